What follows belongs to an exercise in optimizing a design on an open flow for small area and a short achievable clock period; a production flow would make more cautious choices. Where RTL was checked, it was by simulation tests only, not by an equivalence proof against the original. Runs are listed by start time; runs that overlapped did not see each other's results, and the first one shown may already differ from the original design. Some runs may be left out. An edit can pass the tests and still lose a function that they never use. The RTL of runs 2 to 4, 8, 12, 13, 21, 23 and 28 was laid out without a check of its function.

### flow/config.mk
export PLATFORM = sky130hd
export DESIGN_NAME = DF_Fir_Tree
export DESIGN_NICKNAME = DF_Fir_Tree
export VERILOG_FILES = /design/flow/design.v
export SDC_FILE = /design/flow/constraint.sdc
export NUM_CORES = 4
export LEC_CHECK = 0
export CAP_MARGIN = 20
export CORE_MARGIN = 2
export CORE_UTILIZATION = 40
export PLACE_DENSITY = 0.6
export SLEW_MARGIN = 20
### flow/constraint.sdc
create_clock -name core_clock -period 13.0 [get_ports {clk}]
set_input_delay 2.6000 -clock core_clock [delete_from_list [all_inputs] [get_ports {clk}]]
set_output_delay 2.6000 -clock core_clock [all_outputs]
set_load 0.01 [all_outputs]
### flow/design.v
`timescale 1 ns / 1 ns
module DF_Fir_Tree
               (
                clk,
                clk_enable,
                reset,
                filter_in,
                filter_out
                );
  input   clk; 
  input   clk_enable; 
  input   reset; 
  input   signed [15:0] filter_in; 
  output  signed [32:0] filter_out;
  parameter signed [15:0] coeff1 = 16'b1111111011110100;
  parameter signed [15:0] coeff2 = 16'b0000000111111000;
  parameter signed [15:0] coeff3 = 16'b0001011011011010;
  parameter signed [15:0] coeff4 = 16'b0011111001001011;
  parameter signed [15:0] coeff5 = 16'b0101001111011110;
  parameter signed [15:0] coeff6 = 16'b0011111001001011;
  parameter signed [15:0] coeff7 = 16'b0001011011011010;
  parameter signed [15:0] coeff8 = 16'b0000000111111000;
  parameter signed [15:0] coeff9 = 16'b1111111011110100;
  reg  signed [15:0] delay_pipeline [0:8];
  wire signed [30:0] product9, product8, product7,
                     product6, product5, product4,
                     product3, product2, product1;
  wire signed [31:0] mul_temp, mul_temp_1, mul_temp_2,
                     mul_temp_3, mul_temp_4, mul_temp_5,
                     mul_temp_6,mul_temp_7, mul_temp_8;
  wire signed [32:0] sum1_1, sum1_2, sum1_3,
                     sum1_4, sum2_1, sum2_2,
                     sum3_1, sum4_1;
  wire signed [30:0] add_signext, add_signext_1,  add_signext_2,
                     add_signext_3,  add_signext_4,  add_signext_5,  
                     add_signext_6,  add_signext_7; 
  wire signed [32:0] add_signext_8, add_signext_9, add_signext_10, 
                     add_signext_11, add_signext_12, add_signext_13, 
                     add_signext_14, add_signext_15; 
  wire signed [31:0] add_temp, add_temp_1, add_temp_2, add_temp_3;
  wire signed [33:0] add_temp_4, add_temp_5, add_temp_6, add_temp_7; 
  reg  signed [32:0] output_register; 
  always @( posedge clk or posedge reset)
    begin
      if (reset == 1'b1) begin
        delay_pipeline[0] <= 0;
        delay_pipeline[1] <= 0;
        delay_pipeline[2] <= 0;
        delay_pipeline[3] <= 0;
        delay_pipeline[4] <= 0;
        delay_pipeline[5] <= 0;
        delay_pipeline[6] <= 0;
        delay_pipeline[7] <= 0;
        delay_pipeline[8] <= 0;
        output_register <= 0;
      end
      else begin
        if (clk_enable == 1'b1) begin
          delay_pipeline[0] <= filter_in;
          delay_pipeline[1] <= delay_pipeline[0];
          delay_pipeline[2] <= delay_pipeline[1];
          delay_pipeline[3] <= delay_pipeline[2];
          delay_pipeline[4] <= delay_pipeline[3];
          delay_pipeline[5] <= delay_pipeline[4];
          delay_pipeline[6] <= delay_pipeline[5];
          delay_pipeline[7] <= delay_pipeline[6];
          delay_pipeline[8] <= delay_pipeline[7];
          output_register <= sum4_1;
        end
      end
    end 
  assign mul_temp = delay_pipeline[8] * coeff9;
  assign product9 = mul_temp[30:0];
  assign mul_temp_1 = delay_pipeline[7] * coeff8;
  assign product8 = mul_temp_1[30:0];
  assign mul_temp_2 = delay_pipeline[6] * coeff7;
  assign product7 = mul_temp_2[30:0];
  assign mul_temp_3 = delay_pipeline[5] * coeff6;
  assign product6 = mul_temp_3[30:0];
  assign mul_temp_4 = delay_pipeline[4] * coeff5;
  assign product5 = mul_temp_4[30:0];
  assign mul_temp_5 = delay_pipeline[3] * coeff4;
  assign product4 = mul_temp_5[30:0];
  assign mul_temp_6 = delay_pipeline[2] * coeff3;
  assign product3 = mul_temp_6[30:0];
  assign mul_temp_7 = delay_pipeline[1] * coeff2;
  assign product2 = mul_temp_7[30:0];
  assign mul_temp_8 = delay_pipeline[0] * coeff1;
  assign product1 = mul_temp_8[30:0];
  assign add_signext = product9;
  assign add_signext_1 = product8;
  assign add_temp = add_signext + add_signext_1;
  assign sum1_1 = $signed({{1{add_temp[31]}}, add_temp});
  assign add_signext_2 = product7;
  assign add_signext_3 = product6;
  assign add_temp_1 = add_signext_2 + add_signext_3;
  assign sum1_2 = $signed({{1{add_temp_1[31]}}, add_temp_1});
  assign add_signext_4 = product5;
  assign add_signext_5 = product4;
  assign add_temp_2 = add_signext_4 + add_signext_5;
  assign sum1_3 = $signed({{1{add_temp_2[31]}}, add_temp_2});
  assign add_signext_6 = product3;
  assign add_signext_7 = product2;
  assign add_temp_3 = add_signext_6 + add_signext_7;
  assign sum1_4 = $signed({{1{add_temp_3[31]}}, add_temp_3});
  assign add_signext_8 = sum1_1;
  assign add_signext_9 = sum1_2;
  assign add_temp_4 = add_signext_8 + add_signext_9;
  assign sum2_1 = add_temp_4[32:0];
  assign add_signext_10 = sum1_3;
  assign add_signext_11 = sum1_4;
  assign add_temp_5 = add_signext_10 + add_signext_11;
  assign sum2_2 = add_temp_5[32:0];
  assign add_signext_12 = sum2_1;
  assign add_signext_13 = sum2_2;
  assign add_temp_6 = add_signext_12 + add_signext_13;
  assign sum3_1 = add_temp_6[32:0];
  assign add_signext_14 = sum3_1;
  assign add_signext_15 = $signed({{2{product1[30]}}, product1});
  assign add_temp_7 = add_signext_14 + add_signext_15;
  assign sum4_1 = add_temp_7[32:0];
  assign filter_out = output_register;
endmodule   
### flow/run.sh
#!/bin/bash
# synth_recipe.tcl (not shown) runs the flow's synth.tcl, then flattens the netlist and writes it again
# the make line also repeats each setting of config.mk as NAME=value (left out here)
make -C /OpenROAD-flow-scripts/flow DESIGN_CONFIG=/design/flow/config.mk WORK_HOME=/design/flow/orfs CLKGATE_MAP_FILE= SYNTH_SCRIPT=/design/flow/synth_recipe.tcl finish
==> flow_summary.json, run 1 <==
{
  "final_layout_size_suffix_gt1_share_pct": 3.34,
  "place.port_buffers": 51,
  "finalWirelength_mm": 120,
  "io_pins": 52,
  "report.final.slew_viol_count": 0,
  "gr-usage-met3_pct": 2.02,
  "grt_overflow": 0,
  "core.rowCount": 125,
  "critical_path.max_stage_delay_ns": 0.60,
  "clock_path_buffers": 2,
  "async_set_or_reset_register_ratio_after_synthesis_pct": 100,
  "cts_sinks": 177,
  "floorplan.core_area_mm2": 0.116,
  "post-route-period-util_pct": 95.7,
  "final-hold-violation-count": 0,
  "grt_first_pass_wirelength_mm": 192,
  "cts_setup_buffers": 0,
  "synth-edff-count": 0,
  "worst_clock_skew_ns": 0.0276,
  "dominantRegCellSynth": "sky130_fd_sc_hd__dfrtp_1",
  "worstSetupEndpointType": "flip-flop",
  "chipWidth_um": 345,
  "final_instance_area_mm2": 0.0497,
  "cp_data_arrival_time_ns": 12.92,
  "critical_path_peak_fanout": 10,
  "finalSetupViolCount": 0,
  "globalRouteMet2Util_pct": 36.3,
  "drt-vias-per-instance": 4.80,
  "cts.root.buffer_cell": "sky130_fd_sc_hd__clkbuf_16",
  "syn_area_mm2": 0.0466,
  "floorplan.initialDensity_pct": 40.2,
  "critPathSlowestCell": "sky130_fd_sc_hd__dfrtp_1",
  "timing.setup.tns_ns": 0,
  "most_used_routing_layer": "met2",
  "number_of_library_cell_types_mapped_by_synthesis": 66,
  "fin_nets": 6406,
  "synth.ff_latch_count": 177,
  "groute.layer.met1.usage_pct": 29.3,
  "die-height_um": 345,
  "detail_route.drc_violations": 0,
  "gr-usage-all-layers_pct": 21.4,
  "gpl.final_weighted_congestion": 0.969,
  "area_growth_pct": 6.71,
  "portion_of_the_post_synthesis_area_used_by_sequential_elements_pct": 9.51,
  "worst_r2r_path_depth": 41,
  "vias": 30100,
  "critPathMostFrequentCell": "sky130_fd_sc_hd__fa_1",
  "hold_path_class": "flip-flop to flip-flop",
  "path_class": "flip-flop to flip-flop",
  "placement.cell_area_mm2": 0.0491,
  "drt_iter0_markers": 1722,
  "antenna_found_initial": 6,
  "tritoncts": "yes",
  "critical_path.startpoint_type": "flip-flop",
  "dp.final_hpwl_mm": 106,
  "antenna_left": 0,
  "max_transition_margin_pct": 26.3,
  "insertion_delay_ns": 0.56,
  "result_of_the_run": "finished clean",
  "detail_route.wl_per_cell_um": 19.2,
  "worst_ep_required_time_ns": 13.48,
  "synth_cells": 4662,
  "synthesis.yosys.warnings": 2,
  "min_period_ns": 12.44,
  "unrepaired_setup_endpoints_after_global_routing": "false",
  "clkTransAtPathRegs_ns": 0.09,
  "timing.fmax_mhz": 80.4,
  "max-cap-violations": 0,
  "first_global_vias": 32700,
  "drt_pass1_iterations": 5,
  "grt_start_max_net_pins": 116,
  "max_slew.worst_pin.slew_ns": 1.10,
  "cts_buffers": 17,
  "postSynthAreaPerCell_um2": 9.99,
  "ctsHtreeMaxLevel": 4,
  "timing.hold.worst_path_depth": 1,
  "fp.dieArea_mm2": 0.119
}
[kinds of logic (layout without fill, tap and decap cells)]
kind of cell | count (synthesis) | count (layout) | synth area share (%)
buffers and inverters | 1602 | 1672 | 12.9
AND/OR/NAND/NOR | 415 | 415 | 4.07
adder cells (fa/ha/maj) | 1668 | 1668 | 60.8
other | 0 | 1 | 0
XOR/XNOR | 219 | 219 | 4.15
multiplexers | 81 | 81 | 1.93
AO/OA/AOI/OAI | 500 | 500 | 6.61
flip-flops | 177 | 177 | 9.51
[sequential cells by signal (all words and copies together) (netlist names)]
signal,count
delay_pipeline,144
output_register,33
[placed cells by master (no fill, tap or decap), drive strengths merged, types with 4 or more instances in the layout]
cell type / n
nor3: 24
a211o: 4
inv: 1569
or3: 14
a22o: 5
a21oi: 116
a211oi: 14
nand3: 19
o211ai: 11
o21a: 18
o31a: 4
fa: 993
clkbuf: 18
mux2: 72
ha: 675
nor2: 86
o21ai: 188
nand2b: 35
and2: 7
nand2: 179
xor2: 83
a41oi: 4
clkdlybuf4s50: 50
buf: 27
nor4: 5
a21o: 66
nor2b: 21
mux2i: 9
clkinv: 6
a21boi: 5
xnor2: 135
o21bai: 17
a31oi: 8
o31ai: 5
or2: 9
dfrtp: 177
and3: 6
[synthesized netlist by cell type, types with 5 or more instances]
cell	count	area, um^2
sky130_fd_sc_hd__inv_1	1563	5870
sky130_fd_sc_hd__fa_1	993	19900
sky130_fd_sc_hd__ha_1	675	8450
sky130_fd_sc_hd__o21ai_0	186	931
sky130_fd_sc_hd__nand2_1	179	672
sky130_fd_sc_hd__dfrtp_1	177	4430
sky130_fd_sc_hd__xnor2_1	135	1180
sky130_fd_sc_hd__a21oi_1	114	571
sky130_fd_sc_hd__nor2_1	86	323
sky130_fd_sc_hd__xor2_1	83	727
sky130_fd_sc_hd__mux2_2	72	811
sky130_fd_sc_hd__a21o_1	66	495
sky130_fd_sc_hd__nand2b_1	35	219
sky130_fd_sc_hd__clkbuf_1	33	124
sky130_fd_sc_hd__nor3_1	24	120
sky130_fd_sc_hd__nor2b_1	21	131
sky130_fd_sc_hd__nand3_1	19	95.1
sky130_fd_sc_hd__o21a_1	18	135
sky130_fd_sc_hd__o21bai_1	17	128
sky130_fd_sc_hd__a211oi_1	14	105
sky130_fd_sc_hd__or3_1	14	87.6
sky130_fd_sc_hd__o211ai_1	11	82.6
sky130_fd_sc_hd__mux2i_1	9	90.1
sky130_fd_sc_hd__or2_2	9	56.3
sky130_fd_sc_hd__a31oi_1	8	50.1
sky130_fd_sc_hd__and2_1	7	43.8
sky130_fd_sc_hd__and3_1	6	37.5
sky130_fd_sc_hd__buf_1	6	22.5
sky130_fd_sc_hd__a21boi_0	5	37.5
sky130_fd_sc_hd__a22o_1	5	43.8
sky130_fd_sc_hd__nor4_1	5	31.3
sky130_fd_sc_hd__o31ai_1	5	37.5
[through the flow]
stage	util [%]	instances	hold slack (ns)	setup WS (ns)
5_1_grt	42.9	6256	0.521	0.00911
3_3_place_gp	42.3	6224	0.492	0.336
3_5_place_dp	42.3	6224	0.497	0.234
4_1_cts	42.8	6256	0.513	0.189
2_1_floorplan	-	4662	0.524	1.11
6_report	42.9	6257	0.507	0.557
[timing repair]
action	CTS	global route
setup endpoints to repair	0	2
hold buffers	0	0
gates resized for setup	0	8
[path summary, 6_finish.rpt]
kind	startpoint	endpoint	slack, ns
min in group asynchronous	reset	delay_pipeline[2][1]	2.58
max	delay_pipeline[4][14]	output_register[32]	0.56
max in group asynchronous	reset	delay_pipeline[5][15]	9.08
min reg2reg	output_register[14]	output_register[14]	0.51
min	output_register[14]	output_register[14]	0.51
max reg2reg	delay_pipeline[4][14]	output_register[32]	0.56
[cell type report]
| class | instances | area, um^2 |
|---|---|---|
| Clock buffer | 18 | 439 |
| Inverter | 1563 | 5870 |
| Sequential cell | 177 | 4430 |
| Antenna cell | 1 | 2.50 |
| Multi-Input combinational cell | 2883 | 36200 |
| Fill cell | 11300 | 66200 |
| Clock inverter | 14 | 150 |
| Tap cell | 1524 | 1910 |
| Timing Repair Buffer | 77 | 711 |
[critical path: cells and delay by family (launching register included)]
kind | cells | cell delay (ns)
AO/OA/AOI/OAI | 14 | 2.78
XOR/XNOR | 3 | 0.85
flip-flops | 1 | 0.60
adder cells (fa/ha/maj) | 16 | 7.46
AND/OR/NAND/NOR | 1 | 0.22
buffers and inverters | 7 | 0.45
[per-layer routing]
layer	vias to the layer above	wire length [um]	share of wire (%)
met3	88	4040	3.4
met2	485	58800	49
met4	2	3160	2.6
li1	14000	-	-
met5	-	13	0.011
met1	15500	54200	45
Power of run 1 is left out: the tool's default activity adds up to more than one toggle a clock period on the data nets, which glitch-free logic cannot reach.
==> run 2: changes to the inputs <==
==> flow/design.v (replaced) <==
`timescale 1 ns / 1 ns
module DF_Fir_Tree (clk, clk_enable, reset, filter_in, filter_out);
  input clk;
  input clk_enable;
  input reset;
  input signed [15:0] filter_in;
  output signed [32:0] filter_out;
  reg signed [15:0] d0, d1, d2, d3, d4, d5, d6, d7, d8;
  reg signed [32:0] output_register;
  wire signed [16:0] a1 = d0 + d8;
  wire signed [16:0] a2 = d1 + d7;
  wire signed [16:0] a3 = d2 + d6;
  wire signed [16:0] a4 = d3 + d5;
  wire t_1 = a1[11] ^ ~a1[9];
  wire t_2 = a1[11] & ~a1[9];
  wire t_3 = a1[12] ^ ~a1[10] ^ ~a1[6];
  wire t_4 = (a1[12] & ~a1[10]) | (a1[12] & ~a1[6]) | (~a1[10] & ~a1[6]);
  wire t_5 = ~a2[11] ^ a2[5] ^ a3[13];
  wire t_6 = (~a2[11] & a2[5]) | (~a2[11] & a3[13]) | (a2[5] & a3[13]);
  wire t_7 = a1[13] ^ ~a1[11] ^ ~a1[7];
  wire t_8 = (a1[13] & ~a1[11]) | (a1[13] & ~a1[7]) | (~a1[11] & ~a1[7]);
  wire t_9 = ~a2[12] ^ a2[6] ^ a3[14];
  wire t_10 = (~a2[12] & a2[6]) | (~a2[12] & a3[14]) | (a2[6] & a3[14]);
  wire t_11 = ~a3[12] ^ ~a3[10];
  wire t_12 = ~a3[12] & ~a3[10];
  wire t_13 = a1[14] ^ ~a1[12] ^ ~a1[8];
  wire t_14 = (a1[14] & ~a1[12]) | (a1[14] & ~a1[8]) | (~a1[12] & ~a1[8]);
  wire t_15 = ~a2[13] ^ a2[7] ^ a3[15];
  wire t_16 = (~a2[13] & a2[7]) | (~a2[13] & a3[15]) | (a2[7] & a3[15]);
  wire t_17 = ~a3[13] ^ ~a3[11] ^ ~a3[8];
  wire t_18 = (~a3[13] & ~a3[11]) | (~a3[13] & ~a3[8]) | (~a3[11] & ~a3[8]);
  wire t_19 = a1[15] ^ ~a1[13] ^ ~a1[9];
  wire t_20 = (a1[15] & ~a1[13]) | (a1[15] & ~a1[9]) | (~a1[13] & ~a1[9]);
  wire t_21 = ~a2[14] ^ a2[8] ^ ~a3[16];
  wire t_22 = (~a2[14] & a2[8]) | (~a2[14] & ~a3[16]) | (a2[8] & ~a3[16]);
  wire t_23 = 1'b1 ^ ~a1[16] ^ ~a1[14];
  wire t_24 = (1'b1 & ~a1[16]) | (1'b1 & ~a1[14]) | (~a1[16] & ~a1[14]);
  wire t_25 = ~a1[10] ^ ~a2[15];
  wire t_26 = ~a1[10] & ~a2[15];
  wire t_27 = a1[6] ^ ~a1[4];
  wire t_28 = a1[6] & ~a1[4];
  wire t_29 = a1[7] ^ ~a1[5] ^ ~a1[1];
  wire t_30 = (a1[7] & ~a1[5]) | (a1[7] & ~a1[1]) | (~a1[5] & ~a1[1]);
  wire t_31 = ~a2[6] ^ a2[0] ^ a3[8];
  wire t_32 = (~a2[6] & a2[0]) | (~a2[6] & a3[8]) | (a2[0] & a3[8]);
  wire t_33 = 1'b1 ^ a1[8] ^ ~a1[6];
  wire t_34 = (1'b1 & a1[8]) | (1'b1 & ~a1[6]) | (a1[8] & ~a1[6]);
  wire t_35 = ~a1[2] ^ ~a2[7] ^ a2[1];
  wire t_36 = (~a1[2] & ~a2[7]) | (~a1[2] & a2[1]) | (~a2[7] & a2[1]);
  wire t_37 = a3[9] ^ ~a3[7] ^ ~a3[5];
  wire t_38 = (a3[9] & ~a3[7]) | (a3[9] & ~a3[5]) | (~a3[7] & ~a3[5]);
  wire t_39 = ~a3[2] ^ ~a4[10];
  wire t_40 = ~a3[2] & ~a4[10];
  wire t_41 = 1'b1 ^ a1[9] ^ ~a1[7];
  wire t_42 = (1'b1 & a1[9]) | (1'b1 & ~a1[7]) | (a1[9] & ~a1[7]);
  wire t_43 = ~a1[3] ^ ~a2[8] ^ a2[2];
  wire t_44 = (~a1[3] & ~a2[8]) | (~a1[3] & a2[2]) | (~a2[8] & a2[2]);
  wire t_45 = a3[10] ^ ~a3[8] ^ ~a3[6];
  wire t_46 = (a3[10] & ~a3[8]) | (a3[10] & ~a3[6]) | (~a3[8] & ~a3[6]);
  wire t_47 = ~a3[3] ^ ~a3[0] ^ ~a4[11];
  wire t_48 = (~a3[3] & ~a3[0]) | (~a3[3] & ~a4[11]) | (~a3[0] & ~a4[11]);
  wire t_49 = ~a4[9] ^ a4[7] ^ a4[5];
  wire t_50 = (~a4[9] & a4[7]) | (~a4[9] & a4[5]) | (a4[7] & a4[5]);
  wire t_51 = a1[10] ^ ~a1[8] ^ ~a1[4];
  wire t_52 = (a1[10] & ~a1[8]) | (a1[10] & ~a1[4]) | (~a1[8] & ~a1[4]);
  wire t_53 = ~a2[9] ^ a2[3] ^ a3[11];
  wire t_54 = (~a2[9] & a2[3]) | (~a2[9] & a3[11]) | (a2[3] & a3[11]);
  wire t_55 = ~a3[9] ^ ~a3[7] ^ ~a3[4];
  wire t_56 = (~a3[9] & ~a3[7]) | (~a3[9] & ~a3[4]) | (~a3[7] & ~a3[4]);
  wire t_57 = ~a3[1] ^ ~a4[12] ^ ~a4[10];
  wire t_58 = (~a3[1] & ~a4[12]) | (~a3[1] & ~a4[10]) | (~a4[12] & ~a4[10]);
  wire t_59 = a4[8] ^ a4[6] ^ ~a4[3];
  wire t_60 = (a4[8] & a4[6]) | (a4[8] & ~a4[3]) | (a4[6] & ~a4[3]);
  wire t_61 = ~d4[11] ^ ~d4[7];
  wire t_62 = ~d4[11] & ~d4[7];
  wire t_63 = ~a1[5] ^ ~a2[10] ^ a2[4];
  wire t_64 = (~a1[5] & ~a2[10]) | (~a1[5] & a2[4]) | (~a2[10] & a2[4]);
  wire t_65 = a3[12] ^ ~a3[10] ^ ~a3[8];
  wire t_66 = (a3[12] & ~a3[10]) | (a3[12] & ~a3[8]) | (~a3[10] & ~a3[8]);
  wire t_67 = ~a3[5] ^ ~a3[2] ^ a3[0];
  wire t_68 = (~a3[5] & ~a3[2]) | (~a3[5] & a3[0]) | (~a3[2] & a3[0]);
  wire t_69 = ~a4[13] ^ ~a4[11] ^ a4[9];
  wire t_70 = (~a4[13] & ~a4[11]) | (~a4[13] & a4[9]) | (~a4[11] & a4[9]);
  wire t_71 = a4[7] ^ ~a4[4] ^ ~d4[12];
  wire t_72 = (a4[7] & ~a4[4]) | (a4[7] & ~d4[12]) | (~a4[4] & ~d4[12]);
  wire t_73 = ~d4[8] ^ d4[3] ^ d4[1];
  wire t_74 = (~d4[8] & d4[3]) | (~d4[8] & d4[1]) | (d4[3] & d4[1]);
  wire t_75 = ~a3[11] ^ ~a3[9] ^ ~a3[6];
  wire t_76 = (~a3[11] & ~a3[9]) | (~a3[11] & ~a3[6]) | (~a3[9] & ~a3[6]);
  wire t_77 = ~a3[3] ^ a3[1] ^ ~a4[14];
  wire t_78 = (~a3[3] & a3[1]) | (~a3[3] & ~a4[14]) | (a3[1] & ~a4[14]);
  wire t_79 = ~a4[12] ^ a4[10] ^ a4[8];
  wire t_80 = (~a4[12] & a4[10]) | (~a4[12] & a4[8]) | (a4[10] & a4[8]);
  wire t_81 = ~a4[5] ^ a4[0] ^ ~d4[13];
  wire t_82 = (~a4[5] & a4[0]) | (~a4[5] & ~d4[13]) | (a4[0] & ~d4[13]);
  wire t_83 = ~d4[9] ^ d4[4] ^ d4[2];
  wire t_84 = (~d4[9] & d4[4]) | (~d4[9] & d4[2]) | (d4[4] & d4[2]);
  wire t_85 = d4[0] ^ t_2 ^ t_3;
  wire t_86 = (d4[0] & t_2) | (d4[0] & t_3) | (t_2 & t_3);
  wire t_87 = ~a3[7] ^ ~a3[4] ^ a3[2];
  wire t_88 = (~a3[7] & ~a3[4]) | (~a3[7] & a3[2]) | (~a3[4] & a3[2]);
  wire t_89 = ~a4[15] ^ ~a4[13] ^ a4[11];
  wire t_90 = (~a4[15] & ~a4[13]) | (~a4[15] & a4[11]) | (~a4[13] & a4[11]);
  wire t_91 = a4[9] ^ ~a4[6] ^ a4[1];
  wire t_92 = (a4[9] & ~a4[6]) | (a4[9] & a4[1]) | (~a4[6] & a4[1]);
  wire t_93 = ~d4[14] ^ ~d4[10] ^ d4[5];
  wire t_94 = (~d4[14] & ~d4[10]) | (~d4[14] & d4[5]) | (~d4[10] & d4[5]);
  wire t_95 = d4[3] ^ d4[1] ^ t_11;
  wire t_96 = (d4[3] & d4[1]) | (d4[3] & t_11) | (d4[1] & t_11);
  wire t_97 = t_4 ^ t_6 ^ t_7;
  wire t_98 = (t_4 & t_6) | (t_4 & t_7) | (t_6 & t_7);
  wire t_99 = ~a3[5] ^ a3[3] ^ a4[16];
  wire t_100 = (~a3[5] & a3[3]) | (~a3[5] & a4[16]) | (a3[3] & a4[16]);
  wire t_101 = ~a4[14] ^ a4[12] ^ a4[10];
  wire t_102 = (~a4[14] & a4[12]) | (~a4[14] & a4[10]) | (a4[12] & a4[10]);
  wire t_103 = ~a4[7] ^ a4[2] ^ d4[15];
  wire t_104 = (~a4[7] & a4[2]) | (~a4[7] & d4[15]) | (a4[2] & d4[15]);
  wire t_105 = ~d4[11] ^ d4[6] ^ d4[4];
  wire t_106 = (~d4[11] & d4[6]) | (~d4[11] & d4[4]) | (d4[6] & d4[4]);
  wire t_107 = d4[2] ^ t_12 ^ t_8;
  wire t_108 = (d4[2] & t_12) | (d4[2] & t_8) | (t_12 & t_8);
  wire t_109 = t_10 ^ t_13 ^ t_15;
  wire t_110 = (t_10 & t_13) | (t_10 & t_15) | (t_13 & t_15);
  wire t_111 = ~a3[14] ^ ~a3[12] ^ ~a3[9];
  wire t_112 = (~a3[14] & ~a3[12]) | (~a3[14] & ~a3[9]) | (~a3[12] & ~a3[9]);
  wire t_113 = ~a3[6] ^ a3[4] ^ ~a4[15];
  wire t_114 = (~a3[6] & a3[4]) | (~a3[6] & ~a4[15]) | (a3[4] & ~a4[15]);
  wire t_115 = a4[13] ^ a4[11] ^ ~a4[8];
  wire t_116 = (a4[13] & a4[11]) | (a4[13] & ~a4[8]) | (a4[11] & ~a4[8]);
  wire t_117 = a4[3] ^ ~d4[12] ^ d4[7];
  wire t_118 = (a4[3] & ~d4[12]) | (a4[3] & d4[7]) | (~d4[12] & d4[7]);
  wire t_119 = d4[5] ^ d4[3] ^ t_14;
  wire t_120 = (d4[5] & d4[3]) | (d4[5] & t_14) | (d4[3] & t_14);
  wire t_121 = t_16 ^ t_18 ^ t_19;
  wire t_122 = (t_16 & t_18) | (t_16 & t_19) | (t_18 & t_19);
  wire t_123 = a2[9] ^ ~a3[15] ^ ~a3[13];
  wire t_124 = (a2[9] & ~a3[15]) | (a2[9] & ~a3[13]) | (~a3[15] & ~a3[13]);
  wire t_125 = ~a3[10] ^ ~a3[7] ^ a3[5];
  wire t_126 = (~a3[10] & ~a3[7]) | (~a3[10] & a3[5]) | (~a3[7] & a3[5]);
  wire t_127 = a4[16] ^ a4[14] ^ a4[12];
  wire t_128 = (a4[16] & a4[14]) | (a4[16] & a4[12]) | (a4[14] & a4[12]);
  wire t_129 = ~a4[9] ^ a4[4] ^ ~d4[13];
  wire t_130 = (~a4[9] & a4[4]) | (~a4[9] & ~d4[13]) | (a4[4] & ~d4[13]);
  wire t_131 = d4[8] ^ d4[6] ^ d4[4];
  wire t_132 = (d4[8] & d4[6]) | (d4[8] & d4[4]) | (d4[6] & d4[4]);
  wire t_133 = t_25 ^ t_20 ^ t_22;
  wire t_134 = (t_25 & t_20) | (t_25 & t_22) | (t_20 & t_22);
  wire t_135 = ~a1[15] ^ ~a1[11] ^ a2[16];
  wire t_136 = (~a1[15] & ~a1[11]) | (~a1[15] & a2[16]) | (~a1[11] & a2[16]);
  wire t_137 = a2[10] ^ a3[16] ^ ~a3[14];
  wire t_138 = (a2[10] & a3[16]) | (a2[10] & ~a3[14]) | (a3[16] & ~a3[14]);
  wire t_139 = ~a3[11] ^ ~a3[8] ^ a3[6];
  wire t_140 = (~a3[11] & ~a3[8]) | (~a3[11] & a3[6]) | (~a3[8] & a3[6]);
  wire t_141 = a4[15] ^ a4[13] ^ ~a4[10];
  wire t_142 = (a4[15] & a4[13]) | (a4[15] & ~a4[10]) | (a4[13] & ~a4[10]);
  wire t_143 = a4[5] ^ ~d4[14] ^ d4[9];
  wire t_144 = (a4[5] & ~d4[14]) | (a4[5] & d4[9]) | (~d4[14] & d4[9]);
  wire t_145 = d4[7] ^ d4[5] ^ t_26;
  wire t_146 = (d4[7] & d4[5]) | (d4[7] & t_26) | (d4[5] & t_26);
  wire t_147 = 1'b1 ^ a1[16] ^ ~a1[12];
  wire t_148 = (1'b1 & a1[16]) | (1'b1 & ~a1[12]) | (a1[16] & ~a1[12]);
  wire t_149 = a2[11] ^ ~a3[15] ^ ~a3[12];
  wire t_150 = (a2[11] & ~a3[15]) | (a2[11] & ~a3[12]) | (~a3[15] & ~a3[12]);
  wire t_151 = ~a3[9] ^ a3[7] ^ ~a4[16];
  wire t_152 = (~a3[9] & a3[7]) | (~a3[9] & ~a4[16]) | (a3[7] & ~a4[16]);
  wire t_153 = a4[14] ^ ~a4[11] ^ a4[6];
  wire t_154 = (a4[14] & ~a4[11]) | (a4[14] & a4[6]) | (~a4[11] & a4[6]);
  wire t_155 = d4[15] ^ d4[10];
  wire t_156 = d4[15] & d4[10];
  wire t_157 = ~a1[13] ^ a2[12] ^ a3[16];
  wire t_158 = (~a1[13] & a2[12]) | (~a1[13] & a3[16]) | (a2[12] & a3[16]);
  wire t_159 = ~a3[13] ^ ~a3[10] ^ a3[8];
  wire t_160 = (~a3[13] & ~a3[10]) | (~a3[13] & a3[8]) | (~a3[10] & a3[8]);
  wire t_161 = 1'b1 ^ ~a1[14];
  wire t_162 = 1'b1 & ~a1[14];
  wire t_163 = 1'b1 ^ a1[3] ^ ~a1[1];
  wire t_164 = (1'b1 & a1[3]) | (1'b1 & ~a1[1]) | (a1[3] & ~a1[1]);
  wire t_165 = ~a2[2] ^ a3[4];
  wire t_166 = ~a2[2] & a3[4];
  wire t_167 = 1'b1 ^ a1[4] ^ ~a1[2];
  wire t_168 = (1'b1 & a1[4]) | (1'b1 & ~a1[2]) | (a1[4] & ~a1[2]);
  wire t_169 = ~a2[3] ^ a3[5] ^ ~a3[3];
  wire t_170 = (~a2[3] & a3[5]) | (~a2[3] & ~a3[3]) | (a3[5] & ~a3[3]);
  wire t_171 = ~a3[1] ^ ~a4[6] ^ ~a4[4];
  wire t_172 = (~a3[1] & ~a4[6]) | (~a3[1] & ~a4[4]) | (~a4[6] & ~a4[4]);
  wire t_173 = a1[5] ^ ~a1[3] ^ ~a2[4];
  wire t_174 = (a1[5] & ~a1[3]) | (a1[5] & ~a2[4]) | (~a1[3] & ~a2[4]);
  wire t_175 = a3[6] ^ ~a3[4] ^ ~a3[2];
  wire t_176 = (a3[6] & ~a3[4]) | (a3[6] & ~a3[2]) | (~a3[4] & ~a3[2]);
  wire t_177 = ~a4[7] ^ ~a4[5] ^ a4[3];
  wire t_178 = (~a4[7] & ~a4[5]) | (~a4[7] & a4[3]) | (~a4[5] & a4[3]);
  wire t_179 = ~a1[0] ^ ~a2[5] ^ a3[7];
  wire t_180 = (~a1[0] & ~a2[5]) | (~a1[0] & a3[7]) | (~a2[5] & a3[7]);
  wire t_181 = ~a3[5] ^ ~a3[3] ^ ~a3[0];
  wire t_182 = (~a3[5] & ~a3[3]) | (~a3[5] & ~a3[0]) | (~a3[3] & ~a3[0]);
  wire t_183 = ~a4[8] ^ ~a4[6] ^ a4[4];
  wire t_184 = (~a4[8] & ~a4[6]) | (~a4[8] & a4[4]) | (~a4[6] & a4[4]);
  wire t_185 = a4[2] ^ ~d4[7];
  wire t_186 = a4[2] & ~d4[7];
  wire t_187 = ~a3[6] ^ ~a3[4] ^ ~a3[1];
  wire t_188 = (~a3[6] & ~a3[4]) | (~a3[6] & ~a3[1]) | (~a3[4] & ~a3[1]);
  wire t_189 = ~a4[9] ^ ~a4[7] ^ a4[5];
  wire t_190 = (~a4[9] & ~a4[7]) | (~a4[9] & a4[5]) | (~a4[7] & a4[5]);
  wire t_191 = a4[3] ^ ~a4[0] ^ ~d4[8];
  wire t_192 = (a4[3] & ~a4[0]) | (a4[3] & ~d4[8]) | (~a4[0] & ~d4[8]);
  wire t_193 = ~d4[4] ^ t_28 ^ t_29;
  wire t_194 = (~d4[4] & t_28) | (~d4[4] & t_29) | (t_28 & t_29);
  wire t_195 = ~a4[8] ^ a4[6] ^ a4[4];
  wire t_196 = (~a4[8] & a4[6]) | (~a4[8] & a4[4]) | (a4[6] & a4[4]);
  wire t_197 = ~a4[1] ^ ~d4[9] ^ ~d4[5];
  wire t_198 = (~a4[1] & ~d4[9]) | (~a4[1] & ~d4[5]) | (~d4[9] & ~d4[5]);
  wire t_199 = d4[0] ^ t_39 ^ t_30;
  wire t_200 = (d4[0] & t_39) | (d4[0] & t_30) | (t_39 & t_30);
  wire t_201 = t_32 ^ t_33 ^ t_35;
  wire t_202 = (t_32 & t_33) | (t_32 & t_35) | (t_33 & t_35);
  wire t_203 = ~a4[2] ^ ~d4[10] ^ ~d4[6];
  wire t_204 = (~a4[2] & ~d4[10]) | (~a4[2] & ~d4[6]) | (~d4[10] & ~d4[6]);
  wire t_205 = d4[1] ^ t_40 ^ t_34;
  wire t_206 = (d4[1] & t_40) | (d4[1] & t_34) | (t_40 & t_34);
  wire t_207 = t_36 ^ t_38 ^ t_41;
  wire t_208 = (t_36 & t_38) | (t_36 & t_41) | (t_38 & t_41);
  wire t_209 = t_43 ^ t_45 ^ t_47;
  wire t_210 = (t_43 & t_45) | (t_43 & t_47) | (t_45 & t_47);
  wire t_211 = d4[2] ^ d4[0] ^ t_61;
  wire t_212 = (d4[2] & d4[0]) | (d4[2] & t_61) | (d4[0] & t_61);
  wire t_213 = t_42 ^ t_44 ^ t_46;
  wire t_214 = (t_42 & t_44) | (t_42 & t_46) | (t_44 & t_46);
  wire t_215 = t_48 ^ t_50 ^ t_51;
  wire t_216 = (t_48 & t_50) | (t_48 & t_51) | (t_50 & t_51);
  wire t_217 = t_53 ^ t_55 ^ t_57;
  wire t_218 = (t_53 & t_55) | (t_53 & t_57) | (t_55 & t_57);
  wire t_219 = t_62 ^ t_1 ^ t_52;
  wire t_220 = (t_62 & t_1) | (t_62 & t_52) | (t_1 & t_52);
  wire t_221 = t_54 ^ t_56 ^ t_58;
  wire t_222 = (t_54 & t_56) | (t_54 & t_58) | (t_56 & t_58);
  wire t_223 = t_60 ^ t_63 ^ t_65;
  wire t_224 = (t_60 & t_63) | (t_60 & t_65) | (t_63 & t_65);
  wire t_225 = t_67 ^ t_69 ^ t_71;
  wire t_226 = (t_67 & t_69) | (t_67 & t_71) | (t_69 & t_71);
  wire t_227 = t_64 ^ t_66 ^ t_68;
  wire t_228 = (t_64 & t_66) | (t_64 & t_68) | (t_66 & t_68);
  wire t_229 = t_70 ^ t_72 ^ t_74;
  wire t_230 = (t_70 & t_72) | (t_70 & t_74) | (t_72 & t_74);
  wire t_231 = t_75 ^ t_77 ^ t_79;
  wire t_232 = (t_75 & t_77) | (t_75 & t_79) | (t_77 & t_79);
  wire t_233 = t_81 ^ t_83 ^ t_5;
  wire t_234 = (t_81 & t_83) | (t_81 & t_5) | (t_83 & t_5);
  wire t_235 = t_76 ^ t_78 ^ t_80;
  wire t_236 = (t_76 & t_78) | (t_76 & t_80) | (t_78 & t_80);
  wire t_237 = t_82 ^ t_84 ^ t_87;
  wire t_238 = (t_82 & t_84) | (t_82 & t_87) | (t_84 & t_87);
  wire t_239 = t_89 ^ t_91 ^ t_93;
  wire t_240 = (t_89 & t_91) | (t_89 & t_93) | (t_91 & t_93);
  wire t_241 = t_9 ^ t_95 ^ t_86;
  wire t_242 = (t_9 & t_95) | (t_9 & t_86) | (t_95 & t_86);
  wire t_243 = t_88 ^ t_90 ^ t_92;
  wire t_244 = (t_88 & t_90) | (t_88 & t_92) | (t_90 & t_92);
  wire t_245 = t_94 ^ t_99 ^ t_101;
  wire t_246 = (t_94 & t_99) | (t_94 & t_101) | (t_99 & t_101);
  wire t_247 = t_103 ^ t_105 ^ t_17;
  wire t_248 = (t_103 & t_105) | (t_103 & t_17) | (t_105 & t_17);
  wire t_249 = t_96 ^ t_98 ^ t_107;
  wire t_250 = (t_96 & t_98) | (t_96 & t_107) | (t_98 & t_107);
  wire t_251 = t_100 ^ t_102 ^ t_104;
  wire t_252 = (t_100 & t_102) | (t_100 & t_104) | (t_102 & t_104);
  wire t_253 = t_106 ^ t_111 ^ t_113;
  wire t_254 = (t_106 & t_111) | (t_106 & t_113) | (t_111 & t_113);
  wire t_255 = t_115 ^ t_117 ^ t_21;
  wire t_256 = (t_115 & t_117) | (t_115 & t_21) | (t_117 & t_21);
  wire t_257 = t_108 ^ t_110 ^ t_119;
  wire t_258 = (t_108 & t_110) | (t_108 & t_119) | (t_110 & t_119);
  wire t_259 = t_112 ^ t_114 ^ t_116;
  wire t_260 = (t_112 & t_114) | (t_112 & t_116) | (t_114 & t_116);
  wire t_261 = t_118 ^ t_123 ^ t_125;
  wire t_262 = (t_118 & t_123) | (t_118 & t_125) | (t_123 & t_125);
  wire t_263 = t_127 ^ t_129 ^ t_131;
  wire t_264 = (t_127 & t_129) | (t_127 & t_131) | (t_129 & t_131);
  wire t_265 = t_23 ^ t_120 ^ t_122;
  wire t_266 = (t_23 & t_120) | (t_23 & t_122) | (t_120 & t_122);
  wire t_267 = t_124 ^ t_126 ^ t_128;
  wire t_268 = (t_124 & t_126) | (t_124 & t_128) | (t_126 & t_128);
  wire t_269 = t_130 ^ t_132 ^ t_135;
  wire t_270 = (t_130 & t_132) | (t_130 & t_135) | (t_132 & t_135);
  wire t_271 = t_137 ^ t_139 ^ t_141;
  wire t_272 = (t_137 & t_139) | (t_137 & t_141) | (t_139 & t_141);
  wire t_273 = t_143 ^ t_24 ^ t_145;
  wire t_274 = (t_143 & t_24) | (t_143 & t_145) | (t_24 & t_145);
  wire t_275 = d4[8] ^ d4[6] ^ t_155;
  wire t_276 = (d4[8] & d4[6]) | (d4[8] & t_155) | (d4[6] & t_155);
  wire t_277 = t_136 ^ t_138 ^ t_140;
  wire t_278 = (t_136 & t_138) | (t_136 & t_140) | (t_138 & t_140);
  wire t_279 = t_142 ^ t_144 ^ t_147;
  wire t_280 = (t_142 & t_144) | (t_142 & t_147) | (t_144 & t_147);
  wire t_281 = t_149 ^ t_151 ^ t_153;
  wire t_282 = (t_149 & t_151) | (t_149 & t_153) | (t_151 & t_153);
  wire t_283 = a4[15] ^ ~a4[12] ^ a4[7];
  wire t_284 = (a4[15] & ~a4[12]) | (a4[15] & a4[7]) | (~a4[12] & a4[7]);
  wire t_285 = d4[11] ^ d4[9] ^ d4[7];
  wire t_286 = (d4[11] & d4[9]) | (d4[11] & d4[7]) | (d4[9] & d4[7]);
  wire t_287 = t_156 ^ t_148 ^ t_150;
  wire t_288 = (t_156 & t_148) | (t_156 & t_150) | (t_148 & t_150);
  wire t_289 = t_152 ^ t_154 ^ t_157;
  wire t_290 = (t_152 & t_154) | (t_152 & t_157) | (t_154 & t_157);
  wire t_291 = a2[13] ^ ~a3[14] ^ ~a3[11];
  wire t_292 = (a2[13] & ~a3[14]) | (a2[13] & ~a3[11]) | (~a3[14] & ~a3[11]);
  wire t_293 = a3[9] ^ ~a4[16] ^ ~a4[13];
  wire t_294 = (a3[9] & ~a4[16]) | (a3[9] & ~a4[13]) | (~a4[16] & ~a4[13]);
  wire t_295 = a4[8] ^ d4[12] ^ d4[10];
  wire t_296 = (a4[8] & d4[12]) | (a4[8] & d4[10]) | (d4[12] & d4[10]);
  wire t_297 = d4[8] ^ t_161 ^ t_158;
  wire t_298 = (d4[8] & t_161) | (d4[8] & t_158) | (t_161 & t_158);
  wire t_299 = ~a1[15] ^ a2[14] ^ ~a3[15];
  wire t_300 = (~a1[15] & a2[14]) | (~a1[15] & ~a3[15]) | (a2[14] & ~a3[15]);
  wire t_301 = ~a3[12] ^ a3[10] ^ ~a4[14];
  wire t_302 = (~a3[12] & a3[10]) | (~a3[12] & ~a4[14]) | (a3[10] & ~a4[14]);
  wire t_303 = a4[9] ^ d4[13] ^ d4[11];
  wire t_304 = (a4[9] & d4[13]) | (a4[9] & d4[11]) | (d4[13] & d4[11]);
  wire t_305 = 1'b1 ^ a1[16] ^ a2[15];
  wire t_306 = (1'b1 & a1[16]) | (1'b1 & a2[15]) | (a1[16] & a2[15]);
  wire t_307 = a3[16] ^ ~a3[13] ^ a3[11];
  wire t_308 = (a3[16] & ~a3[13]) | (a3[16] & a3[11]) | (~a3[13] & a3[11]);
  wire t_309 = ~a4[15] ^ a4[10];
  wire t_310 = ~a4[15] & a4[10];
  wire t_311 = 1'b1 ^ ~a2[16] ^ ~a3[14];
  wire t_312 = (1'b1 & ~a2[16]) | (1'b1 & ~a3[14]) | (~a2[16] & ~a3[14]);
  wire t_313 = a3[12] ^ a4[16];
  wire t_314 = a3[12] & a4[16];
  wire t_315 = a1[1] ^ ~a2[0];
  wire t_316 = a1[1] & ~a2[0];
  wire t_317 = a1[2] ^ ~a1[0] ^ ~a2[1];
  wire t_318 = (a1[2] & ~a1[0]) | (a1[2] & ~a2[1]) | (~a1[0] & ~a2[1]);
  wire t_319 = a3[3] ^ ~a3[1] ^ ~a4[4];
  wire t_320 = (a3[3] & ~a3[1]) | (a3[3] & ~a4[4]) | (~a3[1] & ~a4[4]);
  wire t_321 = ~a3[2] ^ ~a3[0] ^ ~a4[5];
  wire t_322 = (~a3[2] & ~a3[0]) | (~a3[2] & ~a4[5]) | (~a3[0] & ~a4[5]);
  wire t_323 = ~a4[3] ^ a4[1] ^ ~d4[4];
  wire t_324 = (~a4[3] & a4[1]) | (~a4[3] & ~d4[4]) | (a4[1] & ~d4[4]);
  wire t_325 = ~d4[0] ^ t_165;
  wire t_326 = ~d4[0] & t_165;
  wire t_327 = a4[2] ^ a4[0] ^ ~d4[5];
  wire t_328 = (a4[2] & a4[0]) | (a4[2] & ~d4[5]) | (a4[0] & ~d4[5]);
  wire t_329 = ~d4[1] ^ t_166 ^ t_164;
  wire t_330 = (~d4[1] & t_166) | (~d4[1] & t_164) | (t_166 & t_164);
  wire t_331 = t_167 ^ t_169 ^ t_171;
  wire t_332 = (t_167 & t_169) | (t_167 & t_171) | (t_169 & t_171);
  wire t_333 = a4[1] ^ ~d4[6] ^ ~d4[2];
  wire t_334 = (a4[1] & ~d4[6]) | (a4[1] & ~d4[2]) | (~d4[6] & ~d4[2]);
  wire t_335 = t_168 ^ t_170 ^ t_172;
  wire t_336 = (t_168 & t_170) | (t_168 & t_172) | (t_170 & t_172);
  wire t_337 = t_173 ^ t_175 ^ t_177;
  wire t_338 = (t_173 & t_175) | (t_173 & t_177) | (t_175 & t_177);
  wire t_339 = ~d4[3] ^ t_185 ^ t_27;
  wire t_340 = (~d4[3] & t_185) | (~d4[3] & t_27) | (t_185 & t_27);
  wire t_341 = t_174 ^ t_176 ^ t_178;
  wire t_342 = (t_174 & t_176) | (t_174 & t_178) | (t_176 & t_178);
  wire t_343 = t_179 ^ t_181 ^ t_183;
  wire t_344 = (t_179 & t_181) | (t_179 & t_183) | (t_181 & t_183);
  wire t_345 = t_186 ^ t_180 ^ t_182;
  wire t_346 = (t_186 & t_180) | (t_186 & t_182) | (t_180 & t_182);
  wire t_347 = t_184 ^ t_187 ^ t_189;
  wire t_348 = (t_184 & t_187) | (t_184 & t_189) | (t_187 & t_189);
  wire t_349 = t_191 ^ t_31 ^ t_193;
  wire t_350 = (t_191 & t_31) | (t_191 & t_193) | (t_31 & t_193);
  wire t_351 = t_188 ^ t_190 ^ t_192;
  wire t_352 = (t_188 & t_190) | (t_188 & t_192) | (t_190 & t_192);
  wire t_353 = t_195 ^ t_197 ^ t_37;
  wire t_354 = (t_195 & t_197) | (t_195 & t_37) | (t_197 & t_37);
  wire t_355 = t_194 ^ t_199 ^ t_201;
  wire t_356 = (t_194 & t_199) | (t_194 & t_201) | (t_199 & t_201);
  wire t_357 = t_196 ^ t_198 ^ t_203;
  wire t_358 = (t_196 & t_198) | (t_196 & t_203) | (t_198 & t_203);
  wire t_359 = t_49 ^ t_200 ^ t_202;
  wire t_360 = (t_49 & t_200) | (t_49 & t_202) | (t_200 & t_202);
  wire t_361 = t_205 ^ t_207 ^ t_209;
  wire t_362 = (t_205 & t_207) | (t_205 & t_209) | (t_207 & t_209);
  wire t_363 = t_204 ^ t_59 ^ t_211;
  wire t_364 = (t_204 & t_59) | (t_204 & t_211) | (t_59 & t_211);
  wire t_365 = t_206 ^ t_208 ^ t_210;
  wire t_366 = (t_206 & t_208) | (t_206 & t_210) | (t_208 & t_210);
  wire t_367 = t_213 ^ t_215 ^ t_217;
  wire t_368 = (t_213 & t_215) | (t_213 & t_217) | (t_215 & t_217);
  wire t_369 = t_73 ^ t_212 ^ t_214;
  wire t_370 = (t_73 & t_212) | (t_73 & t_214) | (t_212 & t_214);
  wire t_371 = t_216 ^ t_218 ^ t_219;
  wire t_372 = (t_216 & t_218) | (t_216 & t_219) | (t_218 & t_219);
  wire t_373 = t_221 ^ t_223 ^ t_225;
  wire t_374 = (t_221 & t_223) | (t_221 & t_225) | (t_223 & t_225);
  wire t_375 = t_220 ^ t_222 ^ t_224;
  wire t_376 = (t_220 & t_222) | (t_220 & t_224) | (t_222 & t_224);
  wire t_377 = t_226 ^ t_227 ^ t_229;
  wire t_378 = (t_226 & t_227) | (t_226 & t_229) | (t_227 & t_229);
  wire t_379 = t_231 ^ t_233 ^ t_85;
  wire t_380 = (t_231 & t_233) | (t_231 & t_85) | (t_233 & t_85);
  wire t_381 = t_228 ^ t_230 ^ t_232;
  wire t_382 = (t_228 & t_230) | (t_228 & t_232) | (t_230 & t_232);
  wire t_383 = t_234 ^ t_235 ^ t_237;
  wire t_384 = (t_234 & t_235) | (t_234 & t_237) | (t_235 & t_237);
  wire t_385 = t_239 ^ t_97 ^ t_241;
  wire t_386 = (t_239 & t_97) | (t_239 & t_241) | (t_97 & t_241);
  wire t_387 = t_236 ^ t_238 ^ t_240;
  wire t_388 = (t_236 & t_238) | (t_236 & t_240) | (t_238 & t_240);
  wire t_389 = t_243 ^ t_245 ^ t_247;
  wire t_390 = (t_243 & t_245) | (t_243 & t_247) | (t_245 & t_247);
  wire t_391 = t_109 ^ t_242 ^ t_249;
  wire t_392 = (t_109 & t_242) | (t_109 & t_249) | (t_242 & t_249);
  wire t_393 = t_244 ^ t_246 ^ t_248;
  wire t_394 = (t_244 & t_246) | (t_244 & t_248) | (t_246 & t_248);
  wire t_395 = t_251 ^ t_253 ^ t_255;
  wire t_396 = (t_251 & t_253) | (t_251 & t_255) | (t_253 & t_255);
  wire t_397 = t_121 ^ t_250 ^ t_257;
  wire t_398 = (t_121 & t_250) | (t_121 & t_257) | (t_250 & t_257);
  wire t_399 = t_252 ^ t_254 ^ t_256;
  wire t_400 = (t_252 & t_254) | (t_252 & t_256) | (t_254 & t_256);
  wire t_401 = t_259 ^ t_261 ^ t_263;
  wire t_402 = (t_259 & t_261) | (t_259 & t_263) | (t_261 & t_263);
  wire t_403 = t_133 ^ t_258 ^ t_265;
  wire t_404 = (t_133 & t_258) | (t_133 & t_265) | (t_258 & t_265);
  wire t_405 = t_260 ^ t_262 ^ t_264;
  wire t_406 = (t_260 & t_262) | (t_260 & t_264) | (t_262 & t_264);
  wire t_407 = t_267 ^ t_269 ^ t_271;
  wire t_408 = (t_267 & t_269) | (t_267 & t_271) | (t_269 & t_271);
  wire t_409 = t_134 ^ t_273 ^ t_266;
  wire t_410 = (t_134 & t_273) | (t_134 & t_266) | (t_273 & t_266);
  wire t_411 = t_275 ^ t_146 ^ t_268;
  wire t_412 = (t_275 & t_146) | (t_275 & t_268) | (t_146 & t_268);
  wire t_413 = t_270 ^ t_272 ^ t_277;
  wire t_414 = (t_270 & t_272) | (t_270 & t_277) | (t_272 & t_277);
  wire t_415 = t_279 ^ t_281 ^ t_274;
  wire t_416 = (t_279 & t_281) | (t_279 & t_274) | (t_281 & t_274);
  wire t_417 = t_283 ^ t_285 ^ t_159;
  wire t_418 = (t_283 & t_285) | (t_283 & t_159) | (t_285 & t_159);
  wire t_419 = t_276 ^ t_278 ^ t_280;
  wire t_420 = (t_276 & t_278) | (t_276 & t_280) | (t_278 & t_280);
  wire t_421 = t_282 ^ t_287 ^ t_289;
  wire t_422 = (t_282 & t_287) | (t_282 & t_289) | (t_287 & t_289);
  wire t_423 = t_284 ^ t_286 ^ t_291;
  wire t_424 = (t_284 & t_286) | (t_284 & t_291) | (t_286 & t_291);
  wire t_425 = t_293 ^ t_295 ^ t_160;
  wire t_426 = (t_293 & t_295) | (t_293 & t_160) | (t_295 & t_160);
  wire t_427 = t_288 ^ t_290 ^ t_297;
  wire t_428 = (t_288 & t_290) | (t_288 & t_297) | (t_290 & t_297);
  wire t_429 = d4[9] ^ t_162 ^ t_292;
  wire t_430 = (d4[9] & t_162) | (d4[9] & t_292) | (t_162 & t_292);
  wire t_431 = t_294 ^ t_296 ^ t_299;
  wire t_432 = (t_294 & t_296) | (t_294 & t_299) | (t_296 & t_299);
  wire t_433 = t_301 ^ t_303 ^ t_298;
  wire t_434 = (t_301 & t_303) | (t_301 & t_298) | (t_303 & t_298);
  wire t_435 = d4[14] ^ d4[12] ^ d4[10];
  wire t_436 = (d4[14] & d4[12]) | (d4[14] & d4[10]) | (d4[12] & d4[10]);
  wire t_437 = t_309 ^ t_300 ^ t_302;
  wire t_438 = (t_309 & t_300) | (t_309 & t_302) | (t_300 & t_302);
  wire t_439 = t_304 ^ t_305 ^ t_307;
  wire t_440 = (t_304 & t_305) | (t_304 & t_307) | (t_305 & t_307);
  wire t_441 = a4[11] ^ ~d4[15] ^ d4[13];
  wire t_442 = (a4[11] & ~d4[15]) | (a4[11] & d4[13]) | (~d4[15] & d4[13]);
  wire t_443 = d4[11] ^ t_310 ^ t_313;
  wire t_444 = (d4[11] & t_310) | (d4[11] & t_313) | (t_310 & t_313);
  wire t_445 = t_306 ^ t_308 ^ t_311;
  wire t_446 = (t_306 & t_308) | (t_306 & t_311) | (t_308 & t_311);
  wire t_447 = 1'b1 ^ ~a3[15] ^ a3[13];
  wire t_448 = (1'b1 & ~a3[15]) | (1'b1 & a3[13]) | (~a3[15] & a3[13]);
  wire t_449 = a4[12] ^ d4[14] ^ d4[12];
  wire t_450 = (a4[12] & d4[14]) | (a4[12] & d4[12]) | (d4[14] & d4[12]);
  wire t_451 = t_314 ^ t_312;
  wire t_452 = t_314 & t_312;
  wire t_453 = a3[16] ^ a3[14] ^ a4[13];
  wire t_454 = (a3[16] & a3[14]) | (a3[16] & a4[13]) | (a3[14] & a4[13]);
  wire t_455 = 1'b1 ^ a1[0] ^ a3[1];
  wire t_456 = (1'b1 & a1[0]) | (1'b1 & a3[1]) | (a1[0] & a3[1]);
  wire t_457 = a3[2] ^ ~a3[0] ^ ~a4[3];
  wire t_458 = (a3[2] & ~a3[0]) | (a3[2] & ~a4[3]) | (~a3[0] & ~a4[3]);
  wire t_459 = ~a4[1] ^ ~d4[2];
  wire t_460 = ~a4[1] & ~d4[2];
  wire t_461 = ~a4[2] ^ a4[0] ^ ~d4[3];
  wire t_462 = (~a4[2] & a4[0]) | (~a4[2] & ~d4[3]) | (a4[0] & ~d4[3]);
  wire t_463 = t_316 ^ t_317 ^ t_319;
  wire t_464 = (t_316 & t_317) | (t_316 & t_319) | (t_317 & t_319);
  wire t_465 = t_318 ^ t_320 ^ t_321;
  wire t_466 = (t_318 & t_320) | (t_318 & t_321) | (t_320 & t_321);
  wire t_467 = t_323 ^ t_163 ^ t_325;
  wire t_468 = (t_323 & t_163) | (t_323 & t_325) | (t_163 & t_325);
  wire t_469 = t_322 ^ t_324 ^ t_327;
  wire t_470 = (t_322 & t_324) | (t_322 & t_327) | (t_324 & t_327);
  wire t_471 = t_326 ^ t_329 ^ t_331;
  wire t_472 = (t_326 & t_329) | (t_326 & t_331) | (t_329 & t_331);
  wire t_473 = t_328 ^ t_333 ^ t_330;
  wire t_474 = (t_328 & t_333) | (t_328 & t_330) | (t_333 & t_330);
  wire t_475 = t_332 ^ t_335 ^ t_337;
  wire t_476 = (t_332 & t_335) | (t_332 & t_337) | (t_335 & t_337);
  wire t_477 = t_334 ^ t_339 ^ t_336;
  wire t_478 = (t_334 & t_339) | (t_334 & t_336) | (t_339 & t_336);
  wire t_479 = t_338 ^ t_341 ^ t_343;
  wire t_480 = (t_338 & t_341) | (t_338 & t_343) | (t_341 & t_343);
  wire t_481 = t_340 ^ t_342 ^ t_344;
  wire t_482 = (t_340 & t_342) | (t_340 & t_344) | (t_342 & t_344);
  wire t_483 = t_345 ^ t_347 ^ t_349;
  wire t_484 = (t_345 & t_347) | (t_345 & t_349) | (t_347 & t_349);
  wire t_485 = t_346 ^ t_348 ^ t_351;
  wire t_486 = (t_346 & t_348) | (t_346 & t_351) | (t_348 & t_351);
  wire t_487 = t_353 ^ t_350 ^ t_355;
  wire t_488 = (t_353 & t_350) | (t_353 & t_355) | (t_350 & t_355);
  wire t_489 = t_352 ^ t_354 ^ t_357;
  wire t_490 = (t_352 & t_354) | (t_352 & t_357) | (t_354 & t_357);
  wire t_491 = t_356 ^ t_359 ^ t_361;
  wire t_492 = (t_356 & t_359) | (t_356 & t_361) | (t_359 & t_361);
  wire t_493 = t_358 ^ t_363 ^ t_360;
  wire t_494 = (t_358 & t_363) | (t_358 & t_360) | (t_363 & t_360);
  wire t_495 = t_362 ^ t_365 ^ t_367;
  wire t_496 = (t_362 & t_365) | (t_362 & t_367) | (t_365 & t_367);
  wire t_497 = t_364 ^ t_366 ^ t_368;
  wire t_498 = (t_364 & t_366) | (t_364 & t_368) | (t_366 & t_368);
  wire t_499 = t_369 ^ t_371 ^ t_373;
  wire t_500 = (t_369 & t_371) | (t_369 & t_373) | (t_371 & t_373);
  wire t_501 = t_370 ^ t_372 ^ t_374;
  wire t_502 = (t_370 & t_372) | (t_370 & t_374) | (t_372 & t_374);
  wire t_503 = t_375 ^ t_377 ^ t_379;
  wire t_504 = (t_375 & t_377) | (t_375 & t_379) | (t_377 & t_379);
  wire t_505 = t_376 ^ t_378 ^ t_380;
  wire t_506 = (t_376 & t_378) | (t_376 & t_380) | (t_378 & t_380);
  wire t_507 = t_381 ^ t_383 ^ t_385;
  wire t_508 = (t_381 & t_383) | (t_381 & t_385) | (t_383 & t_385);
  wire t_509 = t_382 ^ t_384 ^ t_387;
  wire t_510 = (t_382 & t_384) | (t_382 & t_387) | (t_384 & t_387);
  wire t_511 = t_389 ^ t_386 ^ t_391;
  wire t_512 = (t_389 & t_386) | (t_389 & t_391) | (t_386 & t_391);
  wire t_513 = t_388 ^ t_390 ^ t_393;
  wire t_514 = (t_388 & t_390) | (t_388 & t_393) | (t_390 & t_393);
  wire t_515 = t_395 ^ t_392 ^ t_397;
  wire t_516 = (t_395 & t_392) | (t_395 & t_397) | (t_392 & t_397);
  wire t_517 = t_394 ^ t_396 ^ t_399;
  wire t_518 = (t_394 & t_396) | (t_394 & t_399) | (t_396 & t_399);
  wire t_519 = t_401 ^ t_398 ^ t_403;
  wire t_520 = (t_401 & t_398) | (t_401 & t_403) | (t_398 & t_403);
  wire t_521 = t_400 ^ t_402 ^ t_405;
  wire t_522 = (t_400 & t_402) | (t_400 & t_405) | (t_402 & t_405);
  wire t_523 = t_407 ^ t_404 ^ t_409;
  wire t_524 = (t_407 & t_404) | (t_407 & t_409) | (t_404 & t_409);
  wire t_525 = t_406 ^ t_408 ^ t_411;
  wire t_526 = (t_406 & t_408) | (t_406 & t_411) | (t_408 & t_411);
  wire t_527 = t_413 ^ t_415 ^ t_410;
  wire t_528 = (t_413 & t_415) | (t_413 & t_410) | (t_415 & t_410);
  wire t_529 = t_417 ^ t_412 ^ t_414;
  wire t_530 = (t_417 & t_412) | (t_417 & t_414) | (t_412 & t_414);
  wire t_531 = t_419 ^ t_421 ^ t_416;
  wire t_532 = (t_419 & t_421) | (t_419 & t_416) | (t_421 & t_416);
  wire t_533 = t_418 ^ t_423 ^ t_425;
  wire t_534 = (t_418 & t_423) | (t_418 & t_425) | (t_423 & t_425);
  wire t_535 = t_420 ^ t_422 ^ t_427;
  wire t_536 = (t_420 & t_422) | (t_420 & t_427) | (t_422 & t_427);
  wire t_537 = t_424 ^ t_426 ^ t_429;
  wire t_538 = (t_424 & t_426) | (t_424 & t_429) | (t_426 & t_429);
  wire t_539 = t_431 ^ t_428 ^ t_433;
  wire t_540 = (t_431 & t_428) | (t_431 & t_433) | (t_428 & t_433);
  wire t_541 = t_435 ^ t_430 ^ t_432;
  wire t_542 = (t_435 & t_430) | (t_435 & t_432) | (t_430 & t_432);
  wire t_543 = t_437 ^ t_439 ^ t_434;
  wire t_544 = (t_437 & t_439) | (t_437 & t_434) | (t_439 & t_434);
  wire t_545 = t_436 ^ t_441 ^ t_443;
  wire t_546 = (t_436 & t_441) | (t_436 & t_443) | (t_441 & t_443);
  wire t_547 = t_438 ^ t_440 ^ t_445;
  wire t_548 = (t_438 & t_440) | (t_438 & t_445) | (t_440 & t_445);
  wire t_549 = t_442 ^ t_447 ^ t_449;
  wire t_550 = (t_442 & t_447) | (t_442 & t_449) | (t_447 & t_449);
  wire t_551 = t_444 ^ t_451 ^ t_446;
  wire t_552 = (t_444 & t_451) | (t_444 & t_446) | (t_451 & t_446);
  wire t_553 = ~d4[15] ^ d4[13] ^ t_448;
  wire t_554 = (~d4[15] & d4[13]) | (~d4[15] & t_448) | (d4[13] & t_448);
  wire t_555 = t_450 ^ t_453 ^ t_452;
  wire t_556 = (t_450 & t_453) | (t_450 & t_452) | (t_453 & t_452);
  wire t_557 = a3[15] ^ a4[14] ^ d4[14];
  wire t_558 = (a3[15] & a4[14]) | (a3[15] & d4[14]) | (a4[14] & d4[14]);
  wire t_559 = 1'b1 ^ ~a3[16];
  wire t_560 = 1'b1 & ~a3[16];
  wire t_561 = 1'b1 ^ a3[0];
  wire t_562 = 1'b1 & a3[0];
  wire t_563 = ~a4[2] ^ ~a4[0] ^ ~d4[1];
  wire t_564 = (~a4[2] & ~a4[0]) | (~a4[2] & ~d4[1]) | (~a4[0] & ~d4[1]);
  wire t_565 = t_459 ^ t_315 ^ t_456;
  wire t_566 = (t_459 & t_315) | (t_459 & t_456) | (t_315 & t_456);
  wire t_567 = t_460 ^ t_458 ^ t_461;
  wire t_568 = (t_460 & t_458) | (t_460 & t_461) | (t_458 & t_461);
  wire t_569 = t_462 ^ t_464 ^ t_465;
  wire t_570 = (t_462 & t_464) | (t_462 & t_465) | (t_464 & t_465);
  wire t_571 = t_466 ^ t_469 ^ t_468;
  wire t_572 = (t_466 & t_469) | (t_466 & t_468) | (t_469 & t_468);
  wire t_573 = t_470 ^ t_472 ^ t_473;
  wire t_574 = (t_470 & t_472) | (t_470 & t_473) | (t_472 & t_473);
  wire t_575 = t_474 ^ t_476 ^ t_477;
  wire t_576 = (t_474 & t_476) | (t_474 & t_477) | (t_476 & t_477);
  wire t_577 = t_478 ^ t_480 ^ t_481;
  wire t_578 = (t_478 & t_480) | (t_478 & t_481) | (t_480 & t_481);
  wire t_579 = t_482 ^ t_485 ^ t_484;
  wire t_580 = (t_482 & t_485) | (t_482 & t_484) | (t_485 & t_484);
  wire t_581 = t_486 ^ t_489 ^ t_488;
  wire t_582 = (t_486 & t_489) | (t_486 & t_488) | (t_489 & t_488);
  wire t_583 = t_490 ^ t_492 ^ t_493;
  wire t_584 = (t_490 & t_492) | (t_490 & t_493) | (t_492 & t_493);
  wire t_585 = t_494 ^ t_496 ^ t_497;
  wire t_586 = (t_494 & t_496) | (t_494 & t_497) | (t_496 & t_497);
  wire t_587 = t_498 ^ t_500 ^ t_501;
  wire t_588 = (t_498 & t_500) | (t_498 & t_501) | (t_500 & t_501);
  wire t_589 = t_502 ^ t_504 ^ t_505;
  wire t_590 = (t_502 & t_504) | (t_502 & t_505) | (t_504 & t_505);
  wire t_591 = t_506 ^ t_509 ^ t_508;
  wire t_592 = (t_506 & t_509) | (t_506 & t_508) | (t_509 & t_508);
  wire t_593 = t_510 ^ t_513 ^ t_512;
  wire t_594 = (t_510 & t_513) | (t_510 & t_512) | (t_513 & t_512);
  wire t_595 = t_514 ^ t_517 ^ t_516;
  wire t_596 = (t_514 & t_517) | (t_514 & t_516) | (t_517 & t_516);
  wire t_597 = t_518 ^ t_521 ^ t_520;
  wire t_598 = (t_518 & t_521) | (t_518 & t_520) | (t_521 & t_520);
  wire t_599 = t_522 ^ t_525 ^ t_524;
  wire t_600 = (t_522 & t_525) | (t_522 & t_524) | (t_525 & t_524);
  wire t_601 = t_526 ^ t_529 ^ t_531;
  wire t_602 = (t_526 & t_529) | (t_526 & t_531) | (t_529 & t_531);
  wire t_603 = t_533 ^ t_530 ^ t_535;
  wire t_604 = (t_533 & t_530) | (t_533 & t_535) | (t_530 & t_535);
  wire t_605 = t_534 ^ t_537 ^ t_536;
  wire t_606 = (t_534 & t_537) | (t_534 & t_536) | (t_537 & t_536);
  wire t_607 = t_538 ^ t_541 ^ t_540;
  wire t_608 = (t_538 & t_541) | (t_538 & t_540) | (t_541 & t_540);
  wire t_609 = t_545 ^ t_542 ^ t_547;
  wire t_610 = (t_545 & t_542) | (t_545 & t_547) | (t_542 & t_547);
  wire t_611 = t_549 ^ t_546 ^ t_548;
  wire t_612 = (t_549 & t_546) | (t_549 & t_548) | (t_546 & t_548);
  wire t_613 = t_550 ^ t_553 ^ t_555;
  wire t_614 = (t_550 & t_553) | (t_550 & t_555) | (t_553 & t_555);
  wire t_615 = t_557 ^ t_454 ^ t_554;
  wire t_616 = (t_557 & t_454) | (t_557 & t_554) | (t_454 & t_554);
  wire t_617 = a4[15] ^ ~d4[15] ^ t_559;
  wire t_618 = (a4[15] & ~d4[15]) | (a4[15] & t_559) | (~d4[15] & t_559);
  wire t_619 = 1'b1 ^ ~a4[16];
  wire t_620 = 1'b1 & ~a4[16];
  wire t_621 = ~a4[1] ^ ~d4[0];
  wire t_622 = ~a4[1] & ~d4[0];
  wire t_623 = t_562 ^ t_563 ^ t_455;
  wire t_624 = (t_562 & t_563) | (t_562 & t_455) | (t_563 & t_455);
  wire t_625 = t_564 ^ t_457 ^ t_565;
  wire t_626 = (t_564 & t_457) | (t_564 & t_565) | (t_457 & t_565);
  wire t_627 = t_566 ^ t_567 ^ t_463;
  wire t_628 = (t_566 & t_567) | (t_566 & t_463) | (t_567 & t_463);
  wire t_629 = t_568 ^ t_467 ^ t_569;
  wire t_630 = (t_568 & t_467) | (t_568 & t_569) | (t_467 & t_569);
  wire t_631 = t_570 ^ t_471 ^ t_571;
  wire t_632 = (t_570 & t_471) | (t_570 & t_571) | (t_471 & t_571);
  wire t_633 = t_475 ^ t_572 ^ t_573;
  wire t_634 = (t_475 & t_572) | (t_475 & t_573) | (t_572 & t_573);
  wire t_635 = t_479 ^ t_574 ^ t_575;
  wire t_636 = (t_479 & t_574) | (t_479 & t_575) | (t_574 & t_575);
  wire t_637 = t_576 ^ t_577 ^ t_483;
  wire t_638 = (t_576 & t_577) | (t_576 & t_483) | (t_577 & t_483);
  wire t_639 = t_578 ^ t_487 ^ t_579;
  wire t_640 = (t_578 & t_487) | (t_578 & t_579) | (t_487 & t_579);
  wire t_641 = t_491 ^ t_580 ^ t_581;
  wire t_642 = (t_491 & t_580) | (t_491 & t_581) | (t_580 & t_581);
  wire t_643 = t_495 ^ t_582 ^ t_583;
  wire t_644 = (t_495 & t_582) | (t_495 & t_583) | (t_582 & t_583);
  wire t_645 = t_499 ^ t_584 ^ t_585;
  wire t_646 = (t_499 & t_584) | (t_499 & t_585) | (t_584 & t_585);
  wire t_647 = t_503 ^ t_586 ^ t_587;
  wire t_648 = (t_503 & t_586) | (t_503 & t_587) | (t_586 & t_587);
  wire t_649 = t_588 ^ t_589 ^ t_507;
  wire t_650 = (t_588 & t_589) | (t_588 & t_507) | (t_589 & t_507);
  wire t_651 = t_590 ^ t_511 ^ t_591;
  wire t_652 = (t_590 & t_511) | (t_590 & t_591) | (t_511 & t_591);
  wire t_653 = t_515 ^ t_592 ^ t_593;
  wire t_654 = (t_515 & t_592) | (t_515 & t_593) | (t_592 & t_593);
  wire t_655 = t_519 ^ t_594 ^ t_595;
  wire t_656 = (t_519 & t_594) | (t_519 & t_595) | (t_594 & t_595);
  wire t_657 = t_523 ^ t_596 ^ t_597;
  wire t_658 = (t_523 & t_596) | (t_523 & t_597) | (t_596 & t_597);
  wire t_659 = t_527 ^ t_598 ^ t_599;
  wire t_660 = (t_527 & t_598) | (t_527 & t_599) | (t_598 & t_599);
  wire t_661 = t_528 ^ t_601 ^ t_600;
  wire t_662 = (t_528 & t_601) | (t_528 & t_600) | (t_601 & t_600);
  wire t_663 = t_532 ^ t_603 ^ t_602;
  wire t_664 = (t_532 & t_603) | (t_532 & t_602) | (t_603 & t_602);
  wire t_665 = t_539 ^ t_604 ^ t_605;
  wire t_666 = (t_539 & t_604) | (t_539 & t_605) | (t_604 & t_605);
  wire t_667 = t_543 ^ t_606 ^ t_607;
  wire t_668 = (t_543 & t_606) | (t_543 & t_607) | (t_606 & t_607);
  wire t_669 = t_609 ^ t_544 ^ t_608;
  wire t_670 = (t_609 & t_544) | (t_609 & t_608) | (t_544 & t_608);
  wire t_671 = t_551 ^ t_610 ^ t_611;
  wire t_672 = (t_551 & t_610) | (t_551 & t_611) | (t_610 & t_611);
  wire t_673 = t_552 ^ t_613 ^ t_612;
  wire t_674 = (t_552 & t_613) | (t_552 & t_612) | (t_613 & t_612);
  wire t_675 = t_556 ^ t_615 ^ t_614;
  wire t_676 = (t_556 & t_615) | (t_556 & t_614) | (t_615 & t_614);
  wire t_677 = t_558 ^ t_617 ^ t_616;
  wire t_678 = (t_558 & t_617) | (t_558 & t_616) | (t_617 & t_616);
  wire t_679 = t_619 ^ t_560 ^ t_618;
  wire t_680 = (t_619 & t_560) | (t_619 & t_618) | (t_560 & t_618);
  wire [32:0] r0 = {1'b1, t_620, t_679, t_677, t_675, t_672, t_671, t_668, t_666, t_665, t_663, t_660, t_658, t_656, t_654, t_652, t_650, t_648, t_646, t_644, t_642, t_640, t_638, t_636, t_634, t_632, t_630, t_628, t_626, t_624, t_622, t_621, 1'b1};
  wire [32:0] r1 = {1'b0, t_680, t_678, t_676, t_674, t_673, t_670, t_669, t_667, t_664, t_662, t_661, t_659, t_657, t_655, t_653, t_651, t_649, t_647, t_645, t_643, t_641, t_639, t_637, t_635, t_633, t_631, t_629, t_627, t_625, t_623, t_561, ~a4[0]};
  wire [32:0] sum = r0 + r1;
  always @(posedge clk or posedge reset)
    if (reset) begin
      d0 <= 0; d1 <= 0; d2 <= 0; d3 <= 0; d4 <= 0; d5 <= 0; d6 <= 0; d7 <= 0; d8 <= 0;
      output_register <= 0;
    end else if (clk_enable) begin
      d0 <= filter_in; d1 <= d0; d2 <= d1; d3 <= d2; d4 <= d3;
      d5 <= d4; d6 <= d5; d7 <= d6; d8 <= d7;
      output_register <= sum;
    end
  assign filter_out = output_register;
endmodule
==> flow_summary.json, run 2 <==
{
  "worstHoldEndpoint": "output_register[27]",
  "ctsHtreeMaxLevel": 4,
  "finalSetupViolCount": 0,
  "drt_iter0_markers": 821,
  "finalWirelength_mm": 51.4,
  "dp.final_hpwl_mm": 43.2,
  "floorplan.initialDensity_pct": 40.8,
  "result_of_the_run": "finished clean",
  "first_global_vias": 13400,
  "final_layout_size_suffix_gt1_share_pct": 11.8,
  "detail_route.wl_per_cell_um": 21.0,
  "core.rowCount": 79,
  "critical_path.max_stage_delay_ns": 0.59,
  "startpoint_of_the_most_critical_hold_path": "output_register[27]",
  "yosys-top-cells-count": "sky130_fd_sc_hd__inv_1 (402), sky130_fd_sc_hd__fa_1 (298), sky130_fd_sc_hd__dfrtp_1 (177), sky130_fd_sc_hd__mux2_2 (143), sky130_fd_sc_hd__ha_1 (128)",
  "place.port_buffers": 51,
  "dominantRegCellSynth": "sky130_fd_sc_hd__dfrtp_1",
  "fin_nets": 2270,
  "cts_buffers": 17,
  "critPathMostFrequentCell": "sky130_fd_sc_hd__fa_1",
  "critical_path_peak_fanout": 6,
  "io_pins": 52,
  "cts-resized-gates": 0,
  "max_flop_register": "output_register",
  "mostFrequentLayoutCell": "sky130_fd_sc_hd__inv_1",
  "min_period_ns": 8.82,
  "fill_cells": 4468,
  "synth_cells": 1769,
  "layout.cells.most_common_list": "sky130_fd_sc_hd__inv_1 (401), sky130_fd_sc_hd__fa_1 (298), sky130_fd_sc_hd__dfrtp_1 (177)",
  "vias": 12500,
  "insertion_delay_ns": 0.51,
  "rr_startpoint": "d0[0]",
  "hold_path_class": "flip-flop to flip-flop",
  "cts_sinks": 177,
  "cp_data_arrival_time_ns": 9.26,
  "grt_start_max_net_pins": 114,
  "die-height_um": 222,
  "cts_setup_buffers": 0,
  "synth-edff-count": 0,
  "unrepaired_setup_endpoints_after_global_routing": "false",
  "critical_path.startpoint_type": "flip-flop",
  "clock_path_buffers": 2,
  "worst_r2r_endpoint": "output_register[31]",
  "antenna_left": 0,
  "placement.setup.worst_slack_ns": 4.18,
  "postSynthAreaPerCell_um2": 10.8,
  "cts.root.buffer_cell": "sky130_fd_sc_hd__clkbuf_16",
  "worst_r2r_path_depth": 28,
  "portion_of_the_post_synthesis_area_used_by_sequential_elements_pct": 23.2,
  "synthesis.yosys.warnings": 1,
  "hold_buffers": 0,
  "grt_first_pass_wirelength_mm": 79.1,
  "floorplan.core_area_mm2": 0.0468,
  "gpl.final_weighted_congestion": 0.943,
  "diodes": 0,
  "max_slew.worst_pin.slew_ns": 1.06,
  "grt_overflow": 0,
  "synthMostInstantiatedCell": "sky130_fd_sc_hd__inv_1",
  "syn_area_mm2": 0.0191,
  "largest_reg_flops": 33,
  "setup_slack_after_layout_ns": 4.18,
  "number_of_library_cell_types_mapped_by_synthesis": 67,
  "async_set_or_reset_register_ratio_after_synthesis_pct": 100,
  "gr-usage-all-layers_pct": 21.7,
  "area_share_of_the_largest_cell_type_after_synthesis_pct": 31.3,
  "synth.largest_area_cell": "sky130_fd_sc_hd__fa_1",
  "clkTransAtPathRegs_ns": 0.08,
  "critPathSlowestCell": "sky130_fd_sc_hd__xor2_1",
  "timing.hold.worst_path_depth": 2,
  "chipWidth_um": 222,
  "path_class": "flip-flop to flip-flop",
  "drt_pass1_iterations": 7,
  "top_cells_by_area_in_the_synthesized_netlist": "sky130_fd_sc_hd__fa_1 (31%), sky130_fd_sc_hd__dfrtp_1 (23%), sky130_fd_sc_hd__mux2_2 (8.4%)",
  "area_growth_pct": 9.87,
  "utilization_pct": 44.8,
  "final-hold-violation-count": 0,
  "worst_clock_skew_ns": 0.0143,
  "tritoncts": "yes",
  "timing.fmax_mhz": 113,
  "report.final.slew_viol_count": 0,
  "detail_route.drc_violations": 0,
  "antenna_found_initial": 0,
  "fp.dieArea_mm2": 0.0494,
  "timing.setup.tns_ns": 0,
  "drt-vias-per-instance": 5.13,
  "worst-r2r-setup-slack_ns": 4.18,
  "max-cap-violations": 0,
  "synth.ff_latch_count": 177,
  "worst_ep_required_time_ns": 13.44,
  "max_transition_margin_pct": 28.6,
  "hold-worst-slack_ns": 0.491,
  "worstSetupEndpointType": "flip-flop",
  "post-route-period-util_pct": 67.9
}
## run 2: changes by cell type after synthesis, sizes merged, moves of 28 or more
cell / delta
fa: -695
nand2: -115
nor2: -34
mux2: +71
xnor2: -67
a21o: -28
ha: -547
o21ai: -138
inv: -1159
a21oi: -40
xor2: -52
## run 2: cells by family after synthesis
kind of cell / after synthesis / synth area share [%]
mux: 143 / 8.45
compound gates: 270 / 9.58
buf+inv: 433 / 8.53
xor+xnor: 101 / 4.82
fa+ha+maj: 434 / 40.1
simple gates: 211 / 5.26
flops: 177 / 23.2
## run 2: per-layer routing
| layer | share of wire, % | wire length (um) | global-route usage (%) |
|---|---|---|---|
| met1 | 47 | 24100 | 29.4 |
| met2 | 46 | 23800 | 35.2 |
| met3 | 3.9 | 2030 | 3.64 |
| met4 | 2.7 | 1400 | 7.35 |
| met5 | 0 | 0 | 0 |
## run 2: worst max-delay path by stage
stage / from / to / slack, ns / cells after the start
6_report: d0[0] / output_register[31] / 4.18 / 28
5_1_grt: d0[0] / output_register[31] / 3.61 / 28
4_1_cts: d0[0] / output_register[31] / 4.13 / 28
3_5_place_dp: d0[0] / output_register[31] / 4.18 / 28
3_3_place_gp: d2[2] / output_register[31] / 4.23 / 27
2_1_floorplan: d3[1] / output_register[28] / 5.33 / 27
## run 2: stage by stage
step | instance area, um^2 | instances
2_1_floorplan | 19100 | 1769
3_5_place_dp | 20400 | 2413
3_3_place_gp | 20300 | 2413
6_report | 20900 | 2445
4_1_cts | 20900 | 2445
5_1_grt | 20900 | 2445
## run 2: cell type report
cell class                 instances  area [um^2]  share of cell area, %
clock buffer                      17          425                   2.03
clock inverter                    15          163                  0.777
inverter                         404         1520                   7.28
multi-input combinational       1159        13000                   62.1
sequential                       177         4430                   21.2
tap                              607          759                   3.63
timing repair buffer              66          627                   2.99
## run 2: critical path: cells and delay by family, from the launching register on
family / cells / cell delay, ns
AO/OA/AOI/OAI: 6 / 1.91
XOR/XNOR: 1 / 0.59
adder cells (fa/ha/maj): 10 / 4.11
buffers and inverters: 5 / 0.40
flip-flops: 1 / 0.40
AND/OR/NAND/NOR: 6 / 1.32
Power of run 2 is left out for the same reason.
==> run 3: changes to the inputs <==
==> flow/design.v (replaced) <==
`timescale 1 ns / 1 ns
module DF_Fir_Tree (clk, clk_enable, reset, filter_in, filter_out);
  input clk;
  input clk_enable;
  input reset;
  input signed [15:0] filter_in;
  output signed [32:0] filter_out;
  reg signed [15:0] d0, d1, d2, d3, d4, d5, d6, d7, d8;
  reg signed [32:0] output_register;
  reg [32:0] Rs, Rc;
  wire signed [16:0] pa0 = d0 + d6;
  wire signed [16:0] pa1 = d1 + d5;
  wire signed [16:0] pa2 = d2 + d4;
  wire t_1, t_2;
  fir_fa ut_1 (.a(d3[9]), .b(d3[5]), .c(~d3[0]), .s(t_1), .co(t_2));
  wire t_3 = d3[10] ^ d3[6];
  wire t_4 = d3[10] & d3[6];
  wire t_5, t_6;
  fir_fa ut_5 (.a(d3[1]), .b(pa0[2]), .c(pa1[10]), .s(t_5), .co(t_6));
  wire t_7, t_8;
  fir_fa ut_7 (.a(d3[11]), .b(d3[7]), .c(~d3[2]), .s(t_7), .co(t_8));
  wire t_9, t_10;
  fir_fa ut_9 (.a(d3[0]), .b(pa0[3]), .c(pa1[11]), .s(t_9), .co(t_10));
  wire t_11 = pa0[9] ^ pa1[9];
  wire t_12 = pa0[9] | pa1[9];
  wire t_13, t_14;
  fir_fa ut_13 (.a(d3[12]), .b(d3[8]), .c(~d3[3]), .s(t_13), .co(t_14));
  wire t_15, t_16;
  fir_fa ut_15 (.a(d3[1]), .b(pa0[4]), .c(pa1[12]), .s(t_15), .co(t_16));
  wire t_17, t_18;
  fir_fa ut_17 (.a(pa0[10]), .b(pa1[10]), .c(pa1[8]), .s(t_17), .co(t_18));
  wire t_19 = pa1[5] ^ pa1[2];
  wire t_20 = pa1[5] | pa1[2];
  wire t_21, t_22;
  fir_fa ut_21 (.a(d3[13]), .b(d3[9]), .c(~d3[4]), .s(t_21), .co(t_22));
  wire t_23, t_24;
  fir_fa ut_23 (.a(d3[2]), .b(d3[0]), .c(pa0[5]), .s(t_23), .co(t_24));
  wire t_25, t_26;
  fir_fa ut_25 (.a(pa0[11]), .b(pa1[11]), .c(pa1[9]), .s(t_25), .co(t_26));
  wire t_27, t_28;
  fir_fa ut_27 (.a(pa1[13]), .b(pa1[1]), .c(pa2[10]), .s(t_27), .co(t_28));
  wire t_29, t_30;
  fir_fa ut_29 (.a(pa1[6]), .b(pa1[3]), .c(pa2[14]), .s(t_29), .co(t_30));
  wire t_31, t_32;
  fir_fa ut_31 (.a(d3[14]), .b(d3[10]), .c(~d3[5]), .s(t_31), .co(t_32));
  wire t_33, t_34;
  fir_fa ut_33 (.a(d3[3]), .b(d3[1]), .c(pa0[6]), .s(t_33), .co(t_34));
  wire t_35, t_36;
  fir_fa ut_35 (.a(pa0[12]), .b(pa1[12]), .c(pa1[10]), .s(t_35), .co(t_36));
  wire t_37, t_38;
  fir_fa ut_37 (.a(pa1[14]), .b(pa1[2]), .c(pa2[11]), .s(t_37), .co(t_38));
  wire t_39, t_40;
  fir_fa ut_39 (.a(pa1[7]), .b(pa1[4]), .c(pa2[15]), .s(t_39), .co(t_40));
  wire t_41 = pa2[13] ^ pa2[6];
  wire t_42 = pa2[13] | pa2[6];
  wire t_43, t_44;
  fir_fa ut_43 (.a(d3[15]), .b(d3[6]), .c(d3[4]), .s(t_43), .co(t_44));
  wire t_45, t_46;
  fir_fa ut_45 (.a(d3[11]), .b(pa0[13]), .c(pa1[13]), .s(t_45), .co(t_46));
  wire t_47, t_48;
  fir_fa ut_47 (.a(d3[2]), .b(pa0[7]), .c(pa1[15]), .s(t_47), .co(t_48));
  wire t_49, t_50;
  fir_fa ut_49 (.a(pa1[11]), .b(pa1[8]), .c(pa1[5]), .s(t_49), .co(t_50));
  wire t_51, t_52;
  fir_fa ut_51 (.a(pa1[3]), .b(pa2[16]), .c(pa2[12]), .s(t_51), .co(t_52));
  wire t_53, t_54;
  fir_fa ut_53 (.a(pa2[14]), .b(~pa2[10]), .c(pa2[7]), .s(t_53), .co(t_54));
  wire t_55, t_56;
  fir_fa ut_55 (.a(~d3[12]), .b(d3[7]), .c(d3[5]), .s(t_55), .co(t_56));
  wire t_57, t_58;
  fir_fa ut_57 (.a(d3[3]), .b(pa0[8]), .c(pa1[4]), .s(t_57), .co(t_58));
  wire t_59, t_60;
  fir_fa ut_59 (.a(pa0[14]), .b(pa1[16]), .c(pa1[14]), .s(t_59), .co(t_60));
  wire t_61, t_62;
  fir_fa ut_61 (.a(pa1[12]), .b(pa1[9]), .c(pa1[6]), .s(t_61), .co(t_62));
  wire t_63, t_64;
  fir_fa ut_63 (.a(~pa2[15]), .b(pa2[13]), .c(pa2[11]), .s(t_63), .co(t_64));
  wire t_65, t_66;
  fir_fa ut_65 (.a(~d3[13]), .b(d3[8]), .c(d3[6]), .s(t_65), .co(t_66));
  wire t_67, t_68;
  fir_fa ut_67 (.a(d3[4]), .b(pa0[9]), .c(pa1[5]), .s(t_67), .co(t_68));
  wire t_69, t_70;
  fir_fa ut_69 (.a(pa0[15]), .b(pa1[15]), .c(pa1[13]), .s(t_69), .co(t_70));
  wire t_71, t_72;
  fir_fa ut_71 (.a(pa1[10]), .b(pa1[7]), .c(pa2[9]), .s(t_71), .co(t_72));
  wire t_73 = d3[9] ^ d3[7];
  wire t_74 = d3[9] | d3[7];
  wire t_75, t_76;
  fir_fa ut_75 (.a(d3[14]), .b(pa1[14]), .c(pa1[11]), .s(t_75), .co(t_76));
  wire t_77, t_78;
  fir_fa ut_77 (.a(d3[5]), .b(pa0[16]), .c(pa0[10]), .s(t_77), .co(t_78));
  wire t_79, t_80;
  fir_ha ut_79 (.a(pa1[16]), .b(pa1[6]), .s(t_79), .co(t_80));
  wire t_81, t_82;
  fir_fa ut_81 (.a(d3[15]), .b(d3[10]), .c(d3[8]), .s(t_81), .co(t_82));
  wire t_83, t_84;
  fir_fa ut_83 (.a(d3[6]), .b(pa0[11]), .c(pa1[7]), .s(t_83), .co(t_84));
  wire t_85 = d3[5] ^ d3[1];
  wire t_86 = d3[5] & d3[1];
  wire t_87, t_88;
  fir_fa ut_87 (.a(d3[6]), .b(d3[2]), .c(pa0[4]), .s(t_87), .co(t_88));
  wire t_89 = d3[7] ^ d3[3];
  wire t_90 = d3[7] & d3[3];
  wire t_91, t_92;
  fir_fa ut_91 (.a(pa0[5]), .b(pa1[5]), .c(pa1[3]), .s(t_91), .co(t_92));
  wire t_93, t_94;
  fir_fa ut_93 (.a(d3[8]), .b(pa0[0]), .c(pa1[8]), .s(t_93), .co(t_94));
  wire t_95, t_96;
  fir_fa ut_95 (.a(d3[4]), .b(pa0[6]), .c(pa1[6]), .s(t_95), .co(t_96));
  wire t_97, t_98;
  fir_fa ut_97 (.a(pa1[4]), .b(pa1[1]), .c(pa2[9]), .s(t_97), .co(t_98));
  wire t_99, t_100;
  fir_fa ut_99 (.a(d3[8]), .b(t_1), .c(pa0[7]), .s(t_99), .co(t_100));
  wire t_101, t_102;
  fir_fa ut_101 (.a(pa0[1]), .b(pa1[9]), .c(pa2[6]), .s(t_101), .co(t_102));
  wire t_103, t_104;
  fir_fa ut_103 (.a(pa1[7]), .b(pa1[5]), .c(pa1[2]), .s(t_103), .co(t_104));
  wire t_105 = pa2[10] ^ pa2[8];
  wire t_106 = pa2[10] | pa2[8];
  wire t_107, t_108;
  fir_fa ut_107 (.a(t_3), .b(t_2), .c(pa0[8]), .s(t_107), .co(t_108));
  wire t_109, t_110;
  fir_fa ut_109 (.a(pa1[8]), .b(pa1[6]), .c(pa1[3]), .s(t_109), .co(t_110));
  wire t_111, t_112;
  fir_fa ut_111 (.a(pa1[0]), .b(pa2[11]), .c(pa2[9]), .s(t_111), .co(t_112));
  wire t_113, t_114;
  fir_fa ut_113 (.a(pa2[7]), .b(pa2[5]), .c(t_5), .s(t_113), .co(t_114));
  wire t_115, t_116;
  fir_fa ut_115 (.a(t_4), .b(t_7), .c(pa1[7]), .s(t_115), .co(t_116));
  wire t_117, t_118;
  fir_fa ut_117 (.a(pa1[4]), .b(pa1[1]), .c(pa2[12]), .s(t_117), .co(t_118));
  wire t_119, t_120;
  fir_fa ut_119 (.a(~pa2[10]), .b(pa2[8]), .c(pa2[6]), .s(t_119), .co(t_120));
  wire t_121, t_122;
  fir_fa ut_121 (.a(~pa2[3]), .b(t_11), .c(t_6), .s(t_121), .co(t_122));
  wire t_123, t_124;
  fir_fa ut_123 (.a(t_8), .b(t_13), .c(pa2[13]), .s(t_123), .co(t_124));
  wire t_125, t_126;
  fir_fa ut_125 (.a(pa1[0]), .b(pa2[9]), .c(pa2[7]), .s(t_125), .co(t_126));
  wire t_127, t_128;
  fir_fa ut_127 (.a(pa2[11]), .b(pa2[4]), .c(t_12), .s(t_127), .co(t_128));
  wire t_129, t_130;
  fir_fa ut_129 (.a(t_19), .b(t_10), .c(t_15), .s(t_129), .co(t_130));
  wire t_131, t_132;
  fir_fa ut_131 (.a(t_14), .b(t_21), .c(pa2[12]), .s(t_131), .co(t_132));
  wire t_133, t_134;
  fir_fa ut_133 (.a(pa2[8]), .b(pa2[0]), .c(t_16), .s(t_133), .co(t_134));
  wire t_135, t_136;
  fir_fa ut_135 (.a(pa2[5]), .b(t_20), .c(t_18), .s(t_135), .co(t_136));
  wire t_137, t_138;
  fir_fa ut_137 (.a(t_23), .b(~t_25), .c(t_27), .s(t_137), .co(t_138));
  wire t_139, t_140;
  fir_fa ut_139 (.a(t_22), .b(t_31), .c(t_26), .s(t_139), .co(t_140));
  wire t_141, t_142;
  fir_fa ut_141 (.a(pa2[9]), .b(pa2[1]), .c(t_41), .s(t_141), .co(t_142));
  wire t_143, t_144;
  fir_fa ut_143 (.a(t_24), .b(t_28), .c(t_33), .s(t_143), .co(t_144));
  wire t_145, t_146;
  fir_fa ut_145 (.a(t_30), .b(t_35), .c(t_39), .s(t_145), .co(t_146));
  wire t_147, t_148;
  fir_fa ut_147 (.a(t_32), .b(t_42), .c(t_36), .s(t_147), .co(t_148));
  wire t_149, t_150;
  fir_fa ut_149 (.a(t_43), .b(pa2[2]), .c(t_34), .s(t_149), .co(t_150));
  wire t_151, t_152;
  fir_fa ut_151 (.a(t_38), .b(t_47), .c(t_51), .s(t_151), .co(t_152));
  wire t_153, t_154;
  fir_fa ut_153 (.a(t_40), .b(t_45), .c(t_49), .s(t_153), .co(t_154));
  wire t_155, t_156;
  fir_fa ut_155 (.a(t_44), .b(t_55), .c(pa2[3]), .s(t_155), .co(t_156));
  wire t_157, t_158;
  fir_fa ut_157 (.a(pa2[8]), .b(t_46), .c(t_50), .s(t_157), .co(t_158));
  wire t_159, t_160;
  fir_fa ut_159 (.a(t_48), .b(t_52), .c(t_57), .s(t_159), .co(t_160));
  wire t_161, t_162;
  fir_fa ut_161 (.a(t_54), .b(t_59), .c(t_61), .s(t_161), .co(t_162));
  wire t_163, t_164;
  fir_fa ut_163 (.a(t_56), .b(t_65), .c(pa2[16]), .s(t_163), .co(t_164));
  wire t_165, t_166;
  fir_fa ut_165 (.a(pa2[14]), .b(pa2[12]), .c(pa2[4]), .s(t_165), .co(t_166));
  wire t_167, t_168;
  fir_fa ut_167 (.a(t_58), .b(t_64), .c(t_67), .s(t_167), .co(t_168));
  wire t_169, t_170;
  fir_fa ut_169 (.a(t_60), .b(t_62), .c(t_69), .s(t_169), .co(t_170));
  wire t_171, t_172;
  fir_fa ut_171 (.a(t_73), .b(pa1[8]), .c(pa2[10]), .s(t_171), .co(t_172));
  wire t_173, t_174;
  fir_fa ut_173 (.a(t_66), .b(pa2[15]), .c(pa2[13]), .s(t_173), .co(t_174));
  wire t_175, t_176;
  fir_fa ut_175 (.a(pa2[5]), .b(t_79), .c(t_68), .s(t_175), .co(t_176));
  wire t_177, t_178;
  fir_fa ut_177 (.a(t_70), .b(t_72), .c(t_75), .s(t_177), .co(t_178));
  wire t_179, t_180;
  fir_fa ut_179 (.a(t_74), .b(t_81), .c(pa2[14]), .s(t_179), .co(t_180));
  wire t_181, t_182;
  fir_fa ut_181 (.a(pa1[15]), .b(pa1[12]), .c(pa1[9]), .s(t_181), .co(t_182));
  wire t_183, t_184;
  fir_fa ut_183 (.a(pa2[16]), .b(pa2[11]), .c(t_76), .s(t_183), .co(t_184));
  wire t_185, t_186;
  fir_fa ut_185 (.a(pa2[6]), .b(t_80), .c(t_78), .s(t_185), .co(t_186));
  wire t_187, t_188;
  fir_fa ut_187 (.a(~d3[11]), .b(d3[9]), .c(d3[7]), .s(t_187), .co(t_188));
  wire t_189, t_190;
  fir_fa ut_189 (.a(t_82), .b(pa0[12]), .c(pa1[16]), .s(t_189), .co(t_190));
  wire t_191, t_192;
  fir_fa ut_191 (.a(pa1[13]), .b(pa1[10]), .c(pa2[12]), .s(t_191), .co(t_192));
  wire t_193, t_194;
  fir_fa ut_193 (.a(pa1[8]), .b(pa2[15]), .c(pa2[7]), .s(t_193), .co(t_194));
  wire t_195 = d3[11] ^ d3[12];
  wire t_196 = d3[11] | d3[12];
  wire t_197, t_198;
  fir_fa ut_197 (.a(d3[10]), .b(d3[8]), .c(pa0[13]), .s(t_197), .co(t_198));
  wire t_199, t_200;
  fir_fa ut_199 (.a(pa1[14]), .b(pa1[11]), .c(pa2[16]), .s(t_199), .co(t_200));
  wire t_201, t_202;
  fir_ha ut_201 (.a(pa1[9]), .b(pa2[8]), .s(t_201), .co(t_202));
  wire t_203, t_204;
  fir_fa ut_203 (.a(d3[13]), .b(d3[11]), .c(d3[9]), .s(t_203), .co(t_204));
  wire t_205, t_206;
  fir_fa ut_205 (.a(pa0[14]), .b(pa1[10]), .c(pa2[9]), .s(t_205), .co(t_206));
  wire t_207, t_208;
  fir_fa ut_207 (.a(d3[14]), .b(d3[12]), .c(d3[10]), .s(t_207), .co(t_208));
  wire t_209 = pa1[3] ^ pa2[0];
  wire t_210 = pa1[3] | pa2[0];
  wire t_211, t_212;
  fir_fa ut_211 (.a(d3[4]), .b(d3[0]), .c(pa0[2]), .s(t_211), .co(t_212));
  wire t_213, t_214;
  fir_fa ut_213 (.a(~pa1[4]), .b(pa1[2]), .c(pa1[0]), .s(t_213), .co(t_214));
  wire t_215, t_216;
  fir_fa ut_215 (.a(t_85), .b(pa0[3]), .c(pa1[3]), .s(t_215), .co(t_216));
  wire t_217, t_218;
  fir_fa ut_217 (.a(pa1[5]), .b(pa2[2]), .c(pa2[0]), .s(t_217), .co(t_218));
  wire t_219 = pa1[1] ^ pa2[6];
  wire t_220 = pa1[1] | pa2[6];
  wire t_221, t_222;
  fir_fa ut_221 (.a(t_86), .b(pa1[4]), .c(pa1[2]), .s(t_221), .co(t_222));
  wire t_223, t_224;
  fir_fa ut_223 (.a(pa1[6]), .b(pa2[3]), .c(pa2[1]), .s(t_223), .co(t_224));
  wire t_225, t_226;
  fir_fa ut_225 (.a(pa2[7]), .b(pa2[5]), .c(t_87), .s(t_225), .co(t_226));
  wire t_227, t_228;
  fir_fa ut_227 (.a(t_89), .b(pa1[0]), .c(pa2[8]), .s(t_227), .co(t_228));
  wire t_229, t_230;
  fir_fa ut_229 (.a(pa1[7]), .b(pa2[4]), .c(pa2[2]), .s(t_229), .co(t_230));
  wire t_231, t_232;
  fir_fa ut_231 (.a(pa2[6]), .b(t_88), .c(t_91), .s(t_231), .co(t_232));
  wire t_233, t_234;
  fir_fa ut_233 (.a(t_90), .b(pa2[7]), .c(pa2[0]), .s(t_233), .co(t_234));
  wire t_235, t_236;
  fir_fa ut_235 (.a(pa2[5]), .b(pa2[3]), .c(t_93), .s(t_235), .co(t_236));
  wire t_237, t_238;
  fir_fa ut_237 (.a(t_92), .b(t_95), .c(t_97), .s(t_237), .co(t_238));
  wire t_239, t_240;
  fir_fa ut_239 (.a(pa2[4]), .b(t_105), .c(t_94), .s(t_239), .co(t_240));
  wire t_241, t_242;
  fir_fa ut_241 (.a(pa2[1]), .b(t_96), .c(t_98), .s(t_241), .co(t_242));
  wire t_243, t_244;
  fir_fa ut_243 (.a(t_99), .b(~t_101), .c(t_103), .s(t_243), .co(t_244));
  wire t_245, t_246;
  fir_fa ut_245 (.a(pa2[2]), .b(t_106), .c(t_100), .s(t_245), .co(t_246));
  wire t_247, t_248;
  fir_fa ut_247 (.a(~t_102), .b(t_104), .c(t_107), .s(t_247), .co(t_248));
  wire t_249, t_250;
  fir_fa ut_249 (.a(t_109), .b(t_111), .c(~t_113), .s(t_249), .co(t_250));
  wire t_251, t_252;
  fir_fa ut_251 (.a(t_108), .b(t_110), .c(t_112), .s(t_251), .co(t_252));
  wire t_253, t_254;
  fir_fa ut_253 (.a(t_115), .b(t_117), .c(~t_119), .s(t_253), .co(t_254));
  wire t_255, t_256;
  fir_fa ut_255 (.a(t_9), .b(t_114), .c(t_121), .s(t_255), .co(t_256));
  wire t_257, t_258;
  fir_fa ut_257 (.a(t_116), .b(t_118), .c(t_123), .s(t_257), .co(t_258));
  wire t_259, t_260;
  fir_fa ut_259 (.a(t_120), .b(t_125), .c(t_122), .s(t_259), .co(t_260));
  wire t_261, t_262;
  fir_fa ut_261 (.a(t_17), .b(t_127), .c(~t_129), .s(t_261), .co(t_262));
  wire t_263, t_264;
  fir_fa ut_263 (.a(t_124), .b(t_131), .c(t_29), .s(t_263), .co(t_264));
  wire t_265, t_266;
  fir_fa ut_265 (.a(t_126), .b(t_130), .c(t_133), .s(t_265), .co(t_266));
  wire t_267, t_268;
  fir_fa ut_267 (.a(t_128), .b(t_135), .c(~t_137), .s(t_267), .co(t_268));
  wire t_269, t_270;
  fir_fa ut_269 (.a(t_132), .b(t_136), .c(t_139), .s(t_269), .co(t_270));
  wire t_271, t_272;
  fir_fa ut_271 (.a(t_37), .b(t_141), .c(t_134), .s(t_271), .co(t_272));
  wire t_273, t_274;
  fir_fa ut_273 (.a(t_138), .b(t_143), .c(~t_145), .s(t_273), .co(t_274));
  wire t_275, t_276;
  fir_fa ut_275 (.a(t_53), .b(t_140), .c(t_146), .s(t_275), .co(t_276));
  wire t_277, t_278;
  fir_fa ut_277 (.a(t_142), .b(t_144), .c(t_149), .s(t_277), .co(t_278));
  wire t_279, t_280;
  fir_fa ut_279 (.a(t_147), .b(~t_151), .c(t_153), .s(t_279), .co(t_280));
  wire t_281, t_282;
  fir_fa ut_281 (.a(t_155), .b(t_63), .c(t_150), .s(t_281), .co(t_282));
  wire t_283, t_284;
  fir_fa ut_283 (.a(t_148), .b(t_154), .c(t_157), .s(t_283), .co(t_284));
  wire t_285, t_286;
  fir_fa ut_285 (.a(t_152), .b(t_159), .c(~t_161), .s(t_285), .co(t_286));
  wire t_287, t_288;
  fir_fa ut_287 (.a(t_156), .b(t_163), .c(t_165), .s(t_287), .co(t_288));
  wire t_289, t_290;
  fir_fa ut_289 (.a(t_71), .b(t_158), .c(t_162), .s(t_289), .co(t_290));
  wire t_291, t_292;
  fir_fa ut_291 (.a(t_160), .b(t_167), .c(~t_169), .s(t_291), .co(t_292));
  wire t_293, t_294;
  fir_fa ut_293 (.a(t_164), .b(t_166), .c(t_173), .s(t_293), .co(t_294));
  wire t_295, t_296;
  fir_fa ut_295 (.a(t_171), .b(t_170), .c(t_177), .s(t_295), .co(t_296));
  wire t_297, t_298;
  fir_fa ut_297 (.a(t_77), .b(t_168), .c(t_175), .s(t_297), .co(t_298));
  wire t_299, t_300;
  fir_fa ut_299 (.a(t_172), .b(t_181), .c(t_178), .s(t_299), .co(t_300));
  wire t_301, t_302;
  fir_fa ut_301 (.a(t_174), .b(t_179), .c(t_83), .s(t_301), .co(t_302));
  wire t_303, t_304;
  fir_fa ut_303 (.a(t_176), .b(~t_183), .c(t_185), .s(t_303), .co(t_304));
  wire t_305, t_306;
  fir_fa ut_305 (.a(t_187), .b(t_180), .c(t_189), .s(t_305), .co(t_306));
  wire t_307, t_308;
  fir_fa ut_307 (.a(t_182), .b(t_191), .c(t_184), .s(t_307), .co(t_308));
  wire t_309, t_310;
  fir_fa ut_309 (.a(t_193), .b(t_84), .c(t_186), .s(t_309), .co(t_310));
  wire t_311, t_312;
  fir_fa ut_311 (.a(t_195), .b(pa2[13]), .c(t_192), .s(t_311), .co(t_312));
  wire t_313, t_314;
  fir_fa ut_313 (.a(t_188), .b(t_201), .c(t_190), .s(t_313), .co(t_314));
  wire t_315, t_316;
  fir_fa ut_315 (.a(t_194), .b(t_197), .c(~t_199), .s(t_315), .co(t_316));
  wire t_317, t_318;
  fir_fa ut_317 (.a(t_196), .b(t_203), .c(t_202), .s(t_317), .co(t_318));
  wire t_319, t_320;
  fir_fa ut_319 (.a(pa1[15]), .b(pa1[12]), .c(pa2[14]), .s(t_319), .co(t_320));
  wire t_321, t_322;
  fir_fa ut_321 (.a(t_198), .b(~t_200), .c(t_205), .s(t_321), .co(t_322));
  wire t_323, t_324;
  fir_fa ut_323 (.a(t_204), .b(t_207), .c(pa0[15]), .s(t_323), .co(t_324));
  wire t_325, t_326;
  fir_fa ut_325 (.a(pa1[16]), .b(pa1[11]), .c(pa2[10]), .s(t_325), .co(t_326));
  wire t_327, t_328;
  fir_fa ut_327 (.a(pa1[13]), .b(pa2[15]), .c(~t_206), .s(t_327), .co(t_328));
  wire t_329, t_330;
  fir_fa ut_329 (.a(~d3[15]), .b(d3[13]), .c(d3[11]), .s(t_329), .co(t_330));
  wire t_331, t_332;
  fir_fa ut_331 (.a(t_208), .b(pa1[12]), .c(pa2[16]), .s(t_331), .co(t_332));
  wire t_333, t_334;
  fir_fa ut_333 (.a(pa0[16]), .b(pa1[14]), .c(~pa2[11]), .s(t_333), .co(t_334));
  wire t_335, t_336;
  fir_fa ut_335 (.a(d3[14]), .b(d3[12]), .c(pa1[13]), .s(t_335), .co(t_336));
  wire t_337, t_338;
  fir_fa ut_337 (.a(d3[2]), .b(pa0[0]), .c(pa1[0]), .s(t_337), .co(t_338));
  wire t_339 = pa1[2] ^ pa2[3];
  wire t_340 = pa1[2] & ~pa2[3];
  wire t_341, t_342;
  fir_fa ut_341 (.a(d3[3]), .b(pa0[1]), .c(pa1[1]), .s(t_341), .co(t_342));
  wire t_343, t_344;
  fir_fa ut_343 (.a(pa2[4]), .b(pa2[2]), .c(t_209), .s(t_343), .co(t_344));
  wire t_345, t_346;
  fir_fa ut_345 (.a(pa2[5]), .b(pa2[3]), .c(t_211), .s(t_345), .co(t_346));
  wire t_347, t_348;
  fir_fa ut_347 (.a(pa2[1]), .b(t_210), .c(~t_213), .s(t_347), .co(t_348));
  wire t_349, t_350;
  fir_fa ut_349 (.a(pa2[4]), .b(t_212), .c(t_214), .s(t_349), .co(t_350));
  wire t_351, t_352;
  fir_fa ut_351 (.a(t_219), .b(~t_215), .c(t_217), .s(t_351), .co(t_352));
  wire t_353, t_354;
  fir_fa ut_353 (.a(t_220), .b(t_216), .c(t_221), .s(t_353), .co(t_354));
  wire t_355, t_356;
  fir_fa ut_355 (.a(t_218), .b(t_223), .c(~t_225), .s(t_355), .co(t_356));
  wire t_357, t_358;
  fir_fa ut_357 (.a(t_222), .b(t_227), .c(t_226), .s(t_357), .co(t_358));
  wire t_359, t_360;
  fir_fa ut_359 (.a(t_224), .b(t_229), .c(~t_231), .s(t_359), .co(t_360));
  wire t_361, t_362;
  fir_fa ut_361 (.a(t_228), .b(t_233), .c(t_232), .s(t_361), .co(t_362));
  wire t_363, t_364;
  fir_fa ut_363 (.a(t_230), .b(t_235), .c(~t_237), .s(t_363), .co(t_364));
  wire t_365, t_366;
  fir_fa ut_365 (.a(t_234), .b(t_238), .c(t_241), .s(t_365), .co(t_366));
  wire t_367, t_368;
  fir_fa ut_367 (.a(t_236), .b(t_239), .c(~t_243), .s(t_367), .co(t_368));
  wire t_369, t_370;
  fir_fa ut_369 (.a(~t_240), .b(t_242), .c(t_244), .s(t_369), .co(t_370));
  wire t_371, t_372;
  fir_fa ut_371 (.a(t_245), .b(t_247), .c(t_249), .s(t_371), .co(t_372));
  wire t_373, t_374;
  fir_fa ut_373 (.a(t_246), .b(t_248), .c(t_251), .s(t_373), .co(t_374));
  wire t_375, t_376;
  fir_fa ut_375 (.a(t_253), .b(t_250), .c(~t_255), .s(t_375), .co(t_376));
  wire t_377, t_378;
  fir_fa ut_377 (.a(t_252), .b(t_254), .c(t_257), .s(t_377), .co(t_378));
  wire t_379, t_380;
  fir_fa ut_379 (.a(t_256), .b(t_259), .c(~t_261), .s(t_379), .co(t_380));
  wire t_381, t_382;
  fir_fa ut_381 (.a(t_258), .b(t_263), .c(t_262), .s(t_381), .co(t_382));
  wire t_383, t_384;
  fir_fa ut_383 (.a(t_260), .b(t_265), .c(~t_267), .s(t_383), .co(t_384));
  wire t_385, t_386;
  fir_fa ut_385 (.a(t_264), .b(t_268), .c(t_269), .s(t_385), .co(t_386));
  wire t_387, t_388;
  fir_fa ut_387 (.a(t_266), .b(t_271), .c(t_273), .s(t_387), .co(t_388));
  wire t_389, t_390;
  fir_fa ut_389 (.a(t_270), .b(t_275), .c(t_279), .s(t_389), .co(t_390));
  wire t_391, t_392;
  fir_fa ut_391 (.a(t_272), .b(t_274), .c(t_277), .s(t_391), .co(t_392));
  wire t_393, t_394;
  fir_fa ut_393 (.a(t_276), .b(t_280), .c(t_283), .s(t_393), .co(t_394));
  wire t_395, t_396;
  fir_fa ut_395 (.a(t_278), .b(t_281), .c(t_285), .s(t_395), .co(t_396));
  wire t_397, t_398;
  fir_fa ut_397 (.a(t_287), .b(t_282), .c(t_286), .s(t_397), .co(t_398));
  wire t_399, t_400;
  fir_fa ut_399 (.a(t_284), .b(t_289), .c(~t_291), .s(t_399), .co(t_400));
  wire t_401, t_402;
  fir_fa ut_401 (.a(t_288), .b(t_293), .c(t_292), .s(t_401), .co(t_402));
  wire t_403, t_404;
  fir_fa ut_403 (.a(t_290), .b(t_295), .c(~t_297), .s(t_403), .co(t_404));
  wire t_405, t_406;
  fir_fa ut_405 (.a(t_294), .b(t_301), .c(t_298), .s(t_405), .co(t_406));
  wire t_407, t_408;
  fir_fa ut_407 (.a(t_296), .b(t_299), .c(~t_303), .s(t_407), .co(t_408));
  wire t_409, t_410;
  fir_fa ut_409 (.a(t_302), .b(t_305), .c(t_304), .s(t_409), .co(t_410));
  wire t_411, t_412;
  fir_fa ut_411 (.a(t_300), .b(t_307), .c(~t_309), .s(t_411), .co(t_412));
  wire t_413, t_414;
  fir_fa ut_413 (.a(t_306), .b(t_313), .c(t_315), .s(t_413), .co(t_414));
  wire t_415, t_416;
  fir_fa ut_415 (.a(t_311), .b(t_308), .c(~t_310), .s(t_415), .co(t_416));
  wire t_417, t_418;
  fir_fa ut_417 (.a(t_319), .b(~t_317), .c(t_312), .s(t_417), .co(t_418));
  wire t_419, t_420;
  fir_fa ut_419 (.a(t_314), .b(t_316), .c(t_321), .s(t_419), .co(t_420));
  wire t_421, t_422;
  fir_fa ut_421 (.a(~t_320), .b(t_323), .c(t_325), .s(t_421), .co(t_422));
  wire t_423, t_424;
  fir_fa ut_423 (.a(t_318), .b(t_322), .c(~t_327), .s(t_423), .co(t_424));
  wire t_425, t_426;
  fir_fa ut_425 (.a(t_329), .b(t_324), .c(t_326), .s(t_425), .co(t_426));
  wire t_427, t_428;
  fir_fa ut_427 (.a(~t_331), .b(t_333), .c(t_328), .s(t_427), .co(t_428));
  wire t_429, t_430;
  fir_fa ut_429 (.a(t_330), .b(pa2[12]), .c(t_332), .s(t_429), .co(t_430));
  wire t_431, t_432;
  fir_fa ut_431 (.a(pa1[15]), .b(t_334), .c(~t_335), .s(t_431), .co(t_432));
  wire t_433, t_434;
  fir_fa ut_433 (.a(d3[13]), .b(d3[15]), .c(~pa1[16]), .s(t_433), .co(t_434));
  wire t_435, t_436;
  fir_fa ut_435 (.a(pa1[14]), .b(pa2[13]), .c(t_336), .s(t_435), .co(t_436));
  wire t_437, t_438;
  fir_fa ut_437 (.a(d3[13]), .b(d3[14]), .c(pa1[15]), .s(t_437), .co(t_438));
  wire t_439, t_440;
  fir_fa ut_439 (.a(d3[1]), .b(pa1[1]), .c(~pa2[2]), .s(t_439), .co(t_440));
  wire t_441, t_442;
  fir_fa ut_441 (.a(d3[1]), .b(pa2[1]), .c(t_339), .s(t_441), .co(t_442));
  wire t_443, t_444;
  fir_fa ut_443 (.a(~t_340), .b(t_338), .c(t_341), .s(t_443), .co(t_444));
  wire t_445, t_446;
  fir_fa ut_445 (.a(t_342), .b(t_344), .c(t_345), .s(t_445), .co(t_446));
  wire t_447, t_448;
  fir_fa ut_447 (.a(t_346), .b(~t_348), .c(t_349), .s(t_447), .co(t_448));
  wire t_449, t_450;
  fir_fa ut_449 (.a(t_350), .b(~t_352), .c(t_353), .s(t_449), .co(t_450));
  wire t_451, t_452;
  fir_fa ut_451 (.a(t_354), .b(~t_356), .c(t_357), .s(t_451), .co(t_452));
  wire t_453, t_454;
  fir_fa ut_453 (.a(t_358), .b(~t_360), .c(t_361), .s(t_453), .co(t_454));
  wire t_455, t_456;
  fir_fa ut_455 (.a(t_362), .b(~t_364), .c(t_365), .s(t_455), .co(t_456));
  wire t_457, t_458;
  fir_fa ut_457 (.a(t_366), .b(t_369), .c(t_371), .s(t_457), .co(t_458));
  wire t_459, t_460;
  fir_fa ut_459 (.a(t_370), .b(t_373), .c(t_372), .s(t_459), .co(t_460));
  wire t_461, t_462;
  fir_fa ut_461 (.a(t_374), .b(t_377), .c(t_376), .s(t_461), .co(t_462));
  wire t_463, t_464;
  fir_fa ut_463 (.a(t_378), .b(~t_380), .c(t_381), .s(t_463), .co(t_464));
  wire t_465, t_466;
  fir_fa ut_465 (.a(t_382), .b(~t_384), .c(t_385), .s(t_465), .co(t_466));
  wire t_467, t_468;
  fir_fa ut_467 (.a(t_386), .b(~t_388), .c(t_389), .s(t_467), .co(t_468));
  wire t_469, t_470;
  fir_fa ut_469 (.a(t_390), .b(~t_392), .c(t_393), .s(t_469), .co(t_470));
  wire t_471, t_472;
  fir_fa ut_471 (.a(~t_394), .b(t_396), .c(t_397), .s(t_471), .co(t_472));
  wire t_473, t_474;
  fir_fa ut_473 (.a(t_398), .b(~t_400), .c(t_401), .s(t_473), .co(t_474));
  wire t_475, t_476;
  fir_fa ut_475 (.a(t_402), .b(~t_404), .c(t_405), .s(t_475), .co(t_476));
  wire t_477, t_478;
  fir_fa ut_477 (.a(t_406), .b(~t_408), .c(t_409), .s(t_477), .co(t_478));
  wire t_479, t_480;
  fir_fa ut_479 (.a(t_413), .b(t_410), .c(~t_412), .s(t_479), .co(t_480));
  wire t_481, t_482;
  fir_fa ut_481 (.a(t_414), .b(~t_417), .c(t_419), .s(t_481), .co(t_482));
  wire t_483, t_484;
  fir_fa ut_483 (.a(t_421), .b(t_420), .c(t_423), .s(t_483), .co(t_484));
  wire t_485, t_486;
  fir_fa ut_485 (.a(t_422), .b(t_425), .c(t_424), .s(t_485), .co(t_486));
  wire t_487, t_488;
  fir_fa ut_487 (.a(t_426), .b(t_429), .c(~t_431), .s(t_487), .co(t_488));
  wire t_489, t_490;
  fir_fa ut_489 (.a(t_433), .b(~t_430), .c(t_432), .s(t_489), .co(t_490));
  wire t_491, t_492;
  fir_fa ut_491 (.a(pa2[14]), .b(t_437), .c(t_436), .s(t_491), .co(t_492));
  wire t_493, t_494;
  fir_fa ut_493 (.a(d3[15]), .b(pa2[15]), .c(t_438), .s(t_493), .co(t_494));
  wire t_495, t_496;
  fir_ha ut_495 (.a(d3[0]), .b(pa1[0]), .s(t_495), .co(t_496));
  wire t_497, t_498;
  fir_fa ut_497 (.a(d3[0]), .b(pa2[0]), .c(~t_439), .s(t_497), .co(t_498));
  wire t_499, t_500;
  fir_fa ut_499 (.a(~t_440), .b(t_337), .c(t_441), .s(t_499), .co(t_500));
  wire t_501, t_502;
  fir_fa ut_501 (.a(t_442), .b(t_343), .c(t_443), .s(t_501), .co(t_502));
  wire t_503, t_504;
  fir_fa ut_503 (.a(t_444), .b(~t_347), .c(t_445), .s(t_503), .co(t_504));
  wire t_505, t_506;
  fir_fa ut_505 (.a(~t_351), .b(t_446), .c(t_447), .s(t_505), .co(t_506));
  wire t_507, t_508;
  fir_fa ut_507 (.a(t_448), .b(t_449), .c(~t_355), .s(t_507), .co(t_508));
  wire t_509, t_510;
  fir_fa ut_509 (.a(t_450), .b(~t_359), .c(t_451), .s(t_509), .co(t_510));
  wire t_511, t_512;
  fir_fa ut_511 (.a(~t_363), .b(t_452), .c(t_453), .s(t_511), .co(t_512));
  wire t_513, t_514;
  fir_fa ut_513 (.a(~t_367), .b(t_454), .c(t_455), .s(t_513), .co(t_514));
  wire t_515, t_516;
  fir_fa ut_515 (.a(~t_368), .b(t_456), .c(t_457), .s(t_515), .co(t_516));
  wire t_517, t_518;
  fir_fa ut_517 (.a(t_375), .b(t_458), .c(t_459), .s(t_517), .co(t_518));
  wire t_519, t_520;
  fir_fa ut_519 (.a(~t_379), .b(t_460), .c(t_461), .s(t_519), .co(t_520));
  wire t_521, t_522;
  fir_fa ut_521 (.a(~t_383), .b(t_462), .c(t_463), .s(t_521), .co(t_522));
  wire t_523, t_524;
  fir_fa ut_523 (.a(~t_387), .b(t_464), .c(t_465), .s(t_523), .co(t_524));
  wire t_525, t_526;
  fir_fa ut_525 (.a(~t_391), .b(t_466), .c(t_467), .s(t_525), .co(t_526));
  wire t_527, t_528;
  fir_fa ut_527 (.a(~t_395), .b(t_468), .c(t_469), .s(t_527), .co(t_528));
  wire t_529, t_530;
  fir_fa ut_529 (.a(t_399), .b(t_470), .c(~t_471), .s(t_529), .co(t_530));
  wire t_531, t_532;
  fir_fa ut_531 (.a(~t_403), .b(t_472), .c(t_473), .s(t_531), .co(t_532));
  wire t_533, t_534;
  fir_fa ut_533 (.a(~t_407), .b(t_474), .c(t_475), .s(t_533), .co(t_534));
  wire t_535, t_536;
  fir_fa ut_535 (.a(~t_411), .b(t_476), .c(t_477), .s(t_535), .co(t_536));
  wire t_537, t_538;
  fir_fa ut_537 (.a(~t_415), .b(t_478), .c(t_479), .s(t_537), .co(t_538));
  wire t_539, t_540;
  fir_fa ut_539 (.a(t_481), .b(~t_416), .c(t_480), .s(t_539), .co(t_540));
  wire t_541, t_542;
  fir_fa ut_541 (.a(~t_418), .b(t_482), .c(t_483), .s(t_541), .co(t_542));
  wire t_543, t_544;
  fir_fa ut_543 (.a(~t_427), .b(t_484), .c(t_485), .s(t_543), .co(t_544));
  wire t_545, t_546;
  fir_fa ut_545 (.a(t_487), .b(~t_428), .c(t_486), .s(t_545), .co(t_546));
  wire t_547, t_548;
  fir_fa ut_547 (.a(t_435), .b(t_488), .c(~t_489), .s(t_547), .co(t_548));
  wire t_549, t_550;
  fir_fa ut_549 (.a(t_434), .b(t_490), .c(~t_491), .s(t_549), .co(t_550));
  wire t_551, t_552;
  fir_fa ut_551 (.a(~pa1[16]), .b(t_493), .c(t_492), .s(t_551), .co(t_552));
  wire t_553, t_554;
  fir_fa ut_553 (.a(d3[15]), .b(~pa2[16]), .c(t_494), .s(t_553), .co(t_554));
  wire [32:0] ns = {1'b1, ~d3[15], t_553, ~t_550, t_548, t_547, t_544, t_542, t_541, t_538, t_536, t_534, t_532, ~t_530, ~t_528, ~t_526, ~t_524, ~t_522, ~t_520, ~t_518, ~t_516, ~t_514, ~t_512, ~t_510, ~t_508, ~t_506, ~t_504, ~t_502, ~t_500, ~t_498, t_496, ~pa2[1], 1'b1};
  wire [32:0] nc = {1'b0, t_554, t_552, t_551, ~t_549, t_546, t_545, t_543, t_540, t_539, t_537, t_535, t_533, t_531, ~t_529, ~t_527, ~t_525, ~t_523, ~t_521, ~t_519, ~t_517, ~t_515, ~t_513, ~t_511, ~t_509, ~t_507, ~t_505, ~t_503, ~t_501, ~t_499, ~t_497, t_495, ~pa2[0]};
  wire tb_1, tb_2;
  fir_ha utb_1 (.a(d0[4]), .b(d8[4]), .s(tb_1), .co(tb_2));
  wire tb_3, tb_4;
  fir_ha utb_3 (.a(d0[5]), .b(d8[5]), .s(tb_3), .co(tb_4));
  wire tb_5, tb_6;
  fir_fa utb_5 (.a(d0[6]), .b(d8[6]), .c(Rs[8]), .s(tb_5), .co(tb_6));
  wire tb_7 = d0[4] ^ d0[0];
  wire tb_8 = d0[4] | d0[0];
  wire tb_9 = d0[7] ^ d8[7];
  wire tb_10 = d0[7] | d8[7];
  wire tb_11, tb_12;
  fir_fa utb_11 (.a(d0[5]), .b(d0[1]), .c(d8[5]), .s(tb_11), .co(tb_12));
  wire tb_13 = Rs[9] ^ d8[1];
  wire tb_14 = Rs[9] & ~d8[1];
  wire tb_15, tb_16;
  fir_fa utb_15 (.a(d0[8]), .b(d8[8]), .c(Rs[10]), .s(tb_15), .co(tb_16));
  wire tb_17, tb_18;
  fir_fa utb_17 (.a(d0[6]), .b(d0[2]), .c(d8[6]), .s(tb_17), .co(tb_18));
  wire tb_19 = Rc[10] ^ d8[2];
  wire tb_20 = Rc[10] & ~d8[2];
  wire tb_21, tb_22;
  fir_fa utb_21 (.a(d0[9]), .b(d8[9]), .c(Rs[11]), .s(tb_21), .co(tb_22));
  wire tb_23, tb_24;
  fir_fa utb_23 (.a(d0[7]), .b(d0[3]), .c(d8[7]), .s(tb_23), .co(tb_24));
  wire tb_25 = Rc[11] ^ d8[3];
  wire tb_26 = Rc[11] & ~d8[3];
  wire tb_27, tb_28;
  fir_fa utb_27 (.a(d0[10]), .b(d8[10]), .c(Rs[12]), .s(tb_27), .co(tb_28));
  wire tb_29, tb_30;
  fir_fa utb_29 (.a(d0[8]), .b(d0[4]), .c(d8[8]), .s(tb_29), .co(tb_30));
  wire tb_31 = Rc[12] ^ d8[4];
  wire tb_32 = Rc[12] & ~d8[4];
  wire tb_33, tb_34;
  fir_fa utb_33 (.a(d0[11]), .b(d8[11]), .c(Rs[13]), .s(tb_33), .co(tb_34));
  wire tb_35, tb_36;
  fir_fa utb_35 (.a(d0[9]), .b(d0[5]), .c(d8[9]), .s(tb_35), .co(tb_36));
  wire tb_37 = Rc[13] ^ d8[5];
  wire tb_38 = Rc[13] & ~d8[5];
  wire tb_39, tb_40;
  fir_fa utb_39 (.a(d0[12]), .b(d8[12]), .c(Rs[14]), .s(tb_39), .co(tb_40));
  wire tb_41, tb_42;
  fir_fa utb_41 (.a(d0[10]), .b(d0[6]), .c(d8[10]), .s(tb_41), .co(tb_42));
  wire tb_43 = Rc[14] ^ d8[6];
  wire tb_44 = Rc[14] & ~d8[6];
  wire tb_45, tb_46;
  fir_fa utb_45 (.a(d0[13]), .b(d8[13]), .c(Rs[15]), .s(tb_45), .co(tb_46));
  wire tb_47, tb_48;
  fir_fa utb_47 (.a(d0[11]), .b(d0[7]), .c(d8[11]), .s(tb_47), .co(tb_48));
  wire tb_49 = Rc[15] ^ d8[7];
  wire tb_50 = Rc[15] & ~d8[7];
  wire tb_51, tb_52;
  fir_fa utb_51 (.a(d0[14]), .b(d8[14]), .c(Rs[16]), .s(tb_51), .co(tb_52));
  wire tb_53, tb_54;
  fir_fa utb_53 (.a(d0[12]), .b(d0[8]), .c(d8[12]), .s(tb_53), .co(tb_54));
  wire tb_55 = Rc[16] ^ d8[8];
  wire tb_56 = Rc[16] & ~d8[8];
  wire tb_57, tb_58;
  fir_fa utb_57 (.a(d0[15]), .b(d0[13]), .c(d0[9]), .s(tb_57), .co(tb_58));
  wire tb_59, tb_60;
  fir_fa utb_59 (.a(d8[15]), .b(d8[13]), .c(d8[9]), .s(tb_59), .co(tb_60));
  wire tb_61, tb_62;
  fir_ha utb_61 (.a(Rs[17]), .b(Rc[17]), .s(tb_61), .co(tb_62));
  wire tb_63 = Rs[18] ^ Rc[18];
  wire tb_64 = Rs[18] | Rc[18];
  wire tb_65, tb_66;
  fir_fa utb_65 (.a(d0[14]), .b(d0[10]), .c(d8[14]), .s(tb_65), .co(tb_66));
  wire tb_67 = d0[15] ^ d8[15];
  wire tb_68 = d0[15] | d8[15];
  wire tb_69 = d0[11] ^ d8[11];
  wire tb_70 = d0[11] | d8[11];
  wire tb_71, tb_72;
  fir_fa utb_71 (.a(d0[2]), .b(d8[2]), .c(Rs[4]), .s(tb_71), .co(tb_72));
  wire tb_73, tb_74;
  fir_fa utb_73 (.a(d0[3]), .b(d0[1]), .c(d8[1]), .s(tb_73), .co(tb_74));
  wire tb_75, tb_76;
  fir_ha utb_75 (.a(d8[3]), .b(Rs[5]), .s(tb_75), .co(tb_76));
  wire tb_77, tb_78;
  fir_fa utb_77 (.a(d0[3]), .b(tb_1), .c(Rs[6]), .s(tb_77), .co(tb_78));
  wire tb_79, tb_80;
  fir_fa utb_79 (.a(d0[2]), .b(d8[2]), .c(~Rc[6]), .s(tb_79), .co(tb_80));
  wire tb_81, tb_82;
  fir_fa utb_81 (.a(d0[3]), .b(d8[3]), .c(~tb_2), .s(tb_81), .co(tb_82));
  wire tb_83, tb_84;
  fir_fa utb_83 (.a(tb_3), .b(Rs[7]), .c(Rc[7]), .s(tb_83), .co(tb_84));
  wire tb_85, tb_86;
  fir_fa utb_85 (.a(d8[4]), .b(d8[0]), .c(~tb_4), .s(tb_85), .co(tb_86));
  wire tb_87, tb_88;
  fir_fa utb_87 (.a(tb_7), .b(Rc[8]), .c(tb_5), .s(tb_87), .co(tb_88));
  wire tb_89, tb_90;
  fir_fa utb_89 (.a(tb_8), .b(tb_9), .c(tb_11), .s(tb_89), .co(tb_90));
  wire tb_91, tb_92;
  fir_fa utb_91 (.a(Rc[9]), .b(~tb_13), .c(tb_6), .s(tb_91), .co(tb_92));
  wire tb_93, tb_94;
  fir_fa utb_93 (.a(tb_10), .b(tb_14), .c(tb_15), .s(tb_93), .co(tb_94));
  wire tb_95, tb_96;
  fir_fa utb_95 (.a(tb_12), .b(tb_17), .c(tb_19), .s(tb_95), .co(tb_96));
  wire tb_97, tb_98;
  fir_fa utb_97 (.a(tb_18), .b(tb_23), .c(tb_25), .s(tb_97), .co(tb_98));
  wire tb_99, tb_100;
  fir_fa utb_99 (.a(tb_20), .b(tb_16), .c(tb_21), .s(tb_99), .co(tb_100));
  wire tb_101, tb_102;
  fir_fa utb_101 (.a(tb_24), .b(tb_29), .c(tb_31), .s(tb_101), .co(tb_102));
  wire tb_103, tb_104;
  fir_fa utb_103 (.a(tb_26), .b(tb_22), .c(tb_27), .s(tb_103), .co(tb_104));
  wire tb_105, tb_106;
  fir_fa utb_105 (.a(tb_30), .b(tb_35), .c(tb_37), .s(tb_105), .co(tb_106));
  wire tb_107, tb_108;
  fir_fa utb_107 (.a(tb_32), .b(tb_28), .c(tb_33), .s(tb_107), .co(tb_108));
  wire tb_109, tb_110;
  fir_fa utb_109 (.a(tb_36), .b(tb_41), .c(tb_43), .s(tb_109), .co(tb_110));
  wire tb_111, tb_112;
  fir_fa utb_111 (.a(tb_38), .b(tb_34), .c(tb_39), .s(tb_111), .co(tb_112));
  wire tb_113, tb_114;
  fir_fa utb_113 (.a(tb_42), .b(tb_47), .c(tb_49), .s(tb_113), .co(tb_114));
  wire tb_115, tb_116;
  fir_fa utb_115 (.a(tb_44), .b(tb_40), .c(tb_45), .s(tb_115), .co(tb_116));
  wire tb_117, tb_118;
  fir_fa utb_117 (.a(tb_48), .b(tb_53), .c(tb_55), .s(tb_117), .co(tb_118));
  wire tb_119, tb_120;
  fir_fa utb_119 (.a(tb_50), .b(tb_46), .c(tb_51), .s(tb_119), .co(tb_120));
  wire tb_121, tb_122;
  fir_fa utb_121 (.a(tb_54), .b(tb_57), .c(tb_59), .s(tb_121), .co(tb_122));
  wire tb_123, tb_124;
  fir_fa utb_123 (.a(tb_56), .b(tb_61), .c(tb_52), .s(tb_123), .co(tb_124));
  wire tb_125, tb_126;
  fir_fa utb_125 (.a(d8[10]), .b(tb_58), .c(tb_60), .s(tb_125), .co(tb_126));
  wire tb_127, tb_128;
  fir_fa utb_127 (.a(tb_65), .b(~tb_62), .c(tb_63), .s(tb_127), .co(tb_128));
  wire tb_129, tb_130;
  fir_fa utb_129 (.a(tb_67), .b(~tb_69), .c(tb_66), .s(tb_129), .co(tb_130));
  wire tb_131, tb_132;
  fir_fa utb_131 (.a(Rs[19]), .b(Rc[19]), .c(tb_64), .s(tb_131), .co(tb_132));
  wire tb_133, tb_134;
  fir_fa utb_133 (.a(d0[12]), .b(d8[12]), .c(tb_70), .s(tb_133), .co(tb_134));
  wire tb_135, tb_136;
  fir_fa utb_135 (.a(tb_68), .b(Rs[20]), .c(Rc[20]), .s(tb_135), .co(tb_136));
  wire tb_137 = Rs[21] ^ Rc[21];
  wire tb_138 = Rs[21] | Rc[21];
  wire tb_139 = d0[13] ^ d8[13];
  wire tb_140 = d0[13] | d8[13];
  wire tb_141 = Rs[22] ^ Rc[22];
  wire tb_142 = Rs[22] | Rc[22];
  wire tb_143 = d0[14] ^ d8[14];
  wire tb_144 = d0[14] | d8[14];
  wire tb_145 = d0[15] ^ d8[15];
  wire tb_146 = d0[15] | d8[15];
  wire tb_147, tb_148;
  fir_ha utb_147 (.a(Rs[23]), .b(Rc[23]), .s(tb_147), .co(tb_148));
  wire tb_149, tb_150;
  fir_ha utb_149 (.a(d0[0]), .b(d8[0]), .s(tb_149), .co(tb_150));
  wire tb_151, tb_152;
  fir_fa utb_151 (.a(d0[1]), .b(d8[1]), .c(Rs[3]), .s(tb_151), .co(tb_152));
  wire tb_153, tb_154;
  fir_fa utb_153 (.a(d0[0]), .b(d8[0]), .c(~Rc[4]), .s(tb_153), .co(tb_154));
  wire tb_155, tb_156;
  fir_fa utb_155 (.a(~tb_73), .b(Rc[5]), .c(tb_75), .s(tb_155), .co(tb_156));
  wire tb_157, tb_158;
  fir_fa utb_157 (.a(~tb_74), .b(tb_76), .c(tb_77), .s(tb_157), .co(tb_158));
  wire tb_159, tb_160;
  fir_fa utb_159 (.a(tb_81), .b(~tb_78), .c(tb_80), .s(tb_159), .co(tb_160));
  wire tb_161, tb_162;
  fir_fa utb_161 (.a(tb_82), .b(tb_85), .c(~tb_84), .s(tb_161), .co(tb_162));
  wire tb_163, tb_164;
  fir_fa utb_163 (.a(tb_86), .b(tb_89), .c(~tb_88), .s(tb_163), .co(tb_164));
  wire tb_165, tb_166;
  fir_fa utb_165 (.a(tb_90), .b(tb_95), .c(~tb_92), .s(tb_165), .co(tb_166));
  wire tb_167, tb_168;
  fir_fa utb_167 (.a(tb_96), .b(tb_97), .c(~tb_94), .s(tb_167), .co(tb_168));
  wire tb_169, tb_170;
  fir_fa utb_169 (.a(tb_98), .b(tb_101), .c(~tb_100), .s(tb_169), .co(tb_170));
  wire tb_171, tb_172;
  fir_fa utb_171 (.a(tb_102), .b(tb_105), .c(~tb_104), .s(tb_171), .co(tb_172));
  wire tb_173, tb_174;
  fir_fa utb_173 (.a(tb_106), .b(tb_109), .c(~tb_108), .s(tb_173), .co(tb_174));
  wire tb_175, tb_176;
  fir_fa utb_175 (.a(tb_110), .b(tb_113), .c(~tb_112), .s(tb_175), .co(tb_176));
  wire tb_177, tb_178;
  fir_fa utb_177 (.a(tb_114), .b(tb_117), .c(~tb_116), .s(tb_177), .co(tb_178));
  wire tb_179, tb_180;
  fir_fa utb_179 (.a(tb_121), .b(tb_118), .c(~tb_120), .s(tb_179), .co(tb_180));
  wire tb_181, tb_182;
  fir_fa utb_181 (.a(tb_122), .b(tb_125), .c(tb_127), .s(tb_181), .co(tb_182));
  wire tb_183, tb_184;
  fir_fa utb_183 (.a(tb_126), .b(tb_129), .c(tb_128), .s(tb_183), .co(tb_184));
  wire tb_185, tb_186;
  fir_fa utb_185 (.a(tb_133), .b(tb_130), .c(~tb_135), .s(tb_185), .co(tb_186));
  wire tb_187, tb_188;
  fir_fa utb_187 (.a(~tb_139), .b(tb_134), .c(tb_137), .s(tb_187), .co(tb_188));
  wire tb_189, tb_190;
  fir_fa utb_189 (.a(~tb_140), .b(tb_143), .c(tb_138), .s(tb_189), .co(tb_190));
  wire tb_191, tb_192;
  fir_fa utb_191 (.a(tb_144), .b(tb_145), .c(~tb_142), .s(tb_191), .co(tb_192));
  wire tb_193, tb_194;
  fir_fa utb_193 (.a(tb_146), .b(Rs[24]), .c(Rc[24]), .s(tb_193), .co(tb_194));
  wire tb_195, tb_196;
  fir_ha utb_195 (.a(tb_149), .b(Rs[2]), .s(tb_195), .co(tb_196));
  wire tb_197, tb_198;
  fir_fa utb_197 (.a(tb_150), .b(Rc[3]), .c(tb_151), .s(tb_197), .co(tb_198));
  wire tb_199, tb_200;
  fir_fa utb_199 (.a(tb_152), .b(~tb_153), .c(tb_71), .s(tb_199), .co(tb_200));
  wire tb_201, tb_202;
  fir_fa utb_201 (.a(~tb_154), .b(tb_72), .c(tb_155), .s(tb_201), .co(tb_202));
  wire tb_203, tb_204;
  fir_fa utb_203 (.a(~tb_79), .b(tb_156), .c(tb_157), .s(tb_203), .co(tb_204));
  wire tb_205, tb_206;
  fir_fa utb_205 (.a(tb_83), .b(tb_158), .c(~tb_159), .s(tb_205), .co(tb_206));
  wire tb_207, tb_208;
  fir_fa utb_207 (.a(tb_160), .b(tb_161), .c(~tb_87), .s(tb_207), .co(tb_208));
  wire tb_209, tb_210;
  fir_fa utb_209 (.a(tb_162), .b(~tb_91), .c(tb_163), .s(tb_209), .co(tb_210));
  wire tb_211, tb_212;
  fir_fa utb_211 (.a(~tb_93), .b(tb_164), .c(tb_165), .s(tb_211), .co(tb_212));
  wire tb_213, tb_214;
  fir_fa utb_213 (.a(~tb_99), .b(tb_166), .c(tb_167), .s(tb_213), .co(tb_214));
  wire tb_215, tb_216;
  fir_fa utb_215 (.a(~tb_103), .b(tb_168), .c(tb_169), .s(tb_215), .co(tb_216));
  wire tb_217, tb_218;
  fir_fa utb_217 (.a(~tb_107), .b(tb_170), .c(tb_171), .s(tb_217), .co(tb_218));
  wire tb_219, tb_220;
  fir_fa utb_219 (.a(~tb_111), .b(tb_172), .c(tb_173), .s(tb_219), .co(tb_220));
  wire tb_221, tb_222;
  fir_fa utb_221 (.a(~tb_115), .b(tb_174), .c(tb_175), .s(tb_221), .co(tb_222));
  wire tb_223, tb_224;
  fir_fa utb_223 (.a(~tb_119), .b(tb_176), .c(tb_177), .s(tb_223), .co(tb_224));
  wire tb_225, tb_226;
  fir_fa utb_225 (.a(~tb_123), .b(tb_178), .c(tb_179), .s(tb_225), .co(tb_226));
  wire tb_227, tb_228;
  fir_fa utb_227 (.a(~tb_124), .b(tb_181), .c(tb_180), .s(tb_227), .co(tb_228));
  wire tb_229, tb_230;
  fir_fa utb_229 (.a(~tb_131), .b(tb_182), .c(tb_183), .s(tb_229), .co(tb_230));
  wire tb_231, tb_232;
  fir_fa utb_231 (.a(~tb_132), .b(tb_185), .c(tb_184), .s(tb_231), .co(tb_232));
  wire tb_233, tb_234;
  fir_fa utb_233 (.a(~tb_136), .b(tb_187), .c(tb_186), .s(tb_233), .co(tb_234));
  wire tb_235, tb_236;
  fir_fa utb_235 (.a(tb_141), .b(tb_188), .c(~tb_189), .s(tb_235), .co(tb_236));
  wire tb_237, tb_238;
  fir_fa utb_237 (.a(tb_147), .b(tb_190), .c(~tb_191), .s(tb_237), .co(tb_238));
  wire tb_239, tb_240;
  fir_fa utb_239 (.a(tb_148), .b(tb_193), .c(~tb_192), .s(tb_239), .co(tb_240));
  wire tb_241, tb_242;
  fir_fa utb_241 (.a(~Rs[25]), .b(Rc[25]), .c(tb_194), .s(tb_241), .co(tb_242));
  wire tb_243, tb_244;
  fir_fa utb_243 (.a(Rs[25]), .b(~Rs[26]), .c(Rc[26]), .s(tb_243), .co(tb_244));
  wire tb_245, tb_246;
  fir_fa utb_245 (.a(Rs[26]), .b(~Rs[27]), .c(Rc[27]), .s(tb_245), .co(tb_246));
  wire tb_247, tb_248;
  fir_fa utb_247 (.a(Rs[27]), .b(~Rs[28]), .c(Rc[28]), .s(tb_247), .co(tb_248));
  wire tb_249, tb_250;
  fir_fa utb_249 (.a(Rs[28]), .b(~Rs[29]), .c(Rc[29]), .s(tb_249), .co(tb_250));
  wire tb_251, tb_252;
  fir_fa utb_251 (.a(Rs[29]), .b(~Rs[30]), .c(Rc[30]), .s(tb_251), .co(tb_252));
  wire tb_253, tb_254;
  fir_fa utb_253 (.a(Rs[30]), .b(~Rs[31]), .c(Rc[31]), .s(tb_253), .co(tb_254));
  wire tb_255, tb_256;
  fir_fa utb_255 (.a(Rs[31]), .b(~Rs[32]), .c(Rc[32]), .s(tb_255), .co(tb_256));
  wire [32:0] r0 = {tb_254, tb_252, tb_250, tb_248, tb_246, tb_244, tb_243, tb_241, tb_238, ~tb_236, ~tb_235, ~tb_233, ~tb_230, ~tb_229, ~tb_226, ~tb_224, ~tb_222, ~tb_220, ~tb_218, ~tb_216, ~tb_214, ~tb_212, ~tb_210, ~tb_208, tb_206, tb_204, tb_202, tb_200, tb_198, tb_196, Rc[2], Rs[1], Rs[0]};
  wire [32:0] r1 = {tb_255, tb_253, tb_251, tb_249, tb_247, tb_245, tb_242, tb_240, tb_239, tb_237, ~tb_234, ~tb_232, ~tb_231, ~tb_228, ~tb_227, ~tb_225, ~tb_223, ~tb_221, ~tb_219, ~tb_217, ~tb_215, ~tb_213, ~tb_211, ~tb_209, ~tb_207, tb_205, tb_203, tb_201, tb_199, tb_197, tb_195, Rc[1], Rc[0]};
  wire [32:0] sum = r0 + r1;
  always @(posedge clk or posedge reset)
    if (reset) begin
      d0 <= 0; d1 <= 0; d2 <= 0; d3 <= 0; d4 <= 0; d5 <= 0; d6 <= 0; d7 <= 0; d8 <= 0;
      Rs <= 33'd7754072059;
      Rc <= 33'd835862533;
      output_register <= 0;
    end else if (clk_enable) begin
      d0 <= filter_in;
      d1 <= d0; d2 <= d1; d3 <= d2; d4 <= d3; d5 <= d4; d6 <= d5; d7 <= d6; d8 <= d7;
      Rs <= ns;
      Rc <= nc;
      output_register <= sum;
    end
  assign filter_out = output_register;
endmodule
module fir_fa (a, b, c, s, co);
  input a, b, c;
  output s, co;
  assign s = a ^ b ^ c;
  assign co = (a & b) | (a & c) | (b & c);
endmodule
module fir_ha (a, b, s, co);
  input a, b;
  output s, co;
  assign s = a ^ b;
  assign co = a & b;
endmodule
--- a/flow/config.mk
+++ b/flow/config.mk
@@ -12 +12,3 @@
 export SLEW_MARGIN = 20
+export SYNTH_HIERARCHICAL = 1
+export SYNTH_MINIMUM_KEEP_SIZE = 0
==> flow_summary.json, run 3 <==
{
  "hold_buffers": 0,
  "tritoncts": "yes",
  "multi_input_comb_area_mm2": 0.0140,
  "result_of_the_run": "finished clean",
  "finalSetupViolCount": 0,
  "synthMostInstantiatedCell": "sky130_fd_sc_hd__fa_1",
  "largest_registers": "output_register (33), Rc (32), Rs (31)",
  "drt_iter0_markers": 737,
  "vias": 12900,
  "place.port_buffers": 51,
  "async_set_or_reset_register_ratio_after_synthesis_pct": 100,
  "yosys-top-cells-count": "sky130_fd_sc_hd__fa_1 (369), sky130_fd_sc_hd__inv_1 (255), sky130_fd_sc_hd__dfrtp_1 (208), sky130_fd_sc_hd__mux2_2 (148), sky130_fd_sc_hd__ha_1 (118)",
  "gpl.final_weighted_congestion": 0.914,
  "hold_path_class": "flip-flop to flip-flop",
  "critical_path.startpoint_type": "flip-flop",
  "io_pins": 52,
  "worstHoldEndpoint": "d8[15]",
  "postSynthAreaPerCell_um2": 12.2,
  "gr-usage-all-layers_pct": 20.8,
  "detail_route.wl_per_cell_um": 21.7,
  "post_layout_cell_count": 2516,
  "drt_pass1_iterations": 5,
  "max_flop_register": "output_register",
  "synthesis.yosys.warnings": 7,
  "timing.setup.tns_ns": 0,
  "unrepaired_setup_endpoints_after_global_routing": "false",
  "final-hold-violation-count": 0,
  "first_global_vias": 14200,
  "syn_area_mm2": 0.0211,
  "startpoint_of_the_most_critical_hold_path": "d7[15]",
  "top_cells_by_area_in_the_synthesized_netlist": "sky130_fd_sc_hd__fa_1 (35%), sky130_fd_sc_hd__dfrtp_1 (25%), sky130_fd_sc_hd__mux2_2 (7.9%)",
  "rr_startpoint": "d1[0]",
  "floorplan.initialDensity_pct": 40.4,
  "synth.ff_latch_count": 240,
  "clkTransAtPathRegs_ns": 0.06,
  "floorplan.core_area_mm2": 0.0523,
  "worst_clock_skew_ns": 0.0167,
  "max_transition_margin_pct": 36.5,
  "worst_r2r_path_depth": 18,
  "numPlacedInstances": 2463,
  "cts_buffers": 28,
  "worst_ep_required_time_ns": 13.44,
  "core.rowCount": 84,
  "antenna_left": 0,
  "portion_of_the_post_synthesis_area_used_by_sequential_elements_pct": 28.6,
  "fin_nets": 2311,
  "cp_data_arrival_time_ns": 6.90,
  "grt_first_pass_wirelength_mm": 85.1,
  "layout.cells.most_common_list": "sky130_fd_sc_hd__fa_1 (369), sky130_fd_sc_hd__inv_1 (254), sky130_fd_sc_hd__dfrtp_1 (208)",
  "regArea_mm2": 0.00605,
  "cts-resized-gates": 0,
  "area_share_of_the_largest_cell_type_after_synthesis_pct": 35.0,
  "mostFrequentLayoutCell": "sky130_fd_sc_hd__fa_1",
  "cts_setup_buffers": 0,
  "clock_path_buffers": 3,
  "max_slew.worst_pin.slew_ns": 0.953,
  "drt-vias-per-instance": 5.13,
  "cts_sinks": 240,
  "max-cap-violations": 0,
  "worstSetupEndpointType": "flip-flop",
  "critical_path_peak_fanout": 4,
  "area_growth_pct": 11.3,
  "hold-worst-slack_ns": 0.482,
  "timing.fmax_mhz": 155,
  "worst-r2r-setup-slack_ns": 6.54,
  "min_period_ns": 6.46,
  "utilization_pct": 44.9,
  "insertion_delay_ns": 0.57,
  "grt_overflow": 0,
  "chipWidth_um": 234,
  "largest_reg_flops": 33,
  "worst_r2r_endpoint": "Rc[19]",
  "number_of_library_cell_types_mapped_by_synthesis": 70,
  "cts.root.buffer_cell": "sky130_fd_sc_hd__clkbuf_16",
  "fill_cells": 4779,
  "synth-edff-count": 0,
  "grt_start_max_net_pins": 138,
  "timing.hold.worst_path_depth": 2,
  "ctsHtreeMaxLevel": 1,
  "synth.largest_area_cell": "sky130_fd_sc_hd__fa_1",
  "path_class": "flip-flop to flip-flop",
  "detail_route.drc_violations": 0,
  "report.final.slew_viol_count": 0,
  "die-height_um": 234,
  "finalWirelength_mm": 54.5,
  "final_layout_size_suffix_gt1_share_pct": 15.6,
  "synth_cells": 1737,
  "post-route-period-util_pct": 49.7,
  "dominantRegCellSynth": "sky130_fd_sc_hd__dfrtp_1",
  "antenna_found_initial": 3,
  "fp.dieArea_mm2": 0.0547,
  "dp.final_hpwl_mm": 44.2
}
## run 3: changes by cell type after synthesis, sizes merged, moves of 12 or more
cell	before	now
a21o	38	26
xnor2	68	50
inv	404	255
dfstp	0	32
o21ai	50	85
dfrtp	177	208
nand2	64	96
fa	298	369
## run 3: how the worst max path moves through the flow
stage	start	to	slack (ns)	cells past startpoint
CTS	d1[0]	Rc[19]	6.48	18
detailed placement	d1[0]	Rc[19]	6.49	18
global placement	d1[1]	Rc[19]	6.32	19
global route	d1[0]	Rc[18]	6.20	19
floorplan	reset	Rc[10]	3.86	1
finish	d1[0]	Rc[19]	6.54	18
## run 3: final cells by class
cell class | instances | share of cell area (%)
Inverter | 256 | 4.12
Tap cell | 688 | 3.66
Clock inverter | 6 | 0.351
Antenna cell | 1 | 0.0106
Sequential cell | 240 | 25.7
Clock buffer | 46 | 3.74
Multi-Input combinational cell | 1201 | 59.4
Timing Repair Buffer | 78 | 3.05
## run 3: stage by stage
step	worst slack, ns	cell area, um^2
after CTS	6.48	23500
after detailed placement	6.49	22600
after floorplan	3.86	21100
after global routing	6.20	23500
after global placement	6.32	22500
final	6.54	23500
## run 3: kinds of logic after synthesis
logic type / synth area share, %
other: 0.0178
muxes: 8.20
xor gates and xnor gates: 2.90
AOI/OAI and AO/OA: 8.43
DFF: 28.6
and+or+nand+nor: 4.50
adders and majority gates: 42.0
buffers and inverters: 5.37
## run 3: worst max-delay path: stages, from the launching register on
cell and delay, ns:
sky130_fd_sc_hd__dfrtp_1 0.39, sky130_fd_sc_hd__ha_1 0.24, sky130_fd_sc_hd__fa_1 0.41, sky130_fd_sc_hd__a21o_1 0.21, sky130_fd_sc_hd__a21oi_1 0.23, sky130_fd_sc_hd__o21bai_1 0.12, sky130_fd_sc_hd__a2111oi_0 0.43, sky130_fd_sc_hd__nor3_1 0.19
sky130_fd_sc_hd__a21oi_1 0.23, sky130_fd_sc_hd__a211oi_1 0.17, sky130_fd_sc_hd__a31oi_1 0.57, sky130_fd_sc_hd__fa_1 0.56, sky130_fd_sc_hd__fa_1 0.51, sky130_fd_sc_hd__inv_1 0.05, sky130_fd_sc_hd__fa_1 0.37, sky130_fd_sc_hd__fa_1 0.42
sky130_fd_sc_hd__fa_1 0.57, sky130_fd_sc_hd__fa_1 0.40, sky130_fd_sc_hd__mux2_2 0.26
## run 3: Yosys stat by module, one instance, submodules excluded
| module | flip-flops and latches | cells inside | times used |
|---|---|---|---|
| DF_Fir_Tree | 240 | 1362 | 1 |
| fir_fa | 0 | 1 | 365 |
| fir_ha | 0 | 1 | 10 |
## run 3: metal layers
layer | wire length, um | GRT usage (%)
met1 | 25900 | 30.1
met2 | 25500 | 33.9
met3 | 1810 | 1.81
met4 | 1310 | 5.50
met5 | 0 | 0
Power of run 3 is left out for the same reason.
==> run 4: changes to the inputs <==
==> flow/design.v (replaced) <==
`timescale 1 ns / 1 ns
module DF_Fir_Tree (clk, clk_enable, reset, filter_in, filter_out);
  input clk;
  input clk_enable;
  input reset;
  input signed [15:0] filter_in;
  output signed [32:0] filter_out;
  reg signed [15:0] d0, d1, d2, d3, d4, d5, d6, d7, d8;
  reg signed [32:0] output_register;
  wire signed [16:0] a1 = d0 + d8;
  wire signed [16:0] a2 = d1 + d7;
  wire signed [16:0] a3 = d2 + d6;
  wire signed [16:0] a4 = d3 + d5;
  wire t_1 = d4[12] ^ d4[8];
  wire t_2 = d4[12] | d4[8];
  wire t_3, t_4;
  fir_fa ut_3 (.a(d4[13]), .b(d4[9]), .c(~d4[4]), .s(t_3), .co(t_4));
  wire t_5, t_6;
  fir_fa ut_5 (.a(d4[2]), .b(d4[0]), .c(a1[12]), .s(t_5), .co(t_6));
  wire t_7, t_8;
  fir_fa ut_7 (.a(d4[14]), .b(d4[10]), .c(~d4[5]), .s(t_7), .co(t_8));
  wire t_9, t_10;
  fir_fa ut_9 (.a(d4[3]), .b(d4[1]), .c(a1[13]), .s(t_9), .co(t_10));
  wire t_11 = a1[11] ^ a1[7];
  wire t_12 = a1[11] | a1[7];
  wire t_13, t_14;
  fir_fa ut_13 (.a(d4[15]), .b(d4[6]), .c(d4[4]), .s(t_13), .co(t_14));
  wire t_15, t_16;
  fir_fa ut_15 (.a(d4[11]), .b(a1[12]), .c(a1[8]), .s(t_15), .co(t_16));
  wire t_17, t_18;
  fir_fa ut_17 (.a(d4[2]), .b(a1[14]), .c(a2[7]), .s(t_17), .co(t_18));
  wire t_19, t_20;
  fir_fa ut_19 (.a(~d4[12]), .b(d4[7]), .c(d4[5]), .s(t_19), .co(t_20));
  wire t_21, t_22;
  fir_fa ut_21 (.a(d4[3]), .b(a1[15]), .c(a2[8]), .s(t_21), .co(t_22));
  wire t_23 = d4[8] ^ d4[6];
  wire t_24 = d4[8] | d4[6];
  wire t_25 = d4[4] ^ d4[13];
  wire t_26 = d4[4] & ~d4[13];
  wire t_27 = d4[7] ^ d4[3];
  wire t_28 = d4[7] | d4[3];
  wire t_29, t_30;
  fir_fa ut_29 (.a(d4[8]), .b(d4[4]), .c(a1[5]), .s(t_29), .co(t_30));
  wire t_31, t_32;
  fir_fa ut_31 (.a(a1[7]), .b(a2[0]), .c(a3[8]), .s(t_31), .co(t_32));
  wire t_33 = d4[9] ^ d4[5];
  wire t_34 = d4[9] & d4[5];
  wire t_35, t_36;
  fir_fa ut_35 (.a(d4[0]), .b(a1[8]), .c(a2[1]), .s(t_35), .co(t_36));
  wire t_37, t_38;
  fir_fa ut_37 (.a(a1[6]), .b(a1[2]), .c(a2[7]), .s(t_37), .co(t_38));
  wire t_39, t_40;
  fir_ha ut_39 (.a(a3[9]), .b(a4[6]), .s(t_39), .co(t_40));
  wire t_41 = d4[10] ^ d4[6];
  wire t_42 = d4[10] & d4[6];
  wire t_43, t_44;
  fir_fa ut_43 (.a(d4[1]), .b(a1[9]), .c(a2[2]), .s(t_43), .co(t_44));
  wire t_45, t_46;
  fir_fa ut_45 (.a(a1[7]), .b(a1[3]), .c(a2[8]), .s(t_45), .co(t_46));
  wire t_47, t_48;
  fir_fa ut_47 (.a(a3[10]), .b(a4[7]), .c(a4[5]), .s(t_47), .co(t_48));
  wire t_49, t_50;
  fir_fa ut_49 (.a(a3[8]), .b(a3[6]), .c(a3[3]), .s(t_49), .co(t_50));
  wire t_51, t_52;
  fir_fa ut_51 (.a(d4[11]), .b(d4[7]), .c(~d4[2]), .s(t_51), .co(t_52));
  wire t_53, t_54;
  fir_fa ut_53 (.a(d4[0]), .b(a1[10]), .c(a2[3]), .s(t_53), .co(t_54));
  wire t_55, t_56;
  fir_fa ut_55 (.a(a1[8]), .b(a1[4]), .c(a2[9]), .s(t_55), .co(t_56));
  wire t_57, t_58;
  fir_fa ut_57 (.a(a3[11]), .b(a4[8]), .c(a4[6]), .s(t_57), .co(t_58));
  wire t_59, t_60;
  fir_fa ut_59 (.a(a3[9]), .b(a3[7]), .c(a3[4]), .s(t_59), .co(t_60));
  wire t_61 = a3[1] ^ a4[12];
  wire t_62 = a3[1] | a4[12];
  wire t_63, t_64;
  fir_fa ut_63 (.a(d4[3]), .b(d4[1]), .c(t_1), .s(t_63), .co(t_64));
  wire t_65, t_66;
  fir_fa ut_65 (.a(a1[11]), .b(a2[4]), .c(a3[12]), .s(t_65), .co(t_66));
  wire t_67, t_68;
  fir_fa ut_67 (.a(a1[9]), .b(a1[5]), .c(a2[10]), .s(t_67), .co(t_68));
  wire t_69, t_70;
  fir_fa ut_69 (.a(a3[10]), .b(a3[8]), .c(a3[5]), .s(t_69), .co(t_70));
  wire t_71, t_72;
  fir_fa ut_71 (.a(a3[2]), .b(a4[13]), .c(a4[11]), .s(t_71), .co(t_72));
  wire t_73, t_74;
  fir_fa ut_73 (.a(a3[0]), .b(a4[9]), .c(a4[7]), .s(t_73), .co(t_74));
  wire t_75, t_76;
  fir_fa ut_75 (.a(t_2), .b(t_3), .c(a1[10]), .s(t_75), .co(t_76));
  wire t_77, t_78;
  fir_fa ut_77 (.a(a1[6]), .b(a2[11]), .c(a3[11]), .s(t_77), .co(t_78));
  wire t_79, t_80;
  fir_fa ut_79 (.a(a2[5]), .b(a3[13]), .c(a3[1]), .s(t_79), .co(t_80));
  wire t_81, t_82;
  fir_fa ut_81 (.a(a3[9]), .b(a3[6]), .c(a3[3]), .s(t_81), .co(t_82));
  wire t_83, t_84;
  fir_fa ut_83 (.a(a4[14]), .b(a4[12]), .c(a4[5]), .s(t_83), .co(t_84));
  wire t_85, t_86;
  fir_fa ut_85 (.a(a4[10]), .b(a4[8]), .c(a4[0]), .s(t_85), .co(t_86));
  wire t_87, t_88;
  fir_fa ut_87 (.a(t_4), .b(t_7), .c(a2[12]), .s(t_87), .co(t_88));
  wire t_89, t_90;
  fir_fa ut_89 (.a(a2[6]), .b(a3[14]), .c(a3[2]), .s(t_89), .co(t_90));
  wire t_91, t_92;
  fir_fa ut_91 (.a(a3[12]), .b(a3[10]), .c(a3[7]), .s(t_91), .co(t_92));
  wire t_93, t_94;
  fir_fa ut_93 (.a(a3[4]), .b(a4[15]), .c(a4[13]), .s(t_93), .co(t_94));
  wire t_95, t_96;
  fir_fa ut_95 (.a(a4[11]), .b(a4[9]), .c(a4[1]), .s(t_95), .co(t_96));
  wire t_97, t_98;
  fir_fa ut_97 (.a(~a4[6]), .b(t_11), .c(t_6), .s(t_97), .co(t_98));
  wire t_99, t_100;
  fir_fa ut_99 (.a(t_8), .b(a2[13]), .c(a3[13]), .s(t_99), .co(t_100));
  wire t_101, t_102;
  fir_fa ut_101 (.a(t_13), .b(a3[15]), .c(a3[3]), .s(t_101), .co(t_102));
  wire t_103, t_104;
  fir_fa ut_103 (.a(a3[11]), .b(a3[8]), .c(a3[5]), .s(t_103), .co(t_104));
  wire t_105, t_106;
  fir_fa ut_105 (.a(a4[16]), .b(a4[12]), .c(a4[10]), .s(t_105), .co(t_106));
  wire t_107, t_108;
  fir_fa ut_107 (.a(a4[14]), .b(a4[7]), .c(~a4[2]), .s(t_107), .co(t_108));
  wire t_109, t_110;
  fir_fa ut_109 (.a(t_12), .b(~t_10), .c(t_15), .s(t_109), .co(t_110));
  wire t_111, t_112;
  fir_fa ut_111 (.a(t_14), .b(t_19), .c(a3[4]), .s(t_111), .co(t_112));
  wire t_113, t_114;
  fir_fa ut_113 (.a(a1[13]), .b(a1[9]), .c(a2[14]), .s(t_113), .co(t_114));
  wire t_115, t_116;
  fir_fa ut_115 (.a(a3[16]), .b(a3[14]), .c(a3[12]), .s(t_115), .co(t_116));
  wire t_117, t_118;
  fir_fa ut_117 (.a(a3[9]), .b(a3[6]), .c(a4[15]), .s(t_117), .co(t_118));
  wire t_119, t_120;
  fir_fa ut_119 (.a(a4[13]), .b(a4[11]), .c(a4[3]), .s(t_119), .co(t_120));
  wire t_121, t_122;
  fir_fa ut_121 (.a(a4[8]), .b(t_16), .c(~t_18), .s(t_121), .co(t_122));
  wire t_123, t_124;
  fir_fa ut_123 (.a(t_23), .b(t_25), .c(~t_20), .s(t_123), .co(t_124));
  wire t_125, t_126;
  fir_fa ut_125 (.a(a1[16]), .b(a1[14]), .c(a1[10]), .s(t_125), .co(t_126));
  wire t_127, t_128;
  fir_fa ut_127 (.a(a2[15]), .b(a3[15]), .c(a3[13]), .s(t_127), .co(t_128));
  wire t_129, t_130;
  fir_fa ut_129 (.a(a2[9]), .b(a3[5]), .c(a4[16]), .s(t_129), .co(t_130));
  wire t_131, t_132;
  fir_fa ut_131 (.a(a3[10]), .b(a3[7]), .c(a4[9]), .s(t_131), .co(t_132));
  wire t_133, t_134;
  fir_fa ut_133 (.a(a4[14]), .b(a4[12]), .c(a4[4]), .s(t_133), .co(t_134));
  wire t_135, t_136;
  fir_fa ut_135 (.a(~d4[14]), .b(d4[9]), .c(d4[7]), .s(t_135), .co(t_136));
  wire t_137, t_138;
  fir_fa ut_137 (.a(d4[5]), .b(t_24), .c(t_26), .s(t_137), .co(t_138));
  wire t_139, t_140;
  fir_fa ut_139 (.a(a1[15]), .b(a1[11]), .c(a3[14]), .s(t_139), .co(t_140));
  wire t_141, t_142;
  fir_fa ut_141 (.a(a2[16]), .b(a2[10]), .c(a3[16]), .s(t_141), .co(t_142));
  wire t_143, t_144;
  fir_fa ut_143 (.a(a3[11]), .b(a3[8]), .c(a4[10]), .s(t_143), .co(t_144));
  wire t_145, t_146;
  fir_fa ut_145 (.a(a3[6]), .b(a4[15]), .c(a4[13]), .s(t_145), .co(t_146));
  wire t_147 = d4[15] ^ d4[10];
  wire t_148 = d4[15] | d4[10];
  wire t_149, t_150;
  fir_fa ut_149 (.a(d4[8]), .b(d4[6]), .c(a1[16]), .s(t_149), .co(t_150));
  wire t_151, t_152;
  fir_fa ut_151 (.a(a1[12]), .b(a3[15]), .c(a3[12]), .s(t_151), .co(t_152));
  wire t_153, t_154;
  fir_fa ut_153 (.a(a2[11]), .b(a3[7]), .c(a4[14]), .s(t_153), .co(t_154));
  wire t_155 = a3[9] ^ a4[16];
  wire t_156 = a3[9] | a4[16];
  wire t_157, t_158;
  fir_fa ut_157 (.a(d4[11]), .b(d4[9]), .c(d4[7]), .s(t_157), .co(t_158));
  wire t_159, t_160;
  fir_fa ut_159 (.a(a1[13]), .b(a3[13]), .c(a3[10]), .s(t_159), .co(t_160));
  wire t_161 = d4[4] ^ d4[0];
  wire t_162 = d4[4] & d4[0];
  wire t_163, t_164;
  fir_ha ut_163 (.a(a1[3]), .b(a3[4]), .s(t_163), .co(t_164));
  wire t_165 = d4[5] ^ d4[1];
  wire t_166 = d4[5] & d4[1];
  wire t_167, t_168;
  fir_fa ut_167 (.a(a1[4]), .b(a3[5]), .c(a4[2]), .s(t_167), .co(t_168));
  wire t_169, t_170;
  fir_fa ut_169 (.a(a1[2]), .b(a2[3]), .c(a3[3]), .s(t_169), .co(t_170));
  wire t_171, t_172;
  fir_fa ut_171 (.a(d4[6]), .b(d4[2]), .c(a1[3]), .s(t_171), .co(t_172));
  wire t_173, t_174;
  fir_fa ut_173 (.a(a1[5]), .b(a3[6]), .c(a4[3]), .s(t_173), .co(t_174));
  wire t_175, t_176;
  fir_fa ut_175 (.a(a2[4]), .b(a3[4]), .c(a3[2]), .s(t_175), .co(t_176));
  wire t_177, t_178;
  fir_fa ut_177 (.a(t_27), .b(a1[6]), .c(a3[7]), .s(t_177), .co(t_178));
  wire t_179, t_180;
  fir_fa ut_179 (.a(a1[4]), .b(a1[0]), .c(a2[5]), .s(t_179), .co(t_180));
  wire t_181, t_182;
  fir_fa ut_181 (.a(a3[5]), .b(a3[3]), .c(a3[0]), .s(t_181), .co(t_182));
  wire t_183 = a4[8] ^ a4[6];
  wire t_184 = a4[8] | a4[6];
  wire t_185, t_186;
  fir_fa ut_185 (.a(t_28), .b(a1[1]), .c(a2[6]), .s(t_185), .co(t_186));
  wire t_187, t_188;
  fir_fa ut_187 (.a(a3[6]), .b(a3[4]), .c(a3[1]), .s(t_187), .co(t_188));
  wire t_189, t_190;
  fir_fa ut_189 (.a(a4[9]), .b(a4[7]), .c(a4[0]), .s(t_189), .co(t_190));
  wire t_191, t_192;
  fir_fa ut_191 (.a(a4[5]), .b(a4[3]), .c(t_31), .s(t_191), .co(t_192));
  wire t_193, t_194;
  fir_fa ut_193 (.a(t_33), .b(a3[7]), .c(a3[5]), .s(t_193), .co(t_194));
  wire t_195, t_196;
  fir_fa ut_195 (.a(a3[2]), .b(a4[10]), .c(a4[8]), .s(t_195), .co(t_196));
  wire t_197, t_198;
  fir_fa ut_197 (.a(a4[4]), .b(t_39), .c(t_32), .s(t_197), .co(t_198));
  wire t_199, t_200;
  fir_fa ut_199 (.a(a4[1]), .b(t_30), .c(t_37), .s(t_199), .co(t_200));
  wire t_201, t_202;
  fir_fa ut_201 (.a(t_34), .b(t_41), .c(a3[0]), .s(t_201), .co(t_202));
  wire t_203, t_204;
  fir_fa ut_203 (.a(a4[11]), .b(a4[9]), .c(a4[2]), .s(t_203), .co(t_204));
  wire t_205, t_206;
  fir_fa ut_205 (.a(t_40), .b(t_36), .c(t_43), .s(t_205), .co(t_206));
  wire t_207, t_208;
  fir_fa ut_207 (.a(t_38), .b(t_45), .c(t_49), .s(t_207), .co(t_208));
  wire t_209, t_210;
  fir_fa ut_209 (.a(t_42), .b(t_51), .c(a4[10]), .s(t_209), .co(t_210));
  wire t_211, t_212;
  fir_fa ut_211 (.a(a4[3]), .b(t_46), .c(t_50), .s(t_211), .co(t_212));
  wire t_213, t_214;
  fir_fa ut_213 (.a(t_61), .b(t_44), .c(t_48), .s(t_213), .co(t_214));
  wire t_215, t_216;
  fir_fa ut_215 (.a(t_53), .b(~t_55), .c(t_57), .s(t_215), .co(t_216));
  wire t_217, t_218;
  fir_fa ut_217 (.a(t_52), .b(~t_63), .c(a4[4]), .s(t_217), .co(t_218));
  wire t_219, t_220;
  fir_fa ut_219 (.a(t_62), .b(t_56), .c(t_60), .s(t_219), .co(t_220));
  wire t_221, t_222;
  fir_fa ut_221 (.a(t_54), .b(t_58), .c(t_65), .s(t_221), .co(t_222));
  wire t_223, t_224;
  fir_fa ut_223 (.a(t_67), .b(t_69), .c(t_71), .s(t_223), .co(t_224));
  wire t_225, t_226;
  fir_fa ut_225 (.a(t_64), .b(t_66), .c(t_74), .s(t_225), .co(t_226));
  wire t_227, t_228;
  fir_fa ut_227 (.a(t_68), .b(t_70), .c(t_72), .s(t_227), .co(t_228));
  wire t_229, t_230;
  fir_fa ut_229 (.a(t_75), .b(t_77), .c(t_81), .s(t_229), .co(t_230));
  wire t_231, t_232;
  fir_fa ut_231 (.a(t_79), .b(t_85), .c(t_5), .s(t_231), .co(t_232));
  wire t_233, t_234;
  fir_fa ut_233 (.a(t_76), .b(t_78), .c(t_82), .s(t_233), .co(t_234));
  wire t_235, t_236;
  fir_fa ut_235 (.a(t_80), .b(t_86), .c(t_89), .s(t_235), .co(t_236));
  wire t_237, t_238;
  fir_fa ut_237 (.a(t_84), .b(t_87), .c(t_91), .s(t_237), .co(t_238));
  wire t_239, t_240;
  fir_fa ut_239 (.a(~t_93), .b(t_95), .c(t_9), .s(t_239), .co(t_240));
  wire t_241, t_242;
  fir_fa ut_241 (.a(t_88), .b(t_92), .c(t_94), .s(t_241), .co(t_242));
  wire t_243, t_244;
  fir_fa ut_243 (.a(t_90), .b(t_96), .c(t_101), .s(t_243), .co(t_244));
  wire t_245, t_246;
  fir_fa ut_245 (.a(t_99), .b(t_103), .c(t_107), .s(t_245), .co(t_246));
  wire t_247, t_248;
  fir_fa ut_247 (.a(t_105), .b(t_17), .c(t_98), .s(t_247), .co(t_248));
  wire t_249, t_250;
  fir_fa ut_249 (.a(t_100), .b(t_104), .c(t_108), .s(t_249), .co(t_250));
  wire t_251, t_252;
  fir_fa ut_251 (.a(t_102), .b(t_106), .c(t_111), .s(t_251), .co(t_252));
  wire t_253, t_254;
  fir_fa ut_253 (.a(t_113), .b(t_115), .c(t_117), .s(t_253), .co(t_254));
  wire t_255, t_256;
  fir_fa ut_255 (.a(t_119), .b(t_21), .c(~t_110), .s(t_255), .co(t_256));
  wire t_257, t_258;
  fir_fa ut_257 (.a(t_123), .b(t_114), .c(t_116), .s(t_257), .co(t_258));
  wire t_259, t_260;
  fir_fa ut_259 (.a(t_112), .b(t_120), .c(t_129), .s(t_259), .co(t_260));
  wire t_261, t_262;
  fir_fa ut_261 (.a(t_118), .b(t_125), .c(t_127), .s(t_261), .co(t_262));
  wire t_263, t_264;
  fir_fa ut_263 (.a(~t_131), .b(t_133), .c(t_22), .s(t_263), .co(t_264));
  wire t_265, t_266;
  fir_fa ut_265 (.a(t_135), .b(t_137), .c(a4[5]), .s(t_265), .co(t_266));
  wire t_267, t_268;
  fir_fa ut_267 (.a(t_124), .b(t_126), .c(t_128), .s(t_267), .co(t_268));
  wire t_269, t_270;
  fir_fa ut_269 (.a(t_130), .b(t_134), .c(t_141), .s(t_269), .co(t_270));
  wire t_271, t_272;
  fir_fa ut_271 (.a(t_132), .b(t_139), .c(t_143), .s(t_271), .co(t_272));
  wire t_273, t_274;
  fir_fa ut_273 (.a(~t_147), .b(t_136), .c(t_138), .s(t_273), .co(t_274));
  wire t_275, t_276;
  fir_fa ut_275 (.a(a4[11]), .b(t_140), .c(t_144), .s(t_275), .co(t_276));
  wire t_277, t_278;
  fir_fa ut_277 (.a(a4[6]), .b(t_155), .c(t_142), .s(t_277), .co(t_278));
  wire t_279, t_280;
  fir_fa ut_279 (.a(t_146), .b(t_149), .c(t_153), .s(t_279), .co(t_280));
  wire t_281, t_282;
  fir_fa ut_281 (.a(t_148), .b(t_157), .c(a2[12]), .s(t_281), .co(t_282));
  wire t_283, t_284;
  fir_fa ut_283 (.a(a3[16]), .b(a3[8]), .c(a4[15]), .s(t_283), .co(t_284));
  wire t_285, t_286;
  fir_fa ut_285 (.a(a4[12]), .b(t_156), .c(t_152), .s(t_285), .co(t_286));
  wire t_287, t_288;
  fir_fa ut_287 (.a(a4[7]), .b(t_150), .c(t_154), .s(t_287), .co(t_288));
  wire t_289, t_290;
  fir_fa ut_289 (.a(~d4[12]), .b(d4[10]), .c(d4[8]), .s(t_289), .co(t_290));
  wire t_291, t_292;
  fir_fa ut_291 (.a(t_158), .b(a2[13]), .c(a3[9]), .s(t_291), .co(t_292));
  wire t_293, t_294;
  fir_fa ut_293 (.a(a1[14]), .b(a3[14]), .c(a3[11]), .s(t_293), .co(t_294));
  wire t_295, t_296;
  fir_fa ut_295 (.a(a4[16]), .b(a4[13]), .c(~a4[8]), .s(t_295), .co(t_296));
  wire t_297, t_298;
  fir_fa ut_297 (.a(d4[12]), .b(d4[13]), .c(d4[11]), .s(t_297), .co(t_298));
  wire t_299, t_300;
  fir_fa ut_299 (.a(d4[9]), .b(a2[14]), .c(a3[10]), .s(t_299), .co(t_300));
  wire t_301, t_302;
  fir_fa ut_301 (.a(a1[15]), .b(a3[15]), .c(a3[12]), .s(t_301), .co(t_302));
  wire t_303 = d4[14] ^ d4[12];
  wire t_304 = d4[14] | d4[12];
  wire t_305, t_306;
  fir_fa ut_305 (.a(d4[10]), .b(a1[16]), .c(a2[15]), .s(t_305), .co(t_306));
  wire t_307, t_308;
  fir_ha ut_307 (.a(a3[16]), .b(a3[11]), .s(t_307), .co(t_308));
  wire t_309 = d4[13] ^ d4[11];
  wire t_310 = d4[13] | d4[11];
  wire t_311 = d4[15] ^ a2[16];
  wire t_312 = d4[15] | a2[16];
  wire t_313 = d4[2] ^ a2[0];
  wire t_314 = d4[2] | a2[0];
  wire t_315, t_316;
  fir_fa ut_315 (.a(d4[3]), .b(a1[0]), .c(a2[1]), .s(t_315), .co(t_316));
  wire t_317, t_318;
  fir_fa ut_317 (.a(a1[2]), .b(a3[3]), .c(a4[0]), .s(t_317), .co(t_318));
  wire t_319, t_320;
  fir_fa ut_319 (.a(t_161), .b(a1[1]), .c(a2[2]), .s(t_319), .co(t_320));
  wire t_321, t_322;
  fir_fa ut_321 (.a(a3[2]), .b(a3[0]), .c(a4[5]), .s(t_321), .co(t_322));
  wire t_323 = a4[1] ^ a4[3];
  wire t_324 = a4[1] & ~a4[3];
  wire t_325, t_326;
  fir_fa ut_325 (.a(t_162), .b(t_165), .c(a3[1]), .s(t_325), .co(t_326));
  wire t_327, t_328;
  fir_fa ut_327 (.a(a4[6]), .b(a4[4]), .c(~a4[0]), .s(t_327), .co(t_328));
  wire t_329, t_330;
  fir_fa ut_329 (.a(t_164), .b(t_167), .c(~t_169), .s(t_329), .co(t_330));
  wire t_331, t_332;
  fir_fa ut_331 (.a(t_166), .b(a4[7]), .c(a4[5]), .s(t_331), .co(t_332));
  wire t_333, t_334;
  fir_fa ut_333 (.a(a4[1]), .b(t_168), .c(t_173), .s(t_333), .co(t_334));
  wire t_335, t_336;
  fir_fa ut_335 (.a(t_170), .b(t_171), .c(t_175), .s(t_335), .co(t_336));
  wire t_337, t_338;
  fir_fa ut_337 (.a(a4[4]), .b(a4[2]), .c(t_183), .s(t_337), .co(t_338));
  wire t_339, t_340;
  fir_fa ut_339 (.a(t_172), .b(t_176), .c(t_179), .s(t_339), .co(t_340));
  wire t_341, t_342;
  fir_fa ut_341 (.a(t_174), .b(t_177), .c(~t_181), .s(t_341), .co(t_342));
  wire t_343, t_344;
  fir_fa ut_343 (.a(t_184), .b(t_180), .c(t_182), .s(t_343), .co(t_344));
  wire t_345, t_346;
  fir_fa ut_345 (.a(~t_178), .b(t_185), .c(t_187), .s(t_345), .co(t_346));
  wire t_347, t_348;
  fir_fa ut_347 (.a(t_189), .b(t_29), .c(~t_191), .s(t_347), .co(t_348));
  wire t_349, t_350;
  fir_fa ut_349 (.a(t_186), .b(t_188), .c(t_190), .s(t_349), .co(t_350));
  wire t_351, t_352;
  fir_fa ut_351 (.a(t_193), .b(t_195), .c(~t_35), .s(t_351), .co(t_352));
  wire t_353, t_354;
  fir_fa ut_353 (.a(t_192), .b(t_197), .c(~t_199), .s(t_353), .co(t_354));
  wire t_355, t_356;
  fir_fa ut_355 (.a(t_194), .b(t_196), .c(t_201), .s(t_355), .co(t_356));
  wire t_357, t_358;
  fir_fa ut_357 (.a(t_203), .b(t_200), .c(t_207), .s(t_357), .co(t_358));
  wire t_359, t_360;
  fir_fa ut_359 (.a(t_47), .b(t_198), .c(t_205), .s(t_359), .co(t_360));
  wire t_361, t_362;
  fir_fa ut_361 (.a(t_202), .b(t_204), .c(t_209), .s(t_361), .co(t_362));
  wire t_363, t_364;
  fir_fa ut_363 (.a(t_59), .b(t_208), .c(t_211), .s(t_363), .co(t_364));
  wire t_365, t_366;
  fir_fa ut_365 (.a(t_206), .b(t_213), .c(t_215), .s(t_365), .co(t_366));
  wire t_367, t_368;
  fir_fa ut_367 (.a(t_210), .b(t_217), .c(~t_73), .s(t_367), .co(t_368));
  wire t_369, t_370;
  fir_fa ut_369 (.a(t_212), .b(t_219), .c(t_223), .s(t_369), .co(t_370));
  wire t_371, t_372;
  fir_fa ut_371 (.a(t_214), .b(t_216), .c(t_221), .s(t_371), .co(t_372));
  wire t_373, t_374;
  fir_fa ut_373 (.a(t_218), .b(t_83), .c(t_220), .s(t_373), .co(t_374));
  wire t_375, t_376;
  fir_fa ut_375 (.a(t_222), .b(t_225), .c(t_231), .s(t_375), .co(t_376));
  wire t_377, t_378;
  fir_fa ut_377 (.a(t_224), .b(t_227), .c(t_229), .s(t_377), .co(t_378));
  wire t_379, t_380;
  fir_fa ut_379 (.a(t_226), .b(t_232), .c(t_235), .s(t_379), .co(t_380));
  wire t_381, t_382;
  fir_fa ut_381 (.a(t_228), .b(t_230), .c(t_233), .s(t_381), .co(t_382));
  wire t_383, t_384;
  fir_fa ut_383 (.a(~t_237), .b(t_239), .c(t_97), .s(t_383), .co(t_384));
  wire t_385, t_386;
  fir_fa ut_385 (.a(t_234), .b(t_238), .c(t_241), .s(t_385), .co(t_386));
  wire t_387, t_388;
  fir_fa ut_387 (.a(t_236), .b(t_240), .c(t_243), .s(t_387), .co(t_388));
  wire t_389, t_390;
  fir_fa ut_389 (.a(t_245), .b(t_109), .c(~t_247), .s(t_389), .co(t_390));
  wire t_391, t_392;
  fir_fa ut_391 (.a(t_242), .b(t_246), .c(t_249), .s(t_391), .co(t_392));
  wire t_393, t_394;
  fir_fa ut_393 (.a(t_244), .b(t_251), .c(~t_253), .s(t_393), .co(t_394));
  wire t_395, t_396;
  fir_fa ut_395 (.a(~t_121), .b(t_248), .c(t_255), .s(t_395), .co(t_396));
  wire t_397, t_398;
  fir_fa ut_397 (.a(t_250), .b(t_254), .c(t_257), .s(t_397), .co(t_398));
  wire t_399, t_400;
  fir_fa ut_399 (.a(t_252), .b(t_259), .c(t_263), .s(t_399), .co(t_400));
  wire t_401, t_402;
  fir_fa ut_401 (.a(t_261), .b(t_122), .c(~t_256), .s(t_401), .co(t_402));
  wire t_403, t_404;
  fir_fa ut_403 (.a(t_265), .b(t_145), .c(t_260), .s(t_403), .co(t_404));
  wire t_405, t_406;
  fir_fa ut_405 (.a(t_258), .b(t_262), .c(t_267), .s(t_405), .co(t_406));
  wire t_407, t_408;
  fir_fa ut_407 (.a(t_264), .b(t_269), .c(~t_271), .s(t_407), .co(t_408));
  wire t_409, t_410;
  fir_fa ut_409 (.a(t_273), .b(t_266), .c(~t_151), .s(t_409), .co(t_410));
  wire t_411, t_412;
  fir_fa ut_411 (.a(t_268), .b(t_272), .c(t_275), .s(t_411), .co(t_412));
  wire t_413, t_414;
  fir_fa ut_413 (.a(t_270), .b(t_277), .c(t_279), .s(t_413), .co(t_414));
  wire t_415, t_416;
  fir_fa ut_415 (.a(t_274), .b(t_281), .c(t_283), .s(t_415), .co(t_416));
  wire t_417, t_418;
  fir_fa ut_417 (.a(t_159), .b(t_276), .c(t_285), .s(t_417), .co(t_418));
  wire t_419, t_420;
  fir_fa ut_419 (.a(t_278), .b(t_280), .c(t_287), .s(t_419), .co(t_420));
  wire t_421, t_422;
  fir_fa ut_421 (.a(t_289), .b(t_282), .c(t_284), .s(t_421), .co(t_422));
  wire t_423, t_424;
  fir_fa ut_423 (.a(~t_291), .b(t_293), .c(t_295), .s(t_423), .co(t_424));
  wire t_425, t_426;
  fir_fa ut_425 (.a(t_160), .b(t_286), .c(~t_288), .s(t_425), .co(t_426));
  wire t_427, t_428;
  fir_fa ut_427 (.a(t_290), .b(t_297), .c(a4[9]), .s(t_427), .co(t_428));
  wire t_429, t_430;
  fir_fa ut_429 (.a(a4[14]), .b(t_294), .c(t_296), .s(t_429), .co(t_430));
  wire t_431, t_432;
  fir_fa ut_431 (.a(t_292), .b(t_299), .c(~t_301), .s(t_431), .co(t_432));
  wire t_433, t_434;
  fir_fa ut_433 (.a(t_303), .b(a3[13]), .c(a4[15]), .s(t_433), .co(t_434));
  wire t_435, t_436;
  fir_fa ut_435 (.a(t_298), .b(a4[10]), .c(t_307), .s(t_435), .co(t_436));
  wire t_437, t_438;
  fir_fa ut_437 (.a(t_300), .b(~t_302), .c(t_305), .s(t_437), .co(t_438));
  wire t_439, t_440;
  fir_fa ut_439 (.a(t_304), .b(a3[12]), .c(a4[16]), .s(t_439), .co(t_440));
  wire t_441, t_442;
  fir_fa ut_441 (.a(t_309), .b(a3[14]), .c(~a4[11]), .s(t_441), .co(t_442));
  wire t_443, t_444;
  fir_fa ut_443 (.a(t_308), .b(t_311), .c(t_306), .s(t_443), .co(t_444));
  wire t_445 = d4[14] ^ d4[12];
  wire t_446 = d4[14] | d4[12];
  wire t_447, t_448;
  fir_fa ut_447 (.a(t_310), .b(a3[13]), .c(a4[12]), .s(t_447), .co(t_448));
  wire t_449 = a3[15] ^ t_312;
  wire t_450 = a3[15] | t_312;
  wire t_451, t_452;
  fir_fa ut_451 (.a(~d4[15]), .b(d4[13]), .c(a3[16]), .s(t_451), .co(t_452));
  wire t_453 = a1[0] ^ a3[1];
  wire t_454 = a1[0] | a3[1];
  wire t_455, t_456;
  fir_fa ut_455 (.a(a1[1]), .b(a3[2]), .c(~a3[0]), .s(t_455), .co(t_456));
  wire t_457 = a4[3] ^ a4[1];
  wire t_458 = a4[3] | a4[1];
  wire t_459, t_460;
  fir_fa ut_459 (.a(a3[1]), .b(a4[4]), .c(a4[2]), .s(t_459), .co(t_460));
  wire t_461, t_462;
  fir_fa ut_461 (.a(t_314), .b(t_315), .c(~t_317), .s(t_461), .co(t_462));
  wire t_463, t_464;
  fir_fa ut_463 (.a(t_323), .b(t_316), .c(t_319), .s(t_463), .co(t_464));
  wire t_465, t_466;
  fir_fa ut_465 (.a(t_163), .b(t_318), .c(~t_321), .s(t_465), .co(t_466));
  wire t_467, t_468;
  fir_fa ut_467 (.a(~t_324), .b(t_320), .c(t_322), .s(t_467), .co(t_468));
  wire t_469, t_470;
  fir_fa ut_469 (.a(t_325), .b(t_327), .c(~t_329), .s(t_469), .co(t_470));
  wire t_471, t_472;
  fir_fa ut_471 (.a(t_326), .b(t_328), .c(t_331), .s(t_471), .co(t_472));
  wire t_473, t_474;
  fir_fa ut_473 (.a(t_330), .b(t_333), .c(~t_335), .s(t_473), .co(t_474));
  wire t_475, t_476;
  fir_fa ut_475 (.a(t_332), .b(t_336), .c(t_339), .s(t_475), .co(t_476));
  wire t_477, t_478;
  fir_fa ut_477 (.a(t_337), .b(t_334), .c(t_341), .s(t_477), .co(t_478));
  wire t_479, t_480;
  fir_fa ut_479 (.a(t_338), .b(~t_340), .c(t_342), .s(t_479), .co(t_480));
  wire t_481, t_482;
  fir_fa ut_481 (.a(t_343), .b(t_345), .c(t_347), .s(t_481), .co(t_482));
  wire t_483, t_484;
  fir_fa ut_483 (.a(t_344), .b(t_346), .c(t_349), .s(t_483), .co(t_484));
  wire t_485, t_486;
  fir_fa ut_485 (.a(t_351), .b(t_348), .c(~t_353), .s(t_485), .co(t_486));
  wire t_487, t_488;
  fir_fa ut_487 (.a(t_350), .b(t_352), .c(t_355), .s(t_487), .co(t_488));
  wire t_489, t_490;
  fir_fa ut_489 (.a(t_354), .b(~t_357), .c(t_359), .s(t_489), .co(t_490));
  wire t_491, t_492;
  fir_fa ut_491 (.a(t_356), .b(t_361), .c(t_358), .s(t_491), .co(t_492));
  wire t_493, t_494;
  fir_fa ut_493 (.a(t_360), .b(~t_363), .c(t_365), .s(t_493), .co(t_494));
  wire t_495, t_496;
  fir_fa ut_495 (.a(t_362), .b(t_367), .c(t_364), .s(t_495), .co(t_496));
  wire t_497, t_498;
  fir_fa ut_497 (.a(t_366), .b(~t_369), .c(t_371), .s(t_497), .co(t_498));
  wire t_499, t_500;
  fir_fa ut_499 (.a(t_368), .b(t_370), .c(t_373), .s(t_499), .co(t_500));
  wire t_501, t_502;
  fir_fa ut_501 (.a(t_372), .b(t_375), .c(~t_377), .s(t_501), .co(t_502));
  wire t_503, t_504;
  fir_fa ut_503 (.a(t_374), .b(t_378), .c(t_381), .s(t_503), .co(t_504));
  wire t_505, t_506;
  fir_fa ut_505 (.a(t_376), .b(t_379), .c(t_383), .s(t_505), .co(t_506));
  wire t_507, t_508;
  fir_fa ut_507 (.a(t_380), .b(t_384), .c(t_387), .s(t_507), .co(t_508));
  wire t_509, t_510;
  fir_fa ut_509 (.a(t_382), .b(t_385), .c(t_389), .s(t_509), .co(t_510));
  wire t_511, t_512;
  fir_fa ut_511 (.a(t_386), .b(~t_388), .c(t_391), .s(t_511), .co(t_512));
  wire t_513, t_514;
  fir_fa ut_513 (.a(t_393), .b(~t_390), .c(t_395), .s(t_513), .co(t_514));
  wire t_515, t_516;
  fir_fa ut_515 (.a(t_392), .b(~t_394), .c(t_397), .s(t_515), .co(t_516));
  wire t_517, t_518;
  fir_fa ut_517 (.a(t_399), .b(t_396), .c(~t_401), .s(t_517), .co(t_518));
  wire t_519, t_520;
  fir_fa ut_519 (.a(~t_398), .b(t_400), .c(t_403), .s(t_519), .co(t_520));
  wire t_521, t_522;
  fir_fa ut_521 (.a(t_405), .b(~t_407), .c(t_402), .s(t_521), .co(t_522));
  wire t_523, t_524;
  fir_fa ut_523 (.a(t_409), .b(t_404), .c(t_408), .s(t_523), .co(t_524));
  wire t_525, t_526;
  fir_fa ut_525 (.a(t_406), .b(t_411), .c(~t_413), .s(t_525), .co(t_526));
  wire t_527, t_528;
  fir_fa ut_527 (.a(t_410), .b(t_415), .c(t_414), .s(t_527), .co(t_528));
  wire t_529, t_530;
  fir_fa ut_529 (.a(t_412), .b(t_417), .c(~t_419), .s(t_529), .co(t_530));
  wire t_531, t_532;
  fir_fa ut_531 (.a(t_416), .b(t_421), .c(~t_423), .s(t_531), .co(t_532));
  wire t_533, t_534;
  fir_fa ut_533 (.a(t_418), .b(~t_420), .c(t_425), .s(t_533), .co(t_534));
  wire t_535, t_536;
  fir_fa ut_535 (.a(t_427), .b(t_422), .c(t_431), .s(t_535), .co(t_536));
  wire t_537, t_538;
  fir_fa ut_537 (.a(t_424), .b(t_429), .c(t_426), .s(t_537), .co(t_538));
  wire t_539, t_540;
  fir_fa ut_539 (.a(t_428), .b(t_435), .c(t_432), .s(t_539), .co(t_540));
  wire t_541, t_542;
  fir_fa ut_541 (.a(t_433), .b(t_430), .c(~t_437), .s(t_541), .co(t_542));
  wire t_543, t_544;
  fir_fa ut_543 (.a(t_434), .b(~t_439), .c(t_441), .s(t_543), .co(t_544));
  wire t_545, t_546;
  fir_fa ut_545 (.a(t_436), .b(t_438), .c(t_443), .s(t_545), .co(t_546));
  wire t_547, t_548;
  fir_fa ut_547 (.a(t_445), .b(~t_440), .c(t_442), .s(t_547), .co(t_548));
  wire t_549, t_550;
  fir_fa ut_549 (.a(t_447), .b(t_449), .c(t_444), .s(t_549), .co(t_550));
  wire t_551, t_552;
  fir_fa ut_551 (.a(t_446), .b(a3[14]), .c(a4[13]), .s(t_551), .co(t_552));
  wire t_553, t_554;
  fir_fa ut_553 (.a(t_448), .b(t_451), .c(~t_450), .s(t_553), .co(t_554));
  wire t_555, t_556;
  fir_fa ut_555 (.a(d4[14]), .b(a3[15]), .c(a4[14]), .s(t_555), .co(t_556));
  wire t_557, t_558;
  fir_fa ut_557 (.a(d4[1]), .b(a4[2]), .c(a4[0]), .s(t_557), .co(t_558));
  wire t_559, t_560;
  fir_fa ut_559 (.a(t_454), .b(t_457), .c(t_313), .s(t_559), .co(t_560));
  wire t_561, t_562;
  fir_fa ut_561 (.a(t_458), .b(~t_456), .c(t_459), .s(t_561), .co(t_562));
  wire t_563, t_564;
  fir_fa ut_563 (.a(t_460), .b(t_462), .c(t_463), .s(t_563), .co(t_564));
  wire t_565, t_566;
  fir_fa ut_565 (.a(t_464), .b(~t_466), .c(t_467), .s(t_565), .co(t_566));
  wire t_567, t_568;
  fir_fa ut_567 (.a(t_468), .b(t_471), .c(t_470), .s(t_567), .co(t_568));
  wire t_569, t_570;
  fir_fa ut_569 (.a(t_472), .b(~t_474), .c(t_475), .s(t_569), .co(t_570));
  wire t_571, t_572;
  fir_fa ut_571 (.a(~t_476), .b(t_478), .c(t_479), .s(t_571), .co(t_572));
  wire t_573, t_574;
  fir_fa ut_573 (.a(~t_480), .b(t_483), .c(t_482), .s(t_573), .co(t_574));
  wire t_575, t_576;
  fir_fa ut_575 (.a(t_484), .b(t_487), .c(t_486), .s(t_575), .co(t_576));
  wire t_577, t_578;
  fir_fa ut_577 (.a(t_488), .b(~t_490), .c(t_491), .s(t_577), .co(t_578));
  wire t_579, t_580;
  fir_fa ut_579 (.a(t_492), .b(~t_494), .c(t_495), .s(t_579), .co(t_580));
  wire t_581, t_582;
  fir_fa ut_581 (.a(t_496), .b(~t_498), .c(t_499), .s(t_581), .co(t_582));
  wire t_583, t_584;
  fir_fa ut_583 (.a(t_500), .b(~t_502), .c(t_503), .s(t_583), .co(t_584));
  wire t_585, t_586;
  fir_fa ut_585 (.a(~t_504), .b(t_506), .c(t_507), .s(t_585), .co(t_586));
  wire t_587, t_588;
  fir_fa ut_587 (.a(~t_508), .b(t_511), .c(t_510), .s(t_587), .co(t_588));
  wire t_589, t_590;
  fir_fa ut_589 (.a(t_512), .b(t_515), .c(~t_514), .s(t_589), .co(t_590));
  wire t_591, t_592;
  fir_fa ut_591 (.a(~t_516), .b(t_519), .c(t_518), .s(t_591), .co(t_592));
  wire t_593, t_594;
  fir_fa ut_593 (.a(t_520), .b(t_523), .c(~t_525), .s(t_593), .co(t_594));
  wire t_595, t_596;
  fir_fa ut_595 (.a(t_524), .b(~t_526), .c(t_527), .s(t_595), .co(t_596));
  wire t_597, t_598;
  fir_fa ut_597 (.a(t_531), .b(t_528), .c(~t_530), .s(t_597), .co(t_598));
  wire t_599, t_600;
  fir_fa ut_599 (.a(t_532), .b(t_535), .c(~t_534), .s(t_599), .co(t_600));
  wire t_601, t_602;
  fir_fa ut_601 (.a(t_536), .b(t_539), .c(~t_541), .s(t_601), .co(t_602));
  wire t_603, t_604;
  fir_fa ut_603 (.a(t_543), .b(~t_540), .c(t_542), .s(t_603), .co(t_604));
  wire t_605, t_606;
  fir_fa ut_605 (.a(t_544), .b(t_547), .c(~t_546), .s(t_605), .co(t_606));
  wire t_607, t_608;
  fir_fa ut_607 (.a(t_551), .b(~t_548), .c(t_553), .s(t_607), .co(t_608));
  wire t_609, t_610;
  fir_fa ut_609 (.a(t_552), .b(t_555), .c(t_452), .s(t_609), .co(t_610));
  wire t_611, t_612;
  fir_fa ut_611 (.a(d4[15]), .b(~a3[16]), .c(a4[15]), .s(t_611), .co(t_612));
  wire t_613, t_614;
  fir_ha ut_613 (.a(d4[0]), .b(a3[0]), .s(t_613), .co(t_614));
  wire t_615, t_616;
  fir_fa ut_615 (.a(d4[0]), .b(t_453), .c(t_557), .s(t_615), .co(t_616));
  wire t_617, t_618;
  fir_fa ut_617 (.a(~t_558), .b(t_455), .c(t_559), .s(t_617), .co(t_618));
  wire t_619, t_620;
  fir_fa ut_619 (.a(~t_560), .b(t_561), .c(t_461), .s(t_619), .co(t_620));
  wire t_621, t_622;
  fir_fa ut_621 (.a(t_562), .b(~t_465), .c(t_563), .s(t_621), .co(t_622));
  wire t_623, t_624;
  fir_fa ut_623 (.a(t_564), .b(t_565), .c(t_469), .s(t_623), .co(t_624));
  wire t_625, t_626;
  fir_fa ut_625 (.a(t_566), .b(~t_473), .c(t_567), .s(t_625), .co(t_626));
  wire t_627, t_628;
  fir_fa ut_627 (.a(~t_477), .b(t_568), .c(t_569), .s(t_627), .co(t_628));
  wire t_629, t_630;
  fir_fa ut_629 (.a(t_570), .b(~t_571), .c(t_481), .s(t_629), .co(t_630));
  wire t_631, t_632;
  fir_fa ut_631 (.a(~t_572), .b(t_485), .c(t_573), .s(t_631), .co(t_632));
  wire t_633, t_634;
  fir_fa ut_633 (.a(~t_489), .b(t_574), .c(t_575), .s(t_633), .co(t_634));
  wire t_635, t_636;
  fir_fa ut_635 (.a(~t_493), .b(t_576), .c(t_577), .s(t_635), .co(t_636));
  wire t_637, t_638;
  fir_fa ut_637 (.a(~t_497), .b(t_578), .c(t_579), .s(t_637), .co(t_638));
  wire t_639, t_640;
  fir_fa ut_639 (.a(~t_501), .b(t_580), .c(t_581), .s(t_639), .co(t_640));
  wire t_641, t_642;
  fir_fa ut_641 (.a(~t_505), .b(t_582), .c(t_583), .s(t_641), .co(t_642));
  wire t_643, t_644;
  fir_fa ut_643 (.a(t_584), .b(~t_585), .c(t_509), .s(t_643), .co(t_644));
  wire t_645, t_646;
  fir_fa ut_645 (.a(t_586), .b(t_513), .c(~t_587), .s(t_645), .co(t_646));
  wire t_647, t_648;
  fir_fa ut_647 (.a(~t_517), .b(t_588), .c(t_589), .s(t_647), .co(t_648));
  wire t_649, t_650;
  fir_fa ut_649 (.a(t_521), .b(t_590), .c(~t_591), .s(t_649), .co(t_650));
  wire t_651, t_652;
  fir_fa ut_651 (.a(t_593), .b(~t_522), .c(t_592), .s(t_651), .co(t_652));
  wire t_653, t_654;
  fir_fa ut_653 (.a(~t_529), .b(t_594), .c(t_595), .s(t_653), .co(t_654));
  wire t_655, t_656;
  fir_fa ut_655 (.a(~t_533), .b(t_596), .c(t_597), .s(t_655), .co(t_656));
  wire t_657, t_658;
  fir_fa ut_657 (.a(~t_537), .b(t_598), .c(t_599), .s(t_657), .co(t_658));
  wire t_659, t_660;
  fir_fa ut_659 (.a(t_601), .b(~t_538), .c(t_600), .s(t_659), .co(t_660));
  wire t_661, t_662;
  fir_fa ut_661 (.a(t_545), .b(t_602), .c(~t_603), .s(t_661), .co(t_662));
  wire t_663, t_664;
  fir_fa ut_663 (.a(~t_549), .b(t_604), .c(t_605), .s(t_663), .co(t_664));
  wire t_665, t_666;
  fir_fa ut_665 (.a(t_550), .b(t_607), .c(~t_606), .s(t_665), .co(t_666));
  wire t_667, t_668;
  fir_fa ut_667 (.a(t_609), .b(t_554), .c(t_608), .s(t_667), .co(t_668));
  wire t_669, t_670;
  fir_fa ut_669 (.a(t_611), .b(t_556), .c(t_610), .s(t_669), .co(t_670));
  wire t_671, t_672;
  fir_fa ut_671 (.a(d4[15]), .b(~a4[16]), .c(t_612), .s(t_671), .co(t_672));
  wire [32:0] r0 = {1'b1, ~d4[15], t_671, t_669, t_667, ~t_664, t_662, t_661, t_658, t_656, t_654, t_653, ~t_650, ~t_648, t_646, ~t_644, ~t_642, ~t_640, ~t_638, ~t_636, ~t_634, ~t_632, ~t_630, ~t_628, ~t_626, ~t_624, ~t_622, ~t_620, t_618, ~t_616, t_614, ~a4[1], 1'b1};
  wire [32:0] r1 = {1'b0, t_672, t_670, t_668, t_666, t_665, ~t_663, t_660, t_659, t_657, t_655, t_652, t_651, ~t_649, ~t_647, t_645, ~t_643, ~t_641, ~t_639, ~t_637, ~t_635, ~t_633, ~t_631, ~t_629, ~t_627, ~t_625, ~t_623, ~t_621, ~t_619, t_617, ~t_615, t_613, ~a4[0]};
  wire [32:0] sum = r0 + r1;
  always @(posedge clk or posedge reset)
    if (reset) begin
      d0 <= 0; d1 <= 0; d2 <= 0; d3 <= 0; d4 <= 0; d5 <= 0; d6 <= 0; d7 <= 0; d8 <= 0;
      output_register <= 0;
    end else if (clk_enable) begin
      d0 <= filter_in; d1 <= d0; d2 <= d1; d3 <= d2; d4 <= d3;
      d5 <= d4; d6 <= d5; d7 <= d6; d8 <= d7;
      output_register <= sum;
    end
  assign filter_out = output_register;
endmodule
module fir_fa (a, b, c, s, co);
  input a, b, c;
  output s, co;
  assign s = a ^ b ^ c;
  assign co = (a & b) | (a & c) | (b & c);
endmodule
module fir_ha (a, b, s, co);
  input a, b;
  output s, co;
  assign s = a ^ b;
  assign co = a & b;
endmodule
==> flow_summary.json, run 4 <==
{
  "fill_cells": 4114,
  "gr-usage-all-layers_pct": 21.1,
  "cp_data_arrival_time_ns": 8.59,
  "floorplan.initialDensity_pct": 40.3,
  "mostFrequentLayoutCell": "sky130_fd_sc_hd__fa_1",
  "dominantRegCellSynth": "sky130_fd_sc_hd__dfrtp_1",
  "unrepaired_setup_endpoints_after_global_routing": "false",
  "grt_overflow": 0,
  "max_flop_register": "output_register",
  "critical_path_peak_fanout": 7,
  "finalSetupViolCount": 0,
  "report.final.slew_viol_count": 0,
  "antenna_found_initial": 0,
  "worst_clock_skew_ns": 0.0134,
  "clkTransAtPathRegs_ns": 0.08,
  "syn_area_mm2": 0.0182,
  "synth_cells": 1532,
  "synth-edff-count": 0,
  "hold_path_class": "flip-flop to flip-flop",
  "cts.root.buffer_cell": "sky130_fd_sc_hd__clkbuf_16",
  "vias": 11700,
  "synthMostInstantiatedCell": "sky130_fd_sc_hd__fa_1",
  "critical_path.startpoint_type": "flip-flop",
  "hold-worst-slack_ns": 0.492,
  "setup_slack_after_layout_ns": 4.77,
  "cts_setup_buffers": 0,
  "synthesis.yosys.warnings": 7,
  "final_layout_size_suffix_gt1_share_pct": 13.9,
  "final-hold-violation-count": 0,
  "place.port_buffers": 51,
  "cts_buffers": 17,
  "synth.ff_latch_count": 177,
  "worstSetupEndpointType": "flip-flop",
  "grt_start_max_net_pins": 116,
  "layout.cells.most_common_list": "sky130_fd_sc_hd__fa_1 (315), sky130_fd_sc_hd__inv_1 (195), sky130_fd_sc_hd__dfrtp_1 (177)",
  "fin_nets": 2042,
  "chipWidth_um": 217,
  "grt_first_pass_wirelength_mm": 74.3,
  "insertion_delay_ns": 0.47,
  "drt-vias-per-instance": 5.32,
  "antenna_left": 0,
  "yosys-top-cells-count": "sky130_fd_sc_hd__fa_1 (315), sky130_fd_sc_hd__inv_1 (196), sky130_fd_sc_hd__dfrtp_1 (177), sky130_fd_sc_hd__mux2_2 (146), sky130_fd_sc_hd__ha_1 (119)",
  "post-route-period-util_pct": 63.3,
  "placement.setup.worst_slack_ns": 4.91,
  "core.rowCount": 78,
  "path_class": "flip-flop to flip-flop",
  "portion_of_the_post_synthesis_area_used_by_sequential_elements_pct": 24.3,
  "gpl.final_weighted_congestion": 0.951,
  "area_growth_pct": 10.5,
  "postSynthAreaPerCell_um2": 11.9,
  "area_share_of_the_largest_cell_type_after_synthesis_pct": 34.6,
  "async_set_or_reset_register_ratio_after_synthesis_pct": 100,
  "max_transition_margin_pct": 27.8,
  "fp.dieArea_mm2": 0.0472,
  "max_slew.worst_pin.slew_ns": 1.08,
  "drt_pass1_iterations": 5,
  "result_of_the_run": "finished clean",
  "timing.setup.tns_ns": 0,
  "diodes": 0,
  "drt_iter0_markers": 630,
  "cts-resized-gates": 0,
  "floorplan.core_area_mm2": 0.0452,
  "die-height_um": 217,
  "largest_reg_flops": 33,
  "finalWirelength_mm": 47.1,
  "timing.fmax_mhz": 122,
  "tritoncts": "yes",
  "ctsHtreeMaxLevel": 4,
  "min_period_ns": 8.23,
  "worst_ep_required_time_ns": 13.36,
  "hold_buffers": 0,
  "clock_path_buffers": 2,
  "dp.final_hpwl_mm": 38.8,
  "number_of_library_cell_types_mapped_by_synthesis": 68,
  "top_cells_by_area_in_the_synthesized_netlist": "sky130_fd_sc_hd__fa_1 (35%), sky130_fd_sc_hd__dfrtp_1 (24%), sky130_fd_sc_hd__mux2_2 (9.0%)",
  "detail_route.drc_violations": 0,
  "io_pins": 52,
  "synth.largest_area_cell": "sky130_fd_sc_hd__fa_1",
  "max-cap-violations": 0,
  "detail_route.wl_per_cell_um": 21.4,
  "first_global_vias": 12500,
  "cts_sinks": 177
}
run 4: cell count changes in the layout (fill, tap and decap cells not counted), sizes merged, moves of 18 or more:
cell / change
fa: -54
inv: -50
o21ai: -34
nand2: -33
dfstp: -32
dfrtp: -31
clkbuf: -28
nor2: -18
run 4: logic make-up after synthesis:
logic type / count (synthesis) / share of synthesized area, %
adders and majority gates: 434 / 42.8
muxes: 147 / 9.09
DFF: 177 / 24.3
xor gates and xnor gates: 69 / 3.32
AOI/OAI and AO/OA: 265 / 9.92
and+or+nand+nor: 209 / 5.62
buffers and inverters: 231 / 4.91
run 4: path summary, 6_finish.rpt:
check                      cells past startpoint                  end          startpoint  slack [ns]
setup / recovery                              22  output_register[31]               d2[6]        4.77
hold / removal                                 1   output_register[4]  output_register[4]        0.49
setup reg to reg                              22  output_register[31]               d2[6]        4.77
hold reg to reg                                1   output_register[4]  output_register[4]        0.49
max in group asynchronous                      3               d0[15]               reset        8.96
min in group asynchronous                      2                d8[2]               reset        2.69
run 4: area by class of cell:
class / instances / area (um^2) / share of cell area (%)
clock buffers: 17 / 425 / 2.11
clock inverters: 15 / 185 / 0.920
inverters: 196 / 743 / 3.69
multi-input cells: 1124 / 12900 / 64.1
flip-flops and latches: 177 / 4430 / 22.0
well taps: 600 / 751 / 3.73
repair buffers: 73 / 679 / 3.38
run 4: per-module statistics from Yosys, one instance, submodules excluded:
module       cells  cell area, um^2  flip-flops and latches
fir_ha           1             12.5                       0
DF_Fir_Tree   1218            11900                     177
fir_fa           1             20.0                       0
run 4: layer usage:
metal	GRT usage [%]	up-vias	wire (um)
met5	0	-	0
met4	5.48	0	855
met3	2.38	51	1630
met2	35.4	239	22900
met1	29.1	6121	21700
li1	-	5304	-
run 4: through the flow:
| stage | utilization (%) | cell area (um^2) | cells |
|---|---|---|---|
| 2_1_floorplan | - | 18200 | 1532 |
| 3_3_place_gp | 43.2 | 19500 | 2170 |
| 3_5_place_dp | 43.2 | 19500 | 2170 |
| 4_1_cts | 44.5 | 20100 | 2202 |
| 5_1_grt | 44.5 | 20100 | 2202 |
| 6_report | 44.5 | 20100 | 2202 |
run 4: worst max-delay path: stages, from the launching register on:
cell and delay, ns:
sky130_fd_sc_hd__dfrtp_1 0.41, sky130_fd_sc_hd__ha_1 0.22, sky130_fd_sc_hd__or3_1 0.41, sky130_fd_sc_hd__a311oi_1 0.58, sky130_fd_sc_hd__o311ai_1 0.22, sky130_fd_sc_hd__a211o_1 0.30
sky130_fd_sc_hd__a21o_1 0.21, sky130_fd_sc_hd__xor2_1 0.76, sky130_fd_sc_hd__fa_1 0.57, sky130_fd_sc_hd__fa_1 0.40, sky130_fd_sc_hd__fa_1 0.44, sky130_fd_sc_hd__fa_1 0.54
sky130_fd_sc_hd__inv_1 0.05, sky130_fd_sc_hd__fa_1 0.46, sky130_fd_sc_hd__fa_1 0.49, sky130_fd_sc_hd__ha_1 0.38, sky130_fd_sc_hd__a21oi_1 0.35, sky130_fd_sc_hd__o21ai_1 0.20
sky130_fd_sc_hd__o21ai_0 0.30, sky130_fd_sc_hd__nor2_1 0.11, sky130_fd_sc_hd__a31oi_1 0.35, sky130_fd_sc_hd__a2111oi_0 0.16, sky130_fd_sc_hd__nand3b_1 0.21
Power of run 4 is left out for the same reason.
## Run 5: large edit since run 4, in outline
flow/design.v: 711 -> 946 lines; modules unchanged: 2
  DF_Fir_Tree: edited, 698 -> 933 lines, shown in part
==> module DF_Fir_Tree, changes in run 5, first 43 of 1318 lines <==
@@ -6,682 +6,912 @@
   output signed [32:0] filter_out;
-  reg signed [15:0] d0, d1, d2, d3, d4, d5, d6, d7, d8;
+  reg signed [15:0] d0, d1, d2, d3, d4, d5, d6, d7;
+  reg signed [16:0] pa, pb;
   reg signed [32:0] output_register;
-  wire signed [16:0] a1 = d0 + d8;
-  wire signed [16:0] a2 = d1 + d7;
-  wire signed [16:0] a3 = d2 + d6;
-  wire signed [16:0] a4 = d3 + d5;
-  wire t_1 = d4[12] ^ d4[8];
-  wire t_2 = d4[12] | d4[8];
-  wire t_3, t_4;
-  fir_fa ut_3 (.a(d4[13]), .b(d4[9]), .c(~d4[4]), .s(t_3), .co(t_4));
+  reg [32:0] Rs, Rc;
+  wire signed [16:0] pa_n = d0 + d4;
+  wire signed [16:0] pb_n = d1 + d3;
+  wire t_1 = d0[2] ^ pa[10];
+  wire t_2 = d0[2] | pa[10];
+  wire t_3 = d0[8] ^ pa[8];
+  wire t_4 = d0[8] | pa[8];
   wire t_5, t_6;
-  fir_fa ut_5 (.a(d4[2]), .b(d4[0]), .c(a1[12]), .s(t_5), .co(t_6));
+  fir_fa ut_5 (.a(d0[9]), .b(pa[9]), .c(pa[7]), .s(t_5), .co(t_6));
   wire t_7, t_8;
-  fir_fa ut_7 (.a(d4[14]), .b(d4[10]), .c(~d4[5]), .s(t_7), .co(t_8));
+  fir_fa ut_7 (.a(d0[3]), .b(pa[11]), .c(pb[8]), .s(t_7), .co(t_8));
   wire t_9, t_10;
-  fir_fa ut_9 (.a(d4[3]), .b(d4[1]), .c(a1[13]), .s(t_9), .co(t_10));
-  wire t_11 = a1[11] ^ a1[7];
-  wire t_12 = a1[11] | a1[7];
-  wire t_13, t_14;
-  fir_fa ut_13 (.a(d4[15]), .b(d4[6]), .c(d4[4]), .s(t_13), .co(t_14));
+  fir_fa ut_9 (.a(d0[10]), .b(pa[10]), .c(pa[8]), .s(t_9), .co(t_10));
+  wire t_11, t_12;
+  fir_fa ut_11 (.a(d0[4]), .b(pa[12]), .c(pa[0]), .s(t_11), .co(t_12));
+  wire t_13 = pa[5] ^ pa[2];
+  wire t_14 = pa[5] | pa[2];
   wire t_15, t_16;
-  fir_fa ut_15 (.a(d4[11]), .b(a1[12]), .c(a1[8]), .s(t_15), .co(t_16));
+  fir_fa ut_15 (.a(d0[11]), .b(pa[11]), .c(pa[9]), .s(t_15), .co(t_16));
   wire t_17, t_18;
-  fir_fa ut_17 (.a(d4[2]), .b(a1[14]), .c(a2[7]), .s(t_17), .co(t_18));
==> flow_summary.json, run 5 <==
{
  "synth.ff_latch_count": 258,
  "synthMostInstantiatedCell": "sky130_fd_sc_hd__fa_1",
  "ctsHtreeMaxLevel": 1,
  "cts.root.buffer_cell": "sky130_fd_sc_hd__clkbuf_16",
  "largest_reg_flops": 33,
  "insertion_delay_ns": 0.58,
  "worstSetupEndpointType": "flip-flop",
  "vias": 13000,
  "drt_iter0_markers": 877,
  "final-hold-violation-count": 0,
  "synth_cells": 1726,
  "antenna_left": 0,
  "max_flop_register": "output_register",
  "top_cells_by_area_in_the_synthesized_netlist": "sky130_fd_sc_hd__fa_1 (37%), sky130_fd_sc_hd__dfrtp_1 (26%), sky130_fd_sc_hd__mux2_2 (7.6%)",
  "mostFrequentLayoutCell": "sky130_fd_sc_hd__fa_1",
  "antenna_found_initial": 0,
  "finalSetupViolCount": 0,
  "clock_path_buffers": 3,
  "grt_start_max_net_pins": 128,
  "drt-vias-per-instance": 5.22,
  "cts_buffers": 31,
  "tritoncts": "yes",
  "timing.setup.tns_ns": 0,
  "largest_registers": "output_register (33), Rc (32), Rs (31)",
  "critPathSlowestCell": "sky130_fd_sc_hd__buf_4",
  "detail_route.wl_per_cell_um": 21.9,
  "placement.setup.worst_slack_ns": 7.36,
  "max-cap-violations": 0,
  "timing.fmax_mhz": 201,
  "first_global_vias": 14100,
  "critical_path.max_stage_delay_ns": 0.86,
  "critical_path.startpoint_type": "input port",
  "chipWidth_um": 238,
  "gpl.final_weighted_congestion": 0.921,
  "detail_route.drc_violations": 0,
  "syn_area_mm2": 0.0218,
  "critPathMostFrequentCell": "sky130_fd_sc_hd__buf_4",
  "io_pins": 52,
  "finalWirelength_mm": 54.6,
  "floorplan.initialDensity_pct": 40.5,
  "number_of_library_cell_types_mapped_by_synthesis": 70,
  "worst_ep_required_time_ns": 13.52,
  "grt_overflow": 0,
  "max_slew.worst_pin.slew_ns": 1.00,
  "layout.cells.most_common_list": "sky130_fd_sc_hd__fa_1 (401), sky130_fd_sc_hd__dfrtp_1 (226), sky130_fd_sc_hd__inv_1 (213)",
  "area_share_of_the_largest_cell_type_after_synthesis_pct": 36.8,
  "cts_sinks": 258,
  "post-route-period-util_pct": 38.4,
  "min_period_ns": 4.99,
  "dominantRegCellSynth": "sky130_fd_sc_hd__dfrtp_1",
  "synth-edff-count": 0,
  "cts_setup_buffers": 0,
  "cp_data_arrival_time_ns": 5.51,
  "placement.cell_area_mm2": 0.0231,
  "final_instance_area_mm2": 0.0241,
  "fp.dieArea_mm2": 0.0565,
  "postSynthAreaPerCell_um2": 12.7,
  "place.port_buffers": 51,
  "hold_path_class": "flip-flop to flip-flop",
  "path_cells": "buf_8, buf_4, buf_4, nand3b_1, a211oi_1, a211o_1",
  "fill_cells": 4898,
  "core.rowCount": 85,
  "drt_pass1_iterations": 4,
  "unrepaired_setup_endpoints_after_global_routing": "false",
  "cts-resized-gates": 0,
  "synthesis.yosys.warnings": 7,
  "floorplan.core_area_mm2": 0.0539,
  "critical_path_peak_fanout": 115,
  "portion_of_the_post_synthesis_area_used_by_sequential_elements_pct": 29.7,
  "area_growth_pct": 10.4,
  "die-height_um": 238,
  "yosys-top-cells-count": "sky130_fd_sc_hd__fa_1 (401), sky130_fd_sc_hd__dfrtp_1 (226), sky130_fd_sc_hd__inv_1 (215), sky130_fd_sc_hd__mux2_2 (147), sky130_fd_sc_hd__nand2_1 (115)",
  "dp.final_hpwl_mm": 42.3,
  "diodes": 0,
  "worst_r2r_path_depth": 10,
  "grt_first_pass_wirelength_mm": 84.5,
  "worst_clock_skew_ns": 0.0170,
  "setup_slack_after_layout_ns": 8.01,
  "hold_buffers": 0,
  "final_layout_size_suffix_gt1_share_pct": 14.5,
  "async_set_or_reset_register_ratio_after_synthesis_pct": 100,
  "path_class": "input port to flip-flop",
  "report.final.slew_viol_count": 0,
  "gr-usage-all-layers_pct": 19.9,
  "result_of_the_run": "finished clean",
  "timing.hold.worst_path_depth": 2,
  "max_transition_margin_pct": 33.2,
  "fin_nets": 2305,
  "clkTransAtPathRegs_ns": 0.06,
  "utilization_pct": 44.7,
  "synth.largest_area_cell": "sky130_fd_sc_hd__fa_1"
}
## run 5: kinds of logic after synthesis
| logic type | Yosys count | share of synthesized area [%] |
|---|---|---|
| fa+ha+maj | 515 | 43.3 |
| compound gates | 265 | 7.78 |
| buf+inv | 260 | 4.50 |
| flops | 258 | 29.7 |
| simple gates | 219 | 4.57 |
| mux | 162 | 8.27 |
| xor+xnor | 46 | 1.84 |
| other cells | 1 | 0.0172 |
## run 5: metrics by stage
stage / instances / hold WS [ns]
finish: 2488 / 0.481
global route: 2488 / 0.503
CTS: 2488 / 0.484
detailed placement: 2434 / 0.471
global placement: 2434 / 0.459
floorplan: 1727 / 0.449
## run 5: area by class of cell
cell class                 count  area [um^2]  share of cell area, %
sequential                   258         6500                   26.9
timing repair buffer          56          553                   2.29
multi-input combinational   1209        14400                   59.6
clock buffer                  38          832                   3.45
inverter                     215          815                   3.38
tap                          696          871                   3.61
clock inverter                16          174                  0.721
## run 5: path summary, 6_finish.rpt
| check | from | end | slack, ns |
|---|---|---|---|
| min in group asynchronous | reset | d2[15] | 2.63 |
| setup reg to reg | d0[7] | Rc[19] | 8.35 |
| hold reg to reg | d2[5] | d3[5] | 0.48 |
| hold / removal | d2[5] | d3[5] | 0.48 |
| max in group asynchronous | reset | output_register[0] | 8.91 |
| setup / recovery | clk_enable | pb[16] | 8.01 |
## run 5: routing by layer
metal	vias up	global-route usage, %	part of all wire [%]	routed length, um
met4	0	6.38	3.2	1760
li1	5771	-	-	-
met2	299	32.0	47	25500
met1	6823	27.4	45	24400
met3	101	3.88	5.3	2900
met5	-	0	0	0
## run 5: per-module statistics from Yosys, one instance, submodules excluded
module / flip-flops and latches / times used / cells inside
DF_Fir_Tree: 258 / 1 / 1317
fir_ha: 0 / 11 / 1
fir_fa: 0 / 398 / 1
## run 5: worst max-delay path: cells and delay by family
family                 cells  cell delay, ns
AO/OA/AOI/OAI              2            0.41
buffers and inverters      3            2.18
AND/OR/NAND/NOR            1            0.19
Power of run 5 is left out for the same reason.
==> run 6: changes to the inputs <==
--- a/flow/config.mk
+++ b/flow/config.mk
@@ -7,3 +7,3 @@
 export LEC_CHECK = 0
-export CAP_MARGIN = 20
+export CAP_MARGIN = 50
 export CORE_MARGIN = 2
@@ -11,3 +11,3 @@
 export PLACE_DENSITY = 0.6
-export SLEW_MARGIN = 20
+export SLEW_MARGIN = 80
 export SYNTH_HIERARCHICAL = 1
==> flow_summary.json, run 6 <==
{
  "worst_r2r_endpoint": "Rc[19]",
  "worstSetupEndpointType": "flip-flop",
  "timing.setup.tns_ns": 0,
  "max_flop_register": "output_register",
  "diodes": 0,
  "cts.root.buffer_cell": "sky130_fd_sc_hd__clkbuf_16",
  "dp.final_hpwl_mm": 44.5,
  "hold-worst-slack_ns": 0.474,
  "insertion_delay_ns": 0.59,
  "critPathMostFrequentCell": "sky130_fd_sc_hd__fa_1",
  "worst_r2r_path_depth": 11,
  "multi_input_comb_area_mm2": 0.0147,
  "vias": 13300,
  "result_of_the_run": "finished clean",
  "hold_path_class": "flip-flop to flip-flop",
  "placement.cell_area_mm2": 0.0242,
  "worst-path-stages": 11,
  "area_growth_pct": 16.0,
  "drt_iter0_markers": 920,
  "synth.ff_latch_count": 258,
  "place.port_buffers": 51,
  "tritoncts": "yes",
  "critical_path_peak_fanout": 6,
  "path_cells": "fa_1, fa_1, fa_1, inv_1, fa_1, inv_1, fa_1, inv_1, fa_1, fa_1, mux2_2",
  "regArea_mm2": 0.00673,
  "clock_path_buffers": 3,
  "final_layout_size_suffix_gt1_share_pct": 22.5,
  "gr-usage-all-layers_pct": 20.4,
  "top_cells_by_area_in_the_synthesized_netlist": "sky130_fd_sc_hd__fa_1 (37%), sky130_fd_sc_hd__dfrtp_1 (26%), sky130_fd_sc_hd__mux2_2 (7.6%)",
  "worst-r2r-setup-slack_ns": 8.55,
  "cts-resized-gates": 0,
  "layout.cells.most_common_list": "sky130_fd_sc_hd__fa_1 (401), sky130_fd_sc_hd__inv_1 (210), sky130_fd_sc_hd__mux2_2 (147)",
  "synth-edff-count": 0,
  "fp.dieArea_mm2": 0.0565,
  "final_instance_area_mm2": 0.0253,
  "largest_registers": "output_register (33), Rc (32), Rs (31)",
  "detail_route.wl_per_cell_um": 22.0,
  "io_pins": 52,
  "gpl.final_weighted_congestion": 0.921,
  "critical_path.max_stage_delay_ns": 0.61,
  "critical_path.startpoint_type": "flip-flop",
  "critPathBufInv": 3,
  "syn_area_mm2": 0.0218,
  "drt-vias-per-instance": 5.25,
  "critical_path_end": "Rc[19]",
  "core.rowCount": 85,
  "synth_cells": 1726,
  "final-hold-violation-count": 0,
  "postSynthAreaPerCell_um2": 12.7,
  "hold_buffers": 0,
  "die-height_um": 238,
  "grt_start_max_net_pins": 41,
  "dominantRegCellSynth": "sky130_fd_sc_hd__dfrtp_1",
  "path_class": "flip-flop to flip-flop",
  "min_period_ns": 4.45,
  "grt_overflow": 0,
  "fin_nets": 2342,
  "mostFrequentLayoutCell": "sky130_fd_sc_hd__fa_1",
  "cts_setup_buffers": 0,
  "wl_met1_mm": 24.4,
  "numPlacedInstances": 2466,
  "worst_ep_required_time_ns": 13.46,
  "max-cap-violations": 0,
  "cts_buffers": 31,
  "largest_reg_flops": 33,
  "first_global_vias": 14500,
  "async_set_or_reset_register_ratio_after_synthesis_pct": 100,
  "synthMostInstantiatedCell": "sky130_fd_sc_hd__fa_1",
  "critPathSlowestCell": "sky130_fd_sc_hd__fa_1",
  "cp_data_arrival_time_ns": 4.91,
  "floorplan.initialDensity_pct": 40.5,
  "highest-signal-layer": "met4",
  "finalSetupViolCount": 0,
  "detail_route.drc_violations": 0,
  "timing.fmax_mhz": 225,
  "antenna_found_initial": 0,
  "path_delay_family": "adder cells",
  "worst_clock_skew_ns": 0.0127,
  "post-route-period-util_pct": 34.2,
  "drt_pass1_iterations": 4,
  "met3RoutedLength_mm": 3.03,
  "synthesis.yosys.warnings": 7,
  "floorplan.core_area_mm2": 0.0539,
  "ctsHtreeMaxLevel": 1,
  "portion_of_the_post_synthesis_area_used_by_sequential_elements_pct": 29.7,
  "startpoint": "pa[15]",
  "synth.largest_area_cell": "sky130_fd_sc_hd__fa_1",
  "clkTransAtPathRegs_ns": 0.06,
  "grt_first_pass_wirelength_mm": 87.1,
  "detail_route_met2_wl_mm": 26.8,
  "finalWirelength_mm": 55.6,
  "yosys-top-cells-count": "sky130_fd_sc_hd__fa_1 (401), sky130_fd_sc_hd__dfrtp_1 (226), sky130_fd_sc_hd__inv_1 (215), sky130_fd_sc_hd__mux2_2 (147), sky130_fd_sc_hd__nand2_1 (115)",
  "cts_sinks": 258,
  "post_layout_cell_count": 2528,
  "antenna_left": 0,
  "area_share_of_the_largest_cell_type_after_synthesis_pct": 36.8,
  "fill_cells": 4752,
  "unrepaired_setup_endpoints_after_global_routing": "false",
  "report.final.slew_viol_count": 0,
  "number_of_library_cell_types_mapped_by_synthesis": 70,
  "chipWidth_um": 238,
  "rr_startpoint": "pa[15]"
}
-- run 6: cell types whose count changed in the layout (fill, tap and decap cells not counted), sizes merged --
cell	previous run	this run
buf	6	39
clkdlybuf4s25	0	1
clkdlybuf4s50	50	51
clkbuf	38	49
clkinvlp	3	2
clkinv	9	5
bufinv	3	2
-- run 6: stage by stage --
stage	setup WS [ns]	utilization, %
6_report	8.55	47.0
3_3_place_gp	7.44	42.8
4_1_cts	8.57	46.7
5_1_grt	8.49	47.0
3_5_place_dp	8.38	44.8
2_1_floorplan	3.35	-
-- run 6: layout make-up --
type                       instances  share of cell area (%)
clock inverter                    10                   0.430
multi-input combinational       1209                    57.9
clock buffer                      47                    3.65
inverter                         215                    3.25
timing repair buffer              93                    4.83
tap                              696                    3.44
sequential                       258                    26.5
-- run 6: per-module statistics from Yosys, one instance, submodules excluded --
module       times used  flip-flops and latches
DF_Fir_Tree           1                     258
fir_ha               11                       0
fir_fa              398                       0
-- run 6: how the worst min path moves through the flow --
stage	slack (ns)	to	cells after the start	startpoint
after floorplan	0.45	d3[15]	2	d2[15]
final	0.47	d3[5]	2	d2[5]
after global placement	0.46	d3[5]	2	d2[5]
after detailed placement	0.47	d3[5]	2	d2[5]
after global routing	0.50	output_register[10]	1	output_register[10]
after CTS	0.48	d3[5]	2	d2[5]
-- run 6: per-layer routing --
layer	vias up	track usage (%)
li1	5842	-
met1	6989	28.6
met2	355	33.6
met3	80	2.79
met4	0	5.22
met5	-	0
-- run 6: logic make-up after synthesis --
kind of cell,count (synthesis),share of synthesized area [%]
AOI/OAI and AO/OA,265,7.78
muxes,162,8.27
DFF,258,29.7
adders and majority gates,515,43.3
xor gates and xnor gates,46,1.84
buffers and inverters,260,4.50
other,1,0.0172
and+or+nand+nor,219,4.57
-- run 6: worst register-to-register path, cell delays in order (launching register included) --
cell and delay [ns]:
sky130_fd_sc_hd__dfrtp_4 0.56, sky130_fd_sc_hd__fa_1 0.61, sky130_fd_sc_hd__fa_1 0.44, sky130_fd_sc_hd__fa_1 0.49
sky130_fd_sc_hd__inv_1 0.05, sky130_fd_sc_hd__fa_1 0.47, sky130_fd_sc_hd__inv_1 0.06, sky130_fd_sc_hd__fa_1 0.36
sky130_fd_sc_hd__inv_1 0.09, sky130_fd_sc_hd__fa_1 0.48, sky130_fd_sc_hd__fa_1 0.44, sky130_fd_sc_hd__mux2_2 0.27
Power of run 6 is left out for the same reason.
==> run 7: changes to the inputs <==
--- a/flow/config.mk
+++ b/flow/config.mk
@@ -7,7 +7,7 @@
 export LEC_CHECK = 0
-export CAP_MARGIN = 50
+export CAP_MARGIN = 20
 export CORE_MARGIN = 2
-export CORE_UTILIZATION = 40
-export PLACE_DENSITY = 0.6
-export SLEW_MARGIN = 80
+export CORE_UTILIZATION = 65
+export PLACE_DENSITY = 0.75
+export SLEW_MARGIN = 60
 export SYNTH_HIERARCHICAL = 1
==> flow_summary.json, run 7 <==
{
  "critical_path.max_stage_delay_ns": 0.56,
  "synth.ff_latch_count": 258,
  "max-cap-violations": 0,
  "drt-vias-per-instance": 5.97,
  "finalSetupViolCount": 0,
  "synth.largest_area_cell": "sky130_fd_sc_hd__fa_1",
  "diodes": 0,
  "max_flop_register": "output_register",
  "clock_path_buffers": 3,
  "min_period_ns": 4.53,
  "detail_route.wl_per_cell_um": 23.7,
  "timing.setup.tns_ns": 0,
  "synth-edff-count": 0,
  "cts_setup_buffers": 0,
  "area_growth_pct": 9.93,
  "critPathMostFrequentCell": "sky130_fd_sc_hd__fa_1",
  "core.rowCount": 67,
  "chipWidth_um": 187,
  "final_layout_size_suffix_gt1_share_pct": 16.5,
  "vias": 13400,
  "top_cells_by_area_in_the_synthesized_netlist": "sky130_fd_sc_hd__fa_1 (37%), sky130_fd_sc_hd__dfrtp_1 (26%), sky130_fd_sc_hd__mux2_2 (7.6%)",
  "placement.cell_area_mm2": 0.0229,
  "worst_ep_required_time_ns": 13.44,
  "floorplan.initialDensity_pct": 65.6,
  "floorplan.core_area_mm2": 0.0333,
  "layout.cells.most_common_list": "sky130_fd_sc_hd__fa_1 (401), sky130_fd_sc_hd__inv_1 (213), sky130_fd_sc_hd__dfrtp_1 (192)",
  "final_instance_area_mm2": 0.0240,
  "cts-resized-gates": 0,
  "die-height_um": 187,
  "path_class": "flip-flop to flip-flop",
  "path_cells": "inv_1, ha_1, fa_1, fa_1, inv_1, fa_1, inv_1, fa_1, inv_1, fa_1, fa_1, mux2_2",
  "syn_area_mm2": 0.0218,
  "dp.final_hpwl_mm": 41.7,
  "antenna_found_initial": 1,
  "synth_cells": 1726,
  "largest_reg_flops": 33,
  "max_slew.worst_pin.slew_ns": 0.566,
  "io_pins": 52,
  "drt_pass1_iterations": 5,
  "fp.dieArea_mm2": 0.0351,
  "synthesis.yosys.warnings": 7,
  "gpl.final_weighted_congestion": 0.993,
  "critPathSlowestCell": "sky130_fd_sc_hd__dfrtp_1",
  "finalWirelength_mm": 53.3,
  "timing.fmax_mhz": 221,
  "number_of_library_cell_types_mapped_by_synthesis": 70,
  "cts_sinks": 258,
  "first_global_vias": 14600,
  "largest_registers": "output_register (33), Rc (32), Rs (31)",
  "cp_data_arrival_time_ns": 4.98,
  "hold_path_class": "flip-flop to flip-flop",
  "antenna_left": 0,
  "unrepaired_setup_endpoints_after_global_routing": "false",
  "tritoncts": "yes",
  "fin_nets": 2308,
  "clkTransAtPathRegs_ns": 0.07,
  "detail_route.drc_violations": 0,
  "grt_overflow": 0,
  "final-hold-violation-count": 0,
  "portion_of_the_post_synthesis_area_used_by_sequential_elements_pct": 29.7,
  "drt_iter0_markers": 925,
  "hold_buffers": 0,
  "report.final.slew_viol_count": 0,
  "post-route-period-util_pct": 34.9,
  "utilization_pct": 72.2,
  "worst_clock_skew_ns": 0.0265,
  "dominantRegCellSynth": "sky130_fd_sc_hd__dfrtp_1",
  "postSynthAreaPerCell_um2": 12.7,
  "insertion_delay_ns": 0.58,
  "grt_start_max_net_pins": 127,
  "async_set_or_reset_register_ratio_after_synthesis_pct": 100,
  "grt_first_pass_wirelength_mm": 84.4,
  "area_share_of_the_largest_cell_type_after_synthesis_pct": 36.8,
  "max_transition_margin_pct": 62.2,
  "critical_path_peak_fanout": 5,
  "yosys-top-cells-count": "sky130_fd_sc_hd__fa_1 (401), sky130_fd_sc_hd__dfrtp_1 (226), sky130_fd_sc_hd__inv_1 (215), sky130_fd_sc_hd__mux2_2 (147), sky130_fd_sc_hd__nand2_1 (115)",
  "ctsHtreeMaxLevel": 1,
  "gr-usage-all-layers_pct": 32.2,
  "cts.root.buffer_cell": "sky130_fd_sc_hd__clkbuf_16",
  "synthMostInstantiatedCell": "sky130_fd_sc_hd__fa_1",
  "place.port_buffers": 51,
  "cts_buffers": 30,
  "critical_path.startpoint_type": "flip-flop",
  "mostFrequentLayoutCell": "sky130_fd_sc_hd__fa_1",
  "result_of_the_run": "finished clean",
  "worstSetupEndpointType": "flip-flop"
}
## run 7: modules after synthesis, one instance, submodules excluded
module,copies in the design,area (um^2)
fir_ha,11,12.5
fir_fa,398,20.0
DF_Fir_Tree,1,13700
## run 7: routing by layer
metal / up-vias / track usage (%) / share of wire, %
met5: - / 0 / 0
met4: 0 / 8.85 / 3.0
met3: 101 / 8.86 / 8.3
met2: 493 / 50.6 / 47
met1: 7004 / 44.8 / 42
li1: 5802 / - / -
## run 7: logic make-up after synthesis
family | synth area share [%]
AND/OR/NAND/NOR | 4.57
adder cells (fa/ha/maj) | 43.3
XOR/XNOR | 1.84
buffers and inverters | 4.50
flip-flops | 29.7
multiplexers | 8.27
other | 0.0172
AO/OA/AOI/OAI | 7.78
## run 7: path summary, 6_finish.rpt
| path | from | end | slack, ns | cells after the start |
|---|---|---|---|---|
| max in group asynchronous | reset | Rc[21] | 9.54 | 3 |
| max reg2reg | d0[8] | Rc[19] | 8.47 | 12 |
| min in group asynchronous | reset | d4[12] | 2.57 | 2 |
| min reg2reg | d2[15] | d3[15] | 0.49 | 2 |
| min | d2[15] | d3[15] | 0.49 | 2 |
| max | d0[8] | Rc[19] | 8.47 | 12 |
## run 7: critical path: cells and delay by family (launching register included)
kind	cells	cell delay (ns)
fa+ha+maj	7	3.12
flops	1	0.56
mux	1	0.28
buf+inv	4	0.46
## run 7: through the flow
stage          setup slack [ns]  cells  hold WS [ns]
2_1_floorplan              3.35   1727         0.449
3_3_place_gp               8.32   2186         0.464
3_5_place_dp               8.50   2189         0.472
4_1_cts                    8.44   2245         0.486
5_1_grt                    8.39   2246         0.503
6_report                   8.47   2246         0.486
## run 7: cell type report
type / instances / area [um^2]
Fill cell: 2312 / 9270
Sequential cell: 258 / 6540
Inverter: 215 / 836
Multi-Input combinational cell: 1209 / 14400
Timing Repair Buffer: 60 / 683
Clock buffer: 50 / 946
Clock inverter: 6 / 76.3
Tap cell: 448 / 561
Power of run 7 is left out for the same reason.
==> run 8: too many edits to list; what changed since run 7 <==
flow/design.v: 946 -> 882 lines; modules unchanged: 2
  DF_Fir_Tree: edited, 933 -> 869 lines, shown in part
==> module DF_Fir_Tree, changes in run 8, first 41 of 1385 lines <==
@@ -12,906 +12,842 @@
   wire signed [16:0] pb_n = d1 + d3;
-  wire t_1 = d0[2] ^ pa[10];
-  wire t_2 = d0[2] | pa[10];
-  wire t_3 = d0[8] ^ pa[8];
-  wire t_4 = d0[8] | pa[8];
+  wire t_1 = pb[1] ^ d3[0];
+  wire t_2 = pb[1] & d3[0];
+  wire t_3, t_4;
+  fir_fa ut_3 (.a(pb[2]), .b(pb[0]), .c(d3[1]), .s(t_3), .co(t_4));
   wire t_5, t_6;
-  fir_fa ut_5 (.a(d0[9]), .b(pa[9]), .c(pa[7]), .s(t_5), .co(t_6));
-  wire t_7, t_8;
-  fir_fa ut_7 (.a(d0[3]), .b(pa[11]), .c(pb[8]), .s(t_7), .co(t_8));
+  fir_fa ut_5 (.a(~d7[0]), .b(pa[1]), .c(t_2), .s(t_5), .co(t_6));
+  wire t_7 = pa[2] ^ d7[1];
+  wire t_8 = pa[2] | d7[1];
   wire t_9, t_10;
-  fir_fa ut_9 (.a(d0[10]), .b(pa[10]), .c(pa[8]), .s(t_9), .co(t_10));
+  fir_fa ut_9 (.a(d0[0]), .b(pa[0]), .c(pb[3]), .s(t_9), .co(t_10));
   wire t_11, t_12;
-  fir_fa ut_11 (.a(d0[4]), .b(pa[12]), .c(pa[0]), .s(t_11), .co(t_12));
-  wire t_13 = pa[5] ^ pa[2];
-  wire t_14 = pa[5] | pa[2];
+  fir_fa ut_11 (.a(pb[1]), .b(d3[2]), .c(d6[0]), .s(t_11), .co(t_12));
+  wire t_13, t_14;
+  fir_fa ut_13 (.a(~pa[1]), .b(t_7), .c(t_4), .s(t_13), .co(t_14));
   wire t_15, t_16;
-  fir_fa ut_15 (.a(d0[11]), .b(pa[11]), .c(pa[9]), .s(t_15), .co(t_16));
-  wire t_17, t_18;
-  fir_fa ut_17 (.a(d0[5]), .b(pa[13]), .c(pa[1]), .s(t_17), .co(t_18));
+  fir_fa ut_15 (.a(t_9), .b(t_11), .c(t_6), .s(t_15), .co(t_16));
+  wire t_17 = d0[1] ^ pa[1];
+  wire t_18 = d0[1] | pa[1];
   wire t_19, t_20;
-  fir_fa ut_19 (.a(pa[6]), .b(pa[3]), .c(pb[14]), .s(t_19), .co(t_20));
+  fir_fa ut_19 (.a(pb[4]), .b(pb[2]), .c(d3[3]), .s(t_19), .co(t_20));
   wire t_21, t_22;
-  fir_fa ut_21 (.a(pb[12]), .b(pb[5]), .c(d3[13]), .s(t_21), .co(t_22));
+  fir_fa ut_21 (.a(pa[3]), .b(pb[0]), .c(d7[2]), .s(t_21), .co(t_22));
   wire t_23, t_24;
--- a/flow/config.mk
+++ b/flow/config.mk
@@ -9,4 +9,4 @@
 export CORE_MARGIN = 2
-export CORE_UTILIZATION = 65
-export PLACE_DENSITY = 0.75
+export CORE_UTILIZATION = 40
+export PLACE_DENSITY = 0.6
 export SLEW_MARGIN = 60
==> flow_summary.json, run 8 <==
{
  "result_of_the_run": "finished clean",
  "cts.root.buffer_cell": "sky130_fd_sc_hd__clkbuf_16",
  "area_share_of_the_largest_cell_type_after_synthesis_pct": 38.5,
  "mostFrequentLayoutCell": "sky130_fd_sc_hd__fa_1",
  "post_layout_cell_count": 2420,
  "dp.final_hpwl_mm": 41.7,
  "drt_pass1_iterations": 5,
  "synth_cells": 1654,
  "place.port_buffers": 51,
  "worst_ep_required_time_ns": 13.45,
  "insertion_delay_ns": 0.58,
  "critical_path.startpoint_type": "flip-flop",
  "max_flop_register": "output_register",
  "cts_sinks": 258,
  "layout.cells.most_common_list": "sky130_fd_sc_hd__fa_1 (410), sky130_fd_sc_hd__inv_1 (208), sky130_fd_sc_hd__dfrtp_1 (173)",
  "syn_area_mm2": 0.0213,
  "top_cells_by_area_in_the_synthesized_netlist": "sky130_fd_sc_hd__fa_1 (39%), sky130_fd_sc_hd__dfrtp_1 (27%), sky130_fd_sc_hd__mux2_2 (8.8%)",
  "diodes": 0,
  "synth.ff_latch_count": 258,
  "worst_r2r_endpoint": "output_register[30]",
  "timing.hold.worst_path_depth": 2,
  "hold_buffers": 0,
  "die-height_um": 235,
  "worstSetupEndpointType": "flip-flop",
  "core.rowCount": 84,
  "gr-usage-all-layers_pct": 20.4,
  "clock_path_buffers": 3,
  "startpoint_of_the_most_critical_hold_path": "Rs[4]",
  "number_of_library_cell_types_mapped_by_synthesis": 66,
  "worstHoldEndpoint": "Rs[4]",
  "critical_path_peak_fanout": 8,
  "grt_first_pass_wirelength_mm": 86.3,
  "report.final.slew_viol_count": 0,
  "detail_route.drc_violations": 0,
  "portion_of_the_post_synthesis_area_used_by_sequential_elements_pct": 30.5,
  "dominantRegCellSynth": "sky130_fd_sc_hd__dfrtp_1",
  "worst_r2r_path_depth": 14,
  "regArea_mm2": 0.00656,
  "multi_input_comb_area_mm2": 0.0139,
  "async_set_or_reset_register_ratio_after_synthesis_pct": 100,
  "numPlacedInstances": 2360,
  "cts_setup_buffers": 0,
  "hold_path_class": "flip-flop to flip-flop",
  "placement.setup.worst_slack_ns": 8.21,
  "floorplan.core_area_mm2": 0.0526,
  "vias": 12900,
  "chipWidth_um": 235,
  "antenna_left": 0,
  "synth.largest_area_cell": "sky130_fd_sc_hd__fa_1",
  "synth-edff-count": 0,
  "min_period_ns": 4.73,
  "ctsHtreeMaxLevel": 1,
  "grt_start_max_net_pins": 87,
  "max_transition_margin_pct": 57.9,
  "max-cap-violations": 0,
  "gpl.final_weighted_congestion": 0.955,
  "postSynthAreaPerCell_um2": 12.9,
  "detail_route.wl_per_cell_um": 22.6,
  "rr_startpoint": "d0[7]",
  "area_growth_pct": 12.3,
  "synthMostInstantiatedCell": "sky130_fd_sc_hd__fa_1",
  "drt_iter0_markers": 737,
  "cts-resized-gates": 0,
  "path_class": "flip-flop to flip-flop",
  "cp_data_arrival_time_ns": 5.19,
  "final-hold-violation-count": 0,
  "fin_nets": 2211,
  "io_pins": 52,
  "floorplan.initialDensity_pct": 40.5,
  "drt-vias-per-instance": 5.31,
  "tritoncts": "yes",
  "clkTransAtPathRegs_ns": 0.06,
  "unrepaired_setup_endpoints_after_global_routing": "false",
  "finalWirelength_mm": 54.8,
  "worst-r2r-setup-slack_ns": 8.27,
  "grt_overflow": 0,
  "max_slew.worst_pin.slew_ns": 0.630,
  "worst_clock_skew_ns": 0.0178,
  "fp.dieArea_mm2": 0.0551,
  "setup_slack_after_layout_ns": 8.27,
  "timing.setup.tns_ns": 0,
  "yosys-top-cells-count": "sky130_fd_sc_hd__fa_1 (410), sky130_fd_sc_hd__dfrtp_1 (226), sky130_fd_sc_hd__inv_1 (210), sky130_fd_sc_hd__mux2_2 (166), sky130_fd_sc_hd__nand2_1 (101)",
  "antenna_found_initial": 0,
  "timing.fmax_mhz": 211,
  "fill_cells": 4747,
  "largest_reg_flops": 33,
  "first_global_vias": 14400,
  "post-route-period-util_pct": 36.4,
  "synthesis.yosys.warnings": 7,
  "cts_buffers": 31,
  "finalSetupViolCount": 0,
  "largest_registers": "output_register (33), Rc (32), Rs (31)",
  "final_layout_size_suffix_gt1_share_pct": 18.9
}
## run 8: final cells by class
class,count,area share [%]
repair buffers,63,3.23
flip-flops and latches,258,27.5
well taps,688,3.60
clock buffers,44,3.70
clock inverters,13,0.707
inverters,210,3.35
multi-input cells,1144,58.0
## run 8: critical path: stages (launching register included)
cell                       delay (ns)
sky130_fd_sc_hd__dfrtp_2         0.56
sky130_fd_sc_hd__fa_1            0.47
sky130_fd_sc_hd__inv_1           0.07
sky130_fd_sc_hd__fa_1            0.42
sky130_fd_sc_hd__fa_1            0.49
sky130_fd_sc_hd__inv_1           0.04
sky130_fd_sc_hd__ha_1            0.36
sky130_fd_sc_hd__and3_1          0.22
sky130_fd_sc_hd__nand4_1         0.11
sky130_fd_sc_hd__or3_4           0.44
sky130_fd_sc_hd__a211oi_4        0.42
sky130_fd_sc_hd__o21ai_2         0.19
sky130_fd_sc_hd__a311oi_4        0.37
sky130_fd_sc_hd__nor4_1          0.10
sky130_fd_sc_hd__or3b_1          0.35
## run 8: worst max-delay path by stage
stage,slack [ns],from,to
floorplan,3.35,reset,Rc[10]
global placement,8.23,clk_enable,pb[13]
detailed placement,8.21,clk_enable,pb[13]
CTS,8.26,d0[6],output_register[30]
global route,8.09,d0[7],output_register[30]
finish,8.27,d0[7],output_register[30]
## run 8: per-stage QoR
stage	area [um^2]	hold WS (ns)	util [%]
CTS	23800	0.484	45.3
floorplan	21300	0.449	-
finish	23900	0.486	45.5
detailed placement	22800	0.468	43.3
global placement	22600	0.472	42.9
global route	23900	0.499	45.5
## run 8: layer usage
| layer | GRT usage, % | part of all wire (%) | vias to the layer above |
|---|---|---|---|
| met3 | 2.73 | 5.0 | 94 |
| met1 | 27.9 | 43 | 6909 |
| met5 | 0 | 0 | - |
| met2 | 34.2 | 49 | 316 |
| met4 | 5.79 | 2.7 | 0 |
| li1 | - | - | 5538 |
## run 8: logic make-up after synthesis
group           synth area share (%)
fa+ha+maj                       42.9
buf+inv                         4.47
xor+xnor                        1.85
other cells                   0.0176
simple gates                    4.28
mux                             9.01
compound gates                  6.96
flops                           30.5
## run 8: modules after synthesis, one instance, submodules excluded
module       cells inside  copies in the design  cell area [um^2]  flip-flops and latches
DF_Fir_Tree          1246                     1             13100                     258
fir_fa                  1                   407              20.0                       0
fir_ha                  1                     1              12.5                       0
Power of run 8 is left out for the same reason.
==> run 9: changes to the inputs <==
==> flow/design.v: back to that of run 5 <==
--- a/flow/config.mk
+++ b/flow/config.mk
@@ -10,2 +10,3 @@
 export CORE_UTILIZATION = 40
+export CTS_BUF_LIST = sky130_fd_sc_hd__clkbuf_8
 export PLACE_DENSITY = 0.6
==> flow_summary.json, run 9 <==
{
  "ctsHtreeMaxLevel": 2,
  "synth.largest_area_cell": "sky130_fd_sc_hd__fa_1",
  "syn_area_mm2": 0.0218,
  "cts_sinks": 258,
  "critPathBufInv": 4,
  "drt_iter0_markers": 918,
  "finalWirelength_mm": 55.3,
  "die-height_um": 238,
  "synthesis.yosys.warnings": 7,
  "portion_of_the_post_synthesis_area_used_by_sequential_elements_pct": 29.7,
  "worst_ep_required_time_ns": 13.50,
  "worstSetupEndpointType": "flip-flop",
  "max_transition_margin_pct": 60.9,
  "cp_data_arrival_time_ns": 5.04,
  "hold-worst-slack_ns": 0.478,
  "number_of_library_cell_types_mapped_by_synthesis": 70,
  "utilization_pct": 45.2,
  "timing.setup.tns_ns": 0,
  "path_class": "flip-flop to flip-flop",
  "worst_r2r_endpoint": "Rc[19]",
  "vias": 13300,
  "fp.dieArea_mm2": 0.0565,
  "path_delay_family": "adder cells",
  "unrepaired_setup_endpoints_after_global_routing": "false",
  "critPathMostFrequentCell": "sky130_fd_sc_hd__fa_1",
  "worst-path-stages": 12,
  "gr-usage-all-layers_pct": 20.3,
  "fin_nets": 2330,
  "worst_r2r_path_depth": 12,
  "startpoint": "d0[8]",
  "critical_path.max_stage_delay_ns": 0.56,
  "io_pins": 52,
  "grt_start_max_net_pins": 91,
  "floorplan.core_area_mm2": 0.0539,
  "core.rowCount": 85,
  "postSynthAreaPerCell_um2": 12.7,
  "synth.ff_latch_count": 258,
  "insertion_delay_ns": 0.63,
  "post-route-period-util_pct": 34.9,
  "report.final.slew_viol_count": 0,
  "area_share_of_the_largest_cell_type_after_synthesis_pct": 36.8,
  "antenna_left": 0,
  "first_global_vias": 14500,
  "grt_overflow": 0,
  "drt_pass1_iterations": 5,
  "result_of_the_run": "finished clean",
  "max-cap-violations": 0,
  "top_cells_by_area_in_the_synthesized_netlist": "sky130_fd_sc_hd__fa_1 (37%), sky130_fd_sc_hd__dfrtp_1 (26%), sky130_fd_sc_hd__mux2_2 (7.6%)",
  "critical_path_end": "Rc[19]",
  "path_cells": "inv_1, ha_1, fa_1, fa_1, inv_1, fa_1, inv_1, fa_1, inv_1, fa_1, fa_1, mux2_2",
  "fill_cells": 4865,
  "min_period_ns": 4.54,
  "dp.final_hpwl_mm": 42.7,
  "antenna_found_initial": 0,
  "critPathSlowestCell": "sky130_fd_sc_hd__dfrtp_1",
  "largest_reg_flops": 33,
  "rr_startpoint": "d0[8]",
  "dominantRegCellSynth": "sky130_fd_sc_hd__dfrtp_1",
  "final-hold-violation-count": 0,
  "hold_path_class": "flip-flop to flip-flop",
  "cts_buffers": 48,
  "area_growth_pct": 11.6,
  "chipWidth_um": 238,
  "synth_cells": 1726,
  "mostFrequentLayoutCell": "sky130_fd_sc_hd__fa_1",
  "clock_path_buffers": 3,
  "final_layout_size_suffix_gt1_share_pct": 17.8,
  "gpl.final_weighted_congestion": 0.921,
  "synthMostInstantiatedCell": "sky130_fd_sc_hd__fa_1",
  "finalSetupViolCount": 0,
  "detail_route.drc_violations": 0,
  "clkTransAtPathRegs_ns": 0.06,
  "diodes": 0,
  "layout.cells.most_common_list": "sky130_fd_sc_hd__fa_1 (401), sky130_fd_sc_hd__inv_1 (229), sky130_fd_sc_hd__dfrtp_1 (189)",
  "hold_buffers": 0,
  "critical_path_peak_fanout": 5,
  "numPlacedInstances": 2437,
  "synth-edff-count": 0,
  "post_layout_cell_count": 2529,
  "worst_clock_skew_ns": 0.0279,
  "cts_setup_buffers": 0,
  "place.port_buffers": 51,
  "grt_first_pass_wirelength_mm": 85.8,
  "critical_path.startpoint_type": "flip-flop",
  "timing.fmax_mhz": 220,
  "tritoncts": "yes",
  "cts-resized-gates": 0,
  "drt-vias-per-instance": 5.24,
  "max_slew.worst_pin.slew_ns": 0.586,
  "floorplan.initialDensity_pct": 40.5,
  "max_flop_register": "output_register",
  "cts.root.buffer_cell": "sky130_fd_sc_hd__clkbuf_8",
  "async_set_or_reset_register_ratio_after_synthesis_pct": 100,
  "yosys-top-cells-count": "sky130_fd_sc_hd__fa_1 (401), sky130_fd_sc_hd__dfrtp_1 (226), sky130_fd_sc_hd__inv_1 (215), sky130_fd_sc_hd__mux2_2 (147), sky130_fd_sc_hd__nand2_1 (115)",
  "detail_route.wl_per_cell_um": 21.8,
  "worst-r2r-setup-slack_ns": 8.46,
  "largest_registers": "output_register (33), Rc (32), Rs (31)"
}
-- run 9: cell types whose count changed in the layout (fill, tap and decap cells not counted), sizes merged, moves of 7 or more --
cell / previous run / this run
a31oi: 15 / 8
clkbuf: 44 / 61
fa: 410 / 401
ha: 74 / 114
inv: 211 / 231
mux2: 166 / 147
mux2i: 5 / 15
nand2: 101 / 115
o21a: 3 / 12
o21ai: 94 / 103
-- run 9: logic make-up (layout without fill, tap and decap cells) --
logic type	count (synthesis)	after routing	share of synthesized area, %
other	1	2	0.0172
buffers and inverters	260	366	4.50
xor gates and xnor gates	46	46	1.84
and+or+nand+nor	219	219	4.57
DFF	258	258	29.7
adders and majority gates	515	515	43.3
AOI/OAI and AO/OA	265	265	7.78
muxes	162	162	8.27
-- run 9: worst min path at each step --
stage               startpoint  endpoint  slack, ns  depth (start not counted)
floorplan               d2[15]    d3[15]       0.45                          2
global placement         d2[5]     d3[5]       0.46                          2
detailed placement       d2[5]     d3[5]       0.47                          2
CTS                      d2[5]     d3[5]       0.48                          2
global route             d2[5]     d3[5]       0.50                          2
finish                   d2[5]     d3[5]       0.48                          2
-- run 9: modules after synthesis, one instance, submodules excluded --
module / copies in the design / cell area, um^2 / flops+latches / cells inside
DF_Fir_Tree: 1 / 13700 / 258 / 1317
fir_fa: 398 / 20.0 / 0 / 1
fir_ha: 11 / 12.5 / 0 / 1
-- run 9: metrics by stage --
step / setup slack (ns) / cell area [um^2]
6_report: 8.46 / 24400
5_1_grt: 8.33 / 24400
2_1_floorplan: 3.35 / 21800
4_1_cts: 8.37 / 24200
3_5_place_dp: 8.34 / 23300
3_3_place_gp: 7.44 / 23100
-- run 9: tightest hold or removal path, stage by stage (launching register included) --
cell and delay, ns:
sky130_fd_sc_hd__dfrtp_1 0.33, sky130_fd_sc_hd__nand2_1 0.05, sky130_fd_sc_hd__o21ai_0 0.06
-- run 9: cell type report --
class / instances / area (um^2) / share of cell area [%]
multi-input combinational: 1209 / 14400 / 58.9
sequential: 258 / 6540 / 26.8
tap: 696 / 871 / 3.57
clock buffer: 61 / 840 / 3.44
inverter: 215 / 823 / 3.38
timing repair buffer: 64 / 795 / 3.26
clock inverter: 26 / 141 / 0.580
-- run 9: layer usage --
metal | up-vias | GRT usage [%] | part of all wire (%)
li1 | 5854 | - | -
met1 | 6933 | 27.1 | 43
met2 | 379 | 32.4 | 47
met3 | 94 | 5.20 | 6.4
met4 | 0 | 6.84 | 3.2
met5 | - | 0 | 0
Power of run 9 is left out for the same reason.
==> run 10: changes to the inputs <==
--- a/flow/config.mk
+++ b/flow/config.mk
@@ -10,3 +10,3 @@
 export CORE_UTILIZATION = 40
-export CTS_BUF_LIST = sky130_fd_sc_hd__clkbuf_8
+export CTS_BUF_LIST = sky130_fd_sc_hd__clkbuf_4
 export PLACE_DENSITY = 0.6
==> flow_summary.json, run 10 <==
{
  "grt_first_pass_wirelength_mm": 86.8,
  "min_period_ns": 4.64,
  "worstSetupEndpointType": "flip-flop",
  "largest_registers": "output_register (33), Rc (32), Rs (31)",
  "synthMuxAreaShare_pct": 8.27,
  "timing.fmax_mhz": 216,
  "wl_met1_mm": 24.6,
  "unrepaired_setup_endpoints_after_global_routing": "false",
  "max_flop_register": "output_register",
  "cts.root.buffer_cell": "sky130_fd_sc_hd__clkbuf_4",
  "synth_simple_gate_area_share_pct": 4.57,
  "synth_xor_area_share_pct": 1.84,
  "dp.final_hpwl_mm": 42.7,
  "area_share_of_the_largest_cell_type_after_synthesis_pct": 36.8,
  "fin_nets": 2356,
  "path_cells": "inv_1, ha_1, fa_1, fa_1, fa_1, fa_1, inv_1, fa_1, fa_1, mux2_2",
  "cts_sinks": 258,
  "layout.cells.most_common_list": "sky130_fd_sc_hd__fa_1 (401), sky130_fd_sc_hd__inv_1 (213), sky130_fd_sc_hd__dfrtp_1 (190)",
  "largest_reg_flops": 33,
  "cts_buffers": 74,
  "max-cap-violations": 0,
  "post-route-period-util_pct": 35.7,
  "synthMostInstantiatedCell": "sky130_fd_sc_hd__fa_1",
  "finalWirelength_mm": 55.3,
  "clock_path_buffers": 3,
  "critPathSlowestCell": "sky130_fd_sc_hd__dfrtp_1",
  "async_set_or_reset_register_ratio_after_synthesis_pct": 100,
  "die-height_um": 238,
  "final_layout_size_suffix_gt1_share_pct": 20.2,
  "yosys.area_share.adder_pct": 43.3,
  "antenna_left": 0,
  "number_of_library_cell_types_mapped_by_synthesis": 70,
  "tritoncts": "yes",
  "first_global_vias": 14700,
  "synthesis.yosys.warnings": 7,
  "fp.dieArea_mm2": 0.0565,
  "io_pins": 52,
  "critical_path_peak_fanout": 6,
  "floorplan.initialDensity_pct": 40.5,
  "drt_iter0_markers": 962,
  "critical_path.startpoint_type": "flip-flop",
  "antenna_found_initial": 1,
  "timing.setup.tns_ns": 0,
  "worst_ep_required_time_ns": 13.69,
  "clkTransAtPathRegs_ns": 0.07,
  "top_cells_by_area_in_the_synthesized_netlist": "sky130_fd_sc_hd__fa_1 (37%), sky130_fd_sc_hd__dfrtp_1 (26%), sky130_fd_sc_hd__mux2_2 (7.6%)",
  "timing.hold.worst_path_depth": 2,
  "report.final.slew_viol_count": 0,
  "numPlacedInstances": 2437,
  "worst_r2r_path_depth": 10,
  "final_instance_area_mm2": 0.0244,
  "mostFrequentLayoutCell": "sky130_fd_sc_hd__fa_1",
  "insertion_delay_ns": 0.83,
  "hold_path_class": "flip-flop to flip-flop",
  "syn_area_mm2": 0.0218,
  "ctsHtreeMaxLevel": 3,
  "core.rowCount": 85,
  "yosys-top-cells-count": "sky130_fd_sc_hd__fa_1 (401), sky130_fd_sc_hd__dfrtp_1 (226), sky130_fd_sc_hd__inv_1 (215), sky130_fd_sc_hd__mux2_2 (147), sky130_fd_sc_hd__nand2_1 (115)",
  "cts_setup_buffers": 0,
  "place.port_buffers": 51,
  "synth.ff_latch_count": 258,
  "detail_route.drc_violations": 0,
  "area_growth_pct": 11.6,
  "final-hold-violation-count": 0,
  "max_slew.worst_pin.slew_ns": 0.573,
  "gpl.final_weighted_congestion": 0.921,
  "postSynthAreaPerCell_um2": 12.7,
  "drt_pass1_iterations": 4,
  "utilization_pct": 45.2,
  "critical_path.max_stage_delay_ns": 0.70,
  "finalSetupViolCount": 0,
  "detail_route_met2_wl_mm": 26.1,
  "worst_clock_skew_ns": 0.0498,
  "synth-edff-count": 0,
  "synth_cells": 1726,
  "floorplan.core_area_mm2": 0.0539,
  "synth_top_family_by_area": "adder cells",
  "grt_start_max_net_pins": 91,
  "chipWidth_um": 238,
  "max_transition_margin_pct": 61.8,
  "cp_data_arrival_time_ns": 5.33,
  "synth.largest_area_cell": "sky130_fd_sc_hd__fa_1",
  "met3RoutedLength_mm": 3.01,
  "post_layout_cell_count": 2576,
  "cts-resized-gates": 0,
  "hold_buffers": 0,
  "drt-vias-per-instance": 5.25,
  "portion_of_the_post_synthesis_area_used_by_sequential_elements_pct": 29.7,
  "critPathMostFrequentCell": "sky130_fd_sc_hd__fa_1",
  "highest-signal-layer": "met4",
  "result_of_the_run": "finished clean",
  "detail_route.wl_per_cell_um": 21.5,
  "synth-compound-area-share_pct": 7.78,
  "vias": 13500,
  "grt_overflow": 0,
  "path_class": "flip-flop to flip-flop",
  "placement.cell_area_mm2": 0.0233,
  "dominantRegCellSynth": "sky130_fd_sc_hd__dfrtp_1",
  "gr-usage-all-layers_pct": 20.6
}
-- run 10: cell counts after synthesis --
No cell type changed its count.
-- run 10: final timing paths --
path,from,to,slack (ns)
min in group asynchronous,reset,output_register[15],2.31
max in group asynchronous,reset,Rc[7],9.83
max,d0[9],Rc[19],8.36
min,d2[5],d3[5],0.48
max reg2reg,d0[9],Rc[19],8.36
min reg2reg,d2[5],d3[5],0.48
-- run 10: layout make-up --
type	count	area (um^2)
clock buffers	114	856
well taps	696	871
diodes	1	2.50
clock inverters	19	129
repair buffers	64	787
fillers	4899	29500
multi-input cells	1209	14400
flip-flops and latches	258	6540
inverters	215	823
-- run 10: critical path, delay by kind of cell (launching register included) --
kind       cells  cell delay, ns
mux            1            0.27
fa+ha+maj      7            3.21
buf+inv        2            0.33
flops          1            0.70
-- run 10: cells by family (layout without fill, tap and decap cells) --
group           Yosys count  in the layout
compound gates          265            265
simple gates            219            219
xor+xnor                 46             46
mux                     162            162
fa+ha+maj               515            515
other cells               1              3
flops                   258            258
buf+inv                 260            412
-- run 10: layer usage --
layer	track usage, %	vias up
li1	-	5937
met1	28.1	7086
met2	32.7	384
met3	3.75	109
met4	8.00	0
met5	0	-
-- run 10: per-module statistics from Yosys (local to each module, per instance) --
| module | cells inside | flip-flops and latches | copies in the design | area (um^2) |
|---|---|---|---|---|
| fir_fa | 1 | 0 | 398 | 20.0 |
| DF_Fir_Tree | 1317 | 258 | 1 | 13700 |
| fir_ha | 1 | 0 | 11 | 12.5 |
-- run 10: per-stage QoR --
stage                     hold WS, ns  setup WS [ns]
after floorplan                 0.449           3.35
after global placement          0.459           7.44
after detailed placement        0.470           8.34
after CTS                       0.486           8.38
after global routing            0.501           8.26
final                           0.481           8.36
Power of run 10 is left out for the same reason.
==> run 11: changes to the inputs <==
--- a/flow/config.mk
+++ b/flow/config.mk
@@ -10,3 +10,2 @@
 export CORE_UTILIZATION = 40
-export CTS_BUF_LIST = sky130_fd_sc_hd__clkbuf_4
 export PLACE_DENSITY = 0.6
==> flow_summary.json, run 11 <==
{
  "result_of_the_run": "finished clean",
  "dominantRegCellSynth": "sky130_fd_sc_hd__dfrtp_1",
  "area_growth_pct": 11.8,
  "grt_start_max_net_pins": 91,
  "fin_nets": 2312,
  "drt_iter0_markers": 943,
  "critPathSlowestCell": "sky130_fd_sc_hd__dfrtp_1",
  "floorplan.initialDensity_pct": 40.5,
  "layout.cells.most_common_list": "sky130_fd_sc_hd__fa_1 (401), sky130_fd_sc_hd__inv_1 (213), sky130_fd_sc_hd__dfrtp_1 (189)",
  "area_share_of_the_largest_cell_type_after_synthesis_pct": 36.8,
  "critical_path_peak_fanout": 5,
  "antenna_found_initial": 0,
  "synth.ff_latch_count": 258,
  "min_period_ns": 4.50,
  "max_transition_margin_pct": 61.2,
  "path_delay_family": "adder cells",
  "gpl.final_weighted_congestion": 0.921,
  "synth_cells": 1726,
  "path_cells": "inv_1, ha_1, fa_1, fa_1, inv_1, fa_1, inv_1, fa_1, inv_1, fa_1, fa_1, mux2_2",
  "detail_route.drc_violations": 0,
  "grt_overflow": 0,
  "final_layout_size_suffix_gt1_share_pct": 16.8,
  "cp_data_arrival_time_ns": 4.97,
  "core.rowCount": 85,
  "cts_sinks": 258,
  "postSynthAreaPerCell_um2": 12.7,
  "critical_path.startpoint_type": "flip-flop",
  "clkTransAtPathRegs_ns": 0.06,
  "hold_buffers": 0,
  "cts.root.buffer_cell": "sky130_fd_sc_hd__clkbuf_16",
  "mostFrequentLayoutCell": "sky130_fd_sc_hd__fa_1",
  "unrepaired_setup_endpoints_after_global_routing": "false",
  "cts_setup_buffers": 0,
  "die-height_um": 238,
  "largest_reg_flops": 33,
  "critPathBufInv": 4,
  "timing.fmax_mhz": 222,
  "worstSetupEndpointType": "flip-flop",
  "yosys-top-cells-count": "sky130_fd_sc_hd__fa_1 (401), sky130_fd_sc_hd__dfrtp_1 (226), sky130_fd_sc_hd__inv_1 (215), sky130_fd_sc_hd__mux2_2 (147), sky130_fd_sc_hd__nand2_1 (115)",
  "synth-edff-count": 0,
  "grt_first_pass_wirelength_mm": 85.1,
  "largest_registers": "output_register (33), Rc (32), Rs (31)",
  "floorplan.core_area_mm2": 0.0539,
  "max-cap-violations": 0,
  "final-hold-violation-count": 0,
  "drt-vias-per-instance": 5.23,
  "dp.final_hpwl_mm": 42.7,
  "max_slew.worst_pin.slew_ns": 0.583,
  "worst_clock_skew_ns": 0.0212,
  "top_cells_by_area_in_the_synthesized_netlist": "sky130_fd_sc_hd__fa_1 (37%), sky130_fd_sc_hd__dfrtp_1 (26%), sky130_fd_sc_hd__mux2_2 (7.6%)",
  "vias": 13100,
  "async_set_or_reset_register_ratio_after_synthesis_pct": 100,
  "place.port_buffers": 51,
  "timing.setup.tns_ns": 0,
  "fp.dieArea_mm2": 0.0565,
  "finalWirelength_mm": 54.7,
  "syn_area_mm2": 0.0218,
  "io_pins": 52,
  "cts_buffers": 30,
  "finalSetupViolCount": 0,
  "drt_pass1_iterations": 4,
  "antenna_left": 0,
  "hold_path_class": "flip-flop to flip-flop",
  "detail_route.wl_per_cell_um": 21.9,
  "gr-usage-all-layers_pct": 20.1,
  "number_of_library_cell_types_mapped_by_synthesis": 70,
  "post-route-period-util_pct": 34.6,
  "critical_path.max_stage_delay_ns": 0.55,
  "critPathMostFrequentCell": "sky130_fd_sc_hd__fa_1",
  "portion_of_the_post_synthesis_area_used_by_sequential_elements_pct": 29.7,
  "max_flop_register": "output_register",
  "clock_path_buffers": 3,
  "synthesis.yosys.warnings": 7,
  "synth.largest_area_cell": "sky130_fd_sc_hd__fa_1",
  "path_class": "flip-flop to flip-flop",
  "diodes": 0,
  "cts-resized-gates": 0,
  "first_global_vias": 14300,
  "synthMostInstantiatedCell": "sky130_fd_sc_hd__fa_1",
  "insertion_delay_ns": 0.59,
  "chipWidth_um": 238,
  "tritoncts": "yes",
  "report.final.slew_viol_count": 0,
  "ctsHtreeMaxLevel": 1,
  "worst_ep_required_time_ns": 13.47
}
-- run 11: cell counts after synthesis --
No cell type changed its count.
-- run 11: cells by family (layout without fill, tap and decap cells) --
logic type	after synthesis	after routing	synth area share, %
simple gates	219	219	4.57
xor+xnor	46	46	1.84
other cells	1	2	0.0172
buf+inv	260	335	4.50
compound gates	265	265	7.78
mux	162	162	8.27
fa+ha+maj	515	515	43.3
flops	258	258	29.7
-- run 11: worst min-delay path, delay by kind of cell (launching register included) --
family           cells  cell delay, ns
flip-flops           1            0.33
AND/OR/NAND/NOR      1            0.05
AO/OA/AOI/OAI        1            0.06
-- run 11: final timing paths --
kind	from	endpoint	slack, ns	cells after the start
max reg2reg	d0[8]	Rc[19]	8.50	12
max in group asynchronous	reset	Rs[4]	9.59	4
min reg2reg	d2[5]	d3[5]	0.48	2
min	d2[5]	d3[5]	0.48	2
min in group asynchronous	reset	d5[13]	2.51	2
max	d0[8]	Rc[19]	8.50	12
-- run 11: metrics by stage --
step           hold slack (ns)  instances  area [um^2]  util, %  setup slack, ns
6_report                 0.478       2498        24400     45.3             8.50
3_3_place_gp             0.459       2434        23100     42.8             7.44
2_1_floorplan            0.449       1727        21800        -             3.35
4_1_cts                  0.483       2493        24300     45.0             8.38
3_5_place_dp             0.470       2437        23300     43.1             8.34
5_1_grt                  0.498       2498        24400     45.3             8.29
-- run 11: area by class of cell --
class                      count  area, um^2
clock inverter                13         174
inverter                     215         823
fill                        4845       29500
multi-input combinational   1209       14400
tap                          696         871
clock buffer                  43         851
sequential                   258        6540
timing repair buffer          64         779
-- run 11: per-layer routing --
| metal | share of wire, % | global-route usage, % |
|---|---|---|
| met1 | 43 | 27.2 |
| met2 | 47 | 32.0 |
| met3 | 6.4 | 4.44 |
| met4 | 3.5 | 6.73 |
| met5 | 0 | 0 |
-- run 11: per-module statistics from Yosys, one instance, submodules excluded --
module       times used  cells  flops+latches  area [um^2]
DF_Fir_Tree           1   1317            258        13700
fir_fa              398      1              0         20.0
fir_ha               11      1              0         12.5
Power of run 11 is left out for the same reason.
==> run 12: changes to the inputs <==
--- a/flow/design.v
+++ b/flow/design.v
@@ -11,4 +11,4 @@
   reg [32:0] Rs, Rc;
-  wire signed [16:0] pa_n = d0 + d4;
-  wire signed [16:0] pb_n = d1 + d3;
+  wire signed [16:0] pa_n = (d0 + d4);
+  wire signed [16:0] pb_n = (d1 + d3);
   wire t_1 = d0[2] ^ pa[10];
@@ -759,54 +759,54 @@
   fir_fa ut_745 (.a(pb[15]), .b(pb[16]), .c(t_686), .s(t_745), .co(t_746));
-  wire [32:0] ns = {1'b1, pb[15], ~t_745, t_743, t_741, t_739, ~t_737, t_735, t_733, t_730, t_728, t_726, t_724, t_722, ~t_720, ~t_718, ~t_716, ~t_714, ~t_712, ~t_710, ~t_708, ~t_706, ~t_704, ~t_702, ~t_700, ~t_698, ~t_696, t_694, ~t_692, ~t_690, ~t_688, ~d3[0], 1'b1};
-  wire [32:0] nc = {1'b0, ~t_746, t_744, t_742, t_740, ~t_738, t_736, t_734, t_732, t_731, t_729, t_727, t_725, t_723, t_721, ~t_719, ~t_717, ~t_715, ~t_713, ~t_711, ~t_709, ~t_707, ~t_705, ~t_703, ~t_701, ~t_699, ~t_697, ~t_695, t_693, ~t_691, ~t_689, t_687, ~pb[0]};
+  wire [32:0] ns = {1'b1, pb[15], t_745, t_743, t_741, t_739, t_737, t_735, t_733, t_730, t_728, t_726, t_724, t_722, t_720, t_718, t_716, t_714, t_712, t_710, t_708, t_706, t_704, t_702, t_700, t_698, t_696, t_694, t_692, t_690, t_688, d3[0], 1'b1};
+  wire [32:0] nc = {1'b0, t_746, t_744, t_742, t_740, t_738, t_736, t_734, t_732, t_731, t_729, t_727, t_725, t_723, t_721, t_719, t_717, t_715, t_713, t_711, t_709, t_707, t_705, t_703, t_701, t_699, t_697, t_695, t_693, t_691, t_689, t_687, pb[0]};
   wire tb_1, tb_2;
   fir_ha utb_1 (.a(d0[3]), .b(Rs[5]), .s(tb_1), .co(tb_2));
-  wire tb_3, tb_4;
-  fir_ha utb_3 (.a(d0[4]), .b(Rs[6]), .s(tb_3), .co(tb_4));
-  wire tb_5, tb_6;
-  fir_ha utb_5 (.a(d0[5]), .b(Rs[7]), .s(tb_5), .co(tb_6));
-  wire tb_7 = d0[6] ^ Rs[8];
-  wire tb_8 = d0[6] | Rs[8];
-  wire tb_9 = d0[4] ^ d0[0];
-  wire tb_10 = d0[4] | d0[0];
+  wire tb_3 = d0[4] ^ d0[2];
+  wire tb_4 = d0[4] & ~d0[2];
+  wire tb_5 = d0[5] ^ d0[3];
+  wire tb_6 = d0[5] & ~d0[3];
+  wire tb_7 = d0[4] ^ d0[0];
+  wire tb_8 = d0[4] & d0[0];
+  wire tb_9 = d0[6] ^ Rs[8];
+  wire tb_10 = d0[6] & ~Rs[8];
   wire tb_11, tb_12;
-  fir_fa utb_11 (.a(d0[7]), .b(Rs[9]), .c(Rc[9]), .s(tb_11), .co(tb_12));
-  wire tb_13 = d0[5] ^ d0[1];
-  wire tb_14 = d0[5] | d0[1];
+  fir_fa utb_11 (.a(~d0[7]), .b(d0[5]), .c(d0[1]), .s(tb_11), .co(tb_12));
+  wire tb_13 = Rs[9] ^ Rc[9];
+  wire tb_14 = Rs[9] | Rc[9];
   wire tb_15, tb_16;
-  fir_fa utb_15 (.a(d0[8]), .b(Rs[10]), .c(Rc[10]), .s(tb_15), .co(tb_16));
-  wire tb_17 = d0[6] ^ d0[2];
-  wire tb_18 = d0[6] | d0[2];
+  fir_fa utb_15 (.a(~d0[8]), .b(d0[6]), .c(d0[2]), .s(tb_15), .co(tb_16));
+  wire tb_17 = Rs[10] ^ Rc[10];
+  wire tb_18 = Rs[10] | Rc[10];
   wire tb_19, tb_20;
-  fir_fa utb_19 (.a(d0[9]), .b(Rs[11]), .c(Rc[11]), .s(tb_19), .co(tb_20));
-  wire tb_21 = d0[7] ^ d0[3];
-  wire tb_22 = d0[7] | d0[3];
+  fir_fa utb_19 (.a(~d0[9]), .b(d0[7]), .c(d0[3]), .s(tb_19), .co(tb_20));
+  wire tb_21 = Rs[11] ^ Rc[11];
+  wire tb_22 = Rs[11] | Rc[11];
   wire tb_23, tb_24;
-  fir_fa utb_23 (.a(d0[10]), .b(Rs[12]), .c(Rc[12]), .s(tb_23), .co(tb_24));
-  wire tb_25 = d0[8] ^ d0[4];
-  wire tb_26 = d0[8] | d0[4];
+  fir_fa utb_23 (.a(~d0[10]), .b(d0[8]), .c(d0[4]), .s(tb_23), .co(tb_24));
+  wire tb_25 = Rs[12] ^ Rc[12];
+  wire tb_26 = Rs[12] | Rc[12];
   wire tb_27, tb_28;
-  fir_fa utb_27 (.a(d0[11]), .b(Rs[13]), .c(Rc[13]), .s(tb_27), .co(tb_28));
-  wire tb_29 = d0[9] ^ d0[5];
-  wire tb_30 = d0[9] | d0[5];
+  fir_fa utb_27 (.a(~d0[11]), .b(d0[9]), .c(d0[5]), .s(tb_27), .co(tb_28));
+  wire tb_29 = Rs[13] ^ Rc[13];
+  wire tb_30 = Rs[13] | Rc[13];
   wire tb_31, tb_32;
-  fir_fa utb_31 (.a(d0[12]), .b(Rs[14]), .c(Rc[14]), .s(tb_31), .co(tb_32));
-  wire tb_33 = d0[10] ^ d0[6];
-  wire tb_34 = d0[10] | d0[6];
+  fir_fa utb_31 (.a(~d0[12]), .b(d0[10]), .c(d0[6]), .s(tb_31), .co(tb_32));
+  wire tb_33 = Rs[14] ^ Rc[14];
+  wire tb_34 = Rs[14] | Rc[14];
   wire tb_35, tb_36;
-  fir_fa utb_35 (.a(d0[13]), .b(Rs[15]), .c(Rc[15]), .s(tb_35), .co(tb_36));
-  wire tb_37 = d0[11] ^ d0[7];
-  wire tb_38 = d0[11] | d0[7];
+  fir_fa utb_35 (.a(~d0[13]), .b(d0[11]), .c(d0[7]), .s(tb_35), .co(tb_36));
+  wire tb_37 = Rs[15] ^ Rc[15];
+  wire tb_38 = Rs[15] | Rc[15];
   wire tb_39, tb_40;
-  fir_fa utb_39 (.a(d0[14]), .b(Rs[16]), .c(Rc[16]), .s(tb_39), .co(tb_40));
-  wire tb_41 = d0[12] ^ d0[8];
-  wire tb_42 = d0[12] | d0[8];
-  wire tb_43 = Rs[17] ^ Rc[17];
-  wire tb_44 = Rs[17] | Rc[17];
+  fir_fa utb_39 (.a(~d0[14]), .b(d0[12]), .c(d0[8]), .s(tb_39), .co(tb_40));
+  wire tb_41 = Rs[16] ^ Rc[16];
+  wire tb_42 = Rs[16] | Rc[16];
+  wire tb_43 = d0[15] ^ d0[13];
+  wire tb_44 = d0[15] & d0[13];
   wire tb_45, tb_46;
-  fir_fa utb_45 (.a(d0[15]), .b(d0[13]), .c(d0[9]), .s(tb_45), .co(tb_46));
-  wire tb_47 = Rs[18] ^ Rc[18];
-  wire tb_48 = Rs[18] | Rc[18];
-  wire tb_49 = d0[14] ^ d0[10];
-  wire tb_50 = d0[14] | d0[10];
+  fir_fa utb_45 (.a(d0[9]), .b(Rs[17]), .c(Rc[17]), .s(tb_45), .co(tb_46));
+  wire tb_47 = d0[14] ^ d0[10];
+  wire tb_48 = d0[14] & d0[10];
+  wire tb_49 = Rc[18] ^ Rs[18];
+  wire tb_50 = Rc[18] & ~Rs[18];
   wire tb_51, tb_52;
@@ -816,31 +816,31 @@
   wire tb_55, tb_56;
-  fir_fa utb_55 (.a(d0[2]), .b(Rc[5]), .c(tb_1), .s(tb_55), .co(tb_56));
+  fir_fa utb_55 (.a(~d0[2]), .b(d0[1]), .c(Rc[5]), .s(tb_55), .co(tb_56));
   wire tb_57, tb_58;
-  fir_fa utb_57 (.a(~d0[2]), .b(Rc[6]), .c(tb_2), .s(tb_57), .co(tb_58));
+  fir_fa utb_57 (.a(Rs[6]), .b(Rc[6]), .c(tb_3), .s(tb_57), .co(tb_58));
   wire tb_59, tb_60;
-  fir_fa utb_59 (.a(~d0[3]), .b(Rc[7]), .c(tb_4), .s(tb_59), .co(tb_60));
+  fir_fa utb_59 (.a(Rs[7]), .b(Rc[7]), .c(tb_5), .s(tb_59), .co(tb_60));
   wire tb_61, tb_62;
-  fir_fa utb_61 (.a(Rc[8]), .b(tb_6), .c(tb_9), .s(tb_61), .co(tb_62));
+  fir_fa utb_61 (.a(Rc[8]), .b(tb_7), .c(tb_9), .s(tb_61), .co(tb_62));
   wire tb_63, tb_64;
-  fir_fa utb_63 (.a(tb_8), .b(tb_13), .c(tb_11), .s(tb_63), .co(tb_64));
+  fir_fa utb_63 (.a(~tb_8), .b(tb_10), .c(tb_13), .s(tb_63), .co(tb_64));
   wire tb_65, tb_66;
-  fir_fa utb_65 (.a(~tb_14), .b(tb_17), .c(tb_12), .s(tb_65), .co(tb_66));
+  fir_fa utb_65 (.a(tb_14), .b(tb_12), .c(tb_15), .s(tb_65), .co(tb_66));
   wire tb_67, tb_68;
-  fir_fa utb_67 (.a(~tb_18), .b(tb_21), .c(tb_16), .s(tb_67), .co(tb_68));
+  fir_fa utb_67 (.a(tb_18), .b(tb_16), .c(tb_19), .s(tb_67), .co(tb_68));
   wire tb_69, tb_70;
-  fir_fa utb_69 (.a(~tb_22), .b(tb_25), .c(tb_20), .s(tb_69), .co(tb_70));
+  fir_fa utb_69 (.a(tb_22), .b(tb_20), .c(tb_23), .s(tb_69), .co(tb_70));
   wire tb_71, tb_72;
-  fir_fa utb_71 (.a(~tb_26), .b(tb_29), .c(tb_24), .s(tb_71), .co(tb_72));
+  fir_fa utb_71 (.a(tb_26), .b(tb_24), .c(tb_27), .s(tb_71), .co(tb_72));
   wire tb_73, tb_74;
-  fir_fa utb_73 (.a(~tb_30), .b(tb_33), .c(tb_28), .s(tb_73), .co(tb_74));
+  fir_fa utb_73 (.a(tb_30), .b(tb_28), .c(tb_31), .s(tb_73), .co(tb_74));
   wire tb_75, tb_76;
-  fir_fa utb_75 (.a(~tb_34), .b(tb_37), .c(tb_32), .s(tb_75), .co(tb_76));
+  fir_fa utb_75 (.a(tb_34), .b(tb_32), .c(tb_35), .s(tb_75), .co(tb_76));
   wire tb_77, tb_78;
-  fir_fa utb_77 (.a(~tb_38), .b(tb_41), .c(tb_36), .s(tb_77), .co(tb_78));
+  fir_fa utb_77 (.a(tb_38), .b(tb_36), .c(tb_39), .s(tb_77), .co(tb_78));
   wire tb_79, tb_80;
-  fir_fa utb_79 (.a(tb_42), .b(tb_43), .c(tb_45), .s(tb_79), .co(tb_80));
+  fir_fa utb_79 (.a(tb_42), .b(tb_43), .c(tb_40), .s(tb_79), .co(tb_80));
   wire tb_81, tb_82;
-  fir_fa utb_81 (.a(tb_44), .b(~tb_47), .c(tb_49), .s(tb_81), .co(tb_82));
+  fir_fa utb_81 (.a(tb_44), .b(tb_47), .c(tb_49), .s(tb_81), .co(tb_82));
   wire tb_83, tb_84;
-  fir_fa utb_83 (.a(d0[11]), .b(~tb_48), .c(tb_50), .s(tb_83), .co(tb_84));
+  fir_fa utb_83 (.a(d0[11]), .b(tb_48), .c(~tb_50), .s(tb_83), .co(tb_84));
   wire tb_85, tb_86;
@@ -853,38 +853,38 @@
   fir_fa utb_91 (.a(Rs[22]), .b(d0[15]), .c(Rs[23]), .s(tb_91), .co(tb_92));
-  wire tb_93, tb_94;
-  fir_ha utb_93 (.a(d0[0]), .b(Rs[2]), .s(tb_93), .co(tb_94));
+  wire tb_93 = d0[0] ^ Rs[2];
+  wire tb_94 = d0[0] & ~Rs[2];
   wire tb_95, tb_96;
-  fir_fa utb_95 (.a(d0[1]), .b(Rs[3]), .c(Rc[3]), .s(tb_95), .co(tb_96));
+  fir_fa utb_95 (.a(~d0[1]), .b(Rs[3]), .c(Rc[3]), .s(tb_95), .co(tb_96));
   wire tb_97, tb_98;
-  fir_fa utb_97 (.a(Rs[4]), .b(Rc[4]), .c(tb_53), .s(tb_97), .co(tb_98));
+  fir_fa utb_97 (.a(~Rs[4]), .b(Rc[4]), .c(tb_53), .s(tb_97), .co(tb_98));
   wire tb_99, tb_100;
-  fir_fa utb_99 (.a(d0[1]), .b(tb_54), .c(~tb_55), .s(tb_99), .co(tb_100));
+  fir_fa utb_99 (.a(tb_54), .b(~tb_1), .c(tb_55), .s(tb_99), .co(tb_100));
   wire tb_101, tb_102;
-  fir_fa utb_101 (.a(tb_3), .b(tb_56), .c(tb_57), .s(tb_101), .co(tb_102));
+  fir_fa utb_101 (.a(~tb_2), .b(tb_56), .c(tb_57), .s(tb_101), .co(tb_102));
   wire tb_103, tb_104;
-  fir_fa utb_103 (.a(tb_5), .b(tb_58), .c(tb_59), .s(tb_103), .co(tb_104));
+  fir_fa utb_103 (.a(~tb_4), .b(tb_58), .c(tb_59), .s(tb_103), .co(tb_104));
   wire tb_105, tb_106;
-  fir_fa utb_105 (.a(~tb_7), .b(tb_60), .c(tb_61), .s(tb_105), .co(tb_106));
+  fir_fa utb_105 (.a(~tb_6), .b(tb_60), .c(tb_61), .s(tb_105), .co(tb_106));
   wire tb_107, tb_108;
-  fir_fa utb_107 (.a(~tb_10), .b(tb_62), .c(tb_63), .s(tb_107), .co(tb_108));
+  fir_fa utb_107 (.a(tb_11), .b(tb_62), .c(~tb_63), .s(tb_107), .co(tb_108));
   wire tb_109, tb_110;
-  fir_fa utb_109 (.a(tb_15), .b(tb_64), .c(tb_65), .s(tb_109), .co(tb_110));
+  fir_fa utb_109 (.a(tb_17), .b(tb_64), .c(~tb_65), .s(tb_109), .co(tb_110));
   wire tb_111, tb_112;
-  fir_fa utb_111 (.a(tb_19), .b(tb_66), .c(tb_67), .s(tb_111), .co(tb_112));
+  fir_fa utb_111 (.a(~tb_21), .b(tb_66), .c(tb_67), .s(tb_111), .co(tb_112));
   wire tb_113, tb_114;
-  fir_fa utb_113 (.a(tb_23), .b(tb_68), .c(tb_69), .s(tb_113), .co(tb_114));
+  fir_fa utb_113 (.a(~tb_25), .b(tb_68), .c(tb_69), .s(tb_113), .co(tb_114));
   wire tb_115, tb_116;
-  fir_fa utb_115 (.a(tb_27), .b(tb_70), .c(tb_71), .s(tb_115), .co(tb_116));
+  fir_fa utb_115 (.a(~tb_29), .b(tb_70), .c(tb_71), .s(tb_115), .co(tb_116));
   wire tb_117, tb_118;
-  fir_fa utb_117 (.a(tb_31), .b(tb_72), .c(tb_73), .s(tb_117), .co(tb_118));
+  fir_fa utb_117 (.a(~tb_33), .b(tb_72), .c(tb_73), .s(tb_117), .co(tb_118));
   wire tb_119, tb_120;
-  fir_fa utb_119 (.a(tb_35), .b(tb_74), .c(tb_75), .s(tb_119), .co(tb_120));
+  fir_fa utb_119 (.a(~tb_37), .b(tb_74), .c(tb_75), .s(tb_119), .co(tb_120));
   wire tb_121, tb_122;
-  fir_fa utb_121 (.a(tb_39), .b(tb_76), .c(tb_77), .s(tb_121), .co(tb_122));
+  fir_fa utb_121 (.a(~tb_41), .b(tb_76), .c(tb_77), .s(tb_121), .co(tb_122));
   wire tb_123, tb_124;
-  fir_fa utb_123 (.a(tb_40), .b(tb_78), .c(~tb_79), .s(tb_123), .co(tb_124));
+  fir_fa utb_123 (.a(tb_45), .b(tb_78), .c(tb_79), .s(tb_123), .co(tb_124));
   wire tb_125, tb_126;
-  fir_fa utb_125 (.a(tb_46), .b(~tb_81), .c(tb_80), .s(tb_125), .co(tb_126));
+  fir_fa utb_125 (.a(tb_46), .b(tb_81), .c(tb_80), .s(tb_125), .co(tb_126));
   wire tb_127, tb_128;
-  fir_fa utb_127 (.a(tb_51), .b(tb_82), .c(~tb_83), .s(tb_127), .co(tb_128));
+  fir_fa utb_127 (.a(~tb_51), .b(tb_82), .c(tb_83), .s(tb_127), .co(tb_128));
   wire tb_129, tb_130;
@@ -902,5 +902,5 @@
   wire tb_141, tb_142;
-  fir_fa utb_141 (.a(Rs[25]), .b(~Rs[26]), .c(Rc[26]), .s(tb_141), .co(tb_142));
+  fir_fa utb_141 (.a(~Rs[25]), .b(Rc[26]), .c(Rs[26]), .s(tb_141), .co(tb_142));
   wire tb_143, tb_144;
-  fir_fa utb_143 (.a(Rs[26]), .b(~Rs[27]), .c(Rc[27]), .s(tb_143), .co(tb_144));
+  fir_fa utb_143 (.a(~Rc[26]), .b(Rs[27]), .c(Rc[27]), .s(tb_143), .co(tb_144));
   wire tb_145, tb_146;
@@ -910,9 +910,7 @@
   wire tb_149, tb_150;
-  fir_fa utb_149 (.a(Rs[29]), .b(~Rs[30]), .c(Rc[30]), .s(tb_149), .co(tb_150));
+  fir_fa utb_149 (.a(~Rs[29]), .b(Rc[30]), .c(Rs[30]), .s(tb_149), .co(tb_150));
   wire tb_151, tb_152;
-  fir_fa utb_151 (.a(Rs[30]), .b(~Rs[31]), .c(Rc[31]), .s(tb_151), .co(tb_152));
-  wire tb_153, tb_154;
-  fir_fa utb_153 (.a(Rs[31]), .b(~Rs[32]), .c(Rc[32]), .s(tb_153), .co(tb_154));
-  wire [32:0] r0 = {tb_152, tb_150, tb_148, tb_146, tb_144, tb_142, tb_140, tb_139, tb_136, ~tb_134, ~tb_132, ~tb_131, tb_128, tb_127, tb_124, tb_122, tb_120, tb_118, tb_116, tb_114, tb_112, tb_110, tb_108, tb_106, tb_104, tb_102, ~tb_100, tb_98, tb_96, tb_94, Rc[2], Rs[1], Rs[0]};
-  wire [32:0] r1 = {tb_153, tb_151, tb_149, tb_147, tb_145, tb_143, tb_141, tb_138, tb_137, tb_135, ~tb_133, ~tb_130, ~tb_129, ~tb_126, ~tb_125, tb_123, tb_121, tb_119, tb_117, tb_115, tb_113, tb_111, tb_109, tb_107, tb_105, tb_103, tb_101, ~tb_99, tb_97, tb_95, tb_93, Rc[1], Rc[0]};
+  fir_fa utb_151 (.a(~Rc[30]), .b(Rs[31]), .c(Rc[31]), .s(tb_151), .co(tb_152));
+  wire [32:0] r0 = {Rs[31], ~tb_150, tb_148, tb_146, ~tb_144, ~tb_142, tb_140, tb_139, tb_136, ~tb_134, ~tb_132, ~tb_131, ~tb_128, ~tb_127, ~tb_124, ~tb_122, ~tb_120, ~tb_118, ~tb_116, ~tb_114, ~tb_112, tb_110, ~tb_108, ~tb_106, ~tb_104, ~tb_102, ~tb_100, tb_98, ~tb_96, tb_94, ~Rc[2], ~Rs[1], 1'b1};
+  wire [32:0] r1 = {~tb_152, ~tb_151, ~tb_149, tb_147, tb_145, ~tb_143, ~tb_141, tb_138, tb_137, tb_135, ~tb_133, ~tb_130, ~tb_129, ~tb_126, ~tb_125, ~tb_123, ~tb_121, ~tb_119, ~tb_117, ~tb_115, ~tb_113, ~tb_111, tb_109, ~tb_107, ~tb_105, ~tb_103, ~tb_101, ~tb_99, tb_97, ~tb_95, ~tb_93, Rc[1], ~Rc[0]};
   wire [32:0] sum = r0 + r1;
@@ -922,4 +920,4 @@
       pa <= 0; pb <= 0;
-      Rs <= 33'd6171721503;
-      Rc <= 33'd2418213089;
+      Rs <= 33'd5030740161;
+      Rc <= 33'd404815628;
       output_register <= 0;
==> flow_summary.json, run 12 <==
{
  "result_of_the_run": "finished clean",
  "tritoncts": "yes",
  "synth.ff_latch_count": 257,
  "finalWirelength_mm": 57.9,
  "final_layout_size_suffix_gt1_share_pct": 16.8,
  "hold_path_class": "flip-flop to flip-flop",
  "antenna_found_initial": 0,
  "vias": 13600,
  "synth.largest_area_cell": "sky130_fd_sc_hd__fa_1",
  "critPathSlowestCell": "sky130_fd_sc_hd__dfrtp_1",
  "worst_r2r_endpoint": "output_register[32]",
  "grt_first_pass_wirelength_mm": 90.1,
  "top_cells_by_area_in_the_synthesized_netlist": "sky130_fd_sc_hd__fa_1 (36%), sky130_fd_sc_hd__dfrtp_1 (26%), sky130_fd_sc_hd__mux2_2 (8.3%)",
  "report.final.slew_viol_count": 0,
  "max-cap-violations": 0,
  "gpl.final_weighted_congestion": 0.943,
  "ctsHtreeMaxLevel": 1,
  "multi_input_comb_area_mm2": 0.0144,
  "rr_startpoint": "d0[9]",
  "antenna_left": 0,
  "async_set_or_reset_register_ratio_after_synthesis_pct": 100,
  "synthesis.yosys.warnings": 7,
  "clkTransAtPathRegs_ns": 0.07,
  "drt_pass1_iterations": 5,
  "critical_path.startpoint_type": "flip-flop",
  "synth_cells": 1790,
  "regArea_mm2": 0.00651,
  "syn_area_mm2": 0.0220,
  "insertion_delay_ns": 0.59,
  "max_flop_register": "output_register",
  "grt_overflow": 0,
  "detail_route.drc_violations": 0,
  "drt_iter0_markers": 927,
  "cts_buffers": 30,
  "fin_nets": 2373,
  "fill_cells": 4983,
  "worstSetupEndpointType": "flip-flop",
  "unrepaired_setup_endpoints_after_global_routing": "false",
  "critPathBufInv": 2,
  "final-hold-violation-count": 0,
  "largest_reg_flops": 33,
  "detail_route.wl_per_cell_um": 22.5,
  "area_growth_pct": 11.9,
  "dominantRegCellSynth": "sky130_fd_sc_hd__dfrtp_1",
  "yosys-top-cells-count": "sky130_fd_sc_hd__fa_1 (400), sky130_fd_sc_hd__inv_1 (284), sky130_fd_sc_hd__dfrtp_1 (232), sky130_fd_sc_hd__mux2_2 (162), sky130_fd_sc_hd__ha_1 (115)",
  "diodes": 0,
  "dp.final_hpwl_mm": 45.6,
  "critical_path_end": "output_register[32]",
  "io_pins": 52,
  "first_global_vias": 14800,
  "floorplan.initialDensity_pct": 40.2,
  "timing.fmax_mhz": 207,
  "fp.dieArea_mm2": 0.0570,
  "largest_registers": "output_register (33), Rc (32), Rs (30)",
  "worst_clock_skew_ns": 0.0168,
  "postSynthAreaPerCell_um2": 12.3,
  "die-height_um": 239,
  "timing.setup.tns_ns": 0,
  "worst-path-stages": 14,
  "worst_r2r_path_depth": 14,
  "number_of_library_cell_types_mapped_by_synthesis": 64,
  "gr-usage-all-layers_pct": 21.2,
  "min_period_ns": 4.84,
  "path_cells": "inv_1, fa_1, fa_1, fa_1, inv_1, ha_1, nand2_1, o21ai_1, a31oi_1, o21ai_1, a31oi_1, a211o_1, a41o_1, a21oi_1",
  "cts-resized-gates": 0,
  "path_delay_family": "adder cells",
  "critical_path.max_stage_delay_ns": 0.70,
  "cts.root.buffer_cell": "sky130_fd_sc_hd__clkbuf_16",
  "clock_path_buffers": 3,
  "synthMostInstantiatedCell": "sky130_fd_sc_hd__fa_1",
  "floorplan.core_area_mm2": 0.0548,
  "post-route-period-util_pct": 37.2,
  "worst_ep_required_time_ns": 13.52,
  "area_share_of_the_largest_cell_type_after_synthesis_pct": 36.3,
  "path_class": "flip-flop to flip-flop",
  "core.rowCount": 86,
  "worst-r2r-setup-slack_ns": 8.16,
  "layout.cells.most_common_list": "sky130_fd_sc_hd__fa_1 (400), sky130_fd_sc_hd__inv_1 (282), sky130_fd_sc_hd__dfrtp_1 (193)",
  "finalSetupViolCount": 0,
  "cp_data_arrival_time_ns": 5.36,
  "mostFrequentLayoutCell": "sky130_fd_sc_hd__fa_1",
  "critPathMostFrequentCell": "sky130_fd_sc_hd__fa_1",
  "grt_start_max_net_pins": 89,
  "chipWidth_um": 239,
  "portion_of_the_post_synthesis_area_used_by_sequential_elements_pct": 29.3,
  "max_slew.worst_pin.slew_ns": 0.657,
  "max_transition_margin_pct": 56.1,
  "cts_setup_buffers": 0,
  "critical_path_peak_fanout": 6,
  "drt-vias-per-instance": 5.31,
  "synth-edff-count": 0,
  "hold_buffers": 0,
  "startpoint": "d0[9]",
  "cts_sinks": 257,
  "place.port_buffers": 51
}
-- run 12: cells by family (layout without fill, tap and decap cells) --
kind of cell	after synthesis	count (layout)	share of synthesized area, %
AO/OA/AOI/OAI	253	253	7.30
XOR/XNOR	43	43	1.71
adder cells (fa/ha/maj)	515	515	42.9
buffers and inverters	332	405	5.66
flip-flops	257	257	29.3
multiplexers	169	169	8.62
AND/OR/NAND/NOR	221	221	4.53
-- run 12: per-module statistics from Yosys, one instance, submodules excluded --
module       area [um^2]  times used  flops+latches
fir_ha              12.5           8              0
DF_Fir_Tree        14000           1            257
fir_fa              20.0         397              0
-- run 12: layer usage --
metal	up-vias	GRT usage (%)	share of wire, %
met2	310	35.4	49
met1	7326	29.7	44
met5	-	0	0
met4	0	5.21	2.5
li1	5916	-	-
met3	80	2.54	4.2
-- run 12: worst min-delay path by stage --
stage	startpoint	end	slack, ns	depth (start not counted)
floorplan	d2[15]	d3[15]	0.45	2
global placement	output_register[23]	output_register[23]	0.47	2
detailed placement	output_register[14]	output_register[14]	0.47	1
CTS	output_register[14]	output_register[14]	0.49	1
global route	output_register[25]	output_register[25]	0.51	1
finish	output_register[14]	output_register[14]	0.48	1
-- run 12: worst register-to-register path: stages, from the launching register on --
cell and delay [ns]:
sky130_fd_sc_hd__dfrtp_1 0.70, sky130_fd_sc_hd__inv_1 0.29, sky130_fd_sc_hd__fa_1 0.61, sky130_fd_sc_hd__fa_1 0.43, sky130_fd_sc_hd__fa_1 0.49, sky130_fd_sc_hd__inv_1 0.04, sky130_fd_sc_hd__ha_1 0.34, sky130_fd_sc_hd__nand2_1 0.16
sky130_fd_sc_hd__o21ai_1 0.30, sky130_fd_sc_hd__a31oi_1 0.16, sky130_fd_sc_hd__o21ai_1 0.29, sky130_fd_sc_hd__a31oi_1 0.28, sky130_fd_sc_hd__a211o_1 0.34, sky130_fd_sc_hd__a41o_1 0.23, sky130_fd_sc_hd__a21oi_1 0.10
-- run 12: cell type report --
| type | instances | area share (%) |
|---|---|---|
| clock buffers | 40 | 3.40 |
| inverters | 284 | 4.39 |
| clock inverters | 16 | 1.00 |
| flip-flops and latches | 257 | 26.4 |
| well taps | 704 | 3.57 |
| repair buffers | 65 | 3.01 |
| multi-input cells | 1201 | 58.2 |
-- run 12: per-stage QoR --
step	util [%]	setup WS [ns]	std cells	area (um^2)	hold slack (ns)
final	45.0	8.16	2567	24700	0.481
after global routing	45.0	7.84	2567	24700	0.513
after CTS	44.8	8.16	2564	24600	0.488
after detailed placement	42.8	8.19	2508	23500	0.474
after global placement	42.6	7.64	2506	23300	0.471
after floorplan	-	3.37	1790	22000	0.449
Power of run 12 is left out for the same reason.
## Run 13: large edit since run 12, in outline
flow/design.v: 944 -> 880 lines; modules unchanged: 2
  DF_Fir_Tree: edited, 931 -> 867 lines, shown in part
==> module DF_Fir_Tree, changes in run 13, first 41 of 1385 lines <==
@@ -12,904 +12,840 @@
   wire signed [16:0] pb_n = (d1 + d3);
-  wire t_1 = d0[2] ^ pa[10];
-  wire t_2 = d0[2] | pa[10];
-  wire t_3 = d0[8] ^ pa[8];
-  wire t_4 = d0[8] | pa[8];
+  wire t_1 = pb[1] ^ d3[0];
+  wire t_2 = pb[1] & d3[0];
+  wire t_3, t_4;
+  fir_fa ut_3 (.a(pb[2]), .b(pb[0]), .c(d3[1]), .s(t_3), .co(t_4));
   wire t_5, t_6;
-  fir_fa ut_5 (.a(d0[9]), .b(pa[9]), .c(pa[7]), .s(t_5), .co(t_6));
-  wire t_7, t_8;
-  fir_fa ut_7 (.a(d0[3]), .b(pa[11]), .c(pb[8]), .s(t_7), .co(t_8));
+  fir_fa ut_5 (.a(~d7[0]), .b(pa[1]), .c(t_2), .s(t_5), .co(t_6));
+  wire t_7 = pa[2] ^ d7[1];
+  wire t_8 = pa[2] | d7[1];
   wire t_9, t_10;
-  fir_fa ut_9 (.a(d0[10]), .b(pa[10]), .c(pa[8]), .s(t_9), .co(t_10));
+  fir_fa ut_9 (.a(d0[0]), .b(pa[0]), .c(pb[3]), .s(t_9), .co(t_10));
   wire t_11, t_12;
-  fir_fa ut_11 (.a(d0[4]), .b(pa[12]), .c(pa[0]), .s(t_11), .co(t_12));
-  wire t_13 = pa[5] ^ pa[2];
-  wire t_14 = pa[5] | pa[2];
+  fir_fa ut_11 (.a(pb[1]), .b(d3[2]), .c(d6[0]), .s(t_11), .co(t_12));
+  wire t_13, t_14;
+  fir_fa ut_13 (.a(~pa[1]), .b(t_7), .c(t_4), .s(t_13), .co(t_14));
   wire t_15, t_16;
-  fir_fa ut_15 (.a(d0[11]), .b(pa[11]), .c(pa[9]), .s(t_15), .co(t_16));
-  wire t_17, t_18;
-  fir_fa ut_17 (.a(d0[5]), .b(pa[13]), .c(pa[1]), .s(t_17), .co(t_18));
+  fir_fa ut_15 (.a(t_9), .b(t_11), .c(t_6), .s(t_15), .co(t_16));
+  wire t_17 = d0[1] ^ pa[1];
+  wire t_18 = d0[1] | pa[1];
   wire t_19, t_20;
-  fir_fa ut_19 (.a(pa[6]), .b(pa[3]), .c(pb[14]), .s(t_19), .co(t_20));
+  fir_fa ut_19 (.a(pb[4]), .b(pb[2]), .c(d3[3]), .s(t_19), .co(t_20));
   wire t_21, t_22;
-  fir_fa ut_21 (.a(pb[12]), .b(pb[5]), .c(d3[13]), .s(t_21), .co(t_22));
+  fir_fa ut_21 (.a(pa[3]), .b(pb[0]), .c(d7[2]), .s(t_21), .co(t_22));
   wire t_23, t_24;
==> flow_summary.json, run 13 <==
{
  "cts_buffers": 31,
  "detail_route.wl_per_cell_um": 22.3,
  "postSynthAreaPerCell_um2": 13.1,
  "max_slew.worst_pin.slew_ns": 0.553,
  "path_class": "flip-flop to flip-flop",
  "floorplan.core_area_mm2": 0.0535,
  "cts_setup_buffers": 0,
  "fill_cells": 4871,
  "gr-usage-all-layers_pct": 20.5,
  "timing.setup.tns_ns": 0,
  "utilization_pct": 45.0,
  "grt_overflow": 0,
  "cts-resized-gates": 0,
  "worst_clock_skew_ns": 0.0147,
  "fp.dieArea_mm2": 0.0557,
  "worst_ep_required_time_ns": 13.50,
  "unrepaired_setup_endpoints_after_global_routing": "false",
  "max_flop_register": "output_register",
  "gr-usage-met3_pct": 3.09,
  "die-height_um": 236,
  "rr_startpoint": "pa[12]",
  "first_global_vias": 14600,
  "result_of_the_run": "finished clean",
  "ctsHtreeMaxLevel": 1,
  "worst_r2r_path_depth": 9,
  "synthesis.yosys.warnings": 7,
  "core.rowCount": 85,
  "finalWirelength_mm": 53.7,
  "grt_first_pass_wirelength_mm": 85.6,
  "min_period_ns": 4.39,
  "post-route-period-util_pct": 33.8,
  "chipWidth_um": 236,
  "numPlacedInstances": 2353,
  "io_pins": 52,
  "diodes": 0,
  "most_used_routing_layer": "met2",
  "tritoncts": "yes",
  "synth.ff_latch_count": 258,
  "post_layout_cell_count": 2413,
  "yosys-top-cells-count": "sky130_fd_sc_hd__fa_1 (409), sky130_fd_sc_hd__dfrtp_1 (230), sky130_fd_sc_hd__inv_1 (203), sky130_fd_sc_hd__mux2_2 (194), sky130_fd_sc_hd__nand2_1 (78)",
  "detail_route.drc_violations": 0,
  "cp_data_arrival_time_ns": 4.89,
  "synth-edff-count": 0,
  "drt_pass1_iterations": 4,
  "clkTransAtPathRegs_ns": 0.07,
  "area_growth_pct": 11.9,
  "report.final.slew_viol_count": 0,
  "vias": 12900,
  "hold_buffers": 0,
  "mostFrequentLayoutCell": "sky130_fd_sc_hd__fa_1",
  "async_set_or_reset_register_ratio_after_synthesis_pct": 100,
  "synth.largest_area_cell": "sky130_fd_sc_hd__fa_1",
  "largest_registers": "output_register (33), Rc (32), Rs (31)",
  "worst-r2r-setup-slack_ns": 8.61,
  "max_transition_margin_pct": 63.1,
  "worstSetupEndpointType": "flip-flop",
  "clock_path_buffers": 3,
  "groute.layer.met1.usage_pct": 26.8,
  "synthMostInstantiatedCell": "sky130_fd_sc_hd__fa_1",
  "drt-vias-per-instance": 5.35,
  "area_share_of_the_largest_cell_type_after_synthesis_pct": 38.0,
  "antenna_found_initial": 0,
  "synth_cells": 1640,
  "fin_nets": 2196,
  "max-cap-violations": 0,
  "antenna_left": 0,
  "worst_r2r_endpoint": "Rc[19]",
  "finalSetupViolCount": 0,
  "final_layout_size_suffix_gt1_share_pct": 20.9,
  "syn_area_mm2": 0.0215,
  "grt_start_max_net_pins": 115,
  "timing.fmax_mhz": 228,
  "largest_reg_flops": 33,
  "place.port_buffers": 51,
  "dp.final_hpwl_mm": 41.4,
  "drt_iter0_markers": 829,
  "gpl.final_weighted_congestion": 0.920,
  "cts_sinks": 258,
  "dominantRegCellSynth": "sky130_fd_sc_hd__dfrtp_1",
  "hold-worst-slack_ns": 0.477,
  "layout.cells.most_common_list": "sky130_fd_sc_hd__fa_1 (409), sky130_fd_sc_hd__inv_1 (202), sky130_fd_sc_hd__mux2_2 (194)",
  "critical_path_peak_fanout": 6,
  "portion_of_the_post_synthesis_area_used_by_sequential_elements_pct": 30.2,
  "startpoint": "pa[12]",
  "hold_path_class": "flip-flop to flip-flop",
  "globalRouteMet2Util_pct": 35.3,
  "number_of_library_cell_types_mapped_by_synthesis": 65,
  "final-hold-violation-count": 0,
  "floorplan.initialDensity_pct": 40.2,
  "top_cells_by_area_in_the_synthesized_netlist": "sky130_fd_sc_hd__fa_1 (38%), sky130_fd_sc_hd__dfrtp_1 (27%), sky130_fd_sc_hd__mux2_2 (10%)",
  "insertion_delay_ns": 0.58,
  "critical_path_end": "Rc[19]",
  "critical_path.startpoint_type": "flip-flop",
  "cts.root.buffer_cell": "sky130_fd_sc_hd__clkbuf_16"
}
run 13: how the worst min path moves through the flow:
| stage | start | to | slack, ns | depth (start not counted) |
|---|---|---|---|---|
| 5_1_grt | d2[9] | d3[9] | 0.52 | 1 |
| 3_5_place_dp | d2[13] | d3[13] | 0.47 | 2 |
| 6_report | d2[13] | d3[13] | 0.48 | 2 |
| 2_1_floorplan | d2[13] | d3[13] | 0.45 | 2 |
| 4_1_cts | d2[13] | d3[13] | 0.48 | 2 |
| 3_3_place_gp | d2[13] | d3[13] | 0.47 | 2 |
run 13: per-layer routing:
layer,routed length [um],up-vias
met2,27000,328
met1,22400,6991
li1,-,5498
met3,2590,97
met5,0,-
met4,1790,0
run 13: metrics by stage:
step / setup slack [ns] / instance area, um^2
final: 8.61 / 24100
after global routing: 8.44 / 24100
after CTS: 8.56 / 24000
after detailed placement: 8.42 / 23000
after global placement: 7.61 / 22800
after floorplan: 3.35 / 21500
run 13: cell families after synthesis:
group | synth area share (%)
flops | 30.2
simple gates | 3.71
buf+inv | 4.30
fa+ha+maj | 42.4
compound gates | 6.89
mux | 10.5
xor+xnor | 2.03
run 13: modules after synthesis, one instance, submodules excluded:
module,area [um^2],times used,cells
fir_fa,20.0,406,1
DF_Fir_Tree,13400,1,1234
run 13: area by class of cell:
cell class	instances	area, um^2	area share [%]
repair buffers	62	743	3.08
flip-flops and latches	258	6560	27.2
clock inverters	11	116	0.483
well taps	696	871	3.61
multi-input cells	1136	14100	58.6
clock buffers	46	882	3.66
inverters	204	793	3.29
run 13: worst max-delay path: stages, from the launching register on:
cell and delay (ns):
sky130_fd_sc_hd__dfrtp_1 0.69, sky130_fd_sc_hd__fa_1 0.55, sky130_fd_sc_hd__fa_1 0.43, sky130_fd_sc_hd__fa_1 0.56
sky130_fd_sc_hd__fa_1 0.44, sky130_fd_sc_hd__fa_1 0.40, sky130_fd_sc_hd__fa_1 0.49, sky130_fd_sc_hd__inv_1 0.05
sky130_fd_sc_hd__fa_1 0.42, sky130_fd_sc_hd__mux2_2 0.27
Power of run 13 is left out for the same reason.
==> run 14: changes to the inputs <==
--- a/flow/design.v
+++ b/flow/design.v
@@ -849,5 +849,6 @@
   fir_fa utb_123 (.a(Rc[31]), .b(Rs[30]), .c(Rs[31]), .s(tb_123), .co(tb_124));
-  wire [32:0] r0 = {~Rs[31], tb_122, tb_120, tb_118, tb_116, tb_114, tb_112, tb_111, tb_108, ~tb_104, tb_100, tb_99, tb_92, ~tb_86, ~tb_80, tb_74, ~tb_68, ~tb_62, tb_56, ~tb_50, ~tb_44, ~tb_38, ~tb_32, ~tb_26, ~tb_20, ~tb_16, ~tb_12, ~tb_8, ~tb_4, ~tb_3, ~Rc[2], Rs[1], 1'b1};
-  wire [32:0] r1 = {tb_124, tb_123, tb_121, tb_119, tb_117, tb_115, tb_113, ~tb_110, ~tb_109, tb_107, ~tb_103, tb_96, tb_95, tb_91, ~tb_85, ~tb_79, tb_73, ~tb_67, ~tb_61, tb_55, ~tb_49, ~tb_43, ~tb_37, ~tb_31, ~tb_25, ~tb_19, ~tb_15, ~tb_11, ~tb_7, tb_2, ~tb_1, ~Rc[1], ~Rc[0]};
-  wire [32:0] sum = r0 + r1;
+  wire [32:0] n0 = {Rs[31], ~tb_122, ~tb_120, ~tb_118, ~tb_116, ~tb_114, ~tb_112, ~tb_111, ~tb_108, tb_104, ~tb_100, ~tb_99, ~tb_92, tb_86, tb_80, ~tb_74, tb_68, tb_62, ~tb_56, tb_50, tb_44, tb_38, tb_32, tb_26, tb_20, tb_16, tb_12, tb_8, tb_4, tb_3, Rc[2], ~Rs[1], 1'b0};
+  wire [32:0] n1 = {~tb_124, ~tb_123, ~tb_121, ~tb_119, ~tb_117, ~tb_115, ~tb_113, tb_110, tb_109, ~tb_107, tb_103, ~tb_96, ~tb_95, ~tb_91, tb_85, tb_79, ~tb_73, tb_67, tb_61, ~tb_55, tb_49, tb_43, tb_37, tb_31, tb_25, tb_19, tb_15, tb_11, tb_7, ~tb_2, tb_1, Rc[1], Rc[0]};
+  wire [32:0] nsum = n0 + n1 + 33'd1;
+  wire [32:0] sum = ~nsum;
   always @(posedge clk or posedge reset)
==> flow_summary.json, run 14 <==
{
  "largest_reg_flops": 33,
  "worst_ep_required_time_ns": 13.43,
  "synth-edff-count": 0,
  "worst_clock_skew_ns": 0.0350,
  "cts.root.buffer_cell": "sky130_fd_sc_hd__clkbuf_16",
  "insertion_delay_ns": 0.57,
  "floorplan.initialDensity_pct": 40.4,
  "worst-r2r-setup-slack_ns": 8.43,
  "final_layout_size_suffix_gt1_share_pct": 19.8,
  "path_delay_family": "adder cells",
  "cts-resized-gates": 0,
  "globalRouteMet2Util_pct": 34.6,
  "regArea_mm2": 0.00655,
  "io_pins": 52,
  "async_set_or_reset_register_ratio_after_synthesis_pct": 100,
  "path_class": "flip-flop to flip-flop",
  "yosys-top-cells-count": "sky130_fd_sc_hd__fa_1 (409), sky130_fd_sc_hd__dfrtp_1 (230), sky130_fd_sc_hd__inv_1 (203), sky130_fd_sc_hd__mux2_2 (178), sky130_fd_sc_hd__ha_1 (74)",
  "dp.final_hpwl_mm": 40.3,
  "cts_sinks": 258,
  "clkTransAtPathRegs_ns": 0.06,
  "finalSetupViolCount": 0,
  "path_cells": "fa_1, inv_1, fa_1, fa_1, inv_1, ha_1, and3_1, and2_1, a221oi_1, o21ai_2, a21oi_2, a31oi_2, xnor2_1, mux2_2",
  "place.port_buffers": 51,
  "drt_iter0_markers": 784,
  "antenna_found_initial": 0,
  "cts_buffers": 35,
  "fin_nets": 2193,
  "placement.setup.worst_slack_ns": 8.24,
  "critical_path.startpoint_type": "flip-flop",
  "grt_start_max_net_pins": 90,
  "diodes": 0,
  "chipWidth_um": 235,
  "cts_setup_buffers": 0,
  "postSynthAreaPerCell_um2": 13.1,
  "timing.setup.tns_ns": 0,
  "critical_path_peak_fanout": 7,
  "grt_first_pass_wirelength_mm": 85.3,
  "setup_slack_after_layout_ns": 8.43,
  "first_global_vias": 14300,
  "detail_route.wl_per_cell_um": 22.3,
  "number_of_library_cell_types_mapped_by_synthesis": 55,
  "dominantRegCellSynth": "sky130_fd_sc_hd__dfrtp_1",
  "drt-vias-per-instance": 5.29,
  "result_of_the_run": "finished clean",
  "final-hold-violation-count": 0,
  "critical_path.max_stage_delay_ns": 0.59,
  "fill_cells": 4770,
  "syn_area_mm2": 0.0213,
  "report.final.slew_viol_count": 0,
  "multi_input_comb_area_mm2": 0.0139,
  "antenna_left": 0,
  "finalWirelength_mm": 53.7,
  "grt_overflow": 0,
  "cp_data_arrival_time_ns": 5.00,
  "layout.cells.most_common_list": "sky130_fd_sc_hd__fa_1 (409), sky130_fd_sc_hd__inv_1 (202), sky130_fd_sc_hd__dfrtp_1 (182)",
  "max-cap-violations": 0,
  "vias": 12700,
  "critPathBufInv": 2,
  "area_growth_pct": 13.0,
  "gpl.final_weighted_congestion": 0.933,
  "synth_cells": 1627,
  "synthMostInstantiatedCell": "sky130_fd_sc_hd__fa_1",
  "drt_pass1_iterations": 5,
  "gr-usage-met3_pct": 3.04,
  "gr-usage-all-layers_pct": 20.9,
  "detail_route.drc_violations": 0,
  "critPathSlowestCell": "sky130_fd_sc_hd__dfrtp_1",
  "mostFrequentLayoutCell": "sky130_fd_sc_hd__fa_1",
  "worstSetupEndpointType": "flip-flop",
  "synthesis.yosys.warnings": 7,
  "timing.fmax_mhz": 219,
  "groute.layer.met1.usage_pct": 28.6,
  "max_transition_margin_pct": 62.0,
  "post-route-period-util_pct": 35.2,
  "largest_registers": "output_register (33), Rc (32), Rs (31)",
  "utilization_pct": 45.7,
  "hold_buffers": 0,
  "clock_path_buffers": 3,
  "max_flop_register": "output_register",
  "floorplan.core_area_mm2": 0.0526,
  "area_share_of_the_largest_cell_type_after_synthesis_pct": 38.5,
  "synth.largest_area_cell": "sky130_fd_sc_hd__fa_1",
  "die-height_um": 235,
  "hold_path_class": "flip-flop to flip-flop",
  "ctsHtreeMaxLevel": 2,
  "unrepaired_setup_endpoints_after_global_routing": "false",
  "fp.dieArea_mm2": 0.0550,
  "max_slew.worst_pin.slew_ns": 0.569,
  "portion_of_the_post_synthesis_area_used_by_sequential_elements_pct": 30.5,
  "critPathMostFrequentCell": "sky130_fd_sc_hd__fa_1",
  "most_used_routing_layer": "met2",
  "synth.ff_latch_count": 258,
  "tritoncts": "yes",
  "min_period_ns": 4.57,
  "top_cells_by_area_in_the_synthesized_netlist": "sky130_fd_sc_hd__fa_1 (39%), sky130_fd_sc_hd__dfrtp_1 (27%), sky130_fd_sc_hd__mux2_2 (9.4%)",
  "core.rowCount": 84
}
==> run 14: metal layers <==
layer	share of wire [%]	up-vias
li1	-	5496
met1	43	6787
met2	49	331
met3	5.2	102
met4	3.0	0
met5	0	-
==> run 14: cell families (layout without fill, tap and decap cells) <==
logic type,count (synthesis),in the layout,share of synthesized area (%)
adders and majority gates,483,483,42.9
and+or+nand+nor,191,191,4.19
DFF,258,258,30.5
xor gates and xnor gates,46,46,1.90
muxes,180,180,9.52
AOI/OAI and AO/OA,226,226,6.68
buffers and inverters,243,334,4.29
==> run 14: path summary, 6_finish.rpt <==
path / start / endpoint / cells after the start
min: d5[7] / d6[7] / 1
max reg2reg: d0[4] / output_register[27] / 14
max: d0[4] / output_register[27] / 14
min in group asynchronous: reset / d0[11] / 2
min reg2reg: d5[7] / d6[7] / 1
max in group asynchronous: reset / Rc[14] / 5
==> run 14: per-stage QoR <==
step | cells | cell area, um^2 | hold WS, ns
finish | 2406 | 24000 | 0.483
global placement | 2336 | 22600 | 0.463
floorplan | 1627 | 21300 | 0.449
CTS | 2402 | 23900 | 0.478
global route | 2406 | 24000 | 0.513
detailed placement | 2338 | 22700 | 0.476
==> run 14: Yosys stat by module, one instance, submodules excluded <==
module       copies in the design  flip-flops and latches  cell area (um^2)
DF_Fir_Tree                     1                     258             13100
fir_fa                        406                       0              20.0
==> run 14: worst register-to-register path, delay by kind of cell, from the launching register on <==
family	cells	cell delay, ns
adder cells (fa/ha/maj)	4	1.74
XOR/XNOR	1	0.18
buffers and inverters	2	0.12
AO/OA/AOI/OAI	4	1.10
flip-flops	1	0.59
multiplexers	1	0.27
AND/OR/NAND/NOR	2	0.43
==> run 14: final cells by class <==
cell class	instances	area share, %
well taps	688	3.58
clock inverters	14	0.713
inverters	203	3.22
flip-flops and latches	258	27.3
multi-input cells	1126	57.8
clock buffers	50	4.17
repair buffers	67	3.29
Power of run 14 is left out for the same reason.
==> run 15: changes to the inputs <==
--- a/flow/config.mk
+++ b/flow/config.mk
@@ -10,2 +10,4 @@
 export CORE_UTILIZATION = 40
+export CTS_CLUSTER_DIAMETER = 70
+export CTS_CLUSTER_SIZE = 26
 export PLACE_DENSITY = 0.6
==> flow_summary.json, run 15 <==
{
  "result_of_the_run": "finished clean",
  "hold_path_class": "flip-flop to flip-flop",
  "worstHoldEndpoint": "output_register[1]",
  "insertion_delay_ns": 0.58,
  "final-hold-violation-count": 0,
  "clkTransAtPathRegs_ns": 0.09,
  "unrepaired_setup_endpoints_after_global_routing": "false",
  "synthesis.yosys.warnings": 7,
  "utilization_pct": 45.2,
  "placement.setup.worst_slack_ns": 8.24,
  "timing.hold.worst_path_depth": 2,
  "number_of_library_cell_types_mapped_by_synthesis": 55,
  "drt_iter0_markers": 788,
  "worst_clock_skew_ns": 0.0220,
  "postSynthAreaPerCell_um2": 13.1,
  "setup_slack_after_layout_ns": 8.38,
  "clock_path_buffers": 3,
  "antenna_found_initial": 0,
  "tritoncts": "yes",
  "detail_route.wl_per_cell_um": 22.3,
  "grt_start_max_net_pins": 90,
  "cts-resized-gates": 0,
  "max_transition_margin_pct": 61.9,
  "chipWidth_um": 235,
  "gpl.final_weighted_congestion": 0.933,
  "die-height_um": 235,
  "critPathMostFrequentCell": "sky130_fd_sc_hd__fa_1",
  "path_delay_family": "adder cells",
  "max_flop_register": "output_register",
  "cp_data_arrival_time_ns": 5.08,
  "vias": 12600,
  "post-route-period-util_pct": 35.6,
  "dp.final_hpwl_mm": 40.3,
  "yosys-top-cells-count": "sky130_fd_sc_hd__fa_1 (409), sky130_fd_sc_hd__dfrtp_1 (230), sky130_fd_sc_hd__inv_1 (203), sky130_fd_sc_hd__mux2_2 (178), sky130_fd_sc_hd__ha_1 (74)",
  "synth.ff_latch_count": 258,
  "antenna_left": 0,
  "critical_path.startpoint_type": "flip-flop",
  "mostFrequentLayoutCell": "sky130_fd_sc_hd__fa_1",
  "cts_buffers": 24,
  "critical_path_peak_fanout": 7,
  "top_cells_by_area_in_the_synthesized_netlist": "sky130_fd_sc_hd__fa_1 (39%), sky130_fd_sc_hd__dfrtp_1 (27%), sky130_fd_sc_hd__mux2_2 (9.4%)",
  "max-cap-violations": 0,
  "area_growth_pct": 11.7,
  "fill_cells": 4797,
  "path_cells": "fa_1, inv_1, fa_1, fa_1, inv_1, ha_1, and3_1, and2_1, a221oi_1, o21ai_2, a21oi_2, a31oi_2, xnor2_1, mux2_2",
  "floorplan.core_area_mm2": 0.0526,
  "worst_r2r_path_depth": 14,
  "synth_cells": 1627,
  "largest_reg_flops": 33,
  "hold_buffers": 0,
  "io_pins": 52,
  "rr_startpoint": "d0[4]",
  "synth.largest_area_cell": "sky130_fd_sc_hd__fa_1",
  "timing.fmax_mhz": 216,
  "dominantRegCellSynth": "sky130_fd_sc_hd__dfrtp_1",
  "grt_overflow": 0,
  "cts.root.buffer_cell": "sky130_fd_sc_hd__clkbuf_16",
  "cts_setup_buffers": 0,
  "min_period_ns": 4.62,
  "finalWirelength_mm": 53.3,
  "floorplan.initialDensity_pct": 40.4,
  "portion_of_the_post_synthesis_area_used_by_sequential_elements_pct": 30.5,
  "grt_first_pass_wirelength_mm": 84.9,
  "timing.setup.tns_ns": 0,
  "drt-vias-per-instance": 5.30,
  "finalSetupViolCount": 0,
  "worst_ep_required_time_ns": 13.46,
  "drt_pass1_iterations": 5,
  "worst-r2r-setup-slack_ns": 8.38,
  "startpoint_of_the_most_critical_hold_path": "output_register[1]",
  "critical_path.max_stage_delay_ns": 0.60,
  "place.port_buffers": 51,
  "synth-edff-count": 0,
  "report.final.slew_viol_count": 0,
  "critPathBufInv": 2,
  "max_slew.worst_pin.slew_ns": 0.571,
  "largest_registers": "output_register (33), Rc (32), Rs (31)",
  "async_set_or_reset_register_ratio_after_synthesis_pct": 100,
  "area_share_of_the_largest_cell_type_after_synthesis_pct": 38.5,
  "worst_r2r_endpoint": "output_register[27]",
  "final_layout_size_suffix_gt1_share_pct": 19.4,
  "diodes": 0,
  "fp.dieArea_mm2": 0.0550,
  "gr-usage-all-layers_pct": 20.7,
  "core.rowCount": 84,
  "detail_route.drc_violations": 0,
  "critPathSlowestCell": "sky130_fd_sc_hd__dfrtp_1",
  "fin_nets": 2182,
  "worstSetupEndpointType": "flip-flop",
  "cts_sinks": 258,
  "syn_area_mm2": 0.0213,
  "synthMostInstantiatedCell": "sky130_fd_sc_hd__fa_1",
  "first_global_vias": 14200,
  "path_class": "flip-flop to flip-flop",
  "layout.cells.most_common_list": "sky130_fd_sc_hd__fa_1 (409), sky130_fd_sc_hd__inv_1 (202), sky130_fd_sc_hd__dfrtp_1 (181)",
  "ctsHtreeMaxLevel": 1
}
## run 15: cell counts after synthesis
Identical to the previous run, type by type.
## run 15: final cells by class
cell class	count	area, um^2	area share (%)
Multi-Input combinational cell	1126	13900	58.4
Timing Repair Buffer	67	791	3.33
Inverter	203	774	3.26
Clock inverter	19	279	1.17
Clock buffer	25	614	2.59
Tap cell	688	861	3.62
Sequential cell	258	6550	27.6
## run 15: worst max-delay path by stage
| stage | start | end | slack [ns] | cells past startpoint |
|---|---|---|---|---|
| 6_report | d0[4] | output_register[27] | 8.38 | 14 |
| 3_3_place_gp | clk_enable | output_register[31] | 7.74 | 6 |
| 2_1_floorplan | reset | Rc[0] | 3.35 | 1 |
| 3_5_place_dp | d0[4] | output_register[27] | 8.24 | 14 |
| 4_1_cts | d0[4] | output_register[27] | 8.17 | 14 |
| 5_1_grt | d0[4] | output_register[27] | 8.15 | 14 |
## run 15: metal layers
layer  GRT usage, %  vias up  wire length [um]
li1               -     5466                 -
met1           28.9     6760             23300
met2           34.4      320             26100
met3           2.53       89              2450
met4           5.54        0              1440
met5              0        -                 0
## run 15: worst register-to-register path, delay by kind of cell (launching register included)
family          cells  cell delay [ns]
xor+xnor            1             0.18
simple gates        2             0.43
mux                 1             0.26
fa+ha+maj           4             1.74
flops               1             0.60
compound gates      4             1.17
buf+inv             2             0.12
## run 15: kinds of logic (layout without fill, tap and decap cells)
kind of cell | count (synthesis) | after routing | share of synthesized area, %
flops | 258 | 258 | 30.5
compound gates | 226 | 226 | 6.68
fa+ha+maj | 483 | 483 | 42.9
xor+xnor | 46 | 46 | 1.90
simple gates | 191 | 191 | 4.19
mux | 180 | 180 | 9.52
buf+inv | 243 | 314 | 4.29
## run 15: modules after synthesis (local to each module, per instance)
module	cells inside	cell area, um^2
DF_Fir_Tree	1221	13100
fir_fa	1	20.0
## run 15: through the flow
stage / std cells / hold WS [ns] / area [um^2]
3_3_place_gp: 2336 / 0.463 / 22600
6_report: 2386 / 0.488 / 23700
4_1_cts: 2382 / 0.496 / 23600
5_1_grt: 2386 / 0.521 / 23700
2_1_floorplan: 1627 / 0.449 / 21300
3_5_place_dp: 2338 / 0.476 / 22700
Power of run 15 is left out for the same reason.
==> run 16: changes to the inputs <==
--- a/flow/config.mk
+++ b/flow/config.mk
@@ -10,4 +10,4 @@
 export CORE_UTILIZATION = 40
-export CTS_CLUSTER_DIAMETER = 70
-export CTS_CLUSTER_SIZE = 26
+export CTS_CLUSTER_DIAMETER = 100
+export CTS_CLUSTER_SIZE = 20
 export PLACE_DENSITY = 0.6
==> flow_summary.json, run 16 <==
{
  "synth-edff-count": 0,
  "antenna_found_initial": 0,
  "path_class": "flip-flop to flip-flop",
  "floorplan.initialDensity_pct": 40.4,
  "fin_nets": 2177,
  "cts-resized-gates": 0,
  "dp.final_hpwl_mm": 40.3,
  "cts_sinks": 258,
  "worst_r2r_path_depth": 14,
  "min_period_ns": 4.62,
  "floorplan.core_area_mm2": 0.0526,
  "grt_overflow": 0,
  "synthMostInstantiatedCell": "sky130_fd_sc_hd__fa_1",
  "largest_registers": "output_register (33), Rc (32), Rs (31)",
  "worst-r2r-setup-slack_ns": 8.38,
  "cts_setup_buffers": 0,
  "max_slew.worst_pin.slew_ns": 0.575,
  "worstSetupEndpointType": "flip-flop",
  "synth.largest_area_cell": "sky130_fd_sc_hd__fa_1",
  "drt_iter0_markers": 833,
  "antenna_left": 0,
  "first_global_vias": 14200,
  "post-route-period-util_pct": 35.5,
  "dominantRegCellSynth": "sky130_fd_sc_hd__dfrtp_1",
  "die-height_um": 235,
  "vias": 12600,
  "startpoint_of_the_most_critical_hold_path": "output_register[1]",
  "finalSetupViolCount": 0,
  "largest_reg_flops": 33,
  "report.final.slew_viol_count": 0,
  "place.port_buffers": 51,
  "max_flop_register": "output_register",
  "worst_ep_required_time_ns": 13.42,
  "synthesis.yosys.warnings": 7,
  "timing.fmax_mhz": 217,
  "cts_buffers": 19,
  "detail_route.wl_per_cell_um": 22.4,
  "gpl.final_weighted_congestion": 0.933,
  "rr_startpoint": "d0[4]",
  "grt_start_max_net_pins": 90,
  "worst_clock_skew_ns": 0.0412,
  "timing.hold.worst_path_depth": 2,
  "worstHoldEndpoint": "output_register[1]",
  "top_cells_by_area_in_the_synthesized_netlist": "sky130_fd_sc_hd__fa_1 (39%), sky130_fd_sc_hd__dfrtp_1 (27%), sky130_fd_sc_hd__mux2_2 (9.4%)",
  "result_of_the_run": "finished clean",
  "clock_path_buffers": 3,
  "max_transition_margin_pct": 61.7,
  "cts.root.buffer_cell": "sky130_fd_sc_hd__clkbuf_16",
  "async_set_or_reset_register_ratio_after_synthesis_pct": 100,
  "cp_data_arrival_time_ns": 5.03,
  "mostFrequentLayoutCell": "sky130_fd_sc_hd__fa_1",
  "area_share_of_the_largest_cell_type_after_synthesis_pct": 38.5,
  "chipWidth_um": 235,
  "layout.cells.most_common_list": "sky130_fd_sc_hd__fa_1 (409), sky130_fd_sc_hd__inv_1 (202), sky130_fd_sc_hd__dfrtp_1 (182)",
  "ctsHtreeMaxLevel": 1,
  "fill_cells": 4838,
  "diodes": 0,
  "fp.dieArea_mm2": 0.0550,
  "clkTransAtPathRegs_ns": 0.09,
  "number_of_library_cell_types_mapped_by_synthesis": 55,
  "critical_path_peak_fanout": 7,
  "finalWirelength_mm": 53.2,
  "core.rowCount": 84,
  "grt_first_pass_wirelength_mm": 84.5,
  "area_growth_pct": 10.3,
  "hold_buffers": 0,
  "detail_route.drc_violations": 0,
  "final-hold-violation-count": 0,
  "synth.ff_latch_count": 258,
  "yosys-top-cells-count": "sky130_fd_sc_hd__fa_1 (409), sky130_fd_sc_hd__dfrtp_1 (230), sky130_fd_sc_hd__inv_1 (203), sky130_fd_sc_hd__mux2_2 (178), sky130_fd_sc_hd__ha_1 (74)",
  "max-cap-violations": 0,
  "critical_path.startpoint_type": "flip-flop",
  "syn_area_mm2": 0.0213,
  "final_layout_size_suffix_gt1_share_pct": 18.5,
  "unrepaired_setup_endpoints_after_global_routing": "false",
  "timing.setup.tns_ns": 0,
  "insertion_delay_ns": 0.55,
  "synth_cells": 1627,
  "drt_pass1_iterations": 5,
  "io_pins": 52,
  "portion_of_the_post_synthesis_area_used_by_sequential_elements_pct": 30.5,
  "postSynthAreaPerCell_um2": 13.1,
  "hold_path_class": "flip-flop to flip-flop",
  "drt-vias-per-instance": 5.30,
  "tritoncts": "yes",
  "gr-usage-all-layers_pct": 20.6,
  "worst_r2r_endpoint": "output_register[27]"
}
[run 16: worst max-delay path, stage by stage, from the launching register on]
cell	delay (ns)
sky130_fd_sc_hd__dfrtp_1	0.60
sky130_fd_sc_hd__fa_1	0.50
sky130_fd_sc_hd__inv_1	0.08
sky130_fd_sc_hd__fa_1	0.43
sky130_fd_sc_hd__fa_1	0.50
sky130_fd_sc_hd__inv_1	0.04
sky130_fd_sc_hd__ha_1	0.34
sky130_fd_sc_hd__and3_1	0.26
sky130_fd_sc_hd__and2_1	0.17
sky130_fd_sc_hd__a221oi_1	0.28
sky130_fd_sc_hd__o21ai_2	0.21
sky130_fd_sc_hd__a21oi_2	0.39
sky130_fd_sc_hd__a31oi_2	0.22
sky130_fd_sc_hd__xnor2_1	0.18
sky130_fd_sc_hd__mux2_2	0.27
[run 16: metrics by stage]
| step | cell area (um^2) | worst slack [ns] | cells | hold slack, ns | util (%) |
|---|---|---|---|---|---|
| 2_1_floorplan | 21300 | 3.35 | 1627 | 0.449 | - |
| 3_3_place_gp | 22600 | 7.74 | 2336 | 0.463 | 43.0 |
| 3_5_place_dp | 22700 | 8.24 | 2338 | 0.476 | 43.2 |
| 4_1_cts | 23300 | 8.15 | 2372 | 0.499 | 44.3 |
| 5_1_grt | 23400 | 8.14 | 2376 | 0.523 | 44.6 |
| 6_report | 23400 | 8.38 | 2376 | 0.490 | 44.6 |
[run 16: per-layer routing]
layer / GRT usage [%] / part of all wire [%] / wire length (um)
met5: 0 / 0 / 0
met4: 5.62 / 3.0 / 1600
met3: 2.34 / 4.2 / 2240
met2: 34.4 / 49 / 25900
met1: 28.8 / 44 / 23400
[run 16: how the worst max path moves through the flow]
stage | start | slack (ns) | to
final | d0[4] | 8.38 | output_register[27]
after global routing | d0[4] | 8.14 | output_register[27]
after CTS | d0[4] | 8.15 | output_register[27]
after detailed placement | d0[4] | 8.24 | output_register[27]
after global placement | clk_enable | 7.74 | output_register[31]
after floorplan | reset | 3.35 | Rc[0]
[run 16: cell families (layout without fill, tap and decap cells)]
family	Yosys count	in the layout	synth area share (%)
mux	180	180	9.52
fa+ha+maj	483	483	42.9
compound gates	226	226	6.68
flops	258	258	30.5
xor+xnor	46	46	1.90
buf+inv	243	304	4.29
simple gates	191	191	4.19
[run 16: area by class of cell]
type,instances,area [um^2],area share (%)
multi-input combinational,1126,13900,59.2
sequential,258,6550,28.0
tap,688,861,3.67
timing repair buffer,67,791,3.37
inverter,203,774,3.30
clock buffer,26,502,2.14
clock inverter,8,82.6,0.352
[run 16: modules after synthesis (local to each module, per instance)]
| module | times used | flip-flops and latches |
|---|---|---|
| fir_fa | 406 | 0 |
| DF_Fir_Tree | 1 | 258 |
Power of run 16 is left out for the same reason.
==> run 17: changes to the inputs <==
==> flow/flow/run.sh (new file) <==
#!/bin/bash
# Standard ORFS layout with two changes to how it is optimised:
#  - port buffers use buf_2 instead of the resizer's default pick;
#  - repair_timing aims for extra setup slack on the worst endpoints.
# Everything else (synthesis, floorplan, CTS, routing) is standard.sh.
set -euo pipefail
bash standard.sh \
  "BUFFER_PORTS_ARGS=-buffer_cell sky130_fd_sc_hd__buf_2" \
  SETUP_SLACK_MARGIN=8.9 \
  TNS_END_PERCENT=10 \
  finish > standard_make.log 2>&1
==> flow/standard.sh (new file) <==
#!/bin/bash
# synth_recipe.tcl (not shown) runs the flow's synth.tcl, then flattens the netlist and writes it again
# the make line also repeats each setting of config.mk as NAME=value (left out here)
make -C /OpenROAD-flow-scripts/flow DESIGN_CONFIG=/design/flow/config.mk WORK_HOME=/design/flow/orfs CLKGATE_MAP_FILE= SYNTH_SCRIPT=/design/flow/synth_recipe.tcl "${@:-finish}"
removed: flow/run.sh
==> flow_summary.json, run 17 <==
{
  "hold_buffers": 0,
  "area_share_of_the_largest_cell_type_after_synthesis_pct": 38.5,
  "timing.fmax_mhz": 240,
  "fin_nets": 2277,
  "cp_data_arrival_time_ns": 4.64,
  "area_growth_pct": 14.9,
  "max_transition_margin_pct": 66.4,
  "largest_registers": "output_register (33), Rc (32), Rs (31)",
  "result_of_the_run": "finished clean",
  "die-height_um": 235,
  "cts.root.buffer_cell": "sky130_fd_sc_hd__clkbuf_16",
  "insertion_delay_ns": 0.55,
  "floorplan.core_area_mm2": 0.0526,
  "drt_pass1_iterations": 5,
  "grt_start_max_net_pins": 77,
  "max_flop_register": "output_register",
  "cts_sinks": 258,
  "drt-vias-per-instance": 5.28,
  "max-cap-violations": 0,
  "ctsHtreeMaxLevel": 1,
  "tritoncts": "yes",
  "worstSetupEndpointType": "flip-flop",
  "timing.setup.tns_ns": 0,
  "layout.cells.most_common_list": "sky130_fd_sc_hd__fa_1 (349), sky130_fd_sc_hd__inv_1 (199), sky130_fd_sc_hd__mux2_2 (178)",
  "synthMostInstantiatedCell": "sky130_fd_sc_hd__fa_1",
  "rr_startpoint": "pb[4]",
  "gr-usage-all-layers_pct": 21.9,
  "fp.dieArea_mm2": 0.0550,
  "drt_iter0_markers": 890,
  "hold_path_class": "flip-flop to flip-flop",
  "synth.largest_area_cell": "sky130_fd_sc_hd__fa_1",
  "final-hold-violation-count": 0,
  "min_period_ns": 4.17,
  "async_set_or_reset_register_ratio_after_synthesis_pct": 100,
  "dominantRegCellSynth": "sky130_fd_sc_hd__dfrtp_1",
  "finalWirelength_mm": 57.4,
  "synth_cells": 1627,
  "diodes": 0,
  "fill_cells": 4744,
  "path_class": "flip-flop to flip-flop",
  "worstHoldEndpoint": "d3[15]",
  "finalSetupViolCount": 0,
  "number_of_library_cell_types_mapped_by_synthesis": 55,
  "worst_r2r_path_depth": 9,
  "synth.ff_latch_count": 258,
  "worst_ep_required_time_ns": 13.47,
  "hold-worst-slack_ns": 0.496,
  "syn_area_mm2": 0.0213,
  "final_layout_size_suffix_gt1_share_pct": 31.4,
  "critical_path_peak_fanout": 5,
  "worst_r2r_endpoint": "Rc[14]",
  "place.port_buffers": 51,
  "grt_overflow": 0,
  "antenna_found_initial": 0,
  "mostFrequentLayoutCell": "sky130_fd_sc_hd__fa_1",
  "synthesis.yosys.warnings": 7,
  "post-route-period-util_pct": 32.1,
  "portion_of_the_post_synthesis_area_used_by_sequential_elements_pct": 30.5,
  "clkTransAtPathRegs_ns": 0.09,
  "gpl.final_weighted_congestion": 0.959,
  "dp.final_hpwl_mm": 41.9,
  "antenna_left": 0,
  "io_pins": 52,
  "postSynthAreaPerCell_um2": 13.1,
  "synth-edff-count": 0,
  "utilization_pct": 46.5,
  "grt_first_pass_wirelength_mm": 88.8,
  "max_slew.worst_pin.slew_ns": 0.498,
  "detail_route.drc_violations": 0,
  "chipWidth_um": 235,
  "worst-r2r-setup-slack_ns": 8.83,
  "report.final.slew_viol_count": 0,
  "floorplan.initialDensity_pct": 40.4,
  "largest_reg_flops": 33,
  "core.rowCount": 84,
  "worst_clock_skew_ns": 0.0345,
  "first_global_vias": 14600,
  "yosys-top-cells-count": "sky130_fd_sc_hd__fa_1 (409), sky130_fd_sc_hd__dfrtp_1 (230), sky130_fd_sc_hd__inv_1 (203), sky130_fd_sc_hd__mux2_2 (178), sky130_fd_sc_hd__ha_1 (74)",
  "clock_path_buffers": 3,
  "vias": 13100,
  "unrepaired_setup_endpoints_after_global_routing": "true",
  "timing.hold.worst_path_depth": 2,
  "detail_route.wl_per_cell_um": 23.2,
  "cts_buffers": 19,
  "critical_path.startpoint_type": "flip-flop",
  "top_cells_by_area_in_the_synthesized_netlist": "sky130_fd_sc_hd__fa_1 (39%), sky130_fd_sc_hd__dfrtp_1 (27%), sky130_fd_sc_hd__mux2_2 (9.4%)",
  "startpoint_of_the_most_critical_hold_path": "d2[15]"
}
-- run 17: layout make-up --
type | count | area, um^2 | share of cell area (%)
multi-input combinational | 1126 | 14200 | 58.1
sequential | 258 | 6640 | 27.2
timing repair buffer | 167 | 1350 | 5.51
tap | 688 | 861 | 3.52
inverter | 203 | 766 | 3.14
clock buffer | 26 | 502 | 2.05
clock inverter | 8 | 114 | 0.466
-- run 17: worst max path at each step --
stage	slack, ns	depth (start not counted)	endpoint	startpoint
after CTS	8.83	9	Rc[18]	d3[11]
final	8.83	9	Rc[14]	pb[4]
after global routing	8.73	9	Rc[18]	d3[9]
after floorplan	7.02	1	Rc[0]	reset
after detailed placement	8.38	5	Rs[11]	clk_enable
after global placement	8.42	14	output_register[27]	d0[8]
-- run 17: metal layers --
layer / global-route usage [%] / vias to the layer above / wire length [um]
met5: 0 / - / 0
met1: 29.6 / 6990 / 24600
met4: 7.25 / 0 / 2270
met2: 36.3 / 352 / 27600
met3: 3.16 / 113 / 2880
li1: - / 5628 / -
-- run 17: kinds of logic after synthesis --
group,share of synthesized area (%)
multiplexers,9.52
flip-flops,30.5
AO/OA/AOI/OAI,6.68
adder cells (fa/ha/maj),42.9
buffers and inverters,4.29
AND/OR/NAND/NOR,4.19
XOR/XNOR,1.90
-- run 17: metrics by stage --
stage,std cells,setup slack (ns),instance area (um^2)
after CTS,2442,8.83,23900
after detailed placement,2341,8.38,22500
after floorplan,1627,7.02,21300
final,2476,8.83,24400
after global placement,2335,8.42,22300
after global routing,2476,8.73,24400
-- run 17: repair_timing --
action / in CTS / in global routing
pin swaps: 14 / 53
resized for setup: 97 / 63
setup endpoints to repair: 31 / 38
setup buffers: 67 / 33
endpoints found under the hold margin: 0 / 0
-- run 17: critical path, stage by stage (launching register included) --
cell                      delay [ns]
sky130_fd_sc_hd__dfrtp_4        0.57
sky130_fd_sc_hd__fa_1           0.46
sky130_fd_sc_hd__fa_1           0.49
sky130_fd_sc_hd__fa_2           0.43
sky130_fd_sc_hd__fa_1           0.47
sky130_fd_sc_hd__fa_1           0.42
sky130_fd_sc_hd__fa_1           0.50
sky130_fd_sc_hd__inv_1          0.05
sky130_fd_sc_hd__fa_1           0.44
sky130_fd_sc_hd__mux2_2         0.29
-- run 17: modules after synthesis (local to each module, per instance) --
module | area, um^2 | cells | flops+latches
DF_Fir_Tree | 13100 | 1221 | 258
fir_fa | 20.0 | 1 | 0
Power of run 17 is left out for the same reason.
==> run 18: changes to the inputs <==
--- a/flow/config.mk
+++ b/flow/config.mk
@@ -13,3 +13,3 @@
 export PLACE_DENSITY = 0.6
-export SLEW_MARGIN = 60
+export SLEW_MARGIN = 40
 export SYNTH_HIERARCHICAL = 1
==> flow_summary.json, run 18 <==
{
  "hold_path_class": "flip-flop to flip-flop",
  "synthMostInstantiatedCell": "sky130_fd_sc_hd__fa_1",
  "max_transition_margin_pct": 55.1,
  "cts_buffers": 18,
  "floorplan.initialDensity_pct": 40.4,
  "timing.hold.worst_path_depth": 1,
  "critPathMostFrequentCell": "sky130_fd_sc_hd__fa_1",
  "synth.ff_latch_count": 258,
  "ctsHtreeMaxLevel": 1,
  "fin_nets": 2268,
  "fp.dieArea_mm2": 0.0550,
  "numPlacedInstances": 2339,
  "post-route-period-util_pct": 32.1,
  "portion_of_the_post_synthesis_area_used_by_sequential_elements_pct": 30.5,
  "gpl.final_weighted_congestion": 0.959,
  "cts_sinks": 258,
  "area_share_of_the_largest_cell_type_after_synthesis_pct": 38.5,
  "io_pins": 52,
  "chipWidth_um": 235,
  "unrepaired_setup_endpoints_after_global_routing": "true",
  "mostFrequentLayoutCell": "sky130_fd_sc_hd__fa_1",
  "critical_path.startpoint_type": "flip-flop",
  "multi_input_comb_area_mm2": 0.0142,
  "synth_cells": 1627,
  "floorplan.core_area_mm2": 0.0526,
  "critical_path_peak_fanout": 6,
  "drt_pass1_iterations": 5,
  "layout.cells.most_common_list": "sky130_fd_sc_hd__fa_1 (358), sky130_fd_sc_hd__inv_1 (200), sky130_fd_sc_hd__mux2_2 (177)",
  "syn_area_mm2": 0.0213,
  "worstSetupEndpointType": "flip-flop",
  "cp_data_arrival_time_ns": 4.65,
  "top_cells_by_area_in_the_synthesized_netlist": "sky130_fd_sc_hd__fa_1 (39%), sky130_fd_sc_hd__dfrtp_1 (27%), sky130_fd_sc_hd__mux2_2 (9.4%)",
  "min_period_ns": 4.18,
  "regArea_mm2": 0.00664,
  "hold-worst-slack_ns": 0.479,
  "timing.fmax_mhz": 239,
  "path_class": "flip-flop to flip-flop",
  "die-height_um": 235,
  "antenna_left": 0,
  "dominantRegCellSynth": "sky130_fd_sc_hd__dfrtp_1",
  "max_flop_register": "output_register",
  "synthesis.yosys.warnings": 7,
  "finalSetupViolCount": 0,
  "finalWirelength_mm": 57.2,
  "area_growth_pct": 14.8,
  "final-hold-violation-count": 0,
  "worst_clock_skew_ns": 0.0355,
  "grt_start_max_net_pins": 113,
  "postSynthAreaPerCell_um2": 13.1,
  "utilization_pct": 46.4,
  "path_cells": "fa_1, fa_1, fa_1, fa_2, fa_1, inv_1, fa_1, fa_1, mux2_2",
  "tritoncts": "yes",
  "max-cap-violations": 0,
  "detail_route.wl_per_cell_um": 23.2,
  "place.port_buffers": 51,
  "antenna_found_initial": 0,
  "yosys-top-cells-count": "sky130_fd_sc_hd__fa_1 (409), sky130_fd_sc_hd__dfrtp_1 (230), sky130_fd_sc_hd__inv_1 (203), sky130_fd_sc_hd__mux2_2 (178), sky130_fd_sc_hd__ha_1 (74)",
  "number_of_library_cell_types_mapped_by_synthesis": 55,
  "clock_path_buffers": 3,
  "grt_overflow": 0,
  "first_global_vias": 14500,
  "drt_iter0_markers": 865,
  "final_layout_size_suffix_gt1_share_pct": 30.5,
  "diodes": 0,
  "result_of_the_run": "finished clean",
  "vias": 13100,
  "critical_path.max_stage_delay_ns": 0.57,
  "detail_route.drc_violations": 0,
  "worst_ep_required_time_ns": 13.47,
  "clkTransAtPathRegs_ns": 0.08,
  "dp.final_hpwl_mm": 41.6,
  "fill_cells": 4721,
  "worst_r2r_path_depth": 9,
  "post_layout_cell_count": 2466,
  "drt-vias-per-instance": 5.32,
  "timing.setup.tns_ns": 0,
  "largest_reg_flops": 33,
  "synth-edff-count": 0,
  "critPathSlowestCell": "sky130_fd_sc_hd__dfrtp_4",
  "async_set_or_reset_register_ratio_after_synthesis_pct": 100,
  "insertion_delay_ns": 0.54,
  "critPathBufInv": 1,
  "largest_registers": "output_register (33), Rc (32), Rs (31)",
  "gr-usage-all-layers_pct": 21.8,
  "grt_first_pass_wirelength_mm": 88.6,
  "worst-path-stages": 9,
  "cts.root.buffer_cell": "sky130_fd_sc_hd__clkbuf_16",
  "path_delay_family": "adder cells",
  "synth.largest_area_cell": "sky130_fd_sc_hd__fa_1",
  "report.final.slew_viol_count": 0,
  "max_slew.worst_pin.slew_ns": 0.673,
  "core.rowCount": 84
}
run 18: cell counts after synthesis:
No cell type changed its count.
run 18: worst reg2reg max path, cell delays in order, from the launching register on:
cell and delay (ns):
sky130_fd_sc_hd__dfrtp_4 0.57, sky130_fd_sc_hd__fa_1 0.53, sky130_fd_sc_hd__fa_1 0.45, sky130_fd_sc_hd__fa_1 0.52, sky130_fd_sc_hd__fa_2 0.44, sky130_fd_sc_hd__fa_1 0.36, sky130_fd_sc_hd__inv_1 0.07, sky130_fd_sc_hd__fa_1 0.42
sky130_fd_sc_hd__fa_1 0.47, sky130_fd_sc_hd__mux2_2 0.28
run 18: per-layer routing:
layer | vias to the layer above | share of wire (%) | GRT usage, % | wire length, um
met1 | 7042 | 42 | 29.1 | 24200
met4 | 0 | 3.8 | 7.61 | 2190
met2 | 359 | 49 | 36.5 | 28200
met3 | 100 | 4.7 | 3.08 | 2680
li1 | 5625 | - | - | -
met5 | - | 0 | 0 | 0
run 18: cells by family after synthesis:
family	synth area share (%)
adder cells (fa/ha/maj)	42.9
flip-flops	30.5
buffers and inverters	4.29
AO/OA/AOI/OAI	6.68
AND/OR/NAND/NOR	4.19
multiplexers	9.52
XOR/XNOR	1.90
run 18: path summary, 6_finish.rpt:
check	startpoint	end	slack, ns
min in group asynchronous	reset	output_register[3]	2.07
max reg2reg	pa[5]	Rc[18]	8.82
min	d2[3]	d3[3]	0.48
max	pa[5]	Rc[18]	8.82
max in group asynchronous	reset	pb[9]	9.60
min reg2reg	d2[3]	d3[3]	0.48
run 18: area by class of cell:
cell class	instances	share of cell area, %
Inverter	203	3.14
Clock buffer	26	2.06
Clock inverter	6	0.425
Tap cell	688	3.53
Timing Repair Buffer	159	5.42
Sequential cell	258	27.2
Multi-Input combinational cell	1126	58.2
run 18: timing repair:
| item | 4_1_cts | 5_1_grt |
|---|---|---|
| setup buffers | 72 | 22 |
| pin swaps | 16 | 31 |
| hold buffers | 0 | 0 |
| setup endpoints to repair | 34 | 33 |
| resized for setup | 145 | 45 |
run 18: modules after synthesis (local to each module, per instance):
module,cell area [um^2],flops+latches
DF_Fir_Tree,13100,258
fir_fa,20.0,0
run 18: per-stage QoR:
step	area, um^2	worst slack [ns]
floorplan	21300	7.02
global placement	22300	8.42
detailed placement	22400	8.37
CTS	24000	8.83
global route	24400	8.73
finish	24400	8.82
Power of run 18 is left out for the same reason.
==> run 19: changes to the inputs <==
--- a/flow/flow/run.sh
+++ b/flow/flow/run.sh
@@ -8,4 +8,4 @@
   "BUFFER_PORTS_ARGS=-buffer_cell sky130_fd_sc_hd__buf_2" \
-  SETUP_SLACK_MARGIN=8.9 \
-  TNS_END_PERCENT=10 \
+  SETUP_SLACK_MARGIN=9.0 \
+  TNS_END_PERCENT=25 \
   finish > standard_make.log 2>&1
--- a/flow/config.mk
+++ b/flow/config.mk
@@ -13,3 +13,3 @@
 export PLACE_DENSITY = 0.6
-export SLEW_MARGIN = 40
+export SLEW_MARGIN = 20
 export SYNTH_HIERARCHICAL = 1
==> flow_summary.json, run 19 <==
{
  "groute.layer.met1.usage_pct": 29.8,
  "mostFrequentLayoutCell": "sky130_fd_sc_hd__fa_1",
  "core.rowCount": 84,
  "timing.setup.tns_ns": 0,
  "worst-r2r-setup-slack_ns": 8.81,
  "fill_cells": 4749,
  "dominantRegCellSynth": "sky130_fd_sc_hd__dfrtp_1",
  "fin_nets": 2281,
  "cts_buffers": 19,
  "antenna_left": 0,
  "finalWirelength_mm": 57.7,
  "clock_path_buffers": 3,
  "min_period_ns": 4.19,
  "critical_path.startpoint_type": "flip-flop",
  "most_used_routing_layer": "met2",
  "max_transition_margin_pct": 28.1,
  "worst_clock_skew_ns": 0.0288,
  "postSynthAreaPerCell_um2": 13.1,
  "globalRouteMet2Util_pct": 36.7,
  "final-hold-violation-count": 0,
  "tritoncts": "yes",
  "floorplan.core_area_mm2": 0.0526,
  "post-route-period-util_pct": 32.2,
  "max-cap-violations": 0,
  "worst_ep_required_time_ns": 13.48,
  "synth_cells": 1627,
  "first_global_vias": 14600,
  "hold_path_class": "flip-flop to flip-flop",
  "floorplan.initialDensity_pct": 40.4,
  "area_share_of_the_largest_cell_type_after_synthesis_pct": 38.5,
  "final_instance_area_mm2": 0.0244,
  "post_layout_cell_count": 2480,
  "drt-vias-per-instance": 5.32,
  "max_slew.worst_pin.slew_ns": 1.08,
  "fp.dieArea_mm2": 0.0550,
  "gr-usage-met3_pct": 3.17,
  "max_flop_register": "output_register",
  "largest_registers": "output_register (33), Rc (32), Rs (31)",
  "worstSetupEndpointType": "flip-flop",
  "diodes": 0,
  "detail_route.wl_per_cell_um": 23.3,
  "layout.cells.most_common_list": "sky130_fd_sc_hd__fa_1 (335), sky130_fd_sc_hd__inv_1 (198), sky130_fd_sc_hd__mux2_2 (178)",
  "result_of_the_run": "finished clean",
  "unrepaired_setup_endpoints_after_global_routing": "true",
  "synthesis.yosys.warnings": 7,
  "drt_pass1_iterations": 5,
  "grt_first_pass_wirelength_mm": 89.4,
  "final_layout_size_suffix_gt1_share_pct": 32.6,
  "cts.root.buffer_cell": "sky130_fd_sc_hd__clkbuf_16",
  "synth.largest_area_cell": "sky130_fd_sc_hd__fa_1",
  "place.port_buffers": 51,
  "dp.final_hpwl_mm": 41.1,
  "portion_of_the_post_synthesis_area_used_by_sequential_elements_pct": 30.5,
  "synth-edff-count": 0,
  "report.final.slew_viol_count": 0,
  "top_cells_by_area_in_the_synthesized_netlist": "sky130_fd_sc_hd__fa_1 (39%), sky130_fd_sc_hd__dfrtp_1 (27%), sky130_fd_sc_hd__mux2_2 (9.4%)",
  "ctsHtreeMaxLevel": 1,
  "die-height_um": 235,
  "insertion_delay_ns": 0.55,
  "area_growth_pct": 14.9,
  "largest_reg_flops": 33,
  "critical_path_peak_fanout": 3,
  "finalSetupViolCount": 0,
  "synthMostInstantiatedCell": "sky130_fd_sc_hd__fa_1",
  "clkTransAtPathRegs_ns": 0.09,
  "syn_area_mm2": 0.0213,
  "cts_sinks": 258,
  "yosys-top-cells-count": "sky130_fd_sc_hd__fa_1 (409), sky130_fd_sc_hd__dfrtp_1 (230), sky130_fd_sc_hd__inv_1 (203), sky130_fd_sc_hd__mux2_2 (178), sky130_fd_sc_hd__ha_1 (74)",
  "io_pins": 52,
  "vias": 13200,
  "grt_start_max_net_pins": 210,
  "async_set_or_reset_register_ratio_after_synthesis_pct": 100,
  "antenna_found_initial": 0,
  "synth.ff_latch_count": 258,
  "grt_overflow": 0,
  "number_of_library_cell_types_mapped_by_synthesis": 55,
  "timing.fmax_mhz": 239,
  "detail_route.drc_violations": 0,
  "cp_data_arrival_time_ns": 4.66,
  "gpl.final_weighted_congestion": 0.959,
  "gr-usage-all-layers_pct": 22.0,
  "path_class": "flip-flop to flip-flop",
  "placement.cell_area_mm2": 0.0223,
  "numPlacedInstances": 2335,
  "chipWidth_um": 235,
  "drt_iter0_markers": 1009
}
[run 19: cell types whose count changed in the layout (fill, tap and decap cells not counted), sizes merged]
| cell | change |
|---|---|
| inv | +3 |
| clkinvlp | -1 |
| clkinv | +1 |
| buf | +12 |
| bufinv | -2 |
| clkbuf | +1 |
[run 19: worst max-delay path, cell delays in order, from the launching register on]
cell	delay, ns
sky130_fd_sc_hd__dfrtp_4	0.52
sky130_fd_sc_hd__buf_4	0.16
sky130_fd_sc_hd__fa_1	0.54
sky130_fd_sc_hd__fa_1	0.44
sky130_fd_sc_hd__fa_2	0.37
sky130_fd_sc_hd__fa_1	0.47
sky130_fd_sc_hd__fa_2	0.36
sky130_fd_sc_hd__fa_1	0.49
sky130_fd_sc_hd__inv_1	0.05
sky130_fd_sc_hd__fa_1	0.43
sky130_fd_sc_hd__mux2_2	0.28
[run 19: path summary, 6_finish.rpt]
kind                       start            endpoint  cells after the start
max                        d0[3]              Rc[14]                     10
min                        d2[3]               d3[3]                      1
max reg2reg                d0[3]              Rc[14]                     10
min reg2reg                d2[3]               d3[3]                      1
max in group asynchronous  reset              pb[15]                      3
min in group asynchronous  reset  output_register[3]                      2
[run 19: per-module statistics from Yosys, one instance, submodules excluded]
module | flops+latches | copies in the design
DF_Fir_Tree | 258 | 1
fir_fa | 0 | 406
[run 19: routing by layer]
| metal | wire length [um] | share of wire (%) |
|---|---|---|
| met4 | 2390 | 4.2 |
| met2 | 27800 | 48 |
| met1 | 24600 | 43 |
| met3 | 2840 | 4.9 |
| met5 | 0 | 0 |
[run 19: logic make-up (layout without fill, tap and decap cells)]
group	Yosys count	in the layout	share of synthesized area (%)
adders and majority gates	483	483	42.9
DFF	258	258	30.5
buffers and inverters	243	408	4.29
AOI/OAI and AO/OA	226	226	6.68
and+or+nand+nor	191	191	4.19
muxes	180	180	9.52
xor gates and xnor gates	46	46	1.90
[run 19: repair_timing]
item | in CTS | in global routing
setup buffers | 82 | 29
resized for setup | 182 | 43
pin swaps | 48 | 32
hold buffers | 0 | 0
endpoints found under the setup margin | 41 | 41
[run 19: final cells by class]
type	count	area (um^2)	share of cell area [%]
multi-input combinational	1126	14300	58.4
sequential	258	6640	27.2
timing repair buffer	171	1310	5.35
tap	688	861	3.52
inverter	203	766	3.14
clock buffer	27	515	2.11
clock inverter	7	81.3	0.333
[run 19: per-stage QoR]
stage          utilization [%]  hold WS [ns]  setup slack [ns]
4_1_cts                   45.8         0.490              8.83
3_5_place_dp              42.5         0.477              8.37
2_1_floorplan                -         0.449              7.02
3_3_place_gp              42.5         0.461              8.42
6_report                  46.5         0.482              8.81
5_1_grt                   46.5         0.514              8.74
Power of run 19 is left out for the same reason.
==> run 20: changes to the inputs <==
--- a/flow/flow/run.sh
+++ b/flow/flow/run.sh
@@ -8,4 +8,4 @@
   "BUFFER_PORTS_ARGS=-buffer_cell sky130_fd_sc_hd__buf_2" \
-  SETUP_SLACK_MARGIN=9.0 \
-  TNS_END_PERCENT=25 \
+  SETUP_SLACK_MARGIN=8.9 \
+  TNS_END_PERCENT=10 \
   finish > standard_make.log 2>&1
--- a/flow/config.mk
+++ b/flow/config.mk
@@ -9,6 +9,6 @@
 export CORE_MARGIN = 2
-export CORE_UTILIZATION = 40
+export CORE_UTILIZATION = 60
 export CTS_CLUSTER_DIAMETER = 100
 export CTS_CLUSTER_SIZE = 20
-export PLACE_DENSITY = 0.6
+export PLACE_DENSITY = 0.72
 export SLEW_MARGIN = 20
==> flow_summary.json, run 20 <==
{
  "gpl.final_weighted_congestion": 0.964,
  "synth-compound-area-share_pct": 6.68,
  "critPathSlowestCell": "sky130_fd_sc_hd__fa_2",
  "post-route-period-util_pct": 32.3,
  "portion_of_the_post_synthesis_area_used_by_sequential_elements_pct": 30.5,
  "yosys.area_share.adder_pct": 42.9,
  "synthesis.yosys.warnings": 7,
  "final_instance_area_mm2": 0.0241,
  "min_period_ns": 4.20,
  "postSynthAreaPerCell_um2": 13.1,
  "synth_simple_gate_area_share_pct": 4.19,
  "clock_path_buffers": 3,
  "clkTransAtPathRegs_ns": 0.09,
  "area_share_of_the_largest_cell_type_after_synthesis_pct": 38.5,
  "yosys-top-cells-count": "sky130_fd_sc_hd__fa_1 (409), sky130_fd_sc_hd__dfrtp_1 (230), sky130_fd_sc_hd__inv_1 (203), sky130_fd_sc_hd__mux2_2 (178), sky130_fd_sc_hd__ha_1 (74)",
  "unrepaired_setup_endpoints_after_global_routing": "true",
  "final-hold-violation-count": 0,
  "grt_overflow": 0,
  "worst_clock_skew_ns": 0.0266,
  "critical_path.startpoint_type": "flip-flop",
  "number_of_library_cell_types_mapped_by_synthesis": 55,
  "synthMostInstantiatedCell": "sky130_fd_sc_hd__fa_1",
  "grt_first_pass_wirelength_mm": 81.9,
  "detail_route.drc_violations": 0,
  "dp.final_hpwl_mm": 38.0,
  "detail_route.wl_per_cell_um": 23.3,
  "timing.fmax_mhz": 238,
  "synth.ff_latch_count": 258,
  "dominantRegCellSynth": "sky130_fd_sc_hd__dfrtp_1",
  "critical_path.max_stage_delay_ns": 0.60,
  "max_slew.worst_pin.slew_ns": 1.04,
  "vias": 13300,
  "syn_area_mm2": 0.0213,
  "chipWidth_um": 192,
  "critPathBufInv": 2,
  "path_delay_family": "adder cells",
  "cts.root.buffer_cell": "sky130_fd_sc_hd__clkbuf_16",
  "insertion_delay_ns": 0.53,
  "worst_ep_required_time_ns": 13.46,
  "antenna_left": 0,
  "layout.cells.most_common_list": "sky130_fd_sc_hd__fa_1 (351), sky130_fd_sc_hd__inv_1 (193), sky130_fd_sc_hd__mux2_2 (176)",
  "fin_nets": 2292,
  "place.port_buffers": 51,
  "hold-worst-slack_ns": 0.487,
  "drt_pass1_iterations": 5,
  "max_flop_register": "output_register",
  "ctsHtreeMaxLevel": 1,
  "hold_buffers": 0,
  "result_of_the_run": "finished clean",
  "synth_cells": 1627,
  "floorplan.core_area_mm2": 0.0347,
  "placement.cell_area_mm2": 0.0220,
  "finalWirelength_mm": 52.7,
  "mostFrequentLayoutCell": "sky130_fd_sc_hd__fa_1",
  "hold_path_class": "flip-flop to flip-flop",
  "cp_data_arrival_time_ns": 4.65,
  "first_global_vias": 14200,
  "fp.dieArea_mm2": 0.0369,
  "synth-edff-count": 0,
  "grt_start_max_net_pins": 94,
  "die-height_um": 192,
  "largest_registers": "output_register (33), Rc (32), Rs (31)",
  "tritoncts": "yes",
  "finalSetupViolCount": 0,
  "critical_path_peak_fanout": 5,
  "report.final.slew_viol_count": 0,
  "area_growth_pct": 13.2,
  "max_transition_margin_pct": 30.7,
  "drt_iter0_markers": 997,
  "core.rowCount": 68,
  "cts_sinks": 258,
  "drt-vias-per-instance": 5.88,
  "floorplan.initialDensity_pct": 61.2,
  "timing.setup.tns_ns": 0,
  "top_cells_by_area_in_the_synthesized_netlist": "sky130_fd_sc_hd__fa_1 (39%), sky130_fd_sc_hd__dfrtp_1 (27%), sky130_fd_sc_hd__mux2_2 (9.4%)",
  "synthMuxAreaShare_pct": 9.52,
  "critPathMostFrequentCell": "sky130_fd_sc_hd__fa_1",
  "async_set_or_reset_register_ratio_after_synthesis_pct": 100,
  "path_class": "flip-flop to flip-flop",
  "worstSetupEndpointType": "flip-flop",
  "fill_cells": 2369,
  "antenna_found_initial": 1,
  "io_pins": 52,
  "cts_buffers": 17,
  "synth.largest_area_cell": "sky130_fd_sc_hd__fa_1",
  "largest_reg_flops": 33,
  "utilization_pct": 69.3,
  "final_layout_size_suffix_gt1_share_pct": 32.2,
  "max-cap-violations": 0,
  "path_cells": "buf_4, fa_2, fa_1, fa_2, fa_1, fa_2, fa_1, inv_1, fa_1, mux2_2",
  "synth_xor_area_share_pct": 1.90,
  "synth_top_family_by_area": "adder cells",
  "gr-usage-all-layers_pct": 30.1
}
## run 20: cell counts after synthesis
Identical to the previous run, type by type.
## run 20: Yosys stat by module (local to each module, per instance)
| module | cell area (um^2) | times used | flops+latches |
|---|---|---|---|
| DF_Fir_Tree | 13100 | 1 | 258 |
| fir_fa | 20.0 | 406 | 0 |
## run 20: per-stage QoR
stage          setup slack, ns  std cells
2_1_floorplan             7.02       1627
3_3_place_gp              7.81       2100
3_5_place_dp              7.77       2100
4_1_cts                   8.81       2194
5_1_grt                   8.71       2256
6_report                  8.80       2257
## run 20: worst paths after layout
| check | start | end | slack (ns) | cells after the start |
|---|---|---|---|---|
| worst max-delay path | pb[8] | Rc[17] | 8.80 | 10 |
| worst min-delay path | d2[3] | d3[3] | 0.49 | 1 |
| worst max register to register | pb[8] | Rc[17] | 8.80 | 10 |
| worst min register to register | d2[3] | d3[3] | 0.49 | 1 |
| max in group asynchronous | reset | pa[13] | 9.09 | 4 |
| min in group asynchronous | reset | output_register[9] | 2.20 | 2 |
## run 20: cells by family (layout without fill, tap and decap cells)
group / after synthesis / in the layout
buffers and inverters: 243 / 417
xor gates and xnor gates: 46 / 46
DFF: 258 / 258
adders and majority gates: 483 / 483
other: 0 / 1
muxes: 180 / 180
AOI/OAI and AO/OA: 226 / 226
and+or+nand+nor: 191 / 191
## run 20: repair_timing
action	CTS	global route
resized for setup	113	95
setup buffers	63	62
cloned	1	0
endpoints found under the setup margin	121	198
pin swaps	11	64
## run 20: per-layer routing
metal  vias to the layer above  GRT usage, %  wire length (um)
li1                       5647             -                 -
met1                      6989          43.0             22100
met2                       515          47.6             24400
met3                       113          6.63              4440
met4                         0          7.57              1680
met5                         -             0                 0
## run 20: area by class of cell
| cell class | count | area (um^2) | area share (%) |
|---|---|---|---|
| Multi-Input combinational cell | 1126 | 14200 | 59.1 |
| Sequential cell | 258 | 6630 | 27.5 |
| Timing Repair Buffer | 183 | 1340 | 5.58 |
| Inverter | 203 | 769 | 3.20 |
| Tap cell | 455 | 569 | 2.37 |
| Clock buffer | 27 | 483 | 2.01 |
| Clock inverter | 3 | 32.5 | 0.135 |
| Timing Repair inverter | 1 | 5.00 | 0.0208 |
| Antenna cell | 1 | 2.50 | 0.0104 |
Power of run 20 is left out for the same reason.
## Run 21: large edit since run 20, in outline
flow/design.v: 881 -> 877 lines; modules unchanged: 2
  DF_Fir_Tree: edited, 868 -> 864 lines, shown in part
==> module DF_Fir_Tree, changes in run 21, first 40 of 1260 lines <==
@@ -12,508 +12,508 @@
   wire signed [16:0] pb_n = (d1 + d3);
-  wire t_1 = pb[1] ^ d3[0];
-  wire t_2 = pb[1] & d3[0];
-  wire t_3, t_4;
-  fir_fa ut_3 (.a(pb[2]), .b(pb[0]), .c(d3[1]), .s(t_3), .co(t_4));
+  wire t_1 = pa[0] ^ pb[1];
+  wire t_2 = pa[0] | pb[1];
+  wire t_3 = pa[1] ^ pa[0];
+  wire t_4 = pa[1] | pa[0];
   wire t_5, t_6;
-  fir_fa ut_5 (.a(~d7[0]), .b(pa[1]), .c(t_2), .s(t_5), .co(t_6));
-  wire t_7 = pa[2] ^ d7[1];
-  wire t_8 = pa[2] | d7[1];
+  fir_fa ut_5 (.a(pb[2]), .b(~pb[0]), .c(d3[1]), .s(t_5), .co(t_6));
+  wire t_7, t_8;
+  fir_fa ut_7 (.a(~d7[0]), .b(t_5), .c(t_2), .s(t_7), .co(t_8));
   wire t_9, t_10;
-  fir_fa ut_9 (.a(d0[0]), .b(pa[0]), .c(pb[3]), .s(t_9), .co(t_10));
+  fir_fa ut_9 (.a(pa[2]), .b(pa[1]), .c(pb[3]), .s(t_9), .co(t_10));
   wire t_11, t_12;
-  fir_fa ut_11 (.a(pb[1]), .b(d3[2]), .c(d6[0]), .s(t_11), .co(t_12));
+  fir_fa ut_11 (.a(pb[1]), .b(pb[0]), .c(d7[1]), .s(t_11), .co(t_12));
   wire t_13, t_14;
-  fir_fa ut_13 (.a(~pa[1]), .b(t_7), .c(t_4), .s(t_13), .co(t_14));
+  fir_fa ut_13 (.a(d3[2]), .b(d6[0]), .c(~d0[0]), .s(t_13), .co(t_14));
   wire t_15, t_16;
-  fir_fa ut_15 (.a(t_9), .b(t_11), .c(t_6), .s(t_15), .co(t_16));
-  wire t_17 = d0[1] ^ pa[1];
-  wire t_18 = d0[1] | pa[1];
+  fir_fa ut_15 (.a(t_6), .b(t_9), .c(t_13), .s(t_15), .co(t_16));
+  wire t_17, t_18;
+  fir_fa ut_17 (.a(~t_11), .b(t_4), .c(t_8), .s(t_17), .co(t_18));
   wire t_19, t_20;
-  fir_fa ut_19 (.a(pb[4]), .b(pb[2]), .c(d3[3]), .s(t_19), .co(t_20));
+  fir_fa ut_19 (.a(d0[1]), .b(pa[3]), .c(pa[2]), .s(t_19), .co(t_20));
   wire t_21, t_22;
-  fir_fa ut_21 (.a(pa[3]), .b(pb[0]), .c(d7[2]), .s(t_21), .co(t_22));
+  fir_fa ut_21 (.a(pb[4]), .b(d3[3]), .c(d6[1]), .s(t_21), .co(t_22));
   wire t_23, t_24;
--- a/flow/config.mk
+++ b/flow/config.mk
@@ -9,6 +9,6 @@
 export CORE_MARGIN = 2
-export CORE_UTILIZATION = 60
+export CORE_UTILIZATION = 40
 export CTS_CLUSTER_DIAMETER = 100
 export CTS_CLUSTER_SIZE = 20
-export PLACE_DENSITY = 0.72
+export PLACE_DENSITY = 0.6
 export SLEW_MARGIN = 20
==> flow_summary.json, run 21 <==
{
  "utilization_pct": 46.1,
  "worst_clock_skew_ns": 0.0218,
  "postSynthAreaPerCell_um2": 13.2,
  "antenna_left": 0,
  "ctsHtreeMaxLevel": 1,
  "floorplan.initialDensity_pct": 40.5,
  "finalSetupViolCount": 0,
  "synth.ff_latch_count": 257,
  "dp.final_hpwl_mm": 40.9,
  "tritoncts": "yes",
  "core.rowCount": 84,
  "final_layout_size_suffix_gt1_share_pct": 32.6,
  "hold_buffers": 0,
  "drt_pass1_iterations": 4,
  "critical_path.startpoint_type": "flip-flop",
  "detail_route.drc_violations": 0,
  "floorplan.core_area_mm2": 0.0527,
  "critical_path_peak_fanout": 8,
  "fin_nets": 2258,
  "io_pins": 52,
  "final_instance_area_mm2": 0.0243,
  "synth_top_family_by_area": "adder cells",
  "synthMostInstantiatedCell": "sky130_fd_sc_hd__fa_1",
  "max_transition_margin_pct": 35.5,
  "cts_buffers": 17,
  "syn_area_mm2": 0.0213,
  "synth_cells": 1613,
  "top_cells_by_area_in_the_synthesized_netlist": "sky130_fd_sc_hd__fa_1 (38%), sky130_fd_sc_hd__dfrtp_1 (27%), sky130_fd_sc_hd__mux2_2 (9.7%)",
  "layout.cells.most_common_list": "sky130_fd_sc_hd__fa_1 (340), sky130_fd_sc_hd__mux2_2 (181), sky130_fd_sc_hd__dfrtp_1 (173)",
  "gpl.final_weighted_congestion": 0.928,
  "number_of_library_cell_types_mapped_by_synthesis": 72,
  "dominantRegCellSynth": "sky130_fd_sc_hd__dfrtp_1",
  "min_period_ns": 4.19,
  "timing.fmax_mhz": 239,
  "synth-edff-count": 0,
  "grt_first_pass_wirelength_mm": 83.2,
  "die-height_um": 235,
  "hold_path_class": "flip-flop to flip-flop",
  "post-route-period-util_pct": 32.3,
  "chipWidth_um": 235,
  "fp.dieArea_mm2": 0.0552,
  "synth.largest_area_cell": "sky130_fd_sc_hd__fa_1",
  "result_of_the_run": "finished clean",
  "area_growth_pct": 13.9,
  "clkTransAtPathRegs_ns": 0.09,
  "cts_sinks": 257,
  "synth-compound-area-share_pct": 7.69,
  "synth_simple_gate_area_share_pct": 4.22,
  "max_flop_register": "output_register",
  "drt_iter0_markers": 902,
  "worstSetupEndpointType": "flip-flop",
  "async_set_or_reset_register_ratio_after_synthesis_pct": 100,
  "first_global_vias": 14100,
  "max_slew.worst_pin.slew_ns": 0.942,
  "final-hold-violation-count": 0,
  "max-cap-violations": 0,
  "finalWirelength_mm": 53.6,
  "largest_reg_flops": 33,
  "vias": 13000,
  "detail_route.wl_per_cell_um": 21.8,
  "portion_of_the_post_synthesis_area_used_by_sequential_elements_pct": 30.3,
  "gr-usage-all-layers_pct": 19.9,
  "largest_registers": "output_register (33), Rc (32), Rs (30)",
  "area_share_of_the_largest_cell_type_after_synthesis_pct": 38.3,
  "path_class": "flip-flop to flip-flop",
  "place.port_buffers": 51,
  "placement.setup.worst_slack_ns": 7.55,
  "unrepaired_setup_endpoints_after_global_routing": "true",
  "yosys-top-cells-count": "sky130_fd_sc_hd__fa_1 (408), sky130_fd_sc_hd__dfrtp_1 (233), sky130_fd_sc_hd__mux2_2 (183), sky130_fd_sc_hd__inv_1 (164), sky130_fd_sc_hd__ha_1 (73)",
  "cts.root.buffer_cell": "sky130_fd_sc_hd__clkbuf_16",
  "cp_data_arrival_time_ns": 4.61,
  "grt_overflow": 0,
  "worst_ep_required_time_ns": 13.42,
  "timing.setup.tns_ns": 0,
  "setup_slack_after_layout_ns": 8.81,
  "synth_xor_area_share_pct": 1.76,
  "antenna_found_initial": 0,
  "report.final.slew_viol_count": 0,
  "clock_path_buffers": 3,
  "fill_cells": 4707,
  "drt-vias-per-instance": 5.29,
  "synthesis.yosys.warnings": 7,
  "placement.cell_area_mm2": 0.0224,
  "insertion_delay_ns": 0.53,
  "diodes": 0,
  "yosys.area_share.adder_pct": 42.6,
  "grt_start_max_net_pins": 98,
  "mostFrequentLayoutCell": "sky130_fd_sc_hd__fa_1",
  "synthMuxAreaShare_pct": 9.70
}
## run 21: changes by cell type in the layout (fill, tap and decap cells not counted), moves of 11 or more
cell                      delta
sky130_fd_sc_hd__inv_1      -36
sky130_fd_sc_hd__nor2_1     -12
sky130_fd_sc_hd__fa_1       -11
sky130_fd_sc_hd__dfrtp_4    +14
sky130_fd_sc_hd__dfrtp_2    -21
## run 21: layer usage
metal | vias to the layer above | share of wire [%] | global-route usage (%)
li1 | 5683 | - | -
met1 | 6969 | 42 | 26.4
met2 | 292 | 51 | 34.4
met3 | 58 | 5.0 | 3.75
met4 | 0 | 1.9 | 3.09
met5 | - | 0 | 0
## run 21: logic make-up (layout without fill, tap and decap cells)
group	after synthesis	after routing
AO/OA/AOI/OAI	250	250
XOR/XNOR	43	43
adder cells (fa/ha/maj)	481	481
buffers and inverters	210	365
flip-flops	257	257
multiplexers	184	184
AND/OR/NAND/NOR	188	188
## run 21: cell type report
class	count	area (um^2)	share of cell area [%]
Clock inverter	4	53.8	0.221
Multi-Input combinational cell	1146	14400	59.4
Timing Repair Buffer	172	1260	5.19
Sequential cell	257	6620	27.3
Inverter	164	619	2.55
Tap cell	688	861	3.54
Clock buffer	25	455	1.87
## run 21: per-module statistics from Yosys (local to each module, per instance)
module	area, um^2	cells	flip-flops and latches	times used
DF_Fir_Tree	13200	1208	257	1
fir_fa	20.0	1	0	405
## run 21: stage by stage
step,cells,hold slack (ns)
after floorplan,1613,0.449
after global placement,2319,0.469
after detailed placement,2319,0.472
after CTS,2348,0.495
after global routing,2456,0.524
final,2456,0.489
## run 21: critical path: stages, from the launching register on
cell	delay [ns]
sky130_fd_sc_hd__dfrtp_4	0.60
sky130_fd_sc_hd__fa_2	0.40
sky130_fd_sc_hd__fa_2	0.37
sky130_fd_sc_hd__fa_1	0.46
sky130_fd_sc_hd__fa_2	0.56
sky130_fd_sc_hd__fa_1	0.47
sky130_fd_sc_hd__fa_1	0.54
sky130_fd_sc_hd__fa_2	0.42
sky130_fd_sc_hd__mux2_2	0.27
## run 21: worst paths after layout
path / from / to / slack [ns] / cells after the start
max: d0[7] / Rc[18] / 8.81 / 8
min: output_register[18] / output_register[18] / 0.49 / 2
max reg2reg: d0[7] / Rc[18] / 8.81 / 8
min reg2reg: output_register[18] / output_register[18] / 0.49 / 2
max in group asynchronous: reset / pb[12] / 9.05 / 4
min in group asynchronous: reset / pa[0] / 2.13 / 2
## run 21: what timing repair did
action                                 4_1_cts  5_1_grt
setup endpoints to repair                  172      202
pin swaps                                    0       61
endpoints found under the hold margin        0        0
buffers inserted                             0      108
gates resized for setup                     54      172
Power of run 21 is left out for the same reason.
==> run 22: changes to the inputs <==
==> flow/design.v: back to that of run 14 <==
--- a/flow/flow/run.sh
+++ b/flow/flow/run.sh
@@ -9,3 +9,3 @@
   SETUP_SLACK_MARGIN=8.9 \
-  TNS_END_PERCENT=10 \
+  TNS_END_PERCENT=100 \
   finish > standard_make.log 2>&1
==> flow_summary.json, run 22 <==
{
  "report.final.slew_viol_count": 0,
  "fin_nets": 2291,
  "worst_r2r_path_depth": 9,
  "timing.hold.worst_path_depth": 1,
  "worst-r2r-setup-slack_ns": 8.84,
  "critPathSlowestCell": "sky130_fd_sc_hd__fa_2",
  "io_pins": 52,
  "fp.dieArea_mm2": 0.0550,
  "largest_reg_flops": 33,
  "timing.setup.tns_ns": 0,
  "critical_path.startpoint_type": "flip-flop",
  "die-height_um": 235,
  "critPathMostFrequentCell": "sky130_fd_sc_hd__fa_2",
  "place.port_buffers": 51,
  "antenna_found_initial": 0,
  "synthesis.yosys.warnings": 7,
  "final-hold-violation-count": 0,
  "final_layout_size_suffix_gt1_share_pct": 34.1,
  "synthMostInstantiatedCell": "sky130_fd_sc_hd__fa_1",
  "gr-usage-all-layers_pct": 21.9,
  "critical_path.max_stage_delay_ns": 0.60,
  "finalWirelength_mm": 57.8,
  "ctsHtreeMaxLevel": 1,
  "worst_ep_required_time_ns": 13.48,
  "insertion_delay_ns": 0.55,
  "detail_route.drc_violations": 0,
  "fill_cells": 4720,
  "vias": 13300,
  "postSynthAreaPerCell_um2": 13.1,
  "detail_route.wl_per_cell_um": 23.2,
  "async_set_or_reset_register_ratio_after_synthesis_pct": 100,
  "grt_first_pass_wirelength_mm": 89.1,
  "cts_buffers": 19,
  "dp.final_hpwl_mm": 41.1,
  "min_period_ns": 4.16,
  "diodes": 0,
  "path_class": "flip-flop to flip-flop",
  "hold-worst-slack_ns": 0.483,
  "area_share_of_the_largest_cell_type_after_synthesis_pct": 38.5,
  "startpoint_of_the_most_critical_hold_path": "d2[3]",
  "cts.root.buffer_cell": "sky130_fd_sc_hd__clkbuf_16",
  "grt_overflow": 0,
  "hold_path_class": "flip-flop to flip-flop",
  "synth-edff-count": 0,
  "cts_sinks": 258,
  "synth.largest_area_cell": "sky130_fd_sc_hd__fa_1",
  "unrepaired_setup_endpoints_after_global_routing": "true",
  "post_layout_cell_count": 2490,
  "timing.fmax_mhz": 240,
  "first_global_vias": 14600,
  "tritoncts": "yes",
  "max-cap-violations": 0,
  "critical_path_peak_fanout": 4,
  "multi_input_comb_area_mm2": 0.0143,
  "number_of_library_cell_types_mapped_by_synthesis": 55,
  "worst_r2r_endpoint": "Rc[18]",
  "layout.cells.most_common_list": "sky130_fd_sc_hd__fa_1 (321), sky130_fd_sc_hd__inv_1 (193), sky130_fd_sc_hd__mux2_2 (173)",
  "rr_startpoint": "pb[14]",
  "syn_area_mm2": 0.0213,
  "numPlacedInstances": 2335,
  "regArea_mm2": 0.00664,
  "mostFrequentLayoutCell": "sky130_fd_sc_hd__fa_1",
  "result_of_the_run": "finished clean",
  "drt_pass1_iterations": 5,
  "clkTransAtPathRegs_ns": 0.08,
  "floorplan.initialDensity_pct": 40.4,
  "area_growth_pct": 16.0,
  "worstSetupEndpointType": "flip-flop",
  "top_cells_by_area_in_the_synthesized_netlist": "sky130_fd_sc_hd__fa_1 (39%), sky130_fd_sc_hd__dfrtp_1 (27%), sky130_fd_sc_hd__mux2_2 (9.4%)",
  "clock_path_buffers": 3,
  "max_slew.worst_pin.slew_ns": 1.06,
  "drt_iter0_markers": 884,
  "core.rowCount": 84,
  "floorplan.core_area_mm2": 0.0526,
  "worst_clock_skew_ns": 0.0298,
  "dominantRegCellSynth": "sky130_fd_sc_hd__dfrtp_1",
  "antenna_left": 0,
  "worstHoldEndpoint": "d3[3]",
  "synth.ff_latch_count": 258,
  "finalSetupViolCount": 0,
  "synth_cells": 1627,
  "max_flop_register": "output_register",
  "max_transition_margin_pct": 29.0,
  "gpl.final_weighted_congestion": 0.959,
  "portion_of_the_post_synthesis_area_used_by_sequential_elements_pct": 30.5,
  "yosys-top-cells-count": "sky130_fd_sc_hd__fa_1 (409), sky130_fd_sc_hd__dfrtp_1 (230), sky130_fd_sc_hd__inv_1 (203), sky130_fd_sc_hd__mux2_2 (178), sky130_fd_sc_hd__ha_1 (74)",
  "chipWidth_um": 235,
  "grt_start_max_net_pins": 210,
  "post-route-period-util_pct": 32.0,
  "largest_registers": "output_register (33), Rc (32), Rs (31)",
  "cp_data_arrival_time_ns": 4.64,
  "path_cells": "fa_2, fa_2, fa_2, fa_2, fa_2, inv_2, fa_1, fa_2, mux2_4",
  "drt-vias-per-instance": 5.33
}
run 22: final cells by class:
cell class	count	share of cell area, %
clock buffers	27	2.09
clock inverters	7	0.330
inverters	203	3.12
multi-input cells	1126	58.1
flip-flops and latches	258	26.9
well taps	688	3.49
repair buffers	181	5.94
run 22: cell families (layout without fill, tap and decap cells):
kind of cell             count (synthesis)  after routing  share of synthesized area [%]
AND/OR/NAND/NOR                        191            191                           4.19
buffers and inverters                  243            418                           4.29
AO/OA/AOI/OAI                          226            226                           6.68
adder cells (fa/ha/maj)                483            483                           42.9
multiplexers                           180            180                           9.52
XOR/XNOR                                46             46                           1.90
flip-flops                             258            258                           30.5
run 22: worst max-delay path, delay by kind of cell (launching register included):
kind / cells / cell delay [ns]
flops: 1 / 0.57
buf+inv: 1 / 0.06
fa+ha+maj: 7 / 3.21
mux: 1 / 0.27
run 22: worst max-delay path by stage:
| stage | from | to | slack, ns | depth (start not counted) |
|---|---|---|---|---|
| 2_1_floorplan | reset | Rc[0] | 7.02 | 1 |
| 3_3_place_gp | d0[8] | output_register[27] | 8.42 | 14 |
| 3_5_place_dp | d0[5] | output_register[27] | 8.37 | 12 |
| 4_1_cts | d0[8] | Rc[21] | 8.84 | 10 |
| 5_1_grt | d0[8] | output_register[27] | 8.75 | 16 |
| 6_report | pb[14] | Rc[18] | 8.84 | 9 |
run 22: what timing repair did:
item	4_1_cts	5_1_grt
gates resized for setup	174	84
buffers inserted	83	38
hold buffers	0	0
endpoints found under the setup margin	34	34
pin swaps	41	67
run 22: through the flow:
step / util (%) / instance area, um^2 / setup WS (ns)
final: 46.9 / 24700 / 8.84
after CTS: 45.7 / 24000 / 8.84
after floorplan: - / 21300 / 7.02
after global routing: 46.9 / 24700 / 8.75
after detailed placement: 42.5 / 22300 / 8.37
after global placement: 42.5 / 22300 / 8.42
run 22: per-layer routing:
metal	global-route usage [%]	vias up	wire length, um
li1	-	5660	-
met1	29.6	7103	24400
met2	36.3	402	28000
met3	3.28	107	3130
met4	7.19	0	2320
met5	0	-	0
run 22: Yosys stat by module, one instance, submodules excluded:
| module | cells inside | copies in the design |
|---|---|---|
| DF_Fir_Tree | 1221 | 1 |
| fir_fa | 1 | 406 |
Power of run 22 is left out for the same reason.
==> run 23: changes to the inputs <==
==> flow/design.v (replaced) <==
`timescale 1 ns / 1 ns
module DF_Fir_Tree (clk, clk_enable, reset, filter_in, filter_out);
  input clk;
  input clk_enable;
  input reset;
  input signed [15:0] filter_in;
  output signed [32:0] filter_out;
  reg signed [15:0] d0, d1, d2, d3, d4, d5, d6, d7;
  reg signed [16:0] pa, pb;
  reg signed [32:0] output_register;
  reg [32:0] Rs, Rc;
  wire signed [16:0] pa_n = (d0 + d4);
  wire signed [16:0] pb_n = (d1 + d3);
  wire t_1, t_2;
  fir_fa ut_1 (.a(~pa[0]), .b(pb[1]), .c(pb[0]), .s(t_1), .co(t_2));
  wire t_3 = pb[2] ^ pb[1];
  wire t_4 = pb[2] | pb[1];
  wire t_5, t_6;
  fir_fa ut_5 (.a(pa[1]), .b(pa[0]), .c(d3[1]), .s(t_5), .co(t_6));
  wire t_7, t_8;
  fir_fa ut_7 (.a(d7[0]), .b(t_3), .c(t_5), .s(t_7), .co(t_8));
  wire t_9 = d0[0] ^ pa[2];
  wire t_10 = d0[0] | pa[2];
  wire t_11, t_12;
  fir_fa ut_11 (.a(pa[1]), .b(d3[2]), .c(d6[0]), .s(t_11), .co(t_12));
  wire t_13, t_14;
  fir_fa ut_13 (.a(pb[3]), .b(pb[2]), .c(pb[0]), .s(t_13), .co(t_14));
  wire t_15, t_16;
  fir_fa ut_15 (.a(d7[1]), .b(d7[0]), .c(~t_4), .s(t_15), .co(t_16));
  wire t_17, t_18;
  fir_fa ut_17 (.a(t_6), .b(t_11), .c(~t_13), .s(t_17), .co(t_18));
  wire t_19, t_20;
  fir_fa ut_19 (.a(~t_9), .b(t_15), .c(t_8), .s(t_19), .co(t_20));
  wire t_21, t_22;
  fir_fa ut_21 (.a(d0[1]), .b(pa[3]), .c(pa[2]), .s(t_21), .co(t_22));
  wire t_23, t_24;
  fir_fa ut_23 (.a(pb[4]), .b(pb[3]), .c(pb[1]), .s(t_23), .co(t_24));
  wire t_25, t_26;
  fir_fa ut_25 (.a(d3[3]), .b(d6[1]), .c(d7[2]), .s(t_25), .co(t_26));
  wire t_27, t_28;
  fir_fa ut_27 (.a(d7[1]), .b(t_12), .c(t_21), .s(t_27), .co(t_28));
  wire t_29, t_30;
  fir_fa ut_29 (.a(t_14), .b(t_23), .c(~t_25), .s(t_29), .co(t_30));
  wire t_31, t_32;
  fir_fa ut_31 (.a(t_10), .b(t_16), .c(t_18), .s(t_31), .co(t_32));
  wire t_33, t_34;
  fir_fa ut_33 (.a(t_27), .b(~t_29), .c(t_20), .s(t_33), .co(t_34));
  wire t_35 = pb[5] ^ pb[4];
  wire t_36 = pb[5] | pb[4];
  wire t_37, t_38;
  fir_fa ut_37 (.a(d0[2]), .b(pa[4]), .c(pa[3]), .s(t_37), .co(t_38));
  wire t_39, t_40;
  fir_fa ut_39 (.a(pa[0]), .b(d3[4]), .c(d3[0]), .s(t_39), .co(t_40));
  wire t_41, t_42;
  fir_fa ut_41 (.a(d6[2]), .b(d7[3]), .c(d7[2]), .s(t_41), .co(t_42));
  wire t_43, t_44;
  fir_fa ut_43 (.a(t_35), .b(t_22), .c(t_26), .s(t_43), .co(t_44));
  wire t_45, t_46;
  fir_fa ut_45 (.a(t_37), .b(t_39), .c(t_41), .s(t_45), .co(t_46));
  wire t_47, t_48;
  fir_fa ut_47 (.a(~pb[2]), .b(t_28), .c(t_43), .s(t_47), .co(t_48));
  wire t_49, t_50;
  fir_fa ut_49 (.a(t_24), .b(t_30), .c(~t_45), .s(t_49), .co(t_50));
  wire t_51, t_52;
  fir_fa ut_51 (.a(t_32), .b(t_47), .c(~t_49), .s(t_51), .co(t_52));
  wire t_53, t_54;
  fir_fa ut_53 (.a(pa[5]), .b(pa[4]), .c(pa[1]), .s(t_53), .co(t_54));
  wire t_55, t_56;
  fir_fa ut_55 (.a(pb[6]), .b(pb[5]), .c(pb[3]), .s(t_55), .co(t_56));
  wire t_57, t_58;
  fir_fa ut_57 (.a(d3[5]), .b(d3[1]), .c(d6[3]), .s(t_57), .co(t_58));
  wire t_59, t_60;
  fir_fa ut_59 (.a(~pb[0]), .b(d7[4]), .c(d7[3]), .s(t_59), .co(t_60));
  wire t_61, t_62;
  fir_fa ut_61 (.a(t_38), .b(t_40), .c(t_42), .s(t_61), .co(t_62));
  wire t_63, t_64;
  fir_fa ut_63 (.a(d0[3]), .b(t_36), .c(t_55), .s(t_63), .co(t_64));
  wire t_65, t_66;
  fir_fa ut_65 (.a(t_53), .b(t_57), .c(t_59), .s(t_65), .co(t_66));
  wire t_67, t_68;
  fir_fa ut_67 (.a(t_44), .b(t_46), .c(t_61), .s(t_67), .co(t_68));
  wire t_69, t_70;
  fir_fa ut_69 (.a(~t_63), .b(t_65), .c(t_48), .s(t_69), .co(t_70));
  wire t_71, t_72;
  fir_fa ut_71 (.a(t_67), .b(~t_50), .c(t_69), .s(t_71), .co(t_72));
  wire t_73, t_74;
  fir_fa ut_73 (.a(d0[4]), .b(pa[6]), .c(pa[5]), .s(t_73), .co(t_74));
  wire t_75, t_76;
  fir_fa ut_75 (.a(pb[7]), .b(pb[6]), .c(pb[4]), .s(t_75), .co(t_76));
  wire t_77, t_78;
  fir_fa ut_77 (.a(pa[2]), .b(d3[6]), .c(d3[2]), .s(t_77), .co(t_78));
  wire t_79, t_80;
  fir_fa ut_79 (.a(d6[4]), .b(d7[5]), .c(d7[4]), .s(t_79), .co(t_80));
  wire t_81, t_82;
  fir_fa ut_81 (.a(d0[3]), .b(t_54), .c(t_58), .s(t_81), .co(t_82));
  wire t_83, t_84;
  fir_fa ut_83 (.a(pb[1]), .b(t_56), .c(t_75), .s(t_83), .co(t_84));
  wire t_85, t_86;
  fir_fa ut_85 (.a(t_60), .b(t_73), .c(t_77), .s(t_85), .co(t_86));
  wire t_87, t_88;
  fir_fa ut_87 (.a(t_79), .b(t_62), .c(t_81), .s(t_87), .co(t_88));
  wire t_89, t_90;
  fir_fa ut_89 (.a(~t_64), .b(t_66), .c(t_85), .s(t_89), .co(t_90));
  wire t_91, t_92;
  fir_fa ut_91 (.a(~t_83), .b(t_68), .c(t_87), .s(t_91), .co(t_92));
  wire t_93, t_94;
  fir_fa ut_93 (.a(t_89), .b(t_70), .c(t_91), .s(t_93), .co(t_94));
  wire t_95, t_96;
  fir_fa ut_95 (.a(d0[5]), .b(pa[7]), .c(pa[6]), .s(t_95), .co(t_96));
  wire t_97, t_98;
  fir_fa ut_97 (.a(pb[8]), .b(pb[7]), .c(pb[5]), .s(t_97), .co(t_98));
  wire t_99, t_100;
  fir_fa ut_99 (.a(pa[3]), .b(pa[0]), .c(d3[7]), .s(t_99), .co(t_100));
  wire t_101, t_102;
  fir_fa ut_101 (.a(d3[3]), .b(d6[5]), .c(d7[6]), .s(t_101), .co(t_102));
  wire t_103, t_104;
  fir_fa ut_103 (.a(~pb[2]), .b(d7[5]), .c(d7[0]), .s(t_103), .co(t_104));
  wire t_105, t_106;
  fir_fa ut_105 (.a(t_74), .b(t_78), .c(t_80), .s(t_105), .co(t_106));
  wire t_107, t_108;
  fir_fa ut_107 (.a(t_95), .b(t_99), .c(t_101), .s(t_107), .co(t_108));
  wire t_109, t_110;
  fir_fa ut_109 (.a(t_76), .b(t_97), .c(~t_103), .s(t_109), .co(t_110));
  wire t_111, t_112;
  fir_fa ut_111 (.a(t_82), .b(t_86), .c(t_105), .s(t_111), .co(t_112));
  wire t_113, t_114;
  fir_fa ut_113 (.a(t_84), .b(~t_107), .c(t_109), .s(t_113), .co(t_114));
  wire t_115, t_116;
  fir_fa ut_115 (.a(t_88), .b(t_90), .c(t_111), .s(t_115), .co(t_116));
  wire t_117, t_118;
  fir_fa ut_117 (.a(~t_113), .b(t_92), .c(t_115), .s(t_117), .co(t_118));
  wire t_119, t_120;
  fir_fa ut_119 (.a(d0[6]), .b(pa[8]), .c(pa[7]), .s(t_119), .co(t_120));
  wire t_121, t_122;
  fir_fa ut_121 (.a(d0[0]), .b(pb[9]), .c(pb[8]), .s(t_121), .co(t_122));
  wire t_123, t_124;
  fir_fa ut_123 (.a(pa[4]), .b(pa[1]), .c(pb[0]), .s(t_123), .co(t_124));
  wire t_125, t_126;
  fir_fa ut_125 (.a(pb[6]), .b(pb[3]), .c(d6[0]), .s(t_125), .co(t_126));
  wire t_127, t_128;
  fir_fa ut_127 (.a(d3[8]), .b(d3[4]), .c(d6[6]), .s(t_127), .co(t_128));
  wire t_129, t_130;
  fir_fa ut_129 (.a(d7[7]), .b(d7[6]), .c(d7[1]), .s(t_129), .co(t_130));
  wire t_131, t_132;
  fir_fa ut_131 (.a(t_96), .b(t_100), .c(t_102), .s(t_131), .co(t_132));
  wire t_133, t_134;
  fir_fa ut_133 (.a(t_98), .b(t_121), .c(t_125), .s(t_133), .co(t_134));
  wire t_135, t_136;
  fir_fa ut_135 (.a(t_104), .b(t_119), .c(t_123), .s(t_135), .co(t_136));
  wire t_137, t_138;
  fir_fa ut_137 (.a(t_127), .b(t_129), .c(t_106), .s(t_137), .co(t_138));
  wire t_139, t_140;
  fir_fa ut_139 (.a(t_108), .b(t_131), .c(t_135), .s(t_139), .co(t_140));
  wire t_141, t_142;
  fir_fa ut_141 (.a(~t_133), .b(t_112), .c(t_137), .s(t_141), .co(t_142));
  wire t_143, t_144;
  fir_fa ut_143 (.a(t_110), .b(~t_139), .c(t_114), .s(t_143), .co(t_144));
  wire t_145, t_146;
  fir_fa ut_145 (.a(t_116), .b(t_141), .c(~t_143), .s(t_145), .co(t_146));
  wire t_147 = d0[1] ^ pb[10];
  wire t_148 = d0[1] | pb[10];
  wire t_149, t_150;
  fir_fa ut_149 (.a(d0[7]), .b(pa[9]), .c(pa[8]), .s(t_149), .co(t_150));
  wire t_151, t_152;
  fir_fa ut_151 (.a(pa[5]), .b(pa[2]), .c(pb[1]), .s(t_151), .co(t_152));
  wire t_153, t_154;
  fir_fa ut_153 (.a(pb[9]), .b(pb[7]), .c(pb[4]), .s(t_153), .co(t_154));
  wire t_155, t_156;
  fir_fa ut_155 (.a(d3[9]), .b(d3[5]), .c(d6[7]), .s(t_155), .co(t_156));
  wire t_157, t_158;
  fir_fa ut_157 (.a(d7[8]), .b(d7[7]), .c(d7[2]), .s(t_157), .co(t_158));
  wire t_159, t_160;
  fir_fa ut_159 (.a(d3[0]), .b(d6[1]), .c(~t_147), .s(t_159), .co(t_160));
  wire t_161, t_162;
  fir_fa ut_161 (.a(t_120), .b(t_124), .c(t_128), .s(t_161), .co(t_162));
  wire t_163, t_164;
  fir_fa ut_163 (.a(t_122), .b(t_126), .c(t_153), .s(t_163), .co(t_164));
  wire t_165, t_166;
  fir_fa ut_165 (.a(t_130), .b(t_149), .c(t_151), .s(t_165), .co(t_166));
  wire t_167, t_168;
  fir_fa ut_167 (.a(t_155), .b(t_157), .c(t_132), .s(t_167), .co(t_168));
  wire t_169, t_170;
  fir_fa ut_169 (.a(~t_159), .b(t_136), .c(t_161), .s(t_169), .co(t_170));
  wire t_171, t_172;
  fir_fa ut_171 (.a(t_134), .b(t_163), .c(~t_165), .s(t_171), .co(t_172));
  wire t_173, t_174;
  fir_fa ut_173 (.a(t_138), .b(t_167), .c(t_140), .s(t_173), .co(t_174));
  wire t_175, t_176;
  fir_fa ut_175 (.a(t_169), .b(~t_171), .c(t_142), .s(t_175), .co(t_176));
  wire t_177, t_178;
  fir_fa ut_177 (.a(t_173), .b(~t_144), .c(t_175), .s(t_177), .co(t_178));
  wire t_179, t_180;
  fir_fa ut_179 (.a(pa[10]), .b(pa[9]), .c(pa[6]), .s(t_179), .co(t_180));
  wire t_181, t_182;
  fir_fa ut_181 (.a(d0[2]), .b(pb[11]), .c(pb[10]), .s(t_181), .co(t_182));
  wire t_183, t_184;
  fir_fa ut_183 (.a(pa[3]), .b(pa[0]), .c(pb[2]), .s(t_183), .co(t_184));
  wire t_185, t_186;
  fir_fa ut_185 (.a(pb[8]), .b(pb[5]), .c(d3[1]), .s(t_185), .co(t_186));
  wire t_187, t_188;
  fir_fa ut_187 (.a(d3[10]), .b(d3[6]), .c(d6[8]), .s(t_187), .co(t_188));
  wire t_189, t_190;
  fir_fa ut_189 (.a(d7[9]), .b(d7[8]), .c(d7[3]), .s(t_189), .co(t_190));
  wire t_191, t_192;
  fir_fa ut_191 (.a(d6[2]), .b(d0[8]), .c(t_148), .s(t_191), .co(t_192));
  wire t_193, t_194;
  fir_fa ut_193 (.a(t_150), .b(t_152), .c(t_156), .s(t_193), .co(t_194));
  wire t_195, t_196;
  fir_fa ut_195 (.a(t_154), .b(t_181), .c(t_185), .s(t_195), .co(t_196));
  wire t_197, t_198;
  fir_fa ut_197 (.a(t_158), .b(t_179), .c(t_183), .s(t_197), .co(t_198));
  wire t_199, t_200;
  fir_fa ut_199 (.a(~t_187), .b(t_191), .c(t_160), .s(t_199), .co(t_200));
  wire t_201, t_202;
  fir_fa ut_201 (.a(t_189), .b(t_162), .c(t_166), .s(t_201), .co(t_202));
  wire t_203, t_204;
  fir_fa ut_203 (.a(t_164), .b(~t_193), .c(t_195), .s(t_203), .co(t_204));
  wire t_205, t_206;
  fir_fa ut_205 (.a(t_197), .b(t_168), .c(t_170), .s(t_205), .co(t_206));
  wire t_207, t_208;
  fir_fa ut_207 (.a(t_199), .b(t_172), .c(t_203), .s(t_207), .co(t_208));
  wire t_209, t_210;
  fir_fa ut_209 (.a(t_201), .b(t_174), .c(t_205), .s(t_209), .co(t_210));
  wire t_211, t_212;
  fir_fa ut_211 (.a(~t_207), .b(t_176), .c(t_209), .s(t_211), .co(t_212));
  wire t_213 = d0[9] ^ pa[11];
  wire t_214 = d0[9] | pa[11];
  wire t_215, t_216;
  fir_fa ut_215 (.a(pa[10]), .b(pa[7]), .c(pa[4]), .s(t_215), .co(t_216));
  wire t_217, t_218;
  fir_fa ut_217 (.a(d0[3]), .b(pb[12]), .c(pb[11]), .s(t_217), .co(t_218));
  wire t_219, t_220;
  fir_fa ut_219 (.a(pa[1]), .b(pb[3]), .c(d3[11]), .s(t_219), .co(t_220));
  wire t_221, t_222;
  fir_fa ut_221 (.a(pb[9]), .b(pb[6]), .c(d3[2]), .s(t_221), .co(t_222));
  wire t_223, t_224;
  fir_fa ut_223 (.a(d3[7]), .b(d6[9]), .c(d7[10]), .s(t_223), .co(t_224));
  wire t_225, t_226;
  fir_fa ut_225 (.a(d7[9]), .b(d7[4]), .c(d0[8]), .s(t_225), .co(t_226));
  wire t_227, t_228;
  fir_fa ut_227 (.a(d3[0]), .b(d6[3]), .c(t_182), .s(t_227), .co(t_228));
  wire t_229, t_230;
  fir_fa ut_229 (.a(t_180), .b(t_184), .c(t_188), .s(t_229), .co(t_230));
  wire t_231, t_232;
  fir_fa ut_231 (.a(t_186), .b(t_217), .c(t_221), .s(t_231), .co(t_232));
  wire t_233, t_234;
  fir_fa ut_233 (.a(t_190), .b(t_215), .c(t_219), .s(t_233), .co(t_234));
  wire t_235, t_236;
  fir_fa ut_235 (.a(~t_223), .b(t_213), .c(t_192), .s(t_235), .co(t_236));
  wire t_237, t_238;
  fir_fa ut_237 (.a(t_225), .b(t_194), .c(t_198), .s(t_237), .co(t_238));
  wire t_239, t_240;
  fir_fa ut_239 (.a(t_196), .b(t_227), .c(t_231), .s(t_239), .co(t_240));
  wire t_241, t_242;
  fir_fa ut_241 (.a(~t_229), .b(t_235), .c(t_200), .s(t_241), .co(t_242));
  wire t_243, t_244;
  fir_fa ut_243 (.a(t_233), .b(t_202), .c(t_237), .s(t_243), .co(t_244));
  wire t_245, t_246;
  fir_fa ut_245 (.a(t_204), .b(t_239), .c(t_241), .s(t_245), .co(t_246));
  wire t_247, t_248;
  fir_fa ut_247 (.a(t_206), .b(~t_208), .c(t_243), .s(t_247), .co(t_248));
  wire t_249, t_250;
  fir_fa ut_249 (.a(~t_245), .b(t_210), .c(t_247), .s(t_249), .co(t_250));
  wire t_251 = d0[10] ^ pa[12];
  wire t_252 = d0[10] | pa[12];
  wire t_253, t_254;
  fir_fa ut_253 (.a(pa[11]), .b(pa[8]), .c(pa[5]), .s(t_253), .co(t_254));
  wire t_255, t_256;
  fir_fa ut_255 (.a(d0[4]), .b(pa[0]), .c(pb[13]), .s(t_255), .co(t_256));
  wire t_257, t_258;
  fir_fa ut_257 (.a(pa[2]), .b(pb[4]), .c(d3[12]), .s(t_257), .co(t_258));
  wire t_259, t_260;
  fir_fa ut_259 (.a(pb[12]), .b(pb[10]), .c(pb[7]), .s(t_259), .co(t_260));
  wire t_261, t_262;
  fir_fa ut_261 (.a(d3[8]), .b(d6[10]), .c(d7[11]), .s(t_261), .co(t_262));
  wire t_263, t_264;
  fir_fa ut_263 (.a(d3[3]), .b(d3[1]), .c(d6[4]), .s(t_263), .co(t_264));
  wire t_265, t_266;
  fir_fa ut_265 (.a(d7[10]), .b(d7[5]), .c(t_216), .s(t_265), .co(t_266));
  wire t_267, t_268;
  fir_fa ut_267 (.a(t_220), .b(t_224), .c(t_226), .s(t_267), .co(t_268));
  wire t_269, t_270;
  fir_fa ut_269 (.a(t_218), .b(t_222), .c(t_255), .s(t_269), .co(t_270));
  wire t_271, t_272;
  fir_fa ut_271 (.a(t_253), .b(t_257), .c(t_261), .s(t_271), .co(t_272));
  wire t_273, t_274;
  fir_fa ut_273 (.a(t_259), .b(t_263), .c(t_251), .s(t_273), .co(t_274));
  wire t_275, t_276;
  fir_fa ut_275 (.a(t_214), .b(t_230), .c(t_234), .s(t_275), .co(t_276));
  wire t_277, t_278;
  fir_fa ut_277 (.a(~t_228), .b(t_265), .c(t_267), .s(t_277), .co(t_278));
  wire t_279, t_280;
  fir_fa ut_279 (.a(t_232), .b(t_269), .c(~t_271), .s(t_279), .co(t_280));
  wire t_281, t_282;
  fir_fa ut_281 (.a(t_236), .b(t_273), .c(t_240), .s(t_281), .co(t_282));
  wire t_283, t_284;
  fir_fa ut_283 (.a(t_238), .b(t_275), .c(t_277), .s(t_283), .co(t_284));
  wire t_285, t_286;
  fir_fa ut_285 (.a(t_279), .b(t_242), .c(t_281), .s(t_285), .co(t_286));
  wire t_287, t_288;
  fir_fa ut_287 (.a(t_244), .b(t_283), .c(~t_246), .s(t_287), .co(t_288));
  wire t_289, t_290;
  fir_fa ut_289 (.a(t_248), .b(~t_285), .c(t_287), .s(t_289), .co(t_290));
  wire t_291, t_292;
  fir_fa ut_291 (.a(d0[11]), .b(pa[13]), .c(pa[12]), .s(t_291), .co(t_292));
  wire t_293, t_294;
  fir_fa ut_293 (.a(d0[5]), .b(pa[1]), .c(pb[14]), .s(t_293), .co(t_294));
  wire t_295, t_296;
  fir_fa ut_295 (.a(pa[9]), .b(pa[6]), .c(pa[3]), .s(t_295), .co(t_296));
  wire t_297, t_298;
  fir_fa ut_297 (.a(pb[13]), .b(pb[11]), .c(pb[8]), .s(t_297), .co(t_298));
  wire t_299, t_300;
  fir_fa ut_299 (.a(pb[5]), .b(d3[13]), .c(d3[9]), .s(t_299), .co(t_300));
  wire t_301, t_302;
  fir_fa ut_301 (.a(pb[0]), .b(d3[4]), .c(d3[2]), .s(t_301), .co(t_302));
  wire t_303, t_304;
  fir_fa ut_303 (.a(d6[11]), .b(d7[12]), .c(d7[11]), .s(t_303), .co(t_304));
  wire t_305, t_306;
  fir_fa ut_305 (.a(d3[0]), .b(d6[5]), .c(~d7[6]), .s(t_305), .co(t_306));
  wire t_307, t_308;
  fir_fa ut_307 (.a(t_254), .b(t_258), .c(t_262), .s(t_307), .co(t_308));
  wire t_309, t_310;
  fir_fa ut_309 (.a(t_256), .b(t_260), .c(t_264), .s(t_309), .co(t_310));
  wire t_311, t_312;
  fir_fa ut_311 (.a(t_291), .b(t_295), .c(t_299), .s(t_311), .co(t_312));
  wire t_313, t_314;
  fir_fa ut_313 (.a(t_293), .b(t_297), .c(t_301), .s(t_313), .co(t_314));
  wire t_315, t_316;
  fir_fa ut_315 (.a(t_303), .b(~t_305), .c(t_252), .s(t_315), .co(t_316));
  wire t_317, t_318;
  fir_fa ut_317 (.a(t_266), .b(t_268), .c(t_272), .s(t_317), .co(t_318));
  wire t_319, t_320;
  fir_fa ut_319 (.a(t_270), .b(t_309), .c(t_313), .s(t_319), .co(t_320));
  wire t_321, t_322;
  fir_fa ut_321 (.a(t_307), .b(t_311), .c(~t_274), .s(t_321), .co(t_322));
  wire t_323, t_324;
  fir_fa ut_323 (.a(t_315), .b(t_276), .c(t_278), .s(t_323), .co(t_324));
  wire t_325, t_326;
  fir_fa ut_325 (.a(~t_317), .b(t_280), .c(t_319), .s(t_325), .co(t_326));
  wire t_327, t_328;
  fir_fa ut_327 (.a(t_321), .b(t_284), .c(t_323), .s(t_327), .co(t_328));
  wire t_329, t_330;
  fir_fa ut_329 (.a(t_282), .b(t_325), .c(t_286), .s(t_329), .co(t_330));
  wire t_331, t_332;
  fir_fa ut_331 (.a(t_327), .b(t_288), .c(~t_329), .s(t_331), .co(t_332));
  wire t_333 = d0[12] ^ pa[14];
  wire t_334 = d0[12] | pa[14];
  wire t_335, t_336;
  fir_fa ut_335 (.a(pa[13]), .b(pa[10]), .c(pa[7]), .s(t_335), .co(t_336));
  wire t_337, t_338;
  fir_fa ut_337 (.a(d0[6]), .b(pa[2]), .c(pb[15]), .s(t_337), .co(t_338));
  wire t_339, t_340;
  fir_fa ut_339 (.a(pb[14]), .b(pb[12]), .c(pb[9]), .s(t_339), .co(t_340));
  wire t_341, t_342;
  fir_fa ut_341 (.a(pa[4]), .b(pb[6]), .c(d3[14]), .s(t_341), .co(t_342));
  wire t_343, t_344;
  fir_fa ut_343 (.a(pb[1]), .b(d3[5]), .c(d3[3]), .s(t_343), .co(t_344));
  wire t_345, t_346;
  fir_fa ut_345 (.a(d3[10]), .b(d6[12]), .c(d7[13]), .s(t_345), .co(t_346));
  wire t_347, t_348;
  fir_fa ut_347 (.a(d3[1]), .b(d6[6]), .c(~d7[12]), .s(t_347), .co(t_348));
  wire t_349, t_350;
  fir_fa ut_349 (.a(d7[7]), .b(t_292), .c(t_296), .s(t_349), .co(t_350));
  wire t_351, t_352;
  fir_fa ut_351 (.a(t_294), .b(t_298), .c(t_302), .s(t_351), .co(t_352));
  wire t_353, t_354;
  fir_fa ut_353 (.a(t_300), .b(t_304), .c(t_335), .s(t_353), .co(t_354));
  wire t_355, t_356;
  fir_fa ut_355 (.a(t_306), .b(t_337), .c(t_339), .s(t_355), .co(t_356));
  wire t_357, t_358;
  fir_fa ut_357 (.a(t_341), .b(~t_343), .c(t_345), .s(t_357), .co(t_358));
  wire t_359, t_360;
  fir_fa ut_359 (.a(t_347), .b(t_333), .c(t_310), .s(t_359), .co(t_360));
  wire t_361, t_362;
  fir_fa ut_361 (.a(t_308), .b(t_312), .c(t_349), .s(t_361), .co(t_362));
  wire t_363, t_364;
  fir_fa ut_363 (.a(t_314), .b(t_351), .c(t_355), .s(t_363), .co(t_364));
  wire t_365, t_366;
  fir_fa ut_365 (.a(t_353), .b(t_316), .c(t_357), .s(t_365), .co(t_366));
  wire t_367, t_368;
  fir_fa ut_367 (.a(~t_318), .b(t_359), .c(t_320), .s(t_367), .co(t_368));
  wire t_369, t_370;
  fir_fa ut_369 (.a(t_361), .b(t_322), .c(t_365), .s(t_369), .co(t_370));
  wire t_371, t_372;
  fir_fa ut_371 (.a(t_363), .b(t_326), .c(t_367), .s(t_371), .co(t_372));
  wire t_373, t_374;
  fir_fa ut_373 (.a(t_324), .b(t_369), .c(t_328), .s(t_373), .co(t_374));
  wire t_375, t_376;
  fir_fa ut_375 (.a(t_371), .b(t_330), .c(~t_373), .s(t_375), .co(t_376));
  wire t_377, t_378;
  fir_fa ut_377 (.a(d0[13]), .b(pa[15]), .c(pa[14]), .s(t_377), .co(t_378));
  wire t_379, t_380;
  fir_fa ut_379 (.a(pa[11]), .b(pa[8]), .c(pa[5]), .s(t_379), .co(t_380));
  wire t_381, t_382;
  fir_fa ut_381 (.a(d0[7]), .b(pa[3]), .c(pb[15]), .s(t_381), .co(t_382));
  wire t_383, t_384;
  fir_fa ut_383 (.a(pb[13]), .b(pb[10]), .c(pb[2]), .s(t_383), .co(t_384));
  wire t_385, t_386;
  fir_fa ut_385 (.a(pb[16]), .b(pb[7]), .c(d3[11]), .s(t_385), .co(t_386));
  wire t_387, t_388;
  fir_fa ut_387 (.a(d3[15]), .b(d3[6]), .c(d3[4]), .s(t_387), .co(t_388));
  wire t_389, t_390;
  fir_fa ut_389 (.a(d6[13]), .b(d7[14]), .c(d7[13]), .s(t_389), .co(t_390));
  wire t_391, t_392;
  fir_fa ut_391 (.a(d3[2]), .b(d6[7]), .c(~d7[8]), .s(t_391), .co(t_392));
  wire t_393, t_394;
  fir_fa ut_393 (.a(t_336), .b(t_342), .c(t_346), .s(t_393), .co(t_394));
  wire t_395, t_396;
  fir_fa ut_395 (.a(t_338), .b(t_340), .c(t_344), .s(t_395), .co(t_396));
  wire t_397, t_398;
  fir_fa ut_397 (.a(t_348), .b(t_381), .c(t_383), .s(t_397), .co(t_398));
  wire t_399, t_400;
  fir_fa ut_399 (.a(t_377), .b(t_379), .c(t_385), .s(t_399), .co(t_400));
  wire t_401, t_402;
  fir_fa ut_401 (.a(t_387), .b(~t_389), .c(t_391), .s(t_401), .co(t_402));
  wire t_403, t_404;
  fir_fa ut_403 (.a(t_334), .b(t_350), .c(t_354), .s(t_403), .co(t_404));
  wire t_405, t_406;
  fir_fa ut_405 (.a(t_352), .b(t_356), .c(t_395), .s(t_405), .co(t_406));
  wire t_407, t_408;
  fir_fa ut_407 (.a(t_393), .b(t_358), .c(t_399), .s(t_407), .co(t_408));
  wire t_409, t_410;
  fir_fa ut_409 (.a(t_397), .b(t_401), .c(t_360), .s(t_409), .co(t_410));
  wire t_411, t_412;
  fir_fa ut_411 (.a(~t_362), .b(t_364), .c(t_405), .s(t_411), .co(t_412));
  wire t_413, t_414;
  fir_fa ut_413 (.a(t_403), .b(t_366), .c(t_407), .s(t_413), .co(t_414));
  wire t_415, t_416;
  fir_fa ut_415 (.a(t_409), .b(t_368), .c(t_411), .s(t_415), .co(t_416));
  wire t_417, t_418;
  fir_fa ut_417 (.a(t_370), .b(t_413), .c(~t_372), .s(t_417), .co(t_418));
  wire t_419, t_420;
  fir_fa ut_419 (.a(~t_415), .b(t_374), .c(t_417), .s(t_419), .co(t_420));
  wire t_421, t_422;
  fir_fa ut_421 (.a(d0[14]), .b(pa[15]), .c(pa[12]), .s(t_421), .co(t_422));
  wire t_423, t_424;
  fir_fa ut_423 (.a(d0[8]), .b(pa[16]), .c(pa[4]), .s(t_423), .co(t_424));
  wire t_425, t_426;
  fir_fa ut_425 (.a(pa[9]), .b(pa[6]), .c(pb[16]), .s(t_425), .co(t_426));
  wire t_427, t_428;
  fir_fa ut_427 (.a(pb[14]), .b(pb[11]), .c(pb[3]), .s(t_427), .co(t_428));
  wire t_429, t_430;
  fir_fa ut_429 (.a(pb[8]), .b(d3[12]), .c(d6[14]), .s(t_429), .co(t_430));
  wire t_431, t_432;
  fir_fa ut_431 (.a(d3[7]), .b(d3[5]), .c(d3[3]), .s(t_431), .co(t_432));
  wire t_433, t_434;
  fir_fa ut_433 (.a(d6[8]), .b(d7[15]), .c(~d7[14]), .s(t_433), .co(t_434));
  wire t_435, t_436;
  fir_fa ut_435 (.a(d7[9]), .b(t_378), .c(t_380), .s(t_435), .co(t_436));
  wire t_437, t_438;
  fir_fa ut_437 (.a(t_382), .b(t_384), .c(t_388), .s(t_437), .co(t_438));
  wire t_439, t_440;
  fir_fa ut_439 (.a(t_386), .b(t_390), .c(t_421), .s(t_439), .co(t_440));
  wire t_441, t_442;
  fir_fa ut_441 (.a(t_392), .b(t_423), .c(t_427), .s(t_441), .co(t_442));
  wire t_443, t_444;
  fir_fa ut_443 (.a(t_425), .b(t_429), .c(~t_431), .s(t_443), .co(t_444));
  wire t_445, t_446;
  fir_fa ut_445 (.a(t_433), .b(t_396), .c(t_398), .s(t_445), .co(t_446));
  wire t_447, t_448;
  fir_fa ut_447 (.a(t_394), .b(t_400), .c(t_435), .s(t_447), .co(t_448));
  wire t_449, t_450;
  fir_fa ut_449 (.a(t_437), .b(t_402), .c(t_441), .s(t_449), .co(t_450));
  wire t_451, t_452;
  fir_fa ut_451 (.a(t_439), .b(t_443), .c(t_404), .s(t_451), .co(t_452));
  wire t_453, t_454;
  fir_fa ut_453 (.a(~t_406), .b(t_408), .c(t_447), .s(t_453), .co(t_454));
  wire t_455, t_456;
  fir_fa ut_455 (.a(t_445), .b(t_449), .c(t_410), .s(t_455), .co(t_456));
  wire t_457, t_458;
  fir_fa ut_457 (.a(t_451), .b(t_414), .c(t_453), .s(t_457), .co(t_458));
  wire t_459, t_460;
  fir_fa ut_459 (.a(t_412), .b(t_455), .c(t_416), .s(t_459), .co(t_460));
  wire t_461, t_462;
  fir_fa ut_461 (.a(t_457), .b(t_418), .c(~t_459), .s(t_461), .co(t_462));
  wire t_463, t_464;
  fir_fa ut_463 (.a(d0[15]), .b(d0[9]), .c(pa[16]), .s(t_463), .co(t_464));
  wire t_465, t_466;
  fir_fa ut_465 (.a(pa[13]), .b(pa[10]), .c(pa[7]), .s(t_465), .co(t_466));
  wire t_467, t_468;
  fir_fa ut_467 (.a(pa[5]), .b(pb[15]), .c(pb[12]), .s(t_467), .co(t_468));
  wire t_469, t_470;
  fir_fa ut_469 (.a(pb[4]), .b(d3[8]), .c(d3[6]), .s(t_469), .co(t_470));
  wire t_471, t_472;
  fir_fa ut_471 (.a(d3[4]), .b(d6[15]), .c(d6[9]), .s(t_471), .co(t_472));
  wire t_473, t_474;
  fir_fa ut_473 (.a(pb[9]), .b(d3[13]), .c(d7[10]), .s(t_473), .co(t_474));
  wire t_475, t_476;
  fir_fa ut_475 (.a(d7[15]), .b(t_424), .c(t_428), .s(t_475), .co(t_476));
  wire t_477, t_478;
  fir_fa ut_477 (.a(t_422), .b(t_426), .c(t_430), .s(t_477), .co(t_478));
  wire t_479, t_480;
  fir_fa ut_479 (.a(t_432), .b(t_434), .c(t_463), .s(t_479), .co(t_480));
  wire t_481, t_482;
  fir_fa ut_481 (.a(t_467), .b(t_469), .c(t_471), .s(t_481), .co(t_482));
  wire t_483, t_484;
  fir_fa ut_483 (.a(t_465), .b(t_473), .c(t_436), .s(t_483), .co(t_484));
  wire t_485, t_486;
  fir_fa ut_485 (.a(t_438), .b(t_442), .c(t_475), .s(t_485), .co(t_486));
  wire t_487, t_488;
  fir_fa ut_487 (.a(t_440), .b(t_477), .c(t_444), .s(t_487), .co(t_488));
  wire t_489, t_490;
  fir_fa ut_489 (.a(t_479), .b(t_481), .c(t_446), .s(t_489), .co(t_490));
  wire t_491, t_492;
  fir_fa ut_491 (.a(~t_448), .b(t_450), .c(t_485), .s(t_491), .co(t_492));
  wire t_493, t_494;
  fir_fa ut_493 (.a(t_483), .b(t_487), .c(t_452), .s(t_493), .co(t_494));
  wire t_495, t_496;
  fir_fa ut_495 (.a(~t_454), .b(t_489), .c(t_491), .s(t_495), .co(t_496));
  wire t_497, t_498;
  fir_fa ut_497 (.a(~t_456), .b(t_493), .c(t_458), .s(t_497), .co(t_498));
  wire t_499, t_500;
  fir_fa ut_499 (.a(t_495), .b(t_460), .c(~t_497), .s(t_499), .co(t_500));
  wire t_501, t_502;
  fir_fa ut_501 (.a(pa[14]), .b(pa[11]), .c(pa[8]), .s(t_501), .co(t_502));
  wire t_503, t_504;
  fir_fa ut_503 (.a(d0[10]), .b(pa[6]), .c(pb[13]), .s(t_503), .co(t_504));
  wire t_505, t_506;
  fir_fa ut_505 (.a(pb[16]), .b(pb[10]), .c(d3[14]), .s(t_505), .co(t_506));
  wire t_507, t_508;
  fir_fa ut_507 (.a(pb[5]), .b(d3[9]), .c(d3[7]), .s(t_507), .co(t_508));
  wire t_509, t_510;
  fir_fa ut_509 (.a(d3[5]), .b(d6[10]), .c(~d7[11]), .s(t_509), .co(t_510));
  wire t_511, t_512;
  fir_fa ut_511 (.a(t_464), .b(t_468), .c(t_470), .s(t_511), .co(t_512));
  wire t_513, t_514;
  fir_fa ut_513 (.a(t_466), .b(t_474), .c(t_501), .s(t_513), .co(t_514));
  wire t_515, t_516;
  fir_fa ut_515 (.a(t_472), .b(t_503), .c(t_507), .s(t_515), .co(t_516));
  wire t_517, t_518;
  fir_fa ut_517 (.a(~t_505), .b(t_509), .c(t_476), .s(t_517), .co(t_518));
  wire t_519, t_520;
  fir_fa ut_519 (.a(t_480), .b(t_482), .c(t_511), .s(t_519), .co(t_520));
  wire t_521, t_522;
  fir_fa ut_521 (.a(t_478), .b(t_513), .c(~t_515), .s(t_521), .co(t_522));
  wire t_523, t_524;
  fir_fa ut_523 (.a(~t_484), .b(t_486), .c(t_517), .s(t_523), .co(t_524));
  wire t_525, t_526;
  fir_fa ut_525 (.a(t_488), .b(~t_519), .c(t_521), .s(t_525), .co(t_526));
  wire t_527, t_528;
  fir_fa ut_527 (.a(t_490), .b(t_492), .c(t_523), .s(t_527), .co(t_528));
  wire t_529, t_530;
  fir_fa ut_529 (.a(~t_525), .b(t_496), .c(t_527), .s(t_529), .co(t_530));
  wire t_531, t_532;
  fir_fa ut_531 (.a(t_494), .b(t_498), .c(~t_529), .s(t_531), .co(t_532));
  wire t_533, t_534;
  fir_fa ut_533 (.a(pa[15]), .b(pa[12]), .c(pa[9]), .s(t_533), .co(t_534));
  wire t_535, t_536;
  fir_fa ut_535 (.a(pa[7]), .b(pb[14]), .c(pb[6]), .s(t_535), .co(t_536));
  wire t_537, t_538;
  fir_fa ut_537 (.a(d3[15]), .b(d3[10]), .c(d3[8]), .s(t_537), .co(t_538));
  wire t_539, t_540;
  fir_fa ut_539 (.a(pb[11]), .b(d7[12]), .c(d0[11]), .s(t_539), .co(t_540));
  wire t_541, t_542;
  fir_fa ut_541 (.a(d3[6]), .b(d6[11]), .c(t_504), .s(t_541), .co(t_542));
  wire t_543, t_544;
  fir_fa ut_543 (.a(t_502), .b(t_506), .c(t_533), .s(t_543), .co(t_544));
  wire t_545, t_546;
  fir_fa ut_545 (.a(t_508), .b(t_510), .c(t_535), .s(t_545), .co(t_546));
  wire t_547, t_548;
  fir_fa ut_547 (.a(t_537), .b(~t_539), .c(t_512), .s(t_547), .co(t_548));
  wire t_549, t_550;
  fir_fa ut_549 (.a(t_516), .b(t_541), .c(t_545), .s(t_549), .co(t_550));
  wire t_551, t_552;
  fir_fa ut_551 (.a(t_518), .b(t_520), .c(t_547), .s(t_551), .co(t_552));
  wire t_553, t_554;
  fir_fa ut_553 (.a(t_514), .b(t_543), .c(t_522), .s(t_553), .co(t_554));
  wire t_555, t_556;
  fir_fa ut_555 (.a(t_549), .b(t_524), .c(t_551), .s(t_555), .co(t_556));
  wire t_557, t_558;
  fir_fa ut_557 (.a(t_526), .b(t_553), .c(~t_528), .s(t_557), .co(t_558));
  wire t_559, t_560;
  fir_fa ut_559 (.a(t_555), .b(t_530), .c(~t_557), .s(t_559), .co(t_560));
  wire t_561, t_562;
  fir_fa ut_561 (.a(pa[16]), .b(pa[8]), .c(pb[15]), .s(t_561), .co(t_562));
  wire t_563, t_564;
  fir_fa ut_563 (.a(pa[13]), .b(pa[10]), .c(pb[12]), .s(t_563), .co(t_564));
  wire t_565, t_566;
  fir_fa ut_565 (.a(pb[7]), .b(d3[11]), .c(d3[9]), .s(t_565), .co(t_566));
  wire t_567, t_568;
  fir_fa ut_567 (.a(d3[7]), .b(d6[12]), .c(d0[11]), .s(t_567), .co(t_568));
  wire t_569, t_570;
  fir_fa ut_569 (.a(d7[13]), .b(d0[12]), .c(t_534), .s(t_569), .co(t_570));
  wire t_571, t_572;
  fir_fa ut_571 (.a(t_536), .b(t_538), .c(t_561), .s(t_571), .co(t_572));
  wire t_573, t_574;
  fir_fa ut_573 (.a(~t_540), .b(t_565), .c(t_567), .s(t_573), .co(t_574));
  wire t_575, t_576;
  fir_fa ut_575 (.a(t_563), .b(t_544), .c(t_569), .s(t_575), .co(t_576));
  wire t_577, t_578;
  fir_fa ut_577 (.a(t_542), .b(t_546), .c(t_571), .s(t_577), .co(t_578));
  wire t_579, t_580;
  fir_fa ut_579 (.a(t_573), .b(t_548), .c(t_550), .s(t_579), .co(t_580));
  wire t_581, t_582;
  fir_fa ut_581 (.a(~t_575), .b(t_577), .c(t_552), .s(t_581), .co(t_582));
  wire t_583, t_584;
  fir_fa ut_583 (.a(t_579), .b(t_556), .c(t_581), .s(t_583), .co(t_584));
  wire t_585, t_586;
  fir_fa ut_585 (.a(t_554), .b(~t_583), .c(t_558), .s(t_585), .co(t_586));
  wire t_587, t_588;
  fir_fa ut_587 (.a(pa[14]), .b(pa[11]), .c(pb[16]), .s(t_587), .co(t_588));
  wire t_589, t_590;
  fir_fa ut_589 (.a(pa[9]), .b(pb[8]), .c(d3[12]), .s(t_589), .co(t_590));
  wire t_591, t_592;
  fir_fa ut_591 (.a(d3[10]), .b(d3[8]), .c(d6[13]), .s(t_591), .co(t_592));
  wire t_593, t_594;
  fir_fa ut_593 (.a(pb[13]), .b(d7[14]), .c(d0[13]), .s(t_593), .co(t_594));
  wire t_595, t_596;
  fir_fa ut_595 (.a(d0[12]), .b(t_562), .c(t_566), .s(t_595), .co(t_596));
  wire t_597, t_598;
  fir_fa ut_597 (.a(t_564), .b(t_587), .c(t_593), .s(t_597), .co(t_598));
  wire t_599, t_600;
  fir_fa ut_599 (.a(t_568), .b(t_589), .c(t_591), .s(t_599), .co(t_600));
  wire t_601, t_602;
  fir_fa ut_601 (.a(t_572), .b(t_574), .c(t_595), .s(t_601), .co(t_602));
  wire t_603, t_604;
  fir_fa ut_603 (.a(t_570), .b(t_597), .c(~t_599), .s(t_603), .co(t_604));
  wire t_605, t_606;
  fir_fa ut_605 (.a(~t_576), .b(t_578), .c(t_601), .s(t_605), .co(t_606));
  wire t_607, t_608;
  fir_fa ut_607 (.a(~t_603), .b(t_580), .c(t_605), .s(t_607), .co(t_608));
  wire t_609, t_610;
  fir_fa ut_609 (.a(t_582), .b(t_607), .c(t_584), .s(t_609), .co(t_610));
  wire t_611, t_612;
  fir_fa ut_611 (.a(pa[15]), .b(pa[12]), .c(pb[14]), .s(t_611), .co(t_612));
  wire t_613, t_614;
  fir_fa ut_613 (.a(pa[10]), .b(pb[9]), .c(d3[13]), .s(t_613), .co(t_614));
  wire t_615, t_616;
  fir_fa ut_615 (.a(d3[11]), .b(d3[9]), .c(d6[14]), .s(t_615), .co(t_616));
  wire t_617, t_618;
  fir_fa ut_617 (.a(d7[15]), .b(d0[13]), .c(~d0[14]), .s(t_617), .co(t_618));
  wire t_619, t_620;
  fir_fa ut_619 (.a(t_588), .b(t_594), .c(t_611), .s(t_619), .co(t_620));
  wire t_621, t_622;
  fir_fa ut_621 (.a(t_590), .b(t_592), .c(t_613), .s(t_621), .co(t_622));
  wire t_623, t_624;
  fir_fa ut_623 (.a(t_615), .b(t_617), .c(t_596), .s(t_623), .co(t_624));
  wire t_625, t_626;
  fir_fa ut_625 (.a(t_598), .b(~t_600), .c(t_619), .s(t_625), .co(t_626));
  wire t_627, t_628;
  fir_fa ut_627 (.a(t_621), .b(t_602), .c(t_623), .s(t_627), .co(t_628));
  wire t_629, t_630;
  fir_fa ut_629 (.a(~t_604), .b(t_606), .c(t_627), .s(t_629), .co(t_630));
  wire t_631, t_632;
  fir_fa ut_631 (.a(~t_625), .b(t_608), .c(t_629), .s(t_631), .co(t_632));
  wire t_633, t_634;
  fir_fa ut_633 (.a(pa[16]), .b(pa[11]), .c(pb[10]), .s(t_633), .co(t_634));
  wire t_635, t_636;
  fir_fa ut_635 (.a(pa[13]), .b(pb[15]), .c(d6[15]), .s(t_635), .co(t_636));
  wire t_637, t_638;
  fir_fa ut_637 (.a(d3[14]), .b(d3[12]), .c(d3[10]), .s(t_637), .co(t_638));
  wire t_639, t_640;
  fir_fa ut_639 (.a(d0[14]), .b(d0[15]), .c(t_614), .s(t_639), .co(t_640));
  wire t_641, t_642;
  fir_fa ut_641 (.a(t_616), .b(t_618), .c(t_633), .s(t_641), .co(t_642));
  wire t_643, t_644;
  fir_fa ut_643 (.a(t_612), .b(t_635), .c(~t_637), .s(t_643), .co(t_644));
  wire t_645, t_646;
  fir_fa ut_645 (.a(t_622), .b(t_639), .c(t_641), .s(t_645), .co(t_646));
  wire t_647, t_648;
  fir_fa ut_647 (.a(t_620), .b(t_643), .c(~t_624), .s(t_647), .co(t_648));
  wire t_649, t_650;
  fir_fa ut_649 (.a(~t_626), .b(t_645), .c(t_628), .s(t_649), .co(t_650));
  wire t_651, t_652;
  fir_fa ut_651 (.a(~t_647), .b(t_630), .c(t_649), .s(t_651), .co(t_652));
  wire t_653, t_654;
  fir_fa ut_653 (.a(pa[12]), .b(pb[16]), .c(pb[11]), .s(t_653), .co(t_654));
  wire t_655, t_656;
  fir_fa ut_655 (.a(d3[13]), .b(d3[11]), .c(pa[14]), .s(t_655), .co(t_656));
  wire t_657, t_658;
  fir_fa ut_657 (.a(d3[15]), .b(d0[15]), .c(t_636), .s(t_657), .co(t_658));
  wire t_659, t_660;
  fir_fa ut_659 (.a(t_634), .b(t_638), .c(t_653), .s(t_659), .co(t_660));
  wire t_661, t_662;
  fir_fa ut_661 (.a(t_655), .b(t_640), .c(t_642), .s(t_661), .co(t_662));
  wire t_663, t_664;
  fir_fa ut_663 (.a(t_657), .b(t_644), .c(~t_659), .s(t_663), .co(t_664));
  wire t_665, t_666;
  fir_fa ut_665 (.a(t_646), .b(t_661), .c(~t_663), .s(t_665), .co(t_666));
  wire t_667, t_668;
  fir_fa ut_667 (.a(~t_648), .b(t_665), .c(t_650), .s(t_667), .co(t_668));
  wire t_669, t_670;
  fir_fa ut_669 (.a(pa[13]), .b(pb[12]), .c(d3[14]), .s(t_669), .co(t_670));
  wire t_671, t_672;
  fir_fa ut_671 (.a(d3[12]), .b(~pa[14]), .c(pa[15]), .s(t_671), .co(t_672));
  wire t_673, t_674;
  fir_fa ut_673 (.a(t_654), .b(t_656), .c(t_669), .s(t_673), .co(t_674));
  wire t_675, t_676;
  fir_fa ut_675 (.a(t_671), .b(~t_658), .c(t_660), .s(t_675), .co(t_676));
  wire t_677, t_678;
  fir_fa ut_677 (.a(t_673), .b(t_662), .c(t_675), .s(t_677), .co(t_678));
  wire t_679, t_680;
  fir_fa ut_679 (.a(~t_664), .b(t_677), .c(t_666), .s(t_679), .co(t_680));
  wire t_681, t_682;
  fir_fa ut_681 (.a(pa[16]), .b(pa[14]), .c(pb[13]), .s(t_681), .co(t_682));
  wire t_683, t_684;
  fir_fa ut_683 (.a(d3[15]), .b(~d3[13]), .c(pa[15]), .s(t_683), .co(t_684));
  wire t_685, t_686;
  fir_fa ut_685 (.a(t_670), .b(t_672), .c(t_681), .s(t_685), .co(t_686));
  wire t_687, t_688;
  fir_fa ut_687 (.a(~t_683), .b(t_674), .c(t_685), .s(t_687), .co(t_688));
  wire t_689, t_690;
  fir_fa ut_689 (.a(t_676), .b(t_687), .c(t_678), .s(t_689), .co(t_690));
  wire t_691, t_692;
  fir_fa ut_691 (.a(pa[15]), .b(pb[14]), .c(d3[14]), .s(t_691), .co(t_692));
  wire t_693, t_694;
  fir_fa ut_693 (.a(t_682), .b(~t_684), .c(t_691), .s(t_693), .co(t_694));
  wire t_695, t_696;
  fir_fa ut_695 (.a(t_686), .b(t_693), .c(t_688), .s(t_695), .co(t_696));
  wire t_697, t_698;
  fir_fa ut_697 (.a(pb[15]), .b(~d3[15]), .c(pa[16]), .s(t_697), .co(t_698));
  wire t_699, t_700;
  fir_fa ut_699 (.a(t_692), .b(t_697), .c(t_694), .s(t_699), .co(t_700));
  wire t_701, t_702;
  fir_fa ut_701 (.a(~pa[16]), .b(pb[16]), .c(t_698), .s(t_701), .co(t_702));
  wire [32:0] ns = {1'b1, pb[16], t_701, t_699, t_695, t_689, t_679, t_652, t_632, t_631, t_609, t_585, t_532, t_500, t_462, t_420, t_376, t_332, t_290, t_250, t_212, t_178, t_146, t_118, t_94, t_72, t_52, t_34, t_31, t_17, t_2, d3[0], pb[0]};
  wire [32:0] nc = {1'b0, t_702, t_700, t_696, t_690, t_680, t_668, t_667, t_651, t_610, t_586, t_560, t_559, t_531, t_499, t_461, t_419, t_375, t_331, t_289, t_249, t_211, t_177, t_145, t_117, t_93, t_71, t_51, t_33, t_19, t_7, t_1, 1'b0};
  wire tb_1 = d0[0] ^ Rc[2];
  wire tb_2 = d0[0] & Rc[2];
  wire tb_3 = d0[1] ^ d0[0];
  wire tb_4 = d0[1] & d0[0];
  wire tb_5, tb_6;
  fir_fa utb_5 (.a(Rs[3]), .b(Rc[3]), .c(tb_2), .s(tb_5), .co(tb_6));
  wire tb_7, tb_8;
  fir_fa utb_7 (.a(d0[2]), .b(d0[1]), .c(Rs[4]), .s(tb_7), .co(tb_8));
  wire tb_9, tb_10;
  fir_fa utb_9 (.a(Rc[4]), .b(tb_4), .c(tb_7), .s(tb_9), .co(tb_10));
  wire tb_11, tb_12;
  fir_fa utb_11 (.a(d0[3]), .b(d0[2]), .c(Rs[5]), .s(tb_11), .co(tb_12));
  wire tb_13, tb_14;
  fir_fa utb_13 (.a(Rc[5]), .b(tb_8), .c(tb_11), .s(tb_13), .co(tb_14));
  wire tb_15, tb_16;
  fir_fa utb_15 (.a(d0[4]), .b(d0[3]), .c(Rs[6]), .s(tb_15), .co(tb_16));
  wire tb_17, tb_18;
  fir_fa utb_17 (.a(Rc[6]), .b(tb_12), .c(tb_15), .s(tb_17), .co(tb_18));
  wire tb_19, tb_20;
  fir_fa utb_19 (.a(d0[5]), .b(d0[4]), .c(Rs[7]), .s(tb_19), .co(tb_20));
  wire tb_21, tb_22;
  fir_fa utb_21 (.a(Rc[7]), .b(tb_16), .c(tb_19), .s(tb_21), .co(tb_22));
  wire tb_23 = d0[6] ^ d0[5];
  wire tb_24 = d0[6] & d0[5];
  wire tb_25, tb_26;
  fir_fa utb_25 (.a(d0[0]), .b(Rs[8]), .c(Rc[8]), .s(tb_25), .co(tb_26));
  wire tb_27, tb_28;
  fir_fa utb_27 (.a(tb_23), .b(tb_20), .c(tb_25), .s(tb_27), .co(tb_28));
  wire tb_29, tb_30;
  fir_fa utb_29 (.a(d0[7]), .b(d0[6]), .c(d0[1]), .s(tb_29), .co(tb_30));
  wire tb_31, tb_32;
  fir_fa utb_31 (.a(Rs[9]), .b(Rc[9]), .c(tb_24), .s(tb_31), .co(tb_32));
  wire tb_33, tb_34;
  fir_fa utb_33 (.a(tb_26), .b(tb_29), .c(tb_31), .s(tb_33), .co(tb_34));
  wire tb_35, tb_36;
  fir_fa utb_35 (.a(d0[8]), .b(d0[7]), .c(d0[2]), .s(tb_35), .co(tb_36));
  wire tb_37, tb_38;
  fir_fa utb_37 (.a(Rs[10]), .b(Rc[10]), .c(tb_30), .s(tb_37), .co(tb_38));
  wire tb_39, tb_40;
  fir_fa utb_39 (.a(tb_35), .b(tb_32), .c(tb_37), .s(tb_39), .co(tb_40));
  wire tb_41, tb_42;
  fir_fa utb_41 (.a(d0[9]), .b(d0[8]), .c(d0[3]), .s(tb_41), .co(tb_42));
  wire tb_43, tb_44;
  fir_fa utb_43 (.a(Rs[11]), .b(Rc[11]), .c(tb_36), .s(tb_43), .co(tb_44));
  wire tb_45, tb_46;
  fir_fa utb_45 (.a(tb_41), .b(tb_38), .c(tb_43), .s(tb_45), .co(tb_46));
  wire tb_47, tb_48;
  fir_fa utb_47 (.a(d0[10]), .b(d0[9]), .c(d0[4]), .s(tb_47), .co(tb_48));
  wire tb_49, tb_50;
  fir_fa utb_49 (.a(Rs[12]), .b(Rc[12]), .c(tb_42), .s(tb_49), .co(tb_50));
  wire tb_51, tb_52;
  fir_fa utb_51 (.a(tb_47), .b(tb_44), .c(tb_49), .s(tb_51), .co(tb_52));
  wire tb_53, tb_54;
  fir_fa utb_53 (.a(d0[11]), .b(d0[10]), .c(d0[5]), .s(tb_53), .co(tb_54));
  wire tb_55, tb_56;
  fir_fa utb_55 (.a(Rs[13]), .b(Rc[13]), .c(tb_48), .s(tb_55), .co(tb_56));
  wire tb_57, tb_58;
  fir_fa utb_57 (.a(tb_53), .b(tb_50), .c(tb_55), .s(tb_57), .co(tb_58));
  wire tb_59, tb_60;
  fir_fa utb_59 (.a(d0[12]), .b(d0[11]), .c(d0[6]), .s(tb_59), .co(tb_60));
  wire tb_61, tb_62;
  fir_fa utb_61 (.a(Rs[14]), .b(Rc[14]), .c(tb_54), .s(tb_61), .co(tb_62));
  wire tb_63, tb_64;
  fir_fa utb_63 (.a(tb_59), .b(tb_56), .c(tb_61), .s(tb_63), .co(tb_64));
  wire tb_65, tb_66;
  fir_fa utb_65 (.a(d0[13]), .b(d0[12]), .c(d0[7]), .s(tb_65), .co(tb_66));
  wire tb_67, tb_68;
  fir_fa utb_67 (.a(Rs[15]), .b(~Rc[15]), .c(tb_60), .s(tb_67), .co(tb_68));
  wire tb_69, tb_70;
  fir_fa utb_69 (.a(tb_65), .b(tb_62), .c(tb_67), .s(tb_69), .co(tb_70));
  wire tb_71, tb_72;
  fir_fa utb_71 (.a(d0[14]), .b(d0[13]), .c(d0[8]), .s(tb_71), .co(tb_72));
  wire tb_73, tb_74;
  fir_fa utb_73 (.a(~Rs[16]), .b(Rc[16]), .c(tb_66), .s(tb_73), .co(tb_74));
  wire tb_75, tb_76;
  fir_fa utb_75 (.a(tb_71), .b(tb_68), .c(tb_73), .s(tb_75), .co(tb_76));
  wire tb_77, tb_78;
  fir_fa utb_77 (.a(d0[14]), .b(d0[9]), .c(Rs[17]), .s(tb_77), .co(tb_78));
  wire tb_79, tb_80;
  fir_fa utb_79 (.a(Rc[17]), .b(d0[15]), .c(tb_72), .s(tb_79), .co(tb_80));
  wire tb_81, tb_82;
  fir_fa utb_81 (.a(tb_77), .b(tb_74), .c(tb_79), .s(tb_81), .co(tb_82));
  wire tb_83, tb_84;
  fir_fa utb_83 (.a(d0[15]), .b(Rc[18]), .c(d0[15]), .s(tb_83), .co(tb_84));
  wire tb_85, tb_86;
  fir_fa utb_85 (.a(d0[10]), .b(Rs[18]), .c(tb_78), .s(tb_85), .co(tb_86));
  wire tb_87, tb_88;
  fir_fa utb_87 (.a(~tb_83), .b(tb_80), .c(tb_85), .s(tb_87), .co(tb_88));
  wire tb_89, tb_90;
  fir_fa utb_89 (.a(Rs[19]), .b(~Rc[19]), .c(d0[11]), .s(tb_89), .co(tb_90));
  wire tb_91, tb_92;
  fir_fa utb_91 (.a(tb_84), .b(tb_89), .c(~tb_86), .s(tb_91), .co(tb_92));
  wire tb_93, tb_94;
  fir_fa utb_93 (.a(Rs[20]), .b(~Rc[20]), .c(d0[11]), .s(tb_93), .co(tb_94));
  wire tb_95, tb_96;
  fir_fa utb_95 (.a(d0[12]), .b(tb_90), .c(~tb_93), .s(tb_95), .co(tb_96));
  wire tb_97, tb_98;
  fir_fa utb_97 (.a(Rs[21]), .b(~Rc[21]), .c(d0[12]), .s(tb_97), .co(tb_98));
  wire tb_99, tb_100;
  fir_fa utb_99 (.a(~d0[13]), .b(tb_94), .c(tb_97), .s(tb_99), .co(tb_100));
  wire tb_101, tb_102;
  fir_fa utb_101 (.a(~Rs[22]), .b(Rc[22]), .c(d0[13]), .s(tb_101), .co(tb_102));
  wire tb_103, tb_104;
  fir_fa utb_103 (.a(~d0[14]), .b(tb_98), .c(tb_101), .s(tb_103), .co(tb_104));
  wire tb_105, tb_106;
  fir_fa utb_105 (.a(d0[15]), .b(Rs[23]), .c(Rc[23]), .s(tb_105), .co(tb_106));
  wire tb_107, tb_108;
  fir_fa utb_107 (.a(d0[14]), .b(tb_102), .c(~tb_105), .s(tb_107), .co(tb_108));
  wire tb_109, tb_110;
  fir_fa utb_109 (.a(Rc[24]), .b(~Rs[24]), .c(tb_106), .s(tb_109), .co(tb_110));
  wire tb_111, tb_112;
  fir_fa utb_111 (.a(Rc[25]), .b(Rs[24]), .c(~Rs[25]), .s(tb_111), .co(tb_112));
  wire tb_113, tb_114;
  fir_fa utb_113 (.a(Rc[26]), .b(Rs[25]), .c(~Rs[26]), .s(tb_113), .co(tb_114));
  wire tb_115, tb_116;
  fir_fa utb_115 (.a(Rc[27]), .b(Rs[26]), .c(~Rs[27]), .s(tb_115), .co(tb_116));
  wire tb_117, tb_118;
  fir_fa utb_117 (.a(Rc[28]), .b(Rs[27]), .c(~Rs[28]), .s(tb_117), .co(tb_118));
  wire tb_119, tb_120;
  fir_fa utb_119 (.a(Rc[29]), .b(Rs[28]), .c(~Rs[29]), .s(tb_119), .co(tb_120));
  wire tb_121, tb_122;
  fir_fa utb_121 (.a(Rc[30]), .b(Rs[29]), .c(~Rs[30]), .s(tb_121), .co(tb_122));
  wire tb_123, tb_124;
  fir_fa utb_123 (.a(Rc[31]), .b(Rs[30]), .c(Rs[31]), .s(tb_123), .co(tb_124));
  wire [32:0] n0 = {Rs[31], ~tb_122, ~tb_120, ~tb_118, ~tb_116, ~tb_114, ~tb_112, ~tb_111, ~tb_109, tb_104, tb_100, ~tb_96, ~tb_95, tb_88, tb_82, tb_76, tb_70, tb_64, tb_58, tb_52, tb_46, tb_40, tb_34, tb_28, tb_22, tb_18, tb_14, tb_10, tb_6, tb_3, ~Rs[2], Rs[1], ~Rs[0]};
  wire [32:0] n1 = {~tb_124, ~tb_123, ~tb_121, ~tb_119, ~tb_117, ~tb_115, ~tb_113, ~tb_110, tb_108, tb_107, tb_103, tb_99, ~tb_92, ~tb_91, tb_87, tb_81, tb_75, tb_69, tb_63, tb_57, tb_51, tb_45, tb_39, tb_33, tb_27, tb_21, tb_17, tb_13, tb_9, tb_5, tb_1, ~Rc[1], 1'b1};
  wire [32:0] nsum = n0 + n1 + 33'd1;
  wire [32:0] sum = ~nsum;
  always @(posedge clk or posedge reset)
    if (reset) begin
      d0 <= 0; d1 <= 0; d2 <= 0; d3 <= 0; d4 <= 0; d5 <= 0; d6 <= 0; d7 <= 0;
      pa <= 0; pb <= 0;
      Rs <= 33'd6411157768;
      Rc <= 33'd27328242;
      output_register <= 0;
    end else if (clk_enable) begin
      d0 <= filter_in; d1 <= d0; d2 <= d1; d3 <= d2; d4 <= d3; d5 <= d4; d6 <= d5; d7 <= d6;
      pa <= pa_n; pb <= pb_n;
      Rs <= ns;
      Rc <= nc;
      output_register <= sum;
    end
  assign filter_out = output_register;
endmodule
module fir_fa (a, b, c, s, co);
  input a, b, c;
  output s, co;
  assign s = a ^ b ^ c;
  assign co = (a & b) | (a & c) | (b & c);
endmodule
module fir_ha (a, b, s, co);
  input a, b;
  output s, co;
  assign s = a ^ b;
  assign co = a & b;
endmodule
--- a/flow/flow/run.sh
+++ b/flow/flow/run.sh
@@ -9,3 +9,3 @@
   SETUP_SLACK_MARGIN=8.9 \
-  TNS_END_PERCENT=100 \
+  TNS_END_PERCENT=10 \
   finish > standard_make.log 2>&1
==> flow_summary.json, run 23 <==
{
  "result_of_the_run": "finished clean",
  "startpoint_of_the_most_critical_hold_path": "output_register[2]",
  "grt_first_pass_wirelength_mm": 84.0,
  "async_set_or_reset_register_ratio_after_synthesis_pct": 100,
  "insertion_delay_ns": 0.54,
  "antenna_left": 0,
  "ctsHtreeMaxLevel": 1,
  "area_share_of_the_largest_cell_type_after_synthesis_pct": 38.1,
  "synth.ff_latch_count": 257,
  "fin_nets": 2281,
  "core.rowCount": 84,
  "max_flop_register": "output_register",
  "chipWidth_um": 235,
  "critPathSlowestCell": "sky130_fd_sc_hd__dfrtp_4",
  "hold_path_class": "flip-flop to flip-flop",
  "synthMostInstantiatedCell": "sky130_fd_sc_hd__fa_1",
  "yosys-top-cells-count": "sky130_fd_sc_hd__fa_1 (406), sky130_fd_sc_hd__dfrtp_1 (231), sky130_fd_sc_hd__mux2_2 (178), sky130_fd_sc_hd__inv_1 (165), sky130_fd_sc_hd__o21ai_0 (80)",
  "die-height_um": 235,
  "cts.root.buffer_cell": "sky130_fd_sc_hd__clkbuf_16",
  "timing.fmax_mhz": 235,
  "cp_data_arrival_time_ns": 4.67,
  "path_cells": "buf_12, fa_1, fa_1, fa_1, ha_2, nand4_1, nor4_1, nand4_1, a21oi_1, a211oi_2, mux2i_1, a21o_1",
  "max_transition_margin_pct": 36.5,
  "cts_buffers": 17,
  "synth.largest_area_cell": "sky130_fd_sc_hd__fa_1",
  "top_cells_by_area_in_the_synthesized_netlist": "sky130_fd_sc_hd__fa_1 (38%), sky130_fd_sc_hd__dfrtp_1 (27%), sky130_fd_sc_hd__mux2_2 (9.4%)",
  "max_slew.worst_pin.slew_ns": 0.951,
  "largest_reg_flops": 33,
  "detail_route.drc_violations": 0,
  "tritoncts": "yes",
  "detail_route.wl_per_cell_um": 21.9,
  "final-hold-violation-count": 0,
  "area_growth_pct": 13.9,
  "place.port_buffers": 51,
  "worstSetupEndpointType": "flip-flop",
  "largest_registers": "output_register (33), Rc (31), Rs (31)",
  "floorplan.initialDensity_pct": 40.6,
  "finalWirelength_mm": 54.2,
  "cts_sinks": 257,
  "startpoint": "d0[8]",
  "path_class": "flip-flop to flip-flop",
  "portion_of_the_post_synthesis_area_used_by_sequential_elements_pct": 30.3,
  "report.final.slew_viol_count": 0,
  "timing.setup.tns_ns": 0,
  "number_of_library_cell_types_mapped_by_synthesis": 64,
  "rr_startpoint": "d0[8]",
  "drt-vias-per-instance": 5.31,
  "layout.cells.most_common_list": "sky130_fd_sc_hd__fa_1 (346), sky130_fd_sc_hd__mux2_2 (178), sky130_fd_sc_hd__dfrtp_1 (166)",
  "antenna_found_initial": 0,
  "fp.dieArea_mm2": 0.0553,
  "finalSetupViolCount": 0,
  "critical_path.startpoint_type": "flip-flop",
  "critPathBufInv": 1,
  "grt_start_max_net_pins": 99,
  "critPathMostFrequentCell": "sky130_fd_sc_hd__fa_1",
  "dp.final_hpwl_mm": 40.8,
  "postSynthAreaPerCell_um2": 13.1,
  "gpl.final_weighted_congestion": 0.899,
  "synth-edff-count": 0,
  "clkTransAtPathRegs_ns": 0.08,
  "grt_overflow": 0,
  "final_layout_size_suffix_gt1_share_pct": 31.5,
  "mostFrequentLayoutCell": "sky130_fd_sc_hd__fa_1",
  "floorplan.core_area_mm2": 0.0527,
  "clock_path_buffers": 3,
  "worst_ep_required_time_ns": 13.42,
  "syn_area_mm2": 0.0214,
  "synth_cells": 1636,
  "first_global_vias": 14200,
  "gr-usage-all-layers_pct": 19.7,
  "drt_iter0_markers": 873,
  "io_pins": 52,
  "drt_pass1_iterations": 5,
  "synthesis.yosys.warnings": 7,
  "post-route-period-util_pct": 32.7,
  "dominantRegCellSynth": "sky130_fd_sc_hd__dfrtp_1",
  "max-cap-violations": 0,
  "critical_path_peak_fanout": 9,
  "diodes": 0,
  "vias": 13200,
  "unrepaired_setup_endpoints_after_global_routing": "true",
  "worst_clock_skew_ns": 0.0231,
  "critical_path.max_stage_delay_ns": 0.58,
  "worst-r2r-setup-slack_ns": 8.75,
  "path_delay_family": "adder cells",
  "min_period_ns": 4.25
}
run 23: changes by cell type in the layout (fill, tap and decap cells not counted), sizes merged, moves of 9 or more:
cell    change
a211oi     +14
o21ai      +21
nand4       +9
and3        -9
inv        -40
run 23: path summary, 6_finish.rpt:
kind                       depth (start not counted)                  end
min in group asynchronous                          3               d1[14]
setup reg to reg                                  12  output_register[32]
hold reg to reg                                    2   output_register[2]
max in group asynchronous                          5                d3[1]
hold / removal                                     2   output_register[2]
setup / recovery                                  12  output_register[32]
run 23: what timing repair did:
action | in CTS | in global routing
hold buffers | 0 | 0
pin swaps | 0 | 44
gates resized for setup | 86 | 125
endpoints found under the hold margin | 0 | 0
setup buffers | 33 | 82
endpoints found under the setup margin | 189 | 169
run 23: per-module statistics from Yosys (local to each module, per instance):
module / cell area [um^2] / flip-flops and latches / cells
DF_Fir_Tree: 13300 / 257 / 1233
fir_fa: 20.0 / 0 / 1
run 23: layer usage:
metal / routed length (um) / vias up / global-route usage [%]
li1: - / 5778 / -
met1: 23200 / 6943 / 26.6
met2: 26100 / 380 / 32.3
met3: 3080 / 89 / 3.59
met4: 1800 / 0 / 6.50
met5: 0 / - / 0
run 23: per-stage QoR:
| step | utilization [%] | hold WS [ns] | cell area [um^2] | cells | setup slack (ns) |
|---|---|---|---|---|---|
| final | 46.2 | 0.494 | 24300 | 2482 | 8.75 |
| after global routing | 46.2 | 0.526 | 24300 | 2482 | 8.71 |
| after CTS | 44.3 | 0.502 | 23300 | 2400 | 8.74 |
| after detailed placement | 42.5 | 0.481 | 22400 | 2337 | 7.61 |
| after global placement | 42.5 | 0.477 | 22400 | 2337 | 7.68 |
| after floorplan | - | 0.449 | 21400 | 1636 | 7.04 |
run 23: kinds of logic after synthesis:
logic type               Yosys count  synth area share (%)
AND/OR/NAND/NOR                  192                  4.31
buffers and inverters            212                  3.77
multiplexers                     181                  9.53
AO/OA/AOI/OAI                    275                  8.15
XOR/XNOR                          40                  1.64
adder cells (fa/ha/maj)          479                  42.3
flip-flops                       257                  30.3
run 23: final cells by class:
type                            instances  area (um^2)
Clock inverter                          3         27.5
Clock buffer                           27          503
Sequential cell                       257         6640
Fill cell                            4633        28300
Multi-Input combinational cell       1167        14400
Inverter                              165          623
Timing Repair Buffer                  175         1310
Tap cell                              688          861
run 23: worst register-to-register path: stages, from the launching register on:
cell and delay [ns]:
sky130_fd_sc_hd__dfrtp_4 0.58, sky130_fd_sc_hd__buf_12 0.16, sky130_fd_sc_hd__fa_1 0.38, sky130_fd_sc_hd__fa_1 0.51, sky130_fd_sc_hd__fa_1 0.41, sky130_fd_sc_hd__ha_2 0.43, sky130_fd_sc_hd__nand4_1 0.19, sky130_fd_sc_hd__nor4_1 0.40
sky130_fd_sc_hd__nand4_1 0.21, sky130_fd_sc_hd__a21oi_1 0.40, sky130_fd_sc_hd__a211oi_2 0.13, sky130_fd_sc_hd__mux2i_1 0.15, sky130_fd_sc_hd__a21o_1 0.19
Power of run 23 is left out for the same reason.
==> run 24: changes to the inputs <==
==> flow/design.v: back to that of run 14 <==
--- a/flow/config.mk
+++ b/flow/config.mk
@@ -10,4 +10,5 @@
 export CORE_UTILIZATION = 40
-export CTS_CLUSTER_DIAMETER = 100
-export CTS_CLUSTER_SIZE = 20
+export CTS_BUF_LIST = sky130_fd_sc_hd__clkbuf_8
+export CTS_CLUSTER_DIAMETER = 80
+export CTS_CLUSTER_SIZE = 15
 export PLACE_DENSITY = 0.6
==> flow_summary.json, run 24 <==
{
  "critical_path_peak_fanout": 5,
  "worst_clock_skew_ns": 0.0466,
  "max_transition_margin_pct": 31.5,
  "finalWirelength_mm": 57.2,
  "drt_pass1_iterations": 4,
  "synthesis.yosys.warnings": 7,
  "rr_startpoint": "d3[5]",
  "critical_path.max_stage_delay_ns": 0.56,
  "io_pins": 52,
  "highest-signal-layer": "met4",
  "path_delay_family": "adder cells",
  "result_of_the_run": "finished clean",
  "synth.ff_latch_count": 258,
  "gpl.final_weighted_congestion": 0.959,
  "number_of_library_cell_types_mapped_by_synthesis": 55,
  "largest_registers": "output_register (33), Rc (32), Rs (31)",
  "startpoint_of_the_most_critical_hold_path": "d2[5]",
  "first_global_vias": 14400,
  "wl_met1_mm": 24.7,
  "yosys.area_share.adder_pct": 42.9,
  "postSynthAreaPerCell_um2": 13.1,
  "grt_start_max_net_pins": 210,
  "floorplan.core_area_mm2": 0.0526,
  "dominantRegCellSynth": "sky130_fd_sc_hd__dfrtp_1",
  "ctsHtreeMaxLevel": 1,
  "fin_nets": 2278,
  "largest_reg_flops": 33,
  "max_flop_register": "output_register",
  "core.rowCount": 84,
  "worstSetupEndpointType": "flip-flop",
  "synth-compound-area-share_pct": 6.68,
  "synth_xor_area_share_pct": 1.90,
  "dp.final_hpwl_mm": 41.1,
  "detail_route.wl_per_cell_um": 23.0,
  "final_layout_size_suffix_gt1_share_pct": 30.8,
  "timing.fmax_mhz": 238,
  "floorplan.initialDensity_pct": 40.4,
  "top_cells_by_area_in_the_synthesized_netlist": "sky130_fd_sc_hd__fa_1 (39%), sky130_fd_sc_hd__dfrtp_1 (27%), sky130_fd_sc_hd__mux2_2 (9.4%)",
  "syn_area_mm2": 0.0213,
  "layout.cells.most_common_list": "sky130_fd_sc_hd__fa_1 (361), sky130_fd_sc_hd__inv_1 (207), sky130_fd_sc_hd__mux2_2 (178)",
  "chipWidth_um": 235,
  "vias": 13100,
  "antenna_left": 0,
  "worst-path-stages": 12,
  "unrepaired_setup_endpoints_after_global_routing": "true",
  "fp.dieArea_mm2": 0.0550,
  "insertion_delay_ns": 0.64,
  "detail_route_met2_wl_mm": 27.6,
  "clkTransAtPathRegs_ns": 0.11,
  "fill_cells": 4777,
  "critPathBufInv": 5,
  "drt-vias-per-instance": 5.29,
  "die-height_um": 235,
  "area_share_of_the_largest_cell_type_after_synthesis_pct": 38.5,
  "critPathMostFrequentCell": "sky130_fd_sc_hd__fa_1",
  "met3RoutedLength_mm": 2.99,
  "diodes": 0,
  "cts_buffers": 24,
  "max_slew.worst_pin.slew_ns": 1.03,
  "grt_overflow": 0,
  "worst_r2r_path_depth": 12,
  "hold_buffers": 0,
  "min_period_ns": 4.20,
  "cts_sinks": 258,
  "cts.root.buffer_cell": "sky130_fd_sc_hd__clkbuf_8",
  "portion_of_the_post_synthesis_area_used_by_sequential_elements_pct": 30.5,
  "area_growth_pct": 13.5,
  "mostFrequentLayoutCell": "sky130_fd_sc_hd__fa_1",
  "timing.setup.tns_ns": 0,
  "post-route-period-util_pct": 32.3,
  "antenna_found_initial": 0,
  "drt_iter0_markers": 938,
  "synth_simple_gate_area_share_pct": 4.19,
  "report.final.slew_viol_count": 0,
  "gr-usage-all-layers_pct": 21.8,
  "path_class": "flip-flop to flip-flop",
  "synthMuxAreaShare_pct": 9.52,
  "tritoncts": "yes",
  "critPathSlowestCell": "sky130_fd_sc_hd__dfrtp_4",
  "path_cells": "buf_4, fa_1, inv_1, fa_1, inv_1, fa_1, inv_1, fa_1, fa_1, inv_1, fa_1, mux2_2",
  "yosys-top-cells-count": "sky130_fd_sc_hd__fa_1 (409), sky130_fd_sc_hd__dfrtp_1 (230), sky130_fd_sc_hd__inv_1 (203), sky130_fd_sc_hd__mux2_2 (178), sky130_fd_sc_hd__ha_1 (74)",
  "synth_cells": 1627,
  "synth_top_family_by_area": "adder cells",
  "synth-edff-count": 0,
  "async_set_or_reset_register_ratio_after_synthesis_pct": 100,
  "detail_route.drc_violations": 0,
  "critical_path.startpoint_type": "flip-flop",
  "cp_data_arrival_time_ns": 4.76,
  "grt_first_pass_wirelength_mm": 88.5,
  "synthMostInstantiatedCell": "sky130_fd_sc_hd__fa_1",
  "final-hold-violation-count": 0,
  "startpoint": "d3[5]",
  "synth.largest_area_cell": "sky130_fd_sc_hd__fa_1",
  "hold_path_class": "flip-flop to flip-flop",
  "timing.hold.worst_path_depth": 1,
  "worst_ep_required_time_ns": 13.56,
  "max-cap-violations": 0,
  "finalSetupViolCount": 0,
  "clock_path_buffers": 3,
  "place.port_buffers": 51
}
## run 24: cell types whose count changed after synthesis, moves of 4 or more
cell | previous run | this run
sky130_fd_sc_hd__o2bb2ai_1 | 5 | 0
sky130_fd_sc_hd__o21ai_0 | 80 | 55
sky130_fd_sc_hd__clkbuf_1 | 44 | 39
sky130_fd_sc_hd__nor2_1 | 50 | 55
sky130_fd_sc_hd__and3_1 | 7 | 15
sky130_fd_sc_hd__o21a_1 | 9 | 5
sky130_fd_sc_hd__xnor2_1 | 27 | 34
sky130_fd_sc_hd__a21o_1 | 22 | 28
sky130_fd_sc_hd__inv_1 | 165 | 203
sky130_fd_sc_hd__nand3_1 | 5 | 12
sky130_fd_sc_hd__nand4_1 | 10 | 2
sky130_fd_sc_hd__a211oi_1 | 16 | 2
sky130_fd_sc_hd__a21oi_1 | 77 | 71
sky130_fd_sc_hd__or3_1 | 9 | 3
## run 24: cell families after synthesis
kind of cell               Yosys count
adders and majority gates          483
DFF                                258
buffers and inverters              243
AOI/OAI and AO/OA                  226
and+or+nand+nor                    191
muxes                              180
xor gates and xnor gates            46
## run 24: through the flow
stage                     worst slack, ns  utilization (%)  cells  hold WS (ns)  instance area [um^2]
final                                8.80             45.9   2481         0.495                 24100
after floorplan                      7.02                -   1627         0.449                 21300
after global routing                 8.72             45.9   2481         0.517                 24100
after detailed placement             8.37             42.5   2335         0.477                 22300
after global placement               8.42             42.5   2335         0.461                 22300
after CTS                            8.82             45.0   2445         0.482                 23700
## run 24: per-module statistics from Yosys, one instance, submodules excluded
module	copies in the design	flops+latches	cell area [um^2]
DF_Fir_Tree	1	258	13100
fir_fa	406	0	20.0
## run 24: what timing repair did
action                                  CTS  global route
cloned                                    0             0
resized for setup                       143            41
endpoints found under the setup margin   33            36
pin swaps                                21            41
buffers inserted                         67            36
## run 24: worst paths after layout
check | endpoint | slack (ns)
worst min-delay path | d3[5] | 0.49
max in group asynchronous | pb[15] | 9.40
worst min register to register | d3[5] | 0.49
worst max register to register | Rc[19] | 8.80
worst max-delay path | Rc[19] | 8.80
min in group asynchronous | output_register[3] | 2.11
## run 24: area by class of cell
cell class              instances  area [um^2]  area share [%]
multi-input cells            1126        14200            58.7
flip-flops and latches        258         6650            27.6
repair buffers                163         1220            5.07
well taps                     688          861            3.57
inverters                     203          766            3.17
clock buffers                  24          330            1.37
clock inverters                19          143           0.591
## run 24: worst reg2reg max path: stages, from the launching register on
cell and delay (ns):
sky130_fd_sc_hd__dfrtp_4 0.56, sky130_fd_sc_hd__buf_4 0.17, sky130_fd_sc_hd__fa_1 0.50, sky130_fd_sc_hd__inv_1 0.05
sky130_fd_sc_hd__fa_1 0.53, sky130_fd_sc_hd__inv_1 0.06, sky130_fd_sc_hd__fa_1 0.49, sky130_fd_sc_hd__inv_1 0.05
sky130_fd_sc_hd__fa_1 0.47, sky130_fd_sc_hd__fa_1 0.52, sky130_fd_sc_hd__inv_1 0.05, sky130_fd_sc_hd__fa_1 0.42
sky130_fd_sc_hd__mux2_2 0.27
## run 24: layer usage
metal | global-route usage [%] | vias to the layer above
met2 | 36.0 | 363
met5 | 0 | -
met4 | 6.76 | 0
met1 | 29.7 | 7043
met3 | 3.21 | 97
li1 | - | 5623
Power of run 24 is left out for the same reason.
==> run 25: changes to the inputs <==
--- a/flow/config.mk
+++ b/flow/config.mk
@@ -10,5 +10,4 @@
 export CORE_UTILIZATION = 40
-export CTS_BUF_LIST = sky130_fd_sc_hd__clkbuf_8
-export CTS_CLUSTER_DIAMETER = 80
-export CTS_CLUSTER_SIZE = 15
+export CTS_CLUSTER_DIAMETER = 100
+export CTS_CLUSTER_SIZE = 20
 export PLACE_DENSITY = 0.6
==> flow_summary.json, run 25 <==
{
  "result_of_the_run": "finished clean",
  "clock_path_buffers": 3,
  "drt_pass1_iterations": 5,
  "floorplan.initialDensity_pct": 40.4,
  "finalSetupViolCount": 0,
  "rr_startpoint": "d0[6]",
  "top_cells_by_area_in_the_synthesized_netlist": "sky130_fd_sc_hd__fa_1 (39%), sky130_fd_sc_hd__dfrtp_1 (27%), sky130_fd_sc_hd__mux2_2 (9.4%)",
  "hold_path_class": "flip-flop to flip-flop",
  "synth.largest_area_cell": "sky130_fd_sc_hd__fa_1",
  "cts_sinks": 258,
  "ctsHtreeMaxLevel": 1,
  "detail_route.wl_per_cell_um": 23.1,
  "worst_ep_required_time_ns": 13.48,
  "floorplan.core_area_mm2": 0.0526,
  "synthesis.yosys.warnings": 7,
  "path_cells": "buf_4, fa_2, fa_2, fa_2, fa_1, fa_2, fa_1, inv_1, fa_1, mux2_2",
  "timing.hold.worst_path_depth": 1,
  "final_instance_area_mm2": 0.0242,
  "postSynthAreaPerCell_um2": 13.1,
  "finalWirelength_mm": 57.0,
  "max_transition_margin_pct": 25.3,
  "critPathBufInv": 2,
  "clkTransAtPathRegs_ns": 0.09,
  "fill_cells": 4751,
  "timing.setup.tns_ns": 0,
  "max_slew.worst_pin.slew_ns": 1.12,
  "worstSetupEndpointType": "flip-flop",
  "worstHoldEndpoint": "d3[3]",
  "synthMostInstantiatedCell": "sky130_fd_sc_hd__fa_1",
  "report.final.slew_viol_count": 0,
  "insertion_delay_ns": 0.55,
  "gr-usage-all-layers_pct": 21.7,
  "die-height_um": 235,
  "first_global_vias": 14400,
  "dp.final_hpwl_mm": 41.1,
  "synth-edff-count": 0,
  "post-route-period-util_pct": 32.2,
  "largest_registers": "output_register (33), Rc (32), Rs (31)",
  "syn_area_mm2": 0.0213,
  "path_class": "flip-flop to flip-flop",
  "final-hold-violation-count": 0,
  "worst_clock_skew_ns": 0.0321,
  "startpoint_of_the_most_critical_hold_path": "d2[3]",
  "yosys-top-cells-count": "sky130_fd_sc_hd__fa_1 (409), sky130_fd_sc_hd__dfrtp_1 (230), sky130_fd_sc_hd__inv_1 (203), sky130_fd_sc_hd__mux2_2 (178), sky130_fd_sc_hd__ha_1 (74)",
  "synth_cells": 1627,
  "core.rowCount": 84,
  "gpl.final_weighted_congestion": 0.959,
  "timing.fmax_mhz": 239,
  "path_delay_family": "adder cells",
  "antenna_found_initial": 1,
  "portion_of_the_post_synthesis_area_used_by_sequential_elements_pct": 30.5,
  "cts_buffers": 19,
  "critPathSlowestCell": "sky130_fd_sc_hd__fa_2",
  "critical_path_peak_fanout": 4,
  "dominantRegCellSynth": "sky130_fd_sc_hd__dfrtp_1",
  "mostFrequentLayoutCell": "sky130_fd_sc_hd__fa_1",
  "grt_overflow": 0,
  "area_share_of_the_largest_cell_type_after_synthesis_pct": 38.5,
  "vias": 13100,
  "drt_iter0_markers": 844,
  "min_period_ns": 4.19,
  "async_set_or_reset_register_ratio_after_synthesis_pct": 100,
  "cp_data_arrival_time_ns": 4.67,
  "io_pins": 52,
  "antenna_left": 0,
  "grt_first_pass_wirelength_mm": 88.3,
  "chipWidth_um": 235,
  "worst-r2r-setup-slack_ns": 8.81,
  "worst_r2r_path_depth": 10,
  "largest_reg_flops": 33,
  "final_layout_size_suffix_gt1_share_pct": 31.0,
  "number_of_library_cell_types_mapped_by_synthesis": 55,
  "unrepaired_setup_endpoints_after_global_routing": "true",
  "max-cap-violations": 0,
  "synth.ff_latch_count": 258,
  "area_growth_pct": 13.9,
  "hold_buffers": 0,
  "tritoncts": "yes",
  "critical_path.max_stage_delay_ns": 0.61,
  "layout.cells.most_common_list": "sky130_fd_sc_hd__fa_1 (351), sky130_fd_sc_hd__inv_1 (197), sky130_fd_sc_hd__mux2_2 (178)",
  "diodes": 0,
  "fp.dieArea_mm2": 0.0550,
  "max_flop_register": "output_register",
  "placement.cell_area_mm2": 0.0223,
  "place.port_buffers": 51,
  "critPathMostFrequentCell": "sky130_fd_sc_hd__fa_2",
  "worst_r2r_endpoint": "Rc[17]",
  "detail_route.drc_violations": 0,
  "grt_start_max_net_pins": 210,
  "critical_path.startpoint_type": "flip-flop",
  "cts.root.buffer_cell": "sky130_fd_sc_hd__clkbuf_16",
  "fin_nets": 2266,
  "drt-vias-per-instance": 5.30
}
==> run 25: cell count changes in the layout (fill, tap and decap cells not counted), moves of 7 or more <==
| cell | change |
|---|---|
| sky130_fd_sc_hd__fa_2 | +10 |
| sky130_fd_sc_hd__clkbuf_8 | -23 |
| sky130_fd_sc_hd__clkbuf_1 | +7 |
| sky130_fd_sc_hd__inv_1 | -10 |
| sky130_fd_sc_hd__clkbuf_16 | +19 |
| sky130_fd_sc_hd__fa_1 | -10 |
==> run 25: cell type report <==
| cell class | count | area [um^2] | share of cell area (%) |
|---|---|---|---|
| tap | 688 | 861 | 3.56 |
| clock buffer | 27 | 515 | 2.13 |
| clock inverter | 7 | 81.3 | 0.336 |
| sequential | 258 | 6640 | 27.4 |
| timing repair buffer | 156 | 1130 | 4.68 |
| inverter | 203 | 766 | 3.16 |
| multi-input combinational | 1126 | 14200 | 58.7 |
==> run 25: metrics by stage <==
step | std cells | utilization [%] | worst slack [ns] | hold slack [ns]
2_1_floorplan | 1627 | - | 7.02 | 0.449
3_5_place_dp | 2335 | 42.5 | 8.37 | 0.477
3_3_place_gp | 2335 | 42.5 | 8.42 | 0.461
5_1_grt | 2465 | 46.1 | 8.74 | 0.515
4_1_cts | 2436 | 45.2 | 8.83 | 0.490
6_report | 2465 | 46.1 | 8.81 | 0.478
==> run 25: repair_timing <==
action / 4_1_cts / 5_1_grt
setup buffers: 67 / 29
pin swaps: 21 / 46
gates resized for setup: 146 / 53
endpoints found under the setup margin: 34 / 34
==> run 25: cells by family after synthesis <==
family                   Yosys count  share of synthesized area, %
multiplexers                     180                          9.52
AO/OA/AOI/OAI                    226                          6.68
XOR/XNOR                          46                          1.90
AND/OR/NAND/NOR                  191                          4.19
adder cells (fa/ha/maj)          483                          42.9
flip-flops                       258                          30.5
buffers and inverters            243                          4.29
==> run 25: worst reg2reg max path, stage by stage, from the launching register on <==
cell	delay, ns
sky130_fd_sc_hd__dfrtp_2	0.45
sky130_fd_sc_hd__buf_4	0.18
sky130_fd_sc_hd__fa_2	0.46
sky130_fd_sc_hd__fa_2	0.39
sky130_fd_sc_hd__fa_2	0.61
sky130_fd_sc_hd__fa_1	0.44
sky130_fd_sc_hd__fa_2	0.35
sky130_fd_sc_hd__fa_1	0.48
sky130_fd_sc_hd__inv_1	0.05
sky130_fd_sc_hd__fa_1	0.43
sky130_fd_sc_hd__mux2_2	0.27
==> run 25: modules after synthesis (local to each module, per instance) <==
module / cells / flops+latches / copies in the design
fir_fa: 1 / 0 / 406
DF_Fir_Tree: 1221 / 258 / 1
==> run 25: worst max-delay path by stage <==
stage / start / to / slack [ns] / depth (start not counted)
after CTS: pa[5] / Rc[18] / 8.83 / 9
after floorplan: reset / Rc[0] / 7.02 / 1
after global routing: pb[9] / Rc[16] / 8.74 / 10
after global placement: d0[8] / output_register[27] / 8.42 / 14
final: d0[6] / Rc[17] / 8.81 / 10
after detailed placement: d0[5] / output_register[27] / 8.37 / 12
==> run 25: metal layers <==
metal	global-route usage [%]	share of wire, %	wire (um)	vias to the layer above
li1	-	-	-	5615
met1	29.7	43	24600	7012
met2	36.0	48	27400	348
met3	2.77	4.7	2660	99
met4	7.08	4.1	2330	0
met5	0	0	0	-
Power of run 25 is left out for the same reason.
==> run 26: changes to the inputs <==
--- a/flow/flow/run.sh
+++ b/flow/flow/run.sh
@@ -7,3 +7,3 @@
 bash standard.sh \
-  "BUFFER_PORTS_ARGS=-buffer_cell sky130_fd_sc_hd__buf_2" \
+  "BUFFER_PORTS_ARGS=-buffer_cell sky130_fd_sc_hd__buf_1" \
   SETUP_SLACK_MARGIN=8.9 \
--- a/flow/config.mk
+++ b/flow/config.mk
@@ -10,4 +10,5 @@
 export CORE_UTILIZATION = 40
-export CTS_CLUSTER_DIAMETER = 100
-export CTS_CLUSTER_SIZE = 20
+export CTS_BUF_LIST = sky130_fd_sc_hd__clkbuf_8
+export CTS_CLUSTER_DIAMETER = 80
+export CTS_CLUSTER_SIZE = 15
 export PLACE_DENSITY = 0.6
==> flow_summary.json, run 26 <==
{
  "result_of_the_run": "finished clean",
  "grt_start_max_net_pins": 166,
  "die-height_um": 235,
  "max_slew.worst_pin.slew_ns": 0.974,
  "first_global_vias": 14300,
  "ctsHtreeMaxLevel": 1,
  "max_flop_register": "output_register",
  "gr-usage-all-layers_pct": 21.4,
  "gpl.final_weighted_congestion": 0.942,
  "io_pins": 52,
  "path_cells": "buf_6, fa_1, fa_2, fa_2, fa_2, fa_2, fa_2, inv_1, fa_1, nand2_1, o21ai_1",
  "finalWirelength_mm": 55.6,
  "syn_area_mm2": 0.0213,
  "largest_reg_flops": 33,
  "dp.final_hpwl_mm": 40.2,
  "final-hold-violation-count": 0,
  "place.port_buffers": 51,
  "critical_path.max_stage_delay_ns": 0.55,
  "drt_iter0_markers": 836,
  "floorplan.initialDensity_pct": 40.4,
  "floorplan.core_area_mm2": 0.0526,
  "synth-edff-count": 0,
  "path_class": "flip-flop to flip-flop",
  "critical_path.startpoint_type": "flip-flop",
  "detail_route.wl_per_cell_um": 22.7,
  "synthesis.yosys.warnings": 7,
  "max_transition_margin_pct": 35.1,
  "synth.ff_latch_count": 258,
  "chipWidth_um": 235,
  "path_delay_family": "adder cells",
  "fill_cells": 4794,
  "dominantRegCellSynth": "sky130_fd_sc_hd__dfrtp_1",
  "timing.setup.tns_ns": 0,
  "grt_first_pass_wirelength_mm": 87.6,
  "final_layout_size_suffix_gt1_share_pct": 26.8,
  "synth.largest_area_cell": "sky130_fd_sc_hd__fa_1",
  "max-cap-violations": 0,
  "cts.root.buffer_cell": "sky130_fd_sc_hd__clkbuf_8",
  "antenna_left": 0,
  "worstSetupEndpointType": "flip-flop",
  "timing.fmax_mhz": 236,
  "synthMostInstantiatedCell": "sky130_fd_sc_hd__fa_1",
  "clock_path_buffers": 3,
  "largest_registers": "output_register (33), Rc (32), Rs (31)",
  "area_share_of_the_largest_cell_type_after_synthesis_pct": 38.5,
  "synth_cells": 1627,
  "cp_data_arrival_time_ns": 4.77,
  "finalSetupViolCount": 0,
  "diodes": 0,
  "report.final.slew_viol_count": 0,
  "post-route-period-util_pct": 32.5,
  "detail_route.drc_violations": 0,
  "worst-path-stages": 11,
  "top_cells_by_area_in_the_synthesized_netlist": "sky130_fd_sc_hd__fa_1 (39%), sky130_fd_sc_hd__dfrtp_1 (27%), sky130_fd_sc_hd__mux2_2 (9.4%)",
  "min_period_ns": 4.23,
  "tritoncts": "yes",
  "cts_buffers": 24,
  "vias": 12900,
  "timing.hold.worst_path_depth": 1,
  "cts_sinks": 258,
  "drt-vias-per-instance": 5.24,
  "insertion_delay_ns": 0.62,
  "grt_overflow": 0,
  "hold_path_class": "flip-flop to flip-flop",
  "worst_r2r_path_depth": 11,
  "worst_ep_required_time_ns": 13.55,
  "critPathBufInv": 2,
  "drt_pass1_iterations": 5,
  "area_growth_pct": 12.2,
  "antenna_found_initial": 0,
  "core.rowCount": 84,
  "critPathMostFrequentCell": "sky130_fd_sc_hd__fa_2",
  "critical_path_peak_fanout": 4,
  "async_set_or_reset_register_ratio_after_synthesis_pct": 100,
  "critPathSlowestCell": "sky130_fd_sc_hd__dfrtp_4",
  "portion_of_the_post_synthesis_area_used_by_sequential_elements_pct": 30.5,
  "mostFrequentLayoutCell": "sky130_fd_sc_hd__fa_1",
  "yosys-top-cells-count": "sky130_fd_sc_hd__fa_1 (409), sky130_fd_sc_hd__dfrtp_1 (230), sky130_fd_sc_hd__inv_1 (203), sky130_fd_sc_hd__mux2_2 (178), sky130_fd_sc_hd__ha_1 (74)",
  "fp.dieArea_mm2": 0.0550,
  "worst_clock_skew_ns": 0.0437,
  "unrepaired_setup_endpoints_after_global_routing": "true",
  "layout.cells.most_common_list": "sky130_fd_sc_hd__fa_1 (358), sky130_fd_sc_hd__inv_1 (208), sky130_fd_sc_hd__mux2_2 (178)",
  "postSynthAreaPerCell_um2": 13.1,
  "clkTransAtPathRegs_ns": 0.10,
  "number_of_library_cell_types_mapped_by_synthesis": 55,
  "fin_nets": 2250,
  "hold_buffers": 0
}
run 26: cell counts after synthesis:
Identical to the previous run, type by type.
run 26: per-stage QoR:
step                setup slack (ns)  util, %  area (um^2)  hold WS [ns]  cells
floorplan                       7.02        -        21300         0.449   1627
global placement                8.01     42.3        22200         0.467   2335
detailed placement              7.96     42.3        22200         0.486   2335
CTS                             8.74     45.3        23800         0.498   2451
global route                    8.66     45.4        23900         0.508   2454
finish                          8.77     45.4        23900         0.489   2454
run 26: cells by family (layout without fill, tap and decap cells):
kind of cell               Yosys count  after routing  share of synthesized area (%)
AOI/OAI and AO/OA                  226            226                           6.68
xor gates and xnor gates            46             46                           1.90
adders and majority gates          483            483                           42.9
buffers and inverters              243            382                           4.29
DFF                                258            258                           30.5
muxes                              180            180                           9.52
and+or+nand+nor                    191            191                           4.19
run 26: layout make-up:
| type | count | area, um^2 | share of cell area, % |
|---|---|---|---|
| Clock inverter | 16 | 123 | 0.514 |
| Inverter | 203 | 766 | 3.21 |
| Clock buffer | 28 | 385 | 1.62 |
| Multi-Input combinational cell | 1126 | 14100 | 59.3 |
| Sequential cell | 258 | 6640 | 27.8 |
| Tap cell | 688 | 861 | 3.61 |
| Timing Repair Buffer | 135 | 927 | 3.89 |
run 26: layer usage:
layer	part of all wire (%)	wire [um]	track usage, %
met1	44	24500	29.6
met2	50	27600	36.3
met3	4.1	2290	2.60
met4	2.3	1270	4.93
met5	0	0	0
run 26: path summary, 6_finish.rpt:
check,startpoint,endpoint,slack (ns)
max,pb[12],Rc[20],8.77
min,d2[2],d3[2],0.49
max reg2reg,pb[12],Rc[20],8.77
min reg2reg,d2[2],d3[2],0.49
max in group asynchronous,reset,d3[11],9.37
min in group asynchronous,reset,output_register[11],2.12
run 26: worst register-to-register path: cells and delay by family (launching register included):
family	cells	cell delay (ns)
adder cells (fa/ha/maj)	7	3.22
AND/OR/NAND/NOR	1	0.06
AO/OA/AOI/OAI	1	0.11
flip-flops	1	0.55
buffers and inverters	2	0.21
run 26: Yosys stat by module (local to each module, per instance):
module	copies in the design	area (um^2)
DF_Fir_Tree	1	13100
fir_fa	406	20.0
run 26: timing repair:
action | in CTS | in global routing
resized for setup | 180 | 8
pin swaps | 33 | 10
endpoints found under the setup margin | 177 | 33
setup buffers | 72 | 3
Power of run 26 is left out for the same reason.
==> run 27: changes to the inputs <==
--- a/flow/flow/run.sh
+++ b/flow/flow/run.sh
@@ -2,3 +2,3 @@
 # Standard ORFS layout with two changes to how it is optimised:
-#  - port buffers use buf_2 instead of the resizer's default pick;
+#  - port buffers use buf_1 instead of the resizer's default pick;
 #  - repair_timing aims for extra setup slack on the worst endpoints.
==> flow_summary.json, run 27 <==
{
  "antenna_left": 0,
  "max-cap-violations": 0,
  "highest-signal-layer": "met4",
  "clkTransAtPathRegs_ns": 0.10,
  "area_share_of_the_largest_cell_type_after_synthesis_pct": 38.5,
  "max_flop_register": "output_register",
  "core.rowCount": 84,
  "path_class": "flip-flop to flip-flop",
  "synthMostInstantiatedCell": "sky130_fd_sc_hd__fa_1",
  "max_transition_margin_pct": 35.1,
  "syn_area_mm2": 0.0213,
  "detail_route.drc_violations": 0,
  "dominantRegCellSynth": "sky130_fd_sc_hd__dfrtp_1",
  "timing.fmax_mhz": 236,
  "max_slew.worst_pin.slew_ns": 0.974,
  "synth-edff-count": 0,
  "final_layout_size_suffix_gt1_share_pct": 26.8,
  "diodes": 0,
  "detail_route_met2_wl_mm": 27.6,
  "floorplan.core_area_mm2": 0.0526,
  "die-height_um": 235,
  "postSynthAreaPerCell_um2": 13.1,
  "timing.setup.tns_ns": 0,
  "area_growth_pct": 12.2,
  "setup_slack_after_layout_ns": 8.77,
  "grt_first_pass_wirelength_mm": 87.6,
  "fp.dieArea_mm2": 0.0550,
  "synth.ff_latch_count": 258,
  "grt_start_max_net_pins": 166,
  "drt_pass1_iterations": 5,
  "final-hold-violation-count": 0,
  "finalWirelength_mm": 55.6,
  "io_pins": 52,
  "met3RoutedLength_mm": 2.29,
  "async_set_or_reset_register_ratio_after_synthesis_pct": 100,
  "critical_path.startpoint_type": "flip-flop",
  "grt_overflow": 0,
  "cts_sinks": 258,
  "top_cells_by_area_in_the_synthesized_netlist": "sky130_fd_sc_hd__fa_1 (39%), sky130_fd_sc_hd__dfrtp_1 (27%), sky130_fd_sc_hd__mux2_2 (9.4%)",
  "clock_path_buffers": 3,
  "portion_of_the_post_synthesis_area_used_by_sequential_elements_pct": 30.5,
  "report.final.slew_viol_count": 0,
  "wl_met1_mm": 24.5,
  "post-route-period-util_pct": 32.5,
  "result_of_the_run": "finished clean",
  "ctsHtreeMaxLevel": 1,
  "startpoint_of_the_most_critical_hold_path": "d2[2]",
  "mostFrequentLayoutCell": "sky130_fd_sc_hd__fa_1",
  "detail_route.wl_per_cell_um": 22.7,
  "first_global_vias": 14300,
  "post_layout_cell_count": 2454,
  "startpoint": "pb[12]",
  "fin_nets": 2250,
  "chipWidth_um": 235,
  "placement.cell_area_mm2": 0.0222,
  "cts.root.buffer_cell": "sky130_fd_sc_hd__clkbuf_8",
  "synth.largest_area_cell": "sky130_fd_sc_hd__fa_1",
  "synth_cells": 1627,
  "floorplan.initialDensity_pct": 40.4,
  "yosys-top-cells-count": "sky130_fd_sc_hd__fa_1 (409), sky130_fd_sc_hd__dfrtp_1 (230), sky130_fd_sc_hd__inv_1 (203), sky130_fd_sc_hd__mux2_2 (178), sky130_fd_sc_hd__ha_1 (74)",
  "place.port_buffers": 51,
  "critical_path_peak_fanout": 4,
  "dp.final_hpwl_mm": 40.2,
  "worst_ep_required_time_ns": 13.55,
  "min_period_ns": 4.23,
  "layout.cells.most_common_list": "sky130_fd_sc_hd__fa_1 (358), sky130_fd_sc_hd__inv_1 (208), sky130_fd_sc_hd__mux2_2 (178)",
  "final_instance_area_mm2": 0.0239,
  "gr-usage-all-layers_pct": 21.4,
  "insertion_delay_ns": 0.62,
  "drt_iter0_markers": 836,
  "fill_cells": 4794,
  "placement.setup.worst_slack_ns": 7.96,
  "largest_registers": "output_register (33), Rc (32), Rs (31)",
  "worst_clock_skew_ns": 0.0437,
  "cp_data_arrival_time_ns": 4.77,
  "cts_buffers": 24,
  "rr_startpoint": "pb[12]",
  "tritoncts": "yes",
  "worstSetupEndpointType": "flip-flop",
  "number_of_library_cell_types_mapped_by_synthesis": 55,
  "drt-vias-per-instance": 5.24,
  "vias": 12900,
  "antenna_found_initial": 0,
  "numPlacedInstances": 2335,
  "hold_path_class": "flip-flop to flip-flop",
  "gpl.final_weighted_congestion": 0.942,
  "finalSetupViolCount": 0,
  "unrepaired_setup_endpoints_after_global_routing": "true",
  "largest_reg_flops": 33,
  "synthesis.yosys.warnings": 7
}
## run 27: cell counts in the layout (fill, tap and decap cells not counted)
Identical to the previous run, type by type.
## run 27: logic make-up (layout without fill, tap and decap cells)
group	Yosys count	after routing	share of synthesized area, %
fa+ha+maj	483	483	42.9
buf+inv	243	382	4.29
compound gates	226	226	6.68
simple gates	191	191	4.19
flops	258	258	30.5
mux	180	180	9.52
xor+xnor	46	46	1.90
## run 27: repair_timing
| item | in CTS | in global routing |
|---|---|---|
| setup buffers | 72 | 3 |
| pin swaps | 33 | 10 |
| hold buffers | 0 | 0 |
| setup endpoints to repair | 177 | 33 |
| resized for setup | 180 | 8 |
## run 27: worst paths after layout
check	to	slack, ns	cells after the start
setup reg to reg	Rc[20]	8.77	11
min in group asynchronous	output_register[11]	2.12	2
hold / removal	d3[2]	0.49	1
max in group asynchronous	d3[11]	9.37	3
setup / recovery	Rc[20]	8.77	11
hold reg to reg	d3[2]	0.49	1
## run 27: worst max-delay path: stages (launching register included)
cell and delay, ns:
sky130_fd_sc_hd__dfrtp_4 0.55, sky130_fd_sc_hd__buf_6 0.16, sky130_fd_sc_hd__fa_1 0.50, sky130_fd_sc_hd__fa_2 0.37, sky130_fd_sc_hd__fa_2 0.54, sky130_fd_sc_hd__fa_2 0.44
sky130_fd_sc_hd__fa_2 0.36, sky130_fd_sc_hd__fa_2 0.53, sky130_fd_sc_hd__inv_1 0.04, sky130_fd_sc_hd__fa_1 0.48, sky130_fd_sc_hd__nand2_1 0.06, sky130_fd_sc_hd__o21ai_1 0.11
## run 27: per-module statistics from Yosys, one instance, submodules excluded
module / flops+latches / copies in the design / cell area, um^2
DF_Fir_Tree: 258 / 1 / 13100
fir_fa: 0 / 406 / 20.0
## run 27: metrics by stage
step | hold slack, ns | util, %
floorplan | 0.449 | -
global placement | 0.467 | 42.3
detailed placement | 0.486 | 42.3
CTS | 0.498 | 45.3
global route | 0.508 | 45.4
finish | 0.489 | 45.4
## run 27: final cells by class
| type | count | area (um^2) | area share, % |
|---|---|---|---|
| Sequential cell | 258 | 6640 | 27.8 |
| Inverter | 203 | 766 | 3.21 |
| Timing Repair Buffer | 135 | 927 | 3.89 |
| Clock inverter | 16 | 123 | 0.514 |
| Multi-Input combinational cell | 1126 | 14100 | 59.3 |
| Clock buffer | 28 | 385 | 1.62 |
| Tap cell | 688 | 861 | 3.61 |
## run 27: layer usage
layer / GRT usage (%) / vias up
met4: 4.93 / 0
met5: 0 / -
met2: 36.3 / 272
li1: - / 5581
met3: 2.60 / 76
met1: 29.6 / 6939
Power of run 27 is left out for the same reason.
==> run 28: changes to the inputs <==
--- a/flow/design.v
+++ b/flow/design.v
@@ -851,3 +851,4 @@
   wire [32:0] n1 = {~tb_124, ~tb_123, ~tb_121, ~tb_119, ~tb_117, ~tb_115, ~tb_113, tb_110, tb_109, ~tb_107, tb_103, ~tb_96, ~tb_95, ~tb_91, tb_85, tb_79, ~tb_73, tb_67, tb_61, ~tb_55, tb_49, tb_43, tb_37, tb_31, tb_25, tb_19, tb_15, tb_11, tb_7, ~tb_2, tb_1, Rc[1], Rc[0]};
-  wire [32:0] nsum = n0 + n1 + 33'd1;
+  wire [32:0] nsum;
+  fir_add33 ucpa (.a(n0), .b(n1), .s(nsum));
   wire [32:0] sum = ~nsum;
@@ -881 +882,6 @@
 endmodule
+module fir_add33 (a, b, s);
+  input [32:0] a, b;
+  output [32:0] s;
+  assign s = a + b + 33'd1;
+endmodule
==> flow_summary.json, run 28 <==
{
  "worst_clock_skew_ns": 0.0389,
  "max_flop_register": "output_register",
  "gpl.final_weighted_congestion": 0.921,
  "gr-usage-all-layers_pct": 20.4,
  "number_of_library_cell_types_mapped_by_synthesis": 77,
  "portion_of_the_post_synthesis_area_used_by_sequential_elements_pct": 30.1,
  "finalSetupViolCount": 0,
  "clkTransAtPathRegs_ns": 0.11,
  "area_share_of_the_largest_cell_type_after_synthesis_pct": 38.0,
  "cts_buffers": 24,
  "max-cap-violations": 0,
  "report.final.slew_viol_count": 0,
  "detail_route.drc_violations": 0,
  "synthesis.yosys.warnings": 7,
  "async_set_or_reset_register_ratio_after_synthesis_pct": 100,
  "insertion_delay_ns": 0.63,
  "first_global_vias": 14700,
  "detail_route.wl_per_cell_um": 22.1,
  "synth.ff_latch_count": 258,
  "fp.dieArea_mm2": 0.0558,
  "syn_area_mm2": 0.0216,
  "antenna_found_initial": 1,
  "floorplan.initialDensity_pct": 40.3,
  "timing.fmax_mhz": 239,
  "synth_cells": 1669,
  "critical_path_peak_fanout": 5,
  "critPathMostFrequentCell": "sky130_fd_sc_hd__fa_1",
  "synth-edff-count": 0,
  "synth.largest_area_cell": "sky130_fd_sc_hd__fa_1",
  "area_growth_pct": 13.9,
  "clock_path_buffers": 3,
  "unrepaired_setup_endpoints_after_global_routing": "true",
  "grt_first_pass_wirelength_mm": 87.2,
  "antenna_left": 0,
  "max_transition_margin_pct": 39.1,
  "max_slew.worst_pin.slew_ns": 0.913,
  "post-route-period-util_pct": 32.2,
  "path_class": "flip-flop to flip-flop",
  "result_of_the_run": "finished clean",
  "largest_registers": "output_register (33), Rc (32), Rs (31)",
  "dp.final_hpwl_mm": 41.3,
  "critPathSlowestCell": "sky130_fd_sc_hd__fa_1",
  "place.port_buffers": 51,
  "path_cells": "fa_1, fa_1, fa_2, fa_2, fa_2, inv_2, fa_1, fa_1, mux2_4",
  "drt_pass1_iterations": 5,
  "postSynthAreaPerCell_um2": 12.9,
  "die-height_um": 236,
  "vias": 13300,
  "critical_path.startpoint_type": "flip-flop",
  "hold_path_class": "flip-flop to flip-flop",
  "top_cells_by_area_in_the_synthesized_netlist": "sky130_fd_sc_hd__fa_1 (38%), sky130_fd_sc_hd__dfrtp_1 (27%), sky130_fd_sc_hd__mux2_2 (9.1%)",
  "dominantRegCellSynth": "sky130_fd_sc_hd__dfrtp_1",
  "worst_ep_required_time_ns": 13.52,
  "floorplan.core_area_mm2": 0.0535,
  "drt_iter0_markers": 837,
  "fin_nets": 2326,
  "ctsHtreeMaxLevel": 1,
  "tritoncts": "yes",
  "hold_buffers": 0,
  "grt_overflow": 0,
  "timing.setup.tns_ns": 0,
  "cp_data_arrival_time_ns": 4.71,
  "layout.cells.most_common_list": "sky130_fd_sc_hd__fa_1 (348), sky130_fd_sc_hd__inv_1 (206), sky130_fd_sc_hd__mux2_2 (172)",
  "largest_reg_flops": 33,
  "core.rowCount": 85,
  "finalWirelength_mm": 56.0,
  "grt_start_max_net_pins": 206,
  "io_pins": 52,
  "drt-vias-per-instance": 5.25,
  "synthMostInstantiatedCell": "sky130_fd_sc_hd__fa_1",
  "final_layout_size_suffix_gt1_share_pct": 29.7,
  "worstSetupEndpointType": "flip-flop",
  "min_period_ns": 4.19,
  "cts.root.buffer_cell": "sky130_fd_sc_hd__clkbuf_8",
  "final-hold-violation-count": 0,
  "chipWidth_um": 236,
  "mostFrequentLayoutCell": "sky130_fd_sc_hd__fa_1",
  "cts_sinks": 258,
  "critical_path.max_stage_delay_ns": 0.64,
  "yosys-top-cells-count": "sky130_fd_sc_hd__fa_1 (409), sky130_fd_sc_hd__dfrtp_1 (230), sky130_fd_sc_hd__inv_1 (202), sky130_fd_sc_hd__mux2_2 (174), sky130_fd_sc_hd__nand2_1 (113)"
}
run 28: changes by cell type after synthesis, sizes merged, moves of 11 or more:
cell | before | now
a21o | 28 | 16
and3 | 16 | 5
buf | 1 | 18
clkbuf | 39 | 25
nand2 | 69 | 113
nor2 | 55 | 37
o21ai | 59 | 96
xor2 | 12 | 23
run 28: modules after synthesis (local to each module, per instance):
module / area [um^2] / flops+latches / cells
DF_Fir_Tree: 11700 / 258 / 1023
fir_add33: 1740 / 0 / 240
fir_fa: 20.0 / 0 / 1
run 28: path summary, 6_finish.rpt:
path                                      from             endpoint  slack, ns  cells after the start
setup / recovery                         d0[5]               Rc[16]       8.81                      9
hold / removal             output_register[19]  output_register[19]       0.49                      2
hold reg to reg            output_register[19]  output_register[19]       0.49                      2
max in group asynchronous                reset               d3[10]       9.33                      4
min in group asynchronous                reset   output_register[4]       2.20                      3
setup reg to reg                         d0[5]               Rc[16]       8.81                      9
run 28: cells by family after synthesis:
logic type               count (synthesis)  share of synthesized area [%]
other                                    1                         0.0174
buffers and inverters                  246                           4.54
XOR/XNOR                                50                           2.03
adder cells (fa/ha/maj)                484                           42.3
flip-flops                             258                           30.1
AND/OR/NAND/NOR                        206                           4.22
multiplexers                           175                           9.14
AO/OA/AOI/OAI                          249                           7.58
run 28: area by class of cell:
class | count | area [um^2]
antenna | 1 | 2.50
clock buffer | 28 | 385
clock inverter | 16 | 169
fill | 4834 | 29000
inverter | 202 | 762
multi-input combinational | 1165 | 14400
sequential | 258 | 6650
tap | 696 | 871
timing repair buffer | 172 | 1280
run 28: routing by layer:
layer | vias up | track usage (%) | wire [um]
met3 | 80 | 2.29 | 2580
met1 | 7139 | 28.0 | 24500
li1 | 5778 | - | -
met5 | - | 0 | 0
met4 | 0 | 6.06 | 1520
met2 | 339 | 34.4 | 27300
run 28: stage by stage:
| step | setup slack [ns] | std cells | util (%) | hold slack (ns) | area (um^2) |
|---|---|---|---|---|---|
| 2_1_floorplan | 7.02 | 1669 | - | 0.449 | 21600 |
| 3_3_place_gp | 8.27 | 2378 | 42.0 | 0.463 | 22500 |
| 3_5_place_dp | 8.23 | 2378 | 42.0 | 0.466 | 22500 |
| 4_1_cts | 8.84 | 2495 | 44.8 | 0.494 | 24000 |
| 5_1_grt | 8.72 | 2538 | 45.9 | 0.514 | 24500 |
| 6_report | 8.81 | 2538 | 45.9 | 0.486 | 24500 |
run 28: timing repair:
action,4_1_cts,5_1_grt
gates cloned,0,1
resized for setup,146,64
endpoints found under the setup margin,42,151
setup buffers,73,41
pin swaps,20,43
run 28: worst max-delay path: cells and delay by family (launching register included):
kind	cells	cell delay, ns
DFF	1	0.52
buffers and inverters	1	0.06
adders and majority gates	7	3.25
muxes	1	0.26
Power of run 28 is left out for the same reason.

## afterwards: timing with drivers on the ports
Ports are ideal in the flow. The routed layouts listed here were re-timed in OpenROAD.
Step 1 sets driving cells, clkbuf_16 on the clock port and buf_2 on the other inputs (assumed; they add their load-dependent delay and slew).
Step 2 adds t to the input delays and takes it off the output delays; t is the mean of the earliest and latest rising clock arrival at the registers after step 1. Input paths then give back, and output paths get back, about the clock's delay inside the block.
Three values: ideal ports, drivers, drivers and shift; two values: the first two.
run | shift t [ns] | setup WS [ns] | latest minus earliest clock arrival (ns) | slew at the worst register clock pin (ns) | worst slew at a driven data input, ns
run 1 | 0.614 | 0.557 / 0.557 / 0.557 | 0.031 / 0.032 | 0.10 / 0.10 | 0.09
run 2 | 0.550 | 4.176 / 4.176 / 4.176 | 0.016 / 0.017 | 0.08 / 0.08 | 0.04
run 3 | 0.617 | 6.536 / 6.536 / 6.536 | 0.017 / 0.017 | 0.07 / 0.07 | 0.05
run 4 | 0.521 | 4.771 / 4.771 / 4.771 | 0.014 / 0.014 | 0.09 / 0.09 | 0.04
run 5 | 0.632 | 8.014 / 8.023 / 7.391 | 0.018 / 0.018 | 0.06 / 0.06 | 0.05
run 6 | 0.639 | 8.549 / 8.549 / 8.338 | 0.013 / 0.013 | 0.07 / 0.07 | 0.05
run 7 | 0.622 | 8.468 / 8.468 / 8.468 | 0.027 / 0.026 | 0.07 / 0.07 | 0.05
run 8 | 0.627 | 8.266 / 8.266 / 8.265 | 0.018 / 0.017 | 0.06 / 0.06 | 0.05
run 9 | 0.664 | 8.459 / 8.459 / 8.349 | 0.028 / 0.028 | 0.07 / 0.07 | 0.05
run 10 | 0.851 | 8.363 / 8.363 / 8.330 | 0.051 / 0.051 | 0.08 / 0.08 | 0.05
run 11 | 0.633 | 8.500 / 8.500 / 8.331 | 0.022 / 0.022 | 0.06 / 0.06 | 0.05
run 12 | 0.643 | 8.160 / 8.160 / 8.130 | 0.017 / 0.017 | 0.08 / 0.08 | 0.06
run 13 | 0.627 | 8.612 / 8.612 / 8.406 | 0.017 / 0.017 | 0.07 / 0.07 | 0.05
run 14 | 0.610 | 8.430 / 8.430 / 8.430 | 0.038 / 0.038 | 0.06 / 0.06 | 0.05
run 15 | 0.625 | 8.377 / 8.377 / 8.377 | 0.022 / 0.023 | 0.09 / 0.09 | 0.05
run 16 | 0.591 | 8.384 / 8.384 / 8.384 | 0.043 / 0.042 | 0.09 / 0.09 | 0.05
run 17 | 0.594 | 8.831 / 8.831 / 8.391 | 0.036 / 0.036 | 0.10 / 0.10 | 0.05
run 18 | 0.581 | 8.821 / 8.821 / 8.390 | 0.036 / 0.036 | 0.09 / 0.09 | 0.05
run 19 | 0.593 | 8.810 / 8.810 / 8.513 | 0.029 / 0.029 | 0.09 / 0.09 | 0.05
run 20 | 0.569 | 8.803 / 8.803 / 8.355 | 0.029 / 0.028 | 0.09 / 0.09 | 0.05
run 21 | 0.572 | 8.807 / 8.807 / 8.320 | 0.023 / 0.023 | 0.09 / 0.09 | 0.05
run 22 | 0.594 | 8.837 / 8.837 / 8.528 | 0.030 / 0.030 | 0.09 / 0.09 | 0.05
run 23 | 0.583 | 8.746 / 8.746 / 8.364 | 0.024 / 0.023 | 0.09 / 0.09 | 0.05
run 24 | 0.670 | 8.800 / 8.800 / 8.542 | 0.047 / 0.047 | 0.11 / 0.11 | 0.05
run 25 | 0.595 | 8.808 / 8.808 / 8.500 | 0.033 / 0.033 | 0.09 / 0.09 | 0.05
run 26 | 0.657 | 8.771 / 8.771 / 8.518 | 0.043 / 0.044 | 0.11 / 0.11 | 0.04
run 27 | 0.657 | 8.771 / 8.771 / 8.518 | 0.043 / 0.044 | 0.11 / 0.11 | 0.04
run 28 | 0.663 | 8.811 / 8.811 / 8.260 | 0.040 / 0.040 | 0.11 / 0.11 | 0.04
After both steps setup and hold are still met in every run listed. For run 5, which loses most, drivers alone change the setup slack by +0.009 ns; drivers and shift together by -0.623 ns.
